What follows belongs to an exercise in optimizing a design on an open flow for small area, a short achievable clock period and few clock cycles per item; a production flow would make more cautious choices. RTL that was checked went through simulation tests only; none was proved equivalent to the original. Order is by start time. A run may have started before the one above it ended, and the first run may already hold edits. Not every run is shown, and edits may drop behaviour that the tests do not exercise. Function not checked in runs 2 to 5, 7 to 9, 11, 13 to 15, 18 to 20, 23, 28, 30, 31 and 38: the RTL went through the layout flow alone.

==> flow/design.v <==
`default_nettype none
`timescale 1ns / 1ps
module fixed_point_multiplier
#(
    parameter                                                           INTEGER_WIDTH = 3,
    parameter                                                           FRACTIONAL_WIDTH = 13
)
(
    input  wire signed             [INTEGER_WIDTH+FRACTIONAL_WIDTH-1:0] input_a,
    input  wire signed             [INTEGER_WIDTH+FRACTIONAL_WIDTH-1:0] input_b,
    output wire signed             [INTEGER_WIDTH+FRACTIONAL_WIDTH-1:0] output_prod
);
    reg signed                 [2*(INTEGER_WIDTH+FRACTIONAL_WIDTH)-1:0] product;
    assign output_prod[INTEGER_WIDTH+FRACTIONAL_WIDTH-1] = product[2*(INTEGER_WIDTH+FRACTIONAL_WIDTH)-1];
    assign output_prod[INTEGER_WIDTH+FRACTIONAL_WIDTH-2:0] = product[INTEGER_WIDTH+2*FRACTIONAL_WIDTH-2:FRACTIONAL_WIDTH];
    always@(*)
        product = input_a * input_b;
endmodule
`default_nettype none
`timescale 1ns / 1ps
module complex_multiplier
#(
    parameter                                                               INTEGER_WIDTH = 3,
    parameter                                                               FRACTIONAL_WIDTH = 13
)
(
    input  wire                                                             clk,
    input  wire                                                             rst_n,
    input  wire                                                             input_a_tvalid,
    output wire                                                             input_a_tready,
    input  wire                    [2*(INTEGER_WIDTH+FRACTIONAL_WIDTH)-1:0] input_a_tdata,
    input  wire                                                             input_b_tvalid,
    output wire                                                             input_b_tready,
    input  wire                    [2*(INTEGER_WIDTH+FRACTIONAL_WIDTH)-1:0] input_b_tdata,
    output reg                                                              output_prod_tvalid,
    input  wire                                                             output_prod_tready,
    output wire                    [2*(INTEGER_WIDTH+FRACTIONAL_WIDTH)-1:0] output_prod_tdata
);
    localparam                                                              MUL_STATE = 2'b00;
    localparam                                                              ADD_STATE = 2'b01;
    localparam                                                              WRITE_STATE = 2'b10;
    wire signed                        [INTEGER_WIDTH+FRACTIONAL_WIDTH-1:0] input_a_real;
    wire signed                        [INTEGER_WIDTH+FRACTIONAL_WIDTH-1:0] input_a_imag;
    wire signed                        [INTEGER_WIDTH+FRACTIONAL_WIDTH-1:0] input_b_real;
    wire signed                        [INTEGER_WIDTH+FRACTIONAL_WIDTH-1:0] input_b_imag;
    reg signed                         [INTEGER_WIDTH+FRACTIONAL_WIDTH-1:0] prod_real1;
    reg signed                         [INTEGER_WIDTH+FRACTIONAL_WIDTH-1:0] prod_real2;
    reg signed                         [INTEGER_WIDTH+FRACTIONAL_WIDTH-1:0] prod_imag1;
    reg signed                         [INTEGER_WIDTH+FRACTIONAL_WIDTH-1:0] prod_imag2;
    wire signed                        [INTEGER_WIDTH+FRACTIONAL_WIDTH-1:0] prod_real1_wire;
    wire signed                        [INTEGER_WIDTH+FRACTIONAL_WIDTH-1:0] prod_real2_wire;
    wire signed                        [INTEGER_WIDTH+FRACTIONAL_WIDTH-1:0] prod_imag1_wire;
    wire signed                        [INTEGER_WIDTH+FRACTIONAL_WIDTH-1:0] prod_imag2_wire;
    reg signed                         [INTEGER_WIDTH+FRACTIONAL_WIDTH-1:0] prod_real;
    reg signed                         [INTEGER_WIDTH+FRACTIONAL_WIDTH-1:0] prod_imag;
    wire                                                                    input_valid;
    reg                                                                     input_ready;
    reg                                                               [1:0] state;
    assign input_a_real = input_a_tdata[INTEGER_WIDTH+FRACTIONAL_WIDTH-1:0];
    assign input_a_imag = input_a_tdata[2*(INTEGER_WIDTH+FRACTIONAL_WIDTH)-1:INTEGER_WIDTH+FRACTIONAL_WIDTH];
    assign input_b_real = input_b_tdata[INTEGER_WIDTH+FRACTIONAL_WIDTH-1:0];
    assign input_b_imag = input_b_tdata[2*(INTEGER_WIDTH+FRACTIONAL_WIDTH)-1:INTEGER_WIDTH+FRACTIONAL_WIDTH];
    assign input_a_tready = rst_n & input_ready;
    assign input_b_tready = rst_n & input_ready;
    assign input_valid = input_a_tvalid & input_b_tvalid;
    assign output_prod_tdata[INTEGER_WIDTH+FRACTIONAL_WIDTH-1:0] = prod_real;
    assign output_prod_tdata[2*(INTEGER_WIDTH+FRACTIONAL_WIDTH)-1:INTEGER_WIDTH+FRACTIONAL_WIDTH] = prod_imag;
    always@(posedge clk)
    begin
        if(rst_n == 1'b0)
        begin
            output_prod_tvalid <= 1'b0;
            input_ready <= 1'b1;
            prod_real1 <=  'h0;
            prod_real2 <=  'h0;
            prod_imag1 <=  'h0;
            prod_imag2 <=  'h0;
            prod_real <=  'h0;
            prod_imag <=  'h0;
            state <= MUL_STATE;
        end
        else
        begin
            case(state)
                MUL_STATE  :    begin
                                    if(input_ready & input_valid)
                                    begin
                                        prod_real1 <= prod_real1_wire;
                                        prod_real2 <= prod_real2_wire;
                                        prod_imag1 <= prod_imag1_wire;
                                        prod_imag2 <= prod_imag2_wire;
                                        input_ready <= 1'b0;
                                        state <= ADD_STATE;
                                    end
                                    else
                                        state <= MUL_STATE;
                                end
                ADD_STATE   :   begin
                                    output_prod_tvalid <= 1'b1;
                                    prod_real <= prod_real1 - prod_real2;
                                    prod_imag <= prod_imag1 + prod_imag2;
                                    state <= WRITE_STATE;
                                end
                WRITE_STATE :   begin
                                    if(output_prod_tready == 1'b1)
                                    begin
                                        output_prod_tvalid <= 1'b0;
                                        input_ready <= 1'b1;
                                        state <= MUL_STATE;
                                    end
                                    else
                                        state <= WRITE_STATE;
                                end
            endcase
        end
    end
    fixed_point_multiplier
    #(
        .INTEGER_WIDTH                                                      (INTEGER_WIDTH),
        .FRACTIONAL_WIDTH                                                   (FRACTIONAL_WIDTH)
    )
    multiplier0
    (
        .input_a                                                            (input_a_real),
        .input_b                                                            (input_b_real),
        .output_prod                                                        (prod_real1_wire)
    );
    fixed_point_multiplier
    #(
        .INTEGER_WIDTH                                                      (INTEGER_WIDTH),
        .FRACTIONAL_WIDTH                                                   (FRACTIONAL_WIDTH)
    )
    multiplier1
    (
        .input_a                                                            (input_a_imag),
        .input_b                                                            (input_b_imag),
        .output_prod                                                        (prod_real2_wire)
    );
    fixed_point_multiplier
    #(
        .INTEGER_WIDTH                                                      (INTEGER_WIDTH),
        .FRACTIONAL_WIDTH                                                   (FRACTIONAL_WIDTH)
    )
    multiplier2
    (
        .input_a                                                            (input_a_real),
        .input_b                                                            (input_b_imag),
        .output_prod                                                        (prod_imag1_wire)
    );
    fixed_point_multiplier
    #(
        .INTEGER_WIDTH                                                      (INTEGER_WIDTH),
        .FRACTIONAL_WIDTH                                                   (FRACTIONAL_WIDTH)
    )
    multiplier3
    (
        .input_a                                                            (input_a_imag),
        .input_b                                                            (input_b_real),
        .output_prod                                                        (prod_imag2_wire)
    );
endmodule
==> flow/run.sh <==
#!/bin/bash
# synth_recipe.tcl (not shown) runs the flow's synth.tcl, then flattens the netlist and writes it again
# the make line also repeats each setting of config.mk as NAME=value (left out here)
make -C /OpenROAD-flow-scripts/flow DESIGN_CONFIG=/design/flow/config.mk WORK_HOME=/design/flow/orfs CLKGATE_MAP_FILE= SYNTH_SCRIPT=/design/flow/synth_recipe.tcl finish
==> flow/config.mk <==
export PLATFORM = sky130hd
export DESIGN_NAME = complex_multiplier
export DESIGN_NICKNAME = complex_multiplier
export VERILOG_FILES = /design/flow/design.v
export SDC_FILE = /design/flow/constraint.sdc
export NUM_CORES = 4
export LEC_CHECK = 0
export CAP_MARGIN = 20
export CORE_MARGIN = 2
export CORE_UTILIZATION = 40
export SLEW_MARGIN = 20
==> flow/constraint.sdc <==
create_clock -name core_clock -period 10.0 [get_ports {clk}]
set_input_delay 2.0000 -clock core_clock [delete_from_list [all_inputs] [get_ports {clk}]]
set_output_delay 2.0000 -clock core_clock [all_outputs]
set_load 0.01 [all_outputs]
==> results of run 1 <==
-- worst register-to-register path: cells and delay by family, from the launching register on --
kind,cells,cell delay [ns]
AOI/OAI and AO/OA,8,2.32
xor gates and xnor gates,1,0.23
adders and majority gates,1,0.26
buffers and inverters,1,0.06
DFF,1,0.38
and+or+nand+nor,1,0.12
-- per-stage QoR --
stage                     area (sq um)  instances  hold WS (ns)  worst slack (ns)
after floorplan                  42100       4613         0.425              2.16
after CTS                        45200       6004         0.474              1.16
after global placement           44900       5988         0.441             0.828
after detailed placement         44900       5988         0.455             0.812
after global routing             45200       6004         0.503             0.718
final                            45200       6004         0.479              1.04
-- synth_stat cells, drive strengths merged, types with 3 or more instances --
library cell	instances
a2111oi	4
a211oi	8
a21boi	8
a21o	27
a21oi	63
a31oi	7
and2	513
and3	8
and4	3
clkbuf	216
dfxtp	100
fa	1046
ha	350
inv	1169
mux2i	18
nand2	563
nand2b	24
nand3	21
nand4	8
nor2	96
nor2b	38
nor3	16
nor4	3
o211a	10
o211ai	5
o21a	12
o21ai	98
o21bai	9
o22ai	7
o41ai	4
or2	6
or3	6
xnor2	83
xor2	39
-- placed cells by master, fill, tap and decap left out, types with 4 or more instances in the layout --
cell	instances
sky130_fd_sc_hd__a31oi_1	7
sky130_fd_sc_hd__o21ai_0	95
sky130_fd_sc_hd__o22ai_1	7
sky130_fd_sc_hd__nand4_1	8
sky130_fd_sc_hd__nor2_1	94
sky130_fd_sc_hd__clkbuf_16	9
sky130_fd_sc_hd__xor2_1	39
sky130_fd_sc_hd__o21a_1	12
sky130_fd_sc_hd__nor2b_1	37
sky130_fd_sc_hd__or2_2	5
sky130_fd_sc_hd__fa_1	1046
sky130_fd_sc_hd__and2_1	511
sky130_fd_sc_hd__nand3_1	21
sky130_fd_sc_hd__a21boi_0	8
sky130_fd_sc_hd__buf_12	5
sky130_fd_sc_hd__a21oi_1	63
sky130_fd_sc_hd__nand2b_1	24
sky130_fd_sc_hd__xnor2_1	83
sky130_fd_sc_hd__o21bai_1	9
sky130_fd_sc_hd__a211oi_1	8
sky130_fd_sc_hd__o211ai_1	5
sky130_fd_sc_hd__dfxtp_1	100
sky130_fd_sc_hd__o211a_1	10
sky130_fd_sc_hd__clkdlybuf4s50_1	102
sky130_fd_sc_hd__nand2_1	563
sky130_fd_sc_hd__inv_1	1169
sky130_fd_sc_hd__mux2i_1	18
sky130_fd_sc_hd__or3_1	4
sky130_fd_sc_hd__ha_1	349
sky130_fd_sc_hd__nor3_1	16
sky130_fd_sc_hd__a21o_1	27
sky130_fd_sc_hd__o41ai_1	4
sky130_fd_sc_hd__and3_1	8
sky130_fd_sc_hd__buf_4	105
sky130_fd_sc_hd__a2111oi_0	4
-- cells by family after synthesis --
| kind of cell | synth area share (%) |
|---|---|
| fa+ha+maj | 60.2 |
| buf+inv | 12.4 |
| simple gates | 15.5 |
| compound gates | 4.16 |
| xor+xnor | 2.54 |
| flops | 4.76 |
| mux | 0.428 |
-- final timing paths --
path                           from             end  slack (ns)  cells after the start
hold reg to reg      prod_imag2[14]  prod_imag2[14]        0.48                      2
setup reg to reg      prod_real2[1]   prod_real[15]        6.47                     12
setup / recovery  input_b_tdata[17]  prod_real2[15]        1.04                     23
hold / removal       prod_imag2[14]  prod_imag2[14]        0.48                      2
-- area by class of cell --
type	count	area, sq um	area share [%]
Multi-Input combinational cell	3125	34800	77.1
Inverter	1170	4390	9.72
Sequential cell	100	2000	4.43
Timing Repair Buffer	213	1910	4.24
Tap cell	1380	1730	3.82
Clock buffer	10	239	0.529
Clock inverter	6	62.6	0.138
-- per-layer routing --
metal / wire [um] / vias to the layer above / track usage (%)
met5: 94 / - / 0
li1: - / 13333 / -
met2: 51800 / 721 / 36.4
met3: 6100 / 122 / 2.64
met4: 2780 / 14 / 4.66
met1: 49800 / 15347 / 31.3
-- registers in the layout, indices dropped and copies added (netlist names) --
name                flops
state                   2
prod_real2             16
prod_imag              16
prod_real1             16
output_prod_tvalid      1
input_ready             1
prod_imag2             16
prod_real              16
prod_imag1             16
==> notes.md, run 1 <==
sequential element share of the synthesized area=4.76%; maxcap violations=0; RePlAce Congestion=0.891; number of fill cells in the layout=10,318; post-cts gate resize count=0; cell breakdown of the critical path=clkdlybuf4s50_1 > buf_4 > nand2_1 > fa_1 > fa_1 > fa_1 > inv_1 > fa_1 > fa_1 > inv_1 > fa_1 > inv_1 > ha_1 > nand3_1 > a211oi_1 > a211oi_1 > o21ai_1 > a31oi_1 > o21ai_1 > nand4_1 > o21ai_0 > nor3_1 > nor3b_1; average wire per standard cell=18.4 um; cell with the largest stage delay on the worst path=sky130_fd_sc_hd__clkdlybuf4s50_1; ratio of routed vias to standard cells=4.92; number of buffers inserted during clock tree synthesis=9; cell area after synthesis=0.0421 sq mm; Setup crit start kind=input pin; via count of the first global-routing pass=32,459; area fraction of the dominant cell type after synthesis=49.8%; distinct cell type count of the synthesized netlist=62; Fin. Hold Viols=0; Area Growth Syn to Fin=7.40%; most frequent cell on the critical path=sky130_fd_sc_hd__fa_1; first-pass GRT wire length=184,000 um; maximum level of the CTS H-tree=3; worst min-delay path class=reg2reg; critical path arrival=9.25 ns; clock-pin slew reported for the worst setup and hold paths after clock tree synthesis=~0.080 ns; TritonCTS clock tree=yes; share of the cycle needed by the critical path after routing=between 80% and 90%; run status=complete, no violations; CTS max path bufs=2; crit path buf inv count=5; routed via count=between 20,000 and 30,000; number of nets with antenna violations after routing=0; total of hold buffers inserted after clock tree synthesis=0; Tmin final=approximately 9.0 ns; share of flip-flops with an asynchronous set or reset after synthesis=0%; RSZ-0062 raised after global routing=no; maximum fanout along the worst path=23; placeable core region=0.104 sq mm; cell type contributing the most total cell area after synthesis=sky130_fd_sc_hd__fa_1; remaining design rule violation count=0; Post-synth EDFFs=0; number of top-level pins=104; CP required=10.30 ns; CP peak stage delay=0.82 ns; fraction of the core area covered by cells at the end of the flow=43.5%; Root Buffer Master=sky130_fd_sc_hd__clkbuf_16; Avg Cell Area, Syn=around 9 sq um; number of nets at the end of the flow=approximately 6,000; routed wire length=111,000 um; top flip-flop cell by instance count after synthesis=sky130_fd_sc_hd__dfxtp_1; detailed placement HPWL=92,800 um; Fin Clk Skew=0.0151 ns; setup TNS=0 ns; Setup Viol. Count Final=0; die outline area=0.108 sq mm; overall die height=328 um; Top delay family on crit path=adder cells; starting density of the core=40.5%; Rel. slew slack=between 20% and 30%; CP Class=in2reg; number of standard cells after synthesis=approximately 4,600; width of the die=328 um; Synth Warn #=2; clock latency at the later pin of the worst-skew pair=roughly 0.38 ns; number of antenna violations at the first check in global routing=10; Fmax=112 MHz; maximum number of pins on one net before global-route repair=67; overflow left after global routing=0; Clock Sinks=100; Detailed Route Iter0 Violations=1,567; number of standard-cell rows in the floorplan=118; Diodes inserted=0; Total GRT Usage=22.1%; Least-Margin Pin Slew=1.10 ns; endpoint kind of the worst setup timing path=register; layout cells sized above 1=3.11%; Yosys reg bits=100; final-report max-slew violation count=0; Synth area leaders=sky130_fd_sc_hd__fa_1 50%, sky130_fd_sc_hd__inv_1 10%, sky130_fd_sc_hd__ha_1 10%; Setup Fix Bufs, Post-CTS=0; number of iterations in the first detailed-routing pass=5; Port Buffer Count=103
Testbench counts, summed over its fixed seeds: cycles 36,000, items 12,000.
Power of run 1 is left out: the tool's default activity adds up to more than one toggle a clock period on the data nets, which glitch-free logic cannot reach.
==> run 2, diff against run 1 <==
==> flow/design.v (replaced) <==
`default_nettype none
`timescale 1ns / 1ps
module fixed_point_multiplier
#(
    parameter INTEGER_WIDTH = 3,
    parameter FRACTIONAL_WIDTH = 13
)
(
    input  wire [15:0] input_a,
    input  wire [15:0] input_b,
    output wire [15:0] output_prod
);
    wire [15:0] x = input_a;
    wire [15:0] y = input_b;
    wire pp0_0;
    wire pp0_1;
    wire pp0_2;
    wire pp0_3;
    wire pp0_4;
    wire pp0_5;
    wire pp0_6;
    wire pp0_7;
    wire pp0_8;
    wire pp0_9;
    wire pp0_10;
    wire pp0_11;
    wire pp0_12;
    wire pp0_13;
    wire pp0_14;
    wire pp0_15;
    wire pp1_0;
    wire pp1_1;
    wire pp1_2;
    wire pp1_3;
    wire pp1_4;
    wire pp1_5;
    wire pp1_6;
    wire pp1_7;
    wire pp1_8;
    wire pp1_9;
    wire pp1_10;
    wire pp1_11;
    wire pp1_12;
    wire pp1_13;
    wire pp1_14;
    wire pp1_15;
    wire pp2_0;
    wire pp2_1;
    wire pp2_2;
    wire pp2_3;
    wire pp2_4;
    wire pp2_5;
    wire pp2_6;
    wire pp2_7;
    wire pp2_8;
    wire pp2_9;
    wire pp2_10;
    wire pp2_11;
    wire pp2_12;
    wire pp2_13;
    wire pp2_14;
    wire pp2_15;
    wire pp3_0;
    wire pp3_1;
    wire pp3_2;
    wire pp3_3;
    wire pp3_4;
    wire pp3_5;
    wire pp3_6;
    wire pp3_7;
    wire pp3_8;
    wire pp3_9;
    wire pp3_10;
    wire pp3_11;
    wire pp3_12;
    wire pp3_13;
    wire pp3_14;
    wire pp3_15;
    wire pp4_0;
    wire pp4_1;
    wire pp4_2;
    wire pp4_3;
    wire pp4_4;
    wire pp4_5;
    wire pp4_6;
    wire pp4_7;
    wire pp4_8;
    wire pp4_9;
    wire pp4_10;
    wire pp4_11;
    wire pp4_12;
    wire pp4_13;
    wire pp4_14;
    wire pp4_15;
    wire pp5_0;
    wire pp5_1;
    wire pp5_2;
    wire pp5_3;
    wire pp5_4;
    wire pp5_5;
    wire pp5_6;
    wire pp5_7;
    wire pp5_8;
    wire pp5_9;
    wire pp5_10;
    wire pp5_11;
    wire pp5_12;
    wire pp5_13;
    wire pp5_14;
    wire pp5_15;
    wire pp6_0;
    wire pp6_1;
    wire pp6_2;
    wire pp6_3;
    wire pp6_4;
    wire pp6_5;
    wire pp6_6;
    wire pp6_7;
    wire pp6_8;
    wire pp6_9;
    wire pp6_10;
    wire pp6_11;
    wire pp6_12;
    wire pp6_13;
    wire pp6_14;
    wire pp6_15;
    wire pp7_0;
    wire pp7_1;
    wire pp7_2;
    wire pp7_3;
    wire pp7_4;
    wire pp7_5;
    wire pp7_6;
    wire pp7_7;
    wire pp7_8;
    wire pp7_9;
    wire pp7_10;
    wire pp7_11;
    wire pp7_12;
    wire pp7_13;
    wire pp7_14;
    wire pp7_15;
    wire pp8_0;
    wire pp8_1;
    wire pp8_2;
    wire pp8_3;
    wire pp8_4;
    wire pp8_5;
    wire pp8_6;
    wire pp8_7;
    wire pp8_8;
    wire pp8_9;
    wire pp8_10;
    wire pp8_11;
    wire pp8_12;
    wire pp8_13;
    wire pp8_14;
    wire pp8_15;
    wire pp9_0;
    wire pp9_1;
    wire pp9_2;
    wire pp9_3;
    wire pp9_4;
    wire pp9_5;
    wire pp9_6;
    wire pp9_7;
    wire pp9_8;
    wire pp9_9;
    wire pp9_10;
    wire pp9_11;
    wire pp9_12;
    wire pp9_13;
    wire pp9_14;
    wire pp9_15;
    wire pp10_0;
    wire pp10_1;
    wire pp10_2;
    wire pp10_3;
    wire pp10_4;
    wire pp10_5;
    wire pp10_6;
    wire pp10_7;
    wire pp10_8;
    wire pp10_9;
    wire pp10_10;
    wire pp10_11;
    wire pp10_12;
    wire pp10_13;
    wire pp10_14;
    wire pp10_15;
    wire pp11_0;
    wire pp11_1;
    wire pp11_2;
    wire pp11_3;
    wire pp11_4;
    wire pp11_5;
    wire pp11_6;
    wire pp11_7;
    wire pp11_8;
    wire pp11_9;
    wire pp11_10;
    wire pp11_11;
    wire pp11_12;
    wire pp11_13;
    wire pp11_14;
    wire pp11_15;
    wire pp12_0;
    wire pp12_1;
    wire pp12_2;
    wire pp12_3;
    wire pp12_4;
    wire pp12_5;
    wire pp12_6;
    wire pp12_7;
    wire pp12_8;
    wire pp12_9;
    wire pp12_10;
    wire pp12_11;
    wire pp12_12;
    wire pp12_13;
    wire pp12_14;
    wire pp12_15;
    wire pp13_0;
    wire pp13_1;
    wire pp13_2;
    wire pp13_3;
    wire pp13_4;
    wire pp13_5;
    wire pp13_6;
    wire pp13_7;
    wire pp13_8;
    wire pp13_9;
    wire pp13_10;
    wire pp13_11;
    wire pp13_12;
    wire pp13_13;
    wire pp13_14;
    wire pp14_0;
    wire pp14_1;
    wire pp14_2;
    wire pp14_3;
    wire pp14_4;
    wire pp14_5;
    wire pp14_6;
    wire pp14_7;
    wire pp14_8;
    wire pp14_9;
    wire pp14_10;
    wire pp14_11;
    wire pp14_12;
    wire pp14_13;
    wire pp15_0;
    wire pp15_1;
    wire pp15_2;
    wire pp15_3;
    wire pp15_4;
    wire pp15_5;
    wire pp15_6;
    wire pp15_7;
    wire pp15_8;
    wire pp15_9;
    wire pp15_10;
    wire pp15_11;
    wire pp15_12;
    wire s1;
    wire c2;
    wire s3;
    wire c4;
    wire s5;
    wire c6;
    wire s7;
    wire c8;
    wire s9;
    wire c10;
    wire s11;
    wire c12;
    wire s13;
    wire c14;
    wire s15;
    wire c16;
    wire s17;
    wire c18;
    wire s19;
    wire c20;
    wire s21;
    wire c22;
    wire s23;
    wire c24;
    wire s25;
    wire c26;
    wire s27;
    wire c28;
    wire s29;
    wire c30;
    wire s31;
    wire c32;
    wire s33;
    wire c34;
    wire s35;
    wire c36;
    wire s37;
    wire c38;
    wire s39;
    wire c40;
    wire s41;
    wire c42;
    wire s43;
    wire c44;
    wire s45;
    wire c46;
    wire s47;
    wire c48;
    wire s49;
    wire c50;
    wire s51;
    wire c52;
    wire s53;
    wire c54;
    wire s55;
    wire c56;
    wire s57;
    wire c58;
    wire s59;
    wire c60;
    wire s61;
    wire c62;
    wire s63;
    wire c64;
    wire s65;
    wire c66;
    wire s67;
    wire c68;
    wire s69;
    wire c70;
    wire s71;
    wire c72;
    wire s73;
    wire c74;
    wire s75;
    wire c76;
    wire s77;
    wire c78;
    wire s79;
    wire c80;
    wire s81;
    wire c82;
    wire s83;
    wire c84;
    wire s85;
    wire c86;
    wire s87;
    wire c88;
    wire s89;
    wire c90;
    wire s91;
    wire c92;
    wire s93;
    wire c94;
    wire s95;
    wire c96;
    wire s97;
    wire c98;
    wire s99;
    wire c100;
    wire s101;
    wire c102;
    wire s103;
    wire c104;
    wire s105;
    wire c106;
    wire s107;
    wire c108;
    wire s109;
    wire c110;
    wire s111;
    wire c112;
    wire s113;
    wire c114;
    wire s115;
    wire c116;
    wire s117;
    wire c118;
    wire s119;
    wire c120;
    wire s121;
    wire c122;
    wire s123;
    wire c124;
    wire s125;
    wire c126;
    wire s127;
    wire c128;
    wire s129;
    wire c130;
    wire s131;
    wire c132;
    wire s133;
    wire c134;
    wire s135;
    wire c136;
    wire s137;
    wire c138;
    wire s139;
    wire c140;
    wire s141;
    wire c142;
    wire s143;
    wire c144;
    wire s145;
    wire c146;
    wire s147;
    wire c148;
    wire s149;
    wire c150;
    wire s151;
    wire c152;
    wire s153;
    wire c154;
    wire s155;
    wire c156;
    wire s157;
    wire c158;
    wire s159;
    wire c160;
    wire s161;
    wire c162;
    wire s163;
    wire c164;
    wire s165;
    wire c166;
    wire s167;
    wire c168;
    wire s169;
    wire c170;
    wire s171;
    wire c172;
    wire s173;
    wire c174;
    wire s175;
    wire c176;
    wire s177;
    wire c178;
    wire s179;
    wire c180;
    wire s181;
    wire c182;
    wire s183;
    wire c184;
    wire s185;
    wire c186;
    wire s187;
    wire c188;
    wire s189;
    wire c190;
    wire s191;
    wire c192;
    wire s193;
    wire c194;
    wire s195;
    wire c196;
    wire s197;
    wire c198;
    wire s199;
    wire c200;
    wire s201;
    wire c202;
    wire s203;
    wire c204;
    wire s205;
    wire c206;
    wire s207;
    wire c208;
    wire s209;
    wire c210;
    wire s211;
    wire c212;
    wire s213;
    wire c214;
    wire s215;
    wire c216;
    wire s217;
    wire c218;
    wire s219;
    wire c220;
    wire s221;
    wire c222;
    wire s223;
    wire c224;
    wire s225;
    wire c226;
    wire s227;
    wire c228;
    wire s229;
    wire c230;
    wire s231;
    wire c232;
    wire s233;
    wire c234;
    wire s235;
    wire c236;
    wire s237;
    wire c238;
    wire s239;
    wire c240;
    wire s241;
    wire c242;
    wire s243;
    wire c244;
    wire s245;
    wire c246;
    wire s247;
    wire c248;
    wire s249;
    wire c250;
    wire s251;
    wire c252;
    wire s253;
    wire c254;
    wire s255;
    wire c256;
    wire s257;
    wire c258;
    wire s259;
    wire c260;
    wire s261;
    wire c262;
    wire s263;
    wire c264;
    wire s265;
    wire c266;
    wire s267;
    wire c268;
    wire s269;
    wire c270;
    wire s271;
    wire c272;
    wire s273;
    wire c274;
    wire s275;
    wire c276;
    wire s277;
    wire c278;
    wire s279;
    wire c280;
    wire s281;
    wire c282;
    wire s283;
    wire c284;
    wire s285;
    wire c286;
    wire s287;
    wire c288;
    wire s289;
    wire c290;
    wire s291;
    wire c292;
    wire s293;
    wire c294;
    wire s295;
    wire c296;
    wire s297;
    wire c298;
    wire s299;
    wire c300;
    wire s301;
    wire c302;
    wire s303;
    wire c304;
    wire s305;
    wire c306;
    wire s307;
    wire c308;
    wire s309;
    wire c310;
    wire s311;
    wire c312;
    wire s313;
    wire c314;
    wire s315;
    wire c316;
    wire s317;
    wire c318;
    wire s319;
    wire c320;
    wire s321;
    wire c322;
    wire s323;
    wire c324;
    wire s325;
    wire c326;
    wire s327;
    wire c328;
    wire s329;
    wire c330;
    wire s331;
    wire c332;
    wire s333;
    wire c334;
    wire s335;
    wire c336;
    wire s337;
    wire c338;
    wire s339;
    wire c340;
    wire s341;
    wire c342;
    wire s343;
    wire c344;
    wire s345;
    wire c346;
    wire s347;
    wire c348;
    wire s349;
    wire c350;
    wire s351;
    wire c352;
    wire s353;
    wire c354;
    wire s355;
    wire c356;
    wire s357;
    wire c358;
    wire s359;
    wire c360;
    wire s361;
    wire c362;
    wire s363;
    wire c364;
    wire s365;
    wire c366;
    wire s367;
    wire c368;
    wire s369;
    wire c370;
    wire s371;
    wire c372;
    wire s373;
    wire c374;
    wire s375;
    wire c376;
    wire s377;
    wire c378;
    wire s379;
    wire c380;
    wire s381;
    wire c382;
    wire s383;
    wire c384;
    wire s385;
    wire c386;
    wire s387;
    wire c388;
    wire s389;
    wire c390;
    wire s391;
    wire c392;
    wire s393;
    wire c394;
    wire s395;
    wire c396;
    wire s397;
    wire c398;
    wire s399;
    wire c400;
    wire s401;
    wire c402;
    wire s403;
    wire c404;
    wire s405;
    wire c406;
    wire s407;
    wire c408;
    wire s409;
    wire c410;
    wire s411;
    wire c412;
    wire s413;
    wire c414;
    assign pp0_0 = x[0] & y[0];
    assign pp0_1 = x[0] & y[1];
    assign pp0_2 = x[0] & y[2];
    assign pp0_3 = x[0] & y[3];
    assign pp0_4 = x[0] & y[4];
    assign pp0_5 = x[0] & y[5];
    assign pp0_6 = x[0] & y[6];
    assign pp0_7 = x[0] & y[7];
    assign pp0_8 = x[0] & y[8];
    assign pp0_9 = x[0] & y[9];
    assign pp0_10 = x[0] & y[10];
    assign pp0_11 = x[0] & y[11];
    assign pp0_12 = x[0] & y[12];
    assign pp0_13 = x[0] & y[13];
    assign pp0_14 = x[0] & y[14];
    assign pp0_15 = ~(x[0] & y[15]);
    assign pp1_0 = x[1] & y[0];
    assign pp1_1 = x[1] & y[1];
    assign pp1_2 = x[1] & y[2];
    assign pp1_3 = x[1] & y[3];
    assign pp1_4 = x[1] & y[4];
    assign pp1_5 = x[1] & y[5];
    assign pp1_6 = x[1] & y[6];
    assign pp1_7 = x[1] & y[7];
    assign pp1_8 = x[1] & y[8];
    assign pp1_9 = x[1] & y[9];
    assign pp1_10 = x[1] & y[10];
    assign pp1_11 = x[1] & y[11];
    assign pp1_12 = x[1] & y[12];
    assign pp1_13 = x[1] & y[13];
    assign pp1_14 = x[1] & y[14];
    assign pp1_15 = ~(x[1] & y[15]);
    assign pp2_0 = x[2] & y[0];
    assign pp2_1 = x[2] & y[1];
    assign pp2_2 = x[2] & y[2];
    assign pp2_3 = x[2] & y[3];
    assign pp2_4 = x[2] & y[4];
    assign pp2_5 = x[2] & y[5];
    assign pp2_6 = x[2] & y[6];
    assign pp2_7 = x[2] & y[7];
    assign pp2_8 = x[2] & y[8];
    assign pp2_9 = x[2] & y[9];
    assign pp2_10 = x[2] & y[10];
    assign pp2_11 = x[2] & y[11];
    assign pp2_12 = x[2] & y[12];
    assign pp2_13 = x[2] & y[13];
    assign pp2_14 = x[2] & y[14];
    assign pp2_15 = ~(x[2] & y[15]);
    assign pp3_0 = x[3] & y[0];
    assign pp3_1 = x[3] & y[1];
    assign pp3_2 = x[3] & y[2];
    assign pp3_3 = x[3] & y[3];
    assign pp3_4 = x[3] & y[4];
    assign pp3_5 = x[3] & y[5];
    assign pp3_6 = x[3] & y[6];
    assign pp3_7 = x[3] & y[7];
    assign pp3_8 = x[3] & y[8];
    assign pp3_9 = x[3] & y[9];
    assign pp3_10 = x[3] & y[10];
    assign pp3_11 = x[3] & y[11];
    assign pp3_12 = x[3] & y[12];
    assign pp3_13 = x[3] & y[13];
    assign pp3_14 = x[3] & y[14];
    assign pp3_15 = ~(x[3] & y[15]);
    assign pp4_0 = x[4] & y[0];
    assign pp4_1 = x[4] & y[1];
    assign pp4_2 = x[4] & y[2];
    assign pp4_3 = x[4] & y[3];
    assign pp4_4 = x[4] & y[4];
    assign pp4_5 = x[4] & y[5];
    assign pp4_6 = x[4] & y[6];
    assign pp4_7 = x[4] & y[7];
    assign pp4_8 = x[4] & y[8];
    assign pp4_9 = x[4] & y[9];
    assign pp4_10 = x[4] & y[10];
    assign pp4_11 = x[4] & y[11];
    assign pp4_12 = x[4] & y[12];
    assign pp4_13 = x[4] & y[13];
    assign pp4_14 = x[4] & y[14];
    assign pp4_15 = ~(x[4] & y[15]);
    assign pp5_0 = x[5] & y[0];
    assign pp5_1 = x[5] & y[1];
    assign pp5_2 = x[5] & y[2];
    assign pp5_3 = x[5] & y[3];
    assign pp5_4 = x[5] & y[4];
    assign pp5_5 = x[5] & y[5];
    assign pp5_6 = x[5] & y[6];
    assign pp5_7 = x[5] & y[7];
    assign pp5_8 = x[5] & y[8];
    assign pp5_9 = x[5] & y[9];
    assign pp5_10 = x[5] & y[10];
    assign pp5_11 = x[5] & y[11];
    assign pp5_12 = x[5] & y[12];
    assign pp5_13 = x[5] & y[13];
    assign pp5_14 = x[5] & y[14];
    assign pp5_15 = ~(x[5] & y[15]);
    assign pp6_0 = x[6] & y[0];
    assign pp6_1 = x[6] & y[1];
    assign pp6_2 = x[6] & y[2];
    assign pp6_3 = x[6] & y[3];
    assign pp6_4 = x[6] & y[4];
    assign pp6_5 = x[6] & y[5];
    assign pp6_6 = x[6] & y[6];
    assign pp6_7 = x[6] & y[7];
    assign pp6_8 = x[6] & y[8];
    assign pp6_9 = x[6] & y[9];
    assign pp6_10 = x[6] & y[10];
    assign pp6_11 = x[6] & y[11];
    assign pp6_12 = x[6] & y[12];
    assign pp6_13 = x[6] & y[13];
    assign pp6_14 = x[6] & y[14];
    assign pp6_15 = ~(x[6] & y[15]);
    assign pp7_0 = x[7] & y[0];
    assign pp7_1 = x[7] & y[1];
    assign pp7_2 = x[7] & y[2];
    assign pp7_3 = x[7] & y[3];
    assign pp7_4 = x[7] & y[4];
    assign pp7_5 = x[7] & y[5];
    assign pp7_6 = x[7] & y[6];
    assign pp7_7 = x[7] & y[7];
    assign pp7_8 = x[7] & y[8];
    assign pp7_9 = x[7] & y[9];
    assign pp7_10 = x[7] & y[10];
    assign pp7_11 = x[7] & y[11];
    assign pp7_12 = x[7] & y[12];
    assign pp7_13 = x[7] & y[13];
    assign pp7_14 = x[7] & y[14];
    assign pp7_15 = ~(x[7] & y[15]);
    assign pp8_0 = x[8] & y[0];
    assign pp8_1 = x[8] & y[1];
    assign pp8_2 = x[8] & y[2];
    assign pp8_3 = x[8] & y[3];
    assign pp8_4 = x[8] & y[4];
    assign pp8_5 = x[8] & y[5];
    assign pp8_6 = x[8] & y[6];
    assign pp8_7 = x[8] & y[7];
    assign pp8_8 = x[8] & y[8];
    assign pp8_9 = x[8] & y[9];
    assign pp8_10 = x[8] & y[10];
    assign pp8_11 = x[8] & y[11];
    assign pp8_12 = x[8] & y[12];
    assign pp8_13 = x[8] & y[13];
    assign pp8_14 = x[8] & y[14];
    assign pp8_15 = ~(x[8] & y[15]);
    assign pp9_0 = x[9] & y[0];
    assign pp9_1 = x[9] & y[1];
    assign pp9_2 = x[9] & y[2];
    assign pp9_3 = x[9] & y[3];
    assign pp9_4 = x[9] & y[4];
    assign pp9_5 = x[9] & y[5];
    assign pp9_6 = x[9] & y[6];
    assign pp9_7 = x[9] & y[7];
    assign pp9_8 = x[9] & y[8];
    assign pp9_9 = x[9] & y[9];
    assign pp9_10 = x[9] & y[10];
    assign pp9_11 = x[9] & y[11];
    assign pp9_12 = x[9] & y[12];
    assign pp9_13 = x[9] & y[13];
    assign pp9_14 = x[9] & y[14];
    assign pp9_15 = ~(x[9] & y[15]);
    assign pp10_0 = x[10] & y[0];
    assign pp10_1 = x[10] & y[1];
    assign pp10_2 = x[10] & y[2];
    assign pp10_3 = x[10] & y[3];
    assign pp10_4 = x[10] & y[4];
    assign pp10_5 = x[10] & y[5];
    assign pp10_6 = x[10] & y[6];
    assign pp10_7 = x[10] & y[7];
    assign pp10_8 = x[10] & y[8];
    assign pp10_9 = x[10] & y[9];
    assign pp10_10 = x[10] & y[10];
    assign pp10_11 = x[10] & y[11];
    assign pp10_12 = x[10] & y[12];
    assign pp10_13 = x[10] & y[13];
    assign pp10_14 = x[10] & y[14];
    assign pp10_15 = ~(x[10] & y[15]);
    assign pp11_0 = x[11] & y[0];
    assign pp11_1 = x[11] & y[1];
    assign pp11_2 = x[11] & y[2];
    assign pp11_3 = x[11] & y[3];
    assign pp11_4 = x[11] & y[4];
    assign pp11_5 = x[11] & y[5];
    assign pp11_6 = x[11] & y[6];
    assign pp11_7 = x[11] & y[7];
    assign pp11_8 = x[11] & y[8];
    assign pp11_9 = x[11] & y[9];
    assign pp11_10 = x[11] & y[10];
    assign pp11_11 = x[11] & y[11];
    assign pp11_12 = x[11] & y[12];
    assign pp11_13 = x[11] & y[13];
    assign pp11_14 = x[11] & y[14];
    assign pp11_15 = ~(x[11] & y[15]);
    assign pp12_0 = x[12] & y[0];
    assign pp12_1 = x[12] & y[1];
    assign pp12_2 = x[12] & y[2];
    assign pp12_3 = x[12] & y[3];
    assign pp12_4 = x[12] & y[4];
    assign pp12_5 = x[12] & y[5];
    assign pp12_6 = x[12] & y[6];
    assign pp12_7 = x[12] & y[7];
    assign pp12_8 = x[12] & y[8];
    assign pp12_9 = x[12] & y[9];
    assign pp12_10 = x[12] & y[10];
    assign pp12_11 = x[12] & y[11];
    assign pp12_12 = x[12] & y[12];
    assign pp12_13 = x[12] & y[13];
    assign pp12_14 = x[12] & y[14];
    assign pp12_15 = ~(x[12] & y[15]);
    assign pp13_0 = x[13] & y[0];
    assign pp13_1 = x[13] & y[1];
    assign pp13_2 = x[13] & y[2];
    assign pp13_3 = x[13] & y[3];
    assign pp13_4 = x[13] & y[4];
    assign pp13_5 = x[13] & y[5];
    assign pp13_6 = x[13] & y[6];
    assign pp13_7 = x[13] & y[7];
    assign pp13_8 = x[13] & y[8];
    assign pp13_9 = x[13] & y[9];
    assign pp13_10 = x[13] & y[10];
    assign pp13_11 = x[13] & y[11];
    assign pp13_12 = x[13] & y[12];
    assign pp13_13 = x[13] & y[13];
    assign pp13_14 = x[13] & y[14];
    assign pp14_0 = x[14] & y[0];
    assign pp14_1 = x[14] & y[1];
    assign pp14_2 = x[14] & y[2];
    assign pp14_3 = x[14] & y[3];
    assign pp14_4 = x[14] & y[4];
    assign pp14_5 = x[14] & y[5];
    assign pp14_6 = x[14] & y[6];
    assign pp14_7 = x[14] & y[7];
    assign pp14_8 = x[14] & y[8];
    assign pp14_9 = x[14] & y[9];
    assign pp14_10 = x[14] & y[10];
    assign pp14_11 = x[14] & y[11];
    assign pp14_12 = x[14] & y[12];
    assign pp14_13 = x[14] & y[13];
    assign pp15_0 = ~(x[15] & y[0]);
    assign pp15_1 = ~(x[15] & y[1]);
    assign pp15_2 = ~(x[15] & y[2]);
    assign pp15_3 = ~(x[15] & y[3]);
    assign pp15_4 = ~(x[15] & y[4]);
    assign pp15_5 = ~(x[15] & y[5]);
    assign pp15_6 = ~(x[15] & y[6]);
    assign pp15_7 = ~(x[15] & y[7]);
    assign pp15_8 = ~(x[15] & y[8]);
    assign pp15_9 = ~(x[15] & y[9]);
    assign pp15_10 = ~(x[15] & y[10]);
    assign pp15_11 = ~(x[15] & y[11]);
    assign pp15_12 = ~(x[15] & y[12]);
    assign s1 = pp0_13 ^ pp1_12;
    assign c2 = pp0_13 & pp1_12;
    assign s3 = pp0_14 ^ pp1_13 ^ pp2_12;
    assign c4 = (pp0_14 & pp1_13) | (pp0_14 & pp2_12) | (pp1_13 & pp2_12);
    assign s5 = pp3_11 ^ pp4_10;
    assign c6 = pp3_11 & pp4_10;
    assign s7 = pp0_15 ^ pp1_14 ^ pp2_13;
    assign c8 = (pp0_15 & pp1_14) | (pp0_15 & pp2_13) | (pp1_14 & pp2_13);
    assign s9 = pp3_12 ^ pp4_11 ^ pp5_10;
    assign c10 = (pp3_12 & pp4_11) | (pp3_12 & pp5_10) | (pp4_11 & pp5_10);
    assign s11 = pp6_9 ^ pp7_8;
    assign c12 = pp6_9 & pp7_8;
    assign s13 = pp1_15 ^ pp2_14 ^ pp3_13;
    assign c14 = (pp1_15 & pp2_14) | (pp1_15 & pp3_13) | (pp2_14 & pp3_13);
    assign s15 = pp4_12 ^ pp5_11 ^ pp6_10;
    assign c16 = (pp4_12 & pp5_11) | (pp4_12 & pp6_10) | (pp5_11 & pp6_10);
    assign s17 = pp7_9 ^ pp8_8 ^ pp9_7;
    assign c18 = (pp7_9 & pp8_8) | (pp7_9 & pp9_7) | (pp8_8 & pp9_7);
    assign s19 = pp2_15 ^ pp3_14 ^ pp4_13;
    assign c20 = (pp2_15 & pp3_14) | (pp2_15 & pp4_13) | (pp3_14 & pp4_13);
    assign s21 = pp5_12 ^ pp6_11 ^ pp7_10;
    assign c22 = (pp5_12 & pp6_11) | (pp5_12 & pp7_10) | (pp6_11 & pp7_10);
    assign s23 = pp3_15 ^ pp4_14 ^ pp5_13;
    assign c24 = (pp3_15 & pp4_14) | (pp3_15 & pp5_13) | (pp4_14 & pp5_13);
    assign s25 = pp0_9 ^ pp1_8;
    assign c26 = pp0_9 & pp1_8;
    assign s27 = pp0_10 ^ pp1_9 ^ pp2_8;
    assign c28 = (pp0_10 & pp1_9) | (pp0_10 & pp2_8) | (pp1_9 & pp2_8);
    assign s29 = pp3_7 ^ pp4_6;
    assign c30 = pp3_7 & pp4_6;
    assign s31 = pp0_11 ^ pp1_10 ^ pp2_9;
    assign c32 = (pp0_11 & pp1_10) | (pp0_11 & pp2_9) | (pp1_10 & pp2_9);
    assign s33 = pp3_8 ^ pp4_7 ^ pp5_6;
    assign c34 = (pp3_8 & pp4_7) | (pp3_8 & pp5_6) | (pp4_7 & pp5_6);
    assign s35 = pp6_5 ^ pp7_4;
    assign c36 = pp6_5 & pp7_4;
    assign s37 = pp0_12 ^ pp1_11 ^ pp2_10;
    assign c38 = (pp0_12 & pp1_11) | (pp0_12 & pp2_10) | (pp1_11 & pp2_10);
    assign s39 = pp3_9 ^ pp4_8 ^ pp5_7;
    assign c40 = (pp3_9 & pp4_8) | (pp3_9 & pp5_7) | (pp4_8 & pp5_7);
    assign s41 = pp6_6 ^ pp7_5 ^ pp8_4;
    assign c42 = (pp6_6 & pp7_5) | (pp6_6 & pp8_4) | (pp7_5 & pp8_4);
    assign s43 = pp9_3 ^ pp10_2;
    assign c44 = pp9_3 & pp10_2;
    assign s45 = s1 ^ pp2_11 ^ pp3_10;
    assign c46 = (s1 & pp2_11) | (s1 & pp3_10) | (pp2_11 & pp3_10);
    assign s47 = pp4_9 ^ pp5_8 ^ pp6_7;
    assign c48 = (pp4_9 & pp5_8) | (pp4_9 & pp6_7) | (pp5_8 & pp6_7);
    assign s49 = pp7_6 ^ pp8_5 ^ pp9_4;
    assign c50 = (pp7_6 & pp8_5) | (pp7_6 & pp9_4) | (pp8_5 & pp9_4);
    assign s51 = pp10_3 ^ pp11_2 ^ pp12_1;
    assign c52 = (pp10_3 & pp11_2) | (pp10_3 & pp12_1) | (pp11_2 & pp12_1);
    assign s53 = s3 ^ s5 ^ pp5_9;
    assign c54 = (s3 & s5) | (s3 & pp5_9) | (s5 & pp5_9);
    assign s55 = pp6_8 ^ pp7_7 ^ pp8_6;
    assign c56 = (pp6_8 & pp7_7) | (pp6_8 & pp8_6) | (pp7_7 & pp8_6);
    assign s57 = pp9_5 ^ pp10_4 ^ pp11_3;
    assign c58 = (pp9_5 & pp10_4) | (pp9_5 & pp11_3) | (pp10_4 & pp11_3);
    assign s59 = pp12_2 ^ pp13_1 ^ pp14_0;
    assign c60 = (pp12_2 & pp13_1) | (pp12_2 & pp14_0) | (pp13_1 & pp14_0);
    assign s61 = s7 ^ s9 ^ s11;
    assign c62 = (s7 & s9) | (s7 & s11) | (s9 & s11);
    assign s63 = pp8_7 ^ pp9_6 ^ pp10_5;
    assign c64 = (pp8_7 & pp9_6) | (pp8_7 & pp10_5) | (pp9_6 & pp10_5);
    assign s65 = pp11_4 ^ pp12_3 ^ pp13_2;
    assign c66 = (pp11_4 & pp12_3) | (pp11_4 & pp13_2) | (pp12_3 & pp13_2);
    assign s67 = pp14_1 ^ pp15_0 ^ c4;
    assign c68 = (pp14_1 & pp15_0) | (pp14_1 & c4) | (pp15_0 & c4);
    assign s69 = s13 ^ s15 ^ s17;
    assign c70 = (s13 & s15) | (s13 & s17) | (s15 & s17);
    assign s71 = pp10_6 ^ pp11_5 ^ pp12_4;
    assign c72 = (pp10_6 & pp11_5) | (pp10_6 & pp12_4) | (pp11_5 & pp12_4);
    assign s73 = pp13_3 ^ pp14_2 ^ pp15_1;
    assign c74 = (pp13_3 & pp14_2) | (pp13_3 & pp15_1) | (pp14_2 & pp15_1);
    assign s75 = 1'b1 ^ c8 ^ c10;
    assign c76 = (1'b1 & c8) | (1'b1 & c10) | (c8 & c10);
    assign s77 = s19 ^ s21 ^ pp8_9;
    assign c78 = (s19 & s21) | (s19 & pp8_9) | (s21 & pp8_9);
    assign s79 = pp9_8 ^ pp10_7 ^ pp11_6;
    assign c80 = (pp9_8 & pp10_7) | (pp9_8 & pp11_6) | (pp10_7 & pp11_6);
    assign s81 = pp12_5 ^ pp13_4 ^ pp14_3;
    assign c82 = (pp12_5 & pp13_4) | (pp12_5 & pp14_3) | (pp13_4 & pp14_3);
    assign s83 = pp15_2 ^ c14 ^ c16;
    assign c84 = (pp15_2 & c14) | (pp15_2 & c16) | (c14 & c16);
    assign s85 = s23 ^ pp6_12 ^ pp7_11;
    assign c86 = (s23 & pp6_12) | (s23 & pp7_11) | (pp6_12 & pp7_11);
    assign s87 = pp8_10 ^ pp9_9 ^ pp10_8;
    assign c88 = (pp8_10 & pp9_9) | (pp8_10 & pp10_8) | (pp9_9 & pp10_8);
    assign s89 = pp11_7 ^ pp12_6 ^ pp13_5;
    assign c90 = (pp11_7 & pp12_6) | (pp11_7 & pp13_5) | (pp12_6 & pp13_5);
    assign s91 = pp14_4 ^ pp15_3 ^ c20;
    assign c92 = (pp14_4 & pp15_3) | (pp14_4 & c20) | (pp15_3 & c20);
    assign s93 = pp4_15 ^ pp5_14 ^ pp6_13;
    assign c94 = (pp4_15 & pp5_14) | (pp4_15 & pp6_13) | (pp5_14 & pp6_13);
    assign s95 = pp7_12 ^ pp8_11 ^ pp9_10;
    assign c96 = (pp7_12 & pp8_11) | (pp7_12 & pp9_10) | (pp8_11 & pp9_10);
    assign s97 = pp10_9 ^ pp11_8 ^ pp12_7;
    assign c98 = (pp10_9 & pp11_8) | (pp10_9 & pp12_7) | (pp11_8 & pp12_7);
    assign s99 = pp13_6 ^ pp14_5 ^ pp15_4;
    assign c100 = (pp13_6 & pp14_5) | (pp13_6 & pp15_4) | (pp14_5 & pp15_4);
    assign s101 = pp5_15 ^ pp6_14 ^ pp7_13;
    assign c102 = (pp5_15 & pp6_14) | (pp5_15 & pp7_13) | (pp6_14 & pp7_13);
    assign s103 = pp8_12 ^ pp9_11 ^ pp10_10;
    assign c104 = (pp8_12 & pp9_11) | (pp8_12 & pp10_10) | (pp9_11 & pp10_10);
    assign s105 = pp11_9 ^ pp12_8 ^ pp13_7;
    assign c106 = (pp11_9 & pp12_8) | (pp11_9 & pp13_7) | (pp12_8 & pp13_7);
    assign s107 = pp6_15 ^ pp7_14 ^ pp8_13;
    assign c108 = (pp6_15 & pp7_14) | (pp6_15 & pp8_13) | (pp7_14 & pp8_13);
    assign s109 = pp9_12 ^ pp10_11 ^ pp11_10;
    assign c110 = (pp9_12 & pp10_11) | (pp9_12 & pp11_10) | (pp10_11 & pp11_10);
    assign s111 = pp7_15 ^ pp8_14 ^ pp9_13;
    assign c112 = (pp7_15 & pp8_14) | (pp7_15 & pp9_13) | (pp8_14 & pp9_13);
    assign s113 = pp0_6 ^ pp1_5;
    assign c114 = pp0_6 & pp1_5;
    assign s115 = pp0_7 ^ pp1_6 ^ pp2_5;
    assign c116 = (pp0_7 & pp1_6) | (pp0_7 & pp2_5) | (pp1_6 & pp2_5);
    assign s117 = pp3_4 ^ pp4_3;
    assign c118 = pp3_4 & pp4_3;
    assign s119 = pp0_8 ^ pp1_7 ^ pp2_6;
    assign c120 = (pp0_8 & pp1_7) | (pp0_8 & pp2_6) | (pp1_7 & pp2_6);
    assign s121 = pp3_5 ^ pp4_4 ^ pp5_3;
    assign c122 = (pp3_5 & pp4_4) | (pp3_5 & pp5_3) | (pp4_4 & pp5_3);
    assign s123 = pp6_2 ^ pp7_1;
    assign c124 = pp6_2 & pp7_1;
    assign s125 = s25 ^ pp2_7 ^ pp3_6;
    assign c126 = (s25 & pp2_7) | (s25 & pp3_6) | (pp2_7 & pp3_6);
    assign s127 = pp4_5 ^ pp5_4 ^ pp6_3;
    assign c128 = (pp4_5 & pp5_4) | (pp4_5 & pp6_3) | (pp5_4 & pp6_3);
    assign s129 = pp7_2 ^ pp8_1 ^ pp9_0;
    assign c130 = (pp7_2 & pp8_1) | (pp7_2 & pp9_0) | (pp8_1 & pp9_0);
    assign s131 = s27 ^ s29 ^ pp5_5;
    assign c132 = (s27 & s29) | (s27 & pp5_5) | (s29 & pp5_5);
    assign s133 = pp6_4 ^ pp7_3 ^ pp8_2;
    assign c134 = (pp6_4 & pp7_3) | (pp6_4 & pp8_2) | (pp7_3 & pp8_2);
    assign s135 = pp9_1 ^ pp10_0 ^ c26;
    assign c136 = (pp9_1 & pp10_0) | (pp9_1 & c26) | (pp10_0 & c26);
    assign s137 = s31 ^ s33 ^ s35;
    assign c138 = (s31 & s33) | (s31 & s35) | (s33 & s35);
    assign s139 = pp8_3 ^ pp9_2 ^ pp10_1;
    assign c140 = (pp8_3 & pp9_2) | (pp8_3 & pp10_1) | (pp9_2 & pp10_1);
    assign s141 = pp11_0 ^ c28 ^ c30;
    assign c142 = (pp11_0 & c28) | (pp11_0 & c30) | (c28 & c30);
    assign s143 = s37 ^ s39 ^ s41;
    assign c144 = (s37 & s39) | (s37 & s41) | (s39 & s41);
    assign s145 = s43 ^ pp11_1 ^ pp12_0;
    assign c146 = (s43 & pp11_1) | (s43 & pp12_0) | (pp11_1 & pp12_0);
    assign s147 = c32 ^ c34 ^ c36;
    assign c148 = (c32 & c34) | (c32 & c36) | (c34 & c36);
    assign s149 = s45 ^ s47 ^ s49;
    assign c150 = (s45 & s47) | (s45 & s49) | (s47 & s49);
    assign s151 = s51 ^ pp13_0 ^ c38;
    assign c152 = (s51 & pp13_0) | (s51 & c38) | (pp13_0 & c38);
    assign s153 = c40 ^ c42 ^ c44;
    assign c154 = (c40 & c42) | (c40 & c44) | (c42 & c44);
    assign s155 = s53 ^ s55 ^ s57;
    assign c156 = (s53 & s55) | (s53 & s57) | (s55 & s57);
    assign s157 = s59 ^ c2 ^ c46;
    assign c158 = (s59 & c2) | (s59 & c46) | (c2 & c46);
    assign s159 = c48 ^ c50 ^ c52;
    assign c160 = (c48 & c50) | (c48 & c52) | (c50 & c52);
    assign s161 = s61 ^ s63 ^ s65;
    assign c162 = (s61 & s63) | (s61 & s65) | (s63 & s65);
    assign s163 = s67 ^ c6 ^ c54;
    assign c164 = (s67 & c6) | (s67 & c54) | (c6 & c54);
    assign s165 = c56 ^ c58 ^ c60;
    assign c166 = (c56 & c58) | (c56 & c60) | (c58 & c60);
    assign s167 = s69 ^ s71 ^ s73;
    assign c168 = (s69 & s71) | (s69 & s73) | (s71 & s73);
    assign s169 = s75 ^ c12 ^ c62;
    assign c170 = (s75 & c12) | (s75 & c62) | (c12 & c62);
    assign s171 = c64 ^ c66 ^ c68;
    assign c172 = (c64 & c66) | (c64 & c68) | (c66 & c68);
    assign s173 = s77 ^ s79 ^ s81;
    assign c174 = (s77 & s79) | (s77 & s81) | (s79 & s81);
    assign s175 = s83 ^ c18 ^ c70;
    assign c176 = (s83 & c18) | (s83 & c70) | (c18 & c70);
    assign s177 = c72 ^ c74 ^ c76;
    assign c178 = (c72 & c74) | (c72 & c76) | (c74 & c76);
    assign s179 = s85 ^ s87 ^ s89;
    assign c180 = (s85 & s87) | (s85 & s89) | (s87 & s89);
    assign s181 = s91 ^ c22 ^ c78;
    assign c182 = (s91 & c22) | (s91 & c78) | (c22 & c78);
    assign s183 = c80 ^ c82 ^ c84;
    assign c184 = (c80 & c82) | (c80 & c84) | (c82 & c84);
    assign s185 = s93 ^ s95 ^ s97;
    assign c186 = (s93 & s95) | (s93 & s97) | (s95 & s97);
    assign s187 = s99 ^ c24 ^ c86;
    assign c188 = (s99 & c24) | (s99 & c86) | (c24 & c86);
    assign s189 = c88 ^ c90 ^ c92;
    assign c190 = (c88 & c90) | (c88 & c92) | (c90 & c92);
    assign s191 = s101 ^ s103 ^ s105;
    assign c192 = (s101 & s103) | (s101 & s105) | (s103 & s105);
    assign s193 = pp14_6 ^ pp15_5 ^ c94;
    assign c194 = (pp14_6 & pp15_5) | (pp14_6 & c94) | (pp15_5 & c94);
    assign s195 = c96 ^ c98 ^ c100;
    assign c196 = (c96 & c98) | (c96 & c100) | (c98 & c100);
    assign s197 = s107 ^ s109 ^ pp12_9;
    assign c198 = (s107 & s109) | (s107 & pp12_9) | (s109 & pp12_9);
    assign s199 = pp13_8 ^ pp14_7 ^ pp15_6;
    assign c200 = (pp13_8 & pp14_7) | (pp13_8 & pp15_6) | (pp14_7 & pp15_6);
    assign s201 = c102 ^ c104 ^ c106;
    assign c202 = (c102 & c104) | (c102 & c106) | (c104 & c106);
    assign s203 = s111 ^ pp10_12 ^ pp11_11;
    assign c204 = (s111 & pp10_12) | (s111 & pp11_11) | (pp10_12 & pp11_11);
    assign s205 = pp12_10 ^ pp13_9 ^ pp14_8;
    assign c206 = (pp12_10 & pp13_9) | (pp12_10 & pp14_8) | (pp13_9 & pp14_8);
    assign s207 = pp15_7 ^ c108 ^ c110;
    assign c208 = (pp15_7 & c108) | (pp15_7 & c110) | (c108 & c110);
    assign s209 = pp8_15 ^ pp9_14 ^ pp10_13;
    assign c210 = (pp8_15 & pp9_14) | (pp8_15 & pp10_13) | (pp9_14 & pp10_13);
    assign s211 = pp11_12 ^ pp12_11 ^ pp13_10;
    assign c212 = (pp11_12 & pp12_11) | (pp11_12 & pp13_10) | (pp12_11 & pp13_10);
    assign s213 = pp14_9 ^ pp15_8 ^ c112;
    assign c214 = (pp14_9 & pp15_8) | (pp14_9 & c112) | (pp15_8 & c112);
    assign s215 = pp9_15 ^ pp10_14 ^ pp11_13;
    assign c216 = (pp9_15 & pp10_14) | (pp9_15 & pp11_13) | (pp10_14 & pp11_13);
    assign s217 = pp12_12 ^ pp13_11 ^ pp14_10;
    assign c218 = (pp12_12 & pp13_11) | (pp12_12 & pp14_10) | (pp13_11 & pp14_10);
    assign s219 = pp10_15 ^ pp11_14 ^ pp12_13;
    assign c220 = (pp10_15 & pp11_14) | (pp10_15 & pp12_13) | (pp11_14 & pp12_13);
    assign s221 = pp0_4 ^ pp1_3;
    assign c222 = pp0_4 & pp1_3;
    assign s223 = pp0_5 ^ pp1_4 ^ pp2_3;
    assign c224 = (pp0_5 & pp1_4) | (pp0_5 & pp2_3) | (pp1_4 & pp2_3);
    assign s225 = pp3_2 ^ pp4_1;
    assign c226 = pp3_2 & pp4_1;
    assign s227 = s113 ^ pp2_4 ^ pp3_3;
    assign c228 = (s113 & pp2_4) | (s113 & pp3_3) | (pp2_4 & pp3_3);
    assign s229 = pp4_2 ^ pp5_1 ^ pp6_0;
    assign c230 = (pp4_2 & pp5_1) | (pp4_2 & pp6_0) | (pp5_1 & pp6_0);
    assign s231 = s115 ^ s117 ^ pp5_2;
    assign c232 = (s115 & s117) | (s115 & pp5_2) | (s117 & pp5_2);
    assign s233 = pp6_1 ^ pp7_0 ^ c114;
    assign c234 = (pp6_1 & pp7_0) | (pp6_1 & c114) | (pp7_0 & c114);
    assign s235 = s119 ^ s121 ^ s123;
    assign c236 = (s119 & s121) | (s119 & s123) | (s121 & s123);
    assign s237 = pp8_0 ^ c116 ^ c118;
    assign c238 = (pp8_0 & c116) | (pp8_0 & c118) | (c116 & c118);
    assign s239 = s125 ^ s127 ^ s129;
    assign c240 = (s125 & s127) | (s125 & s129) | (s127 & s129);
    assign s241 = c120 ^ c122 ^ c124;
    assign c242 = (c120 & c122) | (c120 & c124) | (c122 & c124);
    assign s243 = s131 ^ s133 ^ s135;
    assign c244 = (s131 & s133) | (s131 & s135) | (s133 & s135);
    assign s245 = c126 ^ c128 ^ c130;
    assign c246 = (c126 & c128) | (c126 & c130) | (c128 & c130);
    assign s247 = s137 ^ s139 ^ s141;
    assign c248 = (s137 & s139) | (s137 & s141) | (s139 & s141);
    assign s249 = c132 ^ c134 ^ c136;
    assign c250 = (c132 & c134) | (c132 & c136) | (c134 & c136);
    assign s251 = s143 ^ s145 ^ s147;
    assign c252 = (s143 & s145) | (s143 & s147) | (s145 & s147);
    assign s253 = c138 ^ c140 ^ c142;
    assign c254 = (c138 & c140) | (c138 & c142) | (c140 & c142);
    assign s255 = s149 ^ s151 ^ s153;
    assign c256 = (s149 & s151) | (s149 & s153) | (s151 & s153);
    assign s257 = c144 ^ c146 ^ c148;
    assign c258 = (c144 & c146) | (c144 & c148) | (c146 & c148);
    assign s259 = s155 ^ s157 ^ s159;
    assign c260 = (s155 & s157) | (s155 & s159) | (s157 & s159);
    assign s261 = c150 ^ c152 ^ c154;
    assign c262 = (c150 & c152) | (c150 & c154) | (c152 & c154);
    assign s263 = s161 ^ s163 ^ s165;
    assign c264 = (s161 & s163) | (s161 & s165) | (s163 & s165);
    assign s265 = c156 ^ c158 ^ c160;
    assign c266 = (c156 & c158) | (c156 & c160) | (c158 & c160);
    assign s267 = s167 ^ s169 ^ s171;
    assign c268 = (s167 & s169) | (s167 & s171) | (s169 & s171);
    assign s269 = c162 ^ c164 ^ c166;
    assign c270 = (c162 & c164) | (c162 & c166) | (c164 & c166);
    assign s271 = s173 ^ s175 ^ s177;
    assign c272 = (s173 & s175) | (s173 & s177) | (s175 & s177);
    assign s273 = c168 ^ c170 ^ c172;
    assign c274 = (c168 & c170) | (c168 & c172) | (c170 & c172);
    assign s275 = s179 ^ s181 ^ s183;
    assign c276 = (s179 & s181) | (s179 & s183) | (s181 & s183);
    assign s277 = c174 ^ c176 ^ c178;
    assign c278 = (c174 & c176) | (c174 & c178) | (c176 & c178);
    assign s279 = s185 ^ s187 ^ s189;
    assign c280 = (s185 & s187) | (s185 & s189) | (s187 & s189);
    assign s281 = c180 ^ c182 ^ c184;
    assign c282 = (c180 & c182) | (c180 & c184) | (c182 & c184);
    assign s283 = s191 ^ s193 ^ s195;
    assign c284 = (s191 & s193) | (s191 & s195) | (s193 & s195);
    assign s285 = c186 ^ c188 ^ c190;
    assign c286 = (c186 & c188) | (c186 & c190) | (c188 & c190);
    assign s287 = s197 ^ s199 ^ s201;
    assign c288 = (s197 & s199) | (s197 & s201) | (s199 & s201);
    assign s289 = c192 ^ c194 ^ c196;
    assign c290 = (c192 & c194) | (c192 & c196) | (c194 & c196);
    assign s291 = s203 ^ s205 ^ s207;
    assign c292 = (s203 & s205) | (s203 & s207) | (s205 & s207);
    assign s293 = c198 ^ c200 ^ c202;
    assign c294 = (c198 & c200) | (c198 & c202) | (c200 & c202);
    assign s295 = s209 ^ s211 ^ s213;
    assign c296 = (s209 & s211) | (s209 & s213) | (s211 & s213);
    assign s297 = c204 ^ c206 ^ c208;
    assign c298 = (c204 & c206) | (c204 & c208) | (c206 & c208);
    assign s299 = s215 ^ s217 ^ pp15_9;
    assign c300 = (s215 & s217) | (s215 & pp15_9) | (s217 & pp15_9);
    assign s301 = c210 ^ c212 ^ c214;
    assign c302 = (c210 & c212) | (c210 & c214) | (c212 & c214);
    assign s303 = s219 ^ pp13_12 ^ pp14_11;
    assign c304 = (s219 & pp13_12) | (s219 & pp14_11) | (pp13_12 & pp14_11);
    assign s305 = pp15_10 ^ c216 ^ c218;
    assign c306 = (pp15_10 & c216) | (pp15_10 & c218) | (c216 & c218);
    assign s307 = pp11_15 ^ pp12_14 ^ pp13_13;
    assign c308 = (pp11_15 & pp12_14) | (pp11_15 & pp13_13) | (pp12_14 & pp13_13);
    assign s309 = pp14_12 ^ pp15_11 ^ c220;
    assign c310 = (pp14_12 & pp15_11) | (pp14_12 & c220) | (pp15_11 & c220);
    assign s311 = pp12_15 ^ pp13_14 ^ pp14_13;
    assign c312 = (pp12_15 & pp13_14) | (pp12_15 & pp14_13) | (pp13_14 & pp14_13);
    assign s313 = pp0_3 ^ pp1_2;
    assign c314 = pp0_3 & pp1_2;
    assign s315 = s221 ^ pp2_2 ^ pp3_1;
    assign c316 = (s221 & pp2_2) | (s221 & pp3_1) | (pp2_2 & pp3_1);
    assign s317 = s223 ^ s225 ^ pp5_0;
    assign c318 = (s223 & s225) | (s223 & pp5_0) | (s225 & pp5_0);
    assign s319 = s227 ^ s229 ^ c224;
    assign c320 = (s227 & s229) | (s227 & c224) | (s229 & c224);
    assign s321 = s231 ^ s233 ^ c228;
    assign c322 = (s231 & s233) | (s231 & c228) | (s233 & c228);
    assign s323 = s235 ^ s237 ^ c232;
    assign c324 = (s235 & s237) | (s235 & c232) | (s237 & c232);
    assign s325 = s239 ^ s241 ^ c236;
    assign c326 = (s239 & s241) | (s239 & c236) | (s241 & c236);
    assign s327 = s243 ^ s245 ^ c240;
    assign c328 = (s243 & s245) | (s243 & c240) | (s245 & c240);
    assign s329 = s247 ^ s249 ^ c244;
    assign c330 = (s247 & s249) | (s247 & c244) | (s249 & c244);
    assign s331 = s251 ^ s253 ^ c248;
    assign c332 = (s251 & s253) | (s251 & c248) | (s253 & c248);
    assign s333 = s255 ^ s257 ^ c252;
    assign c334 = (s255 & s257) | (s255 & c252) | (s257 & c252);
    assign s335 = s259 ^ s261 ^ c256;
    assign c336 = (s259 & s261) | (s259 & c256) | (s261 & c256);
    assign s337 = s263 ^ s265 ^ c260;
    assign c338 = (s263 & s265) | (s263 & c260) | (s265 & c260);
    assign s339 = s267 ^ s269 ^ c264;
    assign c340 = (s267 & s269) | (s267 & c264) | (s269 & c264);
    assign s341 = s271 ^ s273 ^ c268;
    assign c342 = (s271 & s273) | (s271 & c268) | (s273 & c268);
    assign s343 = s275 ^ s277 ^ c272;
    assign c344 = (s275 & s277) | (s275 & c272) | (s277 & c272);
    assign s345 = s279 ^ s281 ^ c276;
    assign c346 = (s279 & s281) | (s279 & c276) | (s281 & c276);
    assign s347 = s283 ^ s285 ^ c280;
    assign c348 = (s283 & s285) | (s283 & c280) | (s285 & c280);
    assign s349 = s287 ^ s289 ^ c284;
    assign c350 = (s287 & s289) | (s287 & c284) | (s289 & c284);
    assign s351 = s291 ^ s293 ^ c288;
    assign c352 = (s291 & s293) | (s291 & c288) | (s293 & c288);
    assign s353 = s295 ^ s297 ^ c292;
    assign c354 = (s295 & s297) | (s295 & c292) | (s297 & c292);
    assign s355 = s299 ^ s301 ^ c296;
    assign c356 = (s299 & s301) | (s299 & c296) | (s301 & c296);
    assign s357 = s303 ^ s305 ^ c300;
    assign c358 = (s303 & s305) | (s303 & c300) | (s305 & c300);
    assign s359 = s307 ^ s309 ^ c304;
    assign c360 = (s307 & s309) | (s307 & c304) | (s309 & c304);
    assign s361 = s311 ^ pp15_12 ^ c308;
    assign c362 = (s311 & pp15_12) | (s311 & c308) | (pp15_12 & c308);
    assign s363 = pp0_2 ^ pp1_1;
    assign c364 = pp0_2 & pp1_1;
    assign s365 = s313 ^ pp2_1 ^ pp3_0;
    assign c366 = (s313 & pp2_1) | (s313 & pp3_0) | (pp2_1 & pp3_0);
    assign s367 = s315 ^ pp4_0 ^ c314;
    assign c368 = (s315 & pp4_0) | (s315 & c314) | (pp4_0 & c314);
    assign s369 = s317 ^ c222 ^ c316;
    assign c370 = (s317 & c222) | (s317 & c316) | (c222 & c316);
    assign s371 = s319 ^ c226 ^ c318;
    assign c372 = (s319 & c226) | (s319 & c318) | (c226 & c318);
    assign s373 = s321 ^ c230 ^ c320;
    assign c374 = (s321 & c230) | (s321 & c320) | (c230 & c320);
    assign s375 = s323 ^ c234 ^ c322;
    assign c376 = (s323 & c234) | (s323 & c322) | (c234 & c322);
    assign s377 = s325 ^ c238 ^ c324;
    assign c378 = (s325 & c238) | (s325 & c324) | (c238 & c324);
    assign s379 = s327 ^ c242 ^ c326;
    assign c380 = (s327 & c242) | (s327 & c326) | (c242 & c326);
    assign s381 = s329 ^ c246 ^ c328;
    assign c382 = (s329 & c246) | (s329 & c328) | (c246 & c328);
    assign s383 = s331 ^ c250 ^ c330;
    assign c384 = (s331 & c250) | (s331 & c330) | (c250 & c330);
    assign s385 = s333 ^ c254 ^ c332;
    assign c386 = (s333 & c254) | (s333 & c332) | (c254 & c332);
    assign s387 = s335 ^ c258 ^ c334;
    assign c388 = (s335 & c258) | (s335 & c334) | (c258 & c334);
    assign s389 = s337 ^ c262 ^ c336;
    assign c390 = (s337 & c262) | (s337 & c336) | (c262 & c336);
    assign s391 = s339 ^ c266 ^ c338;
    assign c392 = (s339 & c266) | (s339 & c338) | (c266 & c338);
    assign s393 = s341 ^ c270 ^ c340;
    assign c394 = (s341 & c270) | (s341 & c340) | (c270 & c340);
    assign s395 = s343 ^ c274 ^ c342;
    assign c396 = (s343 & c274) | (s343 & c342) | (c274 & c342);
    assign s397 = s345 ^ c278 ^ c344;
    assign c398 = (s345 & c278) | (s345 & c344) | (c278 & c344);
    assign s399 = s347 ^ c282 ^ c346;
    assign c400 = (s347 & c282) | (s347 & c346) | (c282 & c346);
    assign s401 = s349 ^ c286 ^ c348;
    assign c402 = (s349 & c286) | (s349 & c348) | (c286 & c348);
    assign s403 = s351 ^ c290 ^ c350;
    assign c404 = (s351 & c290) | (s351 & c350) | (c290 & c350);
    assign s405 = s353 ^ c294 ^ c352;
    assign c406 = (s353 & c294) | (s353 & c352) | (c294 & c352);
    assign s407 = s355 ^ c298 ^ c354;
    assign c408 = (s355 & c298) | (s355 & c354) | (c298 & c354);
    assign s409 = s357 ^ c302 ^ c356;
    assign c410 = (s357 & c302) | (s357 & c356) | (c302 & c356);
    assign s411 = s359 ^ c306 ^ c358;
    assign c412 = (s359 & c306) | (s359 & c358) | (c306 & c358);
    assign s413 = s361 ^ c310 ^ c360;
    assign c414 = (s361 & c310) | (s361 & c360) | (c310 & c360);
    wire [27:0] ra = {s413, s411, s409, s407, s405, s403, s401, s399, s397, s395, s393, s391, s389, s387, s385, s383, s381, s379, s377, s375, s373, s371, s369, s367, s365, s363, pp0_1, pp0_0};
    wire [27:0] rb = {c412, c410, c408, c406, c404, c402, c400, c398, c396, c394, c392, c390, c388, c386, c384, c382, c380, c378, c376, c374, c372, c370, c368, c366, c364, pp2_0, pp1_0, 1'b0};
    wire [27:0] p = ra + rb;
    wire sgn = (x[15] ^ y[15]) & (|x) & (|y);
    assign output_prod = {sgn, p[27:13]};
endmodule
`default_nettype none
`timescale 1ns / 1ps
module complex_multiplier
#(
    parameter INTEGER_WIDTH = 3,
    parameter FRACTIONAL_WIDTH = 13
)
(
    input  wire                                          clk,
    input  wire                                          rst_n,
    input  wire                                          input_a_tvalid,
    output wire                                          input_a_tready,
    input  wire [2*(INTEGER_WIDTH+FRACTIONAL_WIDTH)-1:0] input_a_tdata,
    input  wire                                          input_b_tvalid,
    output wire                                          input_b_tready,
    input  wire [2*(INTEGER_WIDTH+FRACTIONAL_WIDTH)-1:0] input_b_tdata,
    output reg                                           output_prod_tvalid,
    input  wire                                          output_prod_tready,
    output wire [2*(INTEGER_WIDTH+FRACTIONAL_WIDTH)-1:0] output_prod_tdata
);
    localparam W = INTEGER_WIDTH + FRACTIONAL_WIDTH;
    reg          v0, v1;
    reg  [W-1:0] ar, ai, br, bi;
    reg  [W-1:0] rr1, rr2, ri1, ri2;
    reg  [W-1:0] prod_real, prod_imag;
    wire en2 = ~output_prod_tvalid | output_prod_tready;
    wire en1 = ~v1 | en2;
    wire en0 = ~v0 | en1;
    assign input_a_tready = en0;
    assign input_b_tready = en0;
    assign output_prod_tdata = {prod_imag, prod_real};
    wire [W-1:0] m_rr1, m_rr2, m_ri1, m_ri2;
    always @(posedge clk) begin
        if (!rst_n) begin
            v0 <= 1'b0;
            v1 <= 1'b0;
            output_prod_tvalid <= 1'b0;
        end else begin
            if (en0) v0 <= input_a_tvalid & input_b_tvalid;
            if (en1) v1 <= v0;
            if (en2) output_prod_tvalid <= v1;
        end
    end
    always @(posedge clk) begin
        if (en0) begin
            ar <= input_a_tdata[W-1:0];
            ai <= input_a_tdata[2*W-1:W];
            br <= input_b_tdata[W-1:0];
            bi <= input_b_tdata[2*W-1:W];
        end
        if (en1) begin
            rr1 <= m_rr1;
            rr2 <= m_rr2;
            ri1 <= m_ri1;
            ri2 <= m_ri2;
        end
        if (en2) begin
            prod_real <= rr1 - rr2;
            prod_imag <= ri1 + ri2;
        end
    end
    fixed_point_multiplier #(.INTEGER_WIDTH(INTEGER_WIDTH), .FRACTIONAL_WIDTH(FRACTIONAL_WIDTH))
        mul_rr1 (.input_a(ar), .input_b(br), .output_prod(m_rr1));
    fixed_point_multiplier #(.INTEGER_WIDTH(INTEGER_WIDTH), .FRACTIONAL_WIDTH(FRACTIONAL_WIDTH))
        mul_rr2 (.input_a(ai), .input_b(bi), .output_prod(m_rr2));
    fixed_point_multiplier #(.INTEGER_WIDTH(INTEGER_WIDTH), .FRACTIONAL_WIDTH(FRACTIONAL_WIDTH))
        mul_ri1 (.input_a(ar), .input_b(bi), .output_prod(m_ri1));
    fixed_point_multiplier #(.INTEGER_WIDTH(INTEGER_WIDTH), .FRACTIONAL_WIDTH(FRACTIONAL_WIDTH))
        mul_ri2 (.input_a(ai), .input_b(br), .output_prod(m_ri2));
endmodule
==> notes.md, run 2 <==
run status=complete, no violations; layout cells sized above 1=3.51% (+0.39 points); cell area after synthesis=0.0346 sq mm (-18%); mux share of post-synthesis cell area=0% (-0.43 points); placeable core region=0.0854 sq mm (-18%); share of the synthesized netlist area taken by xor and xnor gates=2.76% (+0.22 points); maximum level of the CTS H-tree=4 (+1); sequential element share of the synthesized area=14.1% (+9.3 points); TritonCTS clock tree=yes; Rel. slew slack=30.5% (+4.3 points); critical path arrival=7.04 ns (-2.21 ns); number of top-level pins=104 (unchanged); top routing layer in use=met4; CTS max path bufs=2 (unchanged); wire length on met3=5970 um (-2.1%); number of standard-cell rows in the floorplan=107 (-9.3%); cell type contributing the most total cell area after synthesis=sky130_fd_sc_hd__fa_1; Synth Area in Simple Gates=18.4% (+2.9 points); Area Growth Syn to Fin=8.27%; routed via count=23,988 (-19%); Yosys reg bits=163 (+63%); met1 wire length=41,300 um (-17%); PnR worst setup slack=3.22 ns (+2.17 ns); Fin Clk Skew=0.0319 ns (+0.0169 ns); Synth area leaders=sky130_fd_sc_hd__fa_1 44%, sky130_fd_sc_hd__edfxtp_1 14%, sky130_fd_sc_hd__and2_1 11%; RSZ-0062 raised after global routing=no; dominant combinational cell family by area after synthesis=adder cells; overflow left after global routing=0 (unchanged); area fraction of the dominant cell type after synthesis=43.9% (-5.9 points); share of the cycle needed by the critical path after routing=67.8% (-22 points); number of standard cells after synthesis=3,528 (-24%); Root Buffer Master=sky130_fd_sc_hd__clkbuf_16; die outline area=0.0888 sq mm (-18%); Port Buffer Count=103 (unchanged); starting density of the core=40.5% (about the same); FF-to-FF Start=br[11]; maxcap violations=0 (unchanged); adder and majority cell fraction of the synthesized area=50.8% (-9.4 points); maximum fanout along the worst path=18 (-22%); top-count cell post-synth=sky130_fd_sc_hd__fa_1; Setup Fix Bufs, Post-CTS=0 (unchanged); launch point of the worst path=br[11]; startpoint of the most critical hold path=v0; Fmax=147 MHz (+32%); worst slack at placement=3.28 ns (+2.47 ns); number of buffers inserted during clock tree synthesis=17 (+8); total area of sequential cells=0.00486 sq mm (+140%); top flip-flop cell by instance count after synthesis=sky130_fd_sc_hd__edfxtp_1; multi-input logic area=0.0264 sq mm (-24%); RePlAce Congestion=0.860 (-3.4%); first-pass GRT wire length=153,000 um (-17%); Fin. Hold Viols=0 (unchanged); total of hold buffers inserted after clock tree synthesis=0 (unchanged); number of iterations in the first detailed-routing pass=6 (+1); Post-synth EDFFs=160 (+160); final-report max-slew violation count=0 (unchanged); average wire per standard cell=20.5 um (+11%); Met2 Wirelength=46,100 um (-11%); routed wire length=95,800 um (-13%); maximum number of pins on one net before global-route repair=65 (-3.0%); width of the die=298 um (-9.2%); Setup Viol. Count Final=0 (unchanged); clock-pin slew reported for the worst setup and hold paths after clock tree synthesis=0.08 ns (about the same); detailed placement HPWL=66,200 um (-29%); worst min-delay path class=reg2reg; ratio of routed vias to standard cells=5.13 (+4.2%); Diodes inserted=0 (unchanged); fraction of the mapped netlist area in compound gates=4.29% (+0.13 points); remaining design rule violation count=0 (unchanged); number of fill cells in the layout=8,333 (-19%); endpoint kind of the worst setup timing path=register; setup TNS=0 ns (unchanged); share of flip-flops with an asynchronous set or reset after synthesis=0% (unchanged); Setup crit start kind=register; top post-synthesis cells by count=758 x sky130_fd_sc_hd__fa_1, 701 x sky130_fd_sc_hd__inv_1, 631 x sky130_fd_sc_hd__and2_1; via count of the first global-routing pass=26,364 (-19%); Clock Sinks=163 (+63%); CP Class=reg2reg; number of nets with antenna violations after routing=0 (unchanged); Synth Warn #=1 (-1); Detailed Route Iter0 Violations=1,393 (-11%); most common cell after layout, fill and taps aside=sky130_fd_sc_hd__fa_1; Tmin final=6.78 ns (-2.17 ns); clock latency at the later pin of the worst-skew pair=0.53 ns (+0.15 ns); fraction of the core area covered by cells at the end of the flow=43.8% (+0.35 points); commonest cells after routing, fill and taps aside=758 x sky130_fd_sc_hd__fa_1, 700 x sky130_fd_sc_hd__inv_1, 631 x sky130_fd_sc_hd__and2_1; Least-Margin Pin Slew=1.04 ns (-0.0614 ns); number of nets at the end of the flow=4,539 (-25%); number of antenna violations at the first check in global routing=3 (-7); distinct cell type count of the synthesized netlist=73 (+18%); Avg Cell Area, Syn=9.80 sq um (+7.5%); CP required=10.25 ns (-0.05 ns); overall die height=298 um (-9.2%); post-cts gate resize count=0 (unchanged); Total GRT Usage=22.7% (+0.66 points)
[run 2: path summary, 6_finish.rpt]
check | cells past startpoint | slack (ns) | endpoint
setup / recovery | 20 | 3.22 | ri2[14]
setup reg to reg | 20 | 3.22 | ri2[14]
hold / removal | 2 | 0.55 | v1
hold reg to reg | 2 | 0.55 | v1
[run 2: through the flow]
step                cells  cell area (sq um)  hold slack [ns]
floorplan            3528              34600            0.459
finish               4679              37400            0.552
global placement     4647              36800            0.539
global route         4679              37400            0.609
detailed placement   4647              36800            0.540
CTS                  4679              37400            0.559
[run 2: routing by layer]
metal  vias up  GRT usage (%)
met2       796           38.2
met4         0           6.66
met5         -              0
met3       129           3.04
met1     12524           30.7
li1      10539              -
[run 2: layout make-up]
type	instances	share of cell area (%)
Clock buffer	17	1.14
Multi-Input combinational cell	2471	70.4
Clock inverter	15	0.511
Inverter	701	7.03
Timing Repair Buffer	168	4.06
Sequential cell	163	13.0
Tap cell	1144	3.82
[run 2: logic make-up (layout without fill, tap and decap cells)]
family,after synthesis,after routing
simple gates,1196,1196
fa+ha+maj,948,948
buf+inv,894,901
compound gates,219,219
flops,163,163
xor+xnor,108,108
[run 2: worst max-delay path, cell delays in order (launching register included)]
cell and delay [ns]:
sky130_fd_sc_hd__edfxtp_1 0.86, sky130_fd_sc_hd__buf_4 0.39, sky130_fd_sc_hd__nand2_1 0.11, sky130_fd_sc_hd__fa_1 0.53
sky130_fd_sc_hd__inv_1 0.05, sky130_fd_sc_hd__fa_1 0.49, sky130_fd_sc_hd__fa_1 0.52, sky130_fd_sc_hd__fa_1 0.54
sky130_fd_sc_hd__inv_1 0.05, sky130_fd_sc_hd__fa_1 0.53, sky130_fd_sc_hd__inv_1 0.05, sky130_fd_sc_hd__fa_1 0.48
sky130_fd_sc_hd__ha_1 0.35, sky130_fd_sc_hd__o21ai_0 0.27, sky130_fd_sc_hd__a21oi_1 0.12, sky130_fd_sc_hd__a21oi_2 0.18
sky130_fd_sc_hd__nor3b_2 0.23, sky130_fd_sc_hd__a211oi_1 0.11, sky130_fd_sc_hd__or3_1 0.40, sky130_fd_sc_hd__a21oi_2 0.16
sky130_fd_sc_hd__xnor2_1 0.07
Power of run 2 is not shown: the default activity estimate is doubtful for this run.
--- run 3: outline of the changes from run 2 ---
flow/design.v: 1418 -> 1220 lines; modules unchanged: 1
  fixed_point_multiplier: edited, 1346 -> 1140 lines, shown in part
  cm_fa: new, 4 lines
  cm_ha: new, 4 lines
==> module fixed_point_multiplier as of run 3, first 80 of 1140 lines <==
module fixed_point_multiplier
#(
    parameter INTEGER_WIDTH = 3,
    parameter FRACTIONAL_WIDTH = 13
)
(
    input  wire [15:0] input_a,
    input  wire [15:0] input_b,
    output wire [15:0] output_prod
);
    wire [15:0] x = input_a;
    wire [15:0] y = input_b;
    wire pp0_0;
    wire pp0_1;
    wire pp0_2;
    wire pp0_3;
    wire pp0_4;
    wire pp0_5;
    wire pp0_6;
    wire pp0_7;
    wire pp0_8;
    wire pp0_9;
    wire pp0_10;
    wire pp0_11;
    wire pp0_12;
    wire pp0_13;
    wire pp0_14;
    wire pp0_15;
    wire pp1_0;
    wire pp1_1;
    wire pp1_2;
    wire pp1_3;
    wire pp1_4;
    wire pp1_5;
    wire pp1_6;
    wire pp1_7;
    wire pp1_8;
    wire pp1_9;
    wire pp1_10;
    wire pp1_11;
    wire pp1_12;
    wire pp1_13;
    wire pp1_14;
    wire pp1_15;
    wire pp2_0;
    wire pp2_1;
    wire pp2_2;
    wire pp2_3;
    wire pp2_4;
    wire pp2_5;
    wire pp2_6;
    wire pp2_7;
    wire pp2_8;
    wire pp2_9;
    wire pp2_10;
    wire pp2_11;
    wire pp2_12;
    wire pp2_13;
    wire pp2_14;
    wire pp2_15;
    wire pp3_0;
    wire pp3_1;
    wire pp3_2;
    wire pp3_3;
    wire pp3_4;
    wire pp3_5;
    wire pp3_6;
    wire pp3_7;
    wire pp3_8;
    wire pp3_9;
    wire pp3_10;
    wire pp3_11;
    wire pp3_12;
    wire pp3_13;
    wire pp3_14;
    wire pp3_15;
    wire pp4_0;
    wire pp4_1;
    wire pp4_2;
    wire pp4_3;
==> module cm_fa as of run 3 <==
module cm_fa (input wire a, input wire b, input wire ci, output wire s, output wire co);
    assign s = a ^ b ^ ci;
    assign co = (a & b) | (a & ci) | (b & ci);
endmodule
==> module cm_ha as of run 3 <==
module cm_ha (input wire a, input wire b, output wire s, output wire co);
    assign s = a ^ b;
    assign co = a & b;
endmodule
--- a/flow/config.mk
+++ b/flow/config.mk
@@ -9,3 +9,5 @@
 export CORE_MARGIN = 2
 export CORE_UTILIZATION = 40
 export SLEW_MARGIN = 20
+export SYNTH_HIERARCHICAL = 1
+export SYNTH_MINIMUM_KEEP_SIZE = 0
==> notes.md, run 3 <==
run status=complete, no violations; Cell Count Post-Placement=4,173 (-10%); overflow left after global routing=0 (unchanged); Post-synth EDFFs=160 (unchanged); top-count cell post-synth=sky130_fd_sc_hd__and2_1; CP Class=in2out; Setup Fix Bufs, Post-CTS=0 (unchanged); top routing layer in use=met5; number of top-level pins=104 (unchanged); startpoint of the most critical hold path=v0; Root Buffer Master=sky130_fd_sc_hd__clkbuf_16; placeable core region=0.0837 sq mm (-2.0%); number of standard cells after synthesis=3,019 (-14%); share of flip-flops with an asynchronous set or reset after synthesis=0% (unchanged); most common cell after layout, fill and taps aside=sky130_fd_sc_hd__and2_1; share of the cycle needed by the critical path after routing=64.6% (-3.3 points); number of antenna violations at the first check in global routing=2 (-1); CP required=8.00 ns (-2.25 ns); remaining design rule violation count=0 (unchanged); number of nets at the end of the flow=4,087 (-10%); Yosys reg bits=163 (unchanged); Port Buffer Count=103 (unchanged); Avg Cell Area, Syn=11.2 sq um (+14%); area fraction of the dominant cell type after synthesis=45.6% (+1.7 points); layout cells sized above 1=4.72% (+1.2 points); post-cts gate resize count=0 (unchanged); number of fill cells in the layout=7,850 (-5.8%); wire length on met3=8570 um (+44%); final-report max-slew violation count=0 (unchanged); maximum level of the CTS H-tree=4 (unchanged); launch point of the worst path=output_prod_tready; Rel. slew slack=40.9% (+10 points); Finished Layout Cells=4,207 (-10%); reg2reg setup slack=3.65 ns (+0.43 ns); cell type contributing the most total cell area after synthesis=sky130_fd_sc_hd__fa_1; commonest cells after routing, fill and taps aside=887 x sky130_fd_sc_hd__and2_1, 770 x sky130_fd_sc_hd__fa_1, 200 x sky130_fd_sc_hd__nand2_1; routed wire length=99,200 um (+3.5%); Least-Margin Pin Slew=0.886 ns (-0.156 ns); die outline area=0.0869 sq mm (-2.1%); Tmin final=6.46 ns (-0.326 ns); worst min-delay path class=reg2reg; routed via count=23,263 (-3.0%); Fin. Hold Viols=0 (unchanged); number of nets with antenna violations after routing=0 (unchanged); clock-pin slew reported for the worst setup and hold paths after clock tree synthesis=0.07 ns (about the same); via count of the first global-routing pass=25,491 (-3.3%); maxcap violations=0 (unchanged); Met2 Wirelength=45,500 um (-1.3%); met1 wire length=42,500 um (+2.9%); Total GRT Usage=24.0% (+1.3 points); overall die height=295 um (-1.1%); RePlAce Congestion=0.904 (+5.1%); top post-synthesis cells by count=887 x sky130_fd_sc_hd__and2_1, 770 x sky130_fd_sc_hd__fa_1, 201 x sky130_fd_sc_hd__nand2_1; Detailed Route Iter0 Violations=1,436 (+3.1%); maximum number of pins on one net before global-route repair=65 (unchanged); detailed placement HPWL=67,600 um (+2.1%); number of buffers inserted during clock tree synthesis=17 (unchanged); maximum fanout along the worst path=37 (+19); width of the die=295 um (-1.1%); cell area after synthesis=0.0338 sq mm (-2.1%); average wire per standard cell=23.6 um (+15%); top flip-flop cell by instance count after synthesis=sky130_fd_sc_hd__edfxtp_1; first-pass GRT wire length=155,000 um (+1.3%); Setup crit start kind=input pin; TritonCTS clock tree=yes; Area Growth Syn to Fin=8.77%; number of iterations in the first detailed-routing pass=5 (-1); Fin Clk Skew=0.0221 ns (-0.00982 ns); setup TNS=0 ns (unchanged); CTS max path bufs=2 (unchanged); instance count along the most critical hold path=2 (unchanged); endpoint kind of the worst setup timing path=output port; clock latency at the later pin of the worst-skew pair=0.51 ns (-0.02 ns); Fmax=155 MHz (+5.1%); RSZ-0062 raised after global routing=no; total of hold buffers inserted after clock tree synthesis=0 (unchanged); number of standard-cell rows in the floorplan=106 (-0.93%); Clock Sinks=163 (unchanged); sequential element share of the synthesized area=14.4% (+0.31 points); FF-to-FF Start=bi[7]; ratio of routed vias to standard cells=5.53 (+7.9%); Synth Warn #=7 (+6); starting density of the core=40.4% (-0.042 points); critical path arrival=4.46 ns (-2.58 ns); distinct cell type count of the synthesized netlist=55 (-25%); Setup Viol. Count Final=0 (unchanged); FF-to-FF path depth=16 (-20%); Synth area leaders=sky130_fd_sc_hd__fa_1 46%, sky130_fd_sc_hd__and2_1 16%, sky130_fd_sc_hd__edfxtp_1 14%
[run 3: stage by stage]
step | cell area, sq um | hold WS, ns | worst slack [ns] | utilization [%]
3_3_place_gp | 36200 | 0.539 | 3.58 | 43.3
2_1_floorplan | 33800 | 0.458 | 3.50 | -
4_1_cts | 36800 | 0.545 | 3.56 | 44.0
5_1_grt | 36800 | 0.563 | 3.44 | 44.0
6_report | 36800 | 0.545 | 3.54 | 44.0
3_5_place_dp | 36200 | 0.534 | 3.57 | 43.3
[run 3: layout make-up]
cell class | count | area, sq um | share of cell area (%)
Multi-Input combinational cell | 2655 | 28200 | 76.6
Sequential cell | 163 | 4860 | 13.2
Timing Repair Buffer | 169 | 1530 | 4.15
Tap cell | 1134 | 1420 | 3.85
Clock buffer | 18 | 429 | 1.17
Inverter | 52 | 195 | 0.530
Clock inverter | 14 | 163 | 0.442
Antenna cell | 2 | 5.00 | 0.0136
[run 3: final timing paths]
kind,end
max,input_b_tready
min reg2reg,v1
max reg2reg,ri1[12]
min,v1
[run 3: kinds of logic after synthesis]
kind of cell             count (synthesis)  synth area share, %
multiplexers                             4                0.133
AO/OA/AOI/OAI                          318                 6.71
flip-flops                             163                 14.4
buffers and inverters                  201                 2.31
XOR/XNOR                                88                 2.28
AND/OR/NAND/NOR                       1285                 21.6
adder cells (fa/ha/maj)                960                 52.6
[run 3: per-module statistics from Yosys, one instance, submodules excluded, a selection]
module,flip-flops and latches,cells inside
cm_fa,0,1
cm_ha,0,1
complex_multiplier,163,399
[run 3: metal layers]
metal	up-vias	GRT usage [%]
met3	155	6.24
met4	2	6.78
met2	913	38.0
met1	12224	32.6
li1	9969	-
met5	-	0
[run 3: worst max-delay path, cell delays in order]
cell                              delay [ns]
sky130_fd_sc_hd__clkdlybuf4s50_1        0.40
sky130_fd_sc_hd__nor2b_1                0.41
sky130_fd_sc_hd__nand3_4                0.51
sky130_fd_sc_hd__buf_4                  0.52
sky130_fd_sc_hd__clkdlybuf4s50_1        0.56
Power of run 3 is not shown: default switching activity piles up to over one toggle a cycle in this logic, so the estimate is an artifact.
==> run 4, diff against run 3 <==
--- a/flow/design.v
+++ b/flow/design.v
@@ -1,17 +1,6 @@
 `default_nettype none
 `timescale 1ns / 1ps
-module fixed_point_multiplier
-#(
-    parameter INTEGER_WIDTH = 3,
-    parameter FRACTIONAL_WIDTH = 13
-)
-(
-    input  wire [15:0] input_a,
-    input  wire [15:0] input_b,
-    output wire [15:0] output_prod
-);
-    wire [15:0] x = input_a;
-    wire [15:0] y = input_b;
+module cm_mul (input wire [15:0] x, input wire [15:0] y, output wire [15:0] p);
     wire pp0_0;
     wire pp0_1;
     wire pp0_2;
@@ -1136,9 +1125,9 @@
     cm_fa u_s413 (.a(s361), .b(c310), .ci(c360), .s(s413), .co(c414));
     wire [27:0] ra = {s413, s411, s409, s407, s405, s403, s401, s399, s397, s395, s393, s391, s389, s387, s385, s383, s381, s379, s377, s375, s373, s371, s369, s367, s365, s363, pp0_1, pp0_0};
     wire [27:0] rb = {c412, c410, c408, c406, c404, c402, c400, c398, c396, c394, c392, c390, c388, c386, c384, c382, c380, c378, c376, c374, c372, c370, c368, c366, c364, pp2_0, pp1_0, 1'b0};
-    wire [27:0] p = ra + rb;
+    wire [27:0] sum = ra + rb;
     wire sgn = (x[15] ^ y[15]) & (|x) & (|y);
-    assign output_prod = {sgn, p[27:13]};
+    assign p = {sgn, sum[27:13]};
 endmodule
 module cm_fa (input wire a, input wire b, input wire ci, output wire s, output wire co);
     assign s = a ^ b ^ ci;
@@ -1168,18 +1157,15 @@
     input  wire                                          output_prod_tready,
     output wire [2*(INTEGER_WIDTH+FRACTIONAL_WIDTH)-1:0] output_prod_tdata
 );
-    localparam W = INTEGER_WIDTH + FRACTIONAL_WIDTH;
-    reg          v0, v1;
-    reg  [W-1:0] ar, ai, br, bi;
-    reg  [W-1:0] rr1, rr2, ri1, ri2;
-    reg  [W-1:0] prod_real, prod_imag;
+    reg         v0, v1;
+    reg  [15:0] ar, ai, br, bi;
+    reg  [15:0] prod_real, prod_imag;
     wire en2 = ~output_prod_tvalid | output_prod_tready;
     wire en1 = ~v1 | en2;
     wire en0 = ~v0 | en1;
     assign input_a_tready = en0;
     assign input_b_tready = en0;
     assign output_prod_tdata = {prod_imag, prod_real};
-    wire [W-1:0] m_rr1, m_rr2, m_ri1, m_ri2;
     always @(posedge clk) begin
         if (!rst_n) begin
             v0 <= 1'b0;
@@ -1193,11 +1179,19 @@
     end
     always @(posedge clk) begin
         if (en0) begin
-            ar <= input_a_tdata[W-1:0];
-            ai <= input_a_tdata[2*W-1:W];
-            br <= input_b_tdata[W-1:0];
-            bi <= input_b_tdata[2*W-1:W];
+            ar <= input_a_tdata[15:0];
+            ai <= input_a_tdata[31:16];
+            br <= input_b_tdata[15:0];
+            bi <= input_b_tdata[31:16];
         end
+    end
+    wire [15:0] m_rr1, m_rr2, m_ri1, m_ri2;
+    reg  [15:0] rr1, rr2, ri1, ri2;
+    cm_mul mul_rr1 (.x(ar), .y(br), .p(m_rr1));
+    cm_mul mul_rr2 (.x(ai), .y(bi), .p(m_rr2));
+    cm_mul mul_ri1 (.x(ar), .y(bi), .p(m_ri1));
+    cm_mul mul_ri2 (.x(ai), .y(br), .p(m_ri2));
+    always @(posedge clk) begin
         if (en1) begin
             rr1 <= m_rr1;
             rr2 <= m_rr2;
@@ -1209,12 +1203,4 @@
             prod_imag <= ri1 + ri2;
         end
     end
-    fixed_point_multiplier #(.INTEGER_WIDTH(INTEGER_WIDTH), .FRACTIONAL_WIDTH(FRACTIONAL_WIDTH))
-        mul_rr1 (.input_a(ar), .input_b(br), .output_prod(m_rr1));
-    fixed_point_multiplier #(.INTEGER_WIDTH(INTEGER_WIDTH), .FRACTIONAL_WIDTH(FRACTIONAL_WIDTH))
-        mul_rr2 (.input_a(ai), .input_b(bi), .output_prod(m_rr2));
-    fixed_point_multiplier #(.INTEGER_WIDTH(INTEGER_WIDTH), .FRACTIONAL_WIDTH(FRACTIONAL_WIDTH))
-        mul_ri1 (.input_a(ar), .input_b(bi), .output_prod(m_ri1));
-    fixed_point_multiplier #(.INTEGER_WIDTH(INTEGER_WIDTH), .FRACTIONAL_WIDTH(FRACTIONAL_WIDTH))
-        mul_ri2 (.input_a(ai), .input_b(br), .output_prod(m_ri2));
 endmodule
--- a/flow/config.mk
+++ b/flow/config.mk
@@ -5,9 +5,11 @@
 export SDC_FILE = /design/flow/constraint.sdc
 export NUM_CORES = 4
 export LEC_CHECK = 0
+export ABC_CLOCK_PERIOD_IN_PS = 4000
 export CAP_MARGIN = 20
 export CORE_MARGIN = 2
 export CORE_UTILIZATION = 40
+export SETUP_SLACK_MARGIN = 5
 export SLEW_MARGIN = 20
 export SYNTH_HIERARCHICAL = 1
 export SYNTH_MINIMUM_KEEP_SIZE = 0
==> notes.md, run 4 <==
run status=complete, no violations; Tmin final=5.58 ns (-0.879 ns); placeable core region=0.0837 sq mm (unchanged); top-count cell post-synth=sky130_fd_sc_hd__and2_1; sequential element share of the synthesized area=14.4% (unchanged); Area Growth Syn to Fin=23.3%; endpoint of the lowest-slack register-to-register path=rr1[14]; width of the die=295 um (unchanged); maximum fanout along the worst path=5 (-86%); cell area after synthesis=0.0338 sq mm (unchanged); number of fill cells in the layout=7,178 (-8.6%); most common cell after layout, fill and taps aside=sky130_fd_sc_hd__and2_1; CTS max path bufs=2 (unchanged); number of iterations in the first detailed-routing pass=5 (unchanged); critical path arrival=5.84 ns (+1.38 ns); Total GRT Usage=26.8% (+2.8 points); routed via count=25,394 (+9.2%); commonest cells after routing, fill and taps aside=845 x sky130_fd_sc_hd__and2_1, 710 x sky130_fd_sc_hd__fa_1, 175 x sky130_fd_sc_hd__nand2_1; CP Class=reg2reg; Clock Sinks=163 (unchanged); top flip-flop cell by instance count after synthesis=sky130_fd_sc_hd__edfxtp_1; first-pass GRT wire length=172,000 um (+11%); startpoint of the most critical hold path=v0; remaining design rule violation count=0 (unchanged); die outline area=0.0869 sq mm (unchanged); endpoint kind of the worst setup timing path=register; Port Buffer Count=103 (unchanged); Least-Margin Pin Slew=0.875 ns (-0.0109 ns); Synth area leaders=sky130_fd_sc_hd__fa_1 46%, sky130_fd_sc_hd__and2_1 16%, sky130_fd_sc_hd__edfxtp_1 14%; average wire per standard cell=26.1 um (+11%); Hold EP=v1; Setup crit start kind=register; Root Buffer Master=sky130_fd_sc_hd__clkbuf_16; Yosys reg bits=163 (unchanged); top post-synthesis cells by count=887 x sky130_fd_sc_hd__and2_1, 770 x sky130_fd_sc_hd__fa_1, 201 x sky130_fd_sc_hd__nand2_1; CP required=10.26 ns (+2.26 ns); instance count along the most critical hold path=2 (unchanged); number of standard-cell rows in the floorplan=106 (unchanged); FF-to-FF Start=br[13]; reg2reg setup slack=4.42 ns (+0.77 ns); launch point of the worst path=br[13]; number of nets with antenna violations after routing=0 (unchanged); layout cells sized above 1=20.6% (+16 points); Fin Clk Skew=0.0203 ns (-0.00181 ns); clock-pin slew reported for the worst setup and hold paths after clock tree synthesis=0.08 ns (about the same); maximum number of pins on one net before global-route repair=65 (unchanged); Fin. Hold Viols=0 (unchanged); maximum level of the CTS H-tree=4 (unchanged); overflow left after global routing=0 (unchanged); distinct cell type count of the synthesized netlist=55 (unchanged); overall die height=295 um (unchanged); Avg Cell Area, Syn=11.2 sq um (unchanged); Rel. slew slack=41.7% (+0.73 points); number of nets at the end of the flow=4,281 (+4.7%); RSZ-0062 raised after global routing=yes; starting density of the core=40.4% (unchanged); FF-to-FF path depth=17 (+1); Synth Warn #=7 (unchanged); number of antenna violations at the first check in global routing=10 (+8); share of flip-flops with an asynchronous set or reset after synthesis=0% (unchanged); ratio of routed vias to standard cells=5.77 (+4.3%); routed wire length=115,000 um (+16%); detailed placement HPWL=70,600 um (+4.5%); worst min-delay path class=reg2reg; via count of the first global-routing pass=28,310 (+11%); cell type contributing the most total cell area after synthesis=sky130_fd_sc_hd__fa_1; number of top-level pins=104 (unchanged); RePlAce Congestion=0.860 (-4.9%); clock latency at the later pin of the worst-skew pair=0.52 ns (about the same); TritonCTS clock tree=yes; maxcap violations=0 (unchanged); Detailed Route Iter0 Violations=1,804 (+26%); Setup Viol. Count Final=0 (unchanged); Post-synth EDFFs=160 (unchanged); share of the cycle needed by the critical path after routing=55.8% (-8.8 points); area fraction of the dominant cell type after synthesis=45.6% (unchanged); final-report max-slew violation count=0 (unchanged); setup TNS=0 ns (unchanged); number of buffers inserted during clock tree synthesis=17 (unchanged); Fmax=179 MHz (+16%); number of standard cells after synthesis=3,019 (unchanged)
run 4: layout make-up:
class | instances | area (sq um) | share of cell area (%)
multi-input combinational | 2655 | 30300 | 72.7
sequential | 163 | 4860 | 11.7
timing repair buffer | 363 | 4300 | 10.3
tap | 1134 | 1420 | 3.40
clock buffer | 17 | 425 | 1.02
inverter | 52 | 195 | 0.468
clock inverter | 15 | 191 | 0.459
antenna | 5 | 12.5 | 0.0300
run 4: how the worst max path moves through the flow:
| stage | depth (start not counted) | slack (ns) | endpoint |
|---|---|---|---|
| 2_1_floorplan | 17 | 4.78 | ri1[14] |
| 6_report | 17 | 4.42 | rr1[14] |
| 3_5_place_dp | 15 | 3.98 | rr2[14] |
| 4_1_cts | 16 | 4.48 | rr2[13] |
| 3_3_place_gp | 15 | 3.98 | ri2[14] |
| 5_1_grt | 17 | 4.31 | rr1[12] |
run 4: cell families after synthesis:
| group | after synthesis | share of synthesized area, % |
|---|---|---|
| muxes | 4 | 0.133 |
| AOI/OAI and AO/OA | 318 | 6.71 |
| xor gates and xnor gates | 88 | 2.28 |
| DFF | 163 | 14.4 |
| and+or+nand+nor | 1285 | 21.6 |
| buffers and inverters | 201 | 2.31 |
| adders and majority gates | 960 | 52.6 |
run 4: through the flow:
stage | cells | utilization, % | setup slack [ns] | hold slack (ns) | area [sq um]
global route | 4400 | 49.8 | 4.31 | 0.617 | 41700
global placement | 4172 | 43.8 | 3.98 | 0.525 | 36700
CTS | 4347 | 48.3 | 4.48 | 0.579 | 40400
finish | 4404 | 49.9 | 4.42 | 0.573 | 41700
floorplan | 3019 | - | 4.78 | 0.513 | 34500
detailed placement | 4174 | 43.9 | 3.98 | 0.557 | 36700
run 4: per-layer routing:
layer,global-route usage (%),vias to the layer above,routed length (um)
met5,0.227,-,47
met4,11.0,6,5370
met3,5.30,324,9420
met2,43.5,1237,54200
met1,35.1,13452,45900
li1,-,10375,-
run 4: worst max-delay path: stages (launching register included):
cell	delay [ns]
sky130_fd_sc_hd__edfxtp_1	0.47
sky130_fd_sc_hd__buf_6	0.18
sky130_fd_sc_hd__buf_16	0.14
sky130_fd_sc_hd__and2_4	0.16
sky130_fd_sc_hd__fa_1	0.48
sky130_fd_sc_hd__fa_2	0.59
sky130_fd_sc_hd__fa_2	0.44
sky130_fd_sc_hd__fa_2	0.54
sky130_fd_sc_hd__fa_1	0.44
sky130_fd_sc_hd__fa_1	0.49
sky130_fd_sc_hd__ha_4	0.34
sky130_fd_sc_hd__nand2_4	0.07
sky130_fd_sc_hd__nor2_4	0.12
sky130_fd_sc_hd__nand3_2	0.10
sky130_fd_sc_hd__a31oi_4	0.21
sky130_fd_sc_hd__o2111ai_2	0.19
sky130_fd_sc_hd__a31oi_2	0.24
sky130_fd_sc_hd__xnor2_1	0.10
run 4: repair_timing:
| item | CTS | global route |
|---|---|---|
| gates cloned | 22 | 5 |
| setup endpoints to repair | 62 | 60 |
| resized for setup | 345 | 174 |
| hold buffers | 0 | 0 |
| pin swaps | 152 | 152 |
| setup buffers | 119 | 47 |
run 4: Yosys stat by module, one instance, submodules excluded:
module,cells inside,cell area (sq um)
cm_fa,1,20.0
cm_ha,1,12.5
cm_mul,449,2810
complex_multiplier,399,6520
Power of run 4 is left out for the same reason.
==> run 5: too many edits to list; what changed since run 4 <==
flow/design.v: 1206 -> 717 lines; modules unchanged: 3
  cm_mul: edited, 1129 -> 640 lines, shown in part
==> module cm_mul, changes in run 5, first 93 of 1135 lines <==
@@ -1,4 +1,5 @@
 module cm_mul (input wire [15:0] x, input wire [15:0] y, output wire [15:0] p);
+    wire one0, two0, neg0;
     wire pp0_0;
     wire pp0_1;
     wire pp0_2;
@@ -15,6 +16,8 @@
     wire pp0_13;
     wire pp0_14;
     wire pp0_15;
+    wire pp0_16;
+    wire one1, two1, neg1;
     wire pp1_0;
     wire pp1_1;
     wire pp1_2;
@@ -31,6 +34,8 @@
     wire pp1_13;
     wire pp1_14;
     wire pp1_15;
+    wire pp1_16;
+    wire one2, two2, neg2;
     wire pp2_0;
     wire pp2_1;
     wire pp2_2;
@@ -47,6 +52,8 @@
     wire pp2_13;
     wire pp2_14;
     wire pp2_15;
+    wire pp2_16;
+    wire one3, two3, neg3;
     wire pp3_0;
     wire pp3_1;
     wire pp3_2;
@@ -63,6 +70,8 @@
     wire pp3_13;
     wire pp3_14;
     wire pp3_15;
+    wire pp3_16;
+    wire one4, two4, neg4;
     wire pp4_0;
     wire pp4_1;
     wire pp4_2;
@@ -79,6 +88,8 @@
     wire pp4_13;
     wire pp4_14;
     wire pp4_15;
+    wire pp4_16;
+    wire one5, two5, neg5;
     wire pp5_0;
     wire pp5_1;
     wire pp5_2;
@@ -95,6 +106,8 @@
     wire pp5_13;
     wire pp5_14;
     wire pp5_15;
+    wire pp5_16;
+    wire one6, two6, neg6;
     wire pp6_0;
     wire pp6_1;
     wire pp6_2;
@@ -111,6 +124,7 @@
     wire pp6_13;
     wire pp6_14;
     wire pp6_15;
+    wire one7, two7, neg7;
     wire pp7_0;
     wire pp7_1;
     wire pp7_2;
@@ -125,130 +139,6 @@
     wire pp7_11;
     wire pp7_12;
     wire pp7_13;
-    wire pp7_14;
-    wire pp7_15;
-    wire pp8_0;
-    wire pp8_1;
-    wire pp8_2;
-    wire pp8_3;
-    wire pp8_4;
-    wire pp8_5;
-    wire pp8_6;
-    wire pp8_7;
-    wire pp8_8;
-    wire pp8_9;
-    wire pp8_10;
-    wire pp8_11;
-    wire pp8_12;
-    wire pp8_13;
-    wire pp8_14;
-    wire pp8_15;
-    wire pp9_0;
-    wire pp9_1;
-    wire pp9_2;
==> notes.md, run 5 <==
run status=complete, no violations; CTS max path bufs=2 (unchanged); instance count along the most critical hold path=2 (unchanged); cell breakdown of the critical path=buf_12 > buf_4 > maj3_1 > o22ai_1 > a21oi_2 > fa_1 > fa_1 > fa_1 > fa_2 > ha_4 > a21o_1 > a21o_1 > a21oi_2 > or4b_1 > and3_1; setup TNS=0 ns (unchanged); Post-synth EDFFs=160 (unchanged); FF-to-FF path depth=15 (-2); detailed placement HPWL=89,400 um (+27%); Area Growth Syn to Fin=35.0%; crit path buf inv count=2 (unchanged); die outline area=0.0912 sq mm (+4.9%); endpoint kind of the worst setup timing path=register; CP required=10.26 ns (about the same); first-pass GRT wire length=236,000 um (+37%); maxcap violations=0 (unchanged); Root Buffer Master=sky130_fd_sc_hd__clkbuf_16; overall die height=302 um (+2.4%); total area of sequential cells=0.00486 sq mm (unchanged); share of flip-flops with an asynchronous set or reset after synthesis=0% (unchanged); number of buffers inserted during clock tree synthesis=17 (unchanged); most frequent cell on the critical path=sky130_fd_sc_hd__fa_1; Synth Warn #=7 (unchanged); top-count cell post-synth=sky130_fd_sc_hd__nor2_1; number of standard cells after synthesis=4,459 (+48%); Avg Cell Area, Syn=7.96 sq um (-29%); commonest cells after routing, fill and taps aside=737 x sky130_fd_sc_hd__nor2_1, 354 x sky130_fd_sc_hd__buf_4, 309 x sky130_fd_sc_hd__a211oi_1; via count of the first global-routing pass=36,301 (+28%); critical path arrival=5.60 ns (-0.24 ns); sequential element share of the synthesized area=13.7% (-0.68 points); Total GRT Usage=34.3% (+7.6 points); worst min-delay path class=reg2reg; Yosys reg bits=163 (unchanged); remaining design rule violation count=0 (unchanged); Cell Count Post-Placement=5,309 (+27%); Clock Sinks=163 (unchanged); Detailed Route Iter0 Violations=5,874 (+230%); Fin Clk Skew=0.0151 ns (-0.00525 ns); share of the cycle needed by the critical path after routing=53.4% (-2.4 points); clock-pin slew reported for the worst setup and hold paths after clock tree synthesis=0.08 ns (about the same); most common cell after layout, fill and taps aside=sky130_fd_sc_hd__nor2_1; Setup crit start kind=register; width of the die=302 um (+2.4%); number of iterations in the first detailed-routing pass=6 (+1); endpoint of the lowest-slack register-to-register path=rr2[7]; TritonCTS clock tree=yes; RePlAce Congestion=0.897 (+4.3%); reg2reg setup slack=4.66 ns (+0.24 ns); Port Buffer Count=103 (unchanged); starting density of the core=40.2% (-0.19 points); RSZ-0062 raised after global routing=yes; routed wire length=165,000 um (+44%); Setup Viol. Count Final=0 (unchanged); number of standard-cell rows in the floorplan=109 (+2.8%); Finished Layout Cells=5,825 (+32%); Fmax=187 MHz (+4.5%); distinct cell type count of the synthesized netlist=65 (+18%); area of all placed cells without fillers=0.0479 sq mm (+15%); Diodes inserted=0 (-5); CP peak stage delay=0.63 ns (+0.04 ns); Rel. slew slack=39.5% (-2.1 points); number of top-level pins=104 (unchanged); Tmin final=5.34 ns (-0.240 ns); cell type contributing the most total cell area after synthesis=sky130_fd_sc_hd__fa_1; DP Area=0.0378 sq mm (+2.9%); CP Class=reg2reg; cell area after synthesis=0.0355 sq mm (+4.9%); Least-Margin Pin Slew=0.907 ns (+0.0319 ns); Synth area leaders=sky130_fd_sc_hd__fa_1 19%, sky130_fd_sc_hd__edfxtp_1 14%, sky130_fd_sc_hd__a221oi_1 8.4%; placeable core region=0.0882 sq mm (+5.4%); number of nets with antenna violations after routing=0 (unchanged); layout cells sized above 1=25.6% (+5.0 points); startpoint of the most critical hold path=v0; area fraction of the dominant cell type after synthesis=19.3% (-26 points); overflow left after global routing=0 (unchanged); routed via count=39,241 (+55%); average wire per standard cell=28.4 um (+8.8%); FF-to-FF Start=bi[1]; cell with the largest stage delay on the worst path=sky130_fd_sc_hd__fa_2; ratio of routed vias to standard cells=6.74 (+17%); Top delay family on crit path=adder cells; total of hold buffers inserted after clock tree synthesis=0 (unchanged); maximum level of the CTS H-tree=4 (unchanged); number of fill cells in the layout=7,724 (+7.6%); Hold EP=v1; maximum number of pins on one net before global-route repair=75 (+15%); top flip-flop cell by instance count after synthesis=sky130_fd_sc_hd__edfxtp_1; clock latency at the later pin of the worst-skew pair=0.50 ns (-0.02 ns); final-report max-slew violation count=0 (unchanged); number of nets at the end of the flow=5,276 (+23%); top post-synthesis cells by count=782 x sky130_fd_sc_hd__nor2_1, 460 x sky130_fd_sc_hd__clkbuf_1, 342 x sky130_fd_sc_hd__fa_1; maximum fanout along the worst path=7 (+2); multi-input logic area=0.0318 sq mm (+4.8%); Fin. Hold Viols=0 (unchanged); number of antenna violations at the first check in global routing=3 (-7)
run 5: cell families after synthesis:
kind of cell | count (synthesis) | synth area share, %
compound gates | 1458 | 29.0
fa+ha+maj | 632 | 29.0
buf+inv | 717 | 7.66
xor+xnor | 180 | 4.44
simple gates | 1277 | 15.3
mux | 32 | 0.902
flops | 163 | 13.7
run 5: through the flow:
| stage | setup slack, ns | hold slack (ns) | utilization [%] |
|---|---|---|---|
| 6_report | 4.66 | 0.553 | 54.3 |
| 3_5_place_dp | 3.59 | 0.546 | 42.8 |
| 3_3_place_gp | 3.70 | 0.525 | 42.8 |
| 5_1_grt | 4.54 | 0.603 | 54.3 |
| 2_1_floorplan | 4.96 | 0.513 | - |
| 4_1_cts | 4.77 | 0.562 | 51.7 |
run 5: final cells by class:
type                    count  share of cell area [%]
clock inverters            15                   0.350
repair buffers            662                    17.3
well taps                1165                    3.04
multi-input cells        3599                    66.3
clock buffers              17                   0.888
flip-flops and latches    163                    10.2
inverters                 204                    1.93
run 5: how the worst max path moves through the flow:
| stage | startpoint | end | slack (ns) | cells past startpoint |
|---|---|---|---|---|
| 4_1_cts | ai[14] | rr2[7] | 4.77 | 16 |
| 3_5_place_dp | br[2] | rr1[14] | 3.59 | 17 |
| 5_1_grt | br[5] | ri2[14] | 4.54 | 17 |
| 6_report | bi[1] | rr2[7] | 4.66 | 15 |
| 3_3_place_gp | br[4] | rr1[14] | 3.70 | 15 |
| 2_1_floorplan | output_prod_tready | input_b_tready | 4.96 | 3 |
run 5: per-module statistics from Yosys, one instance, submodules excluded:
module | area, sq um | flip-flops and latches
cm_fa | 20.0 | 0
cm_ha | 12.5 | 0
cm_mul | 5320 | 0
complex_multiplier | 6520 | 163
run 5: per-layer routing:
| layer | GRT usage (%) | vias to the layer above | share of wire, % |
|---|---|---|---|
| met3 | 8.67 | 764 | 13 |
| met5 | 0 | - | 0.021 |
| met4 | 18.1 | 4 | 6.7 |
| met1 | 45.9 | 18802 | 38 |
| li1 | - | 16743 | - |
| met2 | 51.1 | 2928 | 42 |
run 5: worst reg2reg max path: stages (launching register included):
cell	delay (ns)
sky130_fd_sc_hd__edfxtp_1	0.54
sky130_fd_sc_hd__buf_12	0.21
sky130_fd_sc_hd__buf_4	0.15
sky130_fd_sc_hd__maj3_1	0.35
sky130_fd_sc_hd__o22ai_1	0.20
sky130_fd_sc_hd__a21oi_2	0.07
sky130_fd_sc_hd__fa_1	0.49
sky130_fd_sc_hd__fa_1	0.60
sky130_fd_sc_hd__fa_1	0.46
sky130_fd_sc_hd__fa_2	0.63
sky130_fd_sc_hd__ha_4	0.24
sky130_fd_sc_hd__a21o_1	0.20
sky130_fd_sc_hd__a21o_1	0.20
sky130_fd_sc_hd__a21oi_2	0.16
sky130_fd_sc_hd__or4b_1	0.43
sky130_fd_sc_hd__and3_1	0.17
run 5: repair_timing:
item                                    4_1_cts  5_1_grt
cloned                                       78       21
endpoints found under the setup margin       62       54
resized for setup                           617      225
buffers inserted                            281      104
pin swaps                                   126      109
Power of run 5 is not shown: the default activity estimate is doubtful for this run.
## Run 6: large edit since run 5, in outline
flow/design.v: 717 -> 1198 lines; modules unchanged: 2
  cm_mul: edited, 640 -> 1129 lines, shown in part
  complex_multiplier: edited, 65 -> 57 lines, not shown
==> module cm_mul, changes in run 6, first 76 of 1135 lines <==
@@ -1,5 +1,4 @@
 module cm_mul (input wire [15:0] x, input wire [15:0] y, output wire [15:0] p);
-    wire one0, two0, neg0;
     wire pp0_0;
     wire pp0_1;
     wire pp0_2;
@@ -16,8 +15,6 @@
     wire pp0_13;
     wire pp0_14;
     wire pp0_15;
-    wire pp0_16;
-    wire one1, two1, neg1;
     wire pp1_0;
     wire pp1_1;
     wire pp1_2;
@@ -34,8 +31,6 @@
     wire pp1_13;
     wire pp1_14;
     wire pp1_15;
-    wire pp1_16;
-    wire one2, two2, neg2;
     wire pp2_0;
     wire pp2_1;
     wire pp2_2;
@@ -52,8 +47,6 @@
     wire pp2_13;
     wire pp2_14;
     wire pp2_15;
-    wire pp2_16;
-    wire one3, two3, neg3;
     wire pp3_0;
     wire pp3_1;
     wire pp3_2;
@@ -70,8 +63,6 @@
     wire pp3_13;
     wire pp3_14;
     wire pp3_15;
-    wire pp3_16;
-    wire one4, two4, neg4;
     wire pp4_0;
     wire pp4_1;
     wire pp4_2;
@@ -88,8 +79,6 @@
     wire pp4_13;
     wire pp4_14;
     wire pp4_15;
-    wire pp4_16;
-    wire one5, two5, neg5;
     wire pp5_0;
     wire pp5_1;
     wire pp5_2;
@@ -106,8 +95,6 @@
     wire pp5_13;
     wire pp5_14;
     wire pp5_15;
-    wire pp5_16;
-    wire one6, two6, neg6;
     wire pp6_0;
     wire pp6_1;
     wire pp6_2;
@@ -124,7 +111,6 @@
     wire pp6_13;
     wire pp6_14;
     wire pp6_15;
-    wire one7, two7, neg7;
     wire pp7_0;
     wire pp7_1;
     wire pp7_2;
@@ -139,6 +125,130 @@
     wire pp7_11;
     wire pp7_12;
     wire pp7_13;
+    wire pp7_14;
+    wire pp7_15;
+    wire pp8_0;
+    wire pp8_1;
--- a/flow/config.mk
+++ b/flow/config.mk
@@ -5,11 +5,9 @@
 export SDC_FILE = /design/flow/constraint.sdc
 export NUM_CORES = 4
 export LEC_CHECK = 0
-export ABC_CLOCK_PERIOD_IN_PS = 4000
 export CAP_MARGIN = 20
 export CORE_MARGIN = 2
 export CORE_UTILIZATION = 40
-export SETUP_SLACK_MARGIN = 5
 export SLEW_MARGIN = 20
 export SYNTH_HIERARCHICAL = 1
 export SYNTH_MINIMUM_KEEP_SIZE = 0
==> notes.md, run 6 <==
run status=complete, no violations; Synth Warn #=7 (unchanged); Post-synth EDFFs=128 (-20%); Setup crit start kind=register; worst min-delay path class=reg2reg; number of standard-cell rows in the floorplan=104 (-4.6%); number of antenna violations at the first check in global routing=3 (unchanged); maxcap violations=0 (unchanged); clock latency at the later pin of the worst-skew pair=0.51 ns (about the same); layout cells sized above 1=5.38% (-20 points); starting density of the core=40.5% (+0.30 points); number of nets at the end of the flow=4,029 (-24%); CP Class=reg2reg; Fin. Hold Viols=0 (unchanged); area fraction of the dominant cell type after synthesis=47.0% (+28 points); startpoint of the most critical hold path=v0; DP Area=0.0350 sq mm (-7.3%); CP required=10.22 ns (-0.04 ns); share of flip-flops with an asynchronous set or reset after synthesis=0% (unchanged); share of the cycle needed by the critical path after routing=63.4% (+10 points); placeable core region=0.0808 sq mm (-8.4%); overall die height=290 um (-3.9%); ratio of routed vias to standard cells=5.73 (-15%); cell area after synthesis=0.0328 sq mm (-7.7%); number of iterations in the first detailed-routing pass=5 (-1); maximum number of pins on one net before global-route repair=65 (-13%); Fmax=158 MHz (-16%); distinct cell type count of the synthesized netlist=64 (-1.5%); Port Buffer Count=103 (unchanged); final-report max-slew violation count=0 (unchanged); first-pass GRT wire length=157,000 um (-34%); CP peak stage delay=0.79 ns (+0.16 ns); worst slack at placement=3.72 ns (+0.132 ns); Detailed Route Iter0 Violations=1,920 (-67%); number of fill cells in the layout=7,463 (-3.4%); remaining design rule violation count=0 (unchanged); number of top-level pins=104 (unchanged); post-cts gate resize count=0 (-100%); Root Buffer Master=sky130_fd_sc_hd__clkbuf_16; commonest cells after routing, fill and taps aside=885 x sky130_fd_sc_hd__and2_1, 770 x sky130_fd_sc_hd__fa_1, 202 x sky130_fd_sc_hd__nand2_1; Tmin final=6.34 ns (+0.999 ns); via count of the first global-routing pass=26,396 (-27%); PnR worst setup slack=3.66 ns (-0.999 ns); Least-Margin Pin Slew=1.00 ns (+0.0925 ns); top-count cell post-synth=sky130_fd_sc_hd__and2_1; critical path arrival=6.56 ns (+0.96 ns); Setup Viol. Count Final=0 (unchanged); endpoint kind of the worst setup timing path=register; maximum level of the CTS H-tree=4 (unchanged); routed via count=23,338 (-41%); TritonCTS clock tree=yes; fraction of the core area covered by cells at the end of the flow=44.2% (-10 points); die outline area=0.0842 sq mm (-7.6%); RSZ-0062 raised after global routing=no; launch point of the worst path=bi[13]; clock-pin slew reported for the worst setup and hold paths after clock tree synthesis=0.07 ns (about the same); number of standard cells after synthesis=2,959 (-34%); number of nets with antenna violations after routing=0 (unchanged); most common cell after layout, fill and taps aside=sky130_fd_sc_hd__and2_1; most frequent cell on the critical path=sky130_fd_sc_hd__fa_1; cell breakdown of the critical path=buf_4 > and2_1 > fa_1 > fa_1 > fa_1 > fa_1 > fa_1 > fa_1 > ha_1 > a21oi_1 > o21ai_0 > a31oi_1 > o21ai_0 > o2111ai_1 > a31oi_1 > xnor2_1; Avg Cell Area, Syn=11.1 sq um (+39%); cell with the largest stage delay on the worst path=sky130_fd_sc_hd__edfxtp_1; Yosys reg bits=130 (-20%); detailed placement HPWL=69,100 um (-23%); top post-synthesis cells by count=885 x sky130_fd_sc_hd__and2_1, 770 x sky130_fd_sc_hd__fa_1, 203 x sky130_fd_sc_hd__nand2_1; routed wire length=99,600 um (-40%); RePlAce Congestion=0.941 (+4.9%); CTS max path bufs=2 (unchanged); Fin Clk Skew=0.0220 ns (+0.00695 ns); FF-to-FF Start=bi[13]; sequential element share of the synthesized area=11.9% (-1.8 points); setup TNS=0 ns (unchanged); top flip-flop cell by instance count after synthesis=sky130_fd_sc_hd__edfxtp_1; Synth area leaders=sky130_fd_sc_hd__fa_1 47%, sky130_fd_sc_hd__and2_1 17%, sky130_fd_sc_hd__edfxtp_1 12%; cell type contributing the most total cell area after synthesis=sky130_fd_sc_hd__fa_1; average wire per standard cell=24.4 um (-14%); Total GRT Usage=24.4% (-9.9 points); Setup Fix Bufs, Post-CTS=0 (-100%); Area Growth Syn to Fin=9.03%; maximum fanout along the worst path=18 (+11); width of the die=290 um (-3.9%); Clock Sinks=130 (-20%); Rel. slew slack=32.9% (-6.6 points); area of all placed cells without fillers=0.0357 sq mm (-25%); overflow left after global routing=0 (unchanged); number of buffers inserted during clock tree synthesis=17 (unchanged); total of hold buffers inserted after clock tree synthesis=0 (unchanged)
[run 6: cell count changes in the layout (fill, tap and decap cells not counted), moves of 67 or more]
| cell | change |
|---|---|
| sky130_fd_sc_hd__buf_12 | -67 |
| sky130_fd_sc_hd__and2_1 | +856 |
| sky130_fd_sc_hd__a21oi_1 | -181 |
| sky130_fd_sc_hd__fa_1 | +463 |
| sky130_fd_sc_hd__buf_4 | -288 |
| sky130_fd_sc_hd__nor2_1 | -678 |
| sky130_fd_sc_hd__a211oi_1 | -303 |
| sky130_fd_sc_hd__xnor2_1 | -67 |
| sky130_fd_sc_hd__inv_1 | -111 |
| sky130_fd_sc_hd__a221oi_2 | -125 |
| sky130_fd_sc_hd__a221oi_1 | -197 |
| sky130_fd_sc_hd__o21ai_0 | -78 |
[run 6: critical path, delay by kind of cell, from the launching register on]
| kind | cells | cell delay, ns |
|---|---|---|
| AND/OR/NAND/NOR | 1 | 0.20 |
| XOR/XNOR | 1 | 0.14 |
| buffers and inverters | 1 | 0.41 |
| adder cells (fa/ha/maj) | 7 | 3.46 |
| flip-flops | 1 | 0.79 |
| AO/OA/AOI/OAI | 6 | 1.04 |
[run 6: per-layer routing]
metal | share of wire, % | vias up | routed length (um) | global-route usage [%]
met5 | 0 | - | 0 | 0
met4 | 3.0 | 0 | 3000 | 8.52
met3 | 8.9 | 171 | 8870 | 6.16
met2 | 47 | 1043 | 46700 | 39.0
met1 | 41 | 12400 | 41000 | 32.4
li1 | - | 9724 | - | -
[run 6: kinds of logic (layout without fill, tap and decap cells)]
| family | count (synthesis) | after routing | synth area share, % |
|---|---|---|---|
| and+or+nand+nor | 1275 | 1275 | 22.2 |
| adders and majority gates | 960 | 960 | 54.3 |
| AOI/OAI and AO/OA | 300 | 300 | 6.66 |
| buffers and inverters | 198 | 252 | 2.38 |
| DFF | 130 | 130 | 11.9 |
| xor gates and xnor gates | 91 | 91 | 2.43 |
| muxes | 5 | 5 | 0.172 |
| other | 0 | 2 | 0 |
[run 6: Yosys stat by module, one instance, submodules excluded]
| module | cell area [sq um] | copies in the design | cells inside |
|---|---|---|---|
| cm_ha | 12.5 | 56 | 1 |
| complex_multiplier | 5450 | 1 | 339 |
| cm_fa | 20.0 | 768 | 1 |
| cm_mul | 2810 | 4 | 449 |
[run 6: worst paths after layout]
path                        endpoint  slack, ns  cells past startpoint
hold reg to reg   output_prod_tvalid       0.54                      1
setup reg to reg             rr2[14]       3.66                     16
hold / removal    output_prod_tvalid       0.54                      1
setup / recovery             rr2[14]       3.66                     16
[run 6: final cells by class]
type	count	area [sq um]	share of cell area (%)
Timing Repair Buffer	169	1530	4.27
Multi-Input combinational cell	2631	28100	78.7
Clock buffer	18	429	1.20
Tap cell	1060	1330	3.71
Clock inverter	14	251	0.704
Sequential cell	130	3880	10.9
Inverter	51	191	0.536
Antenna cell	2	5.00	0.0140
[run 6: through the flow]
step | std cells | hold slack [ns]
4_1_cts | 4073 | 0.543
2_1_floorplan | 2959 | 0.441
5_1_grt | 4073 | 0.574
6_report | 4075 | 0.538
3_5_place_dp | 4041 | 0.527
3_3_place_gp | 4041 | 0.513
Testbench counts for the RTL of run 6, summed over its fixed seeds: cycles 12,016, items 12,000.
Power of run 6 is left out: the tool's default activity adds up to more than one toggle a clock period on the data nets, which glitch-free logic cannot reach.
## Run 7: large edit since run 6, in outline
flow/design.v: 1198 -> 724 lines; modules unchanged: 3
  cm_mul: edited, 1129 -> 652 lines, shown in part
  cm_bsel: new, 3 lines
==> module cm_mul, changes in run 7, first 89 of 1147 lines <==
@@ -1,4 +1,5 @@
 module cm_mul (input wire [15:0] x, input wire [15:0] y, output wire [15:0] p);
+    wire one0, two0, neg0;
     wire pp0_0;
     wire pp0_1;
     wire pp0_2;
@@ -15,6 +16,9 @@
     wire pp0_13;
     wire pp0_14;
     wire pp0_15;
+    wire pp0_16;
+    wire pp0_16_n;
+    wire one1, two1, neg1;
     wire pp1_0;
     wire pp1_1;
     wire pp1_2;
@@ -31,6 +35,9 @@
     wire pp1_13;
     wire pp1_14;
     wire pp1_15;
+    wire pp1_16;
+    wire pp1_16_n;
+    wire one2, two2, neg2;
     wire pp2_0;
     wire pp2_1;
     wire pp2_2;
@@ -47,6 +54,9 @@
     wire pp2_13;
     wire pp2_14;
     wire pp2_15;
+    wire pp2_16;
+    wire pp2_16_n;
+    wire one3, two3, neg3;
     wire pp3_0;
     wire pp3_1;
     wire pp3_2;
@@ -63,6 +73,9 @@
     wire pp3_13;
     wire pp3_14;
     wire pp3_15;
+    wire pp3_16;
+    wire pp3_16_n;
+    wire one4, two4, neg4;
     wire pp4_0;
     wire pp4_1;
     wire pp4_2;
@@ -79,6 +92,9 @@
     wire pp4_13;
     wire pp4_14;
     wire pp4_15;
+    wire pp4_16;
+    wire pp4_16_n;
+    wire one5, two5, neg5;
     wire pp5_0;
     wire pp5_1;
     wire pp5_2;
@@ -95,6 +111,9 @@
     wire pp5_13;
     wire pp5_14;
     wire pp5_15;
+    wire pp5_16;
+    wire pp5_16_n;
+    wire one6, two6, neg6;
     wire pp6_0;
     wire pp6_1;
     wire pp6_2;
@@ -111,6 +130,7 @@
     wire pp6_13;
     wire pp6_14;
     wire pp6_15;
+    wire one7, two7, neg7;
     wire pp7_0;
     wire pp7_1;
     wire pp7_2;
@@ -125,130 +145,6 @@
     wire pp7_11;
     wire pp7_12;
     wire pp7_13;
-    wire pp7_14;
-    wire pp7_15;
-    wire pp8_0;
-    wire pp8_1;
-    wire pp8_2;
-    wire pp8_3;
-    wire pp8_4;
-    wire pp8_5;
-    wire pp8_6;
-    wire pp8_7;
-    wire pp8_8;
==> module cm_bsel as of run 7 <==
module cm_bsel (input wire one, input wire two, input wire neg, input wire xj, input wire xjm, output wire pp);
    assign pp = ((one & xj) | (two & xjm)) ^ neg;
endmodule
==> notes.md, run 7 <==
RePlAce Congestion=0.896 (-4.8%); total of hold buffers inserted after clock tree synthesis=0 (unchanged); setup TNS=0 ns (unchanged); clock-pin slew reported for the worst setup and hold paths after clock tree synthesis=0.08 ns (about the same); share of flip-flops with an asynchronous set or reset after synthesis=0% (unchanged); number of nets at the end of the flow=3,566 (-11%); sequential element share of the synthesized area=12.8% (+0.94 points); FF-to-FF path depth=16 (unchanged); maximum level of the CTS H-tree=4 (unchanged); via count of the first global-routing pass=24,766 (-6.2%); number of fill cells in the layout=6,938 (-7.0%); worst min-delay path class=reg2reg; TritonCTS clock tree=yes; endpoint of the lowest-slack register-to-register path=ri2[11]; first-pass GRT wire length=146,000 um (-6.6%); Clock Sinks=130 (unchanged); Post-synth EDFFs=128 (unchanged); Fin. Hold Viols=0 (unchanged); cell type contributing the most total cell area after synthesis=sky130_fd_sc_hd__fa_1; number of antenna violations at the first check in global routing=3 (unchanged); number of nets with antenna violations after routing=0 (unchanged); DP Area=0.0337 sq mm (-3.7%); reg2reg setup slack=3.05 ns (-0.61 ns); average wire per standard cell=23.9 um (-2.1%); detailed placement HPWL=66,100 um (-4.3%); Total GRT Usage=24.2% (-0.27 points); total area of sequential cells=0.00388 sq mm (unchanged); RSZ-0062 raised after global routing=no; Finished Layout Cells=3,928 (-3.6%); top post-synthesis cells by count=572 x sky130_fd_sc_hd__xnor2_1, 528 x sky130_fd_sc_hd__a22oi_2, 342 x sky130_fd_sc_hd__fa_1; maximum number of pins on one net before global-route repair=65 (unchanged); number of standard cells after synthesis=2,699 (-8.8%); area fraction of the dominant cell type after synthesis=22.6% (-24 points); ratio of routed vias to standard cells=5.99 (+4.6%); routed wire length=93,900 um (-5.7%); crit path buf inv count=1 (unchanged); overall die height=279 um (-3.7%); Top delay family on crit path=adder cells; Cell Count Post-Placement=3,896 (-3.6%); die outline area=0.0781 sq mm (-7.3%); critical path arrival=7.30 ns (+0.74 ns); placeable core region=0.0756 sq mm (-6.5%); Port Buffer Count=103 (unchanged); most common cell after layout, fill and taps aside=sky130_fd_sc_hd__xnor2_1; Fmax=144 MHz (-8.8%); clock latency at the later pin of the worst-skew pair=0.49 ns (-0.02 ns); layout cells sized above 1=25.4% (+20 points); most frequent cell on the critical path=sky130_fd_sc_hd__fa_1; number of buffers inserted during clock tree synthesis=17 (unchanged); commonest cells after routing, fill and taps aside=572 x sky130_fd_sc_hd__xnor2_1, 528 x sky130_fd_sc_hd__a22oi_2, 342 x sky130_fd_sc_hd__fa_1; maximum fanout along the worst path=32 (+14); CP required=10.35 ns (+0.13 ns); Fin Clk Skew=0.0220 ns (+0.0000130 ns); remaining design rule violation count=0 (unchanged); distinct cell type count of the synthesized netlist=63 (-1.6%); cell area after synthesis=0.0304 sq mm (-7.4%); CP Class=reg2reg; Synth Warn #=7 (unchanged); routed via count=23,521 (+0.78%); Setup crit start kind=register; number of standard-cell rows in the floorplan=101 (-2.9%); top-count cell post-synth=sky130_fd_sc_hd__xnor2_1; number of top-level pins=104 (unchanged); Synth area leaders=sky130_fd_sc_hd__fa_1 23%, sky130_fd_sc_hd__a22oi_2 22%, sky130_fd_sc_hd__xnor2_1 17%; Area Growth Syn to Fin=13.4%; CTS max path bufs=2 (unchanged); overflow left after global routing=0 (unchanged); Avg Cell Area, Syn=11.2 sq um (+1.6%); final-report max-slew violation count=0 (unchanged); post-cts gate resize count=0 (unchanged); Tmin final=6.95 ns (+0.613 ns); Yosys reg bits=130 (unchanged); Root Buffer Master=sky130_fd_sc_hd__clkbuf_16; endpoint kind of the worst setup timing path=register; Setup Viol. Count Final=0 (unchanged); top flip-flop cell by instance count after synthesis=sky130_fd_sc_hd__edfxtp_1; Setup Fix Bufs, Post-CTS=0 (unchanged); maxcap violations=0 (unchanged); FF-to-FF Start=br[3]; multi-input logic area=0.0264 sq mm (-6.1%); share of the cycle needed by the critical path after routing=69.5% (+6.1 points); Least-Margin Pin Slew=1.12 ns (+0.124 ns); startpoint of the most critical hold path=v0; instance count along the most critical hold path=1 (unchanged); cell breakdown of the critical path=buf_4 > xor2_4 > a22oi_2 > xnor2_1 > fa_1 > fa_1 > fa_1 > fa_1 > ha_1 > a21oi_1 > nand2_1 > a221oi_2 > a31oi_2 > a211o_1 > or4b_1 > nand3_1; Diodes inserted=0 (-2); CP peak stage delay=0.93 ns (+0.14 ns); cell with the largest stage delay on the worst path=sky130_fd_sc_hd__edfxtp_1; width of the die=279 um (-3.7%); starting density of the core=40.2% (-0.39 points); area of all placed cells without fillers=0.0344 sq mm (-3.6%); Detailed Route Iter0 Violations=1,800 (-6.3%); Hold EP=output_prod_tvalid; number of iterations in the first detailed-routing pass=6 (+1); run status=complete, no violations; Rel. slew slack=25.1% (-7.8 points)
## run 7: cell count changes after synthesis, sizes merged, moves of 32 or more
cell,delta
a22oi,+528
and2,-880
clkbuf,-132
fa,-428
inv,+92
nand2,-108
nand2b,+32
o21ai,+32
xnor2,+512
xor2,+40
## run 7: how the worst max path moves through the flow
stage | from | cells after the start | slack (ns) | endpoint
floorplan | bi[5] | 16 | 2.27 | ri1[11]
global placement | br[3] | 16 | 2.86 | ri2[11]
detailed placement | br[3] | 16 | 2.80 | rr1[11]
CTS | br[3] | 16 | 2.77 | rr1[11]
global route | br[3] | 16 | 2.71 | rr1[11]
finish | br[3] | 16 | 3.05 | ri2[11]
## run 7: cell families after synthesis
family,Yosys count,share of synthesized area (%)
other cells,4,0.0495
xor+xnor,643,18.6
simple gates,339,5.80
mux,5,0.169
compound gates,864,29.1
fa+ha+maj,560,31.5
flops,130,12.8
buf+inv,154,1.99
## run 7: final cells by class
cell class	count	area share [%]
Multi-Input combinational cell	2443	76.7
Sequential cell	130	11.3
Timing Repair Buffer	202	5.15
Tap cell	978	3.55
Inverter	143	1.56
Clock buffer	18	1.25
Clock inverter	14	0.523
## run 7: metrics by stage
| stage | utilization, % | setup WS [ns] | hold slack (ns) |
|---|---|---|---|
| 3_3_place_gp | 44.6 | 2.86 | 0.509 |
| 2_1_floorplan | - | 2.27 | 0.441 |
| 3_5_place_dp | 44.7 | 2.80 | 0.525 |
| 4_1_cts | 45.5 | 2.77 | 0.542 |
| 6_report | 45.6 | 3.05 | 0.536 |
| 5_1_grt | 45.6 | 2.71 | 0.555 |
## run 7: routing by layer
layer | track usage, % | up-vias | routed length, um
li1 | - | 10485 | -
met1 | 32.6 | 11925 | 40900
met2 | 39.3 | 918 | 43500
met3 | 4.08 | 191 | 6680
met4 | 8.13 | 2 | 2820
met5 | 0 | - | 13
## run 7: modules after synthesis (local to each module, per instance)
| module | cells | area, sq um |
|---|---|---|
| cm_bsel | 2 | 21.3 |
| cm_ha | 1 | 12.5 |
| complex_multiplier | 339 | 5440 |
| cm_fa | 1 | 20.0 |
| cm_mul | 223 | 1490 |
Power of run 7 is left out for the same reason.
==> run 8, diff against run 7 <==
--- a/flow/config.mk
+++ b/flow/config.mk
@@ -5,9 +5,11 @@
 export SDC_FILE = /design/flow/constraint.sdc
 export NUM_CORES = 4
 export LEC_CHECK = 0
+export ABC_CLOCK_PERIOD_IN_PS = 4000
 export CAP_MARGIN = 20
 export CORE_MARGIN = 2
 export CORE_UTILIZATION = 40
+export SETUP_SLACK_MARGIN = 5
 export SLEW_MARGIN = 20
 export SYNTH_HIERARCHICAL = 1
 export SYNTH_MINIMUM_KEEP_SIZE = 0
==> notes.md, run 8 <==
Clock Sinks=130 (unchanged); Fin Hold WS=0.727 ns (+0.191 ns); cell type contributing the most total cell area after synthesis=sky130_fd_sc_hd__fa_1; final-report max-slew violation count=0 (unchanged); Fin. Hold Viols=0 (unchanged); maximum fanout along the worst path=6 (-81%); RSZ-0062 raised after global routing=yes; Avg Cell Area, Syn=11.2 sq um (unchanged); clock latency at the later pin of the worst-skew pair=0.50 ns (about the same); top flip-flop cell by instance count after synthesis=sky130_fd_sc_hd__edfxtp_1; met1 wire length=43,600 um (+6.8%); placeable core region=0.0756 sq mm (unchanged); instance count along the most critical hold path=1 (unchanged); Fin Clk Skew=0.0196 ns (-0.00239 ns); CP required=10.35 ns (about the same); distinct cell type count of the synthesized netlist=63 (unchanged); Met2 Wirelength=52,200 um (+20%); number of top-level pins=104 (unchanged); top routing layer in use=met5; cell with the largest stage delay on the worst path=sky130_fd_sc_hd__fa_1; worst min-delay path class=reg2reg; top post-synthesis cells by count=572 x sky130_fd_sc_hd__xnor2_1, 528 x sky130_fd_sc_hd__a22oi_2, 342 x sky130_fd_sc_hd__fa_1; layout cells sized above 1=41.7% (+16 points); sequential element share of the synthesized area=12.8% (unchanged); total of hold buffers inserted after clock tree synthesis=0 (unchanged); number of nets at the end of the flow=3,922 (+10%); most frequent cell on the critical path=sky130_fd_sc_hd__fa_1; share of flip-flops with an asynchronous set or reset after synthesis=0% (unchanged); average wire per standard cell=25.7 um (+7.4%); width of the die=279 um (unchanged); worst slack at placement=2.95 ns (+0.153 ns); Rel. slew slack=39.7% (+15 points); remaining design rule violation count=0 (unchanged); Top delay family on crit path=adder cells; number of antenna violations at the first check in global routing=4 (+1); critical path depth=18 (+2); Total GRT Usage=27.8% (+3.6 points); wire length on met3=8460 um (+27%); area of all placed cells without fillers=0.0412 sq mm (+20%); overflow left after global routing=0 (unchanged); ratio of routed vias to standard cells=6.06 (+1.2%); number of fill cells in the layout=6,114 (-12%); Setup crit start kind=register; Root Buffer Master=sky130_fd_sc_hd__clkbuf_16; Area Growth Syn to Fin=35.9%; maximum level of the CTS H-tree=4 (unchanged); detailed placement HPWL=66,100 um (about the same); critical path arrival=5.89 ns (-1.41 ns); setup TNS=0 ns (unchanged); RePlAce Congestion=0.893 (-0.38%); CTS max path bufs=2 (unchanged); Port Buffer Count=103 (unchanged); number of standard-cell rows in the floorplan=101 (unchanged); number of buffers inserted during clock tree synthesis=17 (unchanged); routed wire length=110,000 um (+17%); Least-Margin Pin Slew=0.905 ns (-0.219 ns); number of standard cells after synthesis=2,699 (unchanged); most common cell after layout, fill and taps aside=sky130_fd_sc_hd__a22oi_2; starting density of the core=40.2% (unchanged); top-count cell post-synth=sky130_fd_sc_hd__xnor2_1; area fraction of the dominant cell type after synthesis=22.6% (unchanged); via count of the first global-routing pass=26,952 (+8.8%); share of the cycle needed by the critical path after routing=55.4% (-14 points); crit path buf inv count=2 (+1); overall die height=279 um (unchanged); cell breakdown of the critical path=buf_12 > nand3b_1 > o21ai_4 > buf_6 > a22oi_2 > xnor2_2 > fa_1 > fa_1 > fa_1 > fa_1 > ha_4 > a21oi_4 > nand2_2 > a221oi_4 > a31oi_4 > a211o_1 > or4b_1 > nand3_1; PnR worst setup slack=4.46 ns (+1.41 ns); Detailed Route Iter0 Violations=1,961 (+8.9%); Setup Viol. Count Final=0 (unchanged); DP Area=0.0343 sq mm (+1.6%); endpoint kind of the worst setup timing path=register; die outline area=0.0781 sq mm (unchanged); TritonCTS clock tree=yes; Tmin final=5.54 ns (-1.41 ns); first-pass GRT wire length=166,000 um (+14%); Yosys reg bits=130 (unchanged); number of nets with antenna violations after routing=0 (unchanged); commonest cells after routing, fill and taps aside=528 x sky130_fd_sc_hd__a22oi_2, 506 x sky130_fd_sc_hd__xnor2_1, 317 x sky130_fd_sc_hd__fa_1; Post-synth EDFFs=128 (unchanged); FF-to-FF path depth=18 (+2); Synth area leaders=sky130_fd_sc_hd__fa_1 23%, sky130_fd_sc_hd__a22oi_2 22%, sky130_fd_sc_hd__xnor2_1 17%; maxcap violations=0 (unchanged); Fmax=181 MHz (+26%); CP peak stage delay=0.57 ns (-0.36 ns); run status=complete, no violations; CP Class=reg2reg; number of iterations in the first detailed-routing pass=5 (-1); Synth Warn #=7 (unchanged); routed via count=25,961 (+10%); cell area after synthesis=0.0304 sq mm (unchanged); maximum number of pins on one net before global-route repair=65 (unchanged); clock-pin slew reported for the worst setup and hold paths after clock tree synthesis=0.08 ns (about the same)
[run 8: cell counts after synthesis]
No cell type changed its count.
[run 8: final cells by class]
type	count	area, sq um	share of cell area (%)
diodes	1	2.50	0.00607
clock buffers	19	433	1.05
clock inverters	13	256	0.622
inverters	143	537	1.30
multi-input cells	2444	28700	69.7
flip-flops and latches	130	3880	9.42
well taps	978	1220	2.97
repair buffers	557	6160	14.9
[run 8: what timing repair did]
| item | in CTS | in global routing |
|---|---|---|
| setup buffers | 246 | 82 |
| pin swaps | 188 | 169 |
| gates resized for setup | 352 | 175 |
| endpoints found under the setup margin | 75 | 67 |
| cloned | 25 | 0 |
[run 8: stage by stage]
stage                     util (%)  instances
after global placement        45.3       3898
final                         54.6       4285
after global routing          54.6       4284
after CTS                     52.5       4202
after floorplan                  -       2727
after detailed placement      45.4       3899
[run 8: Yosys stat by module, one instance, submodules excluded]
module | cell area (sq um) | flip-flops and latches | cells
complex_multiplier | 5440 | 130 | 339
cm_mul | 1490 | 0 | 223
cm_bsel | 21.3 | 0 | 2
cm_fa | 20.0 | 0 | 1
cm_ha | 12.5 | 0 | 1
[run 8: worst paths after layout]
| check | from | endpoint | slack [ns] |
|---|---|---|---|
| setup / recovery | bi[5] | rr2[11] | 4.46 |
| hold reg to reg | v0 | output_prod_tvalid | 0.73 |
| hold / removal | v0 | output_prod_tvalid | 0.73 |
| setup reg to reg | bi[5] | rr2[11] | 4.46 |
[run 8: cell families after synthesis]
group                      Yosys count  synth area share, %
muxes                                5                0.169
AOI/OAI and AO/OA                  864                 29.1
DFF                                130                 12.8
and+or+nand+nor                    339                 5.80
other                                4               0.0495
adders and majority gates          560                 31.5
xor gates and xnor gates           643                 18.6
buffers and inverters              154                 1.99
[run 8: routing by layer]
| metal | track usage (%) | up-vias |
|---|---|---|
| met1 | 34.9 | 13234 |
| met2 | 46.5 | 1190 |
| met5 | 0 | - |
| met3 | 5.00 | 306 |
| li1 | - | 11223 |
| met4 | 12.7 | 8 |
Power of run 8 is left out for the same reason.
==> run 9, diff against run 8 <==
--- a/flow/config.mk
+++ b/flow/config.mk
@@ -9,7 +9,7 @@
 export CAP_MARGIN = 20
 export CORE_MARGIN = 2
 export CORE_UTILIZATION = 40
-export SETUP_SLACK_MARGIN = 5
+export SETUP_SLACK_MARGIN = 3
 export SLEW_MARGIN = 20
 export SYNTH_HIERARCHICAL = 1
 export SYNTH_MINIMUM_KEEP_SIZE = 0
==> notes.md, run 9 <==
run status=complete, no violations; share of flip-flops with an asynchronous set or reset after synthesis=0% (unchanged); commonest cells after routing, fill and taps aside=572 x sky130_fd_sc_hd__xnor2_1, 528 x sky130_fd_sc_hd__a22oi_2, 338 x sky130_fd_sc_hd__fa_1; PnR worst setup slack=3.39 ns (-1.07 ns); CP peak stage delay=0.71 ns (+0.14 ns); Fin. Hold Viols=0 (unchanged); area fraction of the dominant cell type after synthesis=22.6% (unchanged); cell breakdown of the critical path=buf_4 > nand2b_1 > o21ai_4 > a22oi_2 > xnor2_1 > fa_1 > fa_2 > fa_1 > fa_1 > ha_1 > a21oi_1 > o221ai_1 > a21oi_1 > a21bo_2 > a2bb2oi_2 > nand2_1 > xor2_1; RSZ-0062 raised after global routing=no; worst slack at placement=2.91 ns (-0.0389 ns); Fmax=151 MHz (-16%); overflow left after global routing=0 (unchanged); number of iterations in the first detailed-routing pass=8 (+3); ratio of routed vias to standard cells=6.01 (-0.74%); Detailed Route Iter0 Violations=1,655 (-16%); post-cts gate resize count=0 (-100%); top-count cell post-synth=sky130_fd_sc_hd__xnor2_1; Port Buffer Count=103 (unchanged); placeable core region=0.0756 sq mm (unchanged); Setup crit start kind=register; maximum number of pins on one net before global-route repair=65 (unchanged); crit path buf inv count=1 (-1); RePlAce Congestion=0.896 (+0.43%); top post-synthesis cells by count=572 x sky130_fd_sc_hd__xnor2_1, 528 x sky130_fd_sc_hd__a22oi_2, 342 x sky130_fd_sc_hd__fa_1; CP required=10.24 ns (-0.11 ns); number of antenna violations at the first check in global routing=2 (-2); number of buffers inserted during clock tree synthesis=17 (unchanged); CTS max path bufs=2 (unchanged); Rel. slew slack=24.3% (-15 points); first-pass GRT wire length=149,000 um (-10%); number of nets with antenna violations after routing=0 (unchanged); cell area after synthesis=0.0304 sq mm (unchanged); number of fill cells in the layout=6,928 (+13%); via count of the first global-routing pass=24,785 (-8.0%); number of standard-cell rows in the floorplan=101 (unchanged); cell with the largest stage delay on the worst path=sky130_fd_sc_hd__o21ai_4; Yosys reg bits=130 (unchanged); Setup Viol. Count Final=0 (unchanged); Area Growth Syn to Fin=15.0%; Top delay family on crit path=adder cells; routed via count=23,651 (-8.9%); Least-Margin Pin Slew=1.13 ns (+0.230 ns); CP Class=reg2reg; maximum fanout along the worst path=48 (+42); setup TNS=0 ns (unchanged); Avg Cell Area, Syn=11.2 sq um (unchanged); endpoint kind of the worst setup timing path=register; Clock Sinks=130 (unchanged); Post-synth EDFFs=128 (unchanged); number of nets at the end of the flow=3,569 (-9.0%); layout cells sized above 1=27.5% (-14 points); fraction of the core area covered by cells at the end of the flow=46.2% (-8.4 points); worst min-delay path class=reg2reg; Synth area leaders=sky130_fd_sc_hd__fa_1 23%, sky130_fd_sc_hd__a22oi_2 22%, sky130_fd_sc_hd__xnor2_1 17%; Fin Clk Skew=0.0207 ns (+0.00105 ns); TritonCTS clock tree=yes; overall die height=279 um (unchanged); die outline area=0.0781 sq mm (unchanged); top flip-flop cell by instance count after synthesis=sky130_fd_sc_hd__edfxtp_1; Setup Fix Bufs, Post-CTS=1 (-99.6%); Total GRT Usage=24.6% (-3.2 points); sequential element share of the synthesized area=12.8% (unchanged); most common cell after layout, fill and taps aside=sky130_fd_sc_hd__xnor2_1; final-report max-slew violation count=0 (unchanged); remaining design rule violation count=0 (unchanged); clock-pin slew reported for the worst setup and hold paths after clock tree synthesis=0.07 ns (about the same); share of the cycle needed by the critical path after routing=66.1% (+11 points); maximum level of the CTS H-tree=4 (unchanged); detailed placement HPWL=67,200 um (+1.8%); number of top-level pins=104 (unchanged); most frequent cell on the critical path=sky130_fd_sc_hd__fa_1; maxcap violations=0 (unchanged); number of standard cells after synthesis=2,699 (unchanged); critical path arrival=6.85 ns (+0.96 ns); Synth Warn #=7 (unchanged); Root Buffer Master=sky130_fd_sc_hd__clkbuf_16; Tmin final=6.61 ns (+1.07 ns); Fin Hold WS=0.531 ns (-0.196 ns); starting density of the core=40.2% (unchanged); routed wire length=95,300 um (-13%); average wire per standard cell=24.2 um (-5.6%); width of the die=279 um (unchanged); cell type contributing the most total cell area after synthesis=sky130_fd_sc_hd__fa_1; total of hold buffers inserted after clock tree synthesis=0 (unchanged); clock latency at the later pin of the worst-skew pair=0.50 ns (about the same); distinct cell type count of the synthesized netlist=63 (unchanged)
## run 9: layout make-up
class                           count  area [sq um]  area share, %
Antenna cell                        2          5.00         0.0143
Clock buffer                       18           429           1.23
Clock inverter                     14           109          0.312
Inverter                          143           537           1.54
Multi-Input combinational cell   2443         26900           77.1
Sequential cell                   130          3880           11.1
Tap cell                          978          1220           3.51
Timing Repair Buffer              205          1800           5.16
## run 9: cell families after synthesis
group | count (synthesis) | share of synthesized area (%)
AO/OA/AOI/OAI | 864 | 29.1
XOR/XNOR | 643 | 18.6
adder cells (fa/ha/maj) | 560 | 31.5
AND/OR/NAND/NOR | 339 | 5.80
buffers and inverters | 154 | 1.99
flip-flops | 130 | 12.8
multiplexers | 5 | 0.169
other | 4 | 0.0495
## run 9: stage by stage
step           instances  area (sq um)
3_5_place_dp        3893         34300
3_3_place_gp        3892         34200
5_1_grt             3931         34900
6_report            3933         34900
2_1_floorplan       2727         31000
4_1_cts             3926         34800
## run 9: routing by layer
metal / routed length (um) / vias to the layer above / GRT usage, %
met5: 12 / - / 0
met2: 44900 / 849 / 40.2
li1: - / 10484 / -
met1: 42200 / 12193 / 34.2
met4: 1960 / 2 / 6.77
met3: 6330 / 123 / 3.28
## run 9: path summary, 6_finish.rpt
| path | to | cells after the start | slack (ns) | startpoint |
|---|---|---|---|---|
| setup / recovery | ri1[13] | 17 | 3.39 | bi[5] |
| hold reg to reg | output_prod_tvalid | 1 | 0.53 | v0 |
| setup reg to reg | ri1[13] | 17 | 3.39 | bi[5] |
| hold / removal | output_prod_tvalid | 1 | 0.53 | v0 |
## run 9: per-module statistics from Yosys (local to each module, per instance)
| module | flip-flops and latches | copies in the design | cells | cell area (sq um) |
|---|---|---|---|---|
| cm_mul | 0 | 4 | 223 | 1490 |
| cm_fa | 0 | 340 | 1 | 20.0 |
| cm_ha | 0 | 72 | 1 | 12.5 |
| cm_bsel | 0 | 528 | 2 | 21.3 |
| complex_multiplier | 130 | 1 | 339 | 5440 |
## run 9: worst reg2reg max path, cell delays in order (launching register included)
cell                        delay [ns]
sky130_fd_sc_hd__edfxtp_1         0.33
sky130_fd_sc_hd__buf_4            0.67
sky130_fd_sc_hd__nand2b_1         0.26
sky130_fd_sc_hd__o21ai_4          0.71
sky130_fd_sc_hd__a22oi_2          0.14
sky130_fd_sc_hd__xnor2_1          0.32
sky130_fd_sc_hd__fa_1             0.52
sky130_fd_sc_hd__fa_2             0.59
sky130_fd_sc_hd__fa_1             0.44
sky130_fd_sc_hd__fa_1             0.44
sky130_fd_sc_hd__ha_1             0.41
sky130_fd_sc_hd__a21oi_1          0.19
sky130_fd_sc_hd__o221ai_1         0.13
sky130_fd_sc_hd__a21oi_1          0.29
sky130_fd_sc_hd__a21bo_2          0.24
sky130_fd_sc_hd__a2bb2oi_2        0.20
sky130_fd_sc_hd__nand2_1          0.09
sky130_fd_sc_hd__xor2_1           0.38
Power of run 9 is left out for the same reason.
==> run 10, diff against run 9 <==
==> flow/design.v: back to that of run 6 <==
--- a/flow/config.mk
+++ b/flow/config.mk
@@ -9,7 +9,7 @@
 export CAP_MARGIN = 20
 export CORE_MARGIN = 2
 export CORE_UTILIZATION = 40
-export SETUP_SLACK_MARGIN = 3
+export SETUP_SLACK_MARGIN = 5
 export SLEW_MARGIN = 20
 export SYNTH_HIERARCHICAL = 1
 export SYNTH_MINIMUM_KEEP_SIZE = 0
==> notes.md, run 10 <==
ratio of routed vias to standard cells=5.80 (-3.5%); Clock Sinks=130 (unchanged); area fraction of the dominant cell type after synthesis=47.0% (+24 points); layout cells sized above 1=19.2% (-8.3 points); number of nets with antenna violations after routing=0 (unchanged); top flip-flop cell by instance count after synthesis=sky130_fd_sc_hd__edfxtp_1; maxcap violations=0 (unchanged); average wire per standard cell=26.4 um (+9.1%); most common cell after layout, fill and taps aside=sky130_fd_sc_hd__and2_1; Yosys reg bits=130 (unchanged); number of iterations in the first detailed-routing pass=5 (-3); number of antenna violations at the first check in global routing=5 (+3); fraction of the core area covered by cells at the end of the flow=49.7% (+3.5 points); number of standard cells after synthesis=2,959 (+9.6%); number of standard-cell rows in the floorplan=104 (+3.0%); Finished Layout Cells=4,244 (+7.9%); Root Buffer Master=sky130_fd_sc_hd__clkbuf_16; Fin Clk Skew=0.0201 ns (-0.000541 ns); Least-Margin Pin Slew=0.885 ns (-0.250 ns); remaining design rule violation count=0 (unchanged); dominant combinational cell family by area after synthesis=adder cells; top-count cell post-synth=sky130_fd_sc_hd__and2_1; run status=complete, no violations; adder and majority cell fraction of the synthesized area=54.3% (+23 points); number of fill cells in the layout=6,996 (+0.98%); number of buffers inserted during clock tree synthesis=17 (unchanged); detailed placement HPWL=67,000 um (-0.43%); Port Buffer Count=103 (unchanged); CP Class=reg2reg; maximum fanout along the worst path=4 (-92%); share of the synthesized netlist area taken by xor and xnor gates=2.43% (-16 points); share of flip-flops with an asynchronous set or reset after synthesis=0% (unchanged); total of hold buffers inserted after clock tree synthesis=0 (unchanged); Post-synth EDFFs=128 (unchanged); number of nets at the end of the flow=4,197 (+18%); Detailed Route Iter0 Violations=1,956 (+18%); setup TNS=0 ns (unchanged); width of the die=290 um (+3.8%); sequential element share of the synthesized area=11.9% (-0.94 points); fraction of the mapped netlist area in compound gates=6.66% (-22 points); Setup Viol. Count Final=0 (unchanged); Synth Area in Simple Gates=22.2% (+16 points); Tmin final=5.51 ns (-1.10 ns); Avg Cell Area, Syn=11.1 sq um (-1.5%); CTS max path bufs=2 (unchanged); Synth area leaders=sky130_fd_sc_hd__fa_1 47%, sky130_fd_sc_hd__and2_1 17%, sky130_fd_sc_hd__edfxtp_1 12%; overflow left after global routing=0 (unchanged); overall die height=290 um (+3.8%); first-pass GRT wire length=169,000 um (+13%); clock-pin slew reported for the worst setup and hold paths after clock tree synthesis=0.08 ns (about the same); Fin. Hold Viols=0 (unchanged); distinct cell type count of the synthesized netlist=64 (+1.6%); Area Growth Syn to Fin=22.6%; placeable core region=0.0808 sq mm (+6.9%); commonest cells after routing, fill and taps aside=863 x sky130_fd_sc_hd__and2_1, 722 x sky130_fd_sc_hd__fa_1, 185 x sky130_fd_sc_hd__nand2_1; Cell Count Post-Placement=4,041 (+3.8%); mux share of post-synthesis cell area=0.172% (+0.0028 points); clock latency at the later pin of the worst-skew pair=0.48 ns (-0.02 ns); Total GRT Usage=26.6% (+2.0 points); top post-synthesis cells by count=885 x sky130_fd_sc_hd__and2_1, 770 x sky130_fd_sc_hd__fa_1, 203 x sky130_fd_sc_hd__nand2_1; Synth Warn #=7 (unchanged); Fmax=182 MHz (+20%); worst min-delay path class=reg2reg; endpoint kind of the worst setup timing path=register; TritonCTS clock tree=yes; die outline area=0.0842 sq mm (+7.8%); routed via count=24,628 (+4.1%); cell type contributing the most total cell area after synthesis=sky130_fd_sc_hd__fa_1; starting density of the core=40.5% (+0.39 points); cell area after synthesis=0.0328 sq mm (+8.0%); number of top-level pins=104 (unchanged); Setup crit start kind=register; routed wire length=112,000 um (+18%); maximum level of the CTS H-tree=4 (unchanged); RSZ-0062 raised after global routing=yes; critical path arrival=5.72 ns (-1.13 ns); via count of the first global-routing pass=27,769 (+12%); final-report max-slew violation count=0 (unchanged); RePlAce Congestion=0.890 (-0.68%); Rel. slew slack=41.0% (+17 points); share of the cycle needed by the critical path after routing=55.1% (-11 points); CP required=10.21 ns (-0.03 ns); maximum number of pins on one net before global-route repair=65 (unchanged)
-- run 10: cell types whose count changed after synthesis, sizes merged, moves of 20 or more --
cell | previous run | this run
and2 | 5 | 885
a22oi | 528 | 0
xnor2 | 572 | 60
fa | 342 | 770
clkbuf | 5 | 137
nand2 | 96 | 204
inv | 143 | 51
xor2 | 71 | 31
nand2b | 33 | 1
o21ai | 83 | 51
ha | 218 | 190
a21o | 33 | 13
nand3b | 21 | 1
-- run 10: through the flow --
stage	hold slack [ns]	area [sq um]	setup WS, ns
floorplan	0.499	33500	4.79
global placement	0.508	35600	3.76
detailed placement	0.529	35600	3.69
CTS	0.886	38700	4.60
global route	0.916	40200	4.33
finish	0.909	40200	4.49
-- run 10: area by class of cell --
type	count	area, sq um	share of cell area (%)
Antenna cell	3	7.51	0.0187
Clock buffer	17	425	1.06
Clock inverter	15	219	0.545
Inverter	51	191	0.476
Multi-Input combinational cell	2633	30000	74.6
Sequential cell	130	3880	9.67
Tap cell	1060	1330	3.30
Timing Repair Buffer	335	4150	10.3
-- run 10: cells by family (layout without fill, tap and decap cells) --
group / after synthesis / after routing
compound gates: 300 / 300
xor+xnor: 91 / 91
fa+ha+maj: 960 / 960
buf+inv: 198 / 418
flops: 130 / 130
mux: 5 / 5
other cells: 0 / 3
simple gates: 1275 / 1277
-- run 10: metal layers --
layer  vias up  wire length [um]  track usage (%)
met3       284             10500             5.67
met1     13054             43900             34.6
met4         4              5180             11.5
met2      1192             52600             43.2
li1      10094                 -                -
met5         -                34                0
-- run 10: final timing paths --
check,startpoint,end,slack (ns),cells after the start
setup reg to reg,br[10],rr1[14],4.49,17
hold / removal,v0,output_prod_tvalid,0.91,1
setup / recovery,br[10],rr1[14],4.49,17
hold reg to reg,v0,output_prod_tvalid,0.91,1
-- run 10: worst max-delay path, stage by stage, from the launching register on --
cell and delay [ns]:
sky130_fd_sc_hd__edfxtp_1 0.43, sky130_fd_sc_hd__buf_12 0.16, sky130_fd_sc_hd__buf_12 0.12, sky130_fd_sc_hd__and2_4 0.15, sky130_fd_sc_hd__fa_1 0.52, sky130_fd_sc_hd__fa_1 0.45
sky130_fd_sc_hd__fa_2 0.57, sky130_fd_sc_hd__fa_2 0.46, sky130_fd_sc_hd__fa_2 0.57, sky130_fd_sc_hd__fa_2 0.46, sky130_fd_sc_hd__ha_4 0.32, sky130_fd_sc_hd__nand2_4 0.08
sky130_fd_sc_hd__nor2_4 0.17, sky130_fd_sc_hd__nand3_2 0.12, sky130_fd_sc_hd__a31oi_4 0.20, sky130_fd_sc_hd__o2111ai_2 0.16, sky130_fd_sc_hd__a31oi_1 0.23, sky130_fd_sc_hd__xnor2_1 0.08
-- run 10: per-module statistics from Yosys (local to each module, per instance) --
module | times used | area [sq um] | flip-flops and latches
complex_multiplier | 1 | 5450 | 130
cm_mul | 4 | 2810 | 0
cm_fa | 768 | 20.0 | 0
cm_ha | 56 | 12.5 | 0
-- run 10: repair_timing --
| item | 4_1_cts | 5_1_grt |
|---|---|---|
| pin swaps | 72 | 104 |
| gates cloned | 26 | 6 |
| gates resized for setup | 236 | 167 |
| buffers inserted | 82 | 54 |
| setup endpoints to repair | 74 | 73 |
Testbench counts for the RTL of run 10, summed over its fixed seeds: cycles 12,016, items 12,000.
Power of run 10 is left out for the same reason.
## Run 11: large edit since run 10, in outline
flow/design.v: 1198 -> 759 lines; modules unchanged: 2
  cm_mul: edited, 1129 -> 655 lines, shown in part
  cm_bsel: new, 3 lines
  complex_multiplier: edited, 57 -> 89 lines, not shown
==> module cm_mul, changes in run 11, first 67 of 1155 lines <==
@@ -1,4 +1,6 @@
-module cm_mul (input wire [15:0] x, input wire [15:0] y, output wire [15:0] p);
+module cm_mul (input wire [15:0] x, input wire [15:0] y,
+               output wire [14:0] a, output wire [14:0] b, output wire cl, output wire sgn);
+    wire one0, two0, neg0;
     wire pp0_0;
     wire pp0_1;
     wire pp0_2;
@@ -15,6 +17,9 @@
     wire pp0_13;
     wire pp0_14;
     wire pp0_15;
+    wire pp0_16;
+    wire pp0_16_n;
+    wire one1, two1, neg1;
     wire pp1_0;
     wire pp1_1;
     wire pp1_2;
@@ -31,6 +36,9 @@
     wire pp1_13;
     wire pp1_14;
     wire pp1_15;
+    wire pp1_16;
+    wire pp1_16_n;
+    wire one2, two2, neg2;
     wire pp2_0;
     wire pp2_1;
     wire pp2_2;
@@ -47,6 +55,9 @@
     wire pp2_13;
     wire pp2_14;
     wire pp2_15;
+    wire pp2_16;
+    wire pp2_16_n;
+    wire one3, two3, neg3;
     wire pp3_0;
     wire pp3_1;
     wire pp3_2;
@@ -63,6 +74,9 @@
     wire pp3_13;
     wire pp3_14;
     wire pp3_15;
+    wire pp3_16;
+    wire pp3_16_n;
+    wire one4, two4, neg4;
     wire pp4_0;
     wire pp4_1;
     wire pp4_2;
@@ -79,6 +93,9 @@
     wire pp4_13;
     wire pp4_14;
     wire pp4_15;
+    wire pp4_16;
+    wire pp4_16_n;
+    wire one5, two5, neg5;
     wire pp5_0;
     wire pp5_1;
     wire pp5_2;
@@ -95,6 +112,9 @@
     wire pp5_13;
     wire pp5_14;
     wire pp5_15;
+    wire pp5_16;
+    wire pp5_16_n;
+    wire one6, two6, neg6;
     wire pp6_0;
     wire pp6_1;
==> module cm_bsel as of run 11 <==
module cm_bsel (input wire one, input wire two, input wire neg, input wire xj, input wire xjm, output wire pp);
    assign pp = ((one & xj) | (two & xjm)) ^ neg;
endmodule
--- a/flow/config.mk
+++ b/flow/config.mk
@@ -5,7 +5,6 @@
 export SDC_FILE = /design/flow/constraint.sdc
 export NUM_CORES = 4
 export LEC_CHECK = 0
-export ABC_CLOCK_PERIOD_IN_PS = 4000
 export CAP_MARGIN = 20
 export CORE_MARGIN = 2
 export CORE_UTILIZATION = 40
==> notes.md, run 11 <==
Setup Viol. Count Final=0 (unchanged); Detailed Route Iter0 Violations=1,799 (-8.0%); number of fill cells in the layout=7,815 (+12%); layout cells sized above 1=29.1% (+9.9 points); startpoint of the most critical hold path=v0; distinct cell type count of the synthesized netlist=80 (+25%); most common cell after layout, fill and taps aside=sky130_fd_sc_hd__xnor2_1; total of hold buffers inserted after clock tree synthesis=0 (unchanged); maxcap violations=0 (unchanged); setup TNS=0 ns (unchanged); sequential element share of the synthesized area=22.2% (+10 points); overall die height=300 um (+3.2%); Post-synth EDFFs=256 (+100%); cell type contributing the most total cell area after synthesis=sky130_fd_sc_hd__edfxtp_1; die outline area=0.0897 sq mm (+6.5%); area fraction of the dominant cell type after synthesis=22.0% (-25 points); Synth area leaders=sky130_fd_sc_hd__edfxtp_1 22%, sky130_fd_sc_hd__fa_1 20%, sky130_fd_sc_hd__a22oi_2 19%; Port Buffer Count=103 (unchanged); Diodes inserted=0 (-3); reg2reg setup slack=5.18 ns (+0.69 ns); Fin Hold WS=0.479 ns (-0.431 ns); average wire per standard cell=23.3 um (-12%); worst min-delay path class=reg2reg; first-pass GRT wire length=152,000 um (-10%); detailed placement HPWL=68,700 um (+2.6%); Area Growth Syn to Fin=12.9%; Clock Sinks=260 (+100%); width of the die=300 um (+3.2%); ratio of routed vias to standard cells=5.70 (-1.7%); FF-to-FF Start=br[1]; wire length on met3=5810 um (-45%); Met2 Wirelength=43,300 um (-18%); Least-Margin Pin Slew=0.984 ns (+0.0987 ns); Total GRT Usage=21.8% (-4.9 points); top-count cell post-synth=sky130_fd_sc_hd__xnor2_1; placeable core region=0.0866 sq mm (+7.2%); number of buffers inserted during clock tree synthesis=35 (+18); CTS max path bufs=3 (+1); number of standard-cell rows in the floorplan=108 (+3.8%); FF-to-FF path depth=13 (-4); Synth Warn #=7 (unchanged); CP required=10.33 ns (+0.12 ns); via count of the first global-routing pass=24,562 (-12%); critical path arrival=5.15 ns (-0.57 ns); Fin Clk Skew=0.0593 ns (+0.0392 ns); PnR worst setup slack=5.18 ns (+0.692 ns); maximum level of the CTS H-tree=2 (-2); Avg Cell Area, Syn=12.1 sq um (+9.3%); cell area after synthesis=0.0349 sq mm (+6.6%); Yosys reg bits=260 (+100%); RSZ-0062 raised after global routing=no; top post-synthesis cells by count=581 x sky130_fd_sc_hd__xnor2_1, 528 x sky130_fd_sc_hd__a22oi_2, 350 x sky130_fd_sc_hd__fa_1; Rel. slew slack=34.2% (-6.8 points); number of standard cells after synthesis=2,885 (-2.5%); fraction of the core area covered by cells at the end of the flow=45.5% (-4.2 points); maximum fanout along the worst path=46 (+42); final-report max-slew violation count=0 (unchanged); Tmin final=4.82 ns (-0.692 ns); Fin. Hold Viols=0 (unchanged); remaining design rule violation count=0 (unchanged); number of nets with antenna violations after routing=0 (unchanged); routed wire length=97,900 um (-13%); Root Buffer Master=sky130_fd_sc_hd__clkbuf_16; clock latency at the later pin of the worst-skew pair=0.59 ns (+0.11 ns); top routing layer in use=met4; share of the cycle needed by the critical path after routing=48.2% (-6.9 points); number of top-level pins=104 (unchanged); instance count along the most critical hold path=2 (+1); worst slack at placement=4.79 ns (+1.10 ns); share of flip-flops with an asynchronous set or reset after synthesis=0% (unchanged); met1 wire length=45,900 um (+4.7%); overflow left after global routing=0 (unchanged); endpoint kind of the worst setup timing path=register; Hold EP=v1; commonest cells after routing, fill and taps aside=581 x sky130_fd_sc_hd__xnor2_1, 528 x sky130_fd_sc_hd__a22oi_2, 256 x sky130_fd_sc_hd__edfxtp_1; top flip-flop cell by instance count after synthesis=sky130_fd_sc_hd__edfxtp_1; CP Class=reg2reg; number of iterations in the first detailed-routing pass=7 (+2); clock-pin slew reported for the worst setup and hold paths after clock tree synthesis=0.06 ns (-0.02 ns); TritonCTS clock tree=yes; maximum number of pins on one net before global-route repair=130 (+100%); starting density of the core=40.3% (-0.22 points); RePlAce Congestion=0.894 (+0.45%); Fmax=208 MHz (+14%); endpoint of the lowest-slack register-to-register path=c_c[0]; Setup crit start kind=register; registers with the most flip-flops=q0 x32, q1 x32; run status=complete, no violations; number of nets at the end of the flow=3,655 (-13%); routed via count=23,959 (-2.7%); number of antenna violations at the first check in global routing=0 (-5)
[run 11: cell count changes after synthesis, sizes merged, moves of 123 or more]
cell / previous run / this run
xnor2: 60 / 581
a22oi: 0 / 530
and2: 885 / 4
fa: 770 / 350
clkbuf: 137 / 8
nand2: 204 / 81
edfxtp: 128 / 256
[run 11: layout make-up]
| class | instances | area, sq um | area share [%] |
|---|---|---|---|
| multi-input cells | 2376 | 26600 | 67.6 |
| flip-flops and latches | 260 | 7770 | 19.7 |
| repair buffers | 208 | 1900 | 4.82 |
| well taps | 1155 | 1450 | 3.67 |
| clock buffers | 42 | 902 | 2.29 |
| inverters | 141 | 529 | 1.34 |
| clock inverters | 20 | 246 | 0.625 |
[run 11: Yosys stat by module (local to each module, per instance)]
module	area, sq um	cells inside	flip-flops and latches	times used
complex_multiplier	12500	901	260	1
cm_mul	881	129	0	4
cm_bsel	21.3	2	0	528
cm_fa	20.0	1	0	340
cm_ha	12.5	1	0	72
[run 11: worst max path at each step]
stage | startpoint | endpoint | slack [ns]
finish | br[1] | c_c[0] | 5.18
global route | bi[9] | c_c[2] | 5.01
CTS | br[9] | c_c[3] | 4.97
detailed placement | br[1] | c_c[0] | 4.79
global placement | br[5] | c_c[3] | 4.88
floorplan | br[1] | c_c[0] | 3.64
[run 11: per-stage QoR]
stage               cell area [sq um]  instances
floorplan                       35400       2913
global placement                37700       4117
detailed placement              37700       4118
CTS                             39100       4180
global route                    39400       4202
finish                          39400       4202
[run 11: logic make-up after synthesis]
kind of cell,count (synthesis),synth area share [%]
compound gates,813,24.3
xor+xnor,637,16.0
fa+ha+maj,564,27.7
simple gates,309,4.63
buf+inv,277,4.37
flops,260,22.2
mux,21,0.688
other cells,4,0.0430
[run 11: metal layers]
| metal | up-vias | GRT usage [%] |
|---|---|---|
| met1 | 12272 | 31.9 |
| li1 | 10808 | - |
| met3 | 116 | 3.41 |
| met5 | - | 0 |
| met4 | 0 | 6.32 |
| met2 | 763 | 33.1 |
[run 11: critical path, stage by stage, from the launching register on]
cell                        delay, ns
sky130_fd_sc_hd__edfxtp_1        0.35
sky130_fd_sc_hd__buf_6           0.49
sky130_fd_sc_hd__nand2_1         0.19
sky130_fd_sc_hd__o21ai_4         0.61
sky130_fd_sc_hd__a22oi_2         0.12
sky130_fd_sc_hd__xnor2_1         0.17
sky130_fd_sc_hd__ha_1            0.33
sky130_fd_sc_hd__fa_1            0.51
sky130_fd_sc_hd__fa_1            0.52
sky130_fd_sc_hd__fa_1            0.52
sky130_fd_sc_hd__ha_1            0.33
sky130_fd_sc_hd__a31oi_1         0.21
sky130_fd_sc_hd__o2bb2ai_1       0.14
sky130_fd_sc_hd__a31oi_1         0.05
[run 11: what timing repair did]
| item | 4_1_cts | 5_1_grt |
|---|---|---|
| pin swaps | 0 | 3 |
| buffers inserted | 0 | 21 |
| resized for setup | 23 | 14 |
| cloned | 0 | 0 |
| endpoints found under the setup margin | 4 | 4 |
Power of run 11 is not shown: the default activity estimate is doubtful for this run.
--- run 12: outline of the changes from run 11 ---
flow/design.v: 759 -> 1236 lines; modules unchanged: 4
  cm_mul: edited, 655 -> 1132 lines, shown in part
==> module cm_mul, changes in run 12, first 89 of 1148 lines <==
@@ -1,6 +1,5 @@
 module cm_mul (input wire [15:0] x, input wire [15:0] y,
                output wire [14:0] a, output wire [14:0] b, output wire cl, output wire sgn);
-    wire one0, two0, neg0;
     wire pp0_0;
     wire pp0_1;
     wire pp0_2;
@@ -17,9 +16,6 @@
     wire pp0_13;
     wire pp0_14;
     wire pp0_15;
-    wire pp0_16;
-    wire pp0_16_n;
-    wire one1, two1, neg1;
     wire pp1_0;
     wire pp1_1;
     wire pp1_2;
@@ -36,9 +32,6 @@
     wire pp1_13;
     wire pp1_14;
     wire pp1_15;
-    wire pp1_16;
-    wire pp1_16_n;
-    wire one2, two2, neg2;
     wire pp2_0;
     wire pp2_1;
     wire pp2_2;
@@ -55,9 +48,6 @@
     wire pp2_13;
     wire pp2_14;
     wire pp2_15;
-    wire pp2_16;
-    wire pp2_16_n;
-    wire one3, two3, neg3;
     wire pp3_0;
     wire pp3_1;
     wire pp3_2;
@@ -74,9 +64,6 @@
     wire pp3_13;
     wire pp3_14;
     wire pp3_15;
-    wire pp3_16;
-    wire pp3_16_n;
-    wire one4, two4, neg4;
     wire pp4_0;
     wire pp4_1;
     wire pp4_2;
@@ -93,9 +80,6 @@
     wire pp4_13;
     wire pp4_14;
     wire pp4_15;
-    wire pp4_16;
-    wire pp4_16_n;
-    wire one5, two5, neg5;
     wire pp5_0;
     wire pp5_1;
     wire pp5_2;
@@ -112,9 +96,6 @@
     wire pp5_13;
     wire pp5_14;
     wire pp5_15;
-    wire pp5_16;
-    wire pp5_16_n;
-    wire one6, two6, neg6;
     wire pp6_0;
     wire pp6_1;
     wire pp6_2;
@@ -131,7 +112,6 @@
     wire pp6_13;
     wire pp6_14;
     wire pp6_15;
-    wire one7, two7, neg7;
     wire pp7_0;
     wire pp7_1;
     wire pp7_2;
@@ -146,6 +126,130 @@
     wire pp7_11;
     wire pp7_12;
     wire pp7_13;
+    wire pp7_14;
+    wire pp7_15;
+    wire pp8_0;
+    wire pp8_1;
+    wire pp8_2;
+    wire pp8_3;
+    wire pp8_4;
+    wire pp8_5;
+    wire pp8_6;
+    wire pp8_7;
==> notes.md, run 12 <==
run status=complete, no violations; clock-pin slew reported for the worst setup and hold paths after clock tree synthesis=0.06 ns (about the same); final-report max-slew violation count=0 (unchanged); sequential element share of the synthesized area=20.9% (-1.4 points); placeable core region=0.0919 sq mm (+6.1%); share of the cycle needed by the critical path after routing=45.5% (-2.7 points); Fin Clk Skew=0.0219 ns (-0.0374 ns); CP Class=reg2reg; number of fill cells in the layout=8,596 (+10%); width of the die=309 um (+3.1%); ratio of routed vias to standard cells=5.41 (-5.1%); die outline area=0.0954 sq mm (+6.4%); Fin. Hold Viols=0 (unchanged); Synth Warn #=7 (unchanged); top post-synthesis cells by count=885 x sky130_fd_sc_hd__and2_1, 778 x sky130_fd_sc_hd__fa_1, 256 x sky130_fd_sc_hd__edfxtp_1; wire length on met3=8860 um (+52%); average wire per standard cell=23.4 um (+0.27%); first-pass GRT wire length=160,000 um (+4.9%); overflow left after global routing=0 (unchanged); Area Growth Syn to Fin=7.24%; Detailed Route Iter0 Violations=1,785 (-0.78%); Setup Fix Bufs, Post-CTS=0 (unchanged); number of nets with antenna violations after routing=0 (unchanged); number of top-level pins=104 (unchanged); CTS max path bufs=3 (unchanged); top flip-flop cell by instance count after synthesis=sky130_fd_sc_hd__edfxtp_1; TritonCTS clock tree=yes; Port Buffer Count=103 (unchanged); number of iterations in the first detailed-routing pass=5 (-2); CP required=10.31 ns (-0.02 ns); worst min-delay path class=reg2reg; top routing layer in use=met4; cell area after synthesis=0.0372 sq mm (+6.5%); overall die height=309 um (+3.1%); top-count cell post-synth=sky130_fd_sc_hd__and2_1; Avg Cell Area, Syn=11.8 sq um (-2.6%); number of standard cells after synthesis=3,153 (+9.3%); Setup Viol. Count Final=0 (unchanged); multi-input logic area=0.0277 sq mm (+4.0%); maximum number of pins on one net before global-route repair=71 (-45%); Post-synth EDFFs=256 (unchanged); Total GRT Usage=22.3% (+0.53 points); starting density of the core=40.5% (+0.12 points); share of flip-flops with an asynchronous set or reset after synthesis=0% (unchanged); total area of sequential cells=0.00777 sq mm (unchanged); setup TNS=0 ns (unchanged); Setup crit start kind=register; maxcap violations=0 (unchanged); layout cells sized above 1=4.65% (-24 points); most common cell after layout, fill and taps aside=sky130_fd_sc_hd__and2_1; met1 wire length=45,900 um (about the same); Met2 Wirelength=44,800 um (+3.3%); routed via count=23,599 (-1.5%); Synth area leaders=sky130_fd_sc_hd__fa_1 42%, sky130_fd_sc_hd__edfxtp_1 21%, sky130_fd_sc_hd__and2_1 15%; number of buffers inserted during clock tree synthesis=35 (unchanged); Root Buffer Master=sky130_fd_sc_hd__clkbuf_16; distinct cell type count of the synthesized netlist=70 (-13%); Clock Sinks=260 (unchanged); registers with the most flip-flops=q0 x32, q1 x32; number of standard-cell rows in the floorplan=111 (+2.8%); commonest cells after routing, fill and taps aside=885 x sky130_fd_sc_hd__and2_1, 778 x sky130_fd_sc_hd__fa_1, 256 x sky130_fd_sc_hd__edfxtp_1; post-cts gate resize count=0 (-100%); number of nets at the end of the flow=4,127 (+13%); clock latency at the later pin of the worst-skew pair=0.58 ns (about the same); Tmin final=4.55 ns (-0.270 ns); routed wire length=102,000 um (+4.0%); cell type contributing the most total cell area after synthesis=sky130_fd_sc_hd__fa_1; maximum fanout along the worst path=34 (-26%); critical path arrival=4.86 ns (-0.29 ns); RePlAce Congestion=0.824 (-7.9%); Fmax=220 MHz (+5.9%); endpoint kind of the worst setup timing path=register; remaining design rule violation count=0 (unchanged); Rel. slew slack=35.6% (+1.4 points); RSZ-0062 raised after global routing=no; total of hold buffers inserted after clock tree synthesis=0 (unchanged); detailed placement HPWL=66,200 um (-3.6%); Least-Margin Pin Slew=0.966 ns (-0.0175 ns); area fraction of the dominant cell type after synthesis=41.9% (+20 points); Yosys reg bits=260 (unchanged); Diodes inserted=0 (unchanged); via count of the first global-routing pass=25,820 (+5.1%); number of antenna violations at the first check in global routing=3 (+3); maximum level of the CTS H-tree=2 (unchanged)
[run 12: cell types whose count changed after synthesis, moves of 19 or more]
cell | previous run | this run
sky130_fd_sc_hd__and2_1 | 4 | 885
sky130_fd_sc_hd__xor2_1 | 56 | 31
sky130_fd_sc_hd__fa_1 | 350 | 778
sky130_fd_sc_hd__nand2_1 | 81 | 178
sky130_fd_sc_hd__inv_1 | 140 | 61
sky130_fd_sc_hd__nand3b_1 | 22 | 2
sky130_fd_sc_hd__xnor2_1 | 581 | 47
sky130_fd_sc_hd__nand2b_1 | 29 | 6
sky130_fd_sc_hd__clkbuf_1 | 7 | 141
sky130_fd_sc_hd__a22oi_2 | 528 | 0
sky130_fd_sc_hd__o21ai_0 | 58 | 39
sky130_fd_sc_hd__ha_1 | 214 | 186
[run 12: routing by layer]
metal	track usage (%)	vias to the layer above
met4	5.26	0
met1	32.6	12452
met5	0.253	-
li1	-	10074
met2	33.5	956
met3	5.44	117
[run 12: path summary, 6_finish.rpt]
path / from / endpoint / slack [ns] / depth (start not counted)
setup / recovery: bi[9] / c_c[1] / 5.45 / 12
hold / removal: v0 / v1 / 0.48 / 2
setup reg to reg: bi[9] / c_c[1] / 5.45 / 12
hold reg to reg: v0 / v1 / 0.48 / 2
[run 12: logic make-up after synthesis]
kind of cell | share of synthesized area, %
adder cells (fa/ha/maj) | 48.1
AND/OR/NAND/NOR | 19.5
XOR/XNOR | 1.84
buffers and inverters | 4.62
flip-flops | 20.9
multiplexers | 0.548
AO/OA/AOI/OAI | 4.50
[run 12: critical path, cell delays in order, from the launching register on]
cell and delay, ns:
sky130_fd_sc_hd__edfxtp_1 0.32, sky130_fd_sc_hd__buf_4 0.41, sky130_fd_sc_hd__and2_1 0.22, sky130_fd_sc_hd__fa_1 0.44, sky130_fd_sc_hd__fa_1 0.51, sky130_fd_sc_hd__fa_1 0.52, sky130_fd_sc_hd__fa_1 0.54, sky130_fd_sc_hd__fa_1 0.50
sky130_fd_sc_hd__ha_1 0.30, sky130_fd_sc_hd__a21oi_1 0.14, sky130_fd_sc_hd__nor2_1 0.06, sky130_fd_sc_hd__a211oi_1 0.18, sky130_fd_sc_hd__o21ai_1 0.13
[run 12: per-stage QoR]
stage / util (%) / hold WS, ns / worst slack, ns / instances / cell area, sq um
after floorplan: - / 0.436 / 3.69 / 3153 / 37200
final: 43.4 / 0.483 / 5.45 / 4360 / 39900
after CTS: 43.4 / 0.492 / 5.42 / 4360 / 39900
after global routing: 43.4 / 0.524 / 5.18 / 4360 / 39900
after global placement: 42.2 / 0.458 / 5.40 / 4300 / 38800
after detailed placement: 42.2 / 0.464 / 5.36 / 4300 / 38800
[run 12: area by class of cell]
| type | instances | share of cell area [%] |
|---|---|---|
| Clock inverter | 18 | 0.414 |
| Tap cell | 1243 | 3.90 |
| Clock buffer | 42 | 2.26 |
| Timing Repair Buffer | 173 | 3.90 |
| Sequential cell | 260 | 19.5 |
| Inverter | 61 | 0.574 |
| Multi-Input combinational cell | 2563 | 69.5 |
[run 12: per-module statistics from Yosys (local to each module, per instance)]
module	flops+latches	area, sq um	cells	copies in the design
cm_fa	0	20.0	1	768
cm_mul	0	2160	354	4
complex_multiplier	260	12500	913	1
cm_ha	0	12.5	1	56
Testbench counts for the RTL of run 12, summed over its fixed seeds: cycles 12,024, items 12,000.
Power of run 12 is not shown: the default activity estimate is doubtful for this run.
## Run 13: large edit since run 12, in outline
flow/design.v: 1236 -> 1241 lines; modules unchanged: 2
  cm_mul: edited, 1132 -> 1134 lines, shown in part
  cm_hai: new, 4 lines
  complex_multiplier: edited, 89 -> 91 lines, not shown
  removed: cm_bsel
==> module cm_mul as of run 13, first 97 of 1134 lines <==
module cm_mul (input wire [15:0] x, input wire [15:0] y,
               output wire [14:0] a, output wire [14:0] b, output wire cl, output wire sgn);
    wire pp0_0;
    wire pp0_1;
    wire pp0_2;
    wire pp0_3;
    wire pp0_4;
    wire pp0_5;
    wire pp0_6;
    wire pp0_7;
    wire pp0_8;
    wire pp0_9;
    wire pp0_10;
    wire pp0_11;
    wire pp0_12;
    wire pp0_13;
    wire pp0_14;
    wire pp0_15;
    wire pp1_0;
    wire pp1_1;
    wire pp1_2;
    wire pp1_3;
    wire pp1_4;
    wire pp1_5;
    wire pp1_6;
    wire pp1_7;
    wire pp1_8;
    wire pp1_9;
    wire pp1_10;
    wire pp1_11;
    wire pp1_12;
    wire pp1_13;
    wire pp1_14;
    wire pp1_15;
    wire pp2_0;
    wire pp2_1;
    wire pp2_2;
    wire pp2_3;
    wire pp2_4;
    wire pp2_5;
    wire pp2_6;
    wire pp2_7;
    wire pp2_8;
    wire pp2_9;
    wire pp2_10;
    wire pp2_11;
    wire pp2_12;
    wire pp2_13;
    wire pp2_14;
    wire pp2_15;
    wire pp3_0;
    wire pp3_1;
    wire pp3_2;
    wire pp3_3;
    wire pp3_4;
    wire pp3_5;
    wire pp3_6;
    wire pp3_7;
    wire pp3_8;
    wire pp3_9;
    wire pp3_10;
    wire pp3_11;
    wire pp3_12;
    wire pp3_13;
    wire pp3_14;
    wire pp3_15;
    wire pp4_0;
    wire pp4_1;
    wire pp4_2;
    wire pp4_3;
    wire pp4_4;
    wire pp4_5;
    wire pp4_6;
    wire pp4_7;
    wire pp4_8;
    wire pp4_9;
    wire pp4_10;
    wire pp4_11;
    wire pp4_12;
    wire pp4_13;
    wire pp4_14;
    wire pp4_15;
    wire pp5_0;
    wire pp5_1;
    wire pp5_2;
    wire pp5_3;
    wire pp5_4;
    wire pp5_5;
    wire pp5_6;
    wire pp5_7;
    wire pp5_8;
    wire pp5_9;
    wire pp5_10;
    wire pp5_11;
    wire pp5_12;
    wire pp5_13;
    wire pp5_14;
==> module cm_hai as of run 13 <==
module cm_hai (input wire an, input wire bn, output wire sn, output wire con);
    assign sn = ~(an ^ bn);
    assign con = an | bn;
endmodule
==> notes.md, run 13 <==
run status=complete, no violations; maximum fanout along the worst path=34 (unchanged); share of the cycle needed by the critical path after routing=46.7% (+1.3 points); CP peak stage delay=0.53 ns (about the same); Setup Fix Bufs, Post-CTS=0 (unchanged); Cell Count Post-Placement=4,452 (+3.5%); average wire per standard cell=22.1 um (-5.4%); Total GRT Usage=22.1% (-0.16 points); Yosys reg bits=260 (unchanged); layout cells sized above 1=4.97% (+0.32 points); via count of the first global-routing pass=26,983 (+4.5%); Clock Sinks=260 (unchanged); final-report max-slew violation count=0 (unchanged); CP Class=reg2reg; maximum number of pins on one net before global-route repair=67 (-5.6%); Detailed Route Iter0 Violations=1,781 (-0.22%); number of standard cells after synthesis=3,470 (+10%); cell breakdown of the critical path=buf_4 > nand2_1 > fa_1 > fa_1 > fa_1 > fa_1 > fa_1 > ha_1 > a21o_1 > a21o_1 > a21oi_1 > o21ai_1; number of nets at the end of the flow=4,347 (+5.3%); Post-synth EDFFs=256 (unchanged); reg2reg setup slack=5.33 ns (-0.13 ns); FF-to-FF Start=br[9]; clock-pin slew reported for the worst setup and hold paths after clock tree synthesis=0.07 ns (about the same); Synth area leaders=sky130_fd_sc_hd__fa_1 43%, sky130_fd_sc_hd__edfxtp_1 21%, sky130_fd_sc_hd__nand2_1 9.4%; most common cell after layout, fill and taps aside=sky130_fd_sc_hd__nand2_1; number of standard-cell rows in the floorplan=110 (-0.90%); critical path arrival=4.98 ns (+0.12 ns); clock latency at the later pin of the worst-skew pair=0.57 ns (about the same); remaining design rule violation count=0 (unchanged); number of fill cells in the layout=8,421 (-2.0%); post-cts gate resize count=0 (unchanged); width of the die=307 um (-0.78%); ratio of routed vias to standard cells=5.48 (+1.3%); die outline area=0.0940 sq mm (-1.5%); Least-Margin Pin Slew=0.995 ns (+0.0285 ns); cell with the largest stage delay on the worst path=sky130_fd_sc_hd__fa_1; number of antenna violations at the first check in global routing=4 (+1); CP required=10.30 ns (about the same); cell type contributing the most total cell area after synthesis=sky130_fd_sc_hd__fa_1; Area Growth Syn to Fin=6.35%; overflow left after global routing=0 (unchanged); Rel. slew slack=33.7% (-1.9 points); endpoint kind of the worst setup timing path=register; placeable core region=0.0904 sq mm (-1.6%); distinct cell type count of the synthesized netlist=70 (unchanged); registers with the most flip-flops=q0 x32, q1 x32; number of iterations in the first detailed-routing pass=5 (unchanged); top-count cell post-synth=sky130_fd_sc_hd__nand2_1; RSZ-0062 raised after global routing=no; routed via count=24,791 (+5.1%); endpoint of the lowest-slack register-to-register path=c_c[3]; startpoint of the most critical hold path=v0; total of hold buffers inserted after clock tree synthesis=0 (unchanged); TritonCTS clock tree=yes; sequential element share of the synthesized area=21.2% (+0.33 points); Tmin final=4.67 ns (+0.128 ns); number of buffers inserted during clock tree synthesis=36 (+2.9%); detailed placement HPWL=68,200 um (+2.9%); setup TNS=0 ns (unchanged); routed wire length=99,900 um (-2.0%); first-pass GRT wire length=160,000 um (about the same); Fmax=214 MHz (-2.7%); worst min-delay path class=reg2reg; instance count along the most critical hold path=2 (unchanged); area fraction of the dominant cell type after synthesis=42.5% (+0.67 points); maxcap violations=0 (unchanged); Port Buffer Count=103 (unchanged); top flip-flop cell by instance count after synthesis=sky130_fd_sc_hd__edfxtp_1; Finished Layout Cells=4,520 (+3.7%); Root Buffer Master=sky130_fd_sc_hd__clkbuf_16; maximum level of the CTS H-tree=2 (unchanged); Hold EP=v1; commonest cells after routing, fill and taps aside=918 x sky130_fd_sc_hd__nand2_1, 778 x sky130_fd_sc_hd__fa_1, 266 x sky130_fd_sc_hd__inv_1; Setup Viol. Count Final=0 (unchanged); RePlAce Congestion=0.856 (+3.9%); starting density of the core=40.5% (about the same); Avg Cell Area, Syn=10.6 sq um (-11%); overall die height=307 um (-0.78%); Fin Clk Skew=0.0195 ns (-0.00242 ns); number of top-level pins=104 (unchanged); FF-to-FF path depth=12 (unchanged); most frequent cell on the critical path=sky130_fd_sc_hd__fa_1; Setup crit start kind=register; cell area after synthesis=0.0366 sq mm (-1.6%); Synth Warn #=7 (unchanged); top post-synthesis cells by count=918 x sky130_fd_sc_hd__nand2_1, 778 x sky130_fd_sc_hd__fa_1, 266 x sky130_fd_sc_hd__inv_1; share of flip-flops with an asynchronous set or reset after synthesis=0% (unchanged); CTS max path bufs=3 (unchanged); number of nets with antenna violations after routing=0 (unchanged); Fin. Hold Viols=0 (unchanged)
==> run 13: cell type report <==
type                            count  area (sq um)  share of cell area, %
Antenna cell                        2          5.00                 0.0129
Multi-Input combinational cell   2575         26000                   66.7
Inverter                          266           998                   2.56
Tap cell                         1176          1470                   3.78
Clock inverter                     26           221                  0.569
Sequential cell                   260          7770                   20.0
Clock buffer                       40           916                   2.35
Timing Repair Buffer              175          1570                   4.04
==> run 13: worst max-delay path: cells and delay by family, from the launching register on <==
kind                       cells  cell delay (ns)
adders and majority gates      6             2.90
DFF                            1             0.32
AOI/OAI and AO/OA              4             0.58
and+or+nand+nor                1             0.15
buffers and inverters          1             0.43
==> run 13: worst max path at each step <==
stage,startpoint,end,slack (ns),cells after the start
after floorplan,output_prod_tready,c_a0[0],3.69,1
after global placement,ai[0],c_c[1],5.36,12
after detailed placement,br[10],c_c[3],5.31,12
after CTS,bi[10],c_c[2],5.32,12
after global routing,ai[0],c_c[3],5.09,12
final,br[9],c_c[3],5.33,12
==> run 13: cells by family (layout without fill, tap and decap cells) <==
group                    count (synthesis)  count (layout)  share of synthesized area (%)
buffers and inverters                  635             507                           7.82
flip-flops                             260             260                           21.2
other                                    0               2                              0
multiplexers                            23              23                          0.714
AND/OR/NAND/NOR                       1253            1253                           14.8
adder cells (fa/ha/maj)                964             964                           48.9
AO/OA/AOI/OAI                          269             269                           5.00
XOR/XNOR                                66              66                           1.58
==> run 13: modules after synthesis, one instance, submodules excluded <==
module	flip-flops and latches	cell area (sq um)	cells inside
complex_multiplier	260	12600	926
cm_fa	0	20.0	1
cm_mul	0	1770	374
cm_hai	0	27.5	5
==> run 13: stage by stage <==
step	setup WS [ns]	utilization, %	area (sq um)	hold WS (ns)
2_1_floorplan	3.69	-	36600	0.436
3_3_place_gp	5.36	41.8	37800	0.456
3_5_place_dp	5.31	41.8	37800	0.468
4_1_cts	5.32	43.1	38900	0.477
5_1_grt	5.09	43.1	38900	0.505
6_report	5.33	43.1	38900	0.474
==> run 13: metal layers <==
layer | track usage (%) | part of all wire (%)
met1 | 30.6 | 42
met2 | 35.4 | 46
met3 | 4.63 | 8.9
met4 | 6.33 | 2.7
met5 | 0 | 0.034
Power of run 13 is not shown: the default activity estimate is doubtful for this run.
==> run 14, diff against run 13 <==
--- a/flow/config.mk
+++ b/flow/config.mk
@@ -7,7 +7,7 @@
 export LEC_CHECK = 0
 export CAP_MARGIN = 20
 export CORE_MARGIN = 2
-export CORE_UTILIZATION = 40
+export CORE_UTILIZATION = 25
 export SETUP_SLACK_MARGIN = 5
 export SLEW_MARGIN = 20
 export SYNTH_HIERARCHICAL = 1
==> notes.md, run 14 <==
run status=complete, no violations; top-count cell post-synth=sky130_fd_sc_hd__nand2_1; Fmax=212 MHz (-0.99%); commonest cells after routing, fill and taps aside=918 x sky130_fd_sc_hd__nand2_1, 778 x sky130_fd_sc_hd__fa_1, 266 x sky130_fd_sc_hd__inv_1; first-pass GRT wire length=165,000 um (+3.2%); Fin Clk Skew=0.0218 ns (+0.00228 ns); Avg Cell Area, Syn=10.6 sq um (unchanged); final-report max-slew violation count=0 (unchanged); CP Class=reg2reg; cell type contributing the most total cell area after synthesis=sky130_fd_sc_hd__fa_1; number of standard cells after synthesis=3,470 (unchanged); clock latency at the later pin of the worst-skew pair=0.59 ns (+0.02 ns); Fin. Hold Viols=0 (unchanged); die outline area=0.150 sq mm (+59%); Setup crit start kind=register; RePlAce Congestion=0.832 (-2.8%); Yosys reg bits=260 (unchanged); cell breakdown of the critical path=buf_4 > nand2_1 > fa_1 > fa_1 > fa_1 > fa_1 > fa_1 > ha_1 > a21o_1 > a21o_1 > a21oi_1 > o21ai_1; setup TNS=0 ns (unchanged); ratio of routed vias to standard cells=4.74 (-14%); Clock Sinks=260 (unchanged); Root Buffer Master=sky130_fd_sc_hd__clkbuf_16; Port Buffer Count=103 (unchanged); distinct cell type count of the synthesized netlist=70 (unchanged); Synth Warn #=7 (unchanged); Rel. slew slack=30.3% (-3.4 points); Detailed Route Iter0 Violations=1,879 (+5.5%); maximum level of the CTS H-tree=2 (unchanged); maxcap violations=0 (unchanged); detailed placement HPWL=71,900 um (+5.6%); maximum number of pins on one net before global-route repair=73 (+9.0%); width of the die=387 um (+26%); Synth area leaders=sky130_fd_sc_hd__fa_1 43%, sky130_fd_sc_hd__edfxtp_1 21%, sky130_fd_sc_hd__nand2_1 9.4%; registers with the most flip-flops=q0 x32, q1 x32; sequential element share of the synthesized area=21.2% (unchanged); via count of the first global-routing pass=27,165 (+0.67%); CP peak stage delay=0.55 ns (+0.02 ns); number of antenna violations at the first check in global routing=9 (+5); RSZ-0062 raised after global routing=no; number of standard-cell rows in the floorplan=140 (+27%); maximum fanout along the worst path=34 (unchanged); post-cts gate resize count=0 (unchanged); Least-Margin Pin Slew=1.05 ns (+0.0514 ns); most common cell after layout, fill and taps aside=sky130_fd_sc_hd__nand2_1; critical path arrival=5.04 ns (+0.06 ns); endpoint kind of the worst setup timing path=register; remaining design rule violation count=0 (unchanged); number of buffers inserted during clock tree synthesis=38 (+5.6%); CTS max path bufs=3 (unchanged); top post-synthesis cells by count=918 x sky130_fd_sc_hd__nand2_1, 778 x sky130_fd_sc_hd__fa_1, 266 x sky130_fd_sc_hd__inv_1; average wire per standard cell=19.8 um (-11%); Post-synth EDFFs=256 (unchanged); Tmin final=4.72 ns (+0.0470 ns); starting density of the core=25.1% (-15 points); placeable core region=0.146 sq mm (+61%); share of the cycle needed by the critical path after routing=47.2% (+0.47 points); top flip-flop cell by instance count after synthesis=sky130_fd_sc_hd__edfxtp_1; number of nets with antenna violations after routing=0 (unchanged); cell area after synthesis=0.0366 sq mm (unchanged); number of iterations in the first detailed-routing pass=5 (unchanged); routed wire length=104,000 um (+4.1%); cell with the largest stage delay on the worst path=sky130_fd_sc_hd__fa_1; number of nets at the end of the flow=4,347 (unchanged); overall die height=387 um (+26%); overflow left after global routing=0 (unchanged); clock-pin slew reported for the worst setup and hold paths after clock tree synthesis=0.06 ns (about the same); layout cells sized above 1=5.17% (+0.21 points); worst min-delay path class=reg2reg; share of flip-flops with an asynchronous set or reset after synthesis=0% (unchanged); Area Growth Syn to Fin=9.76%; Setup Fix Bufs, Post-CTS=0 (unchanged); CP required=10.32 ns (+0.02 ns); number of top-level pins=104 (unchanged); total of hold buffers inserted after clock tree synthesis=0 (unchanged); routed via count=24,953 (+0.65%); area fraction of the dominant cell type after synthesis=42.5% (unchanged); Setup Viol. Count Final=0 (unchanged); Total GRT Usage=14.1% (-8.0 points); TritonCTS clock tree=yes; most frequent cell on the critical path=sky130_fd_sc_hd__fa_1
-- run 14: metal layers --
metal  wire length, um  global-route usage (%)
met5                97                       0
met4              2680                    3.65
met3              9490                    3.08
met2             46500                    22.1
met1             45100                    19.7
-- run 14: layout make-up --
class / instances / area (sq um)
multi-input cells: 2575 / 26000
diodes: 1 / 2.50
inverters: 266 / 998
clock buffers: 41 / 972
flip-flops and latches: 260 / 7770
clock inverters: 28 / 503
well taps: 1917 / 2400
repair buffers: 173 / 1560
fillers: 14977 / 105000
-- run 14: worst paths after layout --
kind / slack (ns) / cells after the start / endpoint / from
setup / recovery: 5.28 / 12 / c_c[2] / bi[10]
hold / removal: 0.48 / 2 / v1 / v0
setup reg to reg: 5.28 / 12 / c_c[2] / bi[10]
hold reg to reg: 0.48 / 2 / v1 / v0
-- run 14: modules after synthesis (local to each module, per instance) --
module	cells inside	times used	area [sq um]	flip-flops and latches
complex_multiplier	926	1	12600	260
cm_mul	374	4	1770	0
cm_hai	5	56	27.5	0
cm_fa	1	768	20.0	0
-- run 14: per-stage QoR --
| stage | cell area (sq um) | worst slack, ns | util [%] | hold slack (ns) | std cells |
|---|---|---|---|---|---|
| 6_report | 40200 | 5.28 | 27.6 | 0.475 | 5261 |
| 5_1_grt | 40200 | 5.07 | 27.6 | 0.486 | 5260 |
| 4_1_cts | 40200 | 5.28 | 27.6 | 0.470 | 5260 |
| 3_5_place_dp | 38700 | 5.28 | 26.6 | 0.461 | 5191 |
| 3_3_place_gp | 38700 | 5.33 | 26.6 | 0.450 | 5191 |
| 2_1_floorplan | 36600 | 3.69 | - | 0.436 | 3470 |
-- run 14: kinds of logic (layout without fill, tap and decap cells) --
kind of cell | Yosys count | in the layout | synth area share (%)
AO/OA/AOI/OAI | 269 | 269 | 5.00
XOR/XNOR | 66 | 66 | 1.58
adder cells (fa/ha/maj) | 964 | 964 | 48.9
buffers and inverters | 635 | 508 | 7.82
flip-flops | 260 | 260 | 21.2
multiplexers | 23 | 23 | 0.714
other | 0 | 1 | 0
AND/OR/NAND/NOR | 1253 | 1253 | 14.8
-- run 14: worst max-delay path, delay by kind of cell (launching register included) --
family                     cells  cell delay [ns]
adders and majority gates      6             2.94
buffers and inverters          1             0.41
AOI/OAI and AO/OA              4             0.62
and+or+nand+nor                1             0.15
DFF                            1             0.32
Power of run 14 is not shown: the default activity estimate is doubtful for this run.
==> run 15, diff against run 14 <==
--- a/flow/config.mk
+++ b/flow/config.mk
@@ -7,7 +7,7 @@
 export LEC_CHECK = 0
 export CAP_MARGIN = 20
 export CORE_MARGIN = 2
-export CORE_UTILIZATION = 25
+export CORE_UTILIZATION = 60
 export SETUP_SLACK_MARGIN = 5
 export SLEW_MARGIN = 20
 export SYNTH_HIERARCHICAL = 1
==> notes.md, run 15 <==
run status=complete, no violations; maximum level of the CTS H-tree=2 (unchanged); number of standard cells after synthesis=3,470 (unchanged); routed via count=25,353 (+1.6%); starting density of the core=60.7% (+36 points); fraction of the core area covered by cells at the end of the flow=63.8% (+36 points); number of top-level pins=104 (unchanged); number of standard-cell rows in the floorplan=90 (-36%); instance count along the most critical hold path=2 (unchanged); Area Growth Syn to Fin=5.17%; routed wire length=102,000 um (-2.3%); Clock Sinks=260 (unchanged); clock-pin slew reported for the worst setup and hold paths after clock tree synthesis=0.06 ns (about the same); die outline area=0.0630 sq mm (-58%); endpoint of the lowest-slack register-to-register path=c_c[1]; CP Class=reg2reg; commonest cells after routing, fill and taps aside=918 x sky130_fd_sc_hd__nand2_1, 778 x sky130_fd_sc_hd__fa_1, 266 x sky130_fd_sc_hd__inv_1; reg2reg setup slack=5.13 ns (-0.15 ns); area fraction of the dominant cell type after synthesis=42.5% (unchanged); share of the cycle needed by the critical path after routing=48.7% (+1.5 points); Fmax=205 MHz (-3.1%); FF-to-FF Start=ai[1]; Least-Margin Pin Slew=1.12 ns (+0.0704 ns); top flip-flop cell by instance count after synthesis=sky130_fd_sc_hd__edfxtp_1; CP required=10.30 ns (-0.02 ns); Setup crit start kind=register; via count of the first global-routing pass=28,118 (+3.5%); remaining design rule violation count=0 (unchanged); number of nets with antenna violations after routing=0 (unchanged); number of nets at the end of the flow=4,351 (+0.092%); maximum fanout along the worst path=34 (unchanged); Synth area leaders=sky130_fd_sc_hd__fa_1 43%, sky130_fd_sc_hd__edfxtp_1 21%, sky130_fd_sc_hd__nand2_1 9.4%; Fin Clk Skew=0.0328 ns (+0.0110 ns); width of the die=251 um (-35%); endpoint kind of the worst setup timing path=register; Detailed Route Iter0 Violations=2,124 (+13%); startpoint of the most critical hold path=v0; Yosys reg bits=260 (unchanged); first-pass GRT wire length=162,000 um (-1.8%); most common cell after layout, fill and taps aside=sky130_fd_sc_hd__nand2_1; Fin Hold WS=0.470 ns (-0.00551 ns); Hold EP=v1; number of antenna violations at the first check in global routing=1 (-8); share of flip-flops with an asynchronous set or reset after synthesis=0% (unchanged); cell with the largest stage delay on the worst path=sky130_fd_sc_hd__fa_1; Post-synth EDFFs=256 (unchanged); ratio of routed vias to standard cells=6.15 (+30%); Root Buffer Master=sky130_fd_sc_hd__clkbuf_16; TritonCTS clock tree=yes; placeable core region=0.0604 sq mm (-59%); cell breakdown of the critical path=buf_4 > nand2_1 > fa_1 > fa_1 > fa_1 > fa_1 > fa_1 > ha_1 > a21o_1 > a21o_1 > a21oi_1 > o21ai_1; Rel. slew slack=25.6% (-4.7 points); overall die height=251 um (-35%); Fin. Hold Viols=0 (unchanged); Port Buffer Count=103 (unchanged); top-count cell post-synth=sky130_fd_sc_hd__nand2_1; Total GRT Usage=34.0% (+20 points); average wire per standard cell=24.6 um (+25%); sequential element share of the synthesized area=21.2% (unchanged); Synth Warn #=7 (unchanged); CP peak stage delay=0.56 ns (about the same); overflow left after global routing=0 (unchanged); Tmin final=4.87 ns (+0.149 ns); clock latency at the later pin of the worst-skew pair=0.56 ns (-0.03 ns); detailed placement HPWL=68,700 um (-4.5%); maximum number of pins on one net before global-route repair=72 (-1.4%); Avg Cell Area, Syn=10.6 sq um (unchanged); most frequent cell on the critical path=sky130_fd_sc_hd__fa_1; RePlAce Congestion=0.888 (+6.7%); final-report max-slew violation count=0 (unchanged); RSZ-0062 raised after global routing=no; registers with the most flip-flops=q0 x32, q1 x32; setup TNS=0 ns (unchanged); cell area after synthesis=0.0366 sq mm (unchanged); cell type contributing the most total cell area after synthesis=sky130_fd_sc_hd__fa_1; FF-to-FF path depth=12 (unchanged); Setup Viol. Count Final=0 (unchanged); top post-synthesis cells by count=918 x sky130_fd_sc_hd__nand2_1, 778 x sky130_fd_sc_hd__fa_1, 266 x sky130_fd_sc_hd__inv_1; number of buffers inserted during clock tree synthesis=34 (-11%); critical path arrival=5.17 ns (+0.13 ns); worst min-delay path class=reg2reg; maxcap violations=0 (unchanged); number of iterations in the first detailed-routing pass=7 (+2); distinct cell type count of the synthesized netlist=70 (unchanged); CTS max path bufs=3 (unchanged); total of hold buffers inserted after clock tree synthesis=0 (unchanged); layout cells sized above 1=5.03% (-0.15 points)
## run 15: worst max-delay path, delay by kind of cell, from the launching register on
family	cells	cell delay [ns]
AOI/OAI and AO/OA	4	0.56
and+or+nand+nor	1	0.19
DFF	1	0.33
buffers and inverters	1	0.53
adders and majority gates	6	2.98
## run 15: cells by family after synthesis
group / count (synthesis) / synth area share (%)
simple gates: 1253 / 14.8
buf+inv: 635 / 7.82
flops: 260 / 21.2
compound gates: 269 / 5.00
xor+xnor: 66 / 1.58
mux: 23 / 0.714
fa+ha+maj: 964 / 48.9
## run 15: Yosys stat by module (local to each module, per instance)
module	cells inside	flip-flops and latches	cell area (sq um)	times used
cm_hai	5	0	27.5	56
cm_mul	374	0	1770	4
cm_fa	1	0	20.0	768
complex_multiplier	926	260	12600	1
## run 15: worst max path at each step
stage	slack, ns	depth (start not counted)	start	end
after floorplan	3.69	1	output_prod_tready	c_a0[0]
after global placement	5.07	12	ar[2]	c_c[0]
after CTS	5.07	11	ai[5]	c_c[3]
after detailed placement	4.98	12	ar[2]	c_c[0]
after global routing	5.00	12	ai[1]	c_c[1]
final	5.13	12	ai[1]	c_c[1]
## run 15: metal layers
metal | global-route usage (%) | part of all wire [%] | up-vias
met2 | 51.2 | 44 | 1523
met4 | 11.8 | 3.8 | 0
li1 | - | - | 10601
met3 | 9.70 | 12 | 255
met1 | 47.8 | 40 | 12974
met5 | 0 | 0 | -
## run 15: cell type report
cell class                 instances  area [sq um]
inverter                         266           998
fill                            4782         21900
tap                              782           978
clock buffer                      39           880
multi-input combinational       2575         26000
clock inverter                    21           241
antenna                            1          2.50
timing repair buffer             181          1640
sequential                       260          7770
## run 15: metrics by stage
stage	std cells	instance area, sq um	setup WS (ns)
final	4125	38500	5.13
after global routing	4124	38500	5.00
after CTS	4117	38400	5.07
after detailed placement	4056	37300	4.98
after global placement	4056	37300	5.07
after floorplan	3470	36600	3.69
## run 15: timing repair
action	in CTS	in global routing
setup buffers	1	6
pin swaps	0	0
gates resized for setup	0	3
setup endpoints to repair	1	5
Power of run 15 is not shown: the default activity estimate is doubtful for this run.
## Run 16: large edit since run 15, in outline
flow/design.v: 1241 -> 743 lines; modules unchanged: 2
  cm_mul: edited, 1134 -> 623 lines, shown in part
  cm_bsel: new, 3 lines
  complex_multiplier: edited, 91 -> 105 lines, not shown
  removed: cm_hai
==> module cm_mul, changes in run 16, first 68 of 1116 lines <==
@@ -1,4 +1,4 @@
-module cm_mul (input wire [15:0] x, input wire [15:0] y,
+module cm_mul (input wire [15:0] x, input wire [7:0] one, input wire [7:0] two, input wire [7:0] neg,
                output wire [14:0] a, output wire [14:0] b, output wire cl, output wire sgn);
     wire pp0_0;
     wire pp0_1;
@@ -16,6 +16,8 @@
     wire pp0_13;
     wire pp0_14;
     wire pp0_15;
+    wire pp0_16;
+    wire pp0_16_n;
     wire pp1_0;
     wire pp1_1;
     wire pp1_2;
@@ -32,6 +34,8 @@
     wire pp1_13;
     wire pp1_14;
     wire pp1_15;
+    wire pp1_16;
+    wire pp1_16_n;
     wire pp2_0;
     wire pp2_1;
     wire pp2_2;
@@ -48,6 +52,8 @@
     wire pp2_13;
     wire pp2_14;
     wire pp2_15;
+    wire pp2_16;
+    wire pp2_16_n;
     wire pp3_0;
     wire pp3_1;
     wire pp3_2;
@@ -64,6 +70,8 @@
     wire pp3_13;
     wire pp3_14;
     wire pp3_15;
+    wire pp3_16;
+    wire pp3_16_n;
     wire pp4_0;
     wire pp4_1;
     wire pp4_2;
@@ -80,6 +88,8 @@
     wire pp4_13;
     wire pp4_14;
     wire pp4_15;
+    wire pp4_16;
+    wire pp4_16_n;
     wire pp5_0;
     wire pp5_1;
     wire pp5_2;
@@ -96,6 +106,8 @@
     wire pp5_13;
     wire pp5_14;
     wire pp5_15;
+    wire pp5_16;
+    wire pp5_16_n;
     wire pp6_0;
     wire pp6_1;
     wire pp6_2;
@@ -126,130 +138,6 @@
     wire pp7_11;
     wire pp7_12;
     wire pp7_13;
-    wire pp7_14;
-    wire pp7_15;
-    wire pp8_0;
-    wire pp8_1;
==> module cm_bsel as of run 16 <==
module cm_bsel (input wire one, input wire two, input wire neg, input wire xj, input wire xjm, output wire pp);
    assign pp = ((one & xj) | (two & xjm)) ^ neg;
endmodule
--- a/flow/config.mk
+++ b/flow/config.mk
@@ -7,7 +7,7 @@
 export LEC_CHECK = 0
 export CAP_MARGIN = 20
 export CORE_MARGIN = 2
-export CORE_UTILIZATION = 60
+export CORE_UTILIZATION = 40
 export SETUP_SLACK_MARGIN = 5
 export SLEW_MARGIN = 20
 export SYNTH_HIERARCHICAL = 1
==> notes.md, run 16 <==
run status=complete, no violations; RePlAce Congestion=0.885 (-0.37%); top flip-flop cell by instance count after synthesis=sky130_fd_sc_hd__edfxtp_1; CP Class=reg2reg; total of hold buffers inserted after clock tree synthesis=0 (unchanged); area fraction of the dominant cell type after synthesis=23.5% (-19 points); overflow left after global routing=0 (unchanged); width of the die=299 um (+19%); number of top-level pins=104 (unchanged); Root Buffer Master=sky130_fd_sc_hd__clkbuf_16; distinct cell type count of the synthesized netlist=54 (-23%); routed wire length=97,800 um (-3.7%); commonest cells after routing, fill and taps aside=576 x sky130_fd_sc_hd__xnor2_1, 528 x sky130_fd_sc_hd__a22oi_2, 350 x sky130_fd_sc_hd__fa_1; number of fill cells in the layout=8,025 (+68%); share of flip-flops with an asynchronous set or reset after synthesis=0% (unchanged); reg2reg setup slack=5.54 ns (+0.41 ns); Detailed Route Iter0 Violations=1,521 (-28%); setup TNS=0 ns (unchanged); die outline area=0.0893 sq mm (+42%); Clock Sinks=276 (+6.2%); post-cts gate resize count=0 (unchanged); Synth area leaders=sky130_fd_sc_hd__edfxtp_1 23%, sky130_fd_sc_hd__fa_1 20%, sky130_fd_sc_hd__a22oi_2 19%; final-report max-slew violation count=0 (unchanged); RSZ-0062 raised after global routing=no; Setup crit start kind=register; starting density of the core=40.2% (-20 points); Fin Hold WS=0.482 ns (+0.0122 ns); via count of the first global-routing pass=25,435 (-9.5%); average wire per standard cell=23.8 um (-3.2%); PnR worst setup slack=5.54 ns (+0.412 ns); ratio of routed vias to standard cells=5.79 (-5.7%); CP required=10.30 ns (about the same); top-count cell post-synth=sky130_fd_sc_hd__xnor2_1; CP peak stage delay=0.55 ns (about the same); clock-pin slew reported for the worst setup and hold paths after clock tree synthesis=0.06 ns (about the same); registers with the most flip-flops=q0 x32, q1 x32; maximum fanout along the worst path=34 (unchanged); Fin Clk Skew=0.0338 ns (+0.00105 ns); number of buffers inserted during clock tree synthesis=37 (+8.8%); CTS max path bufs=3 (unchanged); Port Buffer Count=103 (unchanged); first-pass GRT wire length=153,000 um (-5.3%); cell breakdown of the critical path=buf_4 > a22oi_2 > xnor2_1 > fa_1 > fa_1 > fa_1 > fa_1 > ha_1 > a31oi_1 > o2bb2ai_1 > a31oi_1; area of all placed cells without fillers=0.0382 sq mm (-0.83%); Diodes inserted=0 (-1); placeable core region=0.0865 sq mm (+43%); cell with the largest stage delay on the worst path=sky130_fd_sc_hd__fa_1; number of iterations in the first detailed-routing pass=5 (-2); DP Area=0.0370 sq mm (-0.69%); most frequent cell on the critical path=sky130_fd_sc_hd__fa_1; cell type contributing the most total cell area after synthesis=sky130_fd_sc_hd__edfxtp_1; cell area after synthesis=0.0348 sq mm (-5.1%); number of antenna violations at the first check in global routing=1 (unchanged); Area Growth Syn to Fin=9.85%; layout cells sized above 1=24.0% (+19 points); remaining design rule violation count=0 (unchanged); Rel. slew slack=34.7% (+9.1 points); TritonCTS clock tree=yes; number of nets at the end of the flow=3,555 (-18%); share of the cycle needed by the critical path after routing=44.6% (-4.1 points); clock latency at the later pin of the worst-skew pair=0.58 ns (+0.02 ns); Total GRT Usage=21.9% (-12 points); sequential element share of the synthesized area=23.7% (+2.5 points); overall die height=299 um (+19%); detailed placement HPWL=63,300 um (-7.9%); maxcap violations=0 (unchanged); number of standard-cell rows in the floorplan=108 (+20%); Least-Margin Pin Slew=0.973 ns (-0.143 ns); Post-synth EDFFs=272 (+6.3%); endpoint kind of the worst setup timing path=register; number of nets with antenna violations after routing=0 (unchanged); Avg Cell Area, Syn=12.4 sq um (+18%); top post-synthesis cells by count=576 x sky130_fd_sc_hd__xnor2_1, 528 x sky130_fd_sc_hd__a22oi_2, 350 x sky130_fd_sc_hd__fa_1; critical path arrival=4.76 ns (-0.41 ns); routed via count=23,757 (-6.3%); Synth Warn #=7 (unchanged); Fin. Hold Viols=0 (unchanged); worst slack at placement=5.42 ns (+0.439 ns); Yosys reg bits=276 (+6.2%); worst min-delay path class=reg2reg; maximum level of the CTS H-tree=2 (unchanged); Fmax=224 MHz (+9.2%); maximum number of pins on one net before global-route repair=84 (+17%); Setup Fix Bufs, Post-CTS=0 (-1); Setup Viol. Count Final=0 (unchanged); Tmin final=4.46 ns (-0.412 ns); number of standard cells after synthesis=2,800 (-19%); most common cell after layout, fill and taps aside=sky130_fd_sc_hd__xnor2_1
-- run 16: cell count changes in the layout (fill, tap and decap cells not counted), moves of 14 or more --
cell,delta
sky130_fd_sc_hd__and3_1,-14
sky130_fd_sc_hd__inv_1,-137
sky130_fd_sc_hd__fa_1,-428
sky130_fd_sc_hd__a22oi_2,+528
sky130_fd_sc_hd__conb_1,+32
sky130_fd_sc_hd__ha_1,+28
sky130_fd_sc_hd__edfxtp_1,+16
sky130_fd_sc_hd__o21ai_0,+19
sky130_fd_sc_hd__and2_1,-105
sky130_fd_sc_hd__xor2_1,+24
sky130_fd_sc_hd__xnor2_1,+536
sky130_fd_sc_hd__nand2_1,-856
sky130_fd_sc_hd__nor2_1,-17
-- run 16: final cells by class --
class                      count  area (sq um)  share of cell area, %
tap                         1155          1450                   3.78
inverter                     130           488                   1.28
clock buffer                  38           930                   2.43
clock inverter                25           223                  0.583
multi-input combinational   2288         25200                   65.9
sequential                   276          8250                   21.6
timing repair buffer         189          1680                   4.40
-- run 16: logic make-up (layout without fill, tap and decap cells) --
logic type               count (synthesis)  after routing  share of synthesized area, %
other                                    4             32                        0.0432
AO/OA/AOI/OAI                          802            802                          24.0
multiplexers                            18             18                         0.583
buffers and inverters                  264            382                          4.18
XOR/XNOR                               626            626                          15.8
AND/OR/NAND/NOR                        246            246                          3.84
flip-flops                             276            276                          23.7
adder cells (fa/ha/maj)                564            564                          27.9
-- run 16: stage by stage --
| step | cells | utilization, % |
|---|---|---|
| final | 4101 | 44.2 |
| after global routing | 4101 | 44.2 |
| after CTS | 4101 | 44.1 |
| after detailed placement | 4038 | 42.8 |
| after global placement | 4038 | 42.8 |
| after floorplan | 2828 | - |
-- run 16: worst paths after layout --
check | from | to | cells after the start
min | v0 | v1 | 2
max | ai[12] | c_c[1] | 11
max reg2reg | ai[12] | c_c[1] | 11
min reg2reg | v0 | v1 | 2
-- run 16: routing by layer --
| layer | vias to the layer above | GRT usage, % | wire length, um |
|---|---|---|---|
| met5 | - | 0 | 0 |
| met4 | 0 | 7.14 | 3170 |
| met3 | 162 | 3.18 | 6050 |
| met2 | 887 | 35.1 | 45200 |
| met1 | 12223 | 30.5 | 43400 |
| li1 | 10485 | - | - |
-- run 16: critical path, delay by kind of cell, from the launching register on --
family                     cells  cell delay [ns]
AOI/OAI and AO/OA              4             0.74
DFF                            1             0.32
xor gates and xnor gates       1             0.20
buffers and inverters          1             0.54
adders and majority gates      5             2.35
-- run 16: per-module statistics from Yosys, one instance, submodules excluded --
| module | times used | cell area (sq um) | flops+latches | cells |
|---|---|---|---|---|
| cm_bsel | 528 | 21.3 | 0 | 2 |
| cm_fa | 340 | 20.0 | 0 | 1 |
| cm_ha | 72 | 12.5 | 0 | 1 |
| cm_mul | 4 | 697 | 0 | 98 |
| complex_multiplier | 1 | 13000 | 276 | 940 |
Testbench counts for the RTL of run 16, summed over its fixed seeds: cycles 12,024, items 12,000.
Power of run 16 is not shown: the default activity estimate is doubtful for this run.
==> run 17: too many edits to list; what changed since run 16 <==
flow/design.v: 743 -> 999 lines; modules unchanged: 2
  cm_mul: edited, 623 -> 875 lines, shown in part
  cm_xor2: new, 3 lines
  cm_ao22: new, 3 lines
  complex_multiplier: edited, 105 -> 106 lines, not shown
  removed: cm_bsel
==> module cm_mul, changes in run 17, first 77 of 681 lines <==
@@ -1,143 +1,269 @@
-module cm_mul (input wire [15:0] x, input wire [7:0] one, input wire [7:0] two, input wire [7:0] neg,
+module cm_mul (input wire [15:0] x, input wire [7:0] one, input wire [7:0] two, input wire [7:0] neg, input wire ys,
                output wire [14:0] a, output wire [14:0] b, output wire cl, output wire sgn);
     wire pp0_0;
+    wire w0_0;
     wire pp0_1;
+    wire w0_1;
     wire pp0_2;
+    wire w0_2;
     wire pp0_3;
+    wire w0_3;
     wire pp0_4;
+    wire w0_4;
     wire pp0_5;
+    wire w0_5;
     wire pp0_6;
+    wire w0_6;
     wire pp0_7;
+    wire w0_7;
     wire pp0_8;
+    wire w0_8;
     wire pp0_9;
+    wire w0_9;
     wire pp0_10;
+    wire w0_10;
     wire pp0_11;
+    wire w0_11;
     wire pp0_12;
+    wire w0_12;
     wire pp0_13;
+    wire w0_13;
     wire pp0_14;
+    wire w0_14;
     wire pp0_15;
+    wire w0_15;
     wire pp0_16;
     wire pp0_16_n;
     wire pp1_0;
+    wire w1_0;
     wire pp1_1;
+    wire w1_1;
     wire pp1_2;
+    wire w1_2;
     wire pp1_3;
+    wire w1_3;
     wire pp1_4;
+    wire w1_4;
     wire pp1_5;
+    wire w1_5;
     wire pp1_6;
+    wire w1_6;
     wire pp1_7;
+    wire w1_7;
     wire pp1_8;
+    wire w1_8;
     wire pp1_9;
+    wire w1_9;
     wire pp1_10;
+    wire w1_10;
     wire pp1_11;
+    wire w1_11;
     wire pp1_12;
+    wire w1_12;
     wire pp1_13;
+    wire w1_13;
     wire pp1_14;
+    wire w1_14;
     wire pp1_15;
+    wire w1_15;
     wire pp1_16;
     wire pp1_16_n;
     wire pp2_0;
+    wire w2_0;
     wire pp2_1;
+    wire w2_1;
     wire pp2_2;
==> module cm_xor2 as of run 17 <==
module cm_xor2 (input wire a, input wire b, output wire y);
    assign y = a ^ b;
endmodule
==> module cm_ao22 as of run 17 <==
module cm_ao22 (input wire a1, input wire a2, input wire b1, input wire b2, output wire y);
    assign y = (a1 & a2) | (b1 & b2);
endmodule
==> notes.md, run 17 <==
top-count cell post-synth=sky130_fd_sc_hd__xor2_1; cell type contributing the most total cell area after synthesis=sky130_fd_sc_hd__edfxtp_1; worst min-delay path class=reg2reg; Yosys reg bits=278 (+0.72%); maxcap violations=0 (unchanged); first-pass GRT wire length=143,000 um (-7.0%); critical path arrival=4.77 ns (about the same); top post-synthesis cells by count=531 x sky130_fd_sc_hd__xor2_1, 528 x sky130_fd_sc_hd__a22o_1, 350 x sky130_fd_sc_hd__fa_1; maximum level of the CTS H-tree=2 (unchanged); number of top-level pins=104 (unchanged); area fraction of the dominant cell type after synthesis=24.8% (+1.3 points); share of flip-flops with an asynchronous set or reset after synthesis=0% (unchanged); top flip-flop cell by instance count after synthesis=sky130_fd_sc_hd__edfxtp_1; die outline area=0.0852 sq mm (-4.6%); most frequent cell on the critical path=sky130_fd_sc_hd__fa_1; cell with the largest stage delay on the worst path=sky130_fd_sc_hd__fa_1; Least-Margin Pin Slew=0.992 ns (+0.0191 ns); Fin. Hold Viols=0 (unchanged); number of buffers inserted during clock tree synthesis=36 (-2.7%); Tmin final=4.47 ns (+0.0163 ns); total of hold buffers inserted after clock tree synthesis=0 (unchanged); DP Area=0.0352 sq mm (-5.0%); average wire per standard cell=22.0 um (-7.7%); endpoint of the lowest-slack register-to-register path=c_c[0]; clock-pin slew reported for the worst setup and hold paths after clock tree synthesis=0.06 ns (about the same); sequential element share of the synthesized area=25.1% (+1.3 points); Port Buffer Count=103 (unchanged); TritonCTS clock tree=yes; endpoint kind of the worst setup timing path=register; multi-input logic area=0.0233 sq mm (-7.3%); run status=complete, no violations; Synth Warn #=7 (unchanged); Synth area leaders=sky130_fd_sc_hd__edfxtp_1 25%, sky130_fd_sc_hd__fa_1 21%, sky130_fd_sc_hd__xor2_1 14%; number of fill cells in the layout=7,582 (-5.5%); number of standard-cell rows in the floorplan=105 (-2.8%); final-report max-slew violation count=0 (unchanged); commonest cells after routing, fill and taps aside=531 x sky130_fd_sc_hd__xor2_1, 528 x sky130_fd_sc_hd__a22o_1, 350 x sky130_fd_sc_hd__fa_1; width of the die=292 um (-2.3%); Setup Fix Bufs, Post-CTS=0 (unchanged); Detailed Route Iter0 Violations=2,260 (+49%); overflow left after global routing=0 (unchanged); most common cell after layout, fill and taps aside=sky130_fd_sc_hd__xor2_1; clock latency at the later pin of the worst-skew pair=0.57 ns (about the same); RSZ-0062 raised after global routing=no; Clock Sinks=278 (+0.72%); number of nets at the end of the flow=3,602 (+1.3%); CP required=10.29 ns (about the same); number of standard cells after synthesis=2,864 (+2.3%); remaining design rule violation count=0 (unchanged); Diodes inserted=0 (unchanged); end point of the critical path=c_c[0]; cell area after synthesis=0.0331 sq mm (-4.7%); reg2reg setup slack=5.53 ns (-0.02 ns); share of the cycle needed by the critical path after routing=44.7% (+0.16 points); via count of the first global-routing pass=24,163 (-5.0%); FF-to-FF path depth=11 (unchanged); Total GRT Usage=21.1% (-0.82 points); Area Growth Syn to Fin=9.77% (about the same); total area of sequential cells=0.00831 sq mm (+0.73%); layout cells sized above 1=6.20% (-18 points); Setup crit start kind=register; Fmax=223 MHz (-0.37%); Post-synth EDFFs=274 (+0.74%); routed wire length=89,200 um (-8.8%); CP Class=reg2reg; post-cts gate resize count=0 (unchanged); CTS max path bufs=3 (unchanged); Setup Viol. Count Final=0 (unchanged); starting density of the core=40.4% (+0.16 points); placeable core region=0.0821 sq mm (-5.1%); detailed placement HPWL=64,700 um (+2.2%); number of nets with antenna violations after routing=0 (unchanged); Root Buffer Master=sky130_fd_sc_hd__clkbuf_16; FF-to-FF Start=br[17]; number of iterations in the first detailed-routing pass=7 (+2); Avg Cell Area, Syn=11.6 sq um (-6.8%); Fin Clk Skew=0.0160 ns (-0.0178 ns); Rel. slew slack=33.4% (-1.3 points); cell breakdown of the critical path=buf_4 > xor2_1 > a22o_1 > fa_1 > fa_1 > fa_1 > fa_1 > ha_1 > a31oi_1 > o2bb2ai_1 > a31oi_1; CP peak stage delay=0.59 ns (+0.04 ns); instance count along the most critical hold path=2 (unchanged); routed via count=23,661 (-0.40%); maximum number of pins on one net before global-route repair=85 (+1.2%); ratio of routed vias to standard cells=5.84 (+0.80%); area of all placed cells without fillers=0.0364 sq mm (-4.7%); launch point of the worst path=br[17]; distinct cell type count of the synthesized netlist=65 (+20%); RePlAce Congestion=0.887 (+0.27%); number of antenna violations at the first check in global routing=1 (unchanged); registers with the most flip-flops=q0 x32, q1 x32; setup TNS=0 ns (unchanged); Fin Hold WS=0.462 ns (-0.0199 ns); overall die height=292 um (-2.3%); maximum fanout along the worst path=36 (+5.9%)
[run 17: cells by family (layout without fill, tap and decap cells)]
| logic type | Yosys count | in the layout | share of synthesized area (%) |
|---|---|---|---|
| AO/OA/AOI/OAI | 820 | 820 | 19.8 |
| XOR/XNOR | 571 | 571 | 15.1 |
| adder cells (fa/ha/maj) | 578 | 578 | 29.8 |
| buffers and inverters | 276 | 394 | 4.50 |
| flip-flops | 278 | 278 | 25.1 |
| multiplexers | 13 | 13 | 0.442 |
| AND/OR/NAND/NOR | 328 | 328 | 5.33 |
[run 17: metrics by stage]
| step | setup WS, ns | std cells | utilization, % |
|---|---|---|---|
| final | 5.53 | 4052 | 44.3 |
| after detailed placement | 5.40 | 3986 | 42.8 |
| after CTS | 5.56 | 4051 | 44.3 |
| after global routing | 5.30 | 4052 | 44.3 |
| after floorplan | 3.69 | 2864 | - |
| after global placement | 5.45 | 3985 | 42.8 |
[run 17: layer usage]
layer  global-route usage [%]  vias to the layer above  wire length [um]  share of wire, %
li1                         -                    10812                 -                 -
met1                     30.3                    11882             41100                46
met2                     33.0                      832             39900                45
met3                     3.08                      133              5520               6.2
met4                     6.08                        2              2610               2.9
met5                        0                        -                10             0.011
[run 17: cell type report]
type,instances,share of cell area (%)
Sequential cell,278,22.8
Multi-Input combinational cell,2310,64.2
Timing Repair Buffer,188,4.64
Inverter,141,1.46
Tap cell,1070,3.68
Clock inverter,25,0.698
Clock buffer,40,2.52
[run 17: how the worst min path moves through the flow]
stage                     start  to  slack [ns]
after detailed placement     v0  v1        0.46
after floorplan              v0  v1        0.44
final                        v0  v1        0.46
after global placement       v0  v1        0.46
after global routing         v0  v1        0.50
after CTS                    v0  v1        0.47
[run 17: Yosys stat by module, one instance, submodules excluded]
module / cell area, sq um / copies in the design
cm_ao22: 8.76 / 528
cm_fa: 20.0 / 340
cm_ha: 12.5 / 72
cm_mul: 693 / 4
cm_xor2: 8.76 / 504
complex_multiplier: 13600 / 1
[run 17: critical path, delay by kind of cell, from the launching register on]
family	cells	cell delay, ns
AOI/OAI and AO/OA	4	0.83
buffers and inverters	1	0.48
xor gates and xnor gates	1	0.18
DFF	1	0.32
adders and majority gates	5	2.37
Testbench counts for the RTL of run 17, summed over its fixed seeds: cycles 12,024, items 12,000.
Power of run 17 is not shown: the default activity estimate is doubtful for this run.
==> run 18, diff against run 17 <==
--- a/flow/design.v
+++ b/flow/design.v
@@ -929,13 +929,14 @@
         end
     endfunction
     reg  [31:0] q0, q1;
+    reg         wp, rp;
     wire take = output_prod_tready;                     
     wire en1  = ~v1 | ~q1v | take;                      
     wire en0  = ~v0 | en1;
     wire rdy  = ~(v0 & v1 & q1v);
     assign input_a_tready = rdy;
     assign input_b_tready = rdy;
-    assign output_prod_tdata = q0;
+    assign output_prod_tdata = rp ? q1 : q0;
     wire fire = input_a_tvalid & input_b_tvalid & rdy;
     wire mv1  = v1 & en1;                               
     always @(posedge clk) begin
@@ -944,7 +945,11 @@
             v1 <= 1'b0;
             output_prod_tvalid <= 1'b0;
             q1v <= 1'b0;
+            wp <= 1'b0;
+            rp <= 1'b0;
         end else begin
+            if (mv1) wp <= ~wp;
+            if (output_prod_tvalid & take) rp <= ~rp;
             if (en0) v0 <= fire;
             if (en1) v1 <= v0;
             if (~output_prod_tvalid | take)
@@ -991,9 +996,9 @@
             c_c <= m_c;
             c_s <= m_s;
         end
-        if (~output_prod_tvalid | take)
-            q0 <= q1v ? q1 : {prod_imag, prod_real};
-        if (~q1v | take)
+        if (mv1 & ~wp)
+            q0 <= {prod_imag, prod_real};
+        if (mv1 & wp)
             q1 <= {prod_imag, prod_real};
     end
 endmodule
==> notes.md, run 18 <==
CTS max path bufs=3 (unchanged); top flip-flop cell by instance count after synthesis=sky130_fd_sc_hd__edfxtp_1; maximum level of the CTS H-tree=2 (unchanged); sequential element share of the synthesized area=25.3% (+0.27 points); run status=complete, no violations; commonest cells after routing, fill and taps aside=535 x sky130_fd_sc_hd__xor2_1, 529 x sky130_fd_sc_hd__a22o_1, 350 x sky130_fd_sc_hd__fa_1; distinct cell type count of the synthesized netlist=64 (-1.5%); CP Class=reg2out; critical path arrival=2.68 ns (-2.09 ns); number of antenna violations at the first check in global routing=1 (unchanged); width of the die=291 um (-0.29%); Least-Margin Pin Slew=1.05 ns (+0.0599 ns); worst min-delay path class=reg2reg; remaining design rule violation count=0 (unchanged); number of nets with antenna violations after routing=0 (unchanged); number of buffers inserted during clock tree synthesis=35 (-2.8%); Synth area leaders=sky130_fd_sc_hd__edfxtp_1 25%, sky130_fd_sc_hd__fa_1 21%, sky130_fd_sc_hd__xor2_1 14%; area fraction of the dominant cell type after synthesis=25.0% (+0.15 points); final-report max-slew violation count=0 (unchanged); endpoint kind of the worst setup timing path=output port; RSZ-0062 raised after global routing=no; reg2reg setup slack=5.50 ns (-0.03 ns); Root Buffer Master=sky130_fd_sc_hd__clkbuf_16; number of nets at the end of the flow=3,527 (-2.1%); startpoint of the most critical hold path=v0; first-pass GRT wire length=145,000 um (+1.4%); TritonCTS clock tree=yes; Yosys reg bits=280 (+0.72%); Hold EP=v1; instance count along the most critical hold path=2 (unchanged); Cell Count Post-Placement=3,913 (-1.8%); Fin Hold WS=0.493 ns (+0.0314 ns); starting density of the core=40.2% (-0.11 points); Rel. slew slack=29.8% (-3.6 points); die outline area=0.0847 sq mm (-0.59%); routed via count=23,269 (-1.7%); cell area after synthesis=0.0329 sq mm (-0.59%); FF-to-FF path depth=10 (-1); Post-synth EDFFs=274 (unchanged); share of flip-flops with an asynchronous set or reset after synthesis=0% (unchanged); Avg Cell Area, Syn=11.8 sq um (+2.3%); Total GRT Usage=21.6% (+0.54 points); endpoint of the lowest-slack register-to-register path=c_c[1]; cell type contributing the most total cell area after synthesis=sky130_fd_sc_hd__edfxtp_1; Clock Sinks=280 (+0.72%); layout cells sized above 1=6.81% (+0.61 points); Finished Layout Cells=3,978 (-1.8%); clock-pin slew reported for the worst setup and hold paths after clock tree synthesis=0.06 ns (about the same); Tmin final=4.68 ns (+0.209 ns); via count of the first global-routing pass=23,717 (-1.8%); Area Growth Syn to Fin=10.1%; Setup Viol. Count Final=0 (unchanged); FF-to-FF Start=ai[11]; total of hold buffers inserted after clock tree synthesis=0 (unchanged); clock latency at the later pin of the worst-skew pair=0.57 ns (about the same); post-cts gate resize count=0 (unchanged); routed wire length=91,200 um (+2.3%); Synth Warn #=7 (unchanged); Setup crit start kind=register; number of top-level pins=104 (unchanged); detailed placement HPWL=65,400 um (+1.1%); placeable core region=0.0818 sq mm (-0.32%); maximum fanout along the worst path=17 (-53%); number of standard-cell rows in the floorplan=105 (unchanged); overflow left after global routing=0 (unchanged); number of fill cells in the layout=7,587 (+0.066%); Fin. Hold Viols=0 (unchanged); average wire per standard cell=22.9 um (+4.2%); number of standard cells after synthesis=2,782 (-2.9%); setup TNS=0 ns (unchanged); RePlAce Congestion=0.919 (+3.6%); share of the cycle needed by the critical path after routing=46.8% (+2.1 points); registers with the most flip-flops=q0 x32, q1 x32; ratio of routed vias to standard cells=5.85 (+0.17%); top-count cell post-synth=sky130_fd_sc_hd__xor2_1; most common cell after layout, fill and taps aside=sky130_fd_sc_hd__xor2_1; overall die height=291 um (-0.29%); maxcap violations=0 (unchanged); Port Buffer Count=103 (unchanged); fraction of the core area covered by cells at the end of the flow=44.3% (about the same); Fin Clk Skew=0.0315 ns (+0.0155 ns); top post-synthesis cells by count=535 x sky130_fd_sc_hd__xor2_1, 529 x sky130_fd_sc_hd__a22o_1, 350 x sky130_fd_sc_hd__fa_1; number of iterations in the first detailed-routing pass=5 (-2); Fmax=213 MHz (-4.5%); maximum number of pins on one net before global-route repair=80 (-5.9%); Detailed Route Iter0 Violations=1,933 (-14%); CP required=8.00 ns (-2.29 ns); Setup Fix Bufs, Post-CTS=0 (unchanged)
-- run 18: worst max-delay path, stage by stage, from the launching register on --
cell and delay, ns:
sky130_fd_sc_hd__dfxtp_1 0.83, sky130_fd_sc_hd__buf_4 0.39, sky130_fd_sc_hd__mux2_2 0.38, sky130_fd_sc_hd__clkdlybuf4s50_1 0.52
-- run 18: cell type report --
type	instances	area, sq um	share of cell area (%)
Tap cell	1070	1340	3.69
Timing Repair Buffer	187	1700	4.69
Clock inverter	24	294	0.811
Antenna cell	1	2.50	0.00690
Sequential cell	280	8350	23.0
Multi-Input combinational cell	2243	23200	63.9
Inverter	133	499	1.38
Clock buffer	40	916	2.52
-- run 18: Yosys stat by module (local to each module, per instance) --
module	cells	area (sq um)
complex_multiplier	950	13400
cm_mul	97	693
cm_xor2	1	8.76
cm_ha	1	12.5
cm_ao22	1	8.76
cm_fa	1	20.0
-- run 18: cell families after synthesis --
kind of cell	Yosys count	share of synthesized area, %
muxes	33	1.12
buffers and inverters	259	4.33
xor gates and xnor gates	589	15.7
AOI/OAI and AO/OA	786	19.2
adders and majority gates	578	29.9
DFF	280	25.3
and+or+nand+nor	257	4.38
-- run 18: per-layer routing --
metal / part of all wire, % / track usage [%] / wire, um
met1: 47 / 31.7 / 42700
met2: 44 / 33.0 / 39900
met3: 6.2 / 2.91 / 5630
met4: 3.3 / 6.91 / 2970
met5: 0.011 / 0 / 10
-- run 18: worst max path at each step --
stage | from | to | slack, ns | depth (start not counted)
2_1_floorplan | br[16] | c_c[0] | 5.49 | 11
3_3_place_gp | ar[8] | c_c[2] | 5.32 | 11
3_5_place_dp | output_prod_tready | c_b3[0] | 5.42 | 3
4_1_cts | rp | output_prod_tdata[28] | 5.19 | 3
5_1_grt | rp | output_prod_tdata[28] | 5.12 | 3
6_report | rp | output_prod_tdata[29] | 5.32 | 3
-- run 18: through the flow --
step,cell area (sq um),setup slack [ns]
final,36300,5.32
after global routing,36300,5.12
after CTS,36300,5.19
after detailed placement,35100,5.42
after global placement,35000,5.32
after floorplan,32900,5.49
Power of run 18 is not shown: the default activity estimate is doubtful for this run.
==> run 19, diff against run 18 <==
--- a/flow/design.v
+++ b/flow/design.v
@@ -1,7 +1,7 @@
 `default_nettype none
 `timescale 1ns / 1ps
 module cm_mul (input wire [15:0] x, input wire [7:0] one, input wire [7:0] two, input wire [7:0] neg, input wire ys,
-               output wire [14:0] a, output wire [14:0] b, output wire cl, output wire sgn);
+               output wire [18:0] a, output wire [18:0] b, output wire cl, output wire sgn);
     wire pp0_0;
     wire w0_0;
     wire pp0_1;
@@ -869,10 +869,10 @@
     assign c220 = s167 | c166;
     wire [27:0] ra = {s219, s217, s215, s213, s211, s209, s207, s205, s203, s201, s199, s197, s195, s193, s191, s189, s187, s185, s183, s181, s179, s177, s175, s173, s171, s169, pp0_1, pp0_0};
     wire [27:0] rb = {c218, c216, c214, c212, c210, c208, c206, c204, c202, c200, c198, c196, c194, c192, c190, c188, c186, c184, c182, c180, c178, c176, c174, c172, c170, neg[1], 1'b0, neg[0]};
-    wire [13:0] lo = ra[12:0] + rb[12:0];
-    assign cl = lo[13];
-    assign a = ra[27:13];
-    assign b = rb[27:13];
+    wire [9:0] lo = ra[8:0] + rb[8:0];
+    assign cl = lo[9];
+    assign a = ra[27:9];
+    assign b = rb[27:9];
     assign sgn = (x[15] ^ ys) & (|x) & (|(one | two));
 endmodule
 module cm_fa (input wire a, input wire b, input wire ci, output wire s, output wire co);
@@ -961,20 +961,24 @@
             end
         end
     end
-    wire [14:0] m_a0, m_a1, m_a2, m_a3;
-    wire [14:0] m_b0, m_b1, m_b2, m_b3;
+    wire [18:0] m_a0, m_a1, m_a2, m_a3;
+    wire [18:0] m_b0, m_b1, m_b2, m_b3;
     wire [3:0]  m_c, m_s;
-    reg  [14:0] c_a0, c_a1, c_a2, c_a3;
-    reg  [14:0] c_b0, c_b1, c_b2, c_b3;
+    reg  [18:0] c_a0, c_a1, c_a2, c_a3;
+    reg  [18:0] c_b0, c_b1, c_b2, c_b3;
     reg  [3:0]  c_c, c_s;
     cm_mul mul_rr1 (.x(ar), .one(br[7:0]), .two(br[15:8]), .neg(br[23:16]), .ys(br[24]), .a(m_a0), .b(m_b0), .cl(m_c[0]), .sgn(m_s[0]));
     cm_mul mul_rr2 (.x(ai), .one(bi[7:0]), .two(bi[15:8]), .neg(bi[23:16]), .ys(bi[24]), .a(m_a1), .b(m_b1), .cl(m_c[1]), .sgn(m_s[1]));
     cm_mul mul_ri1 (.x(ar), .one(bi[7:0]), .two(bi[15:8]), .neg(bi[23:16]), .ys(bi[24]), .a(m_a2), .b(m_b2), .cl(m_c[2]), .sgn(m_s[2]));
     cm_mul mul_ri2 (.x(ai), .one(br[7:0]), .two(br[15:8]), .neg(br[23:16]), .ys(br[24]), .a(m_a3), .b(m_b3), .cl(m_c[3]), .sgn(m_s[3]));
-    wire [14:0] h0 = c_a0 + c_b0 + c_c[0];
-    wire [14:0] h1 = c_a1 + c_b1 + c_c[1];
-    wire [14:0] h2 = c_a2 + c_b2 + c_c[2];
-    wire [14:0] h3 = c_a3 + c_b3 + c_c[3];
+    wire [18:0] t0 = c_a0 + c_b0 + c_c[0];
+    wire [14:0] h0 = t0[18:4];
+    wire [18:0] t1 = c_a1 + c_b1 + c_c[1];
+    wire [14:0] h1 = t1[18:4];
+    wire [18:0] t2 = c_a2 + c_b2 + c_c[2];
+    wire [14:0] h2 = t2[18:4];
+    wire [18:0] t3 = c_a3 + c_b3 + c_c[3];
+    wire [14:0] h3 = t3[18:4];
     wire [15:0] prod_real = {c_s[0], h0} - {c_s[1], h1};
     wire [15:0] prod_imag = {c_s[2], h2} + {c_s[3], h3};
     always @(posedge clk) begin
==> notes.md, run 19 <==
final-report max-slew violation count=0 (unchanged); startpoint of the most critical hold path=v0; most common cell after layout, fill and taps aside=sky130_fd_sc_hd__xor2_1; number of antenna violations at the first check in global routing=3 (+2); cell type contributing the most total cell area after synthesis=sky130_fd_sc_hd__edfxtp_1; ratio of routed vias to standard cells=5.80 (-0.82%); setup TNS=0 ns (unchanged); starting density of the core=40.5% (+0.28 points); maximum level of the CTS H-tree=2 (unchanged); top flip-flop cell by instance count after synthesis=sky130_fd_sc_hd__edfxtp_1; number of top-level pins=104 (unchanged); routed via count=23,518 (+1.1%); worst min-delay path class=reg2reg; total of hold buffers inserted after clock tree synthesis=0 (unchanged); Synth Warn #=7 (unchanged); Fin Clk Skew=0.0193 ns (-0.0123 ns); Fin. Hold Viols=0 (unchanged); fraction of the core area covered by cells at the end of the flow=44.4% (+0.052 points); reg2reg setup slack=5.54 ns (+0.04 ns); RSZ-0062 raised after global routing=no; via count of the first global-routing pass=23,562 (-0.65%); overflow left after global routing=0 (unchanged); distinct cell type count of the synthesized netlist=73 (+14%); top post-synthesis cells by count=538 x sky130_fd_sc_hd__xor2_1, 528 x sky130_fd_sc_hd__a22o_1, 342 x sky130_fd_sc_hd__fa_1; share of flip-flops with an asynchronous set or reset after synthesis=0% (unchanged); maximum number of pins on one net before global-route repair=61 (-24%); endpoint kind of the worst setup timing path=output port; Synth area leaders=sky130_fd_sc_hd__edfxtp_1 27%, sky130_fd_sc_hd__fa_1 20%, sky130_fd_sc_hd__xor2_1 14%; Setup crit start kind=register; overall die height=296 um (+1.6%); number of standard-cell rows in the floorplan=106 (+0.95%); Top delay family on crit path=buffers and inverters; clock latency at the later pin of the worst-skew pair=0.56 ns (about the same); Root Buffer Master=sky130_fd_sc_hd__clkbuf_16; CP required=8.00 ns (about the same); Detailed Route Iter0 Violations=2,011 (+4.0%); critical path arrival=2.61 ns (-0.07 ns); registers with the most flip-flops=q0 x32, q1 x32; Finished Layout Cells=4,054 (+1.9%); TritonCTS clock tree=yes; number of buffers inserted during clock tree synthesis=40 (+14%); instance count along the most critical hold path=2 (unchanged); Port Buffer Count=103 (unchanged); crit path buf inv count=2 (unchanged); die outline area=0.0874 sq mm (+3.2%); maximum fanout along the worst path=17 (unchanged); Setup Fix Bufs, Post-CTS=0 (unchanged); run status=complete, no violations; Cell Count Post-Placement=3,982 (+1.8%); CP Class=reg2out; number of nets at the end of the flow=3,533 (+0.17%); clock-pin slew reported for the worst setup and hold paths after clock tree synthesis=0.06 ns (about the same); average wire per standard cell=22.3 um (-3.0%); maxcap violations=0 (unchanged); Post-synth EDFFs=306 (+12%); Fmax=217 MHz (+1.5%); cell with the largest stage delay on the worst path=sky130_fd_sc_hd__dfxtp_1; Least-Margin Pin Slew=0.985 ns (-0.0669 ns); number of nets with antenna violations after routing=0 (unchanged); Clock Sinks=312 (+11%); top-count cell post-synth=sky130_fd_sc_hd__xor2_1; first-pass GRT wire length=142,000 um (-1.5%); Rel. slew slack=34.1% (+4.3 points); remaining design rule violation count=0 (unchanged); width of the die=296 um (+1.6%); Area Growth Syn to Fin=9.52%; area fraction of the dominant cell type after synthesis=27.0% (+2.0 points); number of standard cells after synthesis=2,820 (+1.4%); number of iterations in the first detailed-routing pass=5 (unchanged); commonest cells after routing, fill and taps aside=538 x sky130_fd_sc_hd__xor2_1, 528 x sky130_fd_sc_hd__a22o_1, 342 x sky130_fd_sc_hd__fa_1; Hold EP=v1; layout cells sized above 1=7.23% (+0.42 points); detailed placement HPWL=64,200 um (-1.9%); FF-to-FF Start=c_b1[0]; sequential element share of the synthesized area=27.4% (+2.0 points); share of the cycle needed by the critical path after routing=46.1% (-0.71 points); RePlAce Congestion=0.876 (-4.6%); Total GRT Usage=20.9% (-0.75 points); Yosys reg bits=312 (+11%); placeable core region=0.0840 sq mm (+2.6%); area of all placed cells without fillers=0.0373 sq mm (+2.7%); endpoint of the lowest-slack register-to-register path=q0[13]; Setup Viol. Count Final=0 (unchanged); routed wire length=90,200 um (-1.1%); Avg Cell Area, Syn=12.1 sq um (+1.9%); cell breakdown of the critical path=buf_4 > mux2_2 > clkdlybuf4s50_1; CTS max path bufs=3 (unchanged); cell area after synthesis=0.0340 sq mm (+3.3%); DP Area=0.0359 sq mm (+2.5%); FF-to-FF path depth=15 (+5); CP peak stage delay=0.80 ns (-0.03 ns); Tmin final=4.61 ns (-0.0708 ns); post-cts gate resize count=0 (unchanged)
[run 19: cell types whose count changed after synthesis, moves of 9 or more]
cell,change
sky130_fd_sc_hd__buf_4,+32
sky130_fd_sc_hd__nand2_1,-9
sky130_fd_sc_hd__edfxtp_1,+32
sky130_fd_sc_hd__inv_1,-9
sky130_fd_sc_hd__a21oi_1,-13
sky130_fd_sc_hd__nor4_1,+9
[run 19: logic make-up (layout without fill, tap and decap cells)]
family	after synthesis	in the layout	synth area share [%]
AOI/OAI and AO/OA	769	769	18.6
xor gates and xnor gates	597	597	15.4
DFF	312	312	27.4
buffers and inverters	284	383	4.82
muxes	32	32	1.06
and+or+nand+nor	252	252	4.09
other	0	1	0
adders and majority gates	574	574	28.7
[run 19: metal layers]
| layer | vias to the layer above | part of all wire, % | wire length (um) | track usage [%] |
|---|---|---|---|---|
| met3 | 125 | 7.2 | 6460 | 3.69 |
| met1 | 11934 | 47 | 42000 | 30.5 |
| met4 | 2 | 2.9 | 2620 | 5.89 |
| li1 | 10562 | - | - | - |
| met5 | - | 0.014 | 13 | 0 |
| met2 | 895 | 43 | 39200 | 31.7 |
[run 19: layout make-up]
type / instances / area (sq um)
well taps: 1134 / 1420
clock inverters: 22 / 253
multi-input cells: 2224 / 23100
diodes: 1 / 2.50
clock buffers: 49 / 1060
fillers: 7777 / 46700
flip-flops and latches: 312 / 9310
inverters: 124 / 465
repair buffers: 188 / 1670
[run 19: modules after synthesis, one instance, submodules excluded]
| module | area [sq um] | flip-flops and latches | cells | times used |
|---|---|---|---|---|
| complex_multiplier | 14600 | 312 | 988 | 1 |
| cm_mul | 664 | 0 | 97 | 4 |
| cm_ao22 | 8.76 | 0 | 1 | 528 |
| cm_ha | 12.5 | 0 | 1 | 72 |
| cm_xor2 | 8.76 | 0 | 1 | 504 |
| cm_fa | 20.0 | 0 | 1 | 340 |
[run 19: worst max path at each step]
stage          depth (start not counted)                   end               start  slack [ns]
4_1_cts                                3  output_prod_tdata[5]                  rp        5.27
3_5_place_dp                           4              c_b2[14]  output_prod_tready        4.88
2_1_floorplan                          2                    v1  output_prod_tready        5.53
6_report                               3  output_prod_tdata[5]                  rp        5.39
3_3_place_gp                           4              c_b2[14]  output_prod_tready        4.96
5_1_grt                                3  output_prod_tdata[5]                  rp        5.20
[run 19: tightest hold or removal path, delay by kind of cell (launching register included)]
family,cells,cell delay (ns)
flip-flops,1,0.32
AO/OA/AOI/OAI,1,0.07
buffers and inverters,1,0.06
[run 19: through the flow]
step | hold slack, ns | worst slack [ns]
final | 0.495 | 5.39
after global routing | 0.524 | 5.20
after CTS | 0.501 | 5.27
after detailed placement | 0.475 | 4.88
after global placement | 0.455 | 4.96
after floorplan | 0.435 | 5.53
Power of run 19 is not shown: the default activity estimate is doubtful for this run.
==> run 20, diff against run 19 <==
--- a/flow/design.v
+++ b/flow/design.v
@@ -1,7 +1,7 @@
 `default_nettype none
 `timescale 1ns / 1ps
 module cm_mul (input wire [15:0] x, input wire [7:0] one, input wire [7:0] two, input wire [7:0] neg, input wire ys,
-               output wire [18:0] a, output wire [18:0] b, output wire cl, output wire sgn);
+               output wire [14:0] a, output wire [14:0] b, output wire cl, output wire sgn);
     wire pp0_0;
     wire w0_0;
     wire pp0_1;
@@ -869,10 +869,10 @@
     assign c220 = s167 | c166;
     wire [27:0] ra = {s219, s217, s215, s213, s211, s209, s207, s205, s203, s201, s199, s197, s195, s193, s191, s189, s187, s185, s183, s181, s179, s177, s175, s173, s171, s169, pp0_1, pp0_0};
     wire [27:0] rb = {c218, c216, c214, c212, c210, c208, c206, c204, c202, c200, c198, c196, c194, c192, c190, c188, c186, c184, c182, c180, c178, c176, c174, c172, c170, neg[1], 1'b0, neg[0]};
-    wire [9:0] lo = ra[8:0] + rb[8:0];
-    assign cl = lo[9];
-    assign a = ra[27:9];
-    assign b = rb[27:9];
+    wire [13:0] lo = ra[12:0] + rb[12:0];
+    assign cl = lo[13];
+    assign a = ra[27:13];
+    assign b = rb[27:13];
     assign sgn = (x[15] ^ ys) & (|x) & (|(one | two));
 endmodule
 module cm_fa (input wire a, input wire b, input wire ci, output wire s, output wire co);
@@ -929,14 +929,13 @@
         end
     endfunction
     reg  [31:0] q0, q1;
-    reg         wp, rp;
     wire take = output_prod_tready;                     
     wire en1  = ~v1 | ~q1v | take;                      
     wire en0  = ~v0 | en1;
     wire rdy  = ~(v0 & v1 & q1v);
     assign input_a_tready = rdy;
     assign input_b_tready = rdy;
-    assign output_prod_tdata = rp ? q1 : q0;
+    assign output_prod_tdata = q0;
     wire fire = input_a_tvalid & input_b_tvalid & rdy;
     wire mv1  = v1 & en1;                               
     always @(posedge clk) begin
@@ -945,11 +944,7 @@
             v1 <= 1'b0;
             output_prod_tvalid <= 1'b0;
             q1v <= 1'b0;
-            wp <= 1'b0;
-            rp <= 1'b0;
         end else begin
-            if (mv1) wp <= ~wp;
-            if (output_prod_tvalid & take) rp <= ~rp;
             if (en0) v0 <= fire;
             if (en1) v1 <= v0;
             if (~output_prod_tvalid | take)
@@ -961,24 +956,24 @@
             end
         end
     end
-    wire [18:0] m_a0, m_a1, m_a2, m_a3;
-    wire [18:0] m_b0, m_b1, m_b2, m_b3;
+    wire [14:0] m_a0, m_a1, m_a2, m_a3;
+    wire [14:0] m_b0, m_b1, m_b2, m_b3;
     wire [3:0]  m_c, m_s;
-    reg  [18:0] c_a0, c_a1, c_a2, c_a3;
-    reg  [18:0] c_b0, c_b1, c_b2, c_b3;
+    reg  [14:0] c_a0, c_a1, c_a2, c_a3;
+    reg  [14:0] c_b0, c_b1, c_b2, c_b3;
     reg  [3:0]  c_c, c_s;
     cm_mul mul_rr1 (.x(ar), .one(br[7:0]), .two(br[15:8]), .neg(br[23:16]), .ys(br[24]), .a(m_a0), .b(m_b0), .cl(m_c[0]), .sgn(m_s[0]));
     cm_mul mul_rr2 (.x(ai), .one(bi[7:0]), .two(bi[15:8]), .neg(bi[23:16]), .ys(bi[24]), .a(m_a1), .b(m_b1), .cl(m_c[1]), .sgn(m_s[1]));
     cm_mul mul_ri1 (.x(ar), .one(bi[7:0]), .two(bi[15:8]), .neg(bi[23:16]), .ys(bi[24]), .a(m_a2), .b(m_b2), .cl(m_c[2]), .sgn(m_s[2]));
     cm_mul mul_ri2 (.x(ai), .one(br[7:0]), .two(br[15:8]), .neg(br[23:16]), .ys(br[24]), .a(m_a3), .b(m_b3), .cl(m_c[3]), .sgn(m_s[3]));
-    wire [18:0] t0 = c_a0 + c_b0 + c_c[0];
-    wire [14:0] h0 = t0[18:4];
-    wire [18:0] t1 = c_a1 + c_b1 + c_c[1];
-    wire [14:0] h1 = t1[18:4];
-    wire [18:0] t2 = c_a2 + c_b2 + c_c[2];
-    wire [14:0] h2 = t2[18:4];
-    wire [18:0] t3 = c_a3 + c_b3 + c_c[3];
-    wire [14:0] h3 = t3[18:4];
+    wire [15:0] u0 = {c_a0, 1'b1} + {c_b0, c_c[0]};
+    wire [14:0] h0 = u0[15:1];    
+    wire [15:0] u1 = {c_a1, 1'b1} + {c_b1, c_c[1]};
+    wire [14:0] h1 = u1[15:1];    
+    wire [15:0] u2 = {c_a2, 1'b1} + {c_b2, c_c[2]};
+    wire [14:0] h2 = u2[15:1];    
+    wire [15:0] u3 = {c_a3, 1'b1} + {c_b3, c_c[3]};
+    wire [14:0] h3 = u3[15:1];    
     wire [15:0] prod_real = {c_s[0], h0} - {c_s[1], h1};
     wire [15:0] prod_imag = {c_s[2], h2} + {c_s[3], h3};
     always @(posedge clk) begin
@@ -1000,9 +995,9 @@
             c_c <= m_c;
             c_s <= m_s;
         end
-        if (mv1 & ~wp)
-            q0 <= {prod_imag, prod_real};
-        if (mv1 & wp)
+        if (~output_prod_tvalid | take)
+            q0 <= q1v ? q1 : {prod_imag, prod_real};
+        if (~q1v | take)
             q1 <= {prod_imag, prod_real};
     end
 endmodule
==> notes.md, run 20 <==
remaining design rule violation count=0 (unchanged); CTS max path bufs=3 (unchanged); Setup Fix Bufs, Post-CTS=0 (unchanged); starting density of the core=40.4% (-0.16 points); number of iterations in the first detailed-routing pass=5 (unchanged); commonest cells after routing, fill and taps aside=538 x sky130_fd_sc_hd__xor2_1, 528 x sky130_fd_sc_hd__a22o_1, 346 x sky130_fd_sc_hd__fa_1; cell breakdown of the critical path=buf_4 > xor2_1 > a22o_1 > fa_1 > fa_1 > fa_1 > fa_1 > ha_1 > a31oi_1 > o2bb2ai_1 > a31oi_1; Detailed Route Iter0 Violations=2,015 (+0.20%); maxcap violations=0 (unchanged); Port Buffer Count=103 (unchanged); routed wire length=92,600 um (+2.6%); share of flip-flops with an asynchronous set or reset after synthesis=0% (unchanged); share of the cycle needed by the critical path after routing=45.0% (-1.1 points); RePlAce Congestion=0.920 (+5.1%); share of the synthesized netlist area taken by xor and xnor gates=15.6% (+0.25 points); total of hold buffers inserted after clock tree synthesis=0 (unchanged); endpoint kind of the worst setup timing path=register; number of fill cells in the layout=7,551 (-2.9%); overall die height=292 um (-1.3%); cell type contributing the most total cell area after synthesis=sky130_fd_sc_hd__edfxtp_1; number of standard-cell rows in the floorplan=105 (-0.94%); Area Growth Syn to Fin=9.98%; setup TNS=0 ns (unchanged); Tmin final=4.50 ns (-0.114 ns); CP required=10.32 ns (+2.32 ns); Fmax=222 MHz (+2.5%); dominant combinational cell family by area after synthesis=adder cells; number of standard cells after synthesis=2,846 (+0.92%); cell with the largest stage delay on the worst path=sky130_fd_sc_hd__edfxtp_1; RSZ-0062 raised after global routing=no; mux share of post-synthesis cell area=0.751% (-0.31 points); Global Route met3 Usage=4.15% (+0.46 points); adder and majority cell fraction of the synthesized area=29.7% (+1.0 points); TritonCTS clock tree=yes; Avg Cell Area, Syn=11.6 sq um (-3.5%); most frequent cell on the critical path=sky130_fd_sc_hd__fa_1; Setup Viol. Count Final=0 (unchanged); critical path arrival=4.82 ns (+2.21 ns); cell area after synthesis=0.0331 sq mm (-2.6%); Synth Warn #=7 (unchanged); distinct cell type count of the synthesized netlist=69 (-5.5%); Synth area leaders=sky130_fd_sc_hd__edfxtp_1 25%, sky130_fd_sc_hd__fa_1 21%, sky130_fd_sc_hd__xor2_1 14%; registers with the most flip-flops=q0 x32, q1 x32; Fin Hold WS=0.478 ns (-0.0169 ns); run status=complete, no violations; post-cts gate resize count=0 (unchanged); width of the die=292 um (-1.3%); CP Class=reg2reg; Synth Area in Simple Gates=4.52% (+0.43 points); number of top-level pins=104 (unchanged); Total GRT Usage=21.8% (+0.91 points); number of nets at the end of the flow=3,579 (+1.3%); number of antenna violations at the first check in global routing=3 (unchanged); maximum level of the CTS H-tree=2 (unchanged); Fin Clk Skew=0.0308 ns (+0.0115 ns); maximum number of pins on one net before global-route repair=73 (+20%); top post-synthesis cells by count=538 x sky130_fd_sc_hd__xor2_1, 528 x sky130_fd_sc_hd__a22o_1, 346 x sky130_fd_sc_hd__fa_1; routed via count=23,831 (+1.3%); fraction of the core area covered by cells at the end of the flow=44.4% (about the same); clock-pin slew reported for the worst setup and hold paths after clock tree synthesis=0.06 ns (about the same); met2 layer usage reported by global route=32.3% (+0.62 points); area of all placed cells without fillers=0.0364 sq mm (-2.2%); first-pass GRT wire length=146,000 um (+2.5%); layout cells sized above 1=6.32% (-0.91 points); top flip-flop cell by instance count after synthesis=sky130_fd_sc_hd__edfxtp_1; GRT busiest layer=met2; M1 GR Usage=31.8% (+1.3 points); final-report max-slew violation count=0 (unchanged); average wire per standard cell=23.0 um (+3.1%); Fin. Hold Viols=0 (unchanged); maximum fanout along the worst path=10 (-7); overflow left after global routing=0 (unchanged); worst min-delay path class=reg2reg; top-count cell post-synth=sky130_fd_sc_hd__xor2_1; sequential element share of the synthesized area=25.1% (-2.3 points); Rel. slew slack=31.3% (-2.8 points); Post-synth EDFFs=274 (-10%); ratio of routed vias to standard cells=5.91 (+1.9%); fraction of the mapped netlist area in compound gates=19.9% (+1.3 points); area fraction of the dominant cell type after synthesis=24.8% (-2.2 points); placeable core region=0.0821 sq mm (-2.2%); Setup crit start kind=register; number of nets with antenna violations after routing=0 (unchanged); Root Buffer Master=sky130_fd_sc_hd__clkbuf_16; via count of the first global-routing pass=24,191 (+2.7%); number of buffers inserted during clock tree synthesis=37 (-7.5%); die outline area=0.0852 sq mm (-2.6%); Least-Margin Pin Slew=1.03 ns (+0.0444 ns); DP Area=0.0352 sq mm (-2.1%); CP peak stage delay=0.72 ns (-0.08 ns); detailed placement HPWL=66,600 um (+3.7%); Yosys reg bits=278 (-11%); most common cell after layout, fill and taps aside=sky130_fd_sc_hd__xor2_1; clock latency at the later pin of the worst-skew pair=0.59 ns (+0.03 ns); Clock Sinks=278 (-11%)
run 20: worst max-delay path, delay by kind of cell, from the launching register on:
family	cells	cell delay, ns
xor+xnor	1	0.13
flops	1	0.72
buf+inv	1	0.38
compound gates	4	0.65
fa+ha+maj	5	2.34
run 20: final cells by class:
type	count	area, sq um	share of cell area, %
inverter	127	477	1.31
clock buffer	41	941	2.58
tap	1070	1340	3.67
multi-input combinational	2299	23400	64.1
timing repair buffer	189	1680	4.62
antenna	2	5.00	0.0137
sequential	278	8310	22.8
clock inverter	27	327	0.896
run 20: per-module statistics from Yosys (local to each module, per instance):
module,times used,cells
cm_ao22,528,1
complex_multiplier,1,1014
cm_mul,4,97
cm_ha,72,1
cm_xor2,504,1
cm_fa,340,1
run 20: kinds of logic after synthesis:
logic type,Yosys count
xor+xnor,591
simple gates,278
buf+inv,269
fa+ha+maj,578
mux,22
flops,278
compound gates,830
run 20: through the flow:
step           instances  worst slack, ns
3_3_place_gp        3962             5.41
3_5_place_dp        3963             5.35
6_report            4033             5.50
2_1_floorplan       2846             3.69
4_1_cts             4031             5.55
5_1_grt             4033             5.29
run 20: path summary, 6_finish.rpt:
path / endpoint / start / slack, ns / cells past startpoint
worst max-delay path: c_c[2] / ar[12] / 5.50 / 11
worst min-delay path: v1 / v0 / 0.48 / 2
worst max register to register: c_c[2] / ar[12] / 5.50 / 11
worst min register to register: v1 / v0 / 0.48 / 2
run 20: per-layer routing:
layer / routed length, um / vias to the layer above
met5: 81 / -
met1: 42900 / 12007
met2: 40000 / 963
met3: 6640 / 142
met4: 2890 / 4
li1: - / 10715
Power of run 20 is not shown: the default activity estimate is doubtful for this run.
==> run 21, diff against run 20 <==
--- a/flow/design.v
+++ b/flow/design.v
@@ -930,7 +930,7 @@
     endfunction
     reg  [31:0] q0, q1;
     wire take = output_prod_tready;                     
-    wire en1  = ~v1 | ~q1v | take;                      
+    wire en1  = ~v1 | ~q1v;                             
     wire en0  = ~v0 | en1;
     wire rdy  = ~(v0 & v1 & q1v);
     assign input_a_tready = rdy;
==> notes.md, run 21 <==
number of iterations in the first detailed-routing pass=6 (+1); final-report max-slew violation count=0 (unchanged); number of nets at the end of the flow=3,582 (+0.084%); ratio of routed vias to standard cells=5.86 (-0.90%); top-count cell post-synth=sky130_fd_sc_hd__xor2_1; CP required=10.32 ns (about the same); FF-to-FF Start=ar[12]; Finished Layout Cells=4,031 (-0.050%); crit path buf inv count=1 (unchanged); total of hold buffers inserted after clock tree synthesis=0 (unchanged); Root Buffer Master=sky130_fd_sc_hd__clkbuf_16; Yosys reg bits=278 (unchanged); cell breakdown of the critical path=buf_4 > xor2_1 > a22o_1 > fa_1 > fa_1 > fa_1 > fa_1 > ha_1 > a31oi_1 > o2bb2ai_1 > a31oi_1; area fraction of the dominant cell type after synthesis=24.9% (+0.062 points); sequential element share of the synthesized area=25.1% (+0.063 points); placeable core region=0.0820 sq mm (-0.16%); Fmax=224 MHz (+0.89%); cell with the largest stage delay on the worst path=sky130_fd_sc_hd__edfxtp_1; RSZ-0062 raised after global routing=no; number of buffers inserted during clock tree synthesis=37 (unchanged); registers with the most flip-flops=q0 x32, q1 x32; number of standard cells after synthesis=2,846 (unchanged); die outline area=0.0849 sq mm (-0.24%); reg2reg setup slack=5.54 ns (+0.04 ns); width of the die=291 um (-0.12%); CTS max path bufs=3 (unchanged); Synth area leaders=sky130_fd_sc_hd__edfxtp_1 25%, sky130_fd_sc_hd__fa_1 21%, sky130_fd_sc_hd__xor2_1 14%; Tmin final=4.46 ns (-0.0396 ns); Setup Fix Bufs, Post-CTS=0 (unchanged); RePlAce Congestion=0.877 (-4.7%); most frequent cell on the critical path=sky130_fd_sc_hd__fa_1; TritonCTS clock tree=yes; overflow left after global routing=0 (unchanged); run status=complete, no violations; CP Class=reg2reg; share of the cycle needed by the critical path after routing=44.6% (-0.40 points); FF-to-FF path depth=11 (unchanged); end point of the critical path=c_c[0]; clock-pin slew reported for the worst setup and hold paths after clock tree synthesis=0.06 ns (about the same); Detailed Route Iter0 Violations=1,779 (-12%); CP peak stage delay=0.78 ns (+0.06 ns); critical path depth=11 (unchanged); detailed placement HPWL=65,500 um (-1.6%); number of nets with antenna violations after routing=0 (unchanged); post-cts gate resize count=0 (unchanged); routed via count=23,606 (-0.94%); remaining design rule violation count=0 (unchanged); critical path arrival=4.78 ns (-0.04 ns); share of flip-flops with an asynchronous set or reset after synthesis=0% (unchanged); number of standard-cell rows in the floorplan=105 (unchanged); Diodes inserted=0 (-2); average wire per standard cell=22.6 um (-1.4%); clock latency at the later pin of the worst-skew pair=0.59 ns (about the same); overall die height=291 um (-0.12%); Setup crit start kind=register; top flip-flop cell by instance count after synthesis=sky130_fd_sc_hd__edfxtp_1; Synth Warn #=7 (unchanged); Fin. Hold Viols=0 (unchanged); cell type contributing the most total cell area after synthesis=sky130_fd_sc_hd__edfxtp_1; most common cell after layout, fill and taps aside=sky130_fd_sc_hd__xor2_1; worst min-delay path class=reg2reg; setup TNS=0 ns (unchanged); first-pass GRT wire length=144,000 um (-1.1%); maximum number of pins on one net before global-route repair=80 (+9.6%); layout cells sized above 1=6.01% (-0.30 points); Post-synth EDFFs=274 (unchanged); Top delay family on crit path=adder cells; Port Buffer Count=103 (unchanged); endpoint kind of the worst setup timing path=register; maximum fanout along the worst path=10 (unchanged); distinct cell type count of the synthesized netlist=59 (-14%); fraction of the core area covered by cells at the end of the flow=44.3% (-0.12 points); routed wire length=91,200 um (-1.5%); Setup Viol. Count Final=0 (unchanged); Avg Cell Area, Syn=11.6 sq um (-0.25%); top post-synthesis cells by count=534 x sky130_fd_sc_hd__xor2_1, 528 x sky130_fd_sc_hd__a22o_1, 346 x sky130_fd_sc_hd__fa_1; maxcap violations=0 (unchanged); Least-Margin Pin Slew=1.04 ns (+0.0129 ns); Cell Count Post-Placement=3,966 (+0.076%); endpoint of the lowest-slack register-to-register path=c_c[0]; launch point of the worst path=ar[12]; Total GRT Usage=21.5% (-0.27 points); cell area after synthesis=0.0331 sq mm (-0.25%); Clock Sinks=278 (unchanged); via count of the first global-routing pass=23,890 (-1.2%); Rel. slew slack=30.5% (-0.86 points); maximum level of the CTS H-tree=2 (unchanged); commonest cells after routing, fill and taps aside=534 x sky130_fd_sc_hd__xor2_1, 528 x sky130_fd_sc_hd__a22o_1, 346 x sky130_fd_sc_hd__fa_1; Fin Clk Skew=0.0447 ns (+0.0140 ns); Area Growth Syn to Fin=9.79%; number of antenna violations at the first check in global routing=0 (-3); number of fill cells in the layout=7,654 (+1.4%); number of top-level pins=104 (unchanged); starting density of the core=40.3% (about the same)
run 21: how the worst min path moves through the flow:
| stage | from | to | slack, ns | cells after the start |
|---|---|---|---|---|
| detailed placement | q1[18] | q0[18] | 0.50 | 2 |
| CTS | q1[18] | q0[18] | 0.52 | 2 |
| global route | q1[18] | q0[18] | 0.54 | 2 |
| floorplan | v0 | v1 | 0.48 | 2 |
| global placement | q1[22] | q0[22] | 0.50 | 2 |
| finish | q1[18] | q0[18] | 0.51 | 2 |
run 21: cell type report:
cell class | instances | area (sq um) | share of cell area [%]
clock buffer | 40 | 937 | 2.58
clock inverter | 25 | 238 | 0.655
inverter | 129 | 484 | 1.33
multi-input combinational | 2301 | 23300 | 64.2
sequential | 278 | 8310 | 22.9
tap | 1070 | 1340 | 3.69
timing repair buffer | 188 | 1680 | 4.62
run 21: cell families after synthesis:
kind of cell / count (synthesis) / share of synthesized area (%)
flip-flops: 278 / 25.1
buffers and inverters: 267 / 4.41
AND/OR/NAND/NOR: 304 / 4.91
adder cells (fa/ha/maj): 578 / 29.7
multiplexers: 23 / 0.780
XOR/XNOR: 591 / 15.7
AO/OA/AOI/OAI: 805 / 19.4
run 21: Yosys stat by module (local to each module, per instance):
| module | flip-flops and latches | copies in the design | cells inside |
|---|---|---|---|
| cm_ha | 0 | 72 | 1 |
| cm_xor2 | 0 | 504 | 1 |
| cm_mul | 0 | 4 | 97 |
| cm_fa | 0 | 340 | 1 |
| cm_ao22 | 0 | 528 | 1 |
| complex_multiplier | 278 | 1 | 1014 |
run 21: worst register-to-register path, cell delays in order, from the launching register on:
cell	delay, ns
sky130_fd_sc_hd__edfxtp_1	0.78
sky130_fd_sc_hd__buf_4	0.36
sky130_fd_sc_hd__xor2_1	0.13
sky130_fd_sc_hd__a22o_1	0.26
sky130_fd_sc_hd__fa_1	0.52
sky130_fd_sc_hd__fa_1	0.52
sky130_fd_sc_hd__fa_1	0.53
sky130_fd_sc_hd__fa_1	0.51
sky130_fd_sc_hd__ha_1	0.23
sky130_fd_sc_hd__a31oi_1	0.15
sky130_fd_sc_hd__o2bb2ai_1	0.12
sky130_fd_sc_hd__a31oi_1	0.06
run 21: metrics by stage:
stage                     hold slack [ns]  setup slack, ns  area, sq um
final                               0.513             5.54        36300
after global placement              0.502             5.35        35100
after global routing                0.541             5.40        36300
after detailed placement            0.503             5.56        35100
after CTS                           0.517             5.57        36300
after floorplan                     0.480             5.49        33100
run 21: routing by layer:
layer / wire length [um] / global-route usage (%) / vias to the layer above / share of wire (%)
li1: - / - / 10713 / -
met1: 42000 / 30.9 / 11822 / 46
met2: 40100 / 33.1 / 903 / 44
met3: 6210 / 3.63 / 168 / 6.8
met4: 2960 / 6.63 / 0 / 3.2
met5: 0 / 0 / - / 0
Testbench counts for the RTL of run 21, summed over its fixed seeds: cycles 12,024, items 12,000.
Power of run 21 is not shown: the default activity estimate is doubtful for this run.
==> run 22, diff against run 21 <==
==> flow/flow/run.sh (new file) <==
#!/bin/bash
# The standard layout (standard.sh), with the port buffers made as sky130_fd_sc_hd__buf_2
# cells instead of buffer_ports' default, and timing repair aiming at 5 ns of setup slack.
set -euo pipefail
export BUFFER_PORTS_ARGS="-buffer_cell sky130_fd_sc_hd__buf_2"
export SETUP_SLACK_MARGIN=5
bash standard.sh > standard.log 2>&1
==> flow/standard.sh (new file) <==
#!/bin/bash
# synth_recipe.tcl (not shown) runs the flow's synth.tcl, then flattens the netlist and writes it again
# the make line also repeats each setting of config.mk as NAME=value (left out here)
make -C /OpenROAD-flow-scripts/flow DESIGN_CONFIG=/design/flow/config.mk WORK_HOME=/design/flow/orfs CLKGATE_MAP_FILE= SYNTH_SCRIPT=/design/flow/synth_recipe.tcl "${@:-finish}"
--- a/flow/config.mk
+++ b/flow/config.mk
@@ -8,7 +8,6 @@
 export CAP_MARGIN = 20
 export CORE_MARGIN = 2
 export CORE_UTILIZATION = 40
-export SETUP_SLACK_MARGIN = 5
 export SLEW_MARGIN = 20
 export SYNTH_HIERARCHICAL = 1
 export SYNTH_MINIMUM_KEEP_SIZE = 0
removed: flow/run.sh
==> notes.md, run 22 <==
run status=complete, no violations; cell type contributing the most total cell area after synthesis=sky130_fd_sc_hd__edfxtp_1; RSZ-0062 raised after global routing=no; number of nets with antenna violations after routing=0 (unchanged); clock latency at the later pin of the worst-skew pair=0.59 ns (about the same); Total GRT Usage=21.4% (-0.11 points); routed wire length=90,400 um (-0.86%); overall die height=291 um (unchanged); share of the cycle needed by the critical path after routing=44.8% (+0.19 points); share of the synthesized netlist area taken by xor and xnor gates=15.7% (unchanged); Synth Warn #=7 (unchanged); overflow left after global routing=0 (unchanged); RePlAce Congestion=0.882 (+0.56%); wire length on met3=6320 um (+1.9%); number of fill cells in the layout=7,716 (+0.81%); cell area after synthesis=0.0331 sq mm (unchanged); number of top-level pins=104 (unchanged); Synth Area in Simple Gates=4.91% (unchanged); number of iterations in the first detailed-routing pass=5 (-1); critical path arrival=4.78 ns (about the same); Port Buffer Count=103 (unchanged); width of the die=291 um (unchanged); top routing layer in use=met5; Synth area leaders=sky130_fd_sc_hd__edfxtp_1 25%, sky130_fd_sc_hd__fa_1 21%, sky130_fd_sc_hd__xor2_1 14%; reg2reg setup slack=5.52 ns (-0.02 ns); CP peak stage delay=0.77 ns (about the same); met1 wire length=41,500 um (-1.0%); cell breakdown of the critical path=buf_4 > xor2_1 > a22o_1 > fa_1 > fa_1 > fa_1 > fa_1 > ha_1 > a31oi_1 > o2bb2ai_1 > a31oi_1; detailed placement HPWL=65,500 um (about the same); final-report max-slew violation count=0 (unchanged); Detailed Route Iter0 Violations=1,938 (+8.9%); Clock Sinks=278 (unchanged); Root Buffer Master=sky130_fd_sc_hd__clkbuf_16; TritonCTS clock tree=yes; maxcap violations=0 (unchanged); endpoint of the lowest-slack register-to-register path=c_c[0]; number of antenna violations at the first check in global routing=2 (+2); sequential element share of the synthesized area=25.1% (unchanged); setup TNS=0 ns (unchanged); Met2 Wirelength=38,600 um (-3.7%); FF-to-FF Start=ar[12]; Avg Cell Area, Syn=11.6 sq um (unchanged); most common cell after layout, fill and taps aside=sky130_fd_sc_hd__xor2_1; Least-Margin Pin Slew=0.984 ns (-0.0591 ns); Hold EP=q0[20]; Setup Fix Bufs, Post-CTS=0 (unchanged); clock-pin slew reported for the worst setup and hold paths after clock tree synthesis=0.07 ns (about the same); most frequent cell on the critical path=sky130_fd_sc_hd__fa_1; die outline area=0.0849 sq mm (unchanged); Setup crit start kind=register; placeable core region=0.0820 sq mm (unchanged); Fin. Hold Viols=0 (unchanged); Rel. slew slack=34.0% (+3.5 points); share of flip-flops with an asynchronous set or reset after synthesis=0% (unchanged); crit path buf inv count=1 (unchanged); remaining design rule violation count=0 (unchanged); area fraction of the dominant cell type after synthesis=24.9% (unchanged); worst min-delay path class=reg2reg; Area Growth Syn to Fin=8.25%; top flip-flop cell by instance count after synthesis=sky130_fd_sc_hd__edfxtp_1; total area of sequential cells=0.00831 sq mm (unchanged); ratio of routed vias to standard cells=5.86 (+0.11%); number of standard-cell rows in the floorplan=105 (unchanged); total of hold buffers inserted after clock tree synthesis=0 (unchanged); CP required=10.30 ns (-0.02 ns); instance count along the most critical hold path=2 (unchanged); Fmax=223 MHz (-0.42%); startpoint of the most critical hold path=q1[20]; post-cts gate resize count=0 (unchanged); mux share of post-synthesis cell area=0.780% (unchanged); distinct cell type count of the synthesized netlist=59 (unchanged); adder and majority cell fraction of the synthesized area=29.7% (unchanged); CP Class=reg2reg; average wire per standard cell=22.4 um (-0.89%); maximum number of pins on one net before global-route repair=77 (-3.8%); starting density of the core=40.3% (unchanged); layout cells sized above 1=9.52% (+3.5 points); Top delay family on crit path=adder cells; via count of the first global-routing pass=24,041 (+0.63%); Diodes inserted=0 (unchanged); top post-synthesis cells by count=534 x sky130_fd_sc_hd__xor2_1, 528 x sky130_fd_sc_hd__a22o_1, 346 x sky130_fd_sc_hd__fa_1; commonest cells after routing, fill and taps aside=534 x sky130_fd_sc_hd__xor2_1, 528 x sky130_fd_sc_hd__a22o_1, 346 x sky130_fd_sc_hd__fa_1; Post-synth EDFFs=274 (unchanged); routed via count=23,639 (+0.14%); endpoint kind of the worst setup timing path=register; Tmin final=4.48 ns (+0.0188 ns); FF-to-FF path depth=11 (unchanged); CTS max path bufs=3 (unchanged); fraction of the mapped netlist area in compound gates=19.4% (unchanged); number of nets at the end of the flow=3,582 (unchanged); registers with the most flip-flops=q0 x32, q1 x32; first-pass GRT wire length=144,000 um (-0.55%); cell with the largest stage delay on the worst path=sky130_fd_sc_hd__edfxtp_1; number of buffers inserted during clock tree synthesis=36 (-2.7%); multi-input logic area=0.0233 sq mm (unchanged); Yosys reg bits=278 (unchanged); dominant combinational cell family by area after synthesis=adder cells; number of standard cells after synthesis=2,846 (unchanged); top-count cell post-synth=sky130_fd_sc_hd__xor2_1; Fin Clk Skew=0.0507 ns (+0.00592 ns); maximum fanout along the worst path=10 (unchanged); maximum level of the CTS H-tree=2 (unchanged); Setup Viol. Count Final=0 (unchanged)
==> run 22: cell type report <==
type                       instances  area share (%)
clock buffer                      41            2.57
inverter                         129            1.35
clock inverter                    24           0.615
multi-input combinational       2301            65.1
timing repair buffer             189            3.36
sequential                       278            23.2
tap                             1070            3.74
==> run 22: modules after synthesis, one instance, submodules excluded <==
module / copies in the design / cells / flip-flops and latches
cm_ao22: 528 / 1 / 0
cm_fa: 340 / 1 / 0
cm_ha: 72 / 1 / 0
cm_mul: 4 / 97 / 0
cm_xor2: 504 / 1 / 0
complex_multiplier: 1 / 1014 / 278
==> run 22: metrics by stage <==
step | setup WS [ns] | cells | hold WS (ns) | utilization, % | instance area [sq um]
finish | 5.52 | 4032 | 0.516 | 43.6 | 35800
global route | 5.39 | 4032 | 0.534 | 43.6 | 35800
CTS | 5.56 | 4032 | 0.511 | 43.6 | 35800
detailed placement | 5.61 | 3967 | 0.503 | 42.3 | 34600
global placement | 5.40 | 3965 | 0.501 | 42.2 | 34600
floorplan | 5.49 | 2846 | 0.480 | - | 33100
==> run 22: kinds of logic (layout without fill, tap and decap cells) <==
family                     Yosys count  in the layout
AOI/OAI and AO/OA                  805            805
xor gates and xnor gates           591            591
adders and majority gates          578            578
buffers and inverters              267            383
DFF                                278            278
muxes                               23             23
and+or+nand+nor                    304            304
==> run 22: how the worst max path moves through the flow <==
| stage | start | end | slack, ns | cells after the start |
|---|---|---|---|---|
| 3_3_place_gp | ar[8] | c_c[0] | 5.40 | 11 |
| 5_1_grt | ar[12] | c_c[0] | 5.39 | 10 |
| 3_5_place_dp | ar[12] | c_c[0] | 5.61 | 11 |
| 6_report | ar[12] | c_c[0] | 5.52 | 11 |
| 4_1_cts | ar[12] | c_c[0] | 5.56 | 11 |
| 2_1_floorplan | br[16] | c_c[0] | 5.49 | 11 |
==> run 22: tightest hold or removal path, cell delays in order, from the launching register on <==
cell,delay (ns)
sky130_fd_sc_hd__edfxtp_1,0.32
sky130_fd_sc_hd__nand2_1,0.05
sky130_fd_sc_hd__nand2_1,0.05
==> run 22: per-layer routing <==
layer | track usage, % | vias up
li1 | - | 10731
met1 | 31.0 | 11819
met2 | 31.6 | 901
met3 | 3.53 | 184
met4 | 8.95 | 4
met5 | 0 | -
Power of run 22 is not shown: the default activity estimate is doubtful for this run.
==> run 23: too many edits to list; what changed since run 22 <==
flow/design.v: 1003 -> 1012 lines; modules unchanged: 5
  cm_mul: edited, 875 -> 875 lines, not shown
  cm_fx: new, 6 lines
  cm_maj3: new, 3 lines
==> module cm_fx as of run 23 <==
module cm_fx (input wire a, input wire b, input wire ci, output wire s, output wire co);
    wire t;
    cm_xor2 u_t (.a(a), .b(b), .y(t));
    cm_xor2 u_s (.a(t), .b(ci), .y(s));
    cm_maj3 u_c (.a(a), .b(b), .c(ci), .y(co));
endmodule
==> module cm_maj3 as of run 23 <==
module cm_maj3 (input wire a, input wire b, input wire c, output wire y);
    assign y = (a & b) | (a & c) | (b & c);
endmodule
removed: flow/flow/run.sh
removed: flow/standard.sh
==> flow/run.sh (new file) <==
#!/bin/bash
# synth_recipe.tcl (not shown) runs the flow's synth.tcl, then flattens the netlist and writes it again
# the make line also repeats each setting of config.mk as NAME=value (left out here)
make -C /OpenROAD-flow-scripts/flow DESIGN_CONFIG=/design/flow/config.mk WORK_HOME=/design/flow/orfs CLKGATE_MAP_FILE= SYNTH_SCRIPT=/design/flow/synth_recipe.tcl finish
--- a/flow/config.mk
+++ b/flow/config.mk
@@ -8,6 +8,7 @@
 export CAP_MARGIN = 20
 export CORE_MARGIN = 2
 export CORE_UTILIZATION = 40
+export SETUP_SLACK_MARGIN = 5
 export SLEW_MARGIN = 20
 export SYNTH_HIERARCHICAL = 1
 export SYNTH_MINIMUM_KEEP_SIZE = 0
==> notes.md, run 23 <==
die outline area=0.0925 sq mm (+8.9%); post-cts gate resize count=0 (unchanged); clock latency at the later pin of the worst-skew pair=0.58 ns (about the same); routed via count=27,052 (+14%); registers with the most flip-flops=q0 x32, q1 x32; run status=complete, no violations; Post-synth EDFFs=274 (unchanged); end point of the critical path=q0[31]; area fraction of the dominant cell type after synthesis=29.5% (+4.6 points); top flip-flop cell by instance count after synthesis=sky130_fd_sc_hd__edfxtp_1; number of top-level pins=104 (unchanged); Setup crit start kind=register; FF-to-FF Start=c_a2[0]; placeable core region=0.0896 sq mm (+9.3%); number of nets at the end of the flow=3,923 (+9.5%); overflow left after global routing=0 (unchanged); reg2reg setup slack=5.83 ns (+0.31 ns); CTS max path bufs=3 (unchanged); number of nets with antenna violations after routing=0 (unchanged); Synth area leaders=sky130_fd_sc_hd__xor2_1 30%, sky130_fd_sc_hd__edfxtp_1 23%, sky130_fd_sc_hd__a22o_1 13%; crit path buf inv count=0 (-1); share of the synthesized netlist area taken by xor and xnor gates=30.9% (+15 points); TritonCTS clock tree=yes; fraction of the mapped netlist area in compound gates=17.8% (-1.6 points); Area Growth Syn to Fin=9.44%; most common cell after layout, fill and taps aside=sky130_fd_sc_hd__xor2_1; number of buffers inserted during clock tree synthesis=37 (+2.8%); distinct cell type count of the synthesized netlist=60 (+1.7%); overall die height=304 um (+4.3%); cell area after synthesis=0.0360 sq mm (+9.0%); PnR worst setup slack=5.83 ns (+0.308 ns); width of the die=304 um (+4.3%); Least-Margin Pin Slew=1.01 ns (+0.0309 ns); Fin. Hold Viols=0 (unchanged); Yosys reg bits=278 (unchanged); layout cells sized above 1=14.2% (+4.7 points); endpoint of the lowest-slack register-to-register path=q0[31]; number of antenna violations at the first check in global routing=1 (-1); total of hold buffers inserted after clock tree synthesis=0 (unchanged); number of iterations in the first detailed-routing pass=5 (unchanged); Setup Viol. Count Final=0 (unchanged); cell with the largest stage delay on the worst path=sky130_fd_sc_hd__o41ai_1; detailed placement HPWL=69,900 um (+6.7%); top-count cell post-synth=sky130_fd_sc_hd__xor2_1; Total GRT Usage=20.2% (-1.1 points); Detailed Route Iter0 Violations=1,799 (-7.2%); worst min-delay path class=reg2reg; top post-synthesis cells by count=1,214 x sky130_fd_sc_hd__xor2_1, 528 x sky130_fd_sc_hd__a22o_1, 340 x sky130_fd_sc_hd__maj3_2; CP required=10.33 ns (+0.03 ns); endpoint kind of the worst setup timing path=register; Diodes inserted=0 (unchanged); starting density of the core=40.2% (-0.11 points); Fin Clk Skew=0.0210 ns (-0.0297 ns); CP Class=reg2reg; setup TNS=0 ns (unchanged); routed wire length=95,200 um (+5.3%); Rel. slew slack=32.4% (-1.7 points); first-pass GRT wire length=150,000 um (+4.5%); via count of the first global-routing pass=25,603 (+6.5%); Setup Fix Bufs, Post-CTS=0 (unchanged); mux share of post-synthesis cell area=0.715% (-0.064 points); Port Buffer Count=103 (unchanged); Synth Warn #=7 (unchanged); RePlAce Congestion=0.854 (-3.2%); average wire per standard cell=19.7 um (-12%); final-report max-slew violation count=0 (unchanged); Tmin final=4.17 ns (-0.308 ns); maximum number of pins on one net before global-route repair=90 (+17%); Avg Cell Area, Syn=10.2 sq um (-12%); number of fill cells in the layout=8,633 (+12%); remaining design rule violation count=0 (unchanged); adder and majority cell fraction of the synthesized area=19.0% (-11 points); ratio of routed vias to standard cells=5.61 (-4.3%); number of standard cells after synthesis=3,526 (+24%); Synth Area in Simple Gates=4.50% (-0.41 points); share of flip-flops with an asynchronous set or reset after synthesis=0% (unchanged); maximum fanout along the worst path=6 (-4); FF-to-FF path depth=14 (+3); launch point of the worst path=c_a2[0]; RSZ-0062 raised after global routing=no; Clock Sinks=278 (unchanged); Fmax=240 MHz (+7.4%); sequential element share of the synthesized area=23.1% (-2.1 points); share of the cycle needed by the critical path after routing=41.7% (-3.1 points); maxcap violations=0 (unchanged); commonest cells after routing, fill and taps aside=1,214 x sky130_fd_sc_hd__xor2_1, 528 x sky130_fd_sc_hd__a22o_1, 340 x sky130_fd_sc_hd__maj3_2; Top delay family on crit path=compound AO/OA/AOI/OAI gates; clock-pin slew reported for the worst setup and hold paths after clock tree synthesis=0.06 ns (about the same); number of standard-cell rows in the floorplan=110 (+4.8%); Root Buffer Master=sky130_fd_sc_hd__clkbuf_16; maximum level of the CTS H-tree=2 (unchanged); cell breakdown of the critical path=ha_1 > a21oi_1 > o211ai_1 > o41ai_1 > o21a_1 > o21ai_0 > xor2_1 > ha_1 > a21oi_1 > o21ai_0 > a221oi_1 > o21ai_1 > xnor2_1 > mux2_2; cell type contributing the most total cell area after synthesis=sky130_fd_sc_hd__xor2_1; CP peak stage delay=0.65 ns (-0.12 ns); Fin Hold WS=0.515 ns (-0.000999 ns); worst slack at placement=5.89 ns (+0.279 ns); dominant combinational cell family by area after synthesis=XOR/XNOR gates; critical path arrival=4.50 ns (-0.28 ns); critical path depth=14 (+3)
-- run 23: logic make-up (layout without fill, tap and decap cells) --
family                   Yosys count  in the layout
adder cells (fa/ha/maj)          578            578
flip-flops                       278            278
AO/OA/AOI/OAI                    805            805
buffers and inverters            267            386
XOR/XNOR                        1271           1271
AND/OR/NAND/NOR                  304            304
multiplexers                      23             23
-- run 23: per-module statistics from Yosys, one instance, submodules excluded, excerpt --
module | cell area, sq um | times used | cells inside
cm_xor2 | 8.76 | 1184 | 1
complex_multiplier | 13500 | 1 | 1014
cm_ha | 12.5 | 72 | 1
cm_ao22 | 8.76 | 528 | 1
cm_mul | 693 | 4 | 97
cm_maj3 | 11.3 | 340 | 1
-- run 23: final cells by class --
class / instances / area, sq um / share of cell area (%)
Multi-Input combinational cell: 2981 / 26300 / 66.7
Sequential cell: 278 / 8310 / 21.1
Timing Repair Buffer: 189 / 1700 / 4.31
Tap cell: 1176 / 1470 / 3.73
Clock buffer: 43 / 970 / 2.46
Inverter: 129 / 484 / 1.23
Clock inverter: 25 / 214 / 0.543
-- run 23: tightest hold or removal path: cells and delay by family, from the launching register on --
family	cells	cell delay (ns)
DFF	1	0.32
and+or+nand+nor	2	0.10
-- run 23: worst min-delay path by stage --
stage	from	end	slack, ns	depth (start not counted)
floorplan	v0	v1	0.48	2
global placement	q1[20]	q0[20]	0.49	2
detailed placement	q1[20]	q0[20]	0.50	2
CTS	q1[20]	q0[20]	0.52	2
global route	q1[22]	q0[22]	0.55	2
finish	q1[20]	q0[20]	0.51	2
-- run 23: stage by stage --
stage	instance area [sq um]	cells	util [%]
global placement	38200	4752	42.7
detailed placement	38200	4752	42.7
finish	39400	4821	44.0
global route	39400	4821	44.0
CTS	39400	4820	44.0
floorplan	36000	3526	-
-- run 23: metal layers --
layer	GRT usage [%]	up-vias	wire [um]
li1	-	13160	-
met1	29.4	13032	47200
met2	30.9	714	40100
met3	2.58	146	4670
met4	6.83	0	3220
met5	0	-	0
Power of run 23 is not shown: the default activity estimate is doubtful for this run.
==> run 24, diff against run 23 <==
==> flow/design.v: back to that of run 21 <==
==> flow/flow/run.sh (new file) <==
#!/bin/bash
# The standard layout (standard.sh), with the port buffers made as sky130_fd_sc_hd__buf_2
# cells instead of buffer_ports' default, and timing repair aiming at 6.3 ns of setup slack.
set -euo pipefail
export BUFFER_PORTS_ARGS="-buffer_cell sky130_fd_sc_hd__buf_2"
export SETUP_SLACK_MARGIN=6.3
bash standard.sh > standard.log 2>&1
==> flow/standard.sh (new file) <==
#!/bin/bash
# synth_recipe.tcl (not shown) runs the flow's synth.tcl, then flattens the netlist and writes it again
# the make line also repeats each setting of config.mk as NAME=value (left out here)
make -C /OpenROAD-flow-scripts/flow DESIGN_CONFIG=/design/flow/config.mk WORK_HOME=/design/flow/orfs CLKGATE_MAP_FILE= SYNTH_SCRIPT=/design/flow/synth_recipe.tcl "${@:-finish}"
--- a/flow/config.mk
+++ b/flow/config.mk
@@ -8,7 +8,6 @@
 export CAP_MARGIN = 20
 export CORE_MARGIN = 2
 export CORE_UTILIZATION = 40
-export SETUP_SLACK_MARGIN = 5
 export SLEW_MARGIN = 20
 export SYNTH_HIERARCHICAL = 1
 export SYNTH_MINIMUM_KEEP_SIZE = 0
removed: flow/run.sh
==> notes.md, run 24 <==
Fin Clk Skew=0.0463 ns (+0.0253 ns); most common cell after layout, fill and taps aside=sky130_fd_sc_hd__a22o_1; RSZ-0062 raised after global routing=yes; Finished Layout Cells=4,126 (-14%); maximum number of pins on one net before global-route repair=75 (-17%); Fin. Hold Viols=0 (unchanged); number of nets at the end of the flow=3,676 (-6.3%); number of standard cells after synthesis=2,846 (-19%); Detailed Route Iter0 Violations=1,838 (+2.2%); via count of the first global-routing pass=24,702 (-3.5%); number of nets with antenna violations after routing=0 (unchanged); Setup crit start kind=register; cell area after synthesis=0.0331 sq mm (-8.3%); RePlAce Congestion=0.853 (about the same); cell type contributing the most total cell area after synthesis=sky130_fd_sc_hd__edfxtp_1; worst slack at placement=5.51 ns (-0.380 ns); final-report max-slew violation count=0 (unchanged); Fmax=256 MHz (+6.7%); layout cells sized above 1=19.2% (+4.9 points); Root Buffer Master=sky130_fd_sc_hd__clkbuf_16; number of iterations in the first detailed-routing pass=6 (+1); clock-pin slew reported for the worst setup and hold paths after clock tree synthesis=0.08 ns (+0.02 ns); maximum level of the CTS H-tree=2 (unchanged); Post-synth EDFFs=274 (unchanged); top post-synthesis cells by count=534 x sky130_fd_sc_hd__xor2_1, 528 x sky130_fd_sc_hd__a22o_1, 346 x sky130_fd_sc_hd__fa_1; maximum fanout along the worst path=4 (-2); area fraction of the dominant cell type after synthesis=24.9% (-4.6 points); critical path arrival=4.17 ns (-0.33 ns); TritonCTS clock tree=yes; Tmin final=3.91 ns (-0.263 ns); distinct cell type count of the synthesized netlist=59 (-1.7%); number of standard-cell rows in the floorplan=105 (-4.5%); routed wire length=94,800 um (-0.38%); sequential element share of the synthesized area=25.1% (+2.1 points); Cell Count Post-Placement=3,964 (-17%); PnR worst setup slack=6.09 ns (+0.263 ns); Least-Margin Pin Slew=1.02 ns (+0.00569 ns); overall die height=291 um (-4.2%); registers with the most flip-flops=q0 x32, q1 x32; cell breakdown of the critical path=fa_2 > a21o_1 > a311oi_2 > o211ai_1 > a31oi_1 > o21bai_1 > xnor2_1 > ha_2 > nand4_1 > o21ai_1 > or4b_1 > mux2i_1 > a311oi_1; Clock Sinks=278 (unchanged); commonest cells after routing, fill and taps aside=528 x sky130_fd_sc_hd__a22o_1, 518 x sky130_fd_sc_hd__xor2_1, 275 x sky130_fd_sc_hd__fa_1; CP Class=reg2reg; Setup Viol. Count Final=0 (unchanged); setup TNS=0 ns (unchanged); number of antenna violations at the first check in global routing=3 (+2); routed via count=24,267 (-10%); number of buffers inserted during clock tree synthesis=36 (-2.7%); Rel. slew slack=31.6% (-0.80 points); first-pass GRT wire length=148,000 um (-1.3%); top flip-flop cell by instance count after synthesis=sky130_fd_sc_hd__edfxtp_1; overflow left after global routing=0 (unchanged); Port Buffer Count=103 (unchanged); maxcap violations=0 (unchanged); Synth area leaders=sky130_fd_sc_hd__edfxtp_1 25%, sky130_fd_sc_hd__fa_1 21%, sky130_fd_sc_hd__xor2_1 14%; detailed placement HPWL=65,900 um (-5.7%); placeable core region=0.0820 sq mm (-8.5%); CTS max path bufs=3 (unchanged); number of top-level pins=104 (unchanged); share of flip-flops with an asynchronous set or reset after synthesis=0% (unchanged); total of hold buffers inserted after clock tree synthesis=0 (unchanged); die outline area=0.0849 sq mm (-8.2%); run status=complete, no violations; CP peak stage delay=0.49 ns (-0.16 ns); worst min-delay path class=reg2reg; width of the die=291 um (-4.2%); endpoint kind of the worst setup timing path=register; average wire per standard cell=23.0 um (+16%); number of fill cells in the layout=7,555 (-12%); CP required=10.26 ns (-0.07 ns); starting density of the core=40.3% (+0.11 points); Avg Cell Area, Syn=11.6 sq um (+14%); ratio of routed vias to standard cells=5.88 (+4.8%); clock latency at the later pin of the worst-skew pair=0.59 ns (about the same); Synth Warn #=7 (unchanged); Diodes inserted=0 (unchanged); Total GRT Usage=22.1% (+1.8 points); share of the cycle needed by the critical path after routing=39.1% (-2.6 points); remaining design rule violation count=0 (unchanged); Area Growth Syn to Fin=15.2%; top-count cell post-synth=sky130_fd_sc_hd__xor2_1; cell with the largest stage delay on the worst path=sky130_fd_sc_hd__edfxtp_1; Yosys reg bits=278 (unchanged)
==> run 24: critical path, delay by kind of cell, from the launching register on <==
kind	cells	cell delay, ns
fa+ha+maj	2	0.79
mux	1	0.14
xor+xnor	1	0.29
flops	1	0.49
simple gates	2	0.71
compound gates	7	1.17
==> run 24: through the flow <==
step	utilization [%]	hold slack [ns]	area (sq um)
2_1_floorplan	-	0.487	33300
3_3_place_gp	42.4	0.496	34800
3_5_place_dp	42.4	0.499	34800
4_1_cts	45.3	0.512	37100
5_1_grt	46.5	0.533	38100
6_report	46.5	0.510	38100
==> run 24: final cells by class <==
type	instances	area [sq um]	share of cell area, %
clock buffers	42	945	2.48
clock inverters	23	249	0.654
inverters	129	484	1.27
multi-input cells	2301	24500	64.3
flip-flops and latches	278	8310	21.8
well taps	1070	1340	3.51
repair buffers	283	2270	5.97
==> run 24: routing by layer <==
layer / routed length, um / vias up / part of all wire, % / track usage [%]
met4: 2980 / 2 / 3.1 / 6.53
met3: 5940 / 173 / 6.3 / 3.86
met5: 13 / - / 0.014 / 0
met1: 43500 / 12332 / 46 / 31.6
met2: 42300 / 857 / 45 / 34.2
li1: - / 10903 / - / -
==> run 24: logic make-up after synthesis <==
| family | after synthesis | synth area share (%) |
|---|---|---|
| flops | 278 | 25.1 |
| simple gates | 304 | 4.91 |
| mux | 23 | 0.780 |
| buf+inv | 267 | 4.41 |
| compound gates | 805 | 19.4 |
| fa+ha+maj | 578 | 29.7 |
| xor+xnor | 591 | 15.7 |
==> run 24: Yosys stat by module, one instance, submodules excluded <==
module / area, sq um / times used / flops+latches
cm_ao22: 8.76 / 528 / 0
cm_ha: 12.5 / 72 / 0
cm_xor2: 8.76 / 504 / 0
cm_mul: 693 / 4 / 0
complex_multiplier: 13500 / 1 / 278
cm_fa: 20.0 / 340 / 0
==> run 24: path summary, 6_finish.rpt <==
check | from | end | slack [ns] | cells after the start
setup / recovery | c_c[1] | q0[13] | 6.09 | 13
hold / removal | q1[22] | q0[22] | 0.51 | 2
setup reg to reg | c_c[1] | q0[13] | 6.09 | 13
hold reg to reg | q1[22] | q0[22] | 0.51 | 2
==> run 24: what timing repair did <==
item	in CTS	in global routing
endpoints found under the setup margin	61	33
buffers inserted	63	27
gates resized for setup	111	125
cloned	6	1
pin swaps	48	74
Testbench counts for the RTL of run 24, summed over its fixed seeds: cycles 12,024, items 12,000.
Power of run 24 is not shown: the default activity estimate is doubtful for this run.
==> run 25, diff against run 24 <==
==> flow/flow/run.sh (replaced) <==
#!/bin/bash
# The standard layout (standard.sh), with the port buffers made as sky130_fd_sc_hd__buf_2
# cells instead of buffer_ports' default, and timing repair aiming at 6.8 ns of setup slack.
set -euo pipefail
export BUFFER_PORTS_ARGS="-buffer_cell sky130_fd_sc_hd__buf_2"
export SETUP_SLACK_MARGIN=6.8
bash standard.sh > standard.log 2>&1
==> notes.md, run 25 <==
RePlAce Congestion=0.884 (+3.6%); detailed placement HPWL=66,100 um (+0.42%); number of iterations in the first detailed-routing pass=5 (-1); reg2reg setup slack=6.14 ns (+0.05 ns); sequential element share of the synthesized area=25.1% (unchanged); top-count cell post-synth=sky130_fd_sc_hd__xor2_1; cell breakdown of the critical path=buf_12 > xor2_2 > a22o_1 > fa_1 > fa_1 > fa_1 > fa_2 > ha_2 > a31oi_1 > o2bb2ai_1 > a31oi_1; number of top-level pins=104 (unchanged); commonest cells after routing, fill and taps aside=528 x sky130_fd_sc_hd__a22o_1, 481 x sky130_fd_sc_hd__xor2_1, 274 x sky130_fd_sc_hd__edfxtp_1; number of antenna violations at the first check in global routing=0 (-3); number of standard-cell rows in the floorplan=105 (unchanged); TritonCTS clock tree=yes; Total GRT Usage=22.7% (+0.63 points); die outline area=0.0849 sq mm (unchanged); number of standard cells after synthesis=2,846 (unchanged); maximum level of the CTS H-tree=2 (unchanged); remaining design rule violation count=0 (unchanged); registers with the most flip-flops=q0 x32, q1 x32; starting density of the core=40.3% (unchanged); endpoint kind of the worst setup timing path=register; Port Buffer Count=103 (unchanged); cell with the largest stage delay on the worst path=sky130_fd_sc_hd__fa_1; CTS max path bufs=3 (unchanged); crit path buf inv count=1 (+1); final-report max-slew violation count=0 (unchanged); routed via count=24,576 (+1.3%); Diodes inserted=0 (unchanged); CP required=10.31 ns (+0.05 ns); share of flip-flops with an asynchronous set or reset after synthesis=0% (unchanged); Synth area leaders=sky130_fd_sc_hd__edfxtp_1 25%, sky130_fd_sc_hd__fa_1 21%, sky130_fd_sc_hd__xor2_1 14%; Fin. Hold Viols=0 (unchanged); maxcap violations=0 (unchanged); total of hold buffers inserted after clock tree synthesis=0 (unchanged); placeable core region=0.0820 sq mm (unchanged); distinct cell type count of the synthesized netlist=59 (unchanged); maximum fanout along the worst path=7 (+3); critical path arrival=4.17 ns (about the same); overflow left after global routing=0 (unchanged); ratio of routed vias to standard cells=5.87 (-0.23%); overall die height=291 um (unchanged); width of the die=291 um (unchanged); CP peak stage delay=0.58 ns (+0.09 ns); run status=complete, no violations; Setup crit start kind=register; maximum number of pins on one net before global-route repair=66 (-12%); startpoint of the most critical hold path=q1[18]; clock-pin slew reported for the worst setup and hold paths after clock tree synthesis=0.06 ns (-0.02 ns); most common cell after layout, fill and taps aside=sky130_fd_sc_hd__a22o_1; worst min-delay path class=reg2reg; Tmin final=3.86 ns (-0.0450 ns); Hold EP=q0[18]; Area Growth Syn to Fin=20.8%; area fraction of the dominant cell type after synthesis=24.9% (unchanged); Avg Cell Area, Syn=11.6 sq um (unchanged); Fin Clk Skew=0.0210 ns (-0.0253 ns); FF-to-FF Start=bi[18]; number of buffers inserted during clock tree synthesis=36 (unchanged); endpoint of the lowest-slack register-to-register path=c_c[1]; Synth Warn #=7 (unchanged); Detailed Route Iter0 Violations=1,983 (+7.9%); Root Buffer Master=sky130_fd_sc_hd__clkbuf_16; clock latency at the later pin of the worst-skew pair=0.56 ns (-0.03 ns); instance count along the most critical hold path=2 (unchanged); setup TNS=0 ns (unchanged); fraction of the core area covered by cells at the end of the flow=48.7% (+2.2 points); FF-to-FF path depth=11 (-2); most frequent cell on the critical path=sky130_fd_sc_hd__fa_1; CP Class=reg2reg; Top delay family on crit path=adder cells; Least-Margin Pin Slew=0.853 ns (-0.167 ns); number of nets at the end of the flow=3,738 (+1.7%); cell area after synthesis=0.0331 sq mm (unchanged); RSZ-0062 raised after global routing=yes; routed wire length=96,600 um (+1.9%); worst slack at placement=5.55 ns (+0.0441 ns); Setup Viol. Count Final=0 (unchanged); first-pass GRT wire length=153,000 um (+3.0%); number of nets with antenna violations after routing=0 (unchanged); PnR worst setup slack=6.14 ns (+0.0450 ns); Clock Sinks=278 (unchanged); layout cells sized above 1=26.4% (+7.2 points); Rel. slew slack=43.1% (+12 points); Post-synth EDFFs=274 (unchanged); Fin Hold WS=0.509 ns (-0.000796 ns); via count of the first global-routing pass=25,382 (+2.8%); share of the cycle needed by the critical path after routing=38.6% (-0.45 points); cell type contributing the most total cell area after synthesis=sky130_fd_sc_hd__edfxtp_1; Fmax=259 MHz (+1.2%); top post-synthesis cells by count=534 x sky130_fd_sc_hd__xor2_1, 528 x sky130_fd_sc_hd__a22o_1, 346 x sky130_fd_sc_hd__fa_1; top flip-flop cell by instance count after synthesis=sky130_fd_sc_hd__edfxtp_1; Yosys reg bits=278 (unchanged); average wire per standard cell=23.1 um (+0.36%)
==> run 25: cell counts after synthesis <==
Identical to the previous run, type by type.
==> run 25: worst min-delay path, delay by kind of cell, from the launching register on <==
kind             cells  cell delay, ns
DFF                  1            0.31
and+or+nand+nor      2            0.09
==> run 25: kinds of logic after synthesis <==
| group | after synthesis | synth area share, % |
|---|---|---|
| flops | 278 | 25.1 |
| xor+xnor | 591 | 15.7 |
| fa+ha+maj | 578 | 29.7 |
| simple gates | 304 | 4.91 |
| compound gates | 805 | 19.4 |
| buf+inv | 267 | 4.41 |
| mux | 23 | 0.780 |
==> run 25: per-layer routing <==
metal / share of wire (%) / GRT usage, %
met1: 45 / 32.2
met2: 44 / 35.0
met3: 6.3 / 3.60
met4: 4.2 / 8.34
met5: 0 / 0
==> run 25: modules after synthesis (local to each module, per instance) <==
| module | times used | cell area (sq um) |
|---|---|---|
| complex_multiplier | 1 | 13500 |
| cm_mul | 4 | 693 |
| cm_fa | 340 | 20.0 |
| cm_ha | 72 | 12.5 |
| cm_ao22 | 528 | 8.76 |
| cm_xor2 | 504 | 8.76 |
==> run 25: what timing repair did <==
action,in CTS,in global routing
pin swaps,172,127
resized for setup,344,124
cloned,10,0
setup endpoints to repair,136,127
buffers inserted,118,33
==> run 25: worst max path at each step <==
stage	start	to	slack [ns]	depth (start not counted)
after floorplan	br[18]	c_c[0]	5.63	10
after global placement	ar[8]	c_c[2]	5.59	10
after detailed placement	ar[8]	c_c[0]	5.55	10
after CTS	ai[12]	c_c[3]	6.18	11
after global routing	c_c[1]	q0[14]	5.99	13
final	bi[18]	c_c[1]	6.14	11
==> run 25: area by class of cell <==
class                           instances  area (sq um)
Inverter                              129           484
Sequential cell                       278          8320
Fill cell                            7374         42100
Timing Repair Buffer                  345          3040
Clock buffer                           42           945
Clock inverter                         23           238
Tap cell                             1070          1340
Multi-Input combinational cell       2301         25600
==> run 25: per-stage QoR <==
step / cell area (sq um) / std cells
2_1_floorplan: 33600 / 2846
3_3_place_gp: 34900 / 3960
3_5_place_dp: 35000 / 3962
4_1_cts: 39000 / 4155
5_1_grt: 39900 / 4188
6_report: 39900 / 4188
Power of run 25 is not shown: the default activity estimate is doubtful for this run.
==> run 26, diff against run 25 <==
--- a/flow/design.v
+++ b/flow/design.v
@@ -782,34 +782,34 @@
     cm_ha u_s55 (.a(pp3_2), .b(pp4_0), .s(s55), .co(c56));
     cm_fa u_s57 (.a(pp0_9), .b(pp1_7), .ci(pp2_5), .s(s57), .co(c58));
     cm_ha u_s59 (.a(pp3_3), .b(pp4_1), .s(s59), .co(c60));
-    cm_fa u_s61 (.a(s1), .b(pp2_6), .ci(pp3_4), .s(s61), .co(c62));
-    cm_fa u_s63 (.a(pp4_2), .b(pp5_0), .ci(neg[5]), .s(s63), .co(c64));
-    cm_fa u_s65 (.a(s3), .b(pp2_7), .ci(pp3_5), .s(s65), .co(c66));
-    cm_fa u_s67 (.a(pp4_3), .b(pp5_1), .ci(c2), .s(s67), .co(c68));
-    cm_fa u_s69 (.a(s5), .b(s7), .ci(pp5_2), .s(s69), .co(c70));
-    cm_fa u_s71 (.a(pp6_0), .b(neg[6]), .ci(c4), .s(s71), .co(c72));
-    cm_fa u_s73 (.a(s9), .b(s11), .ci(pp5_3), .s(s73), .co(c74));
-    cm_fa u_s75 (.a(pp6_1), .b(c6), .ci(c8), .s(s75), .co(c76));
-    cm_fa u_s77 (.a(s13), .b(s15), .ci(s17), .s(s77), .co(c78));
-    cm_fa u_s79 (.a(neg[7]), .b(c10), .ci(c12), .s(s79), .co(c80));
-    cm_fa u_s81 (.a(s19), .b(s21), .ci(s23), .s(s81), .co(c82));
-    cm_fa u_s83 (.a(c14), .b(c16), .ci(c18), .s(s83), .co(c84));
-    cm_fa u_s85 (.a(s25), .b(s27), .ci(s29), .s(s85), .co(c86));
-    cm_fa u_s87 (.a(c20), .b(c22), .ci(c24), .s(s87), .co(c88));
-    cm_fa u_s89 (.a(s31), .b(s33), .ci(s35), .s(s89), .co(c90));
-    cm_fa u_s91 (.a(c26), .b(c28), .ci(c30), .s(s91), .co(c92));
-    cm_fa u_s93 (.a(s37), .b(s39), .ci(pp7_4), .s(s93), .co(c94));
-    cm_fa u_s95 (.a(c32), .b(c34), .ci(c36), .s(s95), .co(c96));
-    cm_fa u_s97 (.a(s41), .b(s43), .ci(pp7_5), .s(s97), .co(c98));
-    assign s99 = ~(c38 ^ c40);
-    assign c100 = c38 | c40;
-    cm_fa u_s101 (.a(s45), .b(pp5_10), .ci(pp6_8), .s(s101), .co(c102));
-    cm_fa u_s103 (.a(pp7_6), .b(c42), .ci(c44), .s(s103), .co(c104));
-    cm_fa u_s105 (.a(s47), .b(pp5_11), .ci(pp6_9), .s(s105), .co(c106));
-    assign s107 = ~(pp7_7 ^ c46);
-    assign c108 = pp7_7 | c46;
+    cm_fa u_s61 (.a(pp2_6), .b(pp3_4), .ci(pp4_2), .s(s61), .co(c62));
+    cm_fa u_s63 (.a(pp5_0), .b(neg[5]), .ci(c60), .s(s63), .co(c64));
+    cm_fa u_s65 (.a(pp2_7), .b(pp3_5), .ci(pp4_3), .s(s65), .co(c66));
+    cm_fa u_s67 (.a(pp5_1), .b(c2), .ci(s3), .s(s67), .co(c68));
+    cm_fa u_s69 (.a(pp5_2), .b(pp6_0), .ci(neg[6]), .s(s69), .co(c70));
+    cm_fa u_s71 (.a(c4), .b(s7), .ci(c66), .s(s71), .co(c72));
+    cm_fa u_s73 (.a(pp5_3), .b(pp6_1), .ci(c8), .s(s73), .co(c74));
+    cm_fa u_s75 (.a(s11), .b(c6), .ci(c70), .s(s75), .co(c76));
+    cm_fa u_s77 (.a(neg[7]), .b(c12), .ci(s17), .s(s77), .co(c78));
+    cm_fa u_s79 (.a(c10), .b(s13), .ci(s15), .s(s79), .co(c80));
+    cm_fa u_s81 (.a(c18), .b(s23), .ci(c14), .s(s81), .co(c82));
+    cm_fa u_s83 (.a(c16), .b(s19), .ci(s21), .s(s83), .co(c84));
+    cm_fa u_s85 (.a(s29), .b(c24), .ci(c20), .s(s85), .co(c86));
+    cm_fa u_s87 (.a(c22), .b(s25), .ci(s27), .s(s87), .co(c88));
+    cm_fa u_s89 (.a(s35), .b(c30), .ci(c26), .s(s89), .co(c90));
+    cm_fa u_s91 (.a(c28), .b(s31), .ci(s33), .s(s91), .co(c92));
+    cm_fa u_s93 (.a(pp7_4), .b(c36), .ci(c32), .s(s93), .co(c94));
+    cm_fa u_s95 (.a(c34), .b(s37), .ci(s39), .s(s95), .co(c96));
+    assign s97 = ~(pp7_5 ^ s43);
+    assign c98 = pp7_5 | s43;
+    cm_fa u_s99 (.a(c38), .b(c40), .ci(s41), .s(s99), .co(c100));
+    cm_fa u_s101 (.a(pp5_10), .b(pp6_8), .ci(pp7_6), .s(s101), .co(c102));
+    cm_fa u_s103 (.a(c98), .b(c44), .ci(c42), .s(s103), .co(c104));
+    cm_fa u_s105 (.a(pp5_11), .b(pp6_9), .ci(pp7_7), .s(s105), .co(c106));
+    assign s107 = ~(s47 ^ c46);
+    assign c108 = s47 | c46;
     cm_fa u_s109 (.a(pp3_16), .b(pp4_14), .ci(pp5_12), .s(s109), .co(c110));
-    cm_fa u_s111 (.a(pp6_10), .b(pp7_8), .ci(c48), .s(s111), .co(c112));
+    cm_fa u_s111 (.a(pp6_10), .b(pp7_8), .ci(c108), .s(s111), .co(c112));
     cm_fa u_s113 (.a(pp4_15), .b(pp5_13), .ci(pp6_11), .s(s113), .co(c114));
     assign s115 = ~pp7_9;
     assign c116 = pp7_9;
@@ -817,58 +817,58 @@
     cm_ha u_s119 (.a(pp5_15), .b(pp6_13), .s(s119), .co(c120));
     cm_ha u_s121 (.a(pp0_4), .b(pp1_2), .s(s121), .co(c122));
     cm_ha u_s123 (.a(pp0_5), .b(pp1_3), .s(s123), .co(c124));
-    cm_fa u_s125 (.a(s49), .b(pp2_2), .ci(pp3_0), .s(s125), .co(c126));
-    cm_fa u_s127 (.a(s51), .b(pp2_3), .ci(pp3_1), .s(s127), .co(c128));
-    cm_fa u_s129 (.a(s53), .b(s55), .ci(neg[4]), .s(s129), .co(c130));
-    cm_fa u_s131 (.a(s57), .b(s59), .ci(c54), .s(s131), .co(c132));
-    cm_fa u_s133 (.a(s61), .b(s63), .ci(c58), .s(s133), .co(c134));
-    cm_fa u_s135 (.a(s65), .b(s67), .ci(c62), .s(s135), .co(c136));
-    cm_fa u_s137 (.a(s69), .b(s71), .ci(c66), .s(s137), .co(c138));
-    cm_fa u_s139 (.a(s73), .b(s75), .ci(c70), .s(s139), .co(c140));
-    cm_fa u_s141 (.a(s77), .b(s79), .ci(c74), .s(s141), .co(c142));
-    cm_fa u_s143 (.a(s81), .b(s83), .ci(c78), .s(s143), .co(c144));
-    cm_fa u_s145 (.a(s85), .b(s87), .ci(c82), .s(s145), .co(c146));
-    cm_fa u_s147 (.a(s89), .b(s91), .ci(c86), .s(s147), .co(c148));
-    cm_fa u_s149 (.a(s93), .b(s95), .ci(c90), .s(s149), .co(c150));
-    cm_fa u_s151 (.a(s97), .b(s99), .ci(c94), .s(s151), .co(c152));
-    cm_fa u_s153 (.a(s101), .b(s103), .ci(c98), .s(s153), .co(c154));
-    cm_fa u_s155 (.a(s105), .b(s107), .ci(c102), .s(s155), .co(c156));
-    cm_fa u_s157 (.a(s109), .b(s111), .ci(c106), .s(s157), .co(c158));
-    cm_fa u_s159 (.a(s113), .b(s115), .ci(c110), .s(s159), .co(c160));
-    cm_fa u_s161 (.a(s117), .b(pp7_10), .ci(c114), .s(s161), .co(c162));
-    assign s163 = ~(s119 ^ pp7_11);
-    assign c164 = s119 | pp7_11;
+    cm_fa u_s125 (.a(pp2_2), .b(pp3_0), .ci(neg[3]), .s(s125), .co(c126));
+    cm_fa u_s127 (.a(pp2_3), .b(pp3_1), .ci(c50), .s(s127), .co(c128));
+    cm_fa u_s129 (.a(neg[4]), .b(c52), .ci(s55), .s(s129), .co(c130));
+    cm_fa u_s131 (.a(c56), .b(s59), .ci(c54), .s(s131), .co(c132));
+    cm_fa u_s133 (.a(s1), .b(c58), .ci(s61), .s(s133), .co(c134));
+    cm_fa u_s135 (.a(c62), .b(s65), .ci(c64), .s(s135), .co(c136));
+    cm_fa u_s137 (.a(s69), .b(s5), .ci(c68), .s(s137), .co(c138));
+    cm_fa u_s139 (.a(s9), .b(s73), .ci(c72), .s(s139), .co(c140));
+    cm_fa u_s141 (.a(c74), .b(s77), .ci(c76), .s(s141), .co(c142));
+    cm_fa u_s143 (.a(c78), .b(s81), .ci(c80), .s(s143), .co(c144));
+    cm_fa u_s145 (.a(c82), .b(s85), .ci(c84), .s(s145), .co(c146));
+    cm_fa u_s147 (.a(c86), .b(s89), .ci(c88), .s(s147), .co(c148));
+    cm_fa u_s149 (.a(c90), .b(s93), .ci(c92), .s(s149), .co(c150));
+    cm_fa u_s151 (.a(s97), .b(c94), .ci(c96), .s(s151), .co(c152));
+    cm_fa u_s153 (.a(s101), .b(s45), .ci(s103), .s(s153), .co(c154));
+    cm_fa u_s155 (.a(s107), .b(c102), .ci(s105), .s(s155), .co(c156));
+    cm_fa u_s157 (.a(c48), .b(c106), .ci(s109), .s(s157), .co(c158));
+    cm_fa u_s159 (.a(s115), .b(c110), .ci(c112), .s(s159), .co(c160));
+    cm_fa u_s161 (.a(pp7_10), .b(c116), .ci(c114), .s(s161), .co(c162));
+    assign s163 = ~(pp7_11 ^ s119);
+    assign c164 = pp7_11 | s119;
     cm_fa u_s165 (.a(pp5_16), .b(pp6_14), .ci(pp7_12), .s(s165), .co(c166));
     cm_ha u_s167 (.a(pp6_15), .b(pp7_13), .s(s167), .co(c168));
     cm_ha u_s169 (.a(pp0_2), .b(pp1_0), .s(s169), .co(c170));
     cm_ha u_s171 (.a(pp0_3), .b(pp1_1), .s(s171), .co(c172));
-    cm_fa u_s173 (.a(s121), .b(pp2_0), .ci(neg[2]), .s(s173), .co(c174));
-    cm_fa u_s175 (.a(s123), .b(pp2_1), .ci(c122), .s(s175), .co(c176));
-    cm_fa u_s177 (.a(s125), .b(neg[3]), .ci(c124), .s(s177), .co(c178));
-    cm_fa u_s179 (.a(s127), .b(c50), .ci(c126), .s(s179), .co(c180));
-    cm_fa u_s181 (.a(s129), .b(c52), .ci(c128), .s(s181), .co(c182));
-    cm_fa u_s183 (.a(s131), .b(c56), .ci(c130), .s(s183), .co(c184));
-    cm_fa u_s185 (.a(s133), .b(c60), .ci(c132), .s(s185), .co(c186));
-    cm_fa u_s187 (.a(s135), .b(c64), .ci(c134), .s(s187), .co(c188));
-    cm_fa u_s189 (.a(s137), .b(c68), .ci(c136), .s(s189), .co(c190));
-    cm_fa u_s191 (.a(s139), .b(c72), .ci(c138), .s(s191), .co(c192));
-    cm_fa u_s193 (.a(s141), .b(c76), .ci(c140), .s(s193), .co(c194));
-    cm_fa u_s195 (.a(s143), .b(c80), .ci(c142), .s(s195), .co(c196));
-    cm_fa u_s197 (.a(s145), .b(c84), .ci(c144), .s(s197), .co(c198));
-    cm_fa u_s199 (.a(s147), .b(c88), .ci(c146), .s(s199), .co(c200));
-    cm_fa u_s201 (.a(s149), .b(c92), .ci(c148), .s(s201), .co(c202));
-    cm_fa u_s203 (.a(s151), .b(c96), .ci(c150), .s(s203), .co(c204));
-    cm_fa u_s205 (.a(s153), .b(c100), .ci(c152), .s(s205), .co(c206));
-    cm_fa u_s207 (.a(s155), .b(c104), .ci(c154), .s(s207), .co(c208));
-    cm_fa u_s209 (.a(s157), .b(c108), .ci(c156), .s(s209), .co(c210));
-    cm_fa u_s211 (.a(s159), .b(c112), .ci(c158), .s(s211), .co(c212));
-    cm_fa u_s213 (.a(s161), .b(c116), .ci(c160), .s(s213), .co(c214));
+    cm_fa u_s173 (.a(pp2_0), .b(neg[2]), .ci(c172), .s(s173), .co(c174));
+    cm_fa u_s175 (.a(pp2_1), .b(c122), .ci(s123), .s(s175), .co(c176));
+    cm_fa u_s177 (.a(c124), .b(s49), .ci(s125), .s(s177), .co(c178));
+    cm_fa u_s179 (.a(s51), .b(c126), .ci(s127), .s(s179), .co(c180));
+    cm_fa u_s181 (.a(s53), .b(c128), .ci(s129), .s(s181), .co(c182));
+    cm_fa u_s183 (.a(s57), .b(c130), .ci(s131), .s(s183), .co(c184));
+    cm_fa u_s185 (.a(s63), .b(c132), .ci(s133), .s(s185), .co(c186));
+    cm_fa u_s187 (.a(s67), .b(c134), .ci(s135), .s(s187), .co(c188));
+    cm_fa u_s189 (.a(s71), .b(c136), .ci(s137), .s(s189), .co(c190));
+    cm_fa u_s191 (.a(s75), .b(c138), .ci(s139), .s(s191), .co(c192));
+    cm_fa u_s193 (.a(s79), .b(c140), .ci(s141), .s(s193), .co(c194));
+    cm_fa u_s195 (.a(s83), .b(c142), .ci(s143), .s(s195), .co(c196));
+    cm_fa u_s197 (.a(s87), .b(c144), .ci(s145), .s(s197), .co(c198));
+    cm_fa u_s199 (.a(s91), .b(c146), .ci(s147), .s(s199), .co(c200));
+    cm_fa u_s201 (.a(s95), .b(c148), .ci(s149), .s(s201), .co(c202));
+    cm_fa u_s203 (.a(s99), .b(c150), .ci(s151), .s(s203), .co(c204));
+    cm_fa u_s205 (.a(c100), .b(c152), .ci(s153), .s(s205), .co(c206));
+    cm_fa u_s207 (.a(c104), .b(s155), .ci(c154), .s(s207), .co(c208));
+    cm_fa u_s209 (.a(s111), .b(c156), .ci(s157), .s(s209), .co(c210));
+    cm_fa u_s211 (.a(s113), .b(s159), .ci(c158), .s(s211), .co(c212));
+    cm_fa u_s213 (.a(s117), .b(c160), .ci(s161), .s(s213), .co(c214));
     cm_fa u_s215 (.a(s163), .b(c118), .ci(c162), .s(s215), .co(c216));
-    cm_fa u_s217 (.a(s165), .b(c120), .ci(c164), .s(s217), .co(c218));
+    cm_fa u_s217 (.a(c164), .b(c120), .ci(s165), .s(s217), .co(c218));
     assign s219 = ~(s167 ^ c166);
     assign c220 = s167 | c166;
     wire [27:0] ra = {s219, s217, s215, s213, s211, s209, s207, s205, s203, s201, s199, s197, s195, s193, s191, s189, s187, s185, s183, s181, s179, s177, s175, s173, s171, s169, pp0_1, pp0_0};
-    wire [27:0] rb = {c218, c216, c214, c212, c210, c208, c206, c204, c202, c200, c198, c196, c194, c192, c190, c188, c186, c184, c182, c180, c178, c176, c174, c172, c170, neg[1], 1'b0, neg[0]};
+    wire [27:0] rb = {c218, c216, c214, c212, c210, c208, c206, c204, c202, c200, c198, c196, c194, c192, c190, c188, c186, c184, c182, c180, c178, c176, c174, s121, c170, neg[1], 1'b0, neg[0]};
     wire [13:0] lo = ra[12:0] + rb[12:0];
     assign cl = lo[13];
     assign a = ra[27:13];
==> flow/run.sh (new file) <==
#!/bin/bash
# synth_recipe.tcl (not shown) runs the flow's synth.tcl, then flattens the netlist and writes it again
# the make line also repeats each setting of config.mk as NAME=value (left out here)
make -C /OpenROAD-flow-scripts/flow DESIGN_CONFIG=/design/flow/config.mk WORK_HOME=/design/flow/orfs CLKGATE_MAP_FILE= SYNTH_SCRIPT=/design/flow/synth_recipe.tcl finish
--- a/flow/config.mk
+++ b/flow/config.mk
@@ -8,6 +8,7 @@
 export CAP_MARGIN = 20
 export CORE_MARGIN = 2
 export CORE_UTILIZATION = 40
+export SETUP_SLACK_MARGIN = 5
 export SLEW_MARGIN = 20
 export SYNTH_HIERARCHICAL = 1
 export SYNTH_MINIMUM_KEEP_SIZE = 0
removed: flow/flow/run.sh
removed: flow/standard.sh
==> notes.md, run 26 <==
cell type contributing the most total cell area after synthesis=sky130_fd_sc_hd__edfxtp_1; Fin Clk Skew=0.0338 ns (+0.0129 ns); Port Buffer Count=103 (unchanged); share of flip-flops with an asynchronous set or reset after synthesis=0% (unchanged); number of antenna violations at the first check in global routing=2 (+2); starting density of the core=40.3% (unchanged); overflow left after global routing=0 (unchanged); endpoint kind of the worst setup timing path=register; Fin. Hold Viols=0 (unchanged); Yosys reg bits=278 (unchanged); Root Buffer Master=sky130_fd_sc_hd__clkbuf_16; share of the cycle needed by the critical path after routing=43.5% (+4.9 points); RePlAce Congestion=0.882 (-0.19%); Hold EP=q0[22]; Detailed Route Iter0 Violations=1,795 (-9.5%); Area Growth Syn to Fin=9.81%; area fraction of the dominant cell type after synthesis=24.9% (unchanged); number of nets at the end of the flow=3,579 (-4.3%); total of hold buffers inserted after clock tree synthesis=0 (unchanged); post-cts gate resize count=0 (-100%); width of the die=291 um (unchanged); overall die height=291 um (unchanged); top-count cell post-synth=sky130_fd_sc_hd__xor2_1; number of standard cells after synthesis=2,846 (unchanged); Setup Fix Bufs, Post-CTS=0 (-100%); Cell Count Post-Placement=3,958 (-0.10%); Rel. slew slack=23.0% (-20 points); number of iterations in the first detailed-routing pass=5 (unchanged); Fmax=230 MHz (-11%); Clock Sinks=278 (unchanged); number of nets with antenna violations after routing=0 (unchanged); clock-pin slew reported for the worst setup and hold paths after clock tree synthesis=0.06 ns (about the same); Post-synth EDFFs=274 (unchanged); Synth area leaders=sky130_fd_sc_hd__edfxtp_1 25%, sky130_fd_sc_hd__fa_1 21%, sky130_fd_sc_hd__xor2_1 14%; ratio of routed vias to standard cells=5.92 (+0.88%); critical path arrival=4.68 ns (+0.51 ns); maximum level of the CTS H-tree=2 (unchanged); CTS max path bufs=3 (unchanged); launch point of the worst path=ar[5]; cell area after synthesis=0.0331 sq mm (unchanged); Finished Layout Cells=4,027 (-3.8%); FF-to-FF Start=ar[5]; top flip-flop cell by instance count after synthesis=sky130_fd_sc_hd__edfxtp_1; final-report max-slew violation count=0 (unchanged); average wire per standard cell=22.6 um (-1.9%); setup TNS=0 ns (unchanged); FF-to-FF path depth=10 (-1); Total GRT Usage=21.5% (-1.2 points); maximum number of pins on one net before global-route repair=80 (+21%); Avg Cell Area, Syn=11.6 sq um (unchanged); Diodes inserted=0 (unchanged); number of top-level pins=104 (unchanged); number of standard-cell rows in the floorplan=105 (unchanged); detailed placement HPWL=65,900 um (-0.39%); number of buffers inserted during clock tree synthesis=37 (+2.8%); Tmin final=4.35 ns (+0.488 ns); layout cells sized above 1=5.92% (-20 points); worst min-delay path class=reg2reg; die outline area=0.0849 sq mm (unchanged); routed via count=23,839 (-3.0%); run status=complete, no violations; distinct cell type count of the synthesized netlist=59 (unchanged); CP Class=reg2reg; RSZ-0062 raised after global routing=no; startpoint of the most critical hold path=q1[22]; CP required=10.33 ns (+0.02 ns); routed wire length=91,100 um (-5.6%); most common cell after layout, fill and taps aside=sky130_fd_sc_hd__xor2_1; via count of the first global-routing pass=24,307 (-4.2%); instance count along the most critical hold path=2 (unchanged); remaining design rule violation count=0 (unchanged); number of fill cells in the layout=7,663 (+3.9%); first-pass GRT wire length=145,000 um (-4.8%); fraction of the core area covered by cells at the end of the flow=44.3% (-4.4 points); registers with the most flip-flops=q0 x32, q1 x32; reg2reg setup slack=5.65 ns (-0.49 ns); Setup crit start kind=register; top post-synthesis cells by count=534 x sky130_fd_sc_hd__xor2_1, 528 x sky130_fd_sc_hd__a22o_1, 346 x sky130_fd_sc_hd__fa_1; Setup Viol. Count Final=0 (unchanged); endpoint of the lowest-slack register-to-register path=c_c[0]; clock latency at the later pin of the worst-skew pair=0.59 ns (+0.03 ns); maximum fanout along the worst path=18 (+11); maxcap violations=0 (unchanged); Synth Warn #=7 (unchanged); Least-Margin Pin Slew=1.16 ns (+0.302 ns); placeable core region=0.0820 sq mm (unchanged); TritonCTS clock tree=yes; sequential element share of the synthesized area=25.1% (unchanged); commonest cells after routing, fill and taps aside=534 x sky130_fd_sc_hd__xor2_1, 528 x sky130_fd_sc_hd__a22o_1, 346 x sky130_fd_sc_hd__fa_1
run 26: cell counts after synthesis:
Identical to the previous run, type by type.
run 26: logic make-up after synthesis:
kind of cell | synth area share (%)
AOI/OAI and AO/OA | 19.4
xor gates and xnor gates | 15.7
adders and majority gates | 29.7
and+or+nand+nor | 4.91
DFF | 25.1
buffers and inverters | 4.41
muxes | 0.780
run 26: per-layer routing:
layer	part of all wire (%)	global-route usage [%]	up-vias	routed length, um
met5	0.039	0	-	36
met4	3.3	7.10	4	3040
met3	6.3	3.28	161	5730
met2	44	33.5	898	40300
met1	46	30.7	12070	42100
li1	-	-	10706	-
run 26: final cells by class:
type / instances / area [sq um] / area share (%)
clock buffer: 42 / 945 / 2.60
clock inverter: 22 / 233 / 0.641
inverter: 129 / 484 / 1.33
multi-input combinational: 2301 / 23300 / 64.2
sequential: 278 / 8310 / 22.9
tap: 1070 / 1340 / 3.69
timing repair buffer: 185 / 1680 / 4.63
run 26: worst max-delay path by stage:
stage / endpoint / slack (ns)
2_1_floorplan: c_a0[0] / 5.67
3_3_place_gp: c_c[0] / 5.75
3_5_place_dp: c_c[0] / 5.72
4_1_cts: input_b_tready / 5.63
5_1_grt: c_c[0] / 5.51
6_report: c_c[0] / 5.65
run 26: Yosys stat by module, one instance, submodules excluded:
module              flops+latches  copies in the design
cm_ha                           0                    72
cm_fa                           0                   340
complex_multiplier            278                     1
cm_xor2                         0                   504
cm_ao22                         0                   528
cm_mul                          0                     4
run 26: critical path: stages (launching register included):
cell                        delay, ns
sky130_fd_sc_hd__edfxtp_1        1.12
sky130_fd_sc_hd__xor2_1          0.21
sky130_fd_sc_hd__a22o_1          0.29
sky130_fd_sc_hd__fa_1            0.58
sky130_fd_sc_hd__fa_1            0.43
sky130_fd_sc_hd__fa_1            0.44
sky130_fd_sc_hd__ha_1            0.31
sky130_fd_sc_hd__a21o_1          0.12
sky130_fd_sc_hd__a21oi_1         0.08
sky130_fd_sc_hd__o2bb2ai_1       0.14
sky130_fd_sc_hd__a31oi_1         0.37
run 26: per-stage QoR:
step                hold WS, ns  worst slack, ns  cell area (sq um)
floorplan                 0.480             5.67              33100
global placement          0.499             5.75              35000
detailed placement        0.500             5.72              35000
CTS                       0.514             5.63              36200
global route              0.548             5.51              36300
finish                    0.510             5.65              36300
Testbench counts for the RTL of run 26, summed over its fixed seeds: cycles 12,024, items 12,000.
Power of run 26 is not shown: the default activity estimate is doubtful for this run.
==> run 27, diff against run 26 <==
==> flow/design.v: back to that of run 21 <==
==> flow/flow/run.sh (new file) <==
#!/bin/bash
# The standard layout (standard.sh), with the port buffers made as sky130_fd_sc_hd__buf_2
# cells instead of buffer_ports' default, and timing repair aiming at 5.8 ns of setup slack.
set -euo pipefail
export BUFFER_PORTS_ARGS="-buffer_cell sky130_fd_sc_hd__buf_2"
export SETUP_SLACK_MARGIN=5.8
bash standard.sh > standard.log 2>&1
==> flow/standard.sh (new file) <==
#!/bin/bash
# synth_recipe.tcl (not shown) runs the flow's synth.tcl, then flattens the netlist and writes it again
# the make line also repeats each setting of config.mk as NAME=value (left out here)
make -C /OpenROAD-flow-scripts/flow DESIGN_CONFIG=/design/flow/config.mk WORK_HOME=/design/flow/orfs CLKGATE_MAP_FILE= SYNTH_SCRIPT=/design/flow/synth_recipe.tcl "${@:-finish}"
--- a/flow/config.mk
+++ b/flow/config.mk
@@ -8,7 +8,6 @@
 export CAP_MARGIN = 20
 export CORE_MARGIN = 2
 export CORE_UTILIZATION = 40
-export SETUP_SLACK_MARGIN = 5
 export SLEW_MARGIN = 20
 export SYNTH_HIERARCHICAL = 1
 export SYNTH_MINIMUM_KEEP_SIZE = 0
removed: flow/run.sh
==> notes.md, run 27 <==
run status=complete, no violations; most common cell after layout, fill and taps aside=sky130_fd_sc_hd__xor2_1; detailed placement HPWL=65,500 um (-0.62%); Diodes inserted=0 (unchanged); Root Buffer Master=sky130_fd_sc_hd__clkbuf_16; area fraction of the dominant cell type after synthesis=24.9% (unchanged); cell with the largest stage delay on the worst path=sky130_fd_sc_hd__fa_1; Area Growth Syn to Fin=9.21%; number of antenna violations at the first check in global routing=3 (+1); Fin. Hold Viols=0 (unchanged); routed wire length=90,700 um (-0.49%); CP peak stage delay=0.56 ns (-0.56 ns); cell type contributing the most total cell area after synthesis=sky130_fd_sc_hd__edfxtp_1; clock-pin slew reported for the worst setup and hold paths after clock tree synthesis=0.06 ns (about the same); share of the cycle needed by the critical path after routing=40.7% (-2.8 points); Synth area leaders=sky130_fd_sc_hd__edfxtp_1 25%, sky130_fd_sc_hd__fa_1 21%, sky130_fd_sc_hd__xor2_1 14%; number of standard-cell rows in the floorplan=105 (unchanged); instance count along the most critical hold path=2 (unchanged); maximum number of pins on one net before global-route repair=56 (-30%); registers with the most flip-flops=q0 x32, q1 x32; top-count cell post-synth=sky130_fd_sc_hd__xor2_1; setup TNS=0 ns (unchanged); Fmax=245 MHz (+6.8%); number of standard cells after synthesis=2,846 (unchanged); commonest cells after routing, fill and taps aside=534 x sky130_fd_sc_hd__xor2_1, 528 x sky130_fd_sc_hd__a22o_1, 346 x sky130_fd_sc_hd__fa_1; CP Class=reg2reg; FF-to-FF path depth=10 (unchanged); via count of the first global-routing pass=24,045 (-1.1%); number of top-level pins=104 (unchanged); Synth Warn #=7 (unchanged); most frequent cell on the critical path=sky130_fd_sc_hd__fa_1; number of nets at the end of the flow=3,590 (+0.31%); Setup crit start kind=register; Port Buffer Count=103 (unchanged); sequential element share of the synthesized area=25.1% (unchanged); maxcap violations=0 (unchanged); top flip-flop cell by instance count after synthesis=sky130_fd_sc_hd__edfxtp_1; width of the die=291 um (unchanged); final-report max-slew violation count=0 (unchanged); Least-Margin Pin Slew=1.03 ns (-0.128 ns); clock latency at the later pin of the worst-skew pair=0.57 ns (-0.02 ns); maximum level of the CTS H-tree=2 (unchanged); number of nets with antenna violations after routing=0 (unchanged); Total GRT Usage=21.5% (-0.051 points); cell area after synthesis=0.0331 sq mm (unchanged); die outline area=0.0849 sq mm (unchanged); Clock Sinks=278 (unchanged); Tmin final=4.07 ns (-0.276 ns); CP required=10.28 ns (-0.05 ns); total of hold buffers inserted after clock tree synthesis=0 (unchanged); Detailed Route Iter0 Violations=1,833 (+2.1%); endpoint kind of the worst setup timing path=register; Post-synth EDFFs=274 (unchanged); RePlAce Congestion=0.869 (-1.5%); layout cells sized above 1=10.6% (+4.7 points); overall die height=291 um (unchanged); critical path arrival=4.36 ns (-0.32 ns); number of iterations in the first detailed-routing pass=5 (unchanged); number of buffers inserted during clock tree synthesis=38 (+2.7%); worst min-delay path class=reg2reg; first-pass GRT wire length=144,000 um (-0.77%); starting density of the core=40.3% (unchanged); average wire per standard cell=22.5 um (-0.81%); Yosys reg bits=278 (unchanged); routed via count=23,503 (-1.4%); distinct cell type count of the synthesized netlist=59 (unchanged); cell breakdown of the critical path=buf_12 > xor2_1 > a22o_1 > fa_1 > fa_1 > fa_1 > fa_1 > ha_2 > a211oi_1 > a31oi_2; overflow left after global routing=0 (unchanged); ratio of routed vias to standard cells=5.82 (-1.7%); maximum fanout along the worst path=36 (+18); RSZ-0062 raised after global routing=yes; share of flip-flops with an asynchronous set or reset after synthesis=0% (unchanged); top post-synthesis cells by count=534 x sky130_fd_sc_hd__xor2_1, 528 x sky130_fd_sc_hd__a22o_1, 346 x sky130_fd_sc_hd__fa_1; CTS max path bufs=3 (unchanged); remaining design rule violation count=0 (unchanged); placeable core region=0.0820 sq mm (unchanged); Fin Clk Skew=0.0285 ns (-0.00534 ns); Setup Viol. Count Final=0 (unchanged); Avg Cell Area, Syn=11.6 sq um (unchanged); Rel. slew slack=31.1% (+8.1 points); TritonCTS clock tree=yes
run 27: cell count changes in the layout (fill, tap and decap cells not counted), moves of 7 or more:
cell	change
sky130_fd_sc_hd__buf_2	+103
sky130_fd_sc_hd__clkdlybuf4s50_1	-103
sky130_fd_sc_hd__ha_1	-10
sky130_fd_sc_hd__ha_2	+8
sky130_fd_sc_hd__buf_6	+7
run 27: modules after synthesis (local to each module, per instance):
module | flip-flops and latches | cell area, sq um
cm_xor2 | 0 | 8.76
complex_multiplier | 278 | 13500
cm_ha | 0 | 12.5
cm_ao22 | 0 | 8.76
cm_fa | 0 | 20.0
cm_mul | 0 | 693
run 27: logic make-up after synthesis:
| group | count (synthesis) | synth area share, % |
|---|---|---|
| adder cells (fa/ha/maj) | 578 | 29.7 |
| buffers and inverters | 267 | 4.41 |
| AO/OA/AOI/OAI | 805 | 19.4 |
| XOR/XNOR | 591 | 15.7 |
| flip-flops | 278 | 25.1 |
| multiplexers | 23 | 0.780 |
| AND/OR/NAND/NOR | 304 | 4.91 |
run 27: final cells by class:
type / count / area [sq um]
Clock buffer: 41 / 962
Clock inverter: 26 / 300
Fill cell: 7710 / 45900
Inverter: 129 / 484
Multi-Input combinational cell: 2301 / 23400
Sequential cell: 278 / 8310
Tap cell: 1070 / 1340
Timing Repair Buffer: 195 / 1260
run 27: what timing repair did:
| action | CTS | global route |
|---|---|---|
| buffers inserted | 5 | 3 |
| pin swaps | 0 | 9 |
| setup endpoints to repair | 4 | 11 |
| resized for setup | 5 | 34 |
run 27: critical path: cells and delay by family (launching register included):
kind	cells	cell delay (ns)
adders and majority gates	5	2.20
AOI/OAI and AO/OA	3	0.77
DFF	1	0.41
buffers and inverters	1	0.21
xor gates and xnor gates	1	0.18
run 27: final timing paths:
check,from,endpoint,slack [ns]
worst max-delay path,bi[18],c_c[1],5.93
worst min-delay path,q1[22],q0[22],0.52
worst max register to register,bi[18],c_c[1],5.93
worst min register to register,q1[22],q0[22],0.52
run 27: stage by stage:
step	area, sq um	util (%)	hold WS, ns	worst slack [ns]	instances
6_report	36100	44.0	0.519	5.93	4040
5_1_grt	36100	44.0	0.542	5.76	4040
4_1_cts	35900	43.8	0.518	5.90	4037
3_5_place_dp	34600	42.2	0.506	5.55	3965
3_3_place_gp	34600	42.2	0.498	5.63	3965
2_1_floorplan	33100	-	0.480	5.63	2846
run 27: layer usage:
layer	wire [um]	up-vias	track usage [%]
met2	39400	845	32.5
met4	3280	2	7.74
met3	6150	159	3.57
li1	-	10731	-
met1	41900	11766	30.9
met5	18	-	0
Testbench counts for the RTL of run 27, summed over its fixed seeds: cycles 12,024, items 12,000.
Power of run 27 is not shown: the default activity estimate is doubtful for this run.
==> run 28, diff against run 27 <==
==> flow/design.v: back to that of run 23 <==
==> flow/flow/run.sh (replaced) <==
#!/bin/bash
# The standard layout (standard.sh), with the port buffers made as sky130_fd_sc_hd__buf_2
# cells instead of buffer_ports' default, and timing repair aiming at 6.3 ns of setup slack.
set -euo pipefail
export BUFFER_PORTS_ARGS="-buffer_cell sky130_fd_sc_hd__buf_2"
export SETUP_SLACK_MARGIN=6.3
bash standard.sh > standard.log 2>&1
==> notes.md, run 28 <==
Setup Viol. Count Final=0 (unchanged); number of standard-cell rows in the floorplan=110 (+4.8%); die outline area=0.0925 sq mm (+8.9%); number of buffers inserted during clock tree synthesis=36 (-5.3%); first-pass GRT wire length=150,000 um (+4.1%); Rel. slew slack=31.6% (+0.49 points); Total GRT Usage=20.1% (-1.3 points); worst min-delay path class=reg2reg; Clock Sinks=278 (unchanged); clock-pin slew reported for the worst setup and hold paths after clock tree synthesis=0.06 ns (about the same); instance count along the most critical hold path=2 (unchanged); startpoint of the most critical hold path=q1[22]; Least-Margin Pin Slew=1.03 ns (-0.000955 ns); CP required=10.42 ns (+0.14 ns); number of standard cells after synthesis=3,526 (+24%); Cell Count Post-Placement=4,752 (+20%); maximum number of pins on one net before global-route repair=90 (+61%); Root Buffer Master=sky130_fd_sc_hd__clkbuf_16; Port Buffer Count=103 (unchanged); placeable core region=0.0896 sq mm (+9.3%); routed wire length=95,400 um (+5.1%); sequential element share of the synthesized area=23.1% (-2.1 points); registers with the most flip-flops=q0 x32, q1 x32; routed via count=27,153 (+16%); number of iterations in the first detailed-routing pass=5 (unchanged); endpoint kind of the worst setup timing path=register; remaining design rule violation count=0 (unchanged); CP Class=reg2reg; endpoint of the lowest-slack register-to-register path=q0[14]; reg2reg setup slack=6.26 ns (+0.33 ns); run status=complete, no violations; Fin. Hold Viols=0 (unchanged); distinct cell type count of the synthesized netlist=60 (+1.7%); number of nets with antenna violations after routing=0 (unchanged); Yosys reg bits=278 (unchanged); maxcap violations=0 (unchanged); total of hold buffers inserted after clock tree synthesis=0 (unchanged); RePlAce Congestion=0.854 (-1.7%); share of flip-flops with an asynchronous set or reset after synthesis=0% (unchanged); number of antenna violations at the first check in global routing=1 (-2); critical path arrival=4.17 ns (-0.19 ns); starting density of the core=40.2% (-0.11 points); Synth area leaders=sky130_fd_sc_hd__xor2_1 30%, sky130_fd_sc_hd__edfxtp_1 23%, sky130_fd_sc_hd__a22o_1 13%; most common cell after layout, fill and taps aside=sky130_fd_sc_hd__xor2_1; average wire per standard cell=19.6 um (-13%); Avg Cell Area, Syn=10.2 sq um (-12%); detailed placement HPWL=69,400 um (+6.1%); width of the die=304 um (+4.3%); FF-to-FF Start=c_c[1]; Tmin final=3.74 ns (-0.330 ns); final-report max-slew violation count=0 (unchanged); Area Growth Syn to Fin=10.6%; area fraction of the dominant cell type after synthesis=29.5% (+4.6 points); overflow left after global routing=0 (unchanged); via count of the first global-routing pass=25,535 (+6.2%); FF-to-FF path depth=13 (+3); Post-synth EDFFs=274 (unchanged); number of top-level pins=104 (unchanged); Detailed Route Iter0 Violations=1,819 (-0.76%); top flip-flop cell by instance count after synthesis=sky130_fd_sc_hd__edfxtp_1; Fin Clk Skew=0.0239 ns (-0.00460 ns); CTS max path bufs=3 (unchanged); TritonCTS clock tree=yes; overall die height=304 um (+4.3%); cell type contributing the most total cell area after synthesis=sky130_fd_sc_hd__xor2_1; ratio of routed vias to standard cells=5.59 (-3.9%); number of nets at the end of the flow=3,965 (+10%); top post-synthesis cells by count=1,214 x sky130_fd_sc_hd__xor2_1, 528 x sky130_fd_sc_hd__a22o_1, 340 x sky130_fd_sc_hd__maj3_2; cell area after synthesis=0.0360 sq mm (+9.0%); RSZ-0062 raised after global routing=yes; maximum level of the CTS H-tree=2 (unchanged); Setup crit start kind=register; share of the cycle needed by the critical path after routing=37.4% (-3.3 points); top-count cell post-synth=sky130_fd_sc_hd__xor2_1; Fmax=267 MHz (+8.8%); setup TNS=0 ns (unchanged); Finished Layout Cells=4,859 (+20%); Synth Warn #=7 (unchanged); Hold EP=q0[22]; maximum fanout along the worst path=6 (-83%); layout cells sized above 1=20.5% (+9.9 points); clock latency at the later pin of the worst-skew pair=0.57 ns (about the same); commonest cells after routing, fill and taps aside=1,211 x sky130_fd_sc_hd__xor2_1, 528 x sky130_fd_sc_hd__a22o_1, 340 x sky130_fd_sc_hd__maj3_2
## run 28: per-layer routing
metal | global-route usage [%] | share of wire [%] | wire, um | up-vias
met5 | 0 | 0.012 | 11 | -
met1 | 29.6 | 50 | 47600 | 13075
met2 | 30.7 | 42 | 40400 | 705
met4 | 6.04 | 3.0 | 2830 | 2
li1 | - | - | - | 13245
met3 | 2.35 | 4.7 | 4500 | 126
## run 28: worst max path at each step
stage	endpoint	slack [ns]	startpoint
3_3_place_gp	q0[14]	5.92	c_c[1]
3_5_place_dp	q0[14]	5.90	c_c[1]
5_1_grt	q0[31]	6.11	c_b2[0]
2_1_floorplan	c_c[0]	6.25	br[18]
6_report	q0[14]	6.26	c_c[1]
4_1_cts	q0[31]	6.26	c_c[3]
## run 28: critical path, stage by stage, from the launching register on
cell,delay [ns]
sky130_fd_sc_hd__edfxtp_1,0.54
sky130_fd_sc_hd__fa_2,0.41
sky130_fd_sc_hd__a21o_1,0.20
sky130_fd_sc_hd__a311oi_2,0.29
sky130_fd_sc_hd__o211ai_1,0.16
sky130_fd_sc_hd__a31oi_1,0.21
sky130_fd_sc_hd__o21bai_1,0.12
sky130_fd_sc_hd__xnor2_2,0.25
sky130_fd_sc_hd__ha_4,0.27
sky130_fd_sc_hd__a21oi_2,0.15
sky130_fd_sc_hd__o21ai_1,0.09
sky130_fd_sc_hd__a221o_1,0.34
sky130_fd_sc_hd__or4b_1,0.47
sky130_fd_sc_hd__nand3_1,0.10
## run 28: cell families (layout without fill, tap and decap cells)
kind of cell / Yosys count / count (layout) / synth area share, %
AO/OA/AOI/OAI: 805 / 805 / 17.8
other: 0 / 1 / 0
multiplexers: 23 / 23 / 0.715
adder cells (fa/ha/maj): 578 / 578 / 19.0
AND/OR/NAND/NOR: 304 / 304 / 4.50
flip-flops: 278 / 278 / 23.1
buffers and inverters: 267 / 423 / 4.05
XOR/XNOR: 1271 / 1271 / 30.9
## run 28: final cells by class
cell class	count	area [sq um]
Clock buffer	45	965
Multi-Input combinational cell	2981	26900
Timing Repair Buffer	232	1560
Tap cell	1176	1470
Antenna cell	1	2.50
Sequential cell	278	8310
Fill cell	8484	49800
Clock inverter	17	189
Inverter	129	484
## run 28: Yosys stat by module (local to each module, per instance), excerpt
module | cells | copies in the design | flops+latches | area [sq um]
cm_ao22 | 1 | 528 | 0 | 8.76
cm_ha | 1 | 72 | 0 | 12.5
cm_maj3 | 1 | 340 | 0 | 11.3
cm_mul | 97 | 4 | 0 | 693
cm_xor2 | 1 | 1184 | 0 | 8.76
complex_multiplier | 1014 | 1 | 278 | 13500
## run 28: repair_timing
| action | CTS | global route |
|---|---|---|
| resized for setup | 31 | 102 |
| gates cloned | 0 | 0 |
| pin swaps | 22 | 46 |
| buffers inserted | 20 | 23 |
| endpoints found under the setup margin | 23 | 23 |
## run 28: metrics by stage
stage               worst slack [ns]  util (%)  hold slack (ns)  instance area (sq um)
floorplan                       6.25         -            0.487                  36100
global placement                5.92      42.1            0.498                  37700
CTS                             6.26      43.7            0.516                  39200
global route                    6.11      44.5            0.544                  39800
finish                          6.26      44.5            0.515                  39800
detailed placement              5.90      42.1            0.502                  37700
Power of run 28 is not shown: the default activity estimate is doubtful for this run.
==> run 29, diff against run 28 <==
==> flow/design.v: back to that of run 26 <==
==> flow/flow/run.sh (replaced) <==
#!/bin/bash
# The standard layout (standard.sh), with the port buffers made as sky130_fd_sc_hd__buf_2
# cells instead of buffer_ports' default, and timing repair aiming at 5.8 ns of setup slack.
set -euo pipefail
export BUFFER_PORTS_ARGS="-buffer_cell sky130_fd_sc_hd__buf_2"
export SETUP_SLACK_MARGIN=5.8
bash standard.sh > standard.log 2>&1
==> notes.md, run 29 <==
CP required=10.33 ns (-0.09 ns); routed via count=23,704 (-13%); number of nets with antenna violations after routing=0 (unchanged); first-pass GRT wire length=144,000 um (-4.2%); top post-synthesis cells by count=534 x sky130_fd_sc_hd__xor2_1, 528 x sky130_fd_sc_hd__a22o_1, 346 x sky130_fd_sc_hd__fa_1; number of iterations in the first detailed-routing pass=5 (unchanged); critical path arrival=4.39 ns (+0.22 ns); area fraction of the dominant cell type after synthesis=24.9% (-4.6 points); number of standard cells after synthesis=2,846 (-19%); placeable core region=0.0820 sq mm (-8.5%); number of standard-cell rows in the floorplan=105 (-4.5%); Diodes inserted=0 (-1); launch point of the worst path=ar[10]; Avg Cell Area, Syn=11.6 sq um (+14%); FF-to-FF Start=ar[10]; cell breakdown of the critical path=buf_8 > xor2_1 > a22o_1 > ha_1 > fa_1 > fa_1 > fa_1 > ha_1 > a31oi_1 > o2bb2ai_1 > a31oi_1; overall die height=291 um (-4.2%); end point of the critical path=c_c[0]; final-report max-slew violation count=0 (unchanged); endpoint kind of the worst setup timing path=register; Fmax=246 MHz (-7.7%); worst min-delay path class=reg2reg; run status=complete, no violations; commonest cells after routing, fill and taps aside=534 x sky130_fd_sc_hd__xor2_1, 528 x sky130_fd_sc_hd__a22o_1, 346 x sky130_fd_sc_hd__fa_1; Least-Margin Pin Slew=1.07 ns (+0.0424 ns); clock-pin slew reported for the worst setup and hold paths after clock tree synthesis=0.06 ns (about the same); CTS max path bufs=3 (unchanged); Met2 Wirelength=39,400 um (-2.5%); Synth area leaders=sky130_fd_sc_hd__edfxtp_1 25%, sky130_fd_sc_hd__fa_1 21%, sky130_fd_sc_hd__xor2_1 14%; number of top-level pins=104 (unchanged); cell type contributing the most total cell area after synthesis=sky130_fd_sc_hd__edfxtp_1; TritonCTS clock tree=yes; top-count cell post-synth=sky130_fd_sc_hd__xor2_1; Rel. slew slack=28.8% (-2.8 points); number of buffers inserted during clock tree synthesis=36 (unchanged); Port Buffer Count=103 (unchanged); Detailed Route Iter0 Violations=1,907 (+4.8%); Synth Warn #=7 (unchanged); die outline area=0.0849 sq mm (-8.2%); share of flip-flops with an asynchronous set or reset after synthesis=0% (unchanged); CP Class=reg2reg; top routing layer in use=met4; cell with the largest stage delay on the worst path=sky130_fd_sc_hd__edfxtp_1; distinct cell type count of the synthesized netlist=59 (-1.7%); area of all placed cells without fillers=0.0360 sq mm (-9.6%); overflow left after global routing=0 (unchanged); RePlAce Congestion=0.912 (+6.8%); number of nets at the end of the flow=3,597 (-9.3%); RSZ-0062 raised after global routing=yes; number of antenna violations at the first check in global routing=1 (unchanged); via count of the first global-routing pass=24,083 (-5.7%); Setup Viol. Count Final=0 (unchanged); CP peak stage delay=0.85 ns (+0.31 ns); share of the cycle needed by the critical path after routing=40.6% (+3.1 points); Yosys reg bits=278 (unchanged); detailed placement HPWL=65,600 um (-5.6%); Tmin final=4.06 ns (+0.313 ns); routed wire length=90,900 um (-4.6%); starting density of the core=40.3% (+0.11 points); sequential element share of the synthesized area=25.1% (+2.1 points); average wire per standard cell=22.5 um (+14%); registers with the most flip-flops=q0 x32, q1 x32; Root Buffer Master=sky130_fd_sc_hd__clkbuf_16; cell area after synthesis=0.0331 sq mm (-8.3%); ratio of routed vias to standard cells=5.86 (+4.8%); width of the die=291 um (-4.2%); Total GRT Usage=21.5% (+1.3 points); Area Growth Syn to Fin=8.95%; Post-synth EDFFs=274 (unchanged); Fin. Hold Viols=0 (unchanged); wire length on met3=6590 um (+46%); maximum level of the CTS H-tree=2 (unchanged); maximum fanout along the worst path=11 (+5); FF-to-FF path depth=11 (-2); Clock Sinks=278 (unchanged); most frequent cell on the critical path=sky130_fd_sc_hd__fa_1; maxcap violations=0 (unchanged); top flip-flop cell by instance count after synthesis=sky130_fd_sc_hd__edfxtp_1; setup TNS=0 ns (unchanged); endpoint of the lowest-slack register-to-register path=c_c[0]; reg2reg setup slack=5.94 ns (-0.31 ns); layout cells sized above 1=10.2% (-10 points); DP Area=0.0346 sq mm (-8.3%); Fin Clk Skew=0.0343 ns (+0.0104 ns); Setup crit start kind=register; clock latency at the later pin of the worst-skew pair=0.58 ns (about the same); most common cell after layout, fill and taps aside=sky130_fd_sc_hd__xor2_1; maximum number of pins on one net before global-route repair=82 (-8.9%); remaining design rule violation count=0 (unchanged); met1 wire length=41,100 um (-14%)
[run 29: cell type report]
type | count | area (sq um)
clock inverter | 24 | 303
fill | 7653 | 46000
sequential | 278 | 8310
inverter | 129 | 484
tap | 1070 | 1340
clock buffer | 41 | 920
timing repair buffer | 204 | 1310
multi-input combinational | 2301 | 23400
[run 29: per-layer routing]
layer / up-vias / track usage, %
met5: - / 0
met4: 0 / 8.60
met3: 170 / 4.31
met2: 926 / 32.4
met1: 11873 / 30.2
li1: 10735 / -
[run 29: critical path, delay by kind of cell (launching register included)]
family,cells,cell delay (ns)
AOI/OAI and AO/OA,4,0.67
xor gates and xnor gates,1,0.22
adders and majority gates,5,1.83
buffers and inverters,1,0.24
DFF,1,0.85
[run 29: kinds of logic (layout without fill, tap and decap cells)]
| kind of cell | after synthesis | after routing | synth area share, % |
|---|---|---|---|
| compound gates | 805 | 805 | 19.4 |
| xor+xnor | 591 | 591 | 15.7 |
| fa+ha+maj | 578 | 578 | 29.7 |
| simple gates | 304 | 304 | 4.91 |
| flops | 278 | 278 | 25.1 |
| buf+inv | 267 | 398 | 4.41 |
| mux | 23 | 23 | 0.780 |
[run 29: what timing repair did]
item,4_1_cts,5_1_grt
setup buffers,16,3
setup endpoints to repair,1,12
cloned,0,0
hold buffers,0,0
endpoints found under the hold margin,0,0
gates resized for setup,0,9
pin swaps,0,1
[run 29: worst min-delay path by stage]
stage | slack (ns) | end | cells past startpoint | start
6_report | 0.52 | q0[23] | 2 | q1[23]
5_1_grt | 0.55 | q0[22] | 2 | q1[22]
4_1_cts | 0.52 | q0[23] | 2 | q1[23]
3_5_place_dp | 0.51 | q0[23] | 2 | q1[23]
3_3_place_gp | 0.50 | q0[22] | 2 | q1[22]
2_1_floorplan | 0.48 | v1 | 2 | v0
[run 29: metrics by stage]
| step | utilization [%] | instances | setup WS (ns) | hold WS (ns) |
|---|---|---|---|---|
| 2_1_floorplan | - | 2846 | 5.82 | 0.480 |
| 3_3_place_gp | 42.1 | 3961 | 5.83 | 0.500 |
| 3_5_place_dp | 42.2 | 3962 | 5.70 | 0.506 |
| 4_1_cts | 43.8 | 4043 | 5.84 | 0.521 |
| 5_1_grt | 43.9 | 4047 | 5.75 | 0.552 |
| 6_report | 43.9 | 4047 | 5.94 | 0.523 |
[run 29: modules after synthesis (local to each module, per instance)]
module	area, sq um	cells inside
cm_ha	12.5	1
cm_mul	693	97
complex_multiplier	13500	1014
cm_fa	20.0	1
cm_xor2	8.76	1
cm_ao22	8.76	1
Testbench counts for the RTL of run 29, summed over its fixed seeds: cycles 12,024, items 12,000.
Power of run 29 is not shown: the default activity estimate is doubtful for this run.
==> run 30, diff against run 29 <==
--- a/flow/design.v
+++ b/flow/design.v
@@ -966,16 +966,18 @@
     cm_mul mul_rr2 (.x(ai), .one(bi[7:0]), .two(bi[15:8]), .neg(bi[23:16]), .ys(bi[24]), .a(m_a1), .b(m_b1), .cl(m_c[1]), .sgn(m_s[1]));
     cm_mul mul_ri1 (.x(ar), .one(bi[7:0]), .two(bi[15:8]), .neg(bi[23:16]), .ys(bi[24]), .a(m_a2), .b(m_b2), .cl(m_c[2]), .sgn(m_s[2]));
     cm_mul mul_ri2 (.x(ai), .one(br[7:0]), .two(br[15:8]), .neg(br[23:16]), .ys(br[24]), .a(m_a3), .b(m_b3), .cl(m_c[3]), .sgn(m_s[3]));
-    wire [15:0] u0 = {c_a0, 1'b1} + {c_b0, c_c[0]};
-    wire [14:0] h0 = u0[15:1];    
-    wire [15:0] u1 = {c_a1, 1'b1} + {c_b1, c_c[1]};
-    wire [14:0] h1 = u1[15:1];    
-    wire [15:0] u2 = {c_a2, 1'b1} + {c_b2, c_c[2]};
-    wire [14:0] h2 = u2[15:1];    
-    wire [15:0] u3 = {c_a3, 1'b1} + {c_b3, c_c[3]};
-    wire [14:0] h3 = u3[15:1];    
-    wire [15:0] prod_real = {c_s[0], h0} - {c_s[1], h1};
-    wire [15:0] prod_imag = {c_s[2], h2} + {c_s[3], h3};
+    wire [16:0] u0 = {1'b0, c_a0, 1'b1} + {1'b0, c_b0, c_c[0]};
+    wire o0 = u0[16];    
+    wire [16:0] u1 = {1'b0, c_a1, 1'b1} + {1'b0, c_b1, c_c[1]};
+    wire o1 = u1[16];    
+    wire [16:0] u2 = {1'b0, c_a2, 1'b1} + {1'b0, c_b2, c_c[2]};
+    wire o2 = u2[16];    
+    wire [16:0] u3 = {1'b0, c_a3, 1'b1} + {1'b0, c_b3, c_c[3]};
+    wire o3 = u3[16];    
+    wire [15:0] t_re = {1'b0, c_a0} + {1'b0, c_b0} + c_c[0] - {1'b0, c_a1} - {1'b0, c_b1} - c_c[1];
+    wire [15:0] t_im = {1'b0, c_a2} + {1'b0, c_b2} + c_c[2] + {1'b0, c_a3} + {1'b0, c_b3} + c_c[3];
+    wire [15:0] prod_real = {t_re[15] ^ o0 ^ o1 ^ c_s[0] ^ c_s[1], t_re[14:0]};
+    wire [15:0] prod_imag = {t_im[15] ^ o2 ^ o3 ^ c_s[2] ^ c_s[3], t_im[14:0]};
     always @(posedge clk) begin
         if (en0) begin
             ar <= input_a_tdata[15:0];
==> notes.md, run 30 <==
most common cell after layout, fill and taps aside=sky130_fd_sc_hd__a22o_1; top post-synthesis cells by count=528 x sky130_fd_sc_hd__a22o_1, 517 x sky130_fd_sc_hd__xor2_1, 407 x sky130_fd_sc_hd__fa_1; GRT busiest layer=met2; Cell Count Post-Placement=3,938 (-0.61%); number of standard-cell rows in the floorplan=106 (+0.95%); sequential element share of the synthesized area=24.8% (-0.34 points); total area of sequential cells=0.00831 sq mm (about the same); overall die height=293 um (+0.67%); DP Area=0.0351 sq mm (+1.5%); ratio of routed vias to standard cells=5.72 (-2.3%); average wire per standard cell=22.9 um (+1.8%); share of flip-flops with an asynchronous set or reset after synthesis=0% (unchanged); registers with the most flip-flops=q0 x32, q1 x32; Synth Warn #=7 (unchanged); multi-input logic area=0.0234 sq mm (about the same); Setup Viol. Count Final=0 (unchanged); setup TNS=0 ns (unchanged); PnR worst setup slack=5.84 ns (-0.107 ns); area fraction of the dominant cell type after synthesis=24.6% (-0.33 points); instance count along the most critical hold path=2 (unchanged); cell with the largest stage delay on the worst path=sky130_fd_sc_hd__fa_1; RSZ-0062 raised after global routing=yes; width of the die=293 um (+0.67%); CTS max path bufs=3 (unchanged); top-count cell post-synth=sky130_fd_sc_hd__a22o_1; Rel. slew slack=36.1% (+7.3 points); number of antenna violations at the first check in global routing=1 (unchanged); Yosys reg bits=278 (unchanged); placeable core region=0.0833 sq mm (+1.6%); met2 layer usage reported by global route=33.8% (+1.5 points); cell type contributing the most total cell area after synthesis=sky130_fd_sc_hd__edfxtp_1; Fin. Hold Viols=0 (unchanged); detailed placement HPWL=67,100 um (+2.3%); maximum fanout along the worst path=5 (-6); maxcap violations=0 (unchanged); worst min-delay path class=reg2reg; maximum number of pins on one net before global-route repair=82 (unchanged); endpoint of the lowest-slack register-to-register path=q1[14]; Clock Sinks=278 (unchanged); M1 GR Usage=30.3% (+0.066 points); Tmin final=4.16 ns (+0.107 ns); Post-synth EDFFs=274 (unchanged); share of the cycle needed by the critical path after routing=41.6% (+1.1 points); endpoint kind of the worst setup timing path=register; Fin Clk Skew=0.0277 ns (-0.00658 ns); startpoint of the most critical hold path=q1[17]; number of buffers inserted during clock tree synthesis=36 (unchanged); first-pass GRT wire length=144,000 um (+0.40%); number of iterations in the first detailed-routing pass=5 (unchanged); distinct cell type count of the synthesized netlist=56 (-5.1%); crit path buf inv count=2 (+1); cell breakdown of the critical path=buf_6 > ha_4 > fa_1 > fa_1 > fa_2 > inv_2 > fa_2 > a21o_1 > a21oi_2 > o21bai_1 > a21oi_2 > o211ai_1 > a21oi_2 > o21bai_1 > xor2_1; number of fill cells in the layout=7,815 (+2.1%); FF-to-FF path depth=15 (+4); FF-to-FF Start=c_c[1]; run status=complete, no violations; die outline area=0.0861 sq mm (+1.3%); Total GRT Usage=21.4% (-0.027 points); remaining design rule violation count=0 (unchanged); CP peak stage delay=0.60 ns (-0.25 ns); Hold EP=q0[17]; CP required=10.30 ns (-0.03 ns); most frequent cell on the critical path=sky130_fd_sc_hd__a21oi_2; Detailed Route Iter0 Violations=1,880 (-1.4%); Area Growth Syn to Fin=8.63%; clock latency at the later pin of the worst-skew pair=0.58 ns (about the same); top flip-flop cell by instance count after synthesis=sky130_fd_sc_hd__edfxtp_1; area of all placed cells without fillers=0.0364 sq mm (+1.1%); Synth area leaders=sky130_fd_sc_hd__edfxtp_1 25%, sky130_fd_sc_hd__fa_1 24%, sky130_fd_sc_hd__a22o_1 14%; cell area after synthesis=0.0335 sq mm (+1.4%); worst slack at placement=5.48 ns (-0.223 ns); starting density of the core=40.2% (-0.097 points); maximum level of the CTS H-tree=2 (unchanged); number of nets at the end of the flow=3,625 (+0.78%); RePlAce Congestion=0.933 (+2.4%); Setup crit start kind=register; final-report max-slew violation count=0 (unchanged); TritonCTS clock tree=yes; launch point of the worst path=c_c[1]; Top delay family on crit path=adder cells; layout cells sized above 1=10.3% (+0.11 points); total of hold buffers inserted after clock tree synthesis=0 (unchanged); CP Class=reg2reg; number of nets with antenna violations after routing=0 (unchanged); routed wire length=91,700 um (+0.84%); commonest cells after routing, fill and taps aside=528 x sky130_fd_sc_hd__a22o_1, 517 x sky130_fd_sc_hd__xor2_1, 405 x sky130_fd_sc_hd__fa_1; critical path arrival=4.46 ns (+0.07 ns); number of standard cells after synthesis=2,797 (-1.7%); clock-pin slew reported for the worst setup and hold paths after clock tree synthesis=0.06 ns (about the same); Finished Layout Cells=4,007 (-0.99%); Root Buffer Master=sky130_fd_sc_hd__clkbuf_16; Diodes inserted=0 (unchanged); Least-Margin Pin Slew=0.935 ns (-0.134 ns); routed via count=22,940 (-3.2%); Fmax=240 MHz (-2.6%); Port Buffer Count=103 (unchanged); Avg Cell Area, Syn=12.0 sq um (+3.1%); overflow left after global routing=0 (unchanged); reg2reg setup slack=5.84 ns (-0.11 ns); Global Route met3 Usage=3.28% (-1.0 points); number of top-level pins=104 (unchanged); via count of the first global-routing pass=23,892 (-0.79%)
-- run 30: cell types whose count changed in the layout (fill, tap and decap cells not counted), sizes merged, moves of 7 or more --
| cell | delta |
|---|---|
| inv | +135 |
| fa | +61 |
| nand2 | -43 |
| nor2 | -42 |
| o21ai | -31 |
| xnor2 | -27 |
| a21oi | -23 |
| xor2 | -17 |
| ha | +14 |
| buf | -10 |
| nand3 | -9 |
| o211ai | -7 |
-- run 30: what timing repair did --
item | 4_1_cts | 5_1_grt
setup buffers | 2 | 4
cloned | 0 | 0
pin swaps | 2 | 21
endpoints found under the hold margin | 0 | 0
resized for setup | 2 | 17
endpoints found under the setup margin | 9 | 9
-- run 30: modules after synthesis (local to each module, per instance) --
module / area (sq um) / flip-flops and latches
cm_ao22: 8.76 / 0
cm_fa: 20.0 / 0
cm_ha: 12.5 / 0
cm_mul: 693 / 0
cm_xor2: 8.76 / 0
complex_multiplier: 14000 / 278
-- run 30: worst register-to-register path, delay by kind of cell, from the launching register on --
| kind | cells | cell delay (ns) |
|---|---|---|
| buf+inv | 2 | 0.20 |
| xor+xnor | 1 | 0.15 |
| flops | 1 | 0.37 |
| compound gates | 7 | 1.26 |
| fa+ha+maj | 5 | 1.90 |
-- run 30: final cells by class --
| type | instances | share of cell area, % |
|---|---|---|
| Clock inverter | 22 | 0.602 |
| Multi-Input combinational cell | 2125 | 64.2 |
| Tap cell | 1080 | 3.71 |
| Sequential cell | 278 | 22.8 |
| Clock buffer | 40 | 2.52 |
| Inverter | 268 | 2.76 |
| Timing Repair Buffer | 194 | 3.34 |
-- run 30: how the worst max path moves through the flow --
stage	to	slack, ns	depth (start not counted)
floorplan	c_c[0]	5.82	10
global placement	q0[12]	5.50	14
finish	q1[14]	5.84	15
global route	q0[12]	5.70	15
CTS	q0[15]	5.81	13
detailed placement	q0[12]	5.48	14
-- run 30: layer usage --
layer | wire length, um | up-vias
met1 | 41000 | 11560
met2 | 41200 | 933
met3 | 6420 | 150
met5 | 13 | -
met4 | 3060 | 2
li1 | - | 10295
-- run 30: cells by family after synthesis --
kind of cell               Yosys count  share of synthesized area, %
muxes                               26                         0.874
DFF                                278                          24.8
xor gates and xnor gates           547                          14.3
adders and majority gates          653                          33.5
AOI/OAI and AO/OA                  713                          17.4
and+or+nand+nor                    186                          3.30
buffers and inverters              394                          5.78
-- run 30: through the flow --
step / hold WS [ns] / util (%)
3_3_place_gp: 0.528 / 42.1
3_5_place_dp: 0.531 / 42.1
5_1_grt: 0.562 / 43.7
2_1_floorplan: 0.480 / -
4_1_cts: 0.544 / 43.5
6_report: 0.535 / 43.7
Power of run 30 is not shown: the default activity estimate is doubtful for this run.
==> run 31, diff against run 30 <==
--- a/flow/design.v
+++ b/flow/design.v
@@ -752,119 +752,119 @@
     cm_ao22 u_pp7_13 (.a1(one[7]), .a2(w7_13), .b1(two[7]), .b2(w7_12), .y(pp7_13));
     cm_ha u_s1 (.a(pp0_10), .b(pp1_8), .s(s1), .co(c2));
     cm_ha u_s3 (.a(pp0_11), .b(pp1_9), .s(s3), .co(c4));
-    cm_fa u_s5 (.a(pp0_12), .b(pp1_10), .ci(pp2_8), .s(s5), .co(c6));
+    cm_fx u_s5 (.a(pp0_12), .b(pp1_10), .ci(pp2_8), .s(s5), .co(c6));
     cm_ha u_s7 (.a(pp3_6), .b(pp4_4), .s(s7), .co(c8));
-    cm_fa u_s9 (.a(pp0_13), .b(pp1_11), .ci(pp2_9), .s(s9), .co(c10));
+    cm_fx u_s9 (.a(pp0_13), .b(pp1_11), .ci(pp2_9), .s(s9), .co(c10));
     cm_ha u_s11 (.a(pp3_7), .b(pp4_5), .s(s11), .co(c12));
-    cm_fa u_s13 (.a(pp0_14), .b(pp1_12), .ci(pp2_10), .s(s13), .co(c14));
-    cm_fa u_s15 (.a(pp3_8), .b(pp4_6), .ci(pp5_4), .s(s15), .co(c16));
+    cm_fx u_s13 (.a(pp0_14), .b(pp1_12), .ci(pp2_10), .s(s13), .co(c14));
+    cm_fx u_s15 (.a(pp3_8), .b(pp4_6), .ci(pp5_4), .s(s15), .co(c16));
     cm_ha u_s17 (.a(pp6_2), .b(pp7_0), .s(s17), .co(c18));
-    cm_fa u_s19 (.a(pp0_15), .b(pp1_13), .ci(pp2_11), .s(s19), .co(c20));
-    cm_fa u_s21 (.a(pp3_9), .b(pp4_7), .ci(pp5_5), .s(s21), .co(c22));
+    cm_fx u_s19 (.a(pp0_15), .b(pp1_13), .ci(pp2_11), .s(s19), .co(c20));
+    cm_fx u_s21 (.a(pp3_9), .b(pp4_7), .ci(pp5_5), .s(s21), .co(c22));
     cm_ha u_s23 (.a(pp6_3), .b(pp7_1), .s(s23), .co(c24));
-    cm_fa u_s25 (.a(pp0_16), .b(pp1_14), .ci(pp2_12), .s(s25), .co(c26));
-    cm_fa u_s27 (.a(pp3_10), .b(pp4_8), .ci(pp5_6), .s(s27), .co(c28));
+    cm_fx u_s25 (.a(pp0_16), .b(pp1_14), .ci(pp2_12), .s(s25), .co(c26));
+    cm_fx u_s27 (.a(pp3_10), .b(pp4_8), .ci(pp5_6), .s(s27), .co(c28));
     assign s29 = ~(pp6_4 ^ pp7_2);
     assign c30 = pp6_4 | pp7_2;
-    cm_fa u_s31 (.a(pp1_15), .b(pp2_13), .ci(pp3_11), .s(s31), .co(c32));
-    cm_fa u_s33 (.a(pp4_9), .b(pp5_7), .ci(pp6_5), .s(s33), .co(c34));
+    cm_fx u_s31 (.a(pp1_15), .b(pp2_13), .ci(pp3_11), .s(s31), .co(c32));
+    cm_fx u_s33 (.a(pp4_9), .b(pp5_7), .ci(pp6_5), .s(s33), .co(c34));
     assign s35 = ~pp7_3;
     assign c36 = pp7_3;
-    cm_fa u_s37 (.a(pp1_16), .b(pp2_14), .ci(pp3_12), .s(s37), .co(c38));
-    cm_fa u_s39 (.a(pp4_10), .b(pp5_8), .ci(pp6_6), .s(s39), .co(c40));
-    cm_fa u_s41 (.a(pp2_15), .b(pp3_13), .ci(pp4_11), .s(s41), .co(c42));
+    cm_fx u_s37 (.a(pp1_16), .b(pp2_14), .ci(pp3_12), .s(s37), .co(c38));
+    cm_fx u_s39 (.a(pp4_10), .b(pp5_8), .ci(pp6_6), .s(s39), .co(c40));
+    cm_fx u_s41 (.a(pp2_15), .b(pp3_13), .ci(pp4_11), .s(s41), .co(c42));
     cm_ha u_s43 (.a(pp5_9), .b(pp6_7), .s(s43), .co(c44));
-    cm_fa u_s45 (.a(pp2_16), .b(pp3_14), .ci(pp4_12), .s(s45), .co(c46));
+    cm_fx u_s45 (.a(pp2_16), .b(pp3_14), .ci(pp4_12), .s(s45), .co(c46));
     cm_ha u_s47 (.a(pp3_15), .b(pp4_13), .s(s47), .co(c48));
     cm_ha u_s49 (.a(pp0_6), .b(pp1_4), .s(s49), .co(c50));
     cm_ha u_s51 (.a(pp0_7), .b(pp1_5), .s(s51), .co(c52));
-    cm_fa u_s53 (.a(pp0_8), .b(pp1_6), .ci(pp2_4), .s(s53), .co(c54));
+    cm_fx u_s53 (.a(pp0_8), .b(pp1_6), .ci(pp2_4), .s(s53), .co(c54));
     cm_ha u_s55 (.a(pp3_2), .b(pp4_0), .s(s55), .co(c56));
-    cm_fa u_s57 (.a(pp0_9), .b(pp1_7), .ci(pp2_5), .s(s57), .co(c58));
+    cm_fx u_s57 (.a(pp0_9), .b(pp1_7), .ci(pp2_5), .s(s57), .co(c58));
     cm_ha u_s59 (.a(pp3_3), .b(pp4_1), .s(s59), .co(c60));
-    cm_fa u_s61 (.a(pp2_6), .b(pp3_4), .ci(pp4_2), .s(s61), .co(c62));
-    cm_fa u_s63 (.a(pp5_0), .b(neg[5]), .ci(c60), .s(s63), .co(c64));
-    cm_fa u_s65 (.a(pp2_7), .b(pp3_5), .ci(pp4_3), .s(s65), .co(c66));
-    cm_fa u_s67 (.a(pp5_1), .b(c2), .ci(s3), .s(s67), .co(c68));
-    cm_fa u_s69 (.a(pp5_2), .b(pp6_0), .ci(neg[6]), .s(s69), .co(c70));
-    cm_fa u_s71 (.a(c4), .b(s7), .ci(c66), .s(s71), .co(c72));
-    cm_fa u_s73 (.a(pp5_3), .b(pp6_1), .ci(c8), .s(s73), .co(c74));
-    cm_fa u_s75 (.a(s11), .b(c6), .ci(c70), .s(s75), .co(c76));
-    cm_fa u_s77 (.a(neg[7]), .b(c12), .ci(s17), .s(s77), .co(c78));
-    cm_fa u_s79 (.a(c10), .b(s13), .ci(s15), .s(s79), .co(c80));
-    cm_fa u_s81 (.a(c18), .b(s23), .ci(c14), .s(s81), .co(c82));
-    cm_fa u_s83 (.a(c16), .b(s19), .ci(s21), .s(s83), .co(c84));
-    cm_fa u_s85 (.a(s29), .b(c24), .ci(c20), .s(s85), .co(c86));
-    cm_fa u_s87 (.a(c22), .b(s25), .ci(s27), .s(s87), .co(c88));
-    cm_fa u_s89 (.a(s35), .b(c30), .ci(c26), .s(s89), .co(c90));
-    cm_fa u_s91 (.a(c28), .b(s31), .ci(s33), .s(s91), .co(c92));
-    cm_fa u_s93 (.a(pp7_4), .b(c36), .ci(c32), .s(s93), .co(c94));
-    cm_fa u_s95 (.a(c34), .b(s37), .ci(s39), .s(s95), .co(c96));
+    cm_fx u_s61 (.a(pp2_6), .b(pp3_4), .ci(pp4_2), .s(s61), .co(c62));
+    cm_fx u_s63 (.a(pp5_0), .b(neg[5]), .ci(c60), .s(s63), .co(c64));
+    cm_fx u_s65 (.a(pp2_7), .b(pp3_5), .ci(pp4_3), .s(s65), .co(c66));
+    cm_fx u_s67 (.a(pp5_1), .b(c2), .ci(s3), .s(s67), .co(c68));
+    cm_fx u_s69 (.a(pp5_2), .b(pp6_0), .ci(neg[6]), .s(s69), .co(c70));
+    cm_fx u_s71 (.a(c4), .b(s7), .ci(c66), .s(s71), .co(c72));
+    cm_fx u_s73 (.a(pp5_3), .b(pp6_1), .ci(c8), .s(s73), .co(c74));
+    cm_fx u_s75 (.a(s11), .b(c6), .ci(c70), .s(s75), .co(c76));
+    cm_fx u_s77 (.a(neg[7]), .b(c12), .ci(s17), .s(s77), .co(c78));
+    cm_fx u_s79 (.a(c10), .b(s13), .ci(s15), .s(s79), .co(c80));
+    cm_fx u_s81 (.a(c18), .b(s23), .ci(c14), .s(s81), .co(c82));
+    cm_fx u_s83 (.a(c16), .b(s19), .ci(s21), .s(s83), .co(c84));
+    cm_fx u_s85 (.a(s29), .b(c24), .ci(c20), .s(s85), .co(c86));
+    cm_fx u_s87 (.a(c22), .b(s25), .ci(s27), .s(s87), .co(c88));
+    cm_fx u_s89 (.a(s35), .b(c30), .ci(c26), .s(s89), .co(c90));
+    cm_fx u_s91 (.a(c28), .b(s31), .ci(s33), .s(s91), .co(c92));
+    cm_fx u_s93 (.a(pp7_4), .b(c36), .ci(c32), .s(s93), .co(c94));
+    cm_fx u_s95 (.a(c34), .b(s37), .ci(s39), .s(s95), .co(c96));
     assign s97 = ~(pp7_5 ^ s43);
     assign c98 = pp7_5 | s43;
-    cm_fa u_s99 (.a(c38), .b(c40), .ci(s41), .s(s99), .co(c100));
-    cm_fa u_s101 (.a(pp5_10), .b(pp6_8), .ci(pp7_6), .s(s101), .co(c102));
-    cm_fa u_s103 (.a(c98), .b(c44), .ci(c42), .s(s103), .co(c104));
-    cm_fa u_s105 (.a(pp5_11), .b(pp6_9), .ci(pp7_7), .s(s105), .co(c106));
+    cm_fx u_s99 (.a(c38), .b(c40), .ci(s41), .s(s99), .co(c100));
+    cm_fx u_s101 (.a(pp5_10), .b(pp6_8), .ci(pp7_6), .s(s101), .co(c102));
+    cm_fx u_s103 (.a(c98), .b(c44), .ci(c42), .s(s103), .co(c104));
+    cm_fx u_s105 (.a(pp5_11), .b(pp6_9), .ci(pp7_7), .s(s105), .co(c106));
     assign s107 = ~(s47 ^ c46);
     assign c108 = s47 | c46;
-    cm_fa u_s109 (.a(pp3_16), .b(pp4_14), .ci(pp5_12), .s(s109), .co(c110));
-    cm_fa u_s111 (.a(pp6_10), .b(pp7_8), .ci(c108), .s(s111), .co(c112));
-    cm_fa u_s113 (.a(pp4_15), .b(pp5_13), .ci(pp6_11), .s(s113), .co(c114));
+    cm_fx u_s109 (.a(pp3_16), .b(pp4_14), .ci(pp5_12), .s(s109), .co(c110));
+    cm_fx u_s111 (.a(pp6_10), .b(pp7_8), .ci(c108), .s(s111), .co(c112));
+    cm_fx u_s113 (.a(pp4_15), .b(pp5_13), .ci(pp6_11), .s(s113), .co(c114));
     assign s115 = ~pp7_9;
     assign c116 = pp7_9;
-    cm_fa u_s117 (.a(pp4_16), .b(pp5_14), .ci(pp6_12), .s(s117), .co(c118));
+    cm_fx u_s117 (.a(pp4_16), .b(pp5_14), .ci(pp6_12), .s(s117), .co(c118));
     cm_ha u_s119 (.a(pp5_15), .b(pp6_13), .s(s119), .co(c120));
     cm_ha u_s121 (.a(pp0_4), .b(pp1_2), .s(s121), .co(c122));
     cm_ha u_s123 (.a(pp0_5), .b(pp1_3), .s(s123), .co(c124));
-    cm_fa u_s125 (.a(pp2_2), .b(pp3_0), .ci(neg[3]), .s(s125), .co(c126));
-    cm_fa u_s127 (.a(pp2_3), .b(pp3_1), .ci(c50), .s(s127), .co(c128));
-    cm_fa u_s129 (.a(neg[4]), .b(c52), .ci(s55), .s(s129), .co(c130));
-    cm_fa u_s131 (.a(c56), .b(s59), .ci(c54), .s(s131), .co(c132));
-    cm_fa u_s133 (.a(s1), .b(c58), .ci(s61), .s(s133), .co(c134));
-    cm_fa u_s135 (.a(c62), .b(s65), .ci(c64), .s(s135), .co(c136));
-    cm_fa u_s137 (.a(s69), .b(s5), .ci(c68), .s(s137), .co(c138));
-    cm_fa u_s139 (.a(s9), .b(s73), .ci(c72), .s(s139), .co(c140));
-    cm_fa u_s141 (.a(c74), .b(s77), .ci(c76), .s(s141), .co(c142));
-    cm_fa u_s143 (.a(c78), .b(s81), .ci(c80), .s(s143), .co(c144));
-    cm_fa u_s145 (.a(c82), .b(s85), .ci(c84), .s(s145), .co(c146));
-    cm_fa u_s147 (.a(c86), .b(s89), .ci(c88), .s(s147), .co(c148));
-    cm_fa u_s149 (.a(c90), .b(s93), .ci(c92), .s(s149), .co(c150));
-    cm_fa u_s151 (.a(s97), .b(c94), .ci(c96), .s(s151), .co(c152));
-    cm_fa u_s153 (.a(s101), .b(s45), .ci(s103), .s(s153), .co(c154));
-    cm_fa u_s155 (.a(s107), .b(c102), .ci(s105), .s(s155), .co(c156));
-    cm_fa u_s157 (.a(c48), .b(c106), .ci(s109), .s(s157), .co(c158));
-    cm_fa u_s159 (.a(s115), .b(c110), .ci(c112), .s(s159), .co(c160));
-    cm_fa u_s161 (.a(pp7_10), .b(c116), .ci(c114), .s(s161), .co(c162));
+    cm_fx u_s125 (.a(pp2_2), .b(pp3_0), .ci(neg[3]), .s(s125), .co(c126));
+    cm_fx u_s127 (.a(pp2_3), .b(pp3_1), .ci(c50), .s(s127), .co(c128));
+    cm_fx u_s129 (.a(neg[4]), .b(c52), .ci(s55), .s(s129), .co(c130));
+    cm_fx u_s131 (.a(c56), .b(s59), .ci(c54), .s(s131), .co(c132));
+    cm_fx u_s133 (.a(s1), .b(c58), .ci(s61), .s(s133), .co(c134));
+    cm_fx u_s135 (.a(c62), .b(s65), .ci(c64), .s(s135), .co(c136));
+    cm_fx u_s137 (.a(s69), .b(s5), .ci(c68), .s(s137), .co(c138));
+    cm_fx u_s139 (.a(s9), .b(s73), .ci(c72), .s(s139), .co(c140));
+    cm_fx u_s141 (.a(c74), .b(c76), .ci(s77), .s(s141), .co(c142));
+    cm_fx u_s143 (.a(c78), .b(s81), .ci(c80), .s(s143), .co(c144));
+    cm_fx u_s145 (.a(c82), .b(s85), .ci(c84), .s(s145), .co(c146));
+    cm_fx u_s147 (.a(s89), .b(c86), .ci(c88), .s(s147), .co(c148));
+    cm_fx u_s149 (.a(s93), .b(c90), .ci(c92), .s(s149), .co(c150));
+    cm_fx u_s151 (.a(s97), .b(c94), .ci(s99), .s(s151), .co(c152));
+    cm_fx u_s153 (.a(s101), .b(s45), .ci(s103), .s(s153), .co(c154));
+    cm_fx u_s155 (.a(s107), .b(c102), .ci(s105), .s(s155), .co(c156));
+    cm_fx u_s157 (.a(c48), .b(c106), .ci(s109), .s(s157), .co(c158));
+    cm_fx u_s159 (.a(s115), .b(c110), .ci(c112), .s(s159), .co(c160));
+    cm_fx u_s161 (.a(pp7_10), .b(c116), .ci(c114), .s(s161), .co(c162));
     assign s163 = ~(pp7_11 ^ s119);
     assign c164 = pp7_11 | s119;
-    cm_fa u_s165 (.a(pp5_16), .b(pp6_14), .ci(pp7_12), .s(s165), .co(c166));
+    cm_fx u_s165 (.a(pp5_16), .b(pp6_14), .ci(pp7_12), .s(s165), .co(c166));
     cm_ha u_s167 (.a(pp6_15), .b(pp7_13), .s(s167), .co(c168));
     cm_ha u_s169 (.a(pp0_2), .b(pp1_0), .s(s169), .co(c170));
     cm_ha u_s171 (.a(pp0_3), .b(pp1_1), .s(s171), .co(c172));
-    cm_fa u_s173 (.a(pp2_0), .b(neg[2]), .ci(c172), .s(s173), .co(c174));
-    cm_fa u_s175 (.a(pp2_1), .b(c122), .ci(s123), .s(s175), .co(c176));
-    cm_fa u_s177 (.a(c124), .b(s49), .ci(s125), .s(s177), .co(c178));
-    cm_fa u_s179 (.a(s51), .b(c126), .ci(s127), .s(s179), .co(c180));
-    cm_fa u_s181 (.a(s53), .b(c128), .ci(s129), .s(s181), .co(c182));
-    cm_fa u_s183 (.a(s57), .b(c130), .ci(s131), .s(s183), .co(c184));
-    cm_fa u_s185 (.a(s63), .b(c132), .ci(s133), .s(s185), .co(c186));
-    cm_fa u_s187 (.a(s67), .b(c134), .ci(s135), .s(s187), .co(c188));
-    cm_fa u_s189 (.a(s71), .b(c136), .ci(s137), .s(s189), .co(c190));
-    cm_fa u_s191 (.a(s75), .b(c138), .ci(s139), .s(s191), .co(c192));
-    cm_fa u_s193 (.a(s79), .b(c140), .ci(s141), .s(s193), .co(c194));
-    cm_fa u_s195 (.a(s83), .b(c142), .ci(s143), .s(s195), .co(c196));
-    cm_fa u_s197 (.a(s87), .b(c144), .ci(s145), .s(s197), .co(c198));
-    cm_fa u_s199 (.a(s91), .b(c146), .ci(s147), .s(s199), .co(c200));
-    cm_fa u_s201 (.a(s95), .b(c148), .ci(s149), .s(s201), .co(c202));
-    cm_fa u_s203 (.a(s99), .b(c150), .ci(s151), .s(s203), .co(c204));
-    cm_fa u_s205 (.a(c100), .b(c152), .ci(s153), .s(s205), .co(c206));
-    cm_fa u_s207 (.a(c104), .b(s155), .ci(c154), .s(s207), .co(c208));
-    cm_fa u_s209 (.a(s111), .b(c156), .ci(s157), .s(s209), .co(c210));
-    cm_fa u_s211 (.a(s113), .b(s159), .ci(c158), .s(s211), .co(c212));
-    cm_fa u_s213 (.a(s117), .b(c160), .ci(s161), .s(s213), .co(c214));
-    cm_fa u_s215 (.a(s163), .b(c118), .ci(c162), .s(s215), .co(c216));
-    cm_fa u_s217 (.a(c164), .b(c120), .ci(s165), .s(s217), .co(c218));
+    cm_fx u_s173 (.a(pp2_0), .b(neg[2]), .ci(c172), .s(s173), .co(c174));
+    cm_fx u_s175 (.a(pp2_1), .b(c122), .ci(s123), .s(s175), .co(c176));
+    cm_fx u_s177 (.a(c124), .b(s49), .ci(s125), .s(s177), .co(c178));
+    cm_fx u_s179 (.a(s51), .b(c126), .ci(s127), .s(s179), .co(c180));
+    cm_fx u_s181 (.a(s53), .b(c128), .ci(s129), .s(s181), .co(c182));
+    cm_fx u_s183 (.a(s57), .b(c130), .ci(s131), .s(s183), .co(c184));
+    cm_fx u_s185 (.a(s63), .b(c132), .ci(s133), .s(s185), .co(c186));
+    cm_fx u_s187 (.a(s67), .b(c134), .ci(s135), .s(s187), .co(c188));
+    cm_fx u_s189 (.a(s71), .b(s137), .ci(c136), .s(s189), .co(c190));
+    cm_fx u_s191 (.a(s75), .b(s139), .ci(c138), .s(s191), .co(c192));
+    cm_fx u_s193 (.a(s79), .b(c140), .ci(s141), .s(s193), .co(c194));
+    cm_fx u_s195 (.a(s83), .b(c142), .ci(s143), .s(s195), .co(c196));
+    cm_fx u_s197 (.a(s87), .b(c144), .ci(s145), .s(s197), .co(c198));
+    cm_fx u_s199 (.a(s91), .b(s147), .ci(c146), .s(s199), .co(c200));
+    cm_fx u_s201 (.a(s95), .b(s149), .ci(c148), .s(s201), .co(c202));
+    cm_fx u_s203 (.a(c96), .b(s151), .ci(c150), .s(s203), .co(c204));
+    cm_fx u_s205 (.a(c100), .b(s153), .ci(c152), .s(s205), .co(c206));
+    cm_fx u_s207 (.a(c104), .b(s155), .ci(c154), .s(s207), .co(c208));
+    cm_fx u_s209 (.a(s111), .b(s157), .ci(c156), .s(s209), .co(c210));
+    cm_fx u_s211 (.a(s113), .b(s159), .ci(c158), .s(s211), .co(c212));
+    cm_fx u_s213 (.a(s117), .b(s161), .ci(c160), .s(s213), .co(c214));
+    cm_fx u_s215 (.a(s163), .b(c118), .ci(c162), .s(s215), .co(c216));
+    cm_fx u_s217 (.a(c164), .b(c120), .ci(s165), .s(s217), .co(c218));
     assign s219 = ~(s167 ^ c166);
     assign c220 = s167 | c166;
     wire [27:0] ra = {s219, s217, s215, s213, s211, s209, s207, s205, s203, s201, s199, s197, s195, s193, s191, s189, s187, s185, s183, s181, s179, s177, s175, s173, s171, s169, pp0_1, pp0_0};
@@ -883,6 +883,15 @@
     assign s = a ^ b;
     assign co = a & b;
 endmodule
+module cm_fx (input wire a, input wire b, input wire ci, output wire s, output wire co);
+    wire t;
+    cm_xor2 u_t (.a(a), .b(b), .y(t));
+    cm_xor2 u_s (.a(t), .b(ci), .y(s));
+    cm_maj3 u_c (.a(a), .b(b), .c(ci), .y(co));
+endmodule
+module cm_maj3 (input wire a, input wire b, input wire c, output wire y);
+    assign y = (a & b) | (a & c) | (b & c);
+endmodule
 module cm_xor2 (input wire a, input wire b, output wire y);
     assign y = a ^ b;
 endmodule
==> flow/flow/run.sh (replaced) <==
#!/bin/bash
# The standard layout (standard.sh), with the port buffers made as sky130_fd_sc_hd__buf_2
# cells instead of buffer_ports' default, and timing repair aiming at 6.3 ns of setup slack.
set -euo pipefail
export BUFFER_PORTS_ARGS="-buffer_cell sky130_fd_sc_hd__buf_2"
export SETUP_SLACK_MARGIN=6.3
bash standard.sh > standard.log 2>&1
==> notes.md, run 31 <==
run status=complete, no violations; Port Buffer Count=103 (unchanged); placeable core region=0.0901 sq mm (+8.2%); sequential element share of the synthesized area=22.8% (-2.0 points); FF-to-FF Start=c_c[1]; CTS max path bufs=3 (unchanged); Fmax=247 MHz (+3.1%); detailed placement HPWL=71,200 um (+6.1%); ratio of routed vias to standard cells=5.49 (-4.1%); maxcap violations=0 (unchanged); via count of the first global-routing pass=25,684 (+7.5%); maximum fanout along the worst path=5 (unchanged); number of iterations in the first detailed-routing pass=5 (unchanged); share of the cycle needed by the critical path after routing=40.4% (-1.2 points); CP Class=reg2reg; registers with the most flip-flops=q0 x32, q1 x32; starting density of the core=40.5% (+0.24 points); fraction of the core area covered by cells at the end of the flow=44.2% (+0.55 points); end point of the critical path=q0[14]; top post-synthesis cells by count=1,197 x sky130_fd_sc_hd__xor2_1, 528 x sky130_fd_sc_hd__a22o_1, 340 x sky130_fd_sc_hd__maj3_2; Avg Cell Area, Syn=10.5 sq um (-12%); RSZ-0062 raised after global routing=yes; top flip-flop cell by instance count after synthesis=sky130_fd_sc_hd__edfxtp_1; Tmin final=4.04 ns (-0.124 ns); Post-synth EDFFs=274 (unchanged); launch point of the worst path=c_c[1]; number of standard-cell rows in the floorplan=110 (+3.8%); Least-Margin Pin Slew=0.945 ns (+0.00985 ns); reg2reg setup slack=5.96 ns (+0.12 ns); Synth Warn #=7 (unchanged); Clock Sinks=278 (unchanged); commonest cells after routing, fill and taps aside=1,197 x sky130_fd_sc_hd__xor2_1, 528 x sky130_fd_sc_hd__a22o_1, 340 x sky130_fd_sc_hd__maj3_2; TritonCTS clock tree=yes; die outline area=0.0936 sq mm (+8.8%); Rel. slew slack=37.0% (+0.95 points); number of nets with antenna violations after routing=0 (unchanged); width of the die=306 um (+4.3%); overall die height=306 um (+4.3%); remaining design rule violation count=0 (unchanged); total of hold buffers inserted after clock tree synthesis=0 (unchanged); routed via count=26,446 (+15%); final-report max-slew violation count=0 (unchanged); worst min-delay path class=reg2reg; Area Growth Syn to Fin=9.34%; clock latency at the later pin of the worst-skew pair=0.57 ns (about the same); endpoint of the lowest-slack register-to-register path=q0[14]; Fin Clk Skew=0.0254 ns (-0.00227 ns); share of flip-flops with an asynchronous set or reset after synthesis=0% (unchanged); layout cells sized above 1=19.4% (+9.1 points); cell type contributing the most total cell area after synthesis=sky130_fd_sc_hd__xor2_1; Synth area leaders=sky130_fd_sc_hd__xor2_1 29%, sky130_fd_sc_hd__edfxtp_1 23%, sky130_fd_sc_hd__a22o_1 13%; routed wire length=97,000 um (+5.8%); first-pass GRT wire length=152,000 um (+5.2%); distinct cell type count of the synthesized netlist=57 (+1.8%); number of buffers inserted during clock tree synthesis=36 (unchanged); Setup crit start kind=register; area fraction of the dominant cell type after synthesis=28.7% (+4.2 points); most common cell after layout, fill and taps aside=sky130_fd_sc_hd__xor2_1; CP required=10.44 ns (+0.14 ns); number of antenna violations at the first check in global routing=8 (+7); Total GRT Usage=20.6% (-0.83 points); Root Buffer Master=sky130_fd_sc_hd__clkbuf_16; maximum level of the CTS H-tree=2 (unchanged); Yosys reg bits=278 (unchanged); endpoint kind of the worst setup timing path=register; overflow left after global routing=0 (unchanged); cell area after synthesis=0.0365 sq mm (+8.9%); clock-pin slew reported for the worst setup and hold paths after clock tree synthesis=0.06 ns (about the same); maximum number of pins on one net before global-route repair=69 (-16%); FF-to-FF path depth=16 (+1); RePlAce Congestion=0.844 (-9.6%); number of nets at the end of the flow=3,998 (+10%); average wire per standard cell=20.1 um (-12%); Detailed Route Iter0 Violations=1,853 (-1.4%); number of top-level pins=104 (unchanged); Fin. Hold Viols=0 (unchanged); critical path arrival=4.48 ns (+0.02 ns); Setup Viol. Count Final=0 (unchanged); number of standard cells after synthesis=3,477 (+24%); setup TNS=0 ns (unchanged); top-count cell post-synth=sky130_fd_sc_hd__xor2_1
-- run 31: what timing repair did --
action	in CTS	in global routing
setup endpoints to repair	32	32
resized for setup	25	36
pin swaps	20	13
buffers inserted	22	18
-- run 31: kinds of logic after synthesis --
family                   synth area share (%)
AO/OA/AOI/OAI                            16.0
XOR/XNOR                                 29.5
adder cells (fa/ha/maj)                  22.6
buffers and inverters                    5.31
flip-flops                               22.8
multiplexers                            0.803
AND/OR/NAND/NOR                          3.03
-- run 31: worst max-delay path, cell delays in order, from the launching register on --
cell and delay, ns:
sky130_fd_sc_hd__edfxtp_1 0.37, sky130_fd_sc_hd__buf_6 0.16, sky130_fd_sc_hd__ha_4 0.25, sky130_fd_sc_hd__fa_1 0.50
sky130_fd_sc_hd__fa_1 0.43, sky130_fd_sc_hd__fa_2 0.36, sky130_fd_sc_hd__inv_2 0.06, sky130_fd_sc_hd__fa_2 0.20
sky130_fd_sc_hd__a21o_1 0.13, sky130_fd_sc_hd__a21oi_2 0.05, sky130_fd_sc_hd__o21bai_1 0.19, sky130_fd_sc_hd__a21oi_2 0.13
sky130_fd_sc_hd__buf_4 0.14, sky130_fd_sc_hd__o211ai_1 0.22, sky130_fd_sc_hd__a21oi_2 0.10, sky130_fd_sc_hd__or4_1 0.52
sky130_fd_sc_hd__nand3_1 0.08
-- run 31: worst min path at each step --
stage / slack [ns] / startpoint / cells after the start / to
after floorplan: 0.50 / q1[3] / 2 / q0[3]
after global placement: 0.53 / q1[10] / 1 / q0[10]
after detailed placement: 0.51 / q1[0] / 2 / q0[0]
after CTS: 0.53 / q1[0] / 2 / q0[0]
after global routing: 0.56 / q1[31] / 1 / q0[31]
final: 0.52 / q1[0] / 2 / q0[0]
-- run 31: area by class of cell --
cell class	instances	area, sq um
antenna	2	5.00
sequential	278	8310
clock inverter	20	140
inverter	268	1010
clock buffer	43	927
fill	8649	50300
multi-input combinational	2805	26500
timing repair buffer	227	1510
tap	1176	1470
-- run 31: Yosys stat by module (local to each module, per instance), excerpt --
module,cells,copies in the design,area (sq um),flip-flops and latches
cm_ao22,1,528,8.76,0
cm_maj3,1,340,11.3,0
cm_ha,1,72,12.5,0
cm_mul,97,4,693,0
complex_multiplier,965,1,14000,278
cm_xor2,1,1184,8.76,0
-- run 31: routing by layer --
metal | vias to the layer above | share of wire (%) | global-route usage [%] | wire length (um)
met5 | - | 0.028 | 0 | 27
li1 | 12815 | - | - | -
met1 | 12735 | 47 | 28.5 | 45500
met3 | 158 | 5.9 | 3.48 | 5680
met2 | 734 | 43 | 32.1 | 42100
met4 | 4 | 3.8 | 7.85 | 3650
-- run 31: stage by stage --
step / instance area (sq um) / setup WS, ns / instances / hold slack (ns)
global route: 39900 / 5.80 / 4818 / 0.557
floorplan: 36600 / 6.25 / 3477 / 0.498
global placement: 38300 / 5.86 / 4714 / 0.529
finish: 39900 / 5.96 / 4819 / 0.519
detailed placement: 38300 / 5.81 / 4714 / 0.513
CTS: 39600 / 6.00 / 4799 / 0.526
Power of run 31 is not shown: the default activity estimate is doubtful for this run.
==> run 32, diff against run 31 <==
==> flow/design.v: back to that of run 26 <==
==> flow/flow/run.sh (replaced) <==
#!/bin/bash
# The standard layout (standard.sh), with the port buffers made as sky130_fd_sc_hd__buf_2
# cells instead of buffer_ports' default, and timing repair aiming at 5.5 ns of setup slack.
set -euo pipefail
export BUFFER_PORTS_ARGS="-buffer_cell sky130_fd_sc_hd__buf_2"
export SETUP_SLACK_MARGIN=5.5
bash standard.sh > standard.log 2>&1
==> notes.md, run 32 <==
worst min-delay path class=reg2reg; Clock Sinks=278 (unchanged); top-count cell post-synth=sky130_fd_sc_hd__xor2_1; FF-to-FF path depth=14 (-2); final-report max-slew violation count=0 (unchanged); detailed placement HPWL=65,300 um (-8.3%); cell area after synthesis=0.0331 sq mm (-9.4%); number of antenna violations at the first check in global routing=0 (-8); clock latency at the later pin of the worst-skew pair=0.57 ns (about the same); Total GRT Usage=21.3% (+0.72 points); share of the cycle needed by the critical path after routing=42.4% (+1.9 points); Root Buffer Master=sky130_fd_sc_hd__clkbuf_16; layout cells sized above 1=9.63% (-9.7 points); maxcap violations=0 (unchanged); placeable core region=0.0820 sq mm (-9.1%); endpoint kind of the worst setup timing path=register; maximum level of the CTS H-tree=2 (unchanged); top flip-flop cell by instance count after synthesis=sky130_fd_sc_hd__edfxtp_1; overall die height=291 um (-4.7%); CP required=10.30 ns (-0.14 ns); maximum fanout along the worst path=6 (+1); Avg Cell Area, Syn=11.6 sq um (+11%); Diodes inserted=0 (-2); starting density of the core=40.3% (-0.15 points); distinct cell type count of the synthesized netlist=59 (+3.5%); Area Growth Syn to Fin=8.77%; Setup Viol. Count Final=0 (unchanged); number of standard cells after synthesis=2,846 (-18%); CP Class=reg2reg; maximum number of pins on one net before global-route repair=66 (-4.3%); Synth area leaders=sky130_fd_sc_hd__edfxtp_1 25%, sky130_fd_sc_hd__fa_1 21%, sky130_fd_sc_hd__xor2_1 14%; setup TNS=0 ns (unchanged); Synth Warn #=7 (unchanged); TritonCTS clock tree=yes; number of iterations in the first detailed-routing pass=5 (unchanged); number of standard-cell rows in the floorplan=105 (-4.5%); instance count along the most critical hold path=2 (unchanged); remaining design rule violation count=0 (unchanged); routed wire length=90,000 um (-7.2%); Fin. Hold Viols=0 (unchanged); sequential element share of the synthesized area=25.1% (+2.4 points); Tmin final=4.24 ns (+0.195 ns); average wire per standard cell=22.3 um (+11%); Port Buffer Count=103 (unchanged); width of the die=291 um (-4.7%); number of nets at the end of the flow=3,581 (-10%); ratio of routed vias to standard cells=5.87 (+6.9%); die outline area=0.0849 sq mm (-9.3%); critical path arrival=4.53 ns (+0.05 ns); overflow left after global routing=0 (unchanged); CTS max path bufs=3 (unchanged); number of nets with antenna violations after routing=0 (unchanged); number of buffers inserted during clock tree synthesis=36 (unchanged); Fin Clk Skew=0.0268 ns (+0.00138 ns); Least-Margin Pin Slew=0.991 ns (+0.0468 ns); share of flip-flops with an asynchronous set or reset after synthesis=0% (unchanged); Rel. slew slack=33.5% (-3.5 points); RePlAce Congestion=0.901 (+6.7%); top post-synthesis cells by count=534 x sky130_fd_sc_hd__xor2_1, 528 x sky130_fd_sc_hd__a22o_1, 346 x sky130_fd_sc_hd__fa_1; Yosys reg bits=278 (unchanged); run status=complete, no violations; clock-pin slew reported for the worst setup and hold paths after clock tree synthesis=0.06 ns (about the same); commonest cells after routing, fill and taps aside=534 x sky130_fd_sc_hd__xor2_1, 528 x sky130_fd_sc_hd__a22o_1, 346 x sky130_fd_sc_hd__fa_1; area fraction of the dominant cell type after synthesis=24.9% (-3.8 points); total of hold buffers inserted after clock tree synthesis=0 (unchanged); number of top-level pins=104 (unchanged); Fmax=236 MHz (-4.6%); first-pass GRT wire length=143,000 um (-5.6%); Detailed Route Iter0 Violations=1,949 (+5.2%); registers with the most flip-flops=q0 x32, q1 x32; RSZ-0062 raised after global routing=no; via count of the first global-routing pass=24,199 (-5.8%); routed via count=23,659 (-11%); Post-synth EDFFs=274 (unchanged); most common cell after layout, fill and taps aside=sky130_fd_sc_hd__xor2_1; cell type contributing the most total cell area after synthesis=sky130_fd_sc_hd__edfxtp_1; Setup crit start kind=register
-- run 32: cell count changes after synthesis, sizes merged, moves of 27 or more --
cell,previous run,this run
xnor2,30,57
maj3,340,0
fa,67,346
nor2,23,65
inv,268,129
o21ai,41,72
nand2,22,65
xor2,1197,534
-- run 32: critical path, stage by stage (launching register included) --
cell                       delay, ns
sky130_fd_sc_hd__edfxtp_1       0.43
sky130_fd_sc_hd__ha_1           0.31
sky130_fd_sc_hd__a21oi_1        0.19
sky130_fd_sc_hd__o211ai_1       0.22
sky130_fd_sc_hd__o41ai_1        0.58
sky130_fd_sc_hd__o21a_1         0.25
sky130_fd_sc_hd__o21ai_0        0.10
sky130_fd_sc_hd__xor2_1         0.19
sky130_fd_sc_hd__ha_1           0.40
sky130_fd_sc_hd__a21oi_1        0.21
sky130_fd_sc_hd__o21ai_0        0.14
sky130_fd_sc_hd__a221oi_1       0.31
sky130_fd_sc_hd__o21ai_1        0.16
sky130_fd_sc_hd__xnor2_1        0.17
sky130_fd_sc_hd__mux2_2         0.29
-- run 32: final cells by class --
| type | instances | area, sq um |
|---|---|---|
| clock buffers | 39 | 912 |
| clock inverters | 26 | 362 |
| fillers | 7759 | 46000 |
| inverters | 129 | 484 |
| multi-input cells | 2301 | 23300 |
| flip-flops and latches | 278 | 8310 |
| well taps | 1070 | 1340 |
| repair buffers | 188 | 1230 |
-- run 32: modules after synthesis, one instance, submodules excluded --
module / area [sq um] / flops+latches
cm_fa: 20.0 / 0
cm_mul: 693 / 0
cm_ha: 12.5 / 0
cm_ao22: 8.76 / 0
complex_multiplier: 13500 / 278
cm_xor2: 8.76 / 0
-- run 32: stage by stage --
stage	utilization, %	setup WS [ns]	area, sq um	instances	hold WS [ns]
after global placement	42.1	5.79	34500	3959	0.501
after CTS	43.7	5.69	35800	4025	0.524
after global routing	43.9	5.51	35900	4031	0.543
after detailed placement	42.1	5.73	34600	3960	0.511
after floorplan	-	5.67	33100	2846	0.480
final	43.9	5.76	35900	4031	0.518
-- run 32: cell families after synthesis --
logic type / Yosys count / synth area share, %
fa+ha+maj: 578 / 29.7
flops: 278 / 25.1
simple gates: 304 / 4.91
mux: 23 / 0.780
buf+inv: 267 / 4.41
xor+xnor: 591 / 15.7
compound gates: 805 / 19.4
-- run 32: layer usage --
metal / up-vias / global-route usage [%] / part of all wire (%)
met2: 903 / 32.3 / 43
met3: 159 / 4.60 / 7.6
li1: 10701 / - / -
met1: 11896 / 30.0 / 45
met5: - / 0 / 0
met4: 0 / 7.86 / 3.9
-- run 32: what timing repair did --
| item | 4_1_cts | 5_1_grt |
|---|---|---|
| buffers inserted | 0 | 0 |
| resized for setup | 0 | 1 |
| hold endpoints to repair | 0 | 0 |
| endpoints found under the setup margin | 0 | 1 |
-- run 32: worst paths after layout --
path	to	startpoint	slack (ns)
hold / removal	q0[22]	q1[22]	0.52
hold reg to reg	q0[22]	q1[22]	0.52
setup reg to reg	q0[31]	c_a2[0]	5.76
setup / recovery	q0[31]	c_a2[0]	5.76
Testbench counts for the RTL of run 32, summed over its fixed seeds: cycles 12,024, items 12,000.
Power of run 32 is not shown: the default activity estimate is doubtful for this run.
==> run 33, diff against run 32 <==
==> flow/flow/run.sh (replaced) <==
#!/bin/bash
# The standard layout (standard.sh), with the port buffers made as sky130_fd_sc_hd__buf_2
# cells instead of buffer_ports' default, and timing repair aiming at 6.0 ns of setup slack.
set -euo pipefail
export BUFFER_PORTS_ARGS="-buffer_cell sky130_fd_sc_hd__buf_2"
export SETUP_SLACK_MARGIN=6.0
bash standard.sh > standard.log 2>&1
==> notes.md, run 33 <==
TritonCTS clock tree=yes; number of top-level pins=104 (unchanged); remaining design rule violation count=0 (unchanged); clock latency at the later pin of the worst-skew pair=0.58 ns (about the same); Root Buffer Master=sky130_fd_sc_hd__clkbuf_16; RePlAce Congestion=0.911 (+1.1%); overflow left after global routing=0 (unchanged); Least-Margin Pin Slew=0.984 ns (-0.00764 ns); Area Growth Syn to Fin=9.86%; cell area after synthesis=0.0331 sq mm (unchanged); reg2reg setup slack=6.09 ns (+0.33 ns); setup TNS=0 ns (unchanged); clock-pin slew reported for the worst setup and hold paths after clock tree synthesis=0.06 ns (about the same); area fraction of the dominant cell type after synthesis=24.9% (unchanged); CP Class=reg2reg; number of buffers inserted during clock tree synthesis=37 (+2.8%); FF-to-FF path depth=13 (-1); Fin. Hold Viols=0 (unchanged); Post-synth EDFFs=274 (unchanged); top flip-flop cell by instance count after synthesis=sky130_fd_sc_hd__edfxtp_1; overall die height=291 um (unchanged); Hold EP=q0[18]; most common cell after layout, fill and taps aside=sky130_fd_sc_hd__xor2_1; Setup Viol. Count Final=0 (unchanged); maximum fanout along the worst path=10 (+4); starting density of the core=40.3% (unchanged); maxcap violations=0 (unchanged); number of standard-cell rows in the floorplan=105 (unchanged); Avg Cell Area, Syn=11.6 sq um (unchanged); Rel. slew slack=34.0% (+0.51 points); routed via count=23,824 (+0.70%); Total GRT Usage=21.2% (-0.15 points); top post-synthesis cells by count=534 x sky130_fd_sc_hd__xor2_1, 528 x sky130_fd_sc_hd__a22o_1, 346 x sky130_fd_sc_hd__fa_1; via count of the first global-routing pass=24,109 (-0.37%); number of standard cells after synthesis=2,846 (unchanged); distinct cell type count of the synthesized netlist=59 (unchanged); Setup crit start kind=register; CP required=10.44 ns (+0.14 ns); run status=complete, no violations; RSZ-0062 raised after global routing=yes; placeable core region=0.0820 sq mm (unchanged); Fmax=256 MHz (+8.4%); worst min-delay path class=reg2reg; width of the die=291 um (unchanged); detailed placement HPWL=65,400 um (+0.18%); Port Buffer Count=103 (unchanged); top-count cell post-synth=sky130_fd_sc_hd__xor2_1; sequential element share of the synthesized area=25.1% (unchanged); first-pass GRT wire length=143,000 um (-0.44%); registers with the most flip-flops=q0 x32, q1 x32; Synth area leaders=sky130_fd_sc_hd__edfxtp_1 25%, sky130_fd_sc_hd__fa_1 21%, sky130_fd_sc_hd__xor2_1 14%; total of hold buffers inserted after clock tree synthesis=0 (unchanged); number of nets with antenna violations after routing=0 (unchanged); instance count along the most critical hold path=2 (unchanged); Detailed Route Iter0 Violations=1,956 (+0.36%); number of iterations in the first detailed-routing pass=5 (unchanged); layout cells sized above 1=12.0% (+2.4 points); number of nets at the end of the flow=3,622 (+1.1%); share of the cycle needed by the critical path after routing=39.1% (-3.3 points); share of flip-flops with an asynchronous set or reset after synthesis=0% (unchanged); startpoint of the most critical hold path=q1[18]; cell type contributing the most total cell area after synthesis=sky130_fd_sc_hd__edfxtp_1; routed wire length=90,500 um (+0.51%); critical path arrival=4.35 ns (-0.18 ns); endpoint of the lowest-slack register-to-register path=q0[14]; endpoint kind of the worst setup timing path=register; Synth Warn #=7 (unchanged); maximum level of the CTS H-tree=2 (unchanged); Yosys reg bits=278 (unchanged); number of antenna violations at the first check in global routing=1 (+1); Clock Sinks=278 (unchanged); final-report max-slew violation count=0 (unchanged); Tmin final=3.91 ns (-0.327 ns); CTS max path bufs=3 (unchanged); die outline area=0.0849 sq mm (unchanged); Fin Clk Skew=0.0210 ns (-0.00579 ns); maximum number of pins on one net before global-route repair=67 (+1.5%); commonest cells after routing, fill and taps aside=533 x sky130_fd_sc_hd__xor2_1, 528 x sky130_fd_sc_hd__a22o_1, 337 x sky130_fd_sc_hd__fa_1; average wire per standard cell=22.2 um (-0.55%); ratio of routed vias to standard cells=5.85 (-0.37%); FF-to-FF Start=c_c[1]
## run 33: cell types whose count changed in the layout (fill, tap and decap cells not counted), sizes merged
cell and delta:
buf +40, diode +1, inv -4, clkinv +2, clkinvlp +6, clkbuf +3
bufinv -5
## run 33: repair_timing
item / CTS / global route
endpoints found under the setup margin: 6 / 15
pin swaps: 1 / 15
resized for setup: 6 / 33
buffers inserted: 30 / 16
## run 33: worst max-delay path by stage
stage	from	end	slack, ns	cells after the start
final	c_c[1]	q0[14]	6.09	13
after global routing	c_c[1]	q0[14]	5.90	13
after CTS	ar[0]	c_c[0]	5.91	11
after detailed placement	ar[5]	c_c[0]	5.76	10
after global placement	ar[6]	c_c[0]	5.76	10
after floorplan	br[18]	c_c[0]	5.82	10
## run 33: modules after synthesis (local to each module, per instance)
| module | times used | cells inside | flip-flops and latches |
|---|---|---|---|
| complex_multiplier | 1 | 1014 | 278 |
| cm_ao22 | 528 | 1 | 0 |
| cm_mul | 4 | 97 | 0 |
| cm_fa | 340 | 1 | 0 |
| cm_ha | 72 | 1 | 0 |
| cm_xor2 | 504 | 1 | 0 |
## run 33: final cells by class
cell class	instances	area, sq um
Inverter	129	484
Clock inverter	25	230
Clock buffer	42	966
Fill cell	7707	45700
Antenna cell	1	2.50
Tap cell	1070	1340
Sequential cell	278	8310
Timing Repair Buffer	228	1520
Multi-Input combinational cell	2301	23500
## run 33: kinds of logic after synthesis
| logic type | count (synthesis) | share of synthesized area, % |
|---|---|---|
| muxes | 23 | 0.780 |
| and+or+nand+nor | 304 | 4.91 |
| adders and majority gates | 578 | 29.7 |
| buffers and inverters | 267 | 4.41 |
| xor gates and xnor gates | 591 | 15.7 |
| AOI/OAI and AO/OA | 805 | 19.4 |
| DFF | 278 | 25.1 |
## run 33: worst max-delay path: stages, from the launching register on
cell	delay, ns
sky130_fd_sc_hd__edfxtp_1	0.51
sky130_fd_sc_hd__fa_2	0.42
sky130_fd_sc_hd__a21o_1	0.21
sky130_fd_sc_hd__a311oi_2	0.27
sky130_fd_sc_hd__o211ai_1	0.17
sky130_fd_sc_hd__a31oi_1	0.20
sky130_fd_sc_hd__o21bai_1	0.12
sky130_fd_sc_hd__xnor2_2	0.25
sky130_fd_sc_hd__ha_4	0.27
sky130_fd_sc_hd__a21oi_1	0.21
sky130_fd_sc_hd__o21ai_0	0.16
sky130_fd_sc_hd__a221o_1	0.40
sky130_fd_sc_hd__or4b_1	0.48
sky130_fd_sc_hd__nand3_1	0.10
## run 33: layer usage
layer  track usage [%]  routed length (um)
met1              30.5               41400
met5                 0                   0
met3              3.34                6290
met4              6.94                3030
met2              32.5               39700
## run 33: stage by stage
step / cell area, sq um / setup slack (ns) / hold WS, ns / util [%] / std cells
2_1_floorplan: 33100 / 5.82 / 0.480 / - / 2846
3_3_place_gp: 34600 / 5.76 / 0.499 / 42.2 / 3959
3_5_place_dp: 34600 / 5.76 / 0.501 / 42.2 / 3960
4_1_cts: 36100 / 5.91 / 0.513 / 44.0 / 4057
5_1_grt: 36300 / 5.90 / 0.526 / 44.3 / 4073
6_report: 36300 / 6.09 / 0.510 / 44.3 / 4074
Power of run 33 is not shown: the default activity estimate is doubtful for this run.
==> run 34, diff against run 33 <==
--- a/flow/design.v
+++ b/flow/design.v
@@ -929,13 +929,14 @@
         end
     endfunction
     reg  [31:0] q0, q1;
+    reg         wp, rp;
     wire take = output_prod_tready;                     
     wire en1  = ~v1 | ~q1v;                             
     wire en0  = ~v0 | en1;
     wire rdy  = ~(v0 & v1 & q1v);
     assign input_a_tready = rdy;
     assign input_b_tready = rdy;
-    assign output_prod_tdata = q0;
+    assign output_prod_tdata = rp ? q1 : q0;
     wire fire = input_a_tvalid & input_b_tvalid & rdy;
     wire mv1  = v1 & en1;                               
     always @(posedge clk) begin
@@ -944,7 +945,11 @@
             v1 <= 1'b0;
             output_prod_tvalid <= 1'b0;
             q1v <= 1'b0;
+            wp <= 1'b0;
+            rp <= 1'b0;
         end else begin
+            if (mv1) wp <= ~wp;
+            if (output_prod_tvalid & take) rp <= ~rp;
             if (en0) v0 <= fire;
             if (en1) v1 <= v0;
             if (~output_prod_tvalid | take)
@@ -995,9 +1000,9 @@
             c_c <= m_c;
             c_s <= m_s;
         end
-        if (~output_prod_tvalid | take)
-            q0 <= q1v ? q1 : {prod_imag, prod_real};
-        if (~q1v | take)
+        if (mv1 & ~wp)
+            q0 <= {prod_imag, prod_real};
+        if (mv1 & wp)
             q1 <= {prod_imag, prod_real};
     end
 endmodule
==> notes.md, run 34 <==
run status=complete, no violations; maxcap violations=0 (unchanged); maximum level of the CTS H-tree=2 (unchanged); multi-input logic area=0.0233 sq mm (-0.58%); number of top-level pins=104 (unchanged); Cell Count Post-Placement=3,919 (-1.0%); area fraction of the dominant cell type after synthesis=25.0% (+0.073 points); overflow left after global routing=0 (unchanged); total area of sequential cells=0.00835 sq mm (+0.48%); Synth area leaders=sky130_fd_sc_hd__edfxtp_1 25%, sky130_fd_sc_hd__fa_1 21%, sky130_fd_sc_hd__xor2_1 14%; clock latency at the later pin of the worst-skew pair=0.58 ns (about the same); Total GRT Usage=21.9% (+0.76 points); Fin Clk Skew=0.0278 ns (+0.00677 ns); Avg Cell Area, Syn=11.8 sq um (+1.4%); CTS max path bufs=3 (unchanged); top post-synthesis cells by count=536 x sky130_fd_sc_hd__xor2_1, 529 x sky130_fd_sc_hd__a22o_1, 346 x sky130_fd_sc_hd__fa_1; most common cell after layout, fill and taps aside=sky130_fd_sc_hd__xor2_1; detailed placement HPWL=67,100 um (+2.5%); width of the die=291 um (-0.14%); number of nets with antenna violations after routing=0 (unchanged); Tmin final=3.86 ns (-0.0446 ns); Hold EP=q1v; reg2reg setup slack=6.14 ns (+0.04 ns); most frequent cell on the critical path=sky130_fd_sc_hd__xnor2_1; total of hold buffers inserted after clock tree synthesis=0 (unchanged); routed via count=23,494 (-1.4%); number of standard cells after synthesis=2,798 (-1.7%); Least-Margin Pin Slew=0.810 ns (-0.173 ns); layout cells sized above 1=12.1% (+0.087 points); CP peak stage delay=0.53 ns (+0.02 ns); RSZ-0062 raised after global routing=no; sequential element share of the synthesized area=25.3% (+0.19 points); Area Growth Syn to Fin=9.42%; cell area after synthesis=0.0330 sq mm (-0.29%); FF-to-FF path depth=16 (+3); dominant combinational cell family by area after synthesis=adder cells; endpoint kind of the worst setup timing path=register; instance count along the most critical hold path=2 (unchanged); CP Class=reg2reg; share of the cycle needed by the critical path after routing=38.6% (-0.45 points); critical path arrival=4.16 ns (-0.19 ns); clock-pin slew reported for the worst setup and hold paths after clock tree synthesis=0.06 ns (about the same); Fin. Hold Viols=0 (unchanged); via count of the first global-routing pass=24,221 (+0.46%); crit path buf inv count=1 (+1); number of fill cells in the layout=7,609 (-1.3%); registers with the most flip-flops=q0 x32, q1 x32; share of the synthesized netlist area taken by xor and xnor gates=15.7% (+0.046 points); DP Area=0.0345 sq mm (-0.16%); top-count cell post-synth=sky130_fd_sc_hd__xor2_1; overall die height=291 um (-0.14%); Top delay family on crit path=compound AO/OA/AOI/OAI gates; number of nets at the end of the flow=3,559 (-1.7%); average wire per standard cell=23.3 um (+4.9%); die outline area=0.0847 sq mm (-0.29%); Setup Viol. Count Final=0 (unchanged); startpoint of the most critical hold path=output_prod_tvalid; placeable core region=0.0818 sq mm (-0.16%); Fin Hold WS=0.557 ns (+0.0472 ns); Diodes inserted=0 (-1); adder and majority cell fraction of the synthesized area=29.8% (+0.087 points); Port Buffer Count=103 (unchanged); cell breakdown of the critical path=inv_1 > fa_2 > nor2b_2 > o21ai_2 > a21boi_2 > o31a_1 > o22a_1 > a31oi_1 > xnor2_1 > ha_1 > nor2b_1 > o21ai_0 > nand2b_1 > a41o_1 > o31ai_2 > xnor2_1; mux share of post-synthesis cell area=1.09% (+0.31 points); Fmax=259 MHz (+1.2%); final-report max-slew violation count=0 (unchanged); top flip-flop cell by instance count after synthesis=sky130_fd_sc_hd__edfxtp_1; routed wire length=93,400 um (+3.2%); Finished Layout Cells=4,010 (-1.6%); maximum fanout along the worst path=4 (-6); CP required=10.30 ns (-0.14 ns); distinct cell type count of the synthesized netlist=66 (+12%); number of standard-cell rows in the floorplan=105 (unchanged); remaining design rule violation count=0 (unchanged); number of buffers inserted during clock tree synthesis=36 (-2.7%); share of flip-flops with an asynchronous set or reset after synthesis=0% (unchanged); Clock Sinks=280 (+0.72%); maximum number of pins on one net before global-route repair=82 (+22%); cell type contributing the most total cell area after synthesis=sky130_fd_sc_hd__edfxtp_1; setup TNS=0 ns (unchanged); Setup crit start kind=register; worst min-delay path class=reg2reg; Root Buffer Master=sky130_fd_sc_hd__clkbuf_16; Detailed Route Iter0 Violations=1,799 (-8.0%); Yosys reg bits=280 (+0.72%); FF-to-FF Start=c_c[3]; endpoint of the lowest-slack register-to-register path=q0[29]; commonest cells after routing, fill and taps aside=536 x sky130_fd_sc_hd__xor2_1, 529 x sky130_fd_sc_hd__a22o_1, 336 x sky130_fd_sc_hd__fa_1; first-pass GRT wire length=146,000 um (+2.5%); TritonCTS clock tree=yes; number of iterations in the first detailed-routing pass=5 (unchanged); fraction of the mapped netlist area in compound gates=19.4% (about the same); Synth Warn #=7 (unchanged); starting density of the core=40.3% (-0.053 points); Synth Area in Simple Gates=4.37% (-0.54 points); number of antenna violations at the first check in global routing=0 (-1); cell with the largest stage delay on the worst path=sky130_fd_sc_hd__edfxtp_1; RePlAce Congestion=0.895 (-1.7%); area of all placed cells without fillers=0.0361 sq mm (-0.69%); Post-synth EDFFs=274 (unchanged); ratio of routed vias to standard cells=5.86 (+0.19%); Rel. slew slack=46.0% (+12 points)
-- run 34: cell count changes after synthesis, sizes merged, moves of 8 or more --
cell	previous run	this run
nand2b	18	27
mux2	22	32
inv	129	119
nor3	16	8
nand3	23	14
nand2	65	40
-- run 34: timing repair --
action	4_1_cts	5_1_grt
gates resized for setup	0	28
endpoints found under the setup margin	2	18
buffers inserted	10	15
pin swaps	0	13
-- run 34: kinds of logic after synthesis --
family          after synthesis
buf+inv                     255
xor+xnor                    591
mux                          32
fa+ha+maj                   578
flops                       280
compound gates              802
simple gates                260
-- run 34: final cells by class --
| cell class | instances | area share [%] |
|---|---|---|
| flip-flops and latches | 280 | 23.2 |
| multi-input cells | 2263 | 64.7 |
| repair buffers | 212 | 3.82 |
| clock inverters | 24 | 0.815 |
| inverters | 119 | 1.24 |
| clock buffers | 42 | 2.56 |
| well taps | 1070 | 3.71 |
-- run 34: metrics by stage --
step | util, % | setup WS (ns)
6_report | 44.1 | 6.14
5_1_grt | 44.1 | 5.97
4_1_cts | 43.8 | 5.99
3_5_place_dp | 42.2 | 5.80
3_3_place_gp | 42.2 | 5.89
2_1_floorplan | - | 5.82
-- run 34: worst max path at each step --
stage | startpoint | to | slack, ns | depth (start not counted)
final | c_c[3] | q0[29] | 6.14 | 16
after global routing | c_c[1] | q1[15] | 5.97 | 14
after CTS | ar[10] | c_c[2] | 5.99 | 10
after detailed placement | ar[4] | c_c[2] | 5.80 | 10
after global placement | ar[5] | c_c[0] | 5.89 | 10
after floorplan | br[18] | c_c[0] | 5.82 | 10
-- run 34: metal layers --
layer	track usage, %	routed length [um]	up-vias
met2	33.9	41100	907
li1	-	-	10594
met4	7.34	3180	0
met3	3.43	6350	145
met1	31.4	42800	11848
met5	0	0	-
-- run 34: worst min-delay path, delay by kind of cell, from the launching register on --
| family | cells | cell delay, ns |
|---|---|---|
| AOI/OAI and AO/OA | 1 | 0.13 |
| and+or+nand+nor | 1 | 0.05 |
| DFF | 1 | 0.33 |
-- run 34: modules after synthesis (local to each module, per instance) --
module | cells inside | flip-flops and latches | area [sq um]
cm_ha | 1 | 0 | 12.5
cm_mul | 97 | 0 | 693
cm_xor2 | 1 | 0 | 8.76
cm_ao22 | 1 | 0 | 8.76
complex_multiplier | 966 | 280 | 13400
cm_fa | 1 | 0 | 20.0
Testbench counts for the RTL of run 34, summed over its fixed seeds: cycles 12,024, items 12,000.
Power of run 34 is not shown: the default activity estimate is doubtful for this run.
==> run 35, diff against run 34 <==
--- a/flow/config.mk
+++ b/flow/config.mk
@@ -8,6 +8,8 @@
 export CAP_MARGIN = 20
 export CORE_MARGIN = 2
 export CORE_UTILIZATION = 40
+export CTS_CLUSTER_DIAMETER = 100
+export CTS_CLUSTER_SIZE = 30
 export SLEW_MARGIN = 20
 export SYNTH_HIERARCHICAL = 1
 export SYNTH_MINIMUM_KEEP_SIZE = 0
==> notes.md, run 35 <==
reg2reg setup slack=6.16 ns (+0.02 ns); maximum level of the CTS H-tree=1 (-1); worst slack at placement=5.80 ns (unchanged); Port Buffer Count=103 (unchanged); overflow left after global routing=0 (unchanged); Tmin final=3.84 ns (-0.0241 ns); Fmax=260 MHz (+0.63%); Total GRT Usage=21.7% (-0.22 points); top flip-flop cell by instance count after synthesis=sky130_fd_sc_hd__edfxtp_1; placeable core region=0.0818 sq mm (unchanged); startpoint of the most critical hold path=output_prod_tvalid; Diodes inserted=0 (unchanged); CP required=10.45 ns (+0.15 ns); routed via count=23,540 (+0.20%); RSZ-0062 raised after global routing=no; number of buffers inserted during clock tree synthesis=24 (-33%); layout cells sized above 1=11.8% (-0.23 points); clock-pin slew reported for the worst setup and hold paths after clock tree synthesis=0.09 ns (+0.03 ns); most common cell after layout, fill and taps aside=sky130_fd_sc_hd__xor2_1; TritonCTS clock tree=yes; Avg Cell Area, Syn=11.8 sq um (unchanged); total of hold buffers inserted after clock tree synthesis=0 (unchanged); fraction of the core area covered by cells at the end of the flow=43.8% (-0.30 points); run status=complete, no violations; PnR worst setup slack=6.16 ns (+0.0241 ns); top-count cell post-synth=sky130_fd_sc_hd__xor2_1; instance count along the most critical hold path=2 (unchanged); Detailed Route Iter0 Violations=1,823 (+1.3%); number of standard-cell rows in the floorplan=105 (unchanged); endpoint of the lowest-slack register-to-register path=q0[14]; Hold EP=q1v; routed wire length=93,000 um (-0.44%); average wire per standard cell=23.3 um (about the same); distinct cell type count of the synthesized netlist=66 (unchanged); CP Class=reg2reg; final-report max-slew violation count=0 (unchanged); first-pass GRT wire length=145,000 um (-0.59%); number of standard cells after synthesis=2,798 (unchanged); area fraction of the dominant cell type after synthesis=25.0% (unchanged); Fin. Hold Viols=0 (unchanged); adder and majority cell fraction of the synthesized area=29.8% (unchanged); Rel. slew slack=46.7% (+0.70 points); Post-synth EDFFs=274 (unchanged); maxcap violations=0 (unchanged); width of the die=291 um (unchanged); clock latency at the later pin of the worst-skew pair=0.63 ns (+0.05 ns); critical path arrival=4.29 ns (+0.13 ns); Setup Viol. Count Final=0 (unchanged); Setup crit start kind=register; starting density of the core=40.3% (unchanged); setup TNS=0 ns (unchanged); die outline area=0.0847 sq mm (unchanged); Synth Area in Simple Gates=4.37% (unchanged); maximum number of pins on one net before global-route repair=82 (unchanged); Fin Clk Skew=0.0623 ns (+0.0345 ns); FF-to-FF path depth=11 (-5); sequential element share of the synthesized area=25.3% (unchanged); mux share of post-synthesis cell area=1.09% (unchanged); number of iterations in the first detailed-routing pass=5 (unchanged); share of flip-flops with an asynchronous set or reset after synthesis=0% (unchanged); FF-to-FF Start=c_c[0]; endpoint kind of the worst setup timing path=register; number of nets at the end of the flow=3,551 (-0.22%); number of nets with antenna violations after routing=0 (unchanged); overall die height=291 um (unchanged); number of antenna violations at the first check in global routing=0 (unchanged); Area Growth Syn to Fin=8.66%; cell area after synthesis=0.0330 sq mm (unchanged); share of the synthesized netlist area taken by xor and xnor gates=15.7% (unchanged); ratio of routed vias to standard cells=5.90 (+0.65%); top post-synthesis cells by count=536 x sky130_fd_sc_hd__xor2_1, 529 x sky130_fd_sc_hd__a22o_1, 346 x sky130_fd_sc_hd__fa_1; CTS max path bufs=3 (unchanged); Yosys reg bits=280 (unchanged); registers with the most flip-flops=q0 x32, q1 x32; detailed placement HPWL=67,100 um (unchanged); Synth Warn #=7 (unchanged); worst min-delay path class=reg2reg; number of top-level pins=104 (unchanged); fraction of the mapped netlist area in compound gates=19.4% (unchanged); commonest cells after routing, fill and taps aside=536 x sky130_fd_sc_hd__xor2_1, 529 x sky130_fd_sc_hd__a22o_1, 335 x sky130_fd_sc_hd__fa_1; cell type contributing the most total cell area after synthesis=sky130_fd_sc_hd__edfxtp_1; remaining design rule violation count=0 (unchanged); Root Buffer Master=sky130_fd_sc_hd__clkbuf_16; Synth area leaders=sky130_fd_sc_hd__edfxtp_1 25%, sky130_fd_sc_hd__fa_1 21%, sky130_fd_sc_hd__xor2_1 14%; dominant combinational cell family by area after synthesis=adder cells; maximum fanout along the worst path=3 (-1); number of fill cells in the layout=7,623 (+0.18%); Clock Sinks=280 (unchanged); via count of the first global-routing pass=24,085 (-0.56%); Least-Margin Pin Slew=0.800 ns (-0.0105 ns); share of the cycle needed by the critical path after routing=38.4% (-0.24 points); RePlAce Congestion=0.895 (unchanged)
-- run 35: cell counts after synthesis --
No cell type changed its count.
-- run 35: layout make-up --
class | count | area [sq um] | area share, %
flip-flops and latches | 280 | 8350 | 23.3
repair buffers | 216 | 1410 | 3.93
well taps | 1070 | 1340 | 3.74
clock inverters | 19 | 332 | 0.926
inverters | 119 | 447 | 1.25
clock buffers | 25 | 604 | 1.69
multi-input cells | 2263 | 23300 | 65.2
-- run 35: cell families after synthesis --
group	Yosys count
compound gates	802
xor+xnor	591
fa+ha+maj	578
buf+inv	255
flops	280
mux	32
simple gates	260
-- run 35: critical path, cell delays in order (launching register included) --
cell and delay (ns):
sky130_fd_sc_hd__edfxtp_1 0.55, sky130_fd_sc_hd__fa_2 0.45, sky130_fd_sc_hd__buf_4 0.15, sky130_fd_sc_hd__xor2_1 0.45
sky130_fd_sc_hd__inv_1 0.12, sky130_fd_sc_hd__fa_1 0.43, sky130_fd_sc_hd__nor2b_1 0.22, sky130_fd_sc_hd__o2111ai_1 0.18
sky130_fd_sc_hd__a31oi_1 0.36, sky130_fd_sc_hd__a211oi_1 0.15, sky130_fd_sc_hd__o31ai_1 0.34, sky130_fd_sc_hd__xor2_1 0.26
-- run 35: worst max-delay path by stage --
stage                start  endpoint  cells after the start
floorplan           br[18]    c_c[0]                     10
global placement     ar[5]    c_c[0]                     10
detailed placement   ar[4]    c_c[2]                     10
CTS                 ar[10]    c_c[2]                     10
global route        c_c[3]    q1[31]                     16
finish              c_c[0]    q0[14]                     11
-- run 35: routing by layer --
metal / track usage [%] / up-vias / wire length [um] / share of wire [%]
met5: 0 / - / 0 / 0
met4: 6.36 / 0 / 2790 / 3.0
met3: 3.12 / 142 / 5860 / 6.3
met2: 33.7 / 888 / 41100 / 44
met1: 31.4 / 11948 / 43300 / 47
li1: - / 10562 / - / -
-- run 35: metrics by stage --
step | hold WS [ns] | cells | area [sq um]
floorplan | 0.480 | 2798 | 33000
global placement | 0.530 | 3919 | 34500
detailed placement | 0.555 | 3919 | 34500
CTS | 0.567 | 3973 | 35500
global route | 0.629 | 3992 | 35800
finish | 0.562 | 3992 | 35800
-- run 35: modules after synthesis, one instance, submodules excluded --
module              area [sq um]  times used  flip-flops and latches  cells
cm_mul                       693           4                       0     97
complex_multiplier         13400           1                     280    966
cm_ao22                     8.76         528                       0      1
cm_fa                       20.0         340                       0      1
cm_ha                       12.5          72                       0      1
cm_xor2                     8.76         504                       0      1
-- run 35: timing repair --
| item | 4_1_cts | 5_1_grt |
|---|---|---|
| pin swaps | 0 | 13 |
| setup buffers | 10 | 19 |
| gates resized for setup | 0 | 30 |
| hold endpoints to repair | 0 | 0 |
| endpoints found under the setup margin | 2 | 39 |
Power of run 35 is not shown: the default activity estimate is doubtful for this run.
==> run 36, diff against run 35 <==
--- a/flow/config.mk
+++ b/flow/config.mk
@@ -8,8 +8,7 @@
 export CAP_MARGIN = 20
 export CORE_MARGIN = 2
 export CORE_UTILIZATION = 40
-export CTS_CLUSTER_DIAMETER = 100
-export CTS_CLUSTER_SIZE = 30
+export CTS_BUF_LIST = sky130_fd_sc_hd__clkbuf_4 sky130_fd_sc_hd__clkbuf_8
 export SLEW_MARGIN = 20
 export SYNTH_HIERARCHICAL = 1
 export SYNTH_MINIMUM_KEEP_SIZE = 0
==> notes.md, run 36 <==
share of the synthesized netlist area taken by xor and xnor gates=15.7% (unchanged); TritonCTS clock tree=yes; commonest cells after routing, fill and taps aside=536 x sky130_fd_sc_hd__xor2_1, 529 x sky130_fd_sc_hd__a22o_1, 335 x sky130_fd_sc_hd__fa_1; top-count cell post-synth=sky130_fd_sc_hd__xor2_1; CP Class=reg2reg; maximum number of pins on one net before global-route repair=82 (unchanged); Fmax=259 MHz (-0.56%); Top delay family on crit path=compound AO/OA/AOI/OAI gates; Tmin final=3.86 ns (+0.0216 ns); number of buffers inserted during clock tree synthesis=54 (+130%); routed via count=23,700 (+0.68%); FF-to-FF path depth=16 (+5); Hold EP=q1v; reg2reg setup slack=6.14 ns (-0.02 ns); number of top-level pins=104 (unchanged); CP required=10.39 ns (-0.06 ns); clock latency at the later pin of the worst-skew pair=0.72 ns (+0.09 ns); instance count along the most critical hold path=2 (unchanged); CP peak stage delay=0.54 ns (about the same); most frequent cell on the critical path=sky130_fd_sc_hd__xnor2_1; PnR worst setup slack=6.14 ns (-0.0216 ns); Fin Clk Skew=0.0700 ns (+0.00768 ns); DP Area=0.0345 sq mm (unchanged); overflow left after global routing=0 (unchanged); crit path buf inv count=1 (-1); Synth Warn #=7 (unchanged); Least-Margin Pin Slew=0.805 ns (+0.00487 ns); cell area after synthesis=0.0330 sq mm (unchanged); run status=complete, no violations; fraction of the mapped netlist area in compound gates=19.4% (unchanged); most common cell after layout, fill and taps aside=sky130_fd_sc_hd__xor2_1; clock-pin slew reported for the worst setup and hold paths after clock tree synthesis=0.06 ns (-0.03 ns); endpoint kind of the worst setup timing path=register; cell with the largest stage delay on the worst path=sky130_fd_sc_hd__edfxtp_1; number of standard-cell rows in the floorplan=105 (unchanged); Clock Sinks=280 (unchanged); setup TNS=0 ns (unchanged); adder and majority cell fraction of the synthesized area=29.8% (unchanged); Fin. Hold Viols=0 (unchanged); number of nets with antenna violations after routing=0 (unchanged); area fraction of the dominant cell type after synthesis=25.0% (unchanged); width of the die=291 um (unchanged); top flip-flop cell by instance count after synthesis=sky130_fd_sc_hd__edfxtp_1; maximum fanout along the worst path=4 (+1); starting density of the core=40.3% (unchanged); number of iterations in the first detailed-routing pass=5 (unchanged); number of antenna violations at the first check in global routing=1 (+1); overall die height=291 um (unchanged); Avg Cell Area, Syn=11.8 sq um (unchanged); Rel. slew slack=46.4% (-0.32 points); dominant combinational cell family by area after synthesis=adder cells; cell type contributing the most total cell area after synthesis=sky130_fd_sc_hd__edfxtp_1; area of all placed cells without fillers=0.0360 sq mm (+0.44%); startpoint of the most critical hold path=output_prod_tvalid; RSZ-0062 raised after global routing=no; maxcap violations=0 (unchanged); ratio of routed vias to standard cells=5.86 (-0.61%); share of flip-flops with an asynchronous set or reset after synthesis=0% (unchanged); Synth area leaders=sky130_fd_sc_hd__edfxtp_1 25%, sky130_fd_sc_hd__fa_1 21%, sky130_fd_sc_hd__xor2_1 14%; number of standard cells after synthesis=2,798 (unchanged); routed wire length=93,400 um (+0.40%); Port Buffer Count=103 (unchanged); total of hold buffers inserted after clock tree synthesis=0 (unchanged); first-pass GRT wire length=146,000 um (+0.47%); share of the cycle needed by the critical path after routing=38.6% (+0.22 points); critical path arrival=4.25 ns (-0.04 ns); Detailed Route Iter0 Violations=1,732 (-5.0%); detailed placement HPWL=67,100 um (unchanged); via count of the first global-routing pass=24,408 (+1.3%); endpoint of the lowest-slack register-to-register path=q1[29]; die outline area=0.0847 sq mm (unchanged); sequential element share of the synthesized area=25.3% (unchanged); worst slack at placement=5.80 ns (unchanged); Synth Area in Simple Gates=4.37% (unchanged); RePlAce Congestion=0.895 (unchanged); Root Buffer Master=sky130_fd_sc_hd__clkbuf_8; average wire per standard cell=23.1 um (-0.89%); Setup Viol. Count Final=0 (unchanged); mux share of post-synthesis cell area=1.09% (unchanged); placeable core region=0.0818 sq mm (unchanged); maximum level of the CTS H-tree=2 (+1); Area Growth Syn to Fin=9.13%; Setup crit start kind=register; Total GRT Usage=21.9% (+0.15 points); Yosys reg bits=280 (unchanged); cell breakdown of the critical path=inv_1 > fa_2 > nor2b_2 > o21ai_2 > a21boi_2 > o31a_1 > o22a_1 > a31oi_1 > xnor2_1 > ha_1 > nor2b_1 > o21ai_0 > nand2b_1 > a41o_1 > o31ai_2 > xnor2_1; layout cells sized above 1=13.0% (+1.1 points); Post-synth EDFFs=274 (unchanged); registers with the most flip-flops=q0 x32, q1 x32; CTS max path bufs=3 (unchanged); top post-synthesis cells by count=536 x sky130_fd_sc_hd__xor2_1, 529 x sky130_fd_sc_hd__a22o_1, 346 x sky130_fd_sc_hd__fa_1; distinct cell type count of the synthesized netlist=66 (unchanged); final-report max-slew violation count=0 (unchanged); FF-to-FF Start=c_c[3]; remaining design rule violation count=0 (unchanged); worst min-delay path class=reg2reg; number of nets at the end of the flow=3,579 (+0.79%)
==> run 36: cell counts after synthesis <==
Identical to the previous run, type by type.
==> run 36: layout make-up <==
cell class                      instances  area, sq um
Multi-Input combinational cell       2263        23300
Inverter                              119          447
Clock inverter                         32          309
Tap cell                             1070         1340
Timing Repair Buffer                  214         1390
Sequential cell                       280         8350
Clock buffer                           64          818
Antenna cell                            2         5.00
Fill cell                            7640        45900
==> run 36: logic make-up (layout without fill, tap and decap cells) <==
group / after synthesis / count (layout)
AOI/OAI and AO/OA: 802 / 802
xor gates and xnor gates: 591 / 591
adders and majority gates: 578 / 578
DFF: 280 / 280
and+or+nand+nor: 260 / 260
buffers and inverters: 255 / 429
muxes: 32 / 32
other: 0 / 2
==> run 36: worst max path at each step <==
stage | start | to | slack (ns) | depth (start not counted)
3_3_place_gp | ar[5] | c_c[0] | 5.89 | 10
6_report | c_c[3] | q1[29] | 6.14 | 16
5_1_grt | ar[1] | c_c[2] | 6.00 | 11
2_1_floorplan | br[18] | c_c[0] | 5.82 | 10
3_5_place_dp | ar[4] | c_c[2] | 5.80 | 10
4_1_cts | ar[8] | c_c[0] | 5.98 | 11
==> run 36: per-module statistics from Yosys (local to each module, per instance) <==
module / cell area (sq um) / cells / flops+latches
cm_ao22: 8.76 / 1 / 0
cm_fa: 20.0 / 1 / 0
cm_ha: 12.5 / 1 / 0
cm_mul: 693 / 97 / 0
cm_xor2: 8.76 / 1 / 0
complex_multiplier: 13400 / 966 / 280
==> run 36: repair_timing <==
item / in CTS / in global routing
setup buffers: 9 / 18
resized for setup: 1 / 25
setup endpoints to repair: 34 / 18
pin swaps: 0 / 11
==> run 36: worst min-delay path: cells and delay by family, from the launching register on <==
kind               cells  cell delay, ns
DFF                    1            0.33
AOI/OAI and AO/OA      1            0.13
and+or+nand+nor        1            0.05
==> run 36: routing by layer <==
| layer | track usage (%) | vias to the layer above | routed length, um |
|---|---|---|---|
| met5 | 0 | - | 0 |
| met4 | 7.38 | 0 | 3180 |
| met3 | 3.66 | 163 | 6260 |
| met2 | 33.5 | 934 | 40800 |
| met1 | 31.3 | 11957 | 43100 |
| li1 | - | 10646 | - |
==> run 36: metrics by stage <==
step                      hold WS [ns]  cells  utilization [%]
after global placement           0.530   3919             42.2
after floorplan                  0.480   2798                -
after global routing             0.623   4044             43.9
after detailed placement         0.555   3919             42.2
after CTS                        0.561   4024             43.6
final                            0.557   4044             43.9
Power of run 36 is not shown: the default activity estimate is doubtful for this run.
==> run 37, diff against run 36 <==
--- a/flow/design.v
+++ b/flow/design.v
@@ -929,14 +929,13 @@
         end
     endfunction
     reg  [31:0] q0, q1;
-    reg         wp, rp;
     wire take = output_prod_tready;                     
     wire en1  = ~v1 | ~q1v;                             
     wire en0  = ~v0 | en1;
     wire rdy  = ~(v0 & v1 & q1v);
     assign input_a_tready = rdy;
     assign input_b_tready = rdy;
-    assign output_prod_tdata = rp ? q1 : q0;
+    assign output_prod_tdata = q0;
     wire fire = input_a_tvalid & input_b_tvalid & rdy;
     wire mv1  = v1 & en1;                               
     always @(posedge clk) begin
@@ -945,11 +944,7 @@
             v1 <= 1'b0;
             output_prod_tvalid <= 1'b0;
             q1v <= 1'b0;
-            wp <= 1'b0;
-            rp <= 1'b0;
         end else begin
-            if (mv1) wp <= ~wp;
-            if (output_prod_tvalid & take) rp <= ~rp;
             if (en0) v0 <= fire;
             if (en1) v1 <= v0;
             if (~output_prod_tvalid | take)
@@ -1000,9 +995,9 @@
             c_c <= m_c;
             c_s <= m_s;
         end
-        if (mv1 & ~wp)
-            q0 <= {prod_imag, prod_real};
-        if (mv1 & wp)
+        if (~output_prod_tvalid | take)
+            q0 <= q1v ? q1 : {prod_imag, prod_real};
+        if (~q1v | take)
             q1 <= {prod_imag, prod_real};
     end
 endmodule
==> flow/flow/run.sh (replaced) <==
#!/bin/bash
# The standard layout (standard.sh), with the port buffers made as sky130_fd_sc_hd__buf_2
# cells instead of buffer_ports' default, and timing repair aiming at 6.3 ns of setup slack.
set -euo pipefail
export BUFFER_PORTS_ARGS="-buffer_cell sky130_fd_sc_hd__buf_2"
export SETUP_SLACK_MARGIN=6.3
bash standard.sh > standard.log 2>&1
--- a/flow/config.mk
+++ b/flow/config.mk
@@ -8,7 +8,6 @@
 export CAP_MARGIN = 20
 export CORE_MARGIN = 2
 export CORE_UTILIZATION = 40
-export CTS_BUF_LIST = sky130_fd_sc_hd__clkbuf_4 sky130_fd_sc_hd__clkbuf_8
 export SLEW_MARGIN = 20
 export SYNTH_HIERARCHICAL = 1
 export SYNTH_MINIMUM_KEEP_SIZE = 0
==> notes.md, run 37 <==
maximum fanout along the worst path=36 (+32); registers with the most flip-flops=q0 x32, q1 x32; maxcap violations=0 (unchanged); critical path arrival=4.02 ns (-0.23 ns); number of buffers inserted during clock tree synthesis=37 (-31%); clock latency at the later pin of the worst-skew pair=0.57 ns (-0.15 ns); Setup Viol. Count Final=0 (unchanged); ratio of routed vias to standard cells=5.87 (+0.23%); cell area after synthesis=0.0331 sq mm (+0.29%); commonest cells after routing, fill and taps aside=528 x sky130_fd_sc_hd__a22o_1, 525 x sky130_fd_sc_hd__xor2_1, 274 x sky130_fd_sc_hd__edfxtp_1; Synth Warn #=7 (unchanged); most common cell after layout, fill and taps aside=sky130_fd_sc_hd__a22o_1; startpoint of the most critical hold path=q1[23]; Post-synth EDFFs=274 (unchanged); share of flip-flops with an asynchronous set or reset after synthesis=0% (unchanged); number of iterations in the first detailed-routing pass=5 (unchanged); Synth area leaders=sky130_fd_sc_hd__edfxtp_1 25%, sky130_fd_sc_hd__fa_1 21%, sky130_fd_sc_hd__xor2_1 14%; Fmax=268 MHz (+3.3%); Total GRT Usage=21.9% (+0.060 points); Diodes inserted=0 (-2); distinct cell type count of the synthesized netlist=59 (-11%); number of top-level pins=104 (unchanged); number of nets with antenna violations after routing=0 (unchanged); final-report max-slew violation count=0 (unchanged); RSZ-0062 raised after global routing=yes; Port Buffer Count=103 (unchanged); most frequent cell on the critical path=sky130_fd_sc_hd__fa_1; width of the die=291 um (+0.14%); endpoint kind of the worst setup timing path=register; Root Buffer Master=sky130_fd_sc_hd__clkbuf_16; maximum level of the CTS H-tree=2 (unchanged); Setup crit start kind=register; starting density of the core=40.3% (+0.053 points); number of standard cells after synthesis=2,846 (+1.7%); CP peak stage delay=0.55 ns (about the same); area fraction of the dominant cell type after synthesis=24.9% (-0.073 points); first-pass GRT wire length=147,000 um (+0.42%); routed via count=24,353 (+2.8%); Fin Clk Skew=0.0195 ns (-0.0505 ns); sequential element share of the synthesized area=25.1% (-0.19 points); Tmin final=3.74 ns (-0.123 ns); Detailed Route Iter0 Violations=1,956 (+13%); total of hold buffers inserted after clock tree synthesis=0 (unchanged); die outline area=0.0849 sq mm (+0.29%); FF-to-FF path depth=11 (-5); routed wire length=96,300 um (+3.2%); total area of sequential cells=0.00831 sq mm (-0.46%); Least-Margin Pin Slew=1.03 ns (+0.222 ns); via count of the first global-routing pass=24,511 (+0.42%); top routing layer in use=met5; multi-input logic area=0.0244 sq mm (+4.9%); run status=complete, no violations; Met2 Wirelength=42,500 um (+4.1%); placeable core region=0.0820 sq mm (+0.16%); FF-to-FF Start=br[19]; cell breakdown of the critical path=buf_12 > xor2_1 > a22o_1 > fa_1 > fa_1 > fa_1 > ha_4 > a21o_1 > a21oi_4 > o2bb2ai_2 > a31oi_4; share of the cycle needed by the critical path after routing=37.4% (-1.2 points); maximum number of pins on one net before global-route repair=82 (unchanged); number of antenna violations at the first check in global routing=1 (unchanged); RePlAce Congestion=0.912 (+1.8%); clock-pin slew reported for the worst setup and hold paths after clock tree synthesis=0.06 ns (about the same); Clock Sinks=278 (-0.71%); average wire per standard cell=23.2 um (+0.66%); worst min-delay path class=reg2reg; number of standard-cell rows in the floorplan=105 (unchanged); CP required=10.28 ns (-0.11 ns); overall die height=291 um (+0.14%); remaining design rule violation count=0 (unchanged); number of nets at the end of the flow=3,696 (+3.3%); Rel. slew slack=31.1% (-15 points); instance count along the most critical hold path=2 (unchanged); Avg Cell Area, Syn=11.6 sq um (-1.4%); cell type contributing the most total cell area after synthesis=sky130_fd_sc_hd__edfxtp_1; Area Growth Syn to Fin=16.0%; setup TNS=0 ns (unchanged); top-count cell post-synth=sky130_fd_sc_hd__xor2_1; CP Class=reg2reg; met1 wire length=43,200 um (+0.22%); Fin. Hold Viols=0 (unchanged); cell with the largest stage delay on the worst path=sky130_fd_sc_hd__fa_1; TritonCTS clock tree=yes; layout cells sized above 1=21.3% (+8.4 points); Yosys reg bits=278 (-0.71%); top flip-flop cell by instance count after synthesis=sky130_fd_sc_hd__edfxtp_1; wire length on met3=7020 um (+12%); overflow left after global routing=0 (unchanged); launch point of the worst path=br[19]; number of fill cells in the layout=7,484 (-2.0%); CTS max path bufs=3 (unchanged); top post-synthesis cells by count=534 x sky130_fd_sc_hd__xor2_1, 528 x sky130_fd_sc_hd__a22o_1, 346 x sky130_fd_sc_hd__fa_1; detailed placement HPWL=65,900 um (-1.7%)
-- run 37: changes by cell type after synthesis, sizes merged, moves of 6 or more --
| cell | previous run | this run |
|---|---|---|
| nand2 | 40 | 65 |
| inv | 119 | 129 |
| mux2 | 32 | 22 |
| nand2b | 27 | 18 |
| nand3 | 14 | 23 |
| nor3 | 8 | 16 |
| nor2 | 58 | 65 |
| o211ai | 7 | 14 |
| a21o | 24 | 18 |
-- run 37: what timing repair did --
item / 4_1_cts / 5_1_grt
resized for setup: 88 / 133
endpoints found under the hold margin: 0 / 0
setup buffers: 62 / 53
gates cloned: 1 / 7
setup endpoints to repair: 74 / 23
pin swaps: 30 / 66
-- run 37: layout make-up --
| type | instances | area share [%] |
|---|---|---|
| timing repair buffer | 302 | 6.34 |
| clock inverter | 26 | 0.950 |
| clock buffer | 40 | 2.50 |
| inverter | 129 | 1.26 |
| tap | 1070 | 3.49 |
| multi-input combinational | 2301 | 63.8 |
| sequential | 278 | 21.7 |
-- run 37: metrics by stage --
| stage | util, % | std cells | hold slack, ns | instance area, sq um | worst slack (ns) |
|---|---|---|---|---|---|
| floorplan | - | 2846 | 0.487 | 33500 | 5.82 |
| global placement | 42.5 | 3956 | 0.498 | 34900 | 5.80 |
| detailed placement | 42.5 | 3956 | 0.504 | 34900 | 5.60 |
| CTS | 45.3 | 4085 | 0.518 | 37100 | 6.09 |
| global route | 46.8 | 4146 | 0.534 | 38300 | 6.17 |
| finish | 46.8 | 4146 | 0.517 | 38300 | 6.26 |
-- run 37: cell families after synthesis --
logic type	share of synthesized area (%)
compound gates	19.4
xor+xnor	15.7
fa+ha+maj	29.7
simple gates	4.91
flops	25.1
buf+inv	4.41
mux	0.780
-- run 37: per-module statistics from Yosys (local to each module, per instance) --
module,times used,cells,flops+latches
complex_multiplier,1,1014,278
cm_ao22,528,1,0
cm_xor2,504,1,0
cm_ha,72,1,0
cm_mul,4,97,0
cm_fa,340,1,0
-- run 37: worst paths after layout --
| check | slack (ns) | end |
|---|---|---|
| setup / recovery | 6.26 | c_c[0] |
| hold / removal | 0.52 | q0[23] |
| setup reg to reg | 6.26 | c_c[0] |
| hold reg to reg | 0.52 | q0[23] |
-- run 37: per-layer routing --
metal  GRT usage, %  vias up
li1               -    10934
met4           7.93        2
met1           31.0    12271
met5              0        -
met3           4.18      183
met2           33.4      963
-- run 37: worst max-delay path, delay by kind of cell (launching register included) --
| family | cells | cell delay [ns] |
|---|---|---|
| adder cells (fa/ha/maj) | 4 | 1.76 |
| XOR/XNOR | 1 | 0.22 |
| flip-flops | 1 | 0.41 |
| AO/OA/AOI/OAI | 5 | 0.83 |
| buffers and inverters | 1 | 0.20 |
Testbench counts for the RTL of run 37, summed over its fixed seeds: cycles 12,024, items 12,000.
Power of run 37 is not shown: the default activity estimate is doubtful for this run.
==> run 38, diff against run 37 <==
--- a/flow/design.v
+++ b/flow/design.v
@@ -752,119 +752,119 @@
     cm_ao22 u_pp7_13 (.a1(one[7]), .a2(w7_13), .b1(two[7]), .b2(w7_12), .y(pp7_13));
     cm_ha u_s1 (.a(pp0_10), .b(pp1_8), .s(s1), .co(c2));
     cm_ha u_s3 (.a(pp0_11), .b(pp1_9), .s(s3), .co(c4));
-    cm_fa u_s5 (.a(pp0_12), .b(pp1_10), .ci(pp2_8), .s(s5), .co(c6));
+    cm_fx u_s5 (.a(pp0_12), .b(pp1_10), .ci(pp2_8), .s(s5), .co(c6));
     cm_ha u_s7 (.a(pp3_6), .b(pp4_4), .s(s7), .co(c8));
-    cm_fa u_s9 (.a(pp0_13), .b(pp1_11), .ci(pp2_9), .s(s9), .co(c10));
+    cm_fx u_s9 (.a(pp0_13), .b(pp1_11), .ci(pp2_9), .s(s9), .co(c10));
     cm_ha u_s11 (.a(pp3_7), .b(pp4_5), .s(s11), .co(c12));
-    cm_fa u_s13 (.a(pp0_14), .b(pp1_12), .ci(pp2_10), .s(s13), .co(c14));
-    cm_fa u_s15 (.a(pp3_8), .b(pp4_6), .ci(pp5_4), .s(s15), .co(c16));
+    cm_fx u_s13 (.a(pp0_14), .b(pp1_12), .ci(pp2_10), .s(s13), .co(c14));
+    cm_fx u_s15 (.a(pp3_8), .b(pp4_6), .ci(pp5_4), .s(s15), .co(c16));
     cm_ha u_s17 (.a(pp6_2), .b(pp7_0), .s(s17), .co(c18));
-    cm_fa u_s19 (.a(pp0_15), .b(pp1_13), .ci(pp2_11), .s(s19), .co(c20));
-    cm_fa u_s21 (.a(pp3_9), .b(pp4_7), .ci(pp5_5), .s(s21), .co(c22));
+    cm_fx u_s19 (.a(pp0_15), .b(pp1_13), .ci(pp2_11), .s(s19), .co(c20));
+    cm_fx u_s21 (.a(pp3_9), .b(pp4_7), .ci(pp5_5), .s(s21), .co(c22));
     cm_ha u_s23 (.a(pp6_3), .b(pp7_1), .s(s23), .co(c24));
-    cm_fa u_s25 (.a(pp0_16), .b(pp1_14), .ci(pp2_12), .s(s25), .co(c26));
-    cm_fa u_s27 (.a(pp3_10), .b(pp4_8), .ci(pp5_6), .s(s27), .co(c28));
+    cm_fx u_s25 (.a(pp0_16), .b(pp1_14), .ci(pp2_12), .s(s25), .co(c26));
+    cm_fx u_s27 (.a(pp3_10), .b(pp4_8), .ci(pp5_6), .s(s27), .co(c28));
     assign s29 = ~(pp6_4 ^ pp7_2);
     assign c30 = pp6_4 | pp7_2;
-    cm_fa u_s31 (.a(pp1_15), .b(pp2_13), .ci(pp3_11), .s(s31), .co(c32));
-    cm_fa u_s33 (.a(pp4_9), .b(pp5_7), .ci(pp6_5), .s(s33), .co(c34));
+    cm_fx u_s31 (.a(pp1_15), .b(pp2_13), .ci(pp3_11), .s(s31), .co(c32));
+    cm_fx u_s33 (.a(pp4_9), .b(pp5_7), .ci(pp6_5), .s(s33), .co(c34));
     assign s35 = ~pp7_3;
     assign c36 = pp7_3;
-    cm_fa u_s37 (.a(pp1_16), .b(pp2_14), .ci(pp3_12), .s(s37), .co(c38));
-    cm_fa u_s39 (.a(pp4_10), .b(pp5_8), .ci(pp6_6), .s(s39), .co(c40));
-    cm_fa u_s41 (.a(pp2_15), .b(pp3_13), .ci(pp4_11), .s(s41), .co(c42));
+    cm_fx u_s37 (.a(pp1_16), .b(pp2_14), .ci(pp3_12), .s(s37), .co(c38));
+    cm_fx u_s39 (.a(pp4_10), .b(pp5_8), .ci(pp6_6), .s(s39), .co(c40));
+    cm_fx u_s41 (.a(pp2_15), .b(pp3_13), .ci(pp4_11), .s(s41), .co(c42));
     cm_ha u_s43 (.a(pp5_9), .b(pp6_7), .s(s43), .co(c44));
-    cm_fa u_s45 (.a(pp2_16), .b(pp3_14), .ci(pp4_12), .s(s45), .co(c46));
+    cm_fx u_s45 (.a(pp2_16), .b(pp3_14), .ci(pp4_12), .s(s45), .co(c46));
     cm_ha u_s47 (.a(pp3_15), .b(pp4_13), .s(s47), .co(c48));
     cm_ha u_s49 (.a(pp0_6), .b(pp1_4), .s(s49), .co(c50));
     cm_ha u_s51 (.a(pp0_7), .b(pp1_5), .s(s51), .co(c52));
-    cm_fa u_s53 (.a(pp0_8), .b(pp1_6), .ci(pp2_4), .s(s53), .co(c54));
+    cm_fx u_s53 (.a(pp0_8), .b(pp1_6), .ci(pp2_4), .s(s53), .co(c54));
     cm_ha u_s55 (.a(pp3_2), .b(pp4_0), .s(s55), .co(c56));
-    cm_fa u_s57 (.a(pp0_9), .b(pp1_7), .ci(pp2_5), .s(s57), .co(c58));
+    cm_fx u_s57 (.a(pp0_9), .b(pp1_7), .ci(pp2_5), .s(s57), .co(c58));
     cm_ha u_s59 (.a(pp3_3), .b(pp4_1), .s(s59), .co(c60));
-    cm_fa u_s61 (.a(pp2_6), .b(pp3_4), .ci(pp4_2), .s(s61), .co(c62));
-    cm_fa u_s63 (.a(pp5_0), .b(neg[5]), .ci(c60), .s(s63), .co(c64));
-    cm_fa u_s65 (.a(pp2_7), .b(pp3_5), .ci(pp4_3), .s(s65), .co(c66));
-    cm_fa u_s67 (.a(pp5_1), .b(c2), .ci(s3), .s(s67), .co(c68));
-    cm_fa u_s69 (.a(pp5_2), .b(pp6_0), .ci(neg[6]), .s(s69), .co(c70));
-    cm_fa u_s71 (.a(c4), .b(s7), .ci(c66), .s(s71), .co(c72));
-    cm_fa u_s73 (.a(pp5_3), .b(pp6_1), .ci(c8), .s(s73), .co(c74));
-    cm_fa u_s75 (.a(s11), .b(c6), .ci(c70), .s(s75), .co(c76));
-    cm_fa u_s77 (.a(neg[7]), .b(c12), .ci(s17), .s(s77), .co(c78));
-    cm_fa u_s79 (.a(c10), .b(s13), .ci(s15), .s(s79), .co(c80));
-    cm_fa u_s81 (.a(c18), .b(s23), .ci(c14), .s(s81), .co(c82));
-    cm_fa u_s83 (.a(c16), .b(s19), .ci(s21), .s(s83), .co(c84));
-    cm_fa u_s85 (.a(s29), .b(c24), .ci(c20), .s(s85), .co(c86));
-    cm_fa u_s87 (.a(c22), .b(s25), .ci(s27), .s(s87), .co(c88));
-    cm_fa u_s89 (.a(s35), .b(c30), .ci(c26), .s(s89), .co(c90));
-    cm_fa u_s91 (.a(c28), .b(s31), .ci(s33), .s(s91), .co(c92));
-    cm_fa u_s93 (.a(pp7_4), .b(c36), .ci(c32), .s(s93), .co(c94));
-    cm_fa u_s95 (.a(c34), .b(s37), .ci(s39), .s(s95), .co(c96));
+    cm_fx u_s61 (.a(pp2_6), .b(pp3_4), .ci(pp4_2), .s(s61), .co(c62));
+    cm_fx u_s63 (.a(pp5_0), .b(neg[5]), .ci(c60), .s(s63), .co(c64));
+    cm_fx u_s65 (.a(pp2_7), .b(pp3_5), .ci(pp4_3), .s(s65), .co(c66));
+    cm_fx u_s67 (.a(pp5_1), .b(c2), .ci(s3), .s(s67), .co(c68));
+    cm_fx u_s69 (.a(pp5_2), .b(pp6_0), .ci(neg[6]), .s(s69), .co(c70));
+    cm_fx u_s71 (.a(c4), .b(s7), .ci(c66), .s(s71), .co(c72));
+    cm_fx u_s73 (.a(pp5_3), .b(pp6_1), .ci(c8), .s(s73), .co(c74));
+    cm_fx u_s75 (.a(s11), .b(c6), .ci(c70), .s(s75), .co(c76));
+    cm_fx u_s77 (.a(neg[7]), .b(c12), .ci(s17), .s(s77), .co(c78));
+    cm_fx u_s79 (.a(c10), .b(s13), .ci(s15), .s(s79), .co(c80));
+    cm_fx u_s81 (.a(c18), .b(s23), .ci(c14), .s(s81), .co(c82));
+    cm_fx u_s83 (.a(c16), .b(s19), .ci(s21), .s(s83), .co(c84));
+    cm_fx u_s85 (.a(s29), .b(c24), .ci(c20), .s(s85), .co(c86));
+    cm_fx u_s87 (.a(c22), .b(s25), .ci(s27), .s(s87), .co(c88));
+    cm_fx u_s89 (.a(s35), .b(c30), .ci(c26), .s(s89), .co(c90));
+    cm_fx u_s91 (.a(c28), .b(s31), .ci(s33), .s(s91), .co(c92));
+    cm_fx u_s93 (.a(pp7_4), .b(c36), .ci(c32), .s(s93), .co(c94));
+    cm_fx u_s95 (.a(c34), .b(s37), .ci(s39), .s(s95), .co(c96));
     assign s97 = ~(pp7_5 ^ s43);
     assign c98 = pp7_5 | s43;
-    cm_fa u_s99 (.a(c38), .b(c40), .ci(s41), .s(s99), .co(c100));
-    cm_fa u_s101 (.a(pp5_10), .b(pp6_8), .ci(pp7_6), .s(s101), .co(c102));
-    cm_fa u_s103 (.a(c98), .b(c44), .ci(c42), .s(s103), .co(c104));
-    cm_fa u_s105 (.a(pp5_11), .b(pp6_9), .ci(pp7_7), .s(s105), .co(c106));
+    cm_fx u_s99 (.a(c38), .b(c40), .ci(s41), .s(s99), .co(c100));
+    cm_fx u_s101 (.a(pp5_10), .b(pp6_8), .ci(pp7_6), .s(s101), .co(c102));
+    cm_fx u_s103 (.a(c98), .b(c44), .ci(c42), .s(s103), .co(c104));
+    cm_fx u_s105 (.a(pp5_11), .b(pp6_9), .ci(pp7_7), .s(s105), .co(c106));
     assign s107 = ~(s47 ^ c46);
     assign c108 = s47 | c46;
-    cm_fa u_s109 (.a(pp3_16), .b(pp4_14), .ci(pp5_12), .s(s109), .co(c110));
-    cm_fa u_s111 (.a(pp6_10), .b(pp7_8), .ci(c108), .s(s111), .co(c112));
-    cm_fa u_s113 (.a(pp4_15), .b(pp5_13), .ci(pp6_11), .s(s113), .co(c114));
+    cm_fx u_s109 (.a(pp3_16), .b(pp4_14), .ci(pp5_12), .s(s109), .co(c110));
+    cm_fx u_s111 (.a(pp6_10), .b(pp7_8), .ci(c108), .s(s111), .co(c112));
+    cm_fx u_s113 (.a(pp4_15), .b(pp5_13), .ci(pp6_11), .s(s113), .co(c114));
     assign s115 = ~pp7_9;
     assign c116 = pp7_9;
-    cm_fa u_s117 (.a(pp4_16), .b(pp5_14), .ci(pp6_12), .s(s117), .co(c118));
+    cm_fx u_s117 (.a(pp4_16), .b(pp5_14), .ci(pp6_12), .s(s117), .co(c118));
     cm_ha u_s119 (.a(pp5_15), .b(pp6_13), .s(s119), .co(c120));
     cm_ha u_s121 (.a(pp0_4), .b(pp1_2), .s(s121), .co(c122));
     cm_ha u_s123 (.a(pp0_5), .b(pp1_3), .s(s123), .co(c124));
-    cm_fa u_s125 (.a(pp2_2), .b(pp3_0), .ci(neg[3]), .s(s125), .co(c126));
-    cm_fa u_s127 (.a(pp2_3), .b(pp3_1), .ci(c50), .s(s127), .co(c128));
-    cm_fa u_s129 (.a(neg[4]), .b(c52), .ci(s55), .s(s129), .co(c130));
-    cm_fa u_s131 (.a(c56), .b(s59), .ci(c54), .s(s131), .co(c132));
-    cm_fa u_s133 (.a(s1), .b(c58), .ci(s61), .s(s133), .co(c134));
-    cm_fa u_s135 (.a(c62), .b(s65), .ci(c64), .s(s135), .co(c136));
-    cm_fa u_s137 (.a(s69), .b(s5), .ci(c68), .s(s137), .co(c138));
-    cm_fa u_s139 (.a(s9), .b(s73), .ci(c72), .s(s139), .co(c140));
-    cm_fa u_s141 (.a(c74), .b(s77), .ci(c76), .s(s141), .co(c142));
-    cm_fa u_s143 (.a(c78), .b(s81), .ci(c80), .s(s143), .co(c144));
-    cm_fa u_s145 (.a(c82), .b(s85), .ci(c84), .s(s145), .co(c146));
-    cm_fa u_s147 (.a(c86), .b(s89), .ci(c88), .s(s147), .co(c148));
-    cm_fa u_s149 (.a(c90), .b(s93), .ci(c92), .s(s149), .co(c150));
-    cm_fa u_s151 (.a(s97), .b(c94), .ci(c96), .s(s151), .co(c152));
-    cm_fa u_s153 (.a(s101), .b(s45), .ci(s103), .s(s153), .co(c154));
-    cm_fa u_s155 (.a(s107), .b(c102), .ci(s105), .s(s155), .co(c156));
-    cm_fa u_s157 (.a(c48), .b(c106), .ci(s109), .s(s157), .co(c158));
-    cm_fa u_s159 (.a(s115), .b(c110), .ci(c112), .s(s159), .co(c160));
-    cm_fa u_s161 (.a(pp7_10), .b(c116), .ci(c114), .s(s161), .co(c162));
+    cm_fx u_s125 (.a(pp2_2), .b(pp3_0), .ci(neg[3]), .s(s125), .co(c126));
+    cm_fx u_s127 (.a(pp2_3), .b(pp3_1), .ci(c50), .s(s127), .co(c128));
+    cm_fx u_s129 (.a(neg[4]), .b(c52), .ci(s55), .s(s129), .co(c130));
+    cm_fx u_s131 (.a(c56), .b(s59), .ci(c54), .s(s131), .co(c132));
+    cm_fx u_s133 (.a(s1), .b(c58), .ci(s61), .s(s133), .co(c134));
+    cm_fx u_s135 (.a(c62), .b(s65), .ci(c64), .s(s135), .co(c136));
+    cm_fx u_s137 (.a(s69), .b(s5), .ci(c68), .s(s137), .co(c138));
+    cm_fx u_s139 (.a(s9), .b(s73), .ci(c72), .s(s139), .co(c140));
+    cm_fx u_s141 (.a(c74), .b(c76), .ci(s77), .s(s141), .co(c142));
+    cm_fx u_s143 (.a(c78), .b(s81), .ci(c80), .s(s143), .co(c144));
+    cm_fx u_s145 (.a(c82), .b(s85), .ci(c84), .s(s145), .co(c146));
+    cm_fx u_s147 (.a(s89), .b(c86), .ci(c88), .s(s147), .co(c148));
+    cm_fx u_s149 (.a(s93), .b(c90), .ci(c92), .s(s149), .co(c150));
+    cm_fx u_s151 (.a(s97), .b(c94), .ci(s99), .s(s151), .co(c152));
+    cm_fx u_s153 (.a(s101), .b(s45), .ci(s103), .s(s153), .co(c154));
+    cm_fx u_s155 (.a(s107), .b(c102), .ci(s105), .s(s155), .co(c156));
+    cm_fx u_s157 (.a(c48), .b(c106), .ci(s109), .s(s157), .co(c158));
+    cm_fx u_s159 (.a(s115), .b(c110), .ci(c112), .s(s159), .co(c160));
+    cm_fx u_s161 (.a(pp7_10), .b(c116), .ci(c114), .s(s161), .co(c162));
     assign s163 = ~(pp7_11 ^ s119);
     assign c164 = pp7_11 | s119;
-    cm_fa u_s165 (.a(pp5_16), .b(pp6_14), .ci(pp7_12), .s(s165), .co(c166));
+    cm_fx u_s165 (.a(pp5_16), .b(pp6_14), .ci(pp7_12), .s(s165), .co(c166));
     cm_ha u_s167 (.a(pp6_15), .b(pp7_13), .s(s167), .co(c168));
     cm_ha u_s169 (.a(pp0_2), .b(pp1_0), .s(s169), .co(c170));
     cm_ha u_s171 (.a(pp0_3), .b(pp1_1), .s(s171), .co(c172));
-    cm_fa u_s173 (.a(pp2_0), .b(neg[2]), .ci(c172), .s(s173), .co(c174));
-    cm_fa u_s175 (.a(pp2_1), .b(c122), .ci(s123), .s(s175), .co(c176));
-    cm_fa u_s177 (.a(c124), .b(s49), .ci(s125), .s(s177), .co(c178));
-    cm_fa u_s179 (.a(s51), .b(c126), .ci(s127), .s(s179), .co(c180));
-    cm_fa u_s181 (.a(s53), .b(c128), .ci(s129), .s(s181), .co(c182));
-    cm_fa u_s183 (.a(s57), .b(c130), .ci(s131), .s(s183), .co(c184));
-    cm_fa u_s185 (.a(s63), .b(c132), .ci(s133), .s(s185), .co(c186));
-    cm_fa u_s187 (.a(s67), .b(c134), .ci(s135), .s(s187), .co(c188));
-    cm_fa u_s189 (.a(s71), .b(c136), .ci(s137), .s(s189), .co(c190));
-    cm_fa u_s191 (.a(s75), .b(c138), .ci(s139), .s(s191), .co(c192));
-    cm_fa u_s193 (.a(s79), .b(c140), .ci(s141), .s(s193), .co(c194));
-    cm_fa u_s195 (.a(s83), .b(c142), .ci(s143), .s(s195), .co(c196));
-    cm_fa u_s197 (.a(s87), .b(c144), .ci(s145), .s(s197), .co(c198));
-    cm_fa u_s199 (.a(s91), .b(c146), .ci(s147), .s(s199), .co(c200));
-    cm_fa u_s201 (.a(s95), .b(c148), .ci(s149), .s(s201), .co(c202));
-    cm_fa u_s203 (.a(s99), .b(c150), .ci(s151), .s(s203), .co(c204));
-    cm_fa u_s205 (.a(c100), .b(c152), .ci(s153), .s(s205), .co(c206));
-    cm_fa u_s207 (.a(c104), .b(s155), .ci(c154), .s(s207), .co(c208));
-    cm_fa u_s209 (.a(s111), .b(c156), .ci(s157), .s(s209), .co(c210));
-    cm_fa u_s211 (.a(s113), .b(s159), .ci(c158), .s(s211), .co(c212));
-    cm_fa u_s213 (.a(s117), .b(c160), .ci(s161), .s(s213), .co(c214));
-    cm_fa u_s215 (.a(s163), .b(c118), .ci(c162), .s(s215), .co(c216));
-    cm_fa u_s217 (.a(c164), .b(c120), .ci(s165), .s(s217), .co(c218));
+    cm_fx u_s173 (.a(pp2_0), .b(neg[2]), .ci(c172), .s(s173), .co(c174));
+    cm_fx u_s175 (.a(pp2_1), .b(c122), .ci(s123), .s(s175), .co(c176));
+    cm_fx u_s177 (.a(c124), .b(s49), .ci(s125), .s(s177), .co(c178));
+    cm_fx u_s179 (.a(s51), .b(c126), .ci(s127), .s(s179), .co(c180));
+    cm_fx u_s181 (.a(s53), .b(c128), .ci(s129), .s(s181), .co(c182));
+    cm_fx u_s183 (.a(s57), .b(c130), .ci(s131), .s(s183), .co(c184));
+    cm_fx u_s185 (.a(s63), .b(c132), .ci(s133), .s(s185), .co(c186));
+    cm_fx u_s187 (.a(s67), .b(c134), .ci(s135), .s(s187), .co(c188));
+    cm_fx u_s189 (.a(s71), .b(s137), .ci(c136), .s(s189), .co(c190));
+    cm_fx u_s191 (.a(s75), .b(s139), .ci(c138), .s(s191), .co(c192));
+    cm_fx u_s193 (.a(s79), .b(c140), .ci(s141), .s(s193), .co(c194));
+    cm_fx u_s195 (.a(s83), .b(c142), .ci(s143), .s(s195), .co(c196));
+    cm_fx u_s197 (.a(s87), .b(c144), .ci(s145), .s(s197), .co(c198));
+    cm_fx u_s199 (.a(s91), .b(s147), .ci(c146), .s(s199), .co(c200));
+    cm_fx u_s201 (.a(s95), .b(s149), .ci(c148), .s(s201), .co(c202));
+    cm_fx u_s203 (.a(c96), .b(s151), .ci(c150), .s(s203), .co(c204));
+    cm_fx u_s205 (.a(c100), .b(s153), .ci(c152), .s(s205), .co(c206));
+    cm_fx u_s207 (.a(c104), .b(s155), .ci(c154), .s(s207), .co(c208));
+    cm_fx u_s209 (.a(s111), .b(s157), .ci(c156), .s(s209), .co(c210));
+    cm_fx u_s211 (.a(s113), .b(s159), .ci(c158), .s(s211), .co(c212));
+    cm_fx u_s213 (.a(s117), .b(s161), .ci(c160), .s(s213), .co(c214));
+    cm_fx u_s215 (.a(s163), .b(c118), .ci(c162), .s(s215), .co(c216));
+    cm_fx u_s217 (.a(c164), .b(c120), .ci(s165), .s(s217), .co(c218));
     assign s219 = ~(s167 ^ c166);
     assign c220 = s167 | c166;
     wire [27:0] ra = {s219, s217, s215, s213, s211, s209, s207, s205, s203, s201, s199, s197, s195, s193, s191, s189, s187, s185, s183, s181, s179, s177, s175, s173, s171, s169, pp0_1, pp0_0};
@@ -883,6 +883,15 @@
     assign s = a ^ b;
     assign co = a & b;
 endmodule
+module cm_fx (input wire a, input wire b, input wire ci, output wire s, output wire co);
+    wire t;
+    cm_xor2 u_t (.a(a), .b(b), .y(t));
+    cm_xor2 u_s (.a(t), .b(ci), .y(s));
+    cm_maj3 u_c (.a(a), .b(b), .c(ci), .y(co));
+endmodule
+module cm_maj3 (input wire a, input wire b, input wire c, output wire y);
+    assign y = (a & b) | (a & c) | (b & c);
+endmodule
 module cm_xor2 (input wire a, input wire b, output wire y);
     assign y = a ^ b;
 endmodule
@@ -929,13 +938,14 @@
         end
     endfunction
     reg  [31:0] q0, q1;
+    reg         wp, rp;
     wire take = output_prod_tready;                     
     wire en1  = ~v1 | ~q1v;                             
     wire en0  = ~v0 | en1;
     wire rdy  = ~(v0 & v1 & q1v);
     assign input_a_tready = rdy;
     assign input_b_tready = rdy;
-    assign output_prod_tdata = q0;
+    assign output_prod_tdata = rp ? q1 : q0;
     wire fire = input_a_tvalid & input_b_tvalid & rdy;
     wire mv1  = v1 & en1;                               
     always @(posedge clk) begin
@@ -944,7 +954,11 @@
             v1 <= 1'b0;
             output_prod_tvalid <= 1'b0;
             q1v <= 1'b0;
+            wp <= 1'b0;
+            rp <= 1'b0;
         end else begin
+            if (mv1) wp <= ~wp;
+            if (output_prod_tvalid & take) rp <= ~rp;
             if (en0) v0 <= fire;
             if (en1) v1 <= v0;
             if (~output_prod_tvalid | take)
@@ -995,9 +1009,9 @@
             c_c <= m_c;
             c_s <= m_s;
         end
-        if (~output_prod_tvalid | take)
-            q0 <= q1v ? q1 : {prod_imag, prod_real};
-        if (~q1v | take)
+        if (mv1 & ~wp)
+            q0 <= {prod_imag, prod_real};
+        if (mv1 & wp)
             q1 <= {prod_imag, prod_real};
     end
 endmodule
==> notes.md, run 38 <==
clock latency at the later pin of the worst-skew pair=0.57 ns (about the same); registers with the most flip-flops=q0 x32, q1 x32; cell area after synthesis=0.0359 sq mm (+8.7%); number of nets with antenna violations after routing=0 (unchanged); starting density of the core=40.5% (+0.22 points); sequential element share of the synthesized area=23.2% (-1.9 points); share of the cycle needed by the critical path after routing=36.8% (-0.61 points); area of all placed cells without fillers=0.0396 sq mm (+3.2%); maximum number of pins on one net before global-route repair=74 (-9.8%); detailed placement HPWL=67,200 um (+1.9%); maximum level of the CTS H-tree=2 (unchanged); RePlAce Congestion=0.851 (-6.6%); final-report max-slew violation count=0 (unchanged); Least-Margin Pin Slew=0.986 ns (-0.0408 ns); overflow left after global routing=0 (unchanged); Area Growth Syn to Fin=10.1%; distinct cell type count of the synthesized netlist=67 (+14%); Setup crit start kind=register; Rel. slew slack=34.3% (+3.1 points); maximum fanout along the worst path=8 (-78%); reg2reg setup slack=6.39 ns (+0.13 ns); Fin Clk Skew=0.0202 ns (+0.000646 ns); ratio of routed vias to standard cells=5.62 (-4.3%); number of iterations in the first detailed-routing pass=5 (unchanged); Detailed Route Iter0 Violations=1,932 (-1.2%); DP Area=0.0376 sq mm (+8.0%); Post-synth EDFFs=274 (unchanged); average wire per standard cell=19.3 um (-17%); critical path arrival=1.68 ns (-2.34 ns); endpoint kind of the worst setup timing path=output port; Setup Viol. Count Final=0 (unchanged); startpoint of the most critical hold path=output_prod_tvalid; Avg Cell Area, Syn=10.3 sq um (-11%); Port Buffer Count=103 (unchanged); FF-to-FF path depth=13 (+2); instance count along the most critical hold path=2 (unchanged); run status=complete, no violations; worst min-delay path class=reg2reg; Synth area leaders=sky130_fd_sc_hd__xor2_1 30%, sky130_fd_sc_hd__edfxtp_1 23%, sky130_fd_sc_hd__a22o_1 13%; total of hold buffers inserted after clock tree synthesis=0 (unchanged); endpoint of the lowest-slack register-to-register path=q0[15]; TritonCTS clock tree=yes; setup TNS=0 ns (unchanged); layout cells sized above 1=19.7% (-1.6 points); Tmin final=3.68 ns (-0.0614 ns); PnR worst setup slack=6.32 ns (+0.0614 ns); wire length on met3=4380 um (-38%); number of top-level pins=104 (unchanged); RSZ-0062 raised after global routing=yes; maxcap violations=0 (unchanged); area fraction of the dominant cell type after synthesis=29.6% (+4.7 points); top flip-flop cell by instance count after synthesis=sky130_fd_sc_hd__edfxtp_1; top-count cell post-synth=sky130_fd_sc_hd__xor2_1; number of nets at the end of the flow=3,895 (+5.4%); die outline area=0.0922 sq mm (+8.6%); Diodes inserted=0 (unchanged); worst slack at placement=6.08 ns (+0.483 ns); Hold EP=q1v; first-pass GRT wire length=146,000 um (-0.50%); number of antenna violations at the first check in global routing=2 (+1); Fin Hold WS=0.562 ns (+0.0449 ns); overall die height=304 um (+4.2%); commonest cells after routing, fill and taps aside=1,214 x sky130_fd_sc_hd__xor2_1, 529 x sky130_fd_sc_hd__a22o_1, 340 x sky130_fd_sc_hd__maj3_2; FF-to-FF Start=c_a0[0]; CTS max path bufs=3 (unchanged); width of the die=304 um (+4.2%); Fmax=272 MHz (+1.7%); Met2 Wirelength=39,600 um (-6.8%); number of buffers inserted during clock tree synthesis=37 (unchanged); clock-pin slew reported for the worst setup and hold paths after clock tree synthesis=0.06 ns (about the same); remaining design rule violation count=0 (unchanged); top routing layer in use=met5; CP Class=reg2out; number of standard cells after synthesis=3,478 (+22%); placeable core region=0.0886 sq mm (+8.1%); most common cell after layout, fill and taps aside=sky130_fd_sc_hd__xor2_1; met1 wire length=46,000 um (+6.5%); Yosys reg bits=280 (+0.72%); share of flip-flops with an asynchronous set or reset after synthesis=0% (unchanged); routed via count=26,873 (+10%); top post-synthesis cells by count=1,216 x sky130_fd_sc_hd__xor2_1, 529 x sky130_fd_sc_hd__a22o_1, 340 x sky130_fd_sc_hd__maj3_2; number of standard-cell rows in the floorplan=109 (+3.8%); CP required=8.00 ns (-2.28 ns); Clock Sinks=280 (+0.72%); Synth Warn #=7 (unchanged); via count of the first global-routing pass=25,181 (+2.7%); Total GRT Usage=19.5% (-2.4 points); Fin. Hold Viols=0 (unchanged); routed wire length=92,500 um (-4.0%); Root Buffer Master=sky130_fd_sc_hd__clkbuf_16; cell type contributing the most total cell area after synthesis=sky130_fd_sc_hd__xor2_1
==> run 38: cell count changes after synthesis, sizes merged, moves of 7 or more <==
cell / delta
maj3: +340
xor2: +682
nand3: -9
nor3: -8
nand2: -25
inv: -10
nor2: -7
nand2b: +9
o211ai: -7
fa: -340
mux2: +10
==> run 38: repair_timing <==
action                     CTS  global route
resized for setup           20            96
buffers inserted             7             9
setup endpoints to repair   46            52
pin swaps                    5            18
hold endpoints to repair     0             0
cloned                       1             2
==> run 38: per-stage QoR <==
stage / cells / utilization (%)
after global placement: 4695 / 42.4
after CTS: 4771 / 44.0
after global routing: 4782 / 44.6
after floorplan: 3478 / -
after detailed placement: 4695 / 42.4
final: 4782 / 44.6
==> run 38: worst max-delay path by stage <==
stage,startpoint,end,cells past startpoint,slack (ns)
2_1_floorplan,br[18],c_c[0],11,6.25
3_3_place_gp,c_c[3],q0[29],16,6.14
4_1_cts,rp,output_prod_tdata[2],3,6.26
3_5_place_dp,c_c[3],q0[29],16,6.08
5_1_grt,c_a2[0],q0[29],14,6.23
6_report,rp,output_prod_tdata[14],3,6.32
==> run 38: Yosys stat by module, one instance, submodules excluded, excerpt <==
module              flops+latches  copies in the design  cells
cm_ao22                         0                   528      1
cm_xor2                         0                  1184      1
complex_multiplier            280                     1    966
cm_ha                           0                    72      1
cm_mul                          0                     4     97
cm_maj3                         0                   340      1
==> run 38: routing by layer <==
metal / vias up / GRT usage [%]
met5: - / 0
met4: 4 / 5.57
met3: 126 / 2.61
met2: 700 / 29.9
met1: 12987 / 28.6
li1: 13056 / -
==> run 38: area by class of cell <==
type                       count  area (sq um)
tap                         1165          1460
clock buffer                  43           970
fill                        8573         49100
sequential                   280          8350
timing repair buffer         207          1510
inverter                     119           447
multi-input combinational   2943         26600
clock inverter                25           248
==> run 38: critical path: stages (launching register included) <==
cell and delay, ns:
sky130_fd_sc_hd__dfxtp_4 0.44, sky130_fd_sc_hd__clkbuf_16 0.20, sky130_fd_sc_hd__mux2_2 0.32, sky130_fd_sc_hd__buf_2 0.15
==> run 38: kinds of logic after synthesis <==
kind of cell / share of synthesized area (%)
buffers and inverters: 3.93
XOR/XNOR: 31.0
AND/OR/NAND/NOR: 4.01
flip-flops: 23.2
multiplexers: 1.00
AO/OA/AOI/OAI: 17.8
adder cells (fa/ha/maj): 19.1
Power of run 38 is not shown: the default activity estimate is doubtful for this run.

static timing again, ports no longer ideal:
The results above use ideal ports. As a check the final layouts listed here were re-extracted and re-timed, cells and wires unchanged. Step 1 sets driving cells, clkbuf_16 on the clock port and buf_2 on the other inputs (assumed; they add their load-dependent delay and slew). Step 2 times the ports against the registers' clock, not the clock port: input delays grow and output delays shrink by t, the midpoint of the rising clock arrivals with the driver on. a / b / c = ideal ports / drivers / drivers and shift; a / b = the first two.
run	shift t [ns]	slack for setup (ns)	pins driven straight from the clock port
run 1	0.417	1.044 / 1.063 / 0.646	1
run 2	0.586	3.217 / 3.217 / 3.217	1
run 3	0.557	3.543 / 3.517 / 3.517	1
run 4	0.578	4.422 / 4.422 / 4.422	1
run 5	0.557	4.663 / 4.663 / 4.663	1
run 6	0.560	3.664 / 3.664 / 3.664	1
run 7	0.546	3.051 / 3.051 / 3.051	1
run 8	0.548	4.464 / 4.464 / 4.464	1
run 9	0.551	3.390 / 3.390 / 3.390	1
run 10	0.538	4.492 / 4.492 / 4.492	1
run 11	0.627	5.183 / 5.183 / 5.183	1
run 12	0.637	5.453 / 5.453 / 5.367	1
run 13	0.631	5.325 / 5.325 / 5.325	1
run 14	0.641	5.278 / 5.278 / 5.278	1
run 15	0.614	5.129 / 5.129 / 5.129	1
run 16	0.626	5.541 / 5.541 / 5.541	1
run 17	0.621	5.525 / 5.525 / 5.525	1
run 18	0.616	5.316 / 5.253 / 5.399	1
run 19	0.613	5.387 / 5.327 / 4.854	1
run 20	0.641	5.501 / 5.501 / 5.343	1
run 21	0.635	5.540 / 5.540 / 5.540	1
run 22	0.625	5.522 / 5.522 / 5.522	1
run 23	0.636	5.830 / 5.830 / 5.830	1
run 24	0.625	6.093 / 6.093 / 6.093	1
run 25	0.617	6.138 / 6.138 / 6.138	1
run 26	0.629	5.649 / 5.634 / 5.649	1
run 27	0.619	5.925 / 5.925 / 5.925	1
run 28	0.625	6.256 / 6.256 / 6.256	1
run 29	0.629	5.943 / 5.943 / 5.943	1
run 30	0.621	5.835 / 5.835 / 5.835	1
run 31	0.630	5.959 / 5.959 / 5.959	1
run 32	0.621	5.764 / 5.764 / 5.764	1
run 33	0.627	6.092 / 6.092 / 6.092	1
run 34	0.629	6.136 / 6.094 / 6.136	1
run 35	0.670	6.160 / 6.109 / 6.160	1
run 36	0.740	6.139 / 6.091 / 6.139	1
run 37	0.629	6.262 / 6.262 / 6.262	1
run 38	0.623	6.324 / 6.262 / 6.389	1
After both steps setup and hold are still met in every run listed. For run 19, which loses most, drivers alone change the setup slack by -0.060 ns; drivers and shift together by -0.533 ns.
